Context: an optimization exercise on an open-source flow, tuned for small area, a short achievable clock period and few clock cycles. The choices shown serve that exercise and are no tape-out recipe.
Where RTL was checked, it was by simulation tests only, not by an equivalence proof against the original.
The runs stand in the order in which they began. Some may have run side by side, so a run need not build on the results above it, and the first need not be the original design.
The series may have gaps, and a smaller design here may also do less where the tests do not look.
No functional check of the RTL was part of runs 3, 4, 6, 10, 12 to 15, 20, 22 and 24.

File: design/flow/run.sh
#!/bin/bash
# synth_recipe.tcl (not shown) runs the flow's synth.tcl, then flattens the netlist and writes it again
# the make line also repeats each setting of config.mk as NAME=value (left out here)
make -C /OpenROAD-flow-scripts/flow DESIGN_CONFIG=/design/flow/config.mk WORK_HOME=/design/flow/orfs CLKGATE_MAP_FILE= SYNTH_SCRIPT=/design/flow/synth_recipe.tcl finish
File: design/flow/config.mk
export PLATFORM = sky130hd
export DESIGN_NAME = proc
export DESIGN_NICKNAME = proc
export VERILOG_FILES = /design/flow/design.v
export SDC_FILE = /design/flow/constraint.sdc
export NUM_CORES = 4
export LEC_CHECK = 0
export CAP_MARGIN = 20
export CORE_MARGIN = 2
export CORE_UTILIZATION = 30
export SLEW_MARGIN = 20
File: design/flow/constraint.sdc
create_clock -name core_clock -period 10.0 [get_ports {clk}]
set_input_delay 2.0000 -clock core_clock [delete_from_list [all_inputs] [get_ports {clk}]]
set_output_delay 2.0000 -clock core_clock [all_outputs]
set_load 0.01 [all_outputs]
File: design/flow/design.v
module dff (q, d, clk, rst);
    output         q;
    input          d;
    input          clk;
    input          rst;
    reg            state;
    assign q = state;
    always @(posedge clk) begin
      state <= rst? 0 : d;
    end
endmodule
module dffen(q, d, en, clk, rst);
  output q;
  input d;
  input en;
  input clk;
  input rst;
  dff dff(.q (q), .d (en ? d : q), .clk (clk), .rst (rst));
endmodule
module dffen3(
	input [2:0] d,
	output [2:0] q,
	input en, clk, rst);
	dffen d0(.d (d[0]), .q (q[0]), .en (en), .rst (rst), .clk (clk));
	dffen d1(.d (d[1]), .q (q[1]), .en (en), .rst (rst), .clk (clk));
	dffen d2(.d (d[2]), .q (q[2]), .en (en), .rst (rst), .clk (clk));
endmodule 
module dffen5(q, d, en, clk, rst);
  output [4:0] q;
  input [4:0] d;
  input en;
  input clk;
  input rst;
  dffen dff0(.q (q[0]), .d (d[0]), .clk (clk), .rst (rst), .en (en));
  dffen dff1(.q (q[1]), .d (d[1]), .clk (clk), .rst (rst), .en (en));
  dffen dff2(.q (q[2]), .d (d[2]), .clk (clk), .rst (rst), .en (en));
  dffen dff3(.q (q[3]), .d (d[3]), .clk (clk), .rst (rst), .en (en));
  dffen dff4(.q (q[4]), .d (d[4]), .clk (clk), .rst (rst), .en (en));
endmodule
module dffen16(q, d, clk, rst, en);
  output [15:0] q;
  input [15:0] d;
  input clk;
  input rst;
  input en;
  dffen dff0(.q (q[0]),  .d (d[0]),  .clk (clk), .rst (rst), .en (en));
  dffen dff1(.q (q[1]),  .d (d[1]),  .clk (clk), .rst (rst), .en (en));
  dffen dff2(.q (q[2]),  .d (d[2]),  .clk (clk), .rst (rst), .en (en));
  dffen dff3(.q (q[3]),  .d (d[3]),  .clk (clk), .rst (rst), .en (en));
  dffen dff4(.q (q[4]),  .d (d[4]),  .clk (clk), .rst (rst), .en (en));
  dffen dff5(.q (q[5]),  .d (d[5]),  .clk (clk), .rst (rst), .en (en));
  dffen dff6(.q (q[6]),  .d (d[6]),  .clk (clk), .rst (rst), .en (en));
  dffen dff7(.q (q[7]),  .d (d[7]),  .clk (clk), .rst (rst), .en (en));
  dffen dff8(.q (q[8]),  .d (d[8]),  .clk (clk), .rst (rst), .en (en));
  dffen dff9(.q (q[9]),  .d (d[9]),  .clk (clk), .rst (rst), .en (en));
  dffen dffA(.q (q[10]), .d (d[10]), .clk (clk), .rst (rst), .en (en));
  dffen dffB(.q (q[11]), .d (d[11]), .clk (clk), .rst (rst), .en (en));
  dffen dffC(.q (q[12]), .d (d[12]), .clk (clk), .rst (rst), .en (en));
  dffen dffD(.q (q[13]), .d (d[13]), .clk (clk), .rst (rst), .en (en));
  dffen dffE(.q (q[14]), .d (d[14]), .clk (clk), .rst (rst), .en (en));
  dffen dffF(.q (q[15]), .d (d[15]), .clk (clk), .rst (rst), .en (en));
endmodule
module cla_4 (
	input [3:0] InA,
	input [3:0] InB,
	input CIn,
	output [3:0] Out,
	output Gen, 
	output Prop,
	output COut);
	wire [3:0] p;
	wire [3:0] g;
	wire [4:0] c;
	assign c[0] = CIn;
	assign COut = c[4];
	assign p[0] = InA[0] | InB[0];
	assign p[1] = InA[1] | InB[1];
	assign p[2] = InA[2] | InB[2];
	assign p[3] = InA[3] | InB[3];
	assign g[0] = InA[0] & InB[0];
	assign g[1] = InA[1] & InB[1];
	assign g[2] = InA[2] & InB[2];
	assign g[3] = InA[3] & InB[3];
	assign c[1] = g[0] | p[0] & c[0];
	assign c[2] = g[1] | (g[0] & p[1]) | (c[0] & p[0] & p[1]);
	assign c[3] = g[2] | (g[1] & p[2]) | (g[0] & p[1] & p[2]) | (c[0] & p[0] & p[1] & p[2]);
	assign c[4] = g[3] | (g[2] & p[3]) | (g[1] & p[2] & p[3]) | (g[0] & p[1] & p[2] & p[3]) | (c[0] & p[0] & p[1] & p[2] & p[3]);
	assign Prop = p[0] & p[1] & p[2] & p[3];
	assign Gen = g[3] | (g[2] & p[3]) | (g[1] & p[2] & p[3]) | (g[0] & p[1] & p[2] & p[3]);
	assign Out[0] = InA[0] ^ InB[0] ^ c[0];
	assign Out[1] = InA[1] ^ InB[1] ^ c[1];
	assign Out[2] = InA[2] ^ InB[2] ^ c[2];
	assign Out[3] = InA[3] ^ InB[3] ^ c[3];
endmodule 
module cla16(
  input [15:0] A,
  input [15:0] B,
  input C,
  output [15:0] Out,
  output OFu,
  output OFs);
  wire CIn1, CIn2, CIn3;
  wire g0, g1, g2, g3, p0, p1, p2, p3;
  assign OFs = (Out[15] != A[15]) & (Out[15] != B[15]);
  wire nc1, nc2, nc3;
  assign CIn1 = g0 | (p0 & C);
  assign CIn2 = g1 | (p1 & CIn1);
  assign CIn3 = g2 | (p2 & CIn2);
  cla_4 submod0(.InA (A[3:0]),   .InB (B[3:0]),   .CIn (C),    .Out (Out[3:0]),   .Gen (g0), .Prop (p0), .COut (nc1));
  cla_4 submod1(.InA (A[7:4]),   .InB (B[7:4]),   .CIn (CIn1), .Out (Out[7:4]),   .Gen (g1), .Prop (p1), .COut (nc2));
  cla_4 submod2(.InA (A[11:8]),  .InB (B[11:8]),  .CIn (CIn2), .Out (Out[11:8]),  .Gen (g2), .Prop (p2), .COut (nc3));
  cla_4 submod3(.InA (A[15:12]), .InB (B[15:12]), .CIn (CIn3), .Out (Out[15:12]), .Gen (g3), .Prop (p3), .COut (OFu)); 
endmodule
module compare(A, B, LT, GT);
  input [15:0] A, B;
  output LT, GT;
  wire [15:0] diff;
  wire posA, posB, posDiff;
  wire negA, negB, negDiff;
  wire nc1, nc2;
  assign negA = A[15];
  assign negB = B[15];
  assign negDiff = diff[15];
  assign posA = (! negA); 
  assign posB = (! negB); 
  assign posDiff = (! negDiff) && (diff != 0);
  assign LT = (negA && posB) || (negDiff && !(posA && negB));
  assign GT = (posA && negB) || (posDiff && !(negA && posB));
  cla16 adder(.A (A), .B (~B), .C (1'b1), .Out (diff), .OFu (nc1), .OFs (nc2));
endmodule
module btr (In, Out);
  input [15:0] In;
  output [15:0] Out;
  assign Out[15] = In[0];
  assign Out[14] = In[1];
  assign Out[13] = In[2];
  assign Out[12] = In[3];
  assign Out[11] = In[4];
  assign Out[10] = In[5];
  assign Out[9] = In[6];
  assign Out[8] = In[7];
  assign Out[7] = In[8];
  assign Out[6] = In[9];
  assign Out[5] = In[10];
  assign Out[4] = In[11];
  assign Out[3] = In[12];
  assign Out[2] = In[13];
  assign Out[1] = In[14];
  assign Out[0] = In[15];
endmodule
module shifter (In, Cnt, Op, Out);
  input [15:0] In;
  input [3:0] Cnt;
  input [1:0] Op;
  output [15:0] Out;
  assign Out =
    Op == 0 ? (
      Cnt == 0 ? In :
      Cnt == 1 ? {In[14:0], In[15]} :
      Cnt == 2 ? {In[13:0], In[15:14]} :
      Cnt == 3 ? {In[12:0], In[15:13]} :
      Cnt == 4 ? {In[11:0], In[15:12]} :
      Cnt == 5 ? {In[10:0], In[15:11]} :
      Cnt == 6 ? {In[9:0], In[15:10]} :
      Cnt == 7 ? {In[8:0], In[15:9]} :
      Cnt == 8 ? {In[7:0], In[15:8]} :
      Cnt == 9 ? {In[6:0], In[15:7]} :
      Cnt == 10 ? {In[5:0], In[15:6]} :
      Cnt == 11 ? {In[4:0], In[15:5]} :
      Cnt == 12 ? {In[3:0], In[15:4]} :
      Cnt == 13 ? {In[2:0], In[15:3]} :
      Cnt == 14 ? {In[1:0], In[15:2]} :
      {In[0], In[15:1]}
    ) : Op == 1 ? (
      Cnt == 0 ? In :
      Cnt == 1 ? In << 1 :
      Cnt == 2 ? In << 2 :
      Cnt == 3 ? In << 3 :
      Cnt == 4 ? In << 4 :
      Cnt == 5 ? In << 5 :
      Cnt == 6 ? In << 6 :
      Cnt == 7 ? In << 7 :
      Cnt == 8 ? In << 8 :
      Cnt == 9 ? In << 9 :
      Cnt == 10 ? In << 10 :
      Cnt == 11 ? In << 11 :
      Cnt == 12 ? In << 12 :
      Cnt == 13 ? In << 13 :
      Cnt == 14 ? In << 14 :
      In << 15
    ) : Op == 2 ? (
      Cnt == 0 ? In :
      Cnt == 1 ? {In[0], In[15:1]} :
      Cnt == 2 ? {In[1:0], In[15:2]} :
      Cnt == 3 ? {In[2:0], In[15:3]} :
      Cnt == 4 ? {In[3:0], In[15:4]} :
      Cnt == 5 ? {In[4:0], In[15:5]} :
      Cnt == 6 ? {In[5:0], In[15:6]} :
      Cnt == 7 ? {In[6:0], In[15:7]} :
      Cnt == 8 ? {In[7:0], In[15:8]} :
      Cnt == 9 ? {In[8:0], In[15:9]} :
      Cnt == 10 ? {In[9:0], In[15:10]} :
      Cnt == 11 ? {In[10:0], In[15:11]} :
      Cnt == 12 ? {In[11:0], In[15:12]} :
      Cnt == 13 ? {In[12:0], In[15:13]} :
      Cnt == 14 ? {In[13:0], In[15:14]} :
      {In[14:0], In[15]}
    ) : (
      Cnt == 0 ? In :
      Cnt == 1 ? In >> 1 :
      Cnt == 2 ? In >> 2 :
      Cnt == 3 ? In >> 3 :
      Cnt == 4 ? In >> 4 :
      Cnt == 5 ? In >> 5 :
      Cnt == 6 ? In >> 6 :
      Cnt == 7 ? In >> 7 :
      Cnt == 8 ? In >> 8 :
      Cnt == 9 ? In >> 9 :
      Cnt == 10 ? In >> 10 :
      Cnt == 11 ? In >> 11 :
      Cnt == 12 ? In >> 12 :
      Cnt == 13 ? In >> 13 :
      Cnt == 14 ? In >> 14 :
      In >> 15
    );
endmodule
module mux8_1x16(A, B, C, D, E, F, G, H, S, Out);
  input [15:0] A, B, C, D, E, F, G, H;
  input [2:0] S;
  output [15:0] Out;
  assign Out =
    S[2]
      ? (S[1]
        ? (S[0] ? H : G)
        : (S[0] ? F : E))
      : (S[1]
        ? (S[0] ? D : C)
        : (S[0] ? B : A));
endmodule
module alu (
  input [15:0] A,
  input [15:0] B,
  input [4:0] Op,
  output err,
  output [15:0] Out);
  wire [15:0] OShift, OAdd, OBtr;
  wire aLTb, aGTb, aNeg, aPos;
  reg [15:0] OutReg;
  wire OFs, OFu; 
  assign Out = OutReg;
  assign err = 0;
  always @* begin
  casex(Op)
   5'b0000x : OutReg = OAdd;  
   5'b00010 : OutReg = A ^ B;  
   5'b00011 : OutReg = A & ~B;  
   5'b001xx : OutReg = OShift;  
   5'b01000 : begin OutReg[15:1] = 15'b0; OutReg[0] = ~(aLTb | aGTb); end  
   5'b01001 : begin OutReg[15:1] = 15'b0; OutReg[0] = aLTb; end  
   5'b01010 : begin OutReg[15:1] = 15'b0; OutReg[0] = ~aGTb; end  
   5'b01011 : begin OutReg[15:1] = 15'b0; OutReg[0] = OFu; end  
   5'b01100 : begin OutReg[15:1] = 15'b0; OutReg[0] = ~(aNeg | aPos); end  
   5'b01101 : begin OutReg[15:1] = 15'b0; OutReg[0] = aNeg | aPos;  end  
   5'b01110 : begin OutReg[15:1] = 15'b0; OutReg[0] = aNeg; end  
   5'b01111 : begin OutReg[15:1] = 15'b0; OutReg[0] = ~aNeg; end  
   5'b10000 : OutReg = B;  
   5'b10001 : begin OutReg[15:8] = A[7:0]; OutReg[7:0] = B[7:0]; end  
   5'b10010 : OutReg = OBtr;  
   default  : OutReg = 16'b0;
  endcase
  end
  shifter shift(.In (A), .Cnt (B[3:0]), .Op (Op[1:0]), .Out (OShift));
  cla16 adder(.A ((Op == 5'b00001) ? ~A : A), .B (B), .C (Op == 5'b00001),
              .Out (OAdd), .OFu (OFu), .OFs (OFs));
  btr btr0(.In (A), .Out (OBtr));
  compare compR(.A (A), .B (B), .LT (aLTb), .GT(aGTb));
  compare compZ(.A (A), .B (16'b0), .LT (aNeg), .GT(aPos));
endmodule
module rf ( read1data, read2data, err,  
            clk, rst, read1regsel, read2regsel, writeregsel, writedata, write  
          );
   input clk, rst;
   input [2:0]  read1regsel;
   input [2:0]  read2regsel;
   input [2:0]  writeregsel;
   input [15:0] writedata;
   input        write;
   output [15:0] read1data;
   output [15:0] read2data;
   output        err;
   wire [15:0] q0, q1, q2, q3, q4, q5, q6, q7;
   wire [15:0] d0, d1, d2, d3, d4, d5, d6, d7;
   assign err = 0;
   assign d0 = (writeregsel == 0) && write ? writedata : q0;
   assign d1 = (writeregsel == 1) && write ? writedata : q1;
   assign d2 = (writeregsel == 2) && write ? writedata : q2;
   assign d3 = (writeregsel == 3) && write ? writedata : q3;
   assign d4 = (writeregsel == 4) && write ? writedata : q4;
   assign d5 = (writeregsel == 5) && write ? writedata : q5;
   assign d6 = (writeregsel == 6) && write ? writedata : q6;
   assign d7 = (writeregsel == 7) && write ? writedata : q7;
   mux8_1x16 r1mux(.A (q0), .B (q1), .C (q2), .D (q3), .E (q4), .F (q5),
      .G (q6), .H (q7), .S (read1regsel), .Out (read1data));
   mux8_1x16 r2mux(.A (q0), .B (q1), .C (q2), .D (q3), .E (q4), .F (q5),
      .G (q6), .H (q7), .S (read2regsel), .Out (read2data));
   dffen16 reg0(.q (q0), .d (d0), .clk (clk), .rst (rst), .en (1'b1));
   dffen16 reg1(.q (q1), .d (d1), .clk (clk), .rst (rst), .en (1'b1));
   dffen16 reg2(.q (q2), .d (d2), .clk (clk), .rst (rst), .en (1'b1));
   dffen16 reg3(.q (q3), .d (d3), .clk (clk), .rst (rst), .en (1'b1));
   dffen16 reg4(.q (q4), .d (d4), .clk (clk), .rst (rst), .en (1'b1));
   dffen16 reg5(.q (q5), .d (d5), .clk (clk), .rst (rst), .en (1'b1));
   dffen16 reg6(.q (q6), .d (d6), .clk (clk), .rst (rst), .en (1'b1));
   dffen16 reg7(.q (q7), .d (d7), .clk (clk), .rst (rst), .en (1'b1));
endmodule
module rf_bypass (read1data, read2data, err,
    clk, rst, read1regsel, read2regsel, writeregsel, writedata, write);
  input clk, rst;
  input [2:0] read1regsel;
  input [2:0] read2regsel;
  input [2:0] writeregsel;
  input [15:0] writedata;
  input        write;
  output [15:0] read1data;
  output [15:0] read2data;
  output        err;
  wire [15:0] r1d, r2d;
  assign read1data = (write && (read1regsel == writeregsel)) ? writedata : r1d;
  assign read2data = (write && (read2regsel == writeregsel)) ? writedata : r2d;
  rf rf0(.clk (clk), .rst (rst),
    .read1regsel (read1regsel),
    .read2regsel (read2regsel),
    .writeregsel (writeregsel),
    .writedata (writedata), .write (write), .err (err),
    .read1data (r1d), .read2data (r2d));
endmodule
module control(
	input [4:0] instr,
	input [1:0] op,
	output[1:0] regdest,
	output zext, imm8, jumpl, jumpr, jumpi, branch, m2r, memrd, memwr, ALU_src, regwrite, err, halt,
	output [4:0] ALU_op);
	reg [17:0] instr_demux;
	assign halt = instr_demux[17];
	assign regdest[1:0] = instr_demux[16:15];
	assign jumpl = instr_demux[14] & ~halt;
	assign jumpr = instr_demux[13] & ~halt;
	assign jumpi = instr_demux[12] & ~halt;
	assign branch = instr_demux[11] & ~halt;
	assign m2r = instr_demux[10];
	assign memrd = instr_demux[9];
	assign memwr = instr_demux[8] & ~halt;
	assign ALU_src = instr_demux[7];
	assign regwrite = instr_demux[6] & ~halt;
	assign err = instr_demux[5];
	assign ALU_op = instr_demux[4:0];
	assign imm8 = (instr[4:2] == 3'b011) || ({instr[4:2], instr[0]} == 4'b0011) || instr == 5'b11000 || instr == 5'b10010;
	assign zext = (instr==5'b01010) || (instr==5'b01011) || (instr==5'b10010);
	always @ (instr, op)
	 begin
	  casex (instr)				    
		5'b00000 : instr_demux = 18'b100000000000000000;  
		5'b00001 : instr_demux = 18'b000000000000000000;  
		5'b0001x : instr_demux = 18'b000000000000100000;  
		5'b00100 : instr_demux = 18'b000001000000000000;  
		5'b00110 : instr_demux = 18'b011101000001000000;  
		5'b00101 : instr_demux = 18'b000010000010000000;  
		5'b00111 : instr_demux = 18'b011110000011000000;  
		5'b010xx : begin instr_demux[17:2] = 16'b0010000000110000; instr_demux[1:0] = instr[1:0]; end  
		5'b011xx : begin instr_demux[17:2] = 16'b0000001000100011; instr_demux[1:0] = instr[1:0]; end  
		5'b10000 : instr_demux = 18'b000000000110000000;  
		5'b10001 : instr_demux = 18'b001000011011000000;  
		5'b10010 : instr_demux = 18'b010000000011010001;  
		5'b10011 : instr_demux = 18'b010000000111000000;  
		5'b101xx : begin instr_demux[17:2] = 16'b0010000000110001; instr_demux[1:0] = instr[1:0]; end  
		5'b11000 : instr_demux = 18'b010000000011010000;  
		5'b11001 : instr_demux = 18'b000000000001010010;  
		5'b1101x : instr_demux = {15'b000000000001000, ~instr[0], op};
		5'b111xx : begin instr_demux[17:2] = 16'b0000000000010010; instr_demux[1:0] = instr[1:0]; end  
		5'b????? : instr_demux = 18'b000000000000000000;  
	  endcase
	 end
endmodule 
module fetch(
	input [15:0] PC_new,
	input clk, rst, halt, stall,
	input brjmp,
	output [15:0] PC_incr,
	output [15:0] instr,
  output ready,
	output err,
	output valid,
	output [15:0] imem_addr,
	input  [15:0] imem_rdata,
	input         imem_ready);
	wire [15:0] pcCurrent;
	wire f_done;
	assign valid = f_done;
	dffen16 pc (.q (pcCurrent), .d (PC_new), .en (~stall || brjmp), .clk (clk), .rst (rst)); 
	cla16 incrPC (.A (pcCurrent), .B (halt ? 16'b0 : 16'h2), .C (1'b0), .Out (PC_incr));
	assign err = pcCurrent[0];
        assign ready = f_done; 
	assign imem_addr = {pcCurrent[15:1], 1'b0};
	assign instr = imem_rdata;
	assign f_done = imem_ready;
endmodule 
module decode(
	input [15:0] instr, write_data,
	input clk, rst, wb_regwrite,
	input [2:0] wb_writesel,
	input valid,
	output jumpr, jumpi, jumpl, branch, memtoreg, memread, memwrite, ALU_Source, halt, regwrite,
	output [15:0] read1data, read2data, imm,
	output [2:0] writesel,
	output [4:0] ALU_op,
	output err);
	wire [1:0] regdest;
	wire [1:0] err_internal;
	wire imm8, zext;
	assign err = |err_internal;
	assign imm[4:0] = instr[4:0];
	assign imm[15:5] = jumpi ? ({{5{zext ? 1'b0 : instr[10]}}, instr[10:5]}) : imm8 ? ({{8{zext ? 1'b0 : instr[7]}}, instr[7:5]}) : ({11{zext ? 1'b0 : instr[4]}});
	control control0 (.instr (valid ? instr[15:11] : 5'b00001), .op (instr[1:0]), .branch(branch), .halt (halt),
					  .m2r(memtoreg), .memrd(memread), .memwr(memwrite), .ALU_op(ALU_op),
					  .ALU_src (ALU_Source), .jumpi(jumpi), .jumpr(jumpr), .jumpl (jumpl),
					  .regwrite(regwrite), .regdest(regdest), .err(err_internal[1]), .imm8 (imm8), .zext (zext));
	assign writesel = regdest[1] ? (regdest[0] ? 3'b111 : instr[10:8]): regdest[0] ? instr[7:5] : instr[4:2];
	rf_bypass regFile0 (.read1data (read1data), .read2data (read2data), .err (err_internal[0]),
				 .clk (clk), .rst (rst), .read1regsel (instr[10:8]), .read2regsel (instr[7:5]),
				 .writeregsel (wb_writesel), .writedata (write_data), .write (wb_regwrite));
endmodule 
module execute(
	input [15:0] PC_incr, read1data, read2data, imm,
	input [4:0] ALU_op,
	input clk, rst,
	input ALU_source,
	input jumpr, jumpi, branch,
	output [15:0] ALU_out, PC_new,
	output err);
  wire [15:0] aluin2;
  wire nc1, nc2;
  cla16 jumpbr(.A (jumpr ? read1data : PC_incr),
               .B ((jumpr | jumpi | (branch & ALU_out[0])) ? imm : 16'b0),
               .C (1'b0), .Out (PC_new));
  assign aluin2 = ALU_source ? imm : read2data;
  alu alu0(.A (read1data), .B (aluin2), .Op (ALU_op), .err (err), .Out (ALU_out));
endmodule 
module memory(
	input [15:0] ALU_out, mem_write_data,
	input mem_read, mem_write,
	input clk, rst,
	output [15:0] mem_out,
  output ready,
	output err,
	output [15:0] dmem_addr,
	output [15:0] dmem_wdata,
	output        dmem_rd,
	output        dmem_wr,
	input  [15:0] dmem_rdata,
	input         dmem_ready);
    assign dmem_addr = {ALU_out[15:1], 1'b0};
    assign dmem_wdata = mem_write_data;
    assign dmem_rd = ~ALU_out[0] & mem_read;
    assign dmem_wr = ~ALU_out[0] & mem_write;
    assign mem_out = dmem_rdata;
    assign ready = dmem_ready | ~(dmem_rd | dmem_wr);
    assign err = 1'b0;
endmodule
module write(
	input [15:0] mem_out, ALU_out, PC_incr,
    input memtoreg,
	input clk, rst, jumpl,
	output [15:0] write_data,
	output err);
	assign write_data = jumpl ? PC_incr : (memtoreg ? mem_out : ALU_out);
  assign err = 0;
endmodule
module pipe_fetch(
	input [15:0] d_PC_incr,
  input [15:0] d_instr,
  input d_valid,
  input en,
  input clk,
  input rst,
  output q_valid,
  output [15:0] q_PC_incr,
  output [15:0] q_instr);
  dffen regvalid(.q (q_valid), .d (d_valid), .en (en), .clk (clk), .rst (rst));
  dffen16 regpci(.q (q_PC_incr), .d (d_PC_incr), .en (en), .clk (clk), .rst (rst));
  dffen16 reginst(.q (q_instr), .d (d_instr), .en (en), .clk (clk), .rst (rst));
endmodule 
module pipe_decode(
  input [15:0] d_PC_incr,
  input en,
  input d_jumpr, d_jumpi, d_jumpl, d_branch, d_memtoreg, d_memread, d_memwrite, d_ALU_Source, d_halt,
  input [15:0] d_read1data, d_read2data, d_imm,
  input [4:0] d_ALU_op,
  input clk,
  input rst,
  input d_regwrite,
  input [2:0] d_writereg,
  input [15:0] d_instr,
  input nopify,
  output [2:0] q_writereg,
  output q_regwrite,
  output q_jumpr, q_jumpi, q_jumpl, q_branch, q_memtoreg, q_memread, q_memwrite, q_ALU_Source, q_halt,
  output [15:0] q_read1data, q_read2data, q_imm,
  output [4:0] q_ALU_op,
  output [15:0] q_PC_incr,
  output [15:0] q_instr);
  dffen3 regwritereg(.q (q_writereg), .d (nopify ? 3'b000 : d_writereg), .en (en), .clk (clk), .rst (rst));
  dffen16 regpci(.q (q_PC_incr), .d (nopify ? 16'h0000 : d_PC_incr), .en (en), .clk (clk), .rst (rst));
  dffen regregwr(.q (q_regwrite), .d (nopify ? 1'b0 : d_regwrite), .en (en), .clk (clk), .rst (rst));
  dffen regji(.q (q_jumpi), .d (nopify ? 1'b0 : d_jumpi), .en (en), .clk (clk), .rst (rst));
  dffen regjr(.q (q_jumpr), .d (nopify ? 1'b0 : d_jumpr), .en (en), .clk (clk), .rst (rst));
  dffen regjl(.q (q_jumpl), .d (nopify ? 1'b0 : d_jumpl), .en (en), .clk (clk), .rst (rst));
  dffen regbr(.q (q_branch), .d (nopify ? 1'b0 : d_branch), .en (en), .clk (clk), .rst (rst));
  dffen regm2r(.q (q_memtoreg), .d (nopify ? 1'b0 : d_memtoreg), .en (en), .clk (clk), .rst (rst));
  dffen regmemrd(.q (q_memread), .d (nopify ? 1'b0 : d_memread), .en (en), .clk (clk), .rst (rst));
  dffen regmemwr(.q (q_memwrite), .d (nopify ? 1'b0 : d_memwrite), .en (en), .clk (clk), .rst (rst));
  dffen regalusrc(.q (q_ALU_Source), .d (nopify ? 1'b0 : d_ALU_Source), .en (en), .clk (clk), .rst (rst));
  dffen reghalt(.q (q_halt), .d (nopify ? 1'b0 : d_halt), .en (en), .clk (clk), .rst (rst));
  dffen16 regr1d(.q (q_read1data), .d (nopify ? 16'h0000 : d_read1data), .en (en), .clk (clk), .rst (rst));
  dffen16 regr2d(.q (q_read2data), .d (nopify ? 16'h0000 : d_read2data), .en (en), .clk (clk), .rst (rst));
  dffen16 regimm(.q (q_imm), .d (nopify ? 16'h0000 : d_imm), .en (en), .clk (clk), .rst (rst));
  dffen5 regaluop(.q (q_ALU_op), .d (nopify ? 5'b00000 : d_ALU_op), .en (en), .clk (clk), .rst (rst));
  dffen16 reginstr(.q (q_instr), .d (nopify ? 16'h0000 : d_instr), .en (en), .clk (clk), .rst (rst));
endmodule 
module pipe_execute(
  input [15:0] d_PC_incr,
  input [15:0] d_PC_new,
  input [15:0] d_ALU_out,
  input [15:0] d_mem_write_data,
  input d_mem_read, d_mem_write, d_memtoreg,
  input clk, rst,
  input d_regwrite,
  input [2:0] d_writereg,
  input d_jumpl,
  input en,
  input d_halt,
  output q_jumpl,
  output [2:0] q_writereg,
  output q_regwrite,
  output [15:0] q_PC_incr,
  output [15:0] q_PC_new,
  output [15:0] q_ALU_out,
  output [15:0] q_mem_write_data,
	output q_halt,
  output q_mem_read, q_mem_write, q_memtoreg);
	dffen reghalt(.q (q_halt), .d (d_halt), .en (en), .clk (clk), .rst (rst));
  dffen regjumpl (.q (q_jumpl), .d (d_jumpl), .en (en), .clk (clk), .rst (rst));
  dffen3 regwritereg(.q (q_writereg), .d (d_writereg), .en (en), .clk (clk), .rst (rst));
  dffen regregwr(.q (q_regwrite), .d (d_regwrite), .en (en), .clk (clk), .rst (rst));
  dffen16 regpcincr (.q (q_PC_incr), .d (d_PC_incr), .en (en), .clk (clk), .rst (rst));
  dffen16 regpcnew (.q (q_PC_new), .d (d_PC_new), .en (en), .clk (clk), .rst (rst));
  dffen16 regaluout (.q (q_ALU_out), .d (d_ALU_out), .en (en), .clk (clk), .rst (rst));
  dffen16 regmemwrdata (.q (q_mem_write_data), .d (d_mem_write_data), .en (en), .clk (clk), .rst (rst));
  dffen regmemrd (.q (q_mem_read), .d (d_mem_read), .en (en), .clk (clk), .rst (rst));
  dffen regmemwr (.q (q_mem_write), .d (d_mem_write), .en (en), .clk (clk), .rst (rst));
  dffen regm2r (.q (q_memtoreg), .d (d_memtoreg), .en (en), .clk (clk), .rst (rst));
endmodule 
module pipe_memory(
	input [15:0] d_mem_out,
	input [15:0] d_ALU_out,
	input [15:0] d_PC_incr,
	input [15:0] d_PC_new,
	input d_memtoreg,
  input d_regwrite,
  input [2:0] d_writereg,
  input d_jumpl,
  input en,
  input d_halt,
  output q_jumpl,
  output [2:0] q_writereg,
  output q_regwrite,
	output [15:0] q_mem_out,
	output [15:0] q_ALU_out,
	output [15:0] q_PC_incr,
	output [15:0] q_PC_new,
	output q_memtoreg,
	output q_halt,
	input clk, rst);
	dffen reghalt(.q (q_halt), .d (d_halt), .en (en), .clk (clk), .rst (rst));
	dffen regjumpl(.q (q_jumpl), .d (d_halt ? 1'b0 : d_jumpl), .en (en), .clk (clk), .rst (rst));
    dffen3 regwritereg(.q (q_writereg), .d (d_halt ? 3'b0 : d_writereg), .en (en), .clk (clk), .rst (rst));
	dffen regregwr(.q (q_regwrite), .d (d_halt ? 1'b0 : d_regwrite), .en (en), .clk (clk), .rst (rst));
	dffen16 regmemout (.q (q_mem_out), .d (d_halt ? 16'b0 : d_mem_out), .en (en), .clk (clk), .rst (rst));
	dffen16 regaluout (.q (q_ALU_out), .d (d_halt ? 16'b0 : d_ALU_out), .en (en), .clk (clk), .rst (rst));
	dffen16 regpcincr (.q (q_PC_incr), .d (d_halt ? 16'b0 : d_PC_incr), .en (en), .clk (clk), .rst (rst));
	dffen16 regpcnew (.q (q_PC_new), .d (d_halt ? 16'b0 : d_PC_new), .en (en), .clk (clk), .rst (rst));
	dffen regm2r (.q (q_memtoreg), .d (d_halt ? 1'b0 : d_memtoreg), .en (en), .clk (clk), .rst (rst));
endmodule 
module proc (
  input         clk,
  input         rst,
  output [15:0] imem_addr,
  input  [15:0] imem_rdata,
  input         imem_ready,
  output [15:0] dmem_addr,
  output [15:0] dmem_wdata,
  output        dmem_rd,
  output        dmem_wr,
  input  [15:0] dmem_rdata,
  input         dmem_ready,
  output        halt);
  wire err;
  wire [4:0] err_all;
  assign err = |err_all;
  wire [15:0] f_PC_new, f_PC_incr, f_instr;
  wire f_en, f_stall;
  wire [15:0] d_instr, d_read1data, d_read2data, d_imm, d_PC_incr;
  wire [4:0] d_ALU_op;
  wire [2:0] d_writereg;
  wire d_en, d_valid;
  wire d_jumpr, d_jumpi, d_jumpl, d_branch, d_m2r, d_memrd, d_memwr, d_ALU_src, d_halt, d_regwrite;
  wire [15:0] e_read1data, e_read2data, e_imm, e_PC_new, e_ALU_out, e_PC_incr;
  wire [15:0] e_read1data_bypass, e_read2data_bypass;
  wire [4:0] e_ALU_op;
  wire [2:0] e_writereg;
  wire e_en;
  wire e_jumpr, e_jumpi, e_jumpl, e_branch, e_m2r, e_memrd, e_memwr, e_ALU_src, e_halt, e_regwrite;
  wire [15:0] e_instr;  
  wire flush;
  wire [15:0] m_PC_new, m_ALU_out, m_PC_incr, m_memdata, m_mem_out;
  wire [2:0] m_writereg;
  wire m_ready;
  wire m_en;
  wire m_jumpl, m_m2r, m_memrd, m_memwr, m_halt, m_regwrite;
  wire [15:0] w_write_data, w_ALU_out, w_mem_out, w_PC_incr, w_PC_new;
  wire w_jumpl, w_m2r, w_regwrite, w_halt;
  wire [2:0] w_writereg;
  wire f_valid, f_ready, f_halt;
  wire mem_stall;
  assign f_PC_new = f_stall ? e_PC_new : f_PC_incr;
  fetch  fetch0 (.PC_new (f_PC_new), .PC_incr (f_PC_incr), .instr (f_instr),
    .halt (f_halt), .err (err_all[0]), .clk (clk), .rst (rst),
    .stall (f_stall | flush), .brjmp (e_branch | e_jumpi | e_jumpr),
    .ready (f_ready), .valid (f_valid),
    .imem_addr (imem_addr), .imem_rdata (imem_rdata), .imem_ready (imem_ready));
  pipe_fetch pfetch0 (.d_valid (f_valid), .q_valid (d_valid), .d_PC_incr (f_PC_incr),
    .d_instr (f_stall | flush ? 16'b0000100000000000 : f_instr), .en (f_en),
    .clk (clk), .rst (rst), .q_PC_incr (d_PC_incr), .q_instr (d_instr));
  decode  decode0 (.valid (d_valid), .instr (d_instr), .jumpi (d_jumpi),
    .jumpr (d_jumpr), .jumpl (d_jumpl), .branch (d_branch), .halt (d_halt),
    .memtoreg (d_m2r), .memread (d_memrd), .memwrite (d_memwr), .ALU_op (d_ALU_op),
		.ALU_Source (d_ALU_src), .read1data (d_read1data), .read2data (d_read2data),
    .imm (d_imm), .writesel (d_writereg), .write_data(w_write_data),
    .regwrite (d_regwrite), .wb_regwrite(w_regwrite & ~mem_stall),
		.wb_writesel (w_writereg), .err (err_all[1]), .clk (clk), .rst (rst));
  pipe_decode pdecode0 (.d_PC_incr (d_PC_incr), .en (d_en), .d_jumpr (d_jumpr),
    .d_jumpi (d_jumpi), .d_jumpl (d_jumpl), .d_branch (d_branch),
    .d_memtoreg (d_m2r), .d_memread (d_memrd), .d_memwrite (d_memwr),
    .d_ALU_Source (d_ALU_src),	.d_halt (d_halt), .d_read1data (d_read1data),
    .d_writereg (d_writereg), .d_read2data (d_read2data), .d_imm (d_imm),
		.d_ALU_op (d_ALU_op), .clk (clk), .rst (rst), .d_regwrite (d_regwrite),
    .q_regwrite (e_regwrite), .q_writereg (e_writereg), .q_jumpr (e_jumpr),
    .q_jumpi (e_jumpi), .q_jumpl (e_jumpl), .q_branch (e_branch),
		.q_memtoreg (e_m2r), .q_memread (e_memrd), .q_memwrite (e_memwr),
    .q_ALU_Source (e_ALU_src), .q_halt (e_halt), .q_read1data (e_read1data),
    .q_read2data (e_read2data), .q_imm (e_imm), .q_ALU_op (e_ALU_op),
    .q_PC_incr (e_PC_incr), .d_instr (d_instr), .q_instr (e_instr),
    .nopify(flush));
  execute execute0 (.PC_incr (e_PC_incr), .PC_new (e_PC_new), .read1data (e_read1data_bypass),
		.read2data (e_read2data_bypass), .imm (e_imm),	.jumpr (e_jumpr), .jumpi (e_jumpi),
		.branch (e_branch), .ALU_source (e_ALU_src), .ALU_op (e_ALU_op), .ALU_out (e_ALU_out),
		.err (err_all[2]), .clk (clk), .rst (rst));
  pipe_execute pexecute0 (.en (e_en), .d_PC_incr (e_PC_incr), .d_PC_new (e_PC_new), .d_ALU_out (e_ALU_out),
		.d_mem_write_data (e_read2data_bypass), .d_mem_read (e_memrd), .d_jumpl (e_jumpl), .d_mem_write (e_memwr),
		.d_memtoreg (e_m2r), .clk (clk), .rst (rst), .d_regwrite (e_regwrite), .q_regwrite (m_regwrite),
		.q_PC_incr (m_PC_incr), .d_writereg (e_writereg), .q_writereg (m_writereg), .q_PC_new (m_PC_new),
		.q_ALU_out (m_ALU_out), .q_mem_write_data (m_memdata), .q_mem_read (m_memrd), .q_mem_write (m_memwr),
		.q_memtoreg (m_m2r), .q_jumpl (m_jumpl), .d_halt (e_halt), .q_halt (m_halt));
  memory  memory0(.ALU_out (m_ALU_out), .mem_write_data (m_memdata), .mem_read (m_memrd), .mem_write (m_memwr),
		.mem_out (m_mem_out), .err (err_all[3]), .clk (clk), .rst (rst), .ready (m_ready),
		.dmem_addr (dmem_addr), .dmem_wdata (dmem_wdata), .dmem_rd (dmem_rd), .dmem_wr (dmem_wr),
		.dmem_rdata (dmem_rdata), .dmem_ready (dmem_ready));
  pipe_memory pmemory0 (.en (m_en), .d_mem_out (m_mem_out), .d_ALU_out (m_ALU_out), .d_PC_incr (m_PC_incr), .d_PC_new (m_PC_new),
		.d_memtoreg (m_m2r), .d_jumpl (m_jumpl), .d_regwrite (m_regwrite), .d_writereg (m_writereg), .q_writereg (w_writereg),
		.q_regwrite (w_regwrite), .q_mem_out (w_mem_out), .q_ALU_out (w_ALU_out), .q_PC_incr (w_PC_incr),
		.q_PC_new (w_PC_new), .q_memtoreg (w_m2r), .q_jumpl (w_jumpl), .d_halt (m_halt | ((m_memwr | m_memrd) & m_ALU_out[0])), .q_halt (w_halt), .clk (clk), .rst (rst));
  write  write0 (.mem_out (w_mem_out), .ALU_out (w_ALU_out), .write_data (w_write_data), .jumpl (w_jumpl),
		.PC_incr (w_PC_incr), .err (err_all[4]), .memtoreg (w_m2r), .clk (clk), .rst (rst));
  assign flush = e_jumpi | e_jumpr | (e_branch & e_ALU_out[0]);
  assign halt = w_halt;
  assign f_halt = d_halt;
  assign mem_stall = (m_memrd | m_memwr) & ~m_ready;
  assign f_en = ~d_halt & ~mem_stall;
  assign d_en = ~mem_stall;
  assign e_en = ~mem_stall;
  assign m_en = ~mem_stall;
  wire d_jump, e_jump;
  assign d_jump = d_jumpi | d_jumpr;
  assign e_jump = e_jumpi | e_jumpr;
  wire dhazard, reads_regs, reads_regt;
  assign f_stall = dhazard | d_branch | e_branch | d_jump | e_jump | mem_stall | ~(f_ready);
  assign dhazard = d_m2r & (reads_regs & (f_instr[10:8] == d_writereg) | reads_regt & (f_instr[7:5] == d_writereg));
  assign reads_regs = ~( ~|f_instr[15:13]                               
                       | ~|f_instr[15:14] & f_instr[13] & ~f_instr[11]  
                       | (f_instr[15:11] == 5'b11000) );                
  assign reads_regt = (f_instr[15:11] == 5'b10000)        
                    | (f_instr[15:11] == 5'b10011)        
                    | &f_instr[15:14] & |f_instr[13:12];  
  assign e_read1data_bypass
    = (m_regwrite & (e_instr[10:8] == m_writereg))
    ? m_ALU_out
    : (w_regwrite & (e_instr[10:8] == w_writereg))
    ? w_write_data
    : e_read1data;
  assign e_read2data_bypass
    = (m_regwrite & (e_instr[7:5] == m_writereg))
    ? m_ALU_out
    : (w_regwrite & (e_instr[7:5] == w_writereg))
    ? w_write_data
    : e_read2data;
endmodule
==> results of run 1 <==
[final cells by class]
type / count / share of cell area [%]
timing repair buffer: 225 / 6.394
clock buffer: 58 / 4.070
sequential: 371 / 24.52
multi-input combinational: 2684 / 57.96
clock inverter: 21 / 1.069
inverter: 95 / 1.177
tap: 1165 / 4.809
[worst max path at each step]
stage / start / end / slack [ns] / cells past startpoint
2_1_floorplan: pmemory0.regwritereg.d0.dff.state$_SDFFE_PP0N_ / fetch0.pc.dffF.dff.state$_SDFFE_PP0P_ / 1.02 / 47
3_3_place_gp: pmemory0.regwritereg.d1.dff.state$_SDFFE_PP0N_ / fetch0.pc.dffF.dff.state$_SDFFE_PP0P_ / 1.10 / 39
3_5_place_dp: pmemory0.regwritereg.d1.dff.state$_SDFFE_PP0N_ / fetch0.pc.dffF.dff.state$_SDFFE_PP0P_ / 0.73 / 39
4_1_cts: pmemory0.regwritereg.d1.dff.state$_SDFFE_PP0N_ / fetch0.pc.dffF.dff.state$_SDFFE_PP0P_ / 0.69 / 39
5_1_grt: pmemory0.regwritereg.d0.dff.state$_SDFFE_PP0N_ / fetch0.pc.dffF.dff.state$_SDFFE_PP0P_ / 0.009 / 39
6_report: pmemory0.regwritereg.d0.dff.state$_SDFFE_PP0N_ / fetch0.pc.dffF.dff.state$_SDFFE_PP0P_ / 0.65 / 39
[placed cells by master (no fill, tap or decap), drive strengths merged, types with 14 or more instances in the layout]
master,count
o211ai,34
nand2,594
nor3,48
a21oi,427
nand4,18
a22o,15
mux4,64
o22ai,66
a32o,71
buf,141
inv,94
nor2b,25
clkbuf,59
clkdlybuf4s50,83
o21ai,200
ha,103
o31ai,17
nand3,70
xnor2,56
a211oi,35
dfxtp,371
mux2i,88
a22oi,88
a221oi,53
o221ai,28
clkinv,14
nor2,279
xor2,16
nand2b,19
mux2,25
a2111oi,16
a31oi,28
nor4,36
[worst reg2reg max path, delay by kind of cell, from the launching register on]
| kind | cells | cell delay, ns |
|---|---|---|
| compound gates | 21 | 5.07 |
| mux | 1 | 0.25 |
| simple gates | 9 | 1.35 |
| xor+xnor | 2 | 0.59 |
| buf+inv | 3 | 0.76 |
| fa+ha+maj | 3 | 0.83 |
| flops | 1 | 0.37 |
[kinds of logic (layout without fill, tap and decap cells)]
logic type	after synthesis	count (layout)	share of synthesized area (%)
compound gates	1199	1199	29.22
xor+xnor	73	73	2.513
fa+ha+maj	114	114	5.613
buf+inv	480	399	7.815
flops	371	371	27.63
mux	177	177	9.686
other cells	1	2	0.01395
simple gates	1119	1119	17.51
[per-layer routing]
metal / vias up / GRT usage [%] / part of all wire [%]
met1: 13810 / 35.68 / 39
met3: 519 / 7.646 / 12
li1: 12670 / - / -
met5: - / 0 / 0.030
met2: 1977 / 40.67 / 42
met4: 6 / 14.17 / 6.4
[timing repair]
item                       CTS  global route
hold endpoints to repair     0             0
setup endpoints to repair    0             1
hold buffers                 0             0
gates resized for setup      0             1
[per-stage QoR]
| step | cell area (µm²) | util (%) | hold WS (ns) |
|---|---|---|---|
| finish | 30310 | 34.19 | 0.4518 |
| CTS | 30290 | 34.17 | 0.4530 |
| detailed placement | 28730 | 32.41 | 0.4449 |
| global placement | 28720 | 32.40 | 0.4414 |
| global route | 30310 | 34.19 | 0.4700 |
| floorplan | 26890 | - | 0.4315 |
==> impl_metrics.py, run 1 <==
metrics = {
    "route": {
        "drtPass1Iterations": 10,
        "avgViaCountPerCell": 6.275,
        "drtAntennaViolNets": 0,
        "wl_per_cell_um": 28.12,
        "drt_iter0_markers": 4459,
        "wl_um": 129900,
        "post-route-drc-count": 0,
        "num_vias": 28980,
    },
    "logic_synthesis": {
        "synth_cell_types": 93,
        "synth_common_cells": "nand2_1, a21oi_1, dfxtp_1",
        "synth-async-reset-ratio_pct": 0,
        "yosysMostFrequentCell": "nand2_1",
        "yosys.area.top_type_share_pct": 27.63,
        "ys_warn_count": 3,
        "syn_inst": 3534,
        "dominantRegCellSynth": "dfxtp_1",
        "yosysTopAreaCell": "dfxtp_1",
        "synth-seq-cells": 371,
        "synth.avg_cell_area_um2": 7.607,
        "netlist_area_mm2": 0.02688,
        "synth-seq-area-share_pct": 27.63,
        "synth_top_cells_by_area": "dfxtp_1, nand2_1, a21oi_1",
        "synth_edf_count": 0,
    },
    "worst_setup_path": {
        "r2r_start": "pmemory0.regwritereg.d0.dff.state$_SDFFE_PP0N_",
        "worstSetupStartpointType": "flop",
        "cp_data_required_time_ns": 10.48,
        "r2r_cells": 39,
        "path_buf_inv": 3,
        "r2r_end": "fetch0.pc.dffF.dff.state$_SDFFE_PP0P_",
        "critPathTopFamily": "compound AO/OA/AOI/OAI gates",
        "crit_path_top_delay_cell": "o41ai_1",
        "critPathMaxStageDelay_ns": 0.61,
        "cp-end-kind": "flop",
        "rrSetupSlack_ns": 0.65,
        "crit_fanout": 29,
        "crit_type": "flop to flop",
        "worstPathArrival_ns": 9.83,
        "crit_path_frequent_cell": "o21bai_1",
    },
    "placed_design": {
        "routabilityCongestion": 1.040,
        "placedCellCount": 4539,
        "dp_hpwl_um": 87140,
        "dp_slack_ns": 0.7251,
        "numPortBuffers": 84,
    },
    "die": {
        "core_area_mm2": 0.08865,
        "die_y_um": 303.3,
        "top_level_ports": 87,
        "floorplan.initialDensity_pct": 30.32,
        "die_w_um": 303.3,
        "die_area_mm2": 0.09202,
        "std_cell_rows": 109,
    },
    "final_layout": {
        "regArea_mm2": 0.007432,
        "final_cells": 4619,
        "drive_gt1_share_pct": 10.74,
        "final.fill_count": 9431,
        "diodes": 0,
        "multi_input_area_mm2": 0.01757,
        "fin_nets": 3571,
        "syn_to_final_growth_pct": 12.75,
    },
    "worst_hold_path": {
        "hold_depth": 2,
        "hold_start": "pexecute0.regpcincr.dffE.dff.state$_SDFFE_PP0N_",
        "hp-class": "flop to flop",
        "hold-path-endpoint": "pexecute0.regpcincr.dffE.dff.state$_SDFFE_PP0N_",
    },
    "cts": {
        "cts_num_sinks": 371,
        "cts_buffers": 44,
        "cts_setup_buffers": 0,
        "clock_latency_ns": 0.61,
        "htreeDepth": 2,
        "clockRootBuffer": "clkbuf_16",
        "cts_tree": "done",
        "clockBufferDepth": 3,
        "clkTransAtPathRegs_ns": 0.06,
    },
    "timing": {
        "drv_slew": 0,
        "fin_worst_skew_ns": 0.04602,
        "setup_viol": 0,
        "layout_setup_ws_ns": 0.6533,
        "fin_crit_sh_pct": 93.47,
        "hold_viol_final": 0,
        "slew_headroom_pct": 19.89,
        "grt_setup_unrepaired": "false",
        "worst_pin_slew_ns": 1.171,
        "max_freq_mhz": 107.0,
        "fin_tns_setup_ns": 0,
        "period_needed_ns": 9.347,
    },
    "grt": {
        "grt.overflow.total": 0,
        "grtUsageTotal_pct": 27.24,
        "grt_pass1_wl_um": 187800,
        "grt_start_max_net_pins": 108,
        "antenna_found_initial": 4,
        "grt_pass1_vias": 27140,
    },
    "outcome": {
        "outcome": "complete, no violations",
    },
    "flow_run": {
        "maxCapViolCount": 0,
    },
}
Testbench counts, summed over its fixed seeds: cycles 27,704.
Power of run 1 is not shown: the default activity estimate is doubtful for this run.
==> inputs of run 2 (changes only) <==
==> design/flow/design.v (replaced) <==
module proc (
  input         clk,
  input         rst,
  output [15:0] imem_addr,
  input  [15:0] imem_rdata,
  input         imem_ready,
  output [15:0] dmem_addr,
  output [15:0] dmem_wdata,
  output        dmem_rd,
  output        dmem_wr,
  input  [15:0] dmem_rdata,
  input         dmem_ready,
  output        halt);
  localparam [15:0] NOP = 16'h0800;
  reg [15:0] ir;
  reg [15:0] pc2;
  reg [15:0] r0, r1, r2, r3, r4, r5, r6, r7;
  wire [4:0] op = ir[15:11];
  wire [1:0] fn = ir[1:0];
  wire op_halt  = (op == 5'b00000);
  wire op_j     = (op == 5'b00100);
  wire op_jr    = (op == 5'b00101);
  wire op_jal   = (op == 5'b00110);
  wire op_jalr  = (op == 5'b00111);
  wire op_addi  = (op == 5'b01000);
  wire op_subi  = (op == 5'b01001);
  wire op_xori  = (op == 5'b01010);
  wire op_andni = (op == 5'b01011);
  wire op_br    = (op[4:2] == 3'b011);
  wire op_st    = (op == 5'b10000);
  wire op_ld    = (op == 5'b10001);
  wire op_slbi  = (op == 5'b10010);
  wire op_stu   = (op == 5'b10011);
  wire op_shi   = (op[4:2] == 3'b101);
  wire op_lbi   = (op == 5'b11000);
  wire op_btr   = (op == 5'b11001);
  wire op_shr   = (op == 5'b11010);
  wire op_ar    = (op == 5'b11011);
  wire op_set   = (op[4:2] == 3'b111);
  wire op_mem   = op_st | op_ld | op_stu;
  wire rfmt     = op_ar | op_shr | op_set;         
  wire inv      = op_subi | (op_ar & fn == 2'b01) | (op == 5'b11101) | (op == 5'b11110);
  wire imm8f    = op_jr | op_jalr | op_lbi;        
  wire zx5      = op_xori | op_andni;
  wire [15:0] imm = imm8f ? {{8{ir[7]}}, ir[7:0]}
                          : {{11{ir[4] & ~zx5}}, ir[4:0]};
  function [15:0] rsel;
    input [2:0] s;
    input [15:0] a0, a1, a2, a3, a4, a5, a6, a7;
    case (s)
      3'd0: rsel = a0; 3'd1: rsel = a1; 3'd2: rsel = a2; 3'd3: rsel = a3;
      3'd4: rsel = a4; 3'd5: rsel = a5; 3'd6: rsel = a6; default: rsel = a7;
    endcase
  endfunction
  wire [15:0] rs = rsel(ir[10:8], r0, r1, r2, r3, r4, r5, r6, r7);
  wire [15:0] rt = rsel(ir[7:5],  r0, r1, r2, r3, r4, r5, r6, r7);
  wire [15:0] y = rfmt ? rt : imm;
  wire [15:0] x = rs ^ {16{inv}};
  wire [16:0] sum = {1'b0, x} + {1'b0, y} + {16'b0, inv};
  wire [3:0] cnt  = op_shr ? rt[3:0] : ir[3:0];
  wire [1:0] sk   = op_shr ? fn : op[1:0];         
  wire [3:0] lamt = sk[1] ? (4'd0 - cnt) : cnt;
  wire [31:0] dbl = {rs, rs} << lamt;
  wire [15:0] rot = dbl[31:16];
  reg  [15:0] smask;
  integer i;
  always @* begin
    for (i = 0; i < 16; i = i + 1)
      smask[i] = ~sk[0] | (sk[1] ? (i + cnt <= 15) : (i >= cnt));
  end
  wire [15:0] shres = rot & smask;
  wire eq  = (rs == rt);
  wire ovf = (rt[15] ^ rs[15]) & (sum[15] ^ rt[15]);
  wire ge  = ~(sum[15] ^ ovf);                     
  reg setbit;
  always @* begin
    case (op[1:0])
      2'b00: setbit = eq;
      2'b01: setbit = ge & ~eq;                    
      2'b10: setbit = ge;                          
      default: setbit = sum[16];                   
    endcase
  end
  wire [15:0] btr;
  genvar g;
  generate for (g = 0; g < 16; g = g + 1) begin : rev
    assign btr[g] = rs[15 - g];
  end endgenerate
  wire arith = op_addi | op_subi | (op_ar & ~fn[1]) | op_stu;
  wire lxor  = op_xori | (op_ar & fn == 2'b10);
  wire landn = op_andni | (op_ar & fn == 2'b11);
  wire shf   = op_shi | op_shr;
  wire link  = op_jal | op_jalr;
  wire [15:0] res =
      ({16{arith}}  & sum[15:0])
    | ({16{lxor}}   & (rs ^ y))
    | ({16{landn}}  & (rs & ~y))
    | ({16{shf}}    & shres)
    | ({16{op_set}} & {15'b0, setbit})
    | ({16{op_btr}} & btr)
    | ({16{op_lbi}} & imm)
    | ({16{op_slbi}} & {rs[7:0], ir[7:0]})
    | ({16{link}}   & pc2)
    | ({16{op_ld}}  & dmem_rdata);
  wire misal = op_mem & sum[0];
  assign dmem_addr  = {sum[15:1], 1'b0};
  assign dmem_wdata = rt;
  assign dmem_rd    = op_ld & ~sum[0];
  assign dmem_wr    = (op_st | op_stu) & ~sum[0];
  wire stop = op_halt | misal;
  wire hold = stop | ((dmem_rd | dmem_wr) & ~dmem_ready);
  assign halt = stop;
  wire wr = arith | lxor | landn | shf | op_set | op_btr | op_lbi | op_slbi | link | op_ld;
  wire [2:0] wsel = link ? 3'd7
                  : (op_lbi | op_slbi | op_stu) ? ir[10:8]
                  : (rfmt | op_btr) ? ir[4:2]
                  : ir[7:5];
  wire we = wr & ~hold;
  always @(posedge clk) begin
    if (we && wsel == 3'd0) r0 <= res;
    if (we && wsel == 3'd1) r1 <= res;
    if (we && wsel == 3'd2) r2 <= res;
    if (we && wsel == 3'd3) r3 <= res;
    if (we && wsel == 3'd4) r4 <= res;
    if (we && wsel == 3'd5) r5 <= res;
    if (we && wsel == 3'd6) r6 <= res;
    if (we && wsel == 3'd7) r7 <= res;
  end
  wire taken = op_br & (op[1] ? (rs[15] ^ op[0]) : ((rs == 16'b0) ^ op[0]));
  wire [15:0] boff = (op_j | op_jal) ? {{5{ir[10]}}, ir[10:0]} : {{8{ir[7]}}, ir[7:0]};
  wire [15:0] btgt = pc2 + boff;
  wire [15:0] nxt = (op_jr | op_jalr) ? sum[15:0]
                  : (taken | op_j | op_jal) ? btgt
                  : pc2;
  assign imem_addr = {nxt[15:1], 1'b0};
  always @(posedge clk) begin
    if (rst) begin
      ir  <= NOP;
      pc2 <= 16'h0000;
    end else if (!hold) begin
      ir  <= imem_ready ? imem_rdata : NOP;
      pc2 <= imem_ready ? nxt + 16'd2 : nxt;
    end
  end
endmodule
==> impl_metrics.py, run 2 <==
metrics = {
    "logic_synthesis": {
        "syn_inst": 1462,
        "yosysMostFrequentCell": "nand2_1",
        "yosys.area.top_type_share_pct": 28.70,
        "synth-seq-cells": 160,
        "synth_cell_types": 104,
        "synth.avg_cell_area_um2": 9.160,
        "yosysTopAreaCell": "edfxtp_1",
        "synth-seq-area-share_pct": 33.49,
        "synth_edf_count": 128,
        "ys_warn_count": 1,
        "synth-async-reset-ratio_pct": 0,
        "netlist_area_mm2": 0.01339,
        "dominantRegCellSynth": "edfxtp_1",
        "synth_top_cells_by_area": "edfxtp_1, mux2i_1, ha_1",
        "synth_common_cells": "nand2_1, edfxtp_1, a21oi_1",
    },
    "final_layout": {
        "syn_to_final_growth_pct": 14.73,
        "layout_common_cells": "nand2_1, edfxtp_1, a21oi_1",
        "drive_gt1_share_pct": 10.51,
        "final_util_pct": 34.82,
        "final_common_cell": "nand2_1",
        "fin_nets": 1593,
        "diodes": 0,
    },
    "worst_setup_path": {
        "worstSetupStartpointType": "flop",
        "rrSetupSlack_ns": 3.59,
        "crit_type": "flop to primary output",
        "cp_data_required_time_ns": 8.00,
        "r2r_end": "r2[2]$_DFFE_PP_",
        "crit_fanout": 26,
        "r2r_cells": 13,
        "r2r_start": "ir[12]$_SDFFE_PP0P_",
        "cp-end-kind": "primary output",
        "worstPathArrival_ns": 6.27,
    },
    "route": {
        "avgViaCountPerCell": 5.863,
        "drtAntennaViolNets": 0,
        "drt_iter0_markers": 1504,
        "drtPass1Iterations": 6,
        "wl_per_cell_um": 23.54,
        "post-route-drc-count": 0,
        "num_vias": 12280,
        "wl_um": 49330,
    },
    "cts": {
        "clockBufferDepth": 2,
        "cts_setup_buffers": 0,
        "cts_buffers": 17,
        "clock_latency_ns": 0.46,
        "clockRootBuffer": "clkbuf_16",
        "hold_buffers": 0,
        "cts_tree": "done",
        "clkTransAtPathRegs_ns": 0.07,
        "post_cts_resize_count": 0,
        "cts_num_sinks": 160,
        "htreeDepth": 4,
    },
    "timing": {
        "grt_setup_unrepaired": "false",
        "fin_tns_setup_ns": 0,
        "max_freq_mhz": 121.0,
        "setup_viol": 0,
        "hold_viol_final": 0,
        "slew_headroom_pct": 20.43,
        "period_needed_ns": 8.266,
        "fin_worst_skew_ns": 0.01830,
        "fin_crit_sh_pct": 82.66,
        "holdWs_ns": 0.5535,
        "worst_pin_slew_ns": 1.181,
        "drv_slew": 0,
    },
    "grt": {
        "antenna_found_initial": 0,
        "grt_pass1_vias": 11630,
        "grt_pass1_wl_um": 73800,
        "grtUsageTotal_pct": 20.86,
        "grt_start_max_net_pins": 42,
        "grt.overflow.total": 0,
    },
    "die": {
        "std_cell_rows": 77,
        "die_y_um": 215.3,
        "die_area_mm2": 0.04635,
        "top_level_ports": 87,
        "floorplan.initialDensity_pct": 30.35,
        "die_w_um": 215.3,
        "core_area_mm2": 0.04412,
    },
    "outcome": {
        "outcome": "complete, no violations",
    },
    "flow_run": {
        "maxCapViolCount": 0,
    },
    "placed_design": {
        "numPortBuffers": 84,
        "routabilityCongestion": 0.9758,
        "dp_hpwl_um": 36590,
    },
    "worst_hold_path": {
        "hp-class": "flop to flop",
        "hold_start": "pc2[4]$_SDFFE_PP0P_",
        "hold-path-endpoint": "pc2[4]$_SDFFE_PP0P_",
        "hold_depth": 2,
    },
}
## run 2: worst max-delay path, cell delays in order (launching register included)
cell and delay, ns:
dfxtp_1 0.90, nor2b_1 0.25, nand3_1 0.61, o2111ai_1 0.32, a21oi_1 0.61, a21oi_1 0.14, inv_1 0.10, ha_1 0.26
a21oi_1 0.36, nand2_1 0.09, a311o_1 0.38, a2111o_1 0.42, o311ai_0 0.19, nor2_1 0.12, a31oi_1 0.43, clkdlybuf4s50_1 0.64
## run 2: worst max-delay path by stage
stage	from	endpoint	slack, ns	cells after the start
after global placement	ir[14]$_SDFFE_PP0P_	imem_addr[12]	2.42	15
final	ir[14]$_SDFFE_PP0P_	imem_addr[12]	1.73	15
after detailed placement	ir[15]$_SDFFE_PP0P_	imem_addr[12]	2.38	15
after CTS	ir[14]$_SDFFE_PP0P_	imem_addr[12]	1.88	15
after floorplan	ir[7]$_SDFFE_PP0P_	imem_addr[12]	3.38	19
after global routing	ir[14]$_SDFFE_PP0P_	imem_addr[12]	1.37	15
## run 2: cell type report
type                            instances  area, µm²
Sequential cell                       160       4491
Fill cell                            4517      28760
Inverter                               56      210.2
Timing Repair Buffer                  120       1111
Clock inverter                         15      173.9
Multi-Input combinational cell       1135       8213
Tap cell                              592      740.7
Clock buffer                           17      425.4
## run 2: routing by layer
layer | share of wire [%] | vias up | GRT usage, %
met2 | 45 | 602 | 33.09
met3 | 8.7 | 124 | 4.020
met4 | 3.6 | 0 | 7.770
met5 | 0 | - | 0
met1 | 43 | 5997 | 28.13
li1 | - | 5559 | -
## run 2: logic make-up after synthesis
kind of cell	Yosys count	share of synthesized area, %
compound gates	446	23.01
mux	126	10.63
buf+inv	168	5.998
xor+xnor	73	4.943
fa+ha+maj	67	6.372
other cells	1	0.02800
simple gates	421	15.53
flops	160	33.49
## run 2: metrics by stage
stage / cell area [µm²] / setup slack (ns) / cells
3_5_place_dp: 14740 / 2.378 / 2063
2_1_floorplan: 13400 / 3.384 / 1463
3_3_place_gp: 14740 / 2.424 / 2063
4_1_cts: 15340 / 1.883 / 2095
6_report: 15360 / 1.734 / 2095
5_1_grt: 15360 / 1.369 / 2095
Testbench counts for the RTL of run 2, summed over its fixed seeds: cycles 20,438.
Power of run 2 is not shown: the default activity estimate is doubtful for this run.
==> inputs of run 3 (changes only) <==
--- a/design/flow/design.v
+++ b/design/flow/design.v
@@ -54,22 +54,22 @@
   endfunction
   wire [15:0] rs = rsel(ir[10:8], r0, r1, r2, r3, r4, r5, r6, r7);
   wire [15:0] rt = rsel(ir[7:5],  r0, r1, r2, r3, r4, r5, r6, r7);
-  wire [15:0] y = rfmt ? rt : imm;
-  wire [15:0] x = rs ^ {16{inv}};
+  wire pcrel = op_br | op_j | op_jal;
+  wire [15:0] boff = (op_j | op_jal) ? {{5{ir[10]}}, ir[10:0]} : {{8{ir[7]}}, ir[7:0]};
+  wire [15:0] y = rfmt ? rt : pcrel ? boff : imm;
+  wire [15:0] x = pcrel ? pc2 : rs ^ {16{inv}};
   wire [16:0] sum = {1'b0, x} + {1'b0, y} + {16'b0, inv};
   wire [3:0] cnt  = op_shr ? rt[3:0] : ir[3:0];
   wire [1:0] sk   = op_shr ? fn : op[1:0];         
   wire [3:0] lamt = sk[1] ? (4'd0 - cnt) : cnt;
   wire [31:0] dbl = {rs, rs} << lamt;
   wire [15:0] rot = dbl[31:16];
-  reg  [15:0] smask;
-  integer i;
-  always @* begin
-    for (i = 0; i < 16; i = i + 1)
-      smask[i] = ~sk[0] | (sk[1] ? (i + cnt <= 15) : (i >= cnt));
-  end
+  wire [15:0] mask_l = 16'hffff << cnt;
+  wire [15:0] mask_r = 16'hffff >> cnt;
+  wire [15:0] smask = ~sk[0] ? 16'hffff : sk[1] ? mask_r : mask_l;
   wire [15:0] shres = rot & smask;
-  wire eq  = (rs == rt);
+  wire [15:0] xr = rs ^ y;
+  wire eq  = ~|xr;
   wire ovf = (rt[15] ^ rs[15]) & (sum[15] ^ rt[15]);
   wire ge  = ~(sum[15] ^ ovf);                     
   reg setbit;
@@ -93,7 +93,7 @@
   wire link  = op_jal | op_jalr;
   wire [15:0] res =
       ({16{arith}}  & sum[15:0])
-    | ({16{lxor}}   & (rs ^ y))
+    | ({16{lxor}}   & xr)
     | ({16{landn}}  & (rs & ~y))
     | ({16{shf}}    & shres)
     | ({16{op_set}} & {15'b0, setbit})
@@ -127,11 +127,7 @@
     if (we && wsel == 3'd7) r7 <= res;
   end
   wire taken = op_br & (op[1] ? (rs[15] ^ op[0]) : ((rs == 16'b0) ^ op[0]));
-  wire [15:0] boff = (op_j | op_jal) ? {{5{ir[10]}}, ir[10:0]} : {{8{ir[7]}}, ir[7:0]};
-  wire [15:0] btgt = pc2 + boff;
-  wire [15:0] nxt = (op_jr | op_jalr) ? sum[15:0]
-                  : (taken | op_j | op_jal) ? btgt
-                  : pc2;
+  wire [15:0] nxt = (taken | op_j | op_jal | op_jr | op_jalr) ? sum[15:0] : pc2;
   assign imem_addr = {nxt[15:1], 1'b0};
   always @(posedge clk) begin
     if (rst) begin
--- a/design/flow/config.mk
+++ b/design/flow/config.mk
@@ -5,7 +5,8 @@
 export SDC_FILE = /design/flow/constraint.sdc
 export NUM_CORES = 4
 export LEC_CHECK = 0
+export ABC_AREA = 1
 export CAP_MARGIN = 20
 export CORE_MARGIN = 2
-export CORE_UTILIZATION = 30
+export CORE_UTILIZATION = 60
 export SLEW_MARGIN = 20
==> impl_metrics.py, run 3 <==
metrics = {
    "cts": {
        "clockRootBuffer": "clkbuf_16",
        "cts_setup_buffers": 0,
        "hold_buffers": 0,
        "post_cts_resize_count": 0,
        "cts_buffers": 17,
        "clock_latency_ns": 0.44,
        "cts_num_sinks": 160,
        "htreeDepth": 4,
        "clkTransAtPathRegs_ns": 0.07,
        "cts_tree": "done",
        "clockBufferDepth": 2,
    },
    "die": {
        "die_y_um": 144.8,
        "floorplan.initialDensity_pct": 61.10,
        "std_cell_rows": 51,
        "die_w_um": 144.8,
        "core_area_mm2": 0.01946,
        "die_area_mm2": 0.02096,
        "top_level_ports": 87,
    },
    "final_layout": {
        "final_common_cell": "nand2_1",
        "final_util_pct": 68.65,
        "diodes": 0,
        "layout_common_cells": "nand2_1, inv_1, o21ai_0",
        "final.fill_count": 1640,
        "fin_nets": 1737,
        "multi_input_area_mm2": 0.006028,
        "drive_gt1_share_pct": 6.265,
        "syn_to_final_growth_pct": 12.35,
        "regArea_mm2": 0.004484,
    },
    "outcome": {
        "outcome": "complete, no violations",
    },
    "flow_run": {
        "maxCapViolCount": 0,
    },
    "grt": {
        "grt_start_max_net_pins": 43,
        "antenna_found_initial": 0,
        "grtUsageTotal_pct": 43.00,
        "grt.overflow.total": 0,
        "grt_pass1_vias": 11250,
        "grt_pass1_wl_um": 66220,
    },
    "route": {
        "num_vias": 12510,
        "post-route-drc-count": 0,
        "drt_iter0_markers": 2137,
        "drtPass1Iterations": 6,
        "avgViaCountPerCell": 6.444,
        "drtAntennaViolNets": 0,
        "wl_um": 44190,
        "wl_per_cell_um": 22.77,
    },
    "worst_hold_path": {
        "hp-class": "flop to flop",
    },
    "worst_setup_path": {
        "worstSetupStartpointType": "flop",
        "crit_type": "flop to primary output",
        "crit_fanout": 21,
        "worstPathArrival_ns": 6.14,
        "cp-end-kind": "primary output",
        "cp_data_required_time_ns": 8.00,
    },
    "logic_synthesis": {
        "ys_warn_count": 1,
        "synth-seq-area-share_pct": 37.71,
        "yosysMostFrequentCell": "nand2_1",
        "netlist_area_mm2": 0.01189,
        "synth-async-reset-ratio_pct": 0,
        "yosys.area.top_type_share_pct": 32.32,
        "yosysTopAreaCell": "edfxtp_1",
        "synth_common_cells": "nand2_1, inv_1, o21ai_0",
        "synth_top_cells_by_area": "edfxtp_1, nand2_1, inv_1",
        "syn_inst": 1623,
        "synth-seq-cells": 160,
        "synth_edf_count": 128,
        "dominantRegCellSynth": "edfxtp_1",
        "synth_cell_types": 54,
        "synth.avg_cell_area_um2": 7.327,
    },
    "timing": {
        "slew_headroom_pct": 20.07,
        "max_freq_mhz": 122.9,
        "setup_viol": 0,
        "hold_viol_final": 0,
        "fin_worst_skew_ns": 0.01495,
        "period_needed_ns": 8.136,
        "fin_tns_setup_ns": 0,
        "worst_pin_slew_ns": 1.195,
        "fin_crit_sh_pct": 81.36,
        "drv_slew": 0,
        "grt_setup_unrepaired": "false",
    },
    "placed_design": {
        "dp_hpwl_um": 32630,
        "routabilityCongestion": 1.057,
        "numPortBuffers": 84,
    },
}
run 3: logic make-up after synthesis:
kind of cell,count (synthesis),synth area share [%]
multiplexers,1,0.08418
XOR/XNOR,18,1.389
AND/OR/NAND/NOR,678,25.33
flip-flops,160,37.71
other,1,0.03154
adder cells (fa/ha/maj),38,4.125
buffers and inverters,335,11.76
AO/OA/AOI/OAI,392,19.57
run 3: area by class of cell:
cell class,instances,area share [%]
inverters,247,6.940
clock inverters,14,1.040
flip-flops and latches,160,33.56
well taps,265,2.482
repair buffers,108,7.642
clock buffers,18,3.212
multi-input cells,1129,45.12
run 3: worst paths after layout:
kind / depth (start not counted) / slack [ns] / start / endpoint
max: 26 / 1.86 / ir[13]$_SDFFE_PP0N_ / imem_addr[12]
min: 2 / 0.54 / pc2[5]$_SDFFE_PP0N_ / pc2[5]$_SDFFE_PP0N_
max reg2reg: 23 / 3.98 / ir[8]$_SDFFE_PP0N_ / r7[0]$_DFFE_PP_
min reg2reg: 2 / 0.54 / pc2[5]$_SDFFE_PP0N_ / pc2[5]$_SDFFE_PP0N_
run 3: layer usage:
layer  routed length, µm  part of all wire [%]  track usage, %
met1               17010                    38           59.36
met2               18100                    41           61.07
met3                6496                    15           12.67
met4                2578                   5.8           22.38
met5                   0                     0               0
run 3: critical path: stages, from the launching register on:
cell,delay [ns]
dfxtp_1,0.37
inv_1,0.05
nor2_1,0.12
inv_1,0.05
nor2_1,0.14
clkinv_1,0.44
nor2_1,0.50
nor2_1,0.08
buf_4,0.22
inv_1,0.44
a21oi_1,0.07
o21ai_0,0.10
o21ai_0,0.11
inv_1,0.09
fa_1,0.18
inv_1,0.09
fa_1,0.45
nand3b_1,0.17
nand2_1,0.12
nand4_1,0.09
o211ai_1,0.14
a31oi_1,0.16
o21ai_0,0.29
xor2_1,0.41
nand2_1,0.12
nand2_1,0.13
clkdlybuf4s50_1,0.55
run 3: through the flow:
stage / setup WS, ns / hold slack (ns) / std cells / cell area, µm²
floorplan: 3.952 / 0.4685 / 1624 / 11900
global placement: 2.546 / 0.5065 / 1909 / 12790
detailed placement: 2.413 / 0.5130 / 1909 / 12790
CTS: 1.929 / 0.5234 / 1941 / 13360
global route: 1.221 / 0.5560 / 1941 / 13360
finish: 1.864 / 0.5384 / 1941 / 13360
Power of run 3 is not shown: the default activity estimate is doubtful for this run.
==> inputs of run 4 (changes only) <==
--- a/design/flow/config.mk
+++ b/design/flow/config.mk
@@ -9,4 +9,5 @@
 export CAP_MARGIN = 20
 export CORE_MARGIN = 2
 export CORE_UTILIZATION = 60
+export SETUP_SLACK_MARGIN = 3
 export SLEW_MARGIN = 20
==> impl_metrics.py, run 4 <==
metrics = {
    "worst_setup_path": {
        "r2r_start": "ir[7]$_SDFFE_PP0N_",
        "startpoint": "ir[6]$_SDFFE_PP0N_",
        "worstPathArrival_ns": 4.92,
        "cp_data_required_time_ns": 8.00,
        "worstPathCellList": "inv_2, nand3_4, clkinvlp_4, buf_4, buf_4, a221oi_2, nand3_2, o21ai_1, inv_1, ha_1, nand2_1, o311a_1, o21ai_1, nand2_1, a21oi_1, xor2_1, nand2_1, nand2_2, clkdlybuf4s50_1",
        "crit_path_frequent_cell": "nand2_1",
        "cp-end-kind": "primary output",
        "crit_fanout": 9,
        "crit_path_top_delay_cell": "clkdlybuf4s50_1",
        "critPathMaxStageDelay_ns": 0.56,
        "path_buf_inv": 6,
        "critPathTopFamily": "compound AO/OA/AOI/OAI gates",
        "crit_type": "flop to primary output",
        "worstSetupStartpointType": "flop",
    },
    "timing": {
        "setup_viol": 0,
        "drv_slew": 0,
        "slew_headroom_pct": 22.07,
        "fin_worst_skew_ns": 0.01838,
        "fin_tns_setup_ns": 0,
        "holdWs_ns": 0.5387,
        "worst_pin_slew_ns": 1.164,
        "layout_setup_ws_ns": 3.077,
        "fin_crit_sh_pct": 69.23,
        "max_freq_mhz": 144.4,
        "period_needed_ns": 6.923,
        "hold_viol_final": 0,
        "grt_setup_unrepaired": "true",
    },
    "grt": {
        "antenna_found_initial": 0,
        "grtUsageTotal_pct": 44.13,
        "grt_start_max_net_pins": 43,
        "grt_pass1_wl_um": 67830,
        "grt.overflow.total": 0,
        "grt_pass1_vias": 11590,
    },
    "route": {
        "drtAntennaViolNets": 0,
        "num_vias": 13190,
        "wl_met3_um": 7641,
        "top_layer": "met4",
        "met2_length_um": 19260,
        "wl_met1_um": 17250,
        "drtPass1Iterations": 10,
        "post-route-drc-count": 0,
        "wl_per_cell_um": 23.53,
        "wl_um": 47290,
        "avgViaCountPerCell": 6.562,
        "drt_iter0_markers": 2266,
    },
    "logic_synthesis": {
        "synth_top_cells_by_area": "edfxtp_1, nand2_1, inv_1",
        "ys_warn_count": 1,
        "syn_inst": 1623,
        "synth-async-reset-ratio_pct": 0,
        "yosysMostFrequentCell": "nand2_1",
        "yosys.area.top_type_share_pct": 32.32,
        "yosysTopAreaCell": "edfxtp_1",
        "netlist_area_mm2": 0.01189,
        "synth_edf_count": 128,
        "synth_common_cells": "nand2_1, inv_1, o21ai_0",
        "synth_cell_types": 54,
        "synth.avg_cell_area_um2": 7.327,
        "dominantRegCellSynth": "edfxtp_1",
        "synth-seq-area-share_pct": 37.71,
        "synth-seq-cells": 160,
    },
    "placed_design": {
        "dp_slack_ns": 2.413,
        "routabilityCongestion": 1.057,
        "dp_hpwl_um": 32630,
        "numPortBuffers": 84,
    },
    "final_layout": {
        "fin_nets": 1806,
        "syn_to_final_growth_pct": 20.14,
        "diodes": 0,
        "drive_gt1_share_pct": 13.70,
        "final_common_cell": "nand2_1",
        "layout_common_cells": "nand2_1, inv_1, nor2_1",
    },
    "worst_hold_path": {
        "hp-class": "flop to flop",
        "hold_start": "pc2[5]$_SDFFE_PP0N_",
    },
    "outcome": {
        "outcome": "complete, no violations",
    },
    "die": {
        "die_area_mm2": 0.02096,
        "core_area_mm2": 0.01946,
        "die_y_um": 144.8,
        "std_cell_rows": 51,
        "floorplan.initialDensity_pct": 61.10,
        "die_w_um": 144.8,
        "top_level_ports": 87,
    },
    "cts": {
        "clockBufferDepth": 2,
        "cts_num_sinks": 160,
        "cts_tree": "done",
        "htreeDepth": 4,
        "hold_buffers": 0,
        "clock_latency_ns": 0.45,
        "clockRootBuffer": "clkbuf_16",
        "cts_buffers": 17,
        "clkTransAtPathRegs_ns": 0.07,
    },
    "flow_run": {
        "maxCapViolCount": 0,
    },
}
## run 4: cell counts after synthesis
Identical to the previous run, type by type.
## run 4: cells by family after synthesis
group	share of synthesized area (%)
AO/OA/AOI/OAI	19.57
XOR/XNOR	1.389
adder cells (fa/ha/maj)	4.125
buffers and inverters	11.76
flip-flops	37.71
multiplexers	0.08418
other	0.03154
AND/OR/NAND/NOR	25.33
## run 4: through the flow
stage | util, % | std cells | area [µm²]
CTS | 70.75 | 1972 | 13770
global placement | 65.73 | 1909 | 12790
floorplan | - | 1624 | 11900
detailed placement | 65.73 | 1909 | 12790
global route | 73.40 | 2010 | 14290
finish | 73.40 | 2010 | 14290
## run 4: worst paths after layout
check,endpoint,slack [ns],cells after the start
setup / recovery,imem_addr[9],3.08,19
hold / removal,pc2[5]$_SDFFE_PP0N_,0.54,2
setup reg to reg,r4[14]$_DFFE_PP_,4.86,17
hold reg to reg,pc2[5]$_SDFFE_PP0N_,0.54,2
## run 4: cell type report
| class | instances | area, µm² |
|---|---|---|
| repair buffers | 174 | 1574 |
| fillers | 1529 | 5176 |
| multi-input cells | 1131 | 6316 |
| inverters | 247 | 978.4 |
| flip-flops and latches | 160 | 4513 |
| clock buffers | 18 | 429.2 |
| repair inverters | 1 | 5.005 |
| well taps | 265 | 331.6 |
| clock inverters | 14 | 138.9 |
## run 4: metal layers
layer | global-route usage, % | up-vias
met5 | 0 | -
met4 | 24.32 | 0
met3 | 13.46 | 256
met2 | 62.12 | 1202
met1 | 60.54 | 5924
li1 | - | 5808
## run 4: repair_timing
action,in CTS,in global routing
gates cloned,0,3
setup buffers,31,34
endpoints found under the setup margin,27,18
resized for setup,53,65
pin swaps,7,19
hold endpoints to repair,0,0
## run 4: tightest hold or removal path: stages, from the launching register on
cell and delay (ns):
dfxtp_1 0.36, nand2_1 0.08, a21oi_1 0.06
Power of run 4 is not shown: the default activity estimate is doubtful for this run.
==> inputs of run 5 (changes only) <==
--- a/design/flow/design.v
+++ b/design/flow/design.v
@@ -1,3 +1,43 @@
+module cla16 (
+  input  [15:0] a,
+  input  [15:0] b,
+  input         ci,
+  output [15:0] s,
+  output        co);
+  wire [15:0] g0 = a & b;
+  wire [15:0] p0 = a ^ b;
+  wire [15:0] g1, p1, g2, p2, g3, p3, g4, p4;
+  genvar i;
+  generate for (i = 0; i < 16; i = i + 1) begin : pfx
+    if (i % 2 == 1) begin : l1
+      assign g1[i] = g0[i] | (p0[i] & g0[i - 1]);
+      assign p1[i] = p0[i] & p0[i - 1];
+    end else begin : l1n
+      assign g1[i] = g0[i]; assign p1[i] = p0[i];
+    end
+    if (i % 4 >= 2) begin : l2
+      assign g2[i] = g1[i] | (p1[i] & g1[(i / 4) * 4 + 1]);
+      assign p2[i] = p1[i] & p1[(i / 4) * 4 + 1];
+    end else begin : l2n
+      assign g2[i] = g1[i]; assign p2[i] = p1[i];
+    end
+    if (i % 8 >= 4) begin : l3
+      assign g3[i] = g2[i] | (p2[i] & g2[(i / 8) * 8 + 3]);
+      assign p3[i] = p2[i] & p2[(i / 8) * 8 + 3];
+    end else begin : l3n
+      assign g3[i] = g2[i]; assign p3[i] = p2[i];
+    end
+    if (i >= 8) begin : l4
+      assign g4[i] = g3[i] | (p3[i] & g3[7]);
+      assign p4[i] = p3[i] & p3[7];
+    end else begin : l4n
+      assign g4[i] = g3[i]; assign p4[i] = p3[i];
+    end
+  end endgenerate
+  wire [16:0] c = {g4 | (p4 & {16{ci}}), ci};
+  assign s  = p0 ^ c[15:0];
+  assign co = c[16];
+endmodule
 module proc (
   input         clk,
   input         rst,
@@ -14,6 +54,7 @@
   localparam [15:0] NOP = 16'h0800;
   reg [15:0] ir;
   reg [15:0] pc2;
+  reg f_pcrel, f_rfmt, f_inv, f_jmp, f_br, f_ld, f_st;
   reg [15:0] r0, r1, r2, r3, r4, r5, r6, r7;
   wire [4:0] op = ir[15:11];
   wire [1:0] fn = ir[1:0];
@@ -37,9 +78,9 @@
   wire op_shr   = (op == 5'b11010);
   wire op_ar    = (op == 5'b11011);
   wire op_set   = (op[4:2] == 3'b111);
-  wire op_mem   = op_st | op_ld | op_stu;
-  wire rfmt     = op_ar | op_shr | op_set;         
-  wire inv      = op_subi | (op_ar & fn == 2'b01) | (op == 5'b11101) | (op == 5'b11110);
+  wire op_mem   = f_ld | f_st;
+  wire rfmt     = f_rfmt;                          
+  wire inv      = f_inv;                           
   wire imm8f    = op_jr | op_jalr | op_lbi;        
   wire zx5      = op_xori | op_andni;
   wire [15:0] imm = imm8f ? {{8{ir[7]}}, ir[7:0]}
@@ -52,13 +93,15 @@
       3'd4: rsel = a4; 3'd5: rsel = a5; 3'd6: rsel = a6; default: rsel = a7;
     endcase
   endfunction
-  wire [15:0] rs = rsel(ir[10:8], r0, r1, r2, r3, r4, r5, r6, r7);
-  wire [15:0] rt = rsel(ir[7:5],  r0, r1, r2, r3, r4, r5, r6, r7);
-  wire pcrel = op_br | op_j | op_jal;
+  reg  [15:0] rs, rt;
+  wire [15:0] rfa = rsel(imem_rdata[10:8], r0, r1, r2, r3, r4, r5, r6, r7);
+  wire [15:0] rfb = rsel(imem_rdata[7:5],  r0, r1, r2, r3, r4, r5, r6, r7);
+  wire pcrel = f_pcrel;
   wire [15:0] boff = (op_j | op_jal) ? {{5{ir[10]}}, ir[10:0]} : {{8{ir[7]}}, ir[7:0]};
   wire [15:0] y = rfmt ? rt : pcrel ? boff : imm;
   wire [15:0] x = pcrel ? pc2 : rs ^ {16{inv}};
-  wire [16:0] sum = {1'b0, x} + {1'b0, y} + {16'b0, inv};
+  wire [16:0] sum;
+  cla16 add (.a(x), .b(y), .ci(inv), .s(sum[15:0]), .co(sum[16]));
   wire [3:0] cnt  = op_shr ? rt[3:0] : ir[3:0];
   wire [1:0] sk   = op_shr ? fn : op[1:0];         
   wire [3:0] lamt = sk[1] ? (4'd0 - cnt) : cnt;
@@ -105,8 +148,8 @@
   wire misal = op_mem & sum[0];
   assign dmem_addr  = {sum[15:1], 1'b0};
   assign dmem_wdata = rt;
-  assign dmem_rd    = op_ld & ~sum[0];
-  assign dmem_wr    = (op_st | op_stu) & ~sum[0];
+  assign dmem_rd    = f_ld & ~sum[0];
+  assign dmem_wr    = f_st & ~sum[0];
   wire stop = op_halt | misal;
   wire hold = stop | ((dmem_rd | dmem_wr) & ~dmem_ready);
   assign halt = stop;
@@ -126,16 +169,33 @@
     if (we && wsel == 3'd6) r6 <= res;
     if (we && wsel == 3'd7) r7 <= res;
   end
-  wire taken = op_br & (op[1] ? (rs[15] ^ op[0]) : ((rs == 16'b0) ^ op[0]));
-  wire [15:0] nxt = (taken | op_j | op_jal | op_jr | op_jalr) ? sum[15:0] : pc2;
+  wire taken = f_br & (op[1] ? (rs[15] ^ op[0]) : ((rs == 16'b0) ^ op[0]));
+  wire [15:0] nxt = (taken | f_jmp) ? sum[15:0] : pc2;
   assign imem_addr = {nxt[15:1], 1'b0};
+  wire [15:0] fi = imem_ready ? imem_rdata : NOP;
+  always @(posedge clk) begin
+    if (!hold) begin
+      rs <= (wr && wsel == imem_rdata[10:8]) ? res : rfa;
+      rt <= (wr && wsel == imem_rdata[7:5])  ? res : rfb;
+    end
+  end
+  wire [4:0] fo = fi[15:11];
   always @(posedge clk) begin
     if (rst) begin
       ir  <= NOP;
       pc2 <= 16'h0000;
+      {f_pcrel, f_rfmt, f_inv, f_jmp, f_br, f_ld, f_st} <= 7'b0;
     end else if (!hold) begin
-      ir  <= imem_ready ? imem_rdata : NOP;
+      ir  <= fi;
       pc2 <= imem_ready ? nxt + 16'd2 : nxt;
+      f_pcrel <= (fo[4:2] == 3'b011) | (fo == 5'b00100) | (fo == 5'b00110);
+      f_rfmt  <= (fo == 5'b11011) | (fo == 5'b11010) | (fo[4:2] == 3'b111);
+      f_inv   <= (fo == 5'b01001) | (fo == 5'b11011 && fi[1:0] == 2'b01)
+               | (fo == 5'b11101) | (fo == 5'b11110);
+      f_jmp   <= (fo[4:2] == 3'b001);
+      f_br    <= (fo[4:2] == 3'b011);
+      f_ld    <= (fo == 5'b10001);
+      f_st    <= (fo == 5'b10000) | (fo == 5'b10011);
     end
   end
 endmodule
==> impl_metrics.py, run 5 <==
metrics = {
    "outcome": {
        "outcome": "complete, no violations",
    },
    "grt": {
        "grtUsageTotal_pct": 39.14,
        "grt_pass1_wl_um": 70610,
        "grt_start_max_net_pins": 37,
        "grt.overflow.total": 0,
        "grt_pass1_vias": 12210,
        "antenna_found_initial": 0,
    },
    "logic_synthesis": {
        "yosysMostFrequentCell": "nand2_1",
        "synth_common_cells": "nand2_1, inv_1, edfxtp_1",
        "netlist_area_mm2": 0.01333,
        "synth.avg_cell_area_um2": 7.908,
        "synth-async-reset-ratio_pct": 0,
        "synth_cell_types": 62,
        "synth-seq-area-share_pct": 41.89,
        "synth_top_cells_by_area": "edfxtp_1, nand2_1, inv_1",
        "yosysTopAreaCell": "edfxtp_1",
        "ys_warn_count": 1,
        "yosys.area.top_type_share_pct": 36.04,
        "dominantRegCellSynth": "edfxtp_1",
        "syn_inst": 1686,
        "synth-seq-cells": 199,
        "synth_edf_count": 160,
    },
    "timing": {
        "setup_viol": 0,
        "fin_crit_sh_pct": 64.96,
        "fin_tns_setup_ns": 0,
        "slew_headroom_pct": 20.95,
        "worst_pin_slew_ns": 1.182,
        "max_freq_mhz": 153.9,
        "hold_viol_final": 0,
        "drv_slew": 0,
        "fin_worst_skew_ns": 0.02183,
        "grt_setup_unrepaired": "false",
        "period_needed_ns": 6.496,
        "layout_setup_ws_ns": 3.504,
    },
    "placed_design": {
        "numPortBuffers": 84,
        "routabilityCongestion": 1.034,
        "dp_hpwl_um": 33820,
        "dp_slack_ns": 3.828,
    },
    "die": {
        "floorplan.initialDensity_pct": 61.09,
        "core_area_mm2": 0.02182,
        "die_area_mm2": 0.02343,
        "top_level_ports": 87,
        "die_w_um": 153.1,
        "die_y_um": 153.1,
        "std_cell_rows": 54,
    },
    "cts": {
        "cts_num_sinks": 199,
        "hold_buffers": 0,
        "clock_latency_ns": 0.45,
        "htreeDepth": 4,
        "cts_setup_buffers": 0,
        "clkTransAtPathRegs_ns": 0.08,
        "cts_buffers": 17,
        "clockRootBuffer": "clkbuf_16",
        "cts_tree": "done",
        "clockBufferDepth": 2,
    },
    "route": {
        "avgViaCountPerCell": 6.412,
        "drt_iter0_markers": 1809,
        "drtPass1Iterations": 8,
        "wl_per_cell_um": 22.92,
        "wl_um": 46150,
        "post-route-drc-count": 0,
        "num_vias": 12910,
        "drtAntennaViolNets": 0,
    },
    "worst_setup_path": {
        "critPathTopFamily": "simple AND/OR/NAND/NOR gates",
        "worstSetupStartpointType": "flop",
        "crit_fanout": 18,
        "cp-end-kind": "primary output",
        "crit_path_top_delay_cell": "dfxtp_1",
        "r2r_cells": 15,
        "cp_data_required_time_ns": 8.00,
        "critical_path_depth": 15,
        "path_buf_inv": 4,
        "worstPathArrival_ns": 4.50,
        "critPathMaxStageDelay_ns": 0.80,
        "crit_type": "flop to primary output",
        "worstPathCellList": "inv_1, or2_2, o21ai_0, inv_1, ha_1, nand2_1, nor2_1, and2_1, nand3_1, nand3_1, nand2_1, nand2_1, inv_1, o21ai_0, clkdlybuf4s50_1",
    },
    "worst_hold_path": {
        "hp-class": "flop to flop",
        "hold_depth": 2,
    },
    "final_layout": {
        "diodes": 0,
        "final.fill_count": 1849,
        "final_common_cell": "nand2_1",
        "fin_nets": 1794,
        "syn_to_final_growth_pct": 11.03,
        "layout_common_cells": "nand2_1, inv_1, edfxtp_1",
        "drive_gt1_share_pct": 6.751,
    },
    "flow_run": {
        "maxCapViolCount": 0,
    },
}
[run 5: cell count changes after synthesis, sizes merged, moves of 12 or more]
cell	delta
o21ai	-29
o221ai	+38
xnor2	+16
a221oi	-21
nand4	-47
nand3	-19
o211ai	+18
o22ai	+51
nand2	+31
nor2	-13
inv	+12
edfxtp	+32
[run 5: cell families after synthesis]
kind of cell | after synthesis | synth area share [%]
adder cells (fa/ha/maj) | 38 | 3.622
AO/OA/AOI/OAI | 447 | 21.21
flip-flops | 199 | 41.89
XOR/XNOR | 33 | 2.309
multiplexers | 2 | 0.1595
AND/OR/NAND/NOR | 620 | 19.94
other | 1 | 0.02813
buffers and inverters | 346 | 10.84
[run 5: worst paths after layout]
| path | slack, ns | to | from |
|---|---|---|---|
| min reg2reg | 0.48 | f_jmp$_SDFFE_PP0N_ | f_jmp$_SDFFE_PP0N_ |
| max reg2reg | 5.34 | rs[12]$_DFFE_PN_ | ir[15]$_SDFFE_PP0N_ |
| max | 3.50 | imem_addr[14] | f_rfmt$_SDFFE_PP0N_ |
| min | 0.48 | f_jmp$_SDFFE_PP0N_ | f_jmp$_SDFFE_PP0N_ |
[run 5: through the flow]
stage,hold slack (ns),util (%),area (µm²),instances
after floorplan,0.4453,-,13340,1687
after global placement,0.4567,64.98,14180,1981
after detailed placement,0.4657,64.99,14180,1981
after CTS,0.4792,67.81,14800,2013
after global routing,0.5316,67.83,14800,2013
final,0.4817,67.83,14800,2013
[run 5: final cells by class]
| type | count | area (µm²) | area share [%] |
|---|---|---|---|
| flip-flops and latches | 199 | 5587 | 37.74 |
| clock inverters | 15 | 191.4 | 1.293 |
| multi-input cells | 1142 | 6306 | 42.60 |
| inverters | 260 | 982.2 | 6.635 |
| clock buffers | 17 | 425.4 | 2.874 |
| repair buffers | 100 | 960.9 | 6.491 |
| well taps | 280 | 350.3 | 2.367 |
[run 5: tightest hold or removal path: stages, from the launching register on]
cell and delay, ns:
dfxtp_1 0.32, nand2_1 0.06, a21oi_1 0.06
[run 5: repair_timing]
action / in CTS / in global routing
endpoints found under the hold margin: 0 / 0
gates resized for setup: 0 / 1
endpoints found under the setup margin: 0 / 5
[run 5: metal layers]
| metal | track usage [%] | routed length, µm | vias up |
|---|---|---|---|
| met5 | 0 | 0 | - |
| met4 | 21.43 | 2911 | 0 |
| met3 | 5.245 | 4877 | 205 |
| met2 | 65.03 | 21380 | 916 |
| met1 | 49.67 | 16980 | 5890 |
| li1 | - | - | 5897 |
Testbench counts for the RTL of run 5, summed over its fixed seeds: cycles 20,438.
Power of run 5 is not shown: the default activity estimate is doubtful for this run.
==> inputs of run 6 (changes only) <==
--- a/design/flow/design.v
+++ b/design/flow/design.v
@@ -93,9 +93,8 @@
       3'd4: rsel = a4; 3'd5: rsel = a5; 3'd6: rsel = a6; default: rsel = a7;
     endcase
   endfunction
-  reg  [15:0] rs, rt;
-  wire [15:0] rfa = rsel(imem_rdata[10:8], r0, r1, r2, r3, r4, r5, r6, r7);
-  wire [15:0] rfb = rsel(imem_rdata[7:5],  r0, r1, r2, r3, r4, r5, r6, r7);
+  wire [15:0] rs = rsel(ir[10:8], r0, r1, r2, r3, r4, r5, r6, r7);
+  wire [15:0] rt = rsel(ir[7:5],  r0, r1, r2, r3, r4, r5, r6, r7);
   wire pcrel = f_pcrel;
   wire [15:0] boff = (op_j | op_jal) ? {{5{ir[10]}}, ir[10:0]} : {{8{ir[7]}}, ir[7:0]};
   wire [15:0] y = rfmt ? rt : pcrel ? boff : imm;
@@ -173,12 +172,6 @@
   wire [15:0] nxt = (taken | f_jmp) ? sum[15:0] : pc2;
   assign imem_addr = {nxt[15:1], 1'b0};
   wire [15:0] fi = imem_ready ? imem_rdata : NOP;
-  always @(posedge clk) begin
-    if (!hold) begin
-      rs <= (wr && wsel == imem_rdata[10:8]) ? res : rfa;
-      rt <= (wr && wsel == imem_rdata[7:5])  ? res : rfb;
-    end
-  end
   wire [4:0] fo = fi[15:11];
   always @(posedge clk) begin
     if (rst) begin
==> impl_metrics.py, run 6 <==
metrics = {
    "grt": {
        "grtUsageTotal_pct": 41.96,
        "grt.met1_usage_pct": 58.02,
        "grt_most_used_layer": "met2",
        "grt_pass1_wl_um": 68490,
        "antenna_found_initial": 0,
        "grt_util_met2_pct": 60.94,
        "grt_pass1_vias": 11880,
        "grtUsageMet3_pct": 11.81,
        "grt.overflow.total": 0,
        "grt_start_max_net_pins": 47,
    },
    "logic_synthesis": {
        "syn_inst": 1658,
        "synth_top_cells_by_area": "edfxtp_1, nand2_1, dfxtp_1",
        "synth.avg_cell_area_um2": 7.357,
        "yosysMostFrequentCell": "nand2_1",
        "synth_cell_types": 63,
        "synth_common_cells": "nand2_1, inv_1, o21ai_0",
        "dominantRegCellSynth": "edfxtp_1",
        "synth-seq-cells": 167,
        "yosysTopAreaCell": "edfxtp_1",
        "ys_warn_count": 1,
        "netlist_area_mm2": 0.01220,
        "synth-async-reset-ratio_pct": 0,
        "synth-seq-area-share_pct": 37.91,
        "yosys.area.top_type_share_pct": 31.51,
        "synth_edf_count": 128,
    },
    "worst_hold_path": {
        "hp-class": "flop to flop",
    },
    "cts": {
        "clockRootBuffer": "clkbuf_16",
        "hold_buffers": 0,
        "htreeDepth": 4,
        "clockBufferDepth": 2,
        "cts_tree": "done",
        "clkTransAtPathRegs_ns": 0.08,
        "cts_buffers": 17,
        "cts_num_sinks": 167,
        "clock_latency_ns": 0.44,
    },
    "final_layout": {
        "diodes": 0,
        "layout_common_cells": "nand2_1, inv_1, edfxtp_1",
        "final.fill_count": 1573,
        "syn_to_final_growth_pct": 18.44,
        "final_common_cell": "nand2_1",
        "final_util_pct": 71.86,
        "fin_nets": 1815,
        "drive_gt1_share_pct": 11.52,
    },
    "die": {
        "top_level_ports": 87,
        "die_area_mm2": 0.02149,
        "std_cell_rows": 52,
        "die_w_um": 146.6,
        "die_y_um": 146.6,
        "floorplan.initialDensity_pct": 60.67,
        "core_area_mm2": 0.02010,
    },
    "route": {
        "drtAntennaViolNets": 0,
        "wl_per_cell_um": 23.45,
        "num_vias": 13370,
        "drt_iter0_markers": 2081,
        "post-route-drc-count": 0,
        "drtPass1Iterations": 14,
        "wl_um": 47450,
        "avgViaCountPerCell": 6.606,
    },
    "worst_setup_path": {
        "worstSetupStartpointType": "flop",
        "cp-end-kind": "primary output",
        "crit_fanout": 12,
        "crit_type": "flop to primary output",
        "worstPathArrival_ns": 4.90,
        "cp_data_required_time_ns": 8.00,
    },
    "outcome": {
        "outcome": "complete, no violations",
    },
    "timing": {
        "fin_crit_sh_pct": 69.01,
        "holdWs_ns": 0.4829,
        "max_freq_mhz": 144.9,
        "period_needed_ns": 6.901,
        "fin_tns_setup_ns": 0,
        "slew_headroom_pct": 32.37,
        "grt_setup_unrepaired": "true",
        "fin_worst_skew_ns": 0.01744,
        "worst_pin_slew_ns": 1.011,
        "hold_viol_final": 0,
        "setup_viol": 0,
        "drv_slew": 0,
    },
    "flow_run": {
        "maxCapViolCount": 0,
    },
    "placed_design": {
        "numPortBuffers": 84,
        "dp_hpwl_um": 32520,
        "routabilityCongestion": 1.061,
    },
}
==> run 6: what timing repair did <==
item / CTS / global route
pin swaps: 3 / 9
resized for setup: 41 / 46
endpoints found under the setup margin: 25 / 21
buffers inserted: 20 / 19
cloned: 3 / 3
==> run 6: worst max-delay path, stage by stage, from the launching register on <==
cell and delay (ns):
dfxtp_2 0.39, inv_2 0.23, nor3_2 0.07, buf_4 0.21, clkinvlp_4 0.29, o21ai_0 0.18, a221oi_1 0.26, a21oi_1 0.19
or2_2 0.31, nand2_1 0.14, inv_1 0.08, ha_1 0.34, nand2_1 0.11, nor4_2 0.20, nand3_1 0.13, o2111ai_2 0.13
a21o_1 0.20, xor2_2 0.23, o21a_1 0.20, clkdlybuf4s50_1 0.55
==> run 6: final timing paths <==
| kind | from | end | slack (ns) | depth (start not counted) |
|---|---|---|---|---|
| worst max-delay path | ir[7]$_SDFFE_PP0N_ | imem_addr[15] | 3.10 | 19 |
| worst min-delay path | f_jmp$_SDFFE_PP0N_ | f_jmp$_SDFFE_PP0N_ | 0.48 | 2 |
| worst min register to register | f_jmp$_SDFFE_PP0N_ | f_jmp$_SDFFE_PP0N_ | 0.48 | 2 |
| worst max register to register | ir[10]$_SDFFE_PP0N_ | r7[1]$_DFFE_PP_ | 4.74 | 17 |
==> run 6: final cells by class <==
class	count	area (µm²)	area share, %
repair inverters	2	15.01	0.1039
inverters	211	837.1	5.794
clock inverters	14	158.9	1.100
flip-flops and latches	167	4644	32.15
repair buffers	147	1484	10.27
well taps	270	337.8	2.338
clock buffers	18	429.2	2.970
multi-input cells	1195	6541	45.28
==> run 6: routing by layer <==
metal	vias up	wire (µm)	part of all wire, %
met2	1202	19880	42
met5	-	0	0
met4	0	2839	6.0
met3	268	7315	15
met1	6054	17420	37
li1	5847	-	-
==> run 6: kinds of logic (layout without fill, tap and decap cells) <==
kind of cell | Yosys count | count (layout) | share of synthesized area [%]
flip-flops | 167 | 167 | 37.91
AO/OA/AOI/OAI | 363 | 363 | 18.26
adder cells (fa/ha/maj) | 38 | 38 | 3.959
XOR/XNOR | 22 | 22 | 1.641
other | 1 | 2 | 0.03074
AND/OR/NAND/NOR | 767 | 768 | 27.79
buffers and inverters | 298 | 392 | 10.25
multiplexers | 2 | 2 | 0.1641
==> run 6: through the flow <==
step	worst slack (ns)	cells	cell area [µm²]
after detailed placement	2.844	1947	13080
after global placement	2.953	1947	13080
after floorplan	4.604	1659	12200
final	3.099	2024	14450
after CTS	3.000	2002	14050
after global routing	2.917	2024	14450
Power of run 6 is not shown: the default activity estimate is doubtful for this run.
==> inputs of run 7 (changes only) <==
--- a/design/flow/design.v
+++ b/design/flow/design.v
@@ -93,8 +93,9 @@
       3'd4: rsel = a4; 3'd5: rsel = a5; 3'd6: rsel = a6; default: rsel = a7;
     endcase
   endfunction
-  wire [15:0] rs = rsel(ir[10:8], r0, r1, r2, r3, r4, r5, r6, r7);
-  wire [15:0] rt = rsel(ir[7:5],  r0, r1, r2, r3, r4, r5, r6, r7);
+  reg  [15:0] rs, rt;
+  wire [15:0] rfa = rsel(imem_rdata[10:8], r0, r1, r2, r3, r4, r5, r6, r7);
+  wire [15:0] rfb = rsel(imem_rdata[7:5],  r0, r1, r2, r3, r4, r5, r6, r7);
   wire pcrel = f_pcrel;
   wire [15:0] boff = (op_j | op_jal) ? {{5{ir[10]}}, ir[10:0]} : {{8{ir[7]}}, ir[7:0]};
   wire [15:0] y = rfmt ? rt : pcrel ? boff : imm;
@@ -172,6 +173,12 @@
   wire [15:0] nxt = (taken | f_jmp) ? sum[15:0] : pc2;
   assign imem_addr = {nxt[15:1], 1'b0};
   wire [15:0] fi = imem_ready ? imem_rdata : NOP;
+  always @(posedge clk) begin
+    if (!hold) begin
+      rs <= (wr && wsel == imem_rdata[10:8]) ? res : rfa;
+      rt <= (wr && wsel == imem_rdata[7:5])  ? res : rfb;
+    end
+  end
   wire [4:0] fo = fi[15:11];
   always @(posedge clk) begin
     if (rst) begin
==> design/flow/flow/run.sh (new file) <==
#!/bin/bash
# The standard layout, with two changes: ports are buffered with buf_1 cells
# (instead of the clkdlybuf4s50_1 that buffer_ports picks by default), and
# the resizer may change a cell's footprint when it sizes cells up or down.
set -euo pipefail
bash standard.sh MATCH_CELL_FOOTPRINT=0 "BUFFER_PORTS_ARGS=-buffer_cell sky130_fd_sc_hd__buf_1" finish > flow_make.log 2>&1
==> design/flow/standard.sh (new file) <==
#!/bin/bash
# synth_recipe.tcl (not shown) runs the flow's synth.tcl, then flattens the netlist and writes it again
# the make line also repeats each setting of config.mk as NAME=value (left out here)
make -C /OpenROAD-flow-scripts/flow DESIGN_CONFIG=/design/flow/config.mk WORK_HOME=/design/flow/orfs CLKGATE_MAP_FILE= SYNTH_SCRIPT=/design/flow/synth_recipe.tcl "${@:-finish}"
removed: design/flow/run.sh
==> impl_metrics.py, run 7 <==
metrics = {
    "final_layout": {
        "fin_nets": 1795,
        "final.fill_count": 1906,
        "layout_common_cells": "nand2_1, inv_1, edfxtp_1",
        "drive_gt1_share_pct": 6.863,
        "fin_area_mm2": 0.01433,
        "syn_to_final_growth_pct": 7.470,
        "final_common_cell": "nand2_1",
        "diodes": 0,
    },
    "cts": {
        "cts_num_sinks": 199,
        "hold_buffers": 0,
        "cts_tree": "done",
        "clockBufferDepth": 2,
        "clockRootBuffer": "clkbuf_16",
        "post_cts_resize_count": 0,
        "cts_setup_buffers": 0,
        "cts_buffers": 17,
        "clock_latency_ns": 0.46,
        "htreeDepth": 4,
        "clkTransAtPathRegs_ns": 0.09,
    },
    "logic_synthesis": {
        "synth_top_cells_by_area": "edfxtp_1, nand2_1, inv_1",
        "yosys.area.top_type_share_pct": 36.04,
        "synth.avg_cell_area_um2": 7.908,
        "syn_inst": 1686,
        "yosysTopAreaCell": "edfxtp_1",
        "ys_warn_count": 1,
        "dominantRegCellSynth": "edfxtp_1",
        "synth_cell_types": 62,
        "synth-async-reset-ratio_pct": 0,
        "yosysMostFrequentCell": "nand2_1",
        "synth-seq-cells": 199,
        "synth_edf_count": 160,
        "synth_common_cells": "nand2_1, inv_1, edfxtp_1",
        "netlist_area_mm2": 0.01333,
        "synth-seq-area-share_pct": 41.89,
    },
    "timing": {
        "slew_headroom_pct": 24.76,
        "grt_setup_unrepaired": "false",
        "setup_viol": 0,
        "fin_crit_sh_pct": 64.65,
        "hold_viol_final": 0,
        "layout_setup_ws_ns": 3.535,
        "worst_pin_slew_ns": 1.125,
        "drv_slew": 0,
        "fin_tns_setup_ns": 0,
        "fin_worst_skew_ns": 0.02087,
        "holdWs_ns": 0.4835,
        "max_freq_mhz": 154.7,
        "period_needed_ns": 6.465,
    },
    "placed_design": {
        "numPortBuffers": 84,
        "postPlaceCellArea_mm2": 0.01366,
        "dp_hpwl_um": 33560,
        "dp_slack_ns": 4.143,
        "routabilityCongestion": 1.012,
    },
    "die": {
        "core_area_mm2": 0.02182,
        "die_area_mm2": 0.02343,
        "floorplan.initialDensity_pct": 61.09,
        "top_level_ports": 87,
        "die_y_um": 153.1,
        "die_w_um": 153.1,
        "std_cell_rows": 54,
    },
    "grt": {
        "grt_pass1_vias": 12150,
        "grt_pass1_wl_um": 70060,
        "antenna_found_initial": 0,
        "grt.overflow.total": 0,
        "grtUsageTotal_pct": 39.16,
        "grt_start_max_net_pins": 61,
    },
    "worst_setup_path": {
        "crit_type": "flop to primary output",
        "cp_data_required_time_ns": 8.00,
        "worstPathArrival_ns": 4.46,
        "cp-end-kind": "primary output",
        "worstSetupStartpointType": "flop",
        "crit_fanout": 35,
    },
    "route": {
        "wl_um": 46150,
        "drtAntennaViolNets": 0,
        "drt_iter0_markers": 1614,
        "drtPass1Iterations": 7,
        "num_vias": 12750,
        "avgViaCountPerCell": 6.332,
        "wl_per_cell_um": 22.92,
        "post-route-drc-count": 0,
    },
    "flow_run": {
        "maxCapViolCount": 0,
    },
    "outcome": {
        "outcome": "complete, no violations",
    },
    "worst_hold_path": {
        "hp-class": "flop to flop",
    },
}
[run 7: cell count changes after synthesis, moves of 19 or more]
cell / previous run / this run
o21ai_0: 135 / 77
a221oi_1: 28 / 9
inv_1: 199 / 234
o21ai_1: 11 / 46
edfxtp_1: 128 / 160
a21oi_1: 83 / 107
o22ai_1: 14 / 76
o211ai_1: 6 / 28
nand2_1: 411 / 350
o221ai_1: 3 / 42
nand4_1: 59 / 25
[run 7: layout make-up]
type | instances | area, µm² | area share, %
tap | 280 | 350.3 | 2.445
sequential | 199 | 5585 | 38.98
multi-input combinational | 1142 | 6316 | 44.08
timing repair buffer | 101 | 442.9 | 3.091
clock inverter | 15 | 230.2 | 1.607
clock buffer | 17 | 425.4 | 2.969
inverter | 260 | 978.4 | 6.829
[run 7: path summary, 6_finish.rpt]
path	cells after the start	from	endpoint	slack (ns)
worst max-delay path	18	f_pcrel$_SDFFE_PP0N_	imem_addr[15]	3.54
worst min-delay path	2	f_jmp$_SDFFE_PP0N_	f_jmp$_SDFFE_PP0N_	0.48
worst max register to register	21	f_pcrel$_SDFFE_PP0N_	rs[0]$_DFFE_PN_	4.98
worst min register to register	2	f_jmp$_SDFFE_PP0N_	f_jmp$_SDFFE_PP0N_	0.48
[run 7: through the flow]
stage | util, % | instances
after detailed placement | 62.61 | 1982
final | 65.66 | 2014
after CTS | 65.61 | 2014
after floorplan | - | 1687
after global routing | 65.66 | 2014
after global placement | 62.61 | 1982
[run 7: cell families after synthesis]
logic type	Yosys count	synth area share, %
xor gates and xnor gates	33	2.309
muxes	2	0.1595
adders and majority gates	38	3.622
DFF	199	41.89
buffers and inverters	346	10.84
AOI/OAI and AO/OA	447	21.21
other	1	0.02813
and+or+nand+nor	620	19.94
[run 7: layer usage]
layer	wire length, µm	up-vias	global-route usage, %	part of all wire, %
met4	3136	0	24.96	6.8
met5	0	-	0	0
met1	16780	5816	48.80	36
li1	-	5910	-	-
met2	21490	844	63.63	47
met3	4745	182	6.323	10
[run 7: critical path, cell delays in order (launching register included)]
cell,delay [ns]
dfxtp_1,0.40
clkinv_1,0.74
o211ai_1,0.59
nand2_1,0.10
nand2_1,0.19
o21ai_0,0.16
inv_1,0.09
ha_1,0.27
a21oi_1,0.15
o21ai_0,0.17
inv_1,0.16
nor2_1,0.06
a211oi_1,0.25
o21ai_0,0.17
nand2_1,0.09
nand2_1,0.10
nand2_1,0.08
nand2_1,0.09
buf_1,0.14
Testbench counts for the RTL of run 7, summed over its fixed seeds: cycles 20,438.
Power of run 7 is not shown: the default activity estimate is doubtful for this run.
==> inputs of run 8 (changes only) <==
--- a/design/flow/config.mk
+++ b/design/flow/config.mk
@@ -9,5 +9,5 @@
 export CAP_MARGIN = 20
 export CORE_MARGIN = 2
 export CORE_UTILIZATION = 60
-export SETUP_SLACK_MARGIN = 3
+export SETUP_SLACK_MARGIN = 5
 export SLEW_MARGIN = 20
==> impl_metrics.py, run 8 <==
metrics = {
    "cts": {
        "clockRootBuffer": "clkbuf_16",
        "cts_num_sinks": 199,
        "clkTransAtPathRegs_ns": 0.09,
        "clockBufferDepth": 2,
        "hold_buffers": 0,
        "clock_latency_ns": 0.46,
        "cts_tree": "done",
        "cts_buffers": 17,
        "htreeDepth": 4,
    },
    "grt": {
        "antenna_found_initial": 0,
        "grt.overflow.total": 0,
        "grt_pass1_vias": 12800,
        "grt_start_max_net_pins": 61,
        "grtUsageTotal_pct": 40.74,
        "grt_pass1_wl_um": 73200,
    },
    "logic_synthesis": {
        "yosys.area.top_type_share_pct": 36.04,
        "syn_inst": 1686,
        "netlist_area_mm2": 0.01333,
        "synth-async-reset-ratio_pct": 0,
        "synth_cell_types": 62,
        "synth_compound_area_share_pct": 21.21,
        "synth-seq-cells": 199,
        "synth-xor-area-share_pct": 2.309,
        "synth_top_family_by_area": "compound AO/OA/AOI/OAI gates",
        "synthSimpleGateAreaFrac_pct": 19.94,
        "synth_edf_count": 160,
        "synth-seq-area-share_pct": 41.89,
        "yosysTopAreaCell": "edfxtp_1",
        "synthMuxAreaShare_pct": 0.1595,
        "synth_fa_ha_area_share_pct": 3.622,
        "synth_common_cells": "nand2_1, inv_1, edfxtp_1",
        "ys_warn_count": 1,
        "dominantRegCellSynth": "edfxtp_1",
        "yosysMostFrequentCell": "nand2_1",
        "synth.avg_cell_area_um2": 7.908,
        "synth_top_cells_by_area": "edfxtp_1, nand2_1, inv_1",
    },
    "timing": {
        "max_freq_mhz": 179.7,
        "hold_viol_final": 0,
        "worst_pin_slew_ns": 1.175,
        "slew_headroom_pct": 21.43,
        "period_needed_ns": 5.564,
        "drv_slew": 0,
        "grt_setup_unrepaired": "true",
        "fin_tns_setup_ns": 0,
        "setup_viol": 0,
        "fin_crit_sh_pct": 55.64,
        "fin_worst_skew_ns": 0.01918,
        "layout_setup_ws_ns": 4.436,
    },
    "die": {
        "top_level_ports": 87,
        "core_area_mm2": 0.02182,
        "die_area_mm2": 0.02343,
        "std_cell_rows": 54,
        "floorplan.initialDensity_pct": 61.09,
        "die_y_um": 153.1,
        "die_w_um": 153.1,
    },
    "worst_setup_path": {
        "worstPathArrival_ns": 3.56,
        "cp_data_required_time_ns": 8.00,
        "crit_fanout": 6,
        "worstSetupStartpointType": "flop",
        "r2r_cells": 38,
        "crit_type": "flop to primary output",
        "cp-end-kind": "primary output",
    },
    "final_layout": {
        "layout_common_cells": "nand2_1, inv_1, edfxtp_1",
        "multi_input_area_mm2": 0.007238,
        "regArea_mm2": 0.005607,
        "fin_nets": 1928,
        "drive_gt1_share_pct": 23.14,
        "final_util_pct": 76.01,
        "final_common_cell": "nand2_1",
        "syn_to_final_growth_pct": 24.42,
        "diodes": 0,
        "final.fill_count": 1591,
    },
    "outcome": {
        "outcome": "complete, no violations",
    },
    "route": {
        "wl_met1_um": 17590,
        "wl_met3_um": 6162,
        "drtAntennaViolNets": 0,
        "drtPass1Iterations": 9,
        "avgViaCountPerCell": 6.543,
        "met2_length_um": 23980,
        "post-route-drc-count": 0,
        "wl_per_cell_um": 24.36,
        "top_layer": "met4",
        "num_vias": 14050,
        "wl_um": 52310,
        "drt_iter0_markers": 1996,
    },
    "placed_design": {
        "numPortBuffers": 84,
        "dp_hpwl_um": 33560,
        "dp_slack_ns": 4.143,
        "routabilityCongestion": 1.012,
    },
    "worst_hold_path": {
        "hold_depth": 2,
        "hp-class": "flop to flop",
    },
    "flow_run": {
        "maxCapViolCount": 0,
    },
}
## run 8: cell counts after synthesis
Identical to the previous run, type by type.
## run 8: cells by family (layout without fill, tap and decap cells)
kind of cell,Yosys count,count (layout)
AND/OR/NAND/NOR,620,623
AO/OA/AOI/OAI,447,447
buffers and inverters,346,523
flip-flops,199,199
adder cells (fa/ha/maj),38,38
XOR/XNOR,33,33
multiplexers,2,2
other,1,2
## run 8: repair_timing
item | 4_1_cts | 5_1_grt
resized for setup | 169 | 174
buffers inserted | 69 | 55
pin swaps | 35 | 54
endpoints found under the setup margin | 30 | 192
gates cloned | 1 | 8
## run 8: routing by layer
| metal | global-route usage, % | vias to the layer above |
|---|---|---|
| li1 | - | 6181 |
| met1 | 50.00 | 6434 |
| met4 | 25.62 | 0 |
| met2 | 67.11 | 1120 |
| met3 | 6.720 | 312 |
| met5 | 0 | - |
## run 8: path summary, 6_finish.rpt
kind	startpoint	endpoint	slack [ns]
worst max-delay path	ir[13]$_SDFFE_PP0N_	imem_addr[15]	4.44
worst min register to register	f_jmp$_SDFFE_PP0N_	f_jmp$_SDFFE_PP0N_	0.48
worst max register to register	ir[13]$_SDFFE_PP0N_	rs[0]$_DFFE_PN_	4.73
worst min-delay path	f_jmp$_SDFFE_PP0N_	f_jmp$_SDFFE_PP0N_	0.48
## run 8: layout make-up
type,count,share of cell area (%)
Inverter,260,6.042
Clock inverter,15,1.388
Multi-Input combinational cell,1145,43.63
Tap cell,280,2.112
Sequential cell,199,33.80
Timing Repair Buffer,230,10.42
Timing Repair inverter,1,0.04526
Clock buffer,17,2.564
## run 8: stage by stage
| stage | instance area, µm² | hold WS [ns] | std cells |
|---|---|---|---|
| floorplan | 13340 | 0.4453 | 1687 |
| global placement | 13660 | 0.4560 | 1982 |
| detailed placement | 13660 | 0.4687 | 1982 |
| CTS | 15390 | 0.4818 | 2084 |
| global route | 16590 | 0.5256 | 2147 |
| finish | 16590 | 0.4834 | 2147 |
## run 8: critical path: stages, from the launching register on
cell,delay (ns)
dfxtp_2,0.36
inv_4,0.05
nor2_4,0.14
nand2_4,0.08
nor2_4,0.10
a21oi_4,0.05
o211ai_1,0.41
nand2_1,0.17
nand2_4,0.16
o21ai_4,0.08
inv_2,0.07
ha_4,0.21
a21oi_2,0.17
o21ai_2,0.10
inv_2,0.07
nor2_2,0.04
a211oi_2,0.25
o21ai_2,0.10
nand2_1,0.11
nand2_2,0.10
nand2_2,0.08
nand2_2,0.06
buf_6,0.12
Power of run 8 is not shown: the default activity estimate is doubtful for this run.
==> inputs of run 9 (changes only) <==
==> design/flow/flow/run.sh (replaced) <==
#!/bin/bash
# The standard layout, with two changes: ports are buffered with buf_1 cells
# (instead of the clkdlybuf4s50_1 that buffer_ports picks by default), and
# the resizer may change a cell's footprint when it sizes cells up or down.
set -euo pipefail
bash standard.sh MATCH_CELL_FOOTPRINT=0 SETUP_SLACK_MARGIN=6 "BUFFER_PORTS_ARGS=-buffer_cell sky130_fd_sc_hd__buf_1" finish > flow_make.log 2>&1
--- a/design/flow/config.mk
+++ b/design/flow/config.mk
@@ -9,5 +9,5 @@
 export CAP_MARGIN = 20
 export CORE_MARGIN = 2
 export CORE_UTILIZATION = 60
-export SETUP_SLACK_MARGIN = 5
+export SETUP_SLACK_MARGIN = 4
 export SLEW_MARGIN = 20
==> impl_metrics.py, run 9 <==
metrics = {
    "outcome": {
        "outcome": "complete, no violations",
    },
    "timing": {
        "slew_headroom_pct": 19.47,
        "worst_pin_slew_ns": 1.203,
        "drv_slew": 0,
        "max_freq_mhz": 184.6,
        "grt_setup_unrepaired": "true",
        "hold_viol_final": 0,
        "setup_viol": 0,
        "period_needed_ns": 5.416,
        "fin_worst_skew_ns": 0.01990,
        "fin_tns_setup_ns": 0,
        "fin_crit_sh_pct": 54.16,
    },
    "cts": {
        "htreeDepth": 4,
        "cts_buffers": 17,
        "clkTransAtPathRegs_ns": 0.09,
        "cts_num_sinks": 199,
        "cts_tree": "done",
        "clockRootBuffer": "clkbuf_16",
        "clockBufferDepth": 2,
        "clock_latency_ns": 0.47,
    },
    "grt": {
        "grt.overflow.total": 0,
        "grtUsageTotal_pct": 41.50,
        "grt_start_max_net_pins": 61,
        "grt_pass1_wl_um": 74090,
        "antenna_found_initial": 0,
        "grt_pass1_vias": 12880,
    },
    "worst_setup_path": {
        "worstPathArrival_ns": 3.42,
        "r2r_start": "ir[13]$_SDFFE_PP0N_",
        "r2r_cells": 27,
        "rrSetupSlack_ns": 5.86,
        "crit_fanout": 4,
        "cp-end-kind": "primary output",
        "crit_type": "flop to primary output",
        "worstSetupStartpointType": "flop",
        "cp_data_required_time_ns": 8.00,
        "r2r_end": "rs[0]$_DFFE_PN_",
    },
    "logic_synthesis": {
        "yosysTopAreaCell": "edfxtp_1",
        "synth_compound_area_share_pct": 21.21,
        "synthSimpleGateAreaFrac_pct": 19.94,
        "netlist_area_mm2": 0.01333,
        "syn_inst": 1686,
        "synth_fa_ha_area_share_pct": 3.622,
        "synth-seq-cells": 199,
        "synth_top_cells_by_area": "edfxtp_1, nand2_1, inv_1",
        "synth-seq-area-share_pct": 41.89,
        "dominantRegCellSynth": "edfxtp_1",
        "synth_top_family_by_area": "compound AO/OA/AOI/OAI gates",
        "synth_cell_types": 62,
        "synth-async-reset-ratio_pct": 0,
        "ys_warn_count": 1,
        "yosysMostFrequentCell": "nand2_1",
        "synth.avg_cell_area_um2": 7.908,
        "yosys.area.top_type_share_pct": 36.04,
        "synth_edf_count": 160,
        "synth-xor-area-share_pct": 2.309,
        "synth_common_cells": "nand2_1, inv_1, edfxtp_1",
        "synthMuxAreaShare_pct": 0.1595,
    },
    "die": {
        "die_area_mm2": 0.02343,
        "core_area_mm2": 0.02182,
        "die_w_um": 153.1,
        "std_cell_rows": 54,
        "top_level_ports": 87,
        "die_y_um": 153.1,
        "floorplan.initialDensity_pct": 61.09,
    },
    "route": {
        "drtAntennaViolNets": 0,
        "drt_iter0_markers": 1894,
        "num_vias": 13690,
        "drtPass1Iterations": 6,
        "avgViaCountPerCell": 6.466,
        "wl_per_cell_um": 23.88,
        "wl_um": 50560,
        "post-route-drc-count": 0,
    },
    "worst_hold_path": {
        "hp-class": "flop to flop",
        "hold-path-endpoint": "f_st$_SDFFE_PP0N_",
        "hold_start": "f_st$_SDFFE_PP0N_",
        "hold_depth": 2,
    },
    "flow_run": {
        "maxCapViolCount": 0,
    },
    "final_layout": {
        "final_common_cell": "nand2_1",
        "layout_common_cells": "nand2_1, inv_1, edfxtp_1",
        "diodes": 0,
        "syn_to_final_growth_pct": 22.22,
        "fin_nets": 1898,
        "drive_gt1_share_pct": 23.14,
        "final_util_pct": 74.67,
    },
    "placed_design": {
        "dp_hpwl_um": 33700,
        "routabilityCongestion": 1.011,
        "numPortBuffers": 84,
    },
}
## run 9: logic make-up (layout without fill, tap and decap cells)
logic type | Yosys count | after routing
adder cells (fa/ha/maj) | 38 | 38
buffers and inverters | 346 | 491
XOR/XNOR | 33 | 33
flip-flops | 199 | 199
AO/OA/AOI/OAI | 447 | 450
AND/OR/NAND/NOR | 620 | 622
other | 1 | 2
multiplexers | 2 | 2
## run 9: timing repair
| item | 4_1_cts | 5_1_grt |
|---|---|---|
| setup endpoints to repair | 193 | 137 |
| setup buffers | 71 | 29 |
| gates cloned | 2 | 3 |
| pin swaps | 71 | 49 |
| resized for setup | 182 | 74 |
| hold buffers | 0 | 0 |
## run 9: metal layers
layer / track usage (%) / wire [µm] / vias to the layer above
met3: 6.861 / 5540 / 260
met2: 66.90 / 23130 / 1052
met5: 0 / 0 / -
met1: 52.33 / 18080 / 6257
li1: - / - / 6119
met4: 25.84 / 3805 / 0
## run 9: worst max-delay path, cell delays in order, from the launching register on
cell and delay, ns:
dfxtp_2 0.36, inv_4 0.05, nor2_4 0.12, nand2_2 0.07
nor2_2 0.10, a21oi_2 0.06, o211ai_1 0.37, buf_4 0.21
o21ai_2 0.05, nand2_1 0.09, o21ai_2 0.07, inv_2 0.08
ha_4 0.22, nand2_1 0.08, nand2_2 0.06, a21oi_4 0.18
nand3_4 0.15, nand2_4 0.10, nand2_1 0.07, nand2_2 0.10
nand2_4 0.09, o21ai_4 0.16, buf_6 0.12
## run 9: cell type report
class	count	area (µm²)
clock buffer	17	425.4
clock inverter	15	231.5
fill	1598	5528
inverter	260	999.7
multi-input combinational	1147	7244
sequential	199	5615
tap	280	350.3
timing repair buffer	199	1429
## run 9: worst max path at each step
stage,depth (start not counted),endpoint,start
after global routing,22,imem_addr[15],ir[13]$_SDFFE_PP0N_
after global placement,16,imem_addr[15],f_rfmt$_SDFFE_PP0N_
after CTS,20,imem_addr[13],ir[13]$_SDFFE_PP0N_
final,22,imem_addr[10],ir[13]$_SDFFE_PP0N_
after detailed placement,16,imem_addr[15],f_rfmt$_SDFFE_PP0N_
after floorplan,19,imem_addr[15],ir[13]$_SDFFE_PP0N_
## run 9: through the flow
| step | worst slack (ns) | cells | hold WS [ns] | instance area [µm²] |
|---|---|---|---|---|
| floorplan | 5.533 | 1687 | 0.4453 | 13660 |
| global placement | 4.803 | 1979 | 0.4573 | 13920 |
| detailed placement | 4.744 | 1979 | 0.4658 | 13920 |
| CTS | 4.687 | 2084 | 0.4767 | 15740 |
| global route | 4.453 | 2117 | 0.5206 | 16300 |
| finish | 4.584 | 2117 | 0.5099 | 16300 |
Power of run 9 is not shown: the default activity estimate is doubtful for this run.
==> inputs of run 10 (changes only) <==
==> design/flow/design.v (replaced) <==
module cla16 (
  input  [15:0] a,
  input  [15:0] b,
  input         ci,
  output [15:0] s,
  output        co);
  wire [15:0] g0 = a & b;
  wire [15:0] p0 = a ^ b;
  wire [15:0] g1, p1, g2, p2, g3, p3, g4, p4;
  genvar i;
  generate for (i = 0; i < 16; i = i + 1) begin : pfx
    if (i % 2 == 1) begin : l1
      assign g1[i] = g0[i] | (p0[i] & g0[i - 1]);
      assign p1[i] = p0[i] & p0[i - 1];
    end else begin : l1n
      assign g1[i] = g0[i]; assign p1[i] = p0[i];
    end
    if (i % 4 >= 2) begin : l2
      assign g2[i] = g1[i] | (p1[i] & g1[(i / 4) * 4 + 1]);
      assign p2[i] = p1[i] & p1[(i / 4) * 4 + 1];
    end else begin : l2n
      assign g2[i] = g1[i]; assign p2[i] = p1[i];
    end
    if (i % 8 >= 4) begin : l3
      assign g3[i] = g2[i] | (p2[i] & g2[(i / 8) * 8 + 3]);
      assign p3[i] = p2[i] & p2[(i / 8) * 8 + 3];
    end else begin : l3n
      assign g3[i] = g2[i]; assign p3[i] = p2[i];
    end
    if (i >= 8) begin : l4
      assign g4[i] = g3[i] | (p3[i] & g3[7]);
      assign p4[i] = p3[i] & p3[7];
    end else begin : l4n
      assign g4[i] = g3[i]; assign p4[i] = p3[i];
    end
  end endgenerate
  wire [16:0] c = {g4 | (p4 & {16{ci}}), ci};
  assign s  = p0 ^ c[15:0];
  assign co = c[16];
endmodule
module proc (
  input         clk,
  input         rst,
  output [15:0] imem_addr,
  input  [15:0] imem_rdata,
  input         imem_ready,
  output [15:0] dmem_addr,
  output [15:0] dmem_wdata,
  output        dmem_rd,
  output        dmem_wr,
  input  [15:0] dmem_rdata,
  input         dmem_ready,
  output        halt);
  localparam [15:0] NOP = 16'h0800;
  reg [15:0] ir;           
  reg [15:0] pc2;          
  reg [15:0] x, y;         
  reg [15:0] rt;           
  reg e_inv;               
  reg e_redir;             
  reg e_ld, e_st, e_halt;
  reg [15:0] r0, r1, r2, r3, r4, r5, r6, r7;
  wire [4:0] op = ir[15:11];
  wire [1:0] fn = ir[1:0];
  wire op_jal   = (op == 5'b00110);
  wire op_jalr  = (op == 5'b00111);
  wire op_addi  = (op == 5'b01000);
  wire op_subi  = (op == 5'b01001);
  wire op_xori  = (op == 5'b01010);
  wire op_andni = (op == 5'b01011);
  wire op_slbi  = (op == 5'b10010);
  wire op_stu   = (op == 5'b10011);
  wire op_shi   = (op[4:2] == 3'b101);
  wire op_lbi   = (op == 5'b11000);
  wire op_btr   = (op == 5'b11001);
  wire op_shr   = (op == 5'b11010);
  wire op_ar    = (op == 5'b11011);
  wire op_set   = (op[4:2] == 3'b111);
  wire [16:0] sum;
  cla16 add (.a(x), .b(y), .ci(e_inv), .s(sum[15:0]), .co(sum[16]));
  wire [3:0] cnt  = y[3:0];
  wire [1:0] sk   = op_shr ? fn : op[1:0];         
  wire [3:0] lamt = sk[1] ? (4'd0 - cnt) : cnt;
  wire [31:0] dbl = {x, x} << lamt;
  wire [15:0] rot = dbl[31:16];
  wire [15:0] mask_l = 16'hffff << cnt;
  wire [15:0] mask_r = 16'hffff >> cnt;
  wire [15:0] smask = ~sk[0] ? 16'hffff : sk[1] ? mask_r : mask_l;
  wire [15:0] shres = rot & smask;
  wire [15:0] xr = x ^ y;
  wire ovf = ~(y[15] ^ x[15]) & (sum[15] ^ y[15]);
  wire ge  = ~(sum[15] ^ ovf);                     
  reg setbit;
  always @* begin
    case (op[1:0])
      2'b00: setbit = ~|xr;                        
      2'b01: setbit = ge & ~&xr;                   
      2'b10: setbit = ge;                          
      default: setbit = sum[16];                   
    endcase
  end
  wire [15:0] btr;
  genvar g;
  generate for (g = 0; g < 16; g = g + 1) begin : rev
    assign btr[g] = x[15 - g];
  end endgenerate
  wire arith = op_addi | op_subi | (op_ar & ~fn[1]) | op_stu;
  wire lxor  = op_xori | (op_ar & fn == 2'b10);
  wire landn = op_andni | (op_ar & fn == 2'b11);
  wire shf   = op_shi | op_shr;
  wire link  = op_jal | op_jalr;
  wire [15:0] res =
      ({16{arith}}   & sum[15:0])
    | ({16{lxor}}    & xr)
    | ({16{landn}}   & (x & ~y))
    | ({16{shf}}     & shres)
    | ({16{op_set}}  & {15'b0, setbit})
    | ({16{op_btr}}  & btr)
    | ({16{op_lbi}}  & y)
    | ({16{op_slbi}} & {x[7:0], ir[7:0]})
    | ({16{link}}    & pc2)
    | ({16{e_ld}}    & dmem_rdata);
  assign dmem_addr  = {sum[15:1], 1'b0};
  assign dmem_wdata = rt;
  assign dmem_rd    = e_ld & ~sum[0];
  assign dmem_wr    = e_st & ~sum[0];
  wire stop = e_halt | ((e_ld | e_st) & sum[0]);
  wire hold = stop | ((dmem_rd | dmem_wr) & ~dmem_ready);
  assign halt = stop;
  wire wr = arith | lxor | landn | shf | op_set | op_btr | op_lbi | op_slbi | link | e_ld;
  wire [2:0] wsel = link ? 3'd7
                  : (op_lbi | op_slbi | op_stu) ? ir[10:8]
                  : (op_ar | op_shr | op_set | op_btr) ? ir[4:2]
                  : ir[7:5];
  wire we = wr & ~hold;
  always @(posedge clk) begin
    if (we && wsel == 3'd0) r0 <= res;
    if (we && wsel == 3'd1) r1 <= res;
    if (we && wsel == 3'd2) r2 <= res;
    if (we && wsel == 3'd3) r3 <= res;
    if (we && wsel == 3'd4) r4 <= res;
    if (we && wsel == 3'd5) r5 <= res;
    if (we && wsel == 3'd6) r6 <= res;
    if (we && wsel == 3'd7) r7 <= res;
  end
  wire [15:0] nxt = e_redir ? sum[15:0] : pc2;
  wire [15:0] nxt2 = nxt + 16'd2;
  assign imem_addr = {nxt[15:1], 1'b0};
  wire [15:0] fi = imem_ready ? imem_rdata : NOP;
  wire [4:0] fo = fi[15:11];
  function [15:0] rsel;
    input [2:0] s;
    input [15:0] a0, a1, a2, a3, a4, a5, a6, a7;
    case (s)
      3'd0: rsel = a0; 3'd1: rsel = a1; 3'd2: rsel = a2; 3'd3: rsel = a3;
      3'd4: rsel = a4; 3'd5: rsel = a5; 3'd6: rsel = a6; default: rsel = a7;
    endcase
  endfunction
  wire [15:0] rfa = rsel(imem_rdata[10:8], r0, r1, r2, r3, r4, r5, r6, r7);
  wire [15:0] rfb = rsel(imem_rdata[7:5],  r0, r1, r2, r3, r4, r5, r6, r7);
  wire [15:0] rsb = (wr && wsel == imem_rdata[10:8]) ? res : rfa;
  wire [15:0] rtb = (wr && wsel == imem_rdata[7:5])  ? res : rfb;
  wire f_j     = (fo == 5'b00100) | (fo == 5'b00110);           
  wire f_jr    = (fo == 5'b00101) | (fo == 5'b00111);           
  wire f_br    = (fo[4:2] == 3'b011);
  wire f_pcrel = f_br | f_j;
  wire f_rfmt  = (fo == 5'b11011) | (fo == 5'b11010) | (fo[4:2] == 3'b111);
  wire f_inv   = (fo == 5'b01001) | (fo == 5'b11011 && fi[1:0] == 2'b01)
               | (fo == 5'b11101) | (fo == 5'b11110);
  wire f_imm8  = f_br | f_jr | (fo == 5'b11000);                 
  wire f_zx5   = (fo == 5'b01010) | (fo == 5'b01011);           
  wire [15:0] f_imm = f_j    ? {{5{fi[10]}}, fi[10:0]}
                    : f_imm8 ? {{8{fi[7]}}, fi[7:0]}
                    : {{11{fi[4] & ~f_zx5}}, fi[4:0]};
  wire f_cond  = fo[1] ? (rsb[15] ^ fo[0]) : ((rsb == 16'b0) ^ fo[0]);
  always @(posedge clk) begin
    if (!hold) begin
      x  <= f_pcrel ? nxt2 : (rsb ^ {16{f_inv}});
      y  <= f_rfmt ? rtb : f_imm;
      rt <= rtb;
    end
    if (rst) begin
      ir  <= NOP;
      pc2 <= 16'h0000;
      {e_inv, e_redir, e_ld, e_st, e_halt} <= 5'b0;
    end else if (!hold) begin
      ir      <= fi;
      pc2     <= imem_ready ? nxt2 : nxt;
      e_inv   <= f_inv;
      e_redir <= f_j | f_jr | (f_br & f_cond);
      e_ld    <= (fo == 5'b10001);
      e_st    <= (fo == 5'b10000) | (fo == 5'b10011);
      e_halt  <= (fo == 5'b00000);
    end
  end
endmodule
==> design/flow/flow/run.sh (replaced) <==
#!/bin/bash
# The standard layout, with two changes: ports are buffered with buf_1 cells
# (instead of the clkdlybuf4s50_1 that buffer_ports picks by default), and
# the resizer may change a cell's footprint when it sizes cells up or down.
set -euo pipefail
bash standard.sh MATCH_CELL_FOOTPRINT=0 "BUFFER_PORTS_ARGS=-buffer_cell sky130_fd_sc_hd__buf_1" finish > flow_make.log 2>&1
==> impl_metrics.py, run 10 <==
metrics = {
    "outcome": {
        "outcome": "complete, no violations",
    },
    "placed_design": {
        "postPlaceCellArea_mm2": 0.01464,
        "numPortBuffers": 84,
        "dp_hpwl_um": 35880,
        "routabilityCongestion": 1.055,
    },
    "cts": {
        "clock_latency_ns": 0.55,
        "htreeDepth": 1,
        "clockBufferDepth": 3,
        "clkTransAtPathRegs_ns": 0.06,
        "clockRootBuffer": "clkbuf_16",
        "hold_buffers": 0,
        "cts_num_sinks": 213,
        "cts_buffers": 24,
        "cts_tree": "done",
    },
    "logic_synthesis": {
        "synth_top_family_by_area": "simple AND/OR/NAND/NOR gates",
        "synth_edf_count": 176,
        "synth-seq-cells": 213,
        "synth_top_cells_by_area": "edfxtp_1, nand2_1, inv_1",
        "netlist_area_mm2": 0.01426,
        "dominantRegCellSynth": "edfxtp_1",
        "syn_inst": 1811,
        "synth_compound_area_share_pct": 16.33,
        "yosys.area.top_type_share_pct": 37.06,
        "synth-xor-area-share_pct": 2.290,
        "yosysMostFrequentCell": "nand2_1",
        "yosysTopAreaCell": "edfxtp_1",
        "synth_common_cells": "nand2_1, inv_1, edfxtp_1",
        "synth_cell_types": 60,
        "synthSimpleGateAreaFrac_pct": 24.37,
        "synth-seq-area-share_pct": 42.26,
        "synth.avg_cell_area_um2": 7.874,
        "ys_warn_count": 1,
        "synthMuxAreaShare_pct": 1.027,
        "synth_fa_ha_area_share_pct": 3.387,
        "synth-async-reset-ratio_pct": 0,
    },
    "worst_setup_path": {
        "crit_fanout": 14,
        "cp_data_required_time_ns": 8.00,
        "worstSetupStartpointType": "flop",
        "crit_type": "flop to primary output",
        "worstPathArrival_ns": 3.72,
        "cp-end-kind": "primary output",
    },
    "die": {
        "die_y_um": 158.2,
        "floorplan.initialDensity_pct": 60.93,
        "top_level_ports": 87,
        "core_area_mm2": 0.02340,
        "std_cell_rows": 56,
        "die_area_mm2": 0.02502,
        "die_w_um": 158.2,
    },
    "final_layout": {
        "fin_area_mm2": 0.01545,
        "final.fill_count": 2056,
        "final_common_cell": "nand2_1",
        "drive_gt1_share_pct": 6.424,
        "syn_to_final_growth_pct": 8.318,
        "diodes": 0,
        "fin_nets": 1925,
        "layout_common_cells": "nand2_1, inv_1, edfxtp_1",
    },
    "route": {
        "drtAntennaViolNets": 0,
        "post-route-drc-count": 0,
        "drtPass1Iterations": 6,
        "drt_iter0_markers": 1841,
        "wl_per_cell_um": 22.18,
        "avgViaCountPerCell": 6.278,
        "wl_um": 48510,
        "num_vias": 13730,
    },
    "timing": {
        "slew_headroom_pct": 20.79,
        "fin_tns_setup_ns": 0,
        "drv_slew": 0,
        "max_freq_mhz": 174.7,
        "period_needed_ns": 5.723,
        "fin_worst_skew_ns": 0.02936,
        "grt_setup_unrepaired": "false",
        "worst_pin_slew_ns": 1.188,
        "hold_viol_final": 0,
        "setup_viol": 0,
        "fin_crit_sh_pct": 57.23,
    },
    "grt": {
        "antenna_found_initial": 0,
        "grt_pass1_vias": 12460,
        "grtUsageTotal_pct": 38.56,
        "grt.overflow.total": 0,
        "grt_pass1_wl_um": 72010,
        "grt_start_max_net_pins": 88,
    },
    "flow_run": {
        "maxCapViolCount": 0,
    },
    "worst_hold_path": {
        "hp-class": "flop to flop",
    },
}
==> run 10: cell types whose count changed in the layout (fill, tap and decap cells not counted), sizes merged, moves of 16 or more <==
cell / change
edfxtp: +16
o221ai: -32
nand3: +99
buf: -93
nand2: +53
o21ai: -36
==> run 10: worst paths after layout <==
kind                       startpoint                   to  slack [ns]  cells after the start
hold reg to reg   pc2[8]$_SDFFE_PP0N_  pc2[8]$_SDFFE_PP0N_        0.46                      2
hold / removal    pc2[8]$_SDFFE_PP0N_  pc2[8]$_SDFFE_PP0N_        0.46                      2
setup / recovery       y[0]$_DFFE_PN_        imem_addr[12]        4.28                     13
setup reg to reg       y[0]$_DFFE_PN_      r3[1]$_DFFE_PP_        4.92                     11
==> run 10: final cells by class <==
| cell class | instances | area [µm²] | share of cell area, % |
|---|---|---|---|
| Inverter | 267 | 1005 | 6.505 |
| Multi-Input combinational cell | 1244 | 6787 | 43.94 |
| Tap cell | 319 | 399.1 | 2.584 |
| Clock buffer | 33 | 686.9 | 4.447 |
| Clock inverter | 10 | 100.1 | 0.6480 |
| Sequential cell | 213 | 6026 | 39.01 |
| Timing Repair Buffer | 101 | 442.9 | 2.868 |
==> run 10: what timing repair did <==
item	in CTS	in global routing
buffers inserted	0	3
gates resized for setup	0	0
endpoints found under the setup margin	0	7
==> run 10: cells by family after synthesis <==
group                      Yosys count
other                                1
muxes                               13
DFF                                213
AOI/OAI and AO/OA                  382
and+or+nand+nor                    776
adders and majority gates           38
buffers and inverters              355
xor gates and xnor gates            33
==> run 10: layer usage <==
metal | global-route usage, % | wire length (µm) | up-vias
met5 | 0 | 0 | -
met4 | 14.97 | 2032 | 0
met3 | 6.570 | 5912 | 148
met2 | 58.49 | 20790 | 970
met1 | 55.32 | 19780 | 6336
li1 | - | - | 6276
==> run 10: metrics by stage <==
stage	hold slack (ns)	std cells	util, %	worst slack [ns]
4_1_cts	0.4638	2184	65.91	4.104
3_3_place_gp	0.4527	2141	62.54	4.724
3_5_place_dp	0.4551	2141	62.54	4.671
2_1_floorplan	0.4384	1812	-	5.418
5_1_grt	0.4834	2187	66.00	4.009
6_report	0.4619	2187	66.00	4.277
==> run 10: critical path, cell delays in order, from the launching register on <==
cell and delay, ns:
edfxtp_1 0.61, inv_1 0.32, ha_1 0.40, nor2_1 0.18
nand2_1 0.09, nor2_2 0.27, nand2_1 0.12, nand3_1 0.17
nand3_1 0.12, nand3_1 0.11, and2_1 0.22, nand2_1 0.07
o21ai_1 0.29, buf_1 0.20
Power of run 10 is not shown: the default activity estimate is doubtful for this run.
==> inputs of run 11 (changes only) <==
==> design/flow/design.v: back to that of run 5 <==
==> impl_metrics.py, run 11 <==
metrics = {
    "timing": {
        "hold_viol_final": 0,
        "fin_worst_skew_ns": 0.02460,
        "max_freq_mhz": 172.7,
        "worst_pin_slew_ns": 1.152,
        "setup_viol": 0,
        "grt_setup_unrepaired": "false",
        "period_needed_ns": 5.792,
        "slew_headroom_pct": 23.00,
        "drv_slew": 0,
        "fin_tns_setup_ns": 0,
        "fin_crit_sh_pct": 57.92,
    },
    "route": {
        "avgViaCountPerCell": 6.393,
        "wl_per_cell_um": 22.99,
        "num_vias": 12900,
        "wl_um": 46390,
        "drt_iter0_markers": 1844,
        "drtAntennaViolNets": 0,
        "post-route-drc-count": 0,
        "drtPass1Iterations": 6,
    },
    "cts": {
        "clkTransAtPathRegs_ns": 0.09,
        "htreeDepth": 4,
        "clock_latency_ns": 0.46,
        "clockRootBuffer": "clkbuf_16",
        "cts_num_sinks": 199,
        "clockBufferDepth": 2,
        "cts_buffers": 17,
        "hold_buffers": 0,
        "cts_tree": "done",
    },
    "logic_synthesis": {
        "dominantRegCellSynth": "edfxtp_1",
        "synth_edf_count": 160,
        "ys_warn_count": 1,
        "synth-seq-area-share_pct": 41.89,
        "synth_common_cells": "nand2_1, inv_1, edfxtp_1",
        "synth.avg_cell_area_um2": 7.908,
        "synth_top_cells_by_area": "edfxtp_1, nand2_1, inv_1",
        "syn_inst": 1686,
        "netlist_area_mm2": 0.01333,
        "yosysMostFrequentCell": "nand2_1",
        "synth-async-reset-ratio_pct": 0,
        "yosys.area.top_type_share_pct": 36.04,
        "synth_cell_types": 62,
        "synth-seq-cells": 199,
        "yosysTopAreaCell": "edfxtp_1",
    },
    "die": {
        "top_level_ports": 87,
        "std_cell_rows": 54,
        "die_w_um": 153.1,
        "die_y_um": 153.1,
        "floorplan.initialDensity_pct": 61.09,
        "die_area_mm2": 0.02343,
        "core_area_mm2": 0.02182,
    },
    "worst_setup_path": {
        "crit_path_top_delay_cell": "dfxtp_1",
        "r2r_cells": 17,
        "worstSetupStartpointType": "flop",
        "rrSetupSlack_ns": 5.38,
        "crit_fanout": 18,
        "crit_path_frequent_cell": "nand2_1",
        "r2r_start": "ir[13]$_SDFFE_PP0N_",
        "crit_type": "flop to primary output",
        "r2r_end": "rs[3]$_DFFE_PN_",
        "worstPathArrival_ns": 3.79,
        "worstPathCellList": "clkinvlp_4, o211ai_1, nand2_1, nand2_4, o21ai_1, inv_1, ha_2, nand2_1, nor2_1, inv_1, nor2_1, a211oi_2, o211ai_1, nand2_1, nand2_1, nand2_1, clkbuf_2",
        "critPathMaxStageDelay_ns": 0.53,
        "cp-end-kind": "primary output",
        "cp_data_required_time_ns": 8.00,
    },
    "final_layout": {
        "layout_common_cells": "nand2_1, inv_1, edfxtp_1",
        "fin_nets": 1799,
        "final_common_cell": "nand2_1",
        "diodes": 0,
        "syn_to_final_growth_pct": 8.446,
        "drive_gt1_share_pct": 8.573,
        "final.fill_count": 1898,
    },
    "flow_run": {
        "maxCapViolCount": 0,
    },
    "worst_hold_path": {
        "hold_start": "f_jmp$_SDFFE_PP0N_",
        "hp-class": "flop to flop",
        "hold-path-endpoint": "f_jmp$_SDFFE_PP0N_",
        "hold_depth": 2,
    },
    "grt": {
        "grt_pass1_vias": 12180,
        "grt.overflow.total": 0,
        "grtUsageTotal_pct": 39.29,
        "grt_start_max_net_pins": 61,
        "grt_pass1_wl_um": 70350,
        "antenna_found_initial": 0,
    },
    "placed_design": {
        "dp_hpwl_um": 33560,
        "routabilityCongestion": 1.012,
        "numPortBuffers": 84,
    },
    "outcome": {
        "outcome": "complete, no violations",
    },
}
## run 11: worst max-delay path, delay by kind of cell, from the launching register on
family                     cells  cell delay (ns)
buffers and inverters          4             0.74
DFF                            1             0.53
and+or+nand+nor                8             0.86
AOI/OAI and AO/OA              4             0.89
adders and majority gates      1             0.32
## run 11: how the worst max path moves through the flow
stage                               end                  from  slack (ns)
final                     imem_addr[15]  f_pcrel$_SDFFE_PP0N_        4.21
after global routing      imem_addr[15]   ir[13]$_SDFFE_PP0N_        3.94
after CTS                 imem_addr[15]   ir[11]$_SDFFE_PP1N_        4.00
after detailed placement  imem_addr[15]  f_pcrel$_SDFFE_PP0N_        4.14
after global placement    imem_addr[13]  f_pcrel$_SDFFE_PP0N_        4.28
after floorplan           imem_addr[14]    f_inv$_SDFFE_PP0N_        5.04
## run 11: logic make-up (layout without fill, tap and decap cells)
family | Yosys count | in the layout | synth area share, %
AOI/OAI and AO/OA | 447 | 447 | 21.21
xor gates and xnor gates | 33 | 33 | 2.309
adders and majority gates | 38 | 38 | 3.622
buffers and inverters | 346 | 397 | 10.84
DFF | 199 | 199 | 41.89
muxes | 2 | 2 | 0.1595
other | 1 | 2 | 0.02813
and+or+nand+nor | 620 | 620 | 19.94
## run 11: routing by layer
metal / global-route usage (%) / vias up / wire (µm)
met3: 6.379 / 205 / 4782
met2: 64.03 / 863 / 21560
met4: 24.56 / 0 / 3245
met5: 0 / - / 0
li1: - / 5916 / -
met1: 48.95 / 5917 / 16810
## run 11: layout make-up
type / count / area [µm²] / share of cell area (%)
Timing Repair Buffer: 104 / 466.7 / 3.228
Multi-Input combinational cell: 1142 / 6410 / 44.33
Tap cell: 280 / 350.3 / 2.423
Clock inverter: 15 / 230.2 / 1.592
Inverter: 260 / 982.2 / 6.793
Clock buffer: 17 / 425.4 / 2.942
Timing Repair inverter: 1 / 5.005 / 0.03461
Sequential cell: 199 / 5589 / 38.66
## run 11: repair_timing
item / in CTS / in global routing
endpoints found under the hold margin: 0 / 0
setup endpoints to repair: 9 / 12
setup buffers: 1 / 2
pin swaps: 2 / 5
resized for setup: 5 / 33
gates cloned: 1 / 0
## run 11: stage by stage
stage          std cells  util, %  hold slack [ns]  cell area [µm²]  setup WS, ns
3_3_place_gp        1982    62.61           0.4560            13660         4.278
4_1_cts             2016    65.71           0.4818            14340         4.001
2_1_floorplan       1687        -           0.4453            13340         5.044
6_report            2018    66.25           0.4834            14460         4.208
5_1_grt             2018    66.25           0.5256            14460         3.943
3_5_place_dp        1982    62.61           0.4687            13660         4.143
Testbench counts for the RTL of run 11, summed over its fixed seeds: cycles 20,438.
Power of run 11 is not shown: the default activity estimate is doubtful for this run.
==> inputs of run 12 (changes only) <==
==> design/flow/design.v (replaced) <==
module cla16 (
  input  [15:0] a,
  input  [15:0] b,
  input         ci,
  output [15:0] s,
  output        co);
  wire [15:0] g0 = a & b;
  wire [15:0] p0 = a ^ b;
  wire [15:0] g1, p1, g2, p2, g3, p3, g4, p4;
  genvar i;
  generate for (i = 0; i < 16; i = i + 1) begin : pfx
    if (i % 2 == 1) begin : l1
      assign g1[i] = g0[i] | (p0[i] & g0[i - 1]);
      assign p1[i] = p0[i] & p0[i - 1];
    end else begin : l1n
      assign g1[i] = g0[i]; assign p1[i] = p0[i];
    end
    if (i % 4 >= 2) begin : l2
      assign g2[i] = g1[i] | (p1[i] & g1[(i / 4) * 4 + 1]);
      assign p2[i] = p1[i] & p1[(i / 4) * 4 + 1];
    end else begin : l2n
      assign g2[i] = g1[i]; assign p2[i] = p1[i];
    end
    if (i % 8 >= 4) begin : l3
      assign g3[i] = g2[i] | (p2[i] & g2[(i / 8) * 8 + 3]);
      assign p3[i] = p2[i] & p2[(i / 8) * 8 + 3];
    end else begin : l3n
      assign g3[i] = g2[i]; assign p3[i] = p2[i];
    end
    if (i >= 8) begin : l4
      assign g4[i] = g3[i] | (p3[i] & g3[7]);
      assign p4[i] = p3[i] & p3[7];
    end else begin : l4n
      assign g4[i] = g3[i]; assign p4[i] = p3[i];
    end
  end endgenerate
  wire [16:0] c = {g4 | (p4 & {16{ci}}), ci};
  assign s  = p0 ^ c[15:0];
  assign co = c[16];
endmodule
module proc (
  input         clk,
  input         rst,
  output [15:0] imem_addr,
  input  [15:0] imem_rdata,
  input         imem_ready,
  output [15:0] dmem_addr,
  output [15:0] dmem_wdata,
  output        dmem_rd,
  output        dmem_wr,
  input  [15:0] dmem_rdata,
  input         dmem_ready,
  output        halt);
  localparam [15:0] NOP = 16'h0800;
  reg [4:0] op;            
  reg [1:0] fn;            
  reg [2:0] wsel;          
  reg [15:0] pc2;          
  reg [15:0] x, y;         
  reg [15:0] rt;           
  reg e_inv;               
  reg e_redir;             
  reg e_ld, e_st, e_halt;
  reg [15:0] r0, r1, r2, r3, r4, r5, r6, r7;
  wire op_jal   = (op == 5'b00110);
  wire op_jalr  = (op == 5'b00111);
  wire op_addi  = (op == 5'b01000);
  wire op_subi  = (op == 5'b01001);
  wire op_xori  = (op == 5'b01010);
  wire op_andni = (op == 5'b01011);
  wire op_slbi  = (op == 5'b10010);
  wire op_stu   = (op == 5'b10011);
  wire op_shi   = (op[4:2] == 3'b101);
  wire op_lbi   = (op == 5'b11000);
  wire op_btr   = (op == 5'b11001);
  wire op_shr   = (op == 5'b11010);
  wire op_ar    = (op == 5'b11011);
  wire op_set   = (op[4:2] == 3'b111);
  wire [16:0] sum;
  cla16 add (.a(x), .b(y), .ci(e_inv), .s(sum[15:0]), .co(sum[16]));
  wire [3:0] cnt  = y[3:0];
  wire [1:0] sk   = op_shr ? fn : op[1:0];         
  wire [3:0] lamt = sk[1] ? (4'd0 - cnt) : cnt;
  wire [31:0] dbl = {x, x} << lamt;
  wire [15:0] rot = dbl[31:16];
  wire [15:0] mask_l = 16'hffff << cnt;
  wire [15:0] mask_r = 16'hffff >> cnt;
  wire [15:0] smask = ~sk[0] ? 16'hffff : sk[1] ? mask_r : mask_l;
  wire [15:0] shres = rot & smask;
  wire [15:0] xr = x ^ y;
  wire ovf = ~(y[15] ^ x[15]) & (sum[15] ^ y[15]);
  wire ge  = ~(sum[15] ^ ovf);                     
  reg setbit;
  always @* begin
    case (op[1:0])
      2'b00: setbit = ~|xr;                        
      2'b01: setbit = ge & ~&xr;                   
      2'b10: setbit = ge;                          
      default: setbit = sum[16];                   
    endcase
  end
  wire [15:0] btr;
  genvar g;
  generate for (g = 0; g < 16; g = g + 1) begin : rev
    assign btr[g] = x[15 - g];
  end endgenerate
  wire arith = op_addi | op_subi | (op_ar & ~fn[1]) | op_stu;
  wire lxor  = op_xori | (op_ar & fn == 2'b10);
  wire landn = op_andni | (op_ar & fn == 2'b11);
  wire shf   = op_shi | op_shr;
  wire link  = op_jal | op_jalr;
  wire [15:0] res =
      ({16{arith}}   & sum[15:0])
    | ({16{lxor}}    & xr)
    | ({16{landn}}   & (x & ~y))
    | ({16{shf}}     & shres)
    | ({16{op_set}}  & {15'b0, setbit})
    | ({16{op_btr}}  & btr)
    | ({16{op_lbi}}  & y)
    | ({16{op_slbi}} & {x[7:0], y[7:0]})
    | ({16{link}}    & pc2)
    | ({16{e_ld}}    & dmem_rdata);
  assign dmem_addr  = {sum[15:1], 1'b0};
  assign dmem_wdata = rt;
  assign dmem_rd    = e_ld & ~sum[0];
  assign dmem_wr    = e_st & ~sum[0];
  wire stop = e_halt | ((e_ld | e_st) & sum[0]);
  wire hold = stop | ((dmem_rd | dmem_wr) & ~dmem_ready);
  assign halt = stop;
  wire wr = arith | lxor | landn | shf | op_set | op_btr | op_lbi | op_slbi | link | e_ld;
  wire we = wr & ~hold;
  always @(posedge clk) begin
    if (we && wsel == 3'd0) r0 <= res;
    if (we && wsel == 3'd1) r1 <= res;
    if (we && wsel == 3'd2) r2 <= res;
    if (we && wsel == 3'd3) r3 <= res;
    if (we && wsel == 3'd4) r4 <= res;
    if (we && wsel == 3'd5) r5 <= res;
    if (we && wsel == 3'd6) r6 <= res;
    if (we && wsel == 3'd7) r7 <= res;
  end
  wire [15:0] nxt = e_redir ? sum[15:0] : pc2;
  wire [15:0] nxt2 = nxt + 16'd2;
  assign imem_addr = {nxt[15:1], 1'b0};
  wire [15:0] fi = imem_ready ? imem_rdata : NOP;
  wire [4:0] fo = fi[15:11];
  function [15:0] rsel;
    input [2:0] s;
    input [15:0] a0, a1, a2, a3, a4, a5, a6, a7;
    case (s)
      3'd0: rsel = a0; 3'd1: rsel = a1; 3'd2: rsel = a2; 3'd3: rsel = a3;
      3'd4: rsel = a4; 3'd5: rsel = a5; 3'd6: rsel = a6; default: rsel = a7;
    endcase
  endfunction
  wire [15:0] rfa = rsel(imem_rdata[10:8], r0, r1, r2, r3, r4, r5, r6, r7);
  wire [15:0] rfb = rsel(imem_rdata[7:5],  r0, r1, r2, r3, r4, r5, r6, r7);
  wire [15:0] rsb = (wr && wsel == imem_rdata[10:8]) ? res : rfa;
  wire [15:0] rtb = (wr && wsel == imem_rdata[7:5])  ? res : rfb;
  wire f_j     = (fo == 5'b00100) | (fo == 5'b00110);           
  wire f_jr    = (fo == 5'b00101) | (fo == 5'b00111);           
  wire f_br    = (fo[4:2] == 3'b011);
  wire f_pcrel = f_br | f_j;
  wire f_rfmt  = (fo == 5'b11011) | (fo == 5'b11010) | (fo[4:2] == 3'b111);
  wire f_inv   = (fo == 5'b01001) | (fo == 5'b11011 && fi[1:0] == 2'b01)
               | (fo == 5'b11101) | (fo == 5'b11110);
  wire f_imm8  = f_br | f_jr | (fo == 5'b11000);                 
  wire f_zx5   = (fo == 5'b01010) | (fo == 5'b01011);           
  wire f_slbi  = (fo == 5'b10010);                                
  wire [15:0] f_imm = f_j    ? {{5{fi[10]}}, fi[10:0]}
                    : f_imm8 ? {{8{fi[7]}}, fi[7:0]}
                    : f_slbi ? {8'b0, fi[7:0]}
                    : {{11{fi[4] & ~f_zx5}}, fi[4:0]};
  wire [2:0] f_wsel = (fo == 5'b00110 || fo == 5'b00111) ? 3'd7               
                    : (fo == 5'b11000 || fo == 5'b10010 || fo == 5'b10011) ? fi[10:8]   
                    : (fo[4:3] == 2'b11) ? fi[4:2]                              
                    : fi[7:5];
  wire f_cond  = fo[1] ? (rsb[15] ^ fo[0]) : ((rsb == 16'b0) ^ fo[0]);
  always @(posedge clk) begin
    if (!hold) begin
      x  <= f_pcrel ? nxt2 : (rsb ^ {16{f_inv}});
      y  <= f_rfmt ? rtb : f_imm;
      rt <= rtb;
    end
    if (rst) begin
      op  <= NOP[15:11];
      pc2 <= 16'h0000;
      {e_inv, e_redir, e_ld, e_st, e_halt} <= 5'b0;
    end else if (!hold) begin
      op      <= fo;
      fn      <= fi[1:0];
      wsel    <= f_wsel;
      pc2     <= imem_ready ? nxt2 : nxt;
      e_inv   <= f_inv;
      e_redir <= f_j | f_jr | (f_br & f_cond);
      e_ld    <= (fo == 5'b10001);
      e_st    <= (fo == 5'b10000) | (fo == 5'b10011);
      e_halt  <= (fo == 5'b00000);
    end
  end
endmodule
==> impl_metrics.py, run 12 <==
metrics = {
    "logic_synthesis": {
        "yosysTopAreaCell": "edfxtp_1",
        "synth_cell_types": 59,
        "synth_common_cells": "nand2_1, inv_1, edfxtp_1",
        "synth-seq-area-share_pct": 42.74,
        "synth_top_cells_by_area": "edfxtp_1, nand2_1, inv_1",
        "netlist_area_mm2": 0.01393,
        "yosys.area.top_type_share_pct": 39.01,
        "synth_edf_count": 181,
        "synth-async-reset-ratio_pct": 0,
        "dominantRegCellSynth": "edfxtp_1",
        "ys_warn_count": 1,
        "synth-seq-cells": 207,
        "synth.avg_cell_area_um2": 7.890,
        "yosysMostFrequentCell": "nand2_1",
        "syn_inst": 1766,
    },
    "cts": {
        "hold_buffers": 0,
        "clkTransAtPathRegs_ns": 0.07,
        "clockRootBuffer": "clkbuf_16",
        "clock_latency_ns": 0.51,
        "htreeDepth": 1,
        "clockBufferDepth": 3,
        "cts_num_sinks": 207,
        "cts_tree": "done",
        "post_cts_resize_count": 0,
        "cts_buffers": 22,
    },
    "grt": {
        "grt.overflow.total": 0,
        "grt_start_max_net_pins": 74,
        "grt_pass1_vias": 11960,
        "grt_pass1_wl_um": 69370,
        "grtUsageTotal_pct": 37.85,
        "antenna_found_initial": 0,
    },
    "die": {
        "die_w_um": 156.4,
        "die_y_um": 156.4,
        "top_level_ports": 87,
        "core_area_mm2": 0.02271,
        "std_cell_rows": 55,
        "floorplan.initialDensity_pct": 61.36,
        "die_area_mm2": 0.02446,
    },
    "route": {
        "num_vias": 13320,
        "wl_per_cell_um": 21.96,
        "drtAntennaViolNets": 0,
        "wl_um": 46430,
        "avgViaCountPerCell": 6.300,
        "post-route-drc-count": 0,
        "drt_iter0_markers": 2067,
        "drtPass1Iterations": 6,
    },
    "worst_setup_path": {
        "crit_type": "flop to primary output",
        "r2r_start": "y[0]$_DFFE_PN_",
        "cp_data_required_time_ns": 8.00,
        "crit_fanout": 17,
        "worstPathCellList": "inv_1, ha_1, nor2_1, nand2_1, nor2_2, nand2_1, nand3_2, nand2_1, nand3_1, and2_1, nand2_1, o21ai_1, buf_1",
        "startpoint": "y[0]$_DFFE_PN_",
        "cp-end-kind": "primary output",
        "rrSetupSlack_ns": 4.80,
        "crit_path_top_delay_cell": "edfxtp_1",
        "worstSetupStartpointType": "flop",
        "critPathMaxStageDelay_ns": 0.73,
        "r2r_cells": 10,
        "worstPathArrival_ns": 3.62,
        "crit_path_frequent_cell": "nand2_1",
    },
    "timing": {
        "hold_viol_final": 0,
        "max_freq_mhz": 178.0,
        "drv_slew": 0,
        "setup_viol": 0,
        "fin_crit_sh_pct": 56.19,
        "layout_setup_ws_ns": 4.381,
        "fin_worst_skew_ns": 0.01608,
        "slew_headroom_pct": 23.18,
        "period_needed_ns": 5.619,
        "worst_pin_slew_ns": 1.140,
        "fin_tns_setup_ns": 0,
        "grt_setup_unrepaired": "false",
    },
    "final_layout": {
        "layout_common_cells": "nand2_1, inv_1, edfxtp_1",
        "final_common_cell": "nand2_1",
        "syn_to_final_growth_pct": 8.530,
        "fin_nets": 1888,
        "drive_gt1_share_pct": 6.124,
        "diodes": 0,
    },
    "worst_hold_path": {
        "hold_depth": 2,
        "hold_start": "pc2[15]$_SDFFE_PP0N_",
        "hp-class": "flop to flop",
    },
    "placed_design": {
        "dp_slack_ns": 4.564,
        "numPortBuffers": 84,
        "routabilityCongestion": 0.9904,
        "dp_hpwl_um": 34950,
    },
    "outcome": {
        "outcome": "complete, no violations",
    },
    "flow_run": {
        "maxCapViolCount": 0,
    },
}
-- run 12: cells by family after synthesis --
family	synth area share, %
AND/OR/NAND/NOR	23.35
AO/OA/AOI/OAI	15.97
buffers and inverters	10.58
flip-flops	42.74
adder cells (fa/ha/maj)	3.466
XOR/XNOR	2.469
multiplexers	1.392
other	0.02691
-- run 12: metrics by stage --
stage | instances | hold WS (ns) | area [µm²] | utilization (%)
after CTS | 2110 | 0.4677 | 15080 | 66.42
after floorplan | 1767 | 0.4438 | 13940 | -
after detailed placement | 2071 | 0.4570 | 14310 | 62.99
after global placement | 2071 | 0.4532 | 14310 | 62.99
after global routing | 2114 | 0.4907 | 15120 | 66.60
final | 2114 | 0.4687 | 15120 | 66.60
-- run 12: path summary, 6_finish.rpt --
kind | end
worst max-delay path | imem_addr[12]
worst min-delay path | pc2[15]$_SDFFE_PP0N_
worst max register to register | r6[8]$_DFFE_PP_
worst min register to register | pc2[15]$_SDFFE_PP0N_
-- run 12: area by class of cell --
cell class                      instances  area [µm²]
Clock buffer                           24       579.3
Clock inverter                         15       198.9
Fill cell                            1952        7586
Inverter                              274        1033
Multi-Input combinational cell       1204        6519
Sequential cell                       207        5956
Tap cell                              285       356.6
Timing Repair Buffer                  105       480.5
-- run 12: repair_timing --
item | in CTS | in global routing
setup buffers | 0 | 3
hold endpoints to repair | 0 | 0
setup endpoints to repair | 0 | 9
-- run 12: routing by layer --
layer / track usage [%] / routed length, µm
met2: 54.46 / 19250
met5: 0 / 0
met1: 56.57 / 19190
met3: 7.200 / 6013
met4: 14.50 / 1982
-- run 12: worst max-delay path: cells and delay by family (launching register included) --
family	cells	cell delay, ns
simple gates	9	1.27
fa+ha+maj	1	0.38
compound gates	1	0.24
buf+inv	2	0.46
flops	1	0.73
Power of run 12 is not shown: the default activity estimate is doubtful for this run.
==> inputs of run 13 (changes only) <==
--- a/design/flow/design.v
+++ b/design/flow/design.v
@@ -54,11 +54,12 @@
   localparam [15:0] NOP = 16'h0800;
   reg [4:0] op;            
   reg [1:0] fn;            
+  reg [7:0] imm;           
   reg [2:0] wsel;          
   reg [15:0] pc2;          
-  reg [15:0] x, y;         
-  reg [15:0] rt;           
-  reg e_inv;               
+  reg [15:0] rs, rt;       
+  reg [15:0] s;            
+  reg sco;                 
   reg e_redir;             
   reg e_ld, e_st, e_halt;
   reg [15:0] r0, r1, r2, r3, r4, r5, r6, r7;
@@ -76,33 +77,33 @@
   wire op_shr   = (op == 5'b11010);
   wire op_ar    = (op == 5'b11011);
   wire op_set   = (op[4:2] == 3'b111);
-  wire [16:0] sum;
-  cla16 add (.a(x), .b(y), .ci(e_inv), .s(sum[15:0]), .co(sum[16]));
+  wire [15:0] y = (op_ar | op_shr | op_set) ? rt : {11'b0, imm[4:0]};
   wire [3:0] cnt  = y[3:0];
   wire [1:0] sk   = op_shr ? fn : op[1:0];         
   wire [3:0] lamt = sk[1] ? (4'd0 - cnt) : cnt;
-  wire [31:0] dbl = {x, x} << lamt;
+  wire [31:0] dbl = {rs, rs} << lamt;
   wire [15:0] rot = dbl[31:16];
   wire [15:0] mask_l = 16'hffff << cnt;
   wire [15:0] mask_r = 16'hffff >> cnt;
   wire [15:0] smask = ~sk[0] ? 16'hffff : sk[1] ? mask_r : mask_l;
   wire [15:0] shres = rot & smask;
-  wire [15:0] xr = x ^ y;
-  wire ovf = ~(y[15] ^ x[15]) & (sum[15] ^ y[15]);
-  wire ge  = ~(sum[15] ^ ovf);                     
+  wire [15:0] xr = rs ^ y;
+  wire eq  = ~|xr;
+  wire ovf = (rt[15] ^ rs[15]) & (s[15] ^ rt[15]);
+  wire ge  = ~(s[15] ^ ovf);                       
   reg setbit;
   always @* begin
     case (op[1:0])
-      2'b00: setbit = ~|xr;                        
-      2'b01: setbit = ge & ~&xr;                   
+      2'b00: setbit = eq;
+      2'b01: setbit = ge & ~eq;                    
       2'b10: setbit = ge;                          
-      default: setbit = sum[16];                   
+      default: setbit = sco;                       
     endcase
   end
   wire [15:0] btr;
   genvar g;
   generate for (g = 0; g < 16; g = g + 1) begin : rev
-    assign btr[g] = x[15 - g];
+    assign btr[g] = rs[15 - g];
   end endgenerate
   wire arith = op_addi | op_subi | (op_ar & ~fn[1]) | op_stu;
   wire lxor  = op_xori | (op_ar & fn == 2'b10);
@@ -110,21 +111,21 @@
   wire shf   = op_shi | op_shr;
   wire link  = op_jal | op_jalr;
   wire [15:0] res =
-      ({16{arith}}   & sum[15:0])
+      ({16{arith}}   & s)
     | ({16{lxor}}    & xr)
-    | ({16{landn}}   & (x & ~y))
+    | ({16{landn}}   & (rs & ~y))
     | ({16{shf}}     & shres)
     | ({16{op_set}}  & {15'b0, setbit})
     | ({16{op_btr}}  & btr)
-    | ({16{op_lbi}}  & y)
-    | ({16{op_slbi}} & {x[7:0], y[7:0]})
+    | ({16{op_lbi}}  & {{8{imm[7]}}, imm})
+    | ({16{op_slbi}} & {rs[7:0], imm})
     | ({16{link}}    & pc2)
     | ({16{e_ld}}    & dmem_rdata);
-  assign dmem_addr  = {sum[15:1], 1'b0};
+  assign dmem_addr  = {s[15:1], 1'b0};
   assign dmem_wdata = rt;
-  assign dmem_rd    = e_ld & ~sum[0];
-  assign dmem_wr    = e_st & ~sum[0];
-  wire stop = e_halt | ((e_ld | e_st) & sum[0]);
+  assign dmem_rd    = e_ld & ~s[0];
+  assign dmem_wr    = e_st & ~s[0];
+  wire stop = e_halt | ((e_ld | e_st) & s[0]);
   wire hold = stop | ((dmem_rd | dmem_wr) & ~dmem_ready);
   assign halt = stop;
   wire wr = arith | lxor | landn | shf | op_set | op_btr | op_lbi | op_slbi | link | e_ld;
@@ -139,15 +140,16 @@
     if (we && wsel == 3'd6) r6 <= res;
     if (we && wsel == 3'd7) r7 <= res;
   end
-  wire [15:0] nxt = e_redir ? sum[15:0] : pc2;
+  wire [15:0] nxt = e_redir ? s : pc2;
   wire [15:0] nxt2 = nxt + 16'd2;
   assign imem_addr = {nxt[15:1], 1'b0};
-  wire [15:0] fi = imem_ready ? imem_rdata : NOP;
+  wire [15:0] fi = imem_rdata;
   wire [4:0] fo = fi[15:11];
+  wire [4:0] fop = imem_ready ? fo : NOP[15:11];
   function [15:0] rsel;
-    input [2:0] s;
+    input [2:0] sl;
     input [15:0] a0, a1, a2, a3, a4, a5, a6, a7;
-    case (s)
+    case (sl)
       3'd0: rsel = a0; 3'd1: rsel = a1; 3'd2: rsel = a2; 3'd3: rsel = a3;
       3'd4: rsel = a4; 3'd5: rsel = a5; 3'd6: rsel = a6; default: rsel = a7;
     endcase
@@ -163,38 +165,40 @@
   wire f_rfmt  = (fo == 5'b11011) | (fo == 5'b11010) | (fo[4:2] == 3'b111);
   wire f_inv   = (fo == 5'b01001) | (fo == 5'b11011 && fi[1:0] == 2'b01)
                | (fo == 5'b11101) | (fo == 5'b11110);
-  wire f_imm8  = f_br | f_jr | (fo == 5'b11000);                 
-  wire f_zx5   = (fo == 5'b01010) | (fo == 5'b01011);           
-  wire f_slbi  = (fo == 5'b10010);                                
+  wire f_imm8  = f_br | f_jr;                                     
   wire [15:0] f_imm = f_j    ? {{5{fi[10]}}, fi[10:0]}
                     : f_imm8 ? {{8{fi[7]}}, fi[7:0]}
-                    : f_slbi ? {8'b0, fi[7:0]}
-                    : {{11{fi[4] & ~f_zx5}}, fi[4:0]};
+                    : {{11{fi[4]}}, fi[4:0]};
   wire [2:0] f_wsel = (fo == 5'b00110 || fo == 5'b00111) ? 3'd7               
                     : (fo == 5'b11000 || fo == 5'b10010 || fo == 5'b10011) ? fi[10:8]   
                     : (fo[4:3] == 2'b11) ? fi[4:2]                              
                     : fi[7:5];
   wire f_cond  = fo[1] ? (rsb[15] ^ fo[0]) : ((rsb == 16'b0) ^ fo[0]);
+  wire [15:0] fx = f_pcrel ? nxt2 : (rsb ^ {16{f_inv}});
+  wire [15:0] fy = f_rfmt ? rtb : f_imm;
+  wire [16:0] fsum;
+  cla16 add (.a(fx), .b(fy), .ci(f_inv), .s(fsum[15:0]), .co(fsum[16]));
   always @(posedge clk) begin
     if (!hold) begin
-      x  <= f_pcrel ? nxt2 : (rsb ^ {16{f_inv}});
-      y  <= f_rfmt ? rtb : f_imm;
-      rt <= rtb;
+      rs  <= rsb;
+      rt  <= rtb;
+      s   <= fsum[15:0];
+      sco <= fsum[16];
+      fn  <= fi[1:0];
+      imm <= fi[7:0];
     end
     if (rst) begin
       op  <= NOP[15:11];
       pc2 <= 16'h0000;
-      {e_inv, e_redir, e_ld, e_st, e_halt} <= 5'b0;
+      {e_redir, e_ld, e_st, e_halt} <= 4'b0;
     end else if (!hold) begin
-      op      <= fo;
-      fn      <= fi[1:0];
+      op      <= fop;
       wsel    <= f_wsel;
       pc2     <= imem_ready ? nxt2 : nxt;
-      e_inv   <= f_inv;
-      e_redir <= f_j | f_jr | (f_br & f_cond);
-      e_ld    <= (fo == 5'b10001);
-      e_st    <= (fo == 5'b10000) | (fo == 5'b10011);
-      e_halt  <= (fo == 5'b00000);
+      e_redir <= imem_ready & (f_j | f_jr | (f_br & f_cond));
+      e_ld    <= (fop == 5'b10001);
+      e_st    <= (fop == 5'b10000) | (fop == 5'b10011);
+      e_halt  <= (fop == 5'b00000);
     end
   end
 endmodule
==> impl_metrics.py, run 13 <==
metrics = {
    "route": {
        "num_vias": 13600,
        "drtAntennaViolNets": 0,
        "wl_um": 50330,
        "wl_per_cell_um": 23.55,
        "avgViaCountPerCell": 6.365,
        "post-route-drc-count": 0,
        "drtPass1Iterations": 6,
        "drt_iter0_markers": 2098,
    },
    "final_layout": {
        "drive_gt1_share_pct": 12.55,
        "syn_to_final_growth_pct": 10.60,
        "final.fill_count": 2020,
        "final_util_pct": 67.43,
        "final_cells": 2137,
        "fin_nets": 1874,
        "final_common_cell": "nand2_1",
        "layout_common_cells": "nand2_1, inv_1, edfxtp_1",
    },
    "grt": {
        "grt.overflow.total": 0,
        "grtUsageTotal_pct": 39.66,
        "antenna_found_initial": 1,
        "grt_pass1_vias": 12130,
        "grt_pass1_wl_um": 73040,
        "grt_start_max_net_pins": 79,
    },
    "logic_synthesis": {
        "yosysMostFrequentCell": "nand2_1",
        "synth_edf_count": 188,
        "synth-seq-cells": 213,
        "yosys.area.top_type_share_pct": 39.45,
        "ys_warn_count": 1,
        "synth_cell_types": 63,
        "syn_inst": 1733,
        "synth_common_cells": "nand2_1, inv_1, edfxtp_1",
        "synth.avg_cell_area_um2": 8.257,
        "synth-seq-area-share_pct": 42.95,
        "dominantRegCellSynth": "edfxtp_1",
        "yosysTopAreaCell": "edfxtp_1",
        "netlist_area_mm2": 0.01431,
        "synth_top_cells_by_area": "edfxtp_1, nand2_1, inv_1",
        "synth-async-reset-ratio_pct": 0,
    },
    "cts": {
        "clock_latency_ns": 0.55,
        "clkTransAtPathRegs_ns": 0.06,
        "htreeDepth": 1,
        "cts_num_sinks": 213,
        "clockBufferDepth": 3,
        "cts_buffers": 24,
        "clockRootBuffer": "clkbuf_16",
        "cts_tree": "done",
        "hold_buffers": 0,
    },
    "worst_setup_path": {
        "worstPathArrival_ns": 6.08,
        "critPathMaxStageDelay_ns": 0.32,
        "cp_data_required_time_ns": 10.36,
        "critPathTopFamily": "compound AO/OA/AOI/OAI gates",
        "crit_type": "input port to flop",
        "path_buf_inv": 6,
        "cp-end-kind": "flop",
        "r2r_start": "op[4]$_SDFFE_PP0N_",
        "crit_fanout": 10,
        "worstSetupStartpointType": "input port",
        "crit_path_top_delay_cell": "a221oi_1",
        "startpoint": "imem_rdata[9]",
    },
    "timing": {
        "setup_viol": 0,
        "fin_worst_skew_ns": 0.03222,
        "slew_headroom_pct": 33.91,
        "grt_setup_unrepaired": "false",
        "worst_pin_slew_ns": 0.9913,
        "drv_slew": 0,
        "fin_crit_sh_pct": 57.23,
        "period_needed_ns": 5.723,
        "hold_viol_final": 0,
        "fin_tns_setup_ns": 0,
        "max_freq_mhz": 174.7,
    },
    "outcome": {
        "outcome": "complete, no violations",
    },
    "die": {
        "floorplan.initialDensity_pct": 60.96,
        "die_w_um": 158.4,
        "die_area_mm2": 0.02510,
        "core_area_mm2": 0.02347,
        "die_y_um": 158.4,
        "top_level_ports": 87,
        "std_cell_rows": 56,
    },
    "worst_hold_path": {
        "hp-class": "flop to flop",
        "hold_start": "pc2[4]$_SDFFE_PP0N_",
    },
    "placed_design": {
        "dp_hpwl_um": 36630,
        "routabilityCongestion": 1.012,
        "placedCellCount": 2063,
        "numPortBuffers": 84,
    },
    "flow_run": {
        "maxCapViolCount": 0,
    },
}
-- run 13: cell types whose count changed after synthesis, moves of 21 or more --
cell and delta:
nand2_1 -26, inv_1 -28, nand2_2 +37, nand3_1 -73, a21oi_1 -25, nand3_2 +21
-- run 13: final timing paths --
check                              to  slack, ns  cells past startpoint
hold reg to reg   pc2[4]$_SDFFE_PP0N_       0.48                      2
hold / removal    pc2[4]$_SDFFE_PP0N_       0.48                      2
setup reg to reg      s[15]$_DFFE_PN_       4.37                     30
setup / recovery      s[15]$_DFFE_PN_       4.28                     27
-- run 13: timing repair --
action / in CTS / in global routing
buffers inserted: 9 / 20
cloned: 0 / 1
resized for setup: 13 / 32
endpoints found under the setup margin: 8 / 10
pin swaps: 1 / 5
-- run 13: logic make-up after synthesis --
kind of cell | share of synthesized area (%)
DFF | 42.95
and+or+nand+nor | 23.34
adders and majority gates | 3.445
xor gates and xnor gates | 2.754
buffers and inverters | 10.68
other | 0.02621
AOI/OAI and AO/OA | 16.74
muxes | 0.06995
-- run 13: metrics by stage --
step | hold WS [ns] | worst slack, ns | cell area (µm²)
floorplan | 0.4446 | 4.239 | 14310
global placement | 0.4530 | 3.132 | 14630
detailed placement | 0.4676 | 3.049 | 14630
finish | 0.4791 | 4.277 | 15830
CTS | 0.4805 | 4.012 | 15530
global route | 0.5058 | 3.988 | 15830
-- run 13: layer usage --
layer  global-route usage (%)  up-vias  routed length [µm]
li1                         -     6080                   -
met1                    53.64     6312               19360
met2                    63.23      995               22010
met3                    5.879      216                5716
met4                    18.53        0                3242
met5                        0        -                   0
-- run 13: worst reg2reg max path: cells and delay by family, from the launching register on --
kind                       cells  cell delay [ns]
xor gates and xnor gates       1             0.16
buffers and inverters          4             0.64
and+or+nand+nor               14             1.65
AOI/OAI and AO/OA              9             1.92
adders and majority gates      2             0.54
DFF                            1             0.46
-- run 13: area by class of cell --
class,count,area [µm²],share of cell area (%)
Multi-Input combinational cell,1173,6753,42.67
Sequential cell,213,6155,38.89
Inverter,253,984.7,6.222
Timing Repair Buffer,134,729.5,4.609
Clock buffer,32,693.2,4.380
Tap cell,319,399.1,2.522
Clock inverter,11,102.6,0.6483
Timing Repair inverter,1,7.507,0.04743
Antenna cell,1,2.502,0.01581
Power of run 13 is not shown: the default activity estimate is doubtful for this run.
==> inputs of run 14 (changes only) <==
--- a/design/flow/config.mk
+++ b/design/flow/config.mk
@@ -5,7 +5,7 @@
 export SDC_FILE = /design/flow/constraint.sdc
 export NUM_CORES = 4
 export LEC_CHECK = 0
-export ABC_AREA = 1
+export ABC_AREA = 0
 export CAP_MARGIN = 20
 export CORE_MARGIN = 2
 export CORE_UTILIZATION = 60
==> impl_metrics.py, run 14 <==
metrics = {
    "outcome": {
        "outcome": "complete, no violations",
    },
    "timing": {
        "max_freq_mhz": 172.1,
        "fin_worst_skew_ns": 0.02879,
        "hold_viol_final": 0,
        "setup_viol": 0,
        "fin_tns_setup_ns": 0,
        "grt_setup_unrepaired": "false",
        "fin_crit_sh_pct": 58.12,
        "period_needed_ns": 5.812,
        "slew_headroom_pct": 25.00,
        "drv_slew": 0,
        "worst_pin_slew_ns": 1.124,
    },
    "final_layout": {
        "multi_input_area_mm2": 0.007415,
        "fin_nets": 1534,
        "final.fill_count": 1885,
        "layout_common_cells": "edfxtp_1, nand2_1, nor2_1",
        "drive_gt1_share_pct": 13.79,
        "regArea_mm2": 0.006162,
        "final_common_cell": "edfxtp_1",
        "syn_to_final_growth_pct": 11.22,
    },
    "worst_setup_path": {
        "worstSetupStartpointType": "input port",
        "worstPathCellList": "clkbuf_4, buf_4, nand2b_1, nor2_2, a22oi_1, a21oi_1, mux2i_4, xor2_1, o21ai_1, inv_1, ha_1, nand2_1, a21oi_1, o31ai_2, a21oi_2, a41oi_2, nor3_2, o31a_1, o21a_1, o21ai_0, nand2b_1",
        "critPathMaxStageDelay_ns": 0.36,
        "crit_type": "input port to flop",
        "cp_data_required_time_ns": 10.29,
        "worstPathArrival_ns": 6.10,
        "rrSetupSlack_ns": 4.22,
        "crit_fanout": 31,
        "crit_path_top_delay_cell": "a21oi_1",
        "cp-end-kind": "flop",
    },
    "logic_synthesis": {
        "synth_top_cells_by_area": "edfxtp_1, mux2i_1, nand2_1",
        "dominantRegCellSynth": "edfxtp_1",
        "netlist_area_mm2": 0.01414,
        "syn_inst": 1429,
        "synth.avg_cell_area_um2": 9.897,
        "synth-seq-cells": 213,
        "synth-async-reset-ratio_pct": 0,
        "yosysTopAreaCell": "edfxtp_1",
        "ys_warn_count": 1,
        "yosysMostFrequentCell": "edfxtp_1",
        "synth_common_cells": "edfxtp_1, nand2_1, nor2_1",
        "synth_edf_count": 188,
        "synth-seq-area-share_pct": 43.46,
        "yosys.area.top_type_share_pct": 39.92,
        "synth_cell_types": 78,
    },
    "grt": {
        "grt_most_used_layer": "met2",
        "grt_pass1_vias": 11040,
        "grt.overflow.total": 0,
        "grt_start_max_net_pins": 81,
        "antenna_found_initial": 1,
        "grtUsageMet3_pct": 11.23,
        "grtUsageTotal_pct": 37.89,
        "grt.met1_usage_pct": 53.38,
        "grt_pass1_wl_um": 68880,
        "grt_util_met2_pct": 56.48,
    },
    "worst_hold_path": {
        "hp-class": "flop to flop",
    },
    "cts": {
        "cts_buffers": 25,
        "cts_num_sinks": 213,
        "hold_buffers": 0,
        "cts_tree": "done",
        "clockBufferDepth": 3,
        "clock_latency_ns": 0.56,
        "htreeDepth": 1,
        "clkTransAtPathRegs_ns": 0.06,
        "clockRootBuffer": "clkbuf_16",
    },
    "route": {
        "post-route-drc-count": 0,
        "avgViaCountPerCell": 6.774,
        "drtPass1Iterations": 10,
        "wl_um": 47620,
        "drt_iter0_markers": 1644,
        "wl_per_cell_um": 26.47,
        "drtAntennaViolNets": 0,
        "num_vias": 12190,
    },
    "placed_design": {
        "dp_hpwl_um": 33970,
        "routabilityCongestion": 1.016,
        "numPortBuffers": 84,
    },
    "die": {
        "std_cell_rows": 56,
        "die_y_um": 157.5,
        "top_level_ports": 87,
        "die_area_mm2": 0.02481,
        "die_w_um": 157.5,
        "core_area_mm2": 0.02333,
        "floorplan.initialDensity_pct": 60.61,
    },
    "flow_run": {
        "maxCapViolCount": 0,
    },
}
==> run 14: path summary, 6_finish.rpt <==
kind                           start                end  cells after the start
hold reg to reg    e_st$_SDFFE_PP0N_  e_st$_SDFFE_PP0N_                      2
hold / removal     e_st$_SDFFE_PP0N_  e_st$_SDFFE_PP0N_                      2
setup / recovery       imem_rdata[9]      sco$_DFFE_PN_                     21
setup reg to reg  op[4]$_SDFFE_PP0N_      sco$_DFFE_PN_                     22
==> run 14: routing by layer <==
layer	wire, µm	share of wire (%)
met1	18860	40
met2	21050	44
met3	6117	13
met4	1595	3.3
met5	0	0
==> run 14: stage by stage <==
step,hold slack (ns),utilization [%],area [µm²],setup slack (ns),instances
floorplan,0.4403,-,14150,4.036,1430
global placement,0.4648,62.27,14530,2.702,1739
detailed placement,0.4729,62.27,14530,2.458,1739
CTS,0.4818,66.69,15560,4.040,1792
global route,0.4960,67.40,15730,4.003,1798
finish,0.4822,67.41,15730,4.188,1799
==> run 14: final cells by class <==
cell class / instances / share of cell area, %
Multi-Input combinational cell: 1051 / 47.14
Inverter: 35 / 0.8750
Antenna cell: 1 / 0.01591
Sequential cell: 213 / 39.18
Timing Repair Buffer: 134 / 4.606
Clock buffer: 29 / 4.137
Clock inverter: 17 / 1.511
Tap cell: 319 / 2.538
==> run 14: kinds of logic after synthesis <==
family	count (synthesis)	synth area share, %
flip-flops	213	43.46
multiplexers	135	12.32
other	1	0.02652
adder cells (fa/ha/maj)	38	3.415
AO/OA/AOI/OAI	368	16.82
XOR/XNOR	63	4.167
AND/OR/NAND/NOR	445	14.31
buffers and inverters	166	5.476
==> run 14: repair_timing <==
item                                    in CTS  in global routing
setup buffers                                7                  6
hold endpoints to repair                     0                  0
resized for setup                           35                 27
endpoints found under the setup margin      15                  7
pin swaps                                    2                  2
==> run 14: critical path: cells and delay by family <==
family / cells / cell delay (ns)
AOI/OAI and AO/OA: 10 / 2.05
and+or+nand+nor: 5 / 0.76
buffers and inverters: 3 / 0.66
adders and majority gates: 1 / 0.27
xor gates and xnor gates: 1 / 0.16
muxes: 1 / 0.15
Power of run 14 is not shown: the default activity estimate is doubtful for this run.
==> inputs of run 15 (changes only) <==
==> design/flow/config.mk (replaced) <==
export PLATFORM = sky130hd
export DESIGN_NAME = proc
export DESIGN_NICKNAME = proc
export VERILOG_FILES = /design/flow/design.v
export SDC_FILE = /design/flow/constraint.sdc
export NUM_CORES = 4
export LEC_CHECK = 0
export ABC_AREA = 1
export CAP_MARGIN = 20
export CORE_MARGIN = 2
export CORE_UTILIZATION = 60
export SETUP_SLACK_MARGIN = 5
export SLEW_MARGIN = 20
==> impl_metrics.py, run 15 <==
metrics = {
    "logic_synthesis": {
        "synth_common_cells": "nand2_1, inv_1, edfxtp_1",
        "syn_inst": 1733,
        "synthMuxAreaShare_pct": 0.06995,
        "netlist_area_mm2": 0.01431,
        "synth_fa_ha_area_share_pct": 3.445,
        "yosys.area.top_type_share_pct": 39.45,
        "synth-xor-area-share_pct": 2.754,
        "synth.avg_cell_area_um2": 8.257,
        "synth_top_cells_by_area": "edfxtp_1, nand2_1, inv_1",
        "synth_compound_area_share_pct": 16.74,
        "yosysTopAreaCell": "edfxtp_1",
        "synth-async-reset-ratio_pct": 0,
        "synth_top_family_by_area": "simple AND/OR/NAND/NOR gates",
        "dominantRegCellSynth": "edfxtp_1",
        "synth-seq-area-share_pct": 42.95,
        "ys_warn_count": 1,
        "synthSimpleGateAreaFrac_pct": 23.34,
        "synth_cell_types": 63,
        "yosysMostFrequentCell": "nand2_1",
        "synth_edf_count": 188,
        "synth-seq-cells": 213,
    },
    "die": {
        "die_area_mm2": 0.02510,
        "std_cell_rows": 56,
        "die_w_um": 158.4,
        "top_level_ports": 87,
        "die_y_um": 158.4,
        "core_area_mm2": 0.02347,
        "floorplan.initialDensity_pct": 60.96,
    },
    "placed_design": {
        "dp_hpwl_um": 36940,
        "numPortBuffers": 84,
        "routabilityCongestion": 1.028,
    },
    "cts": {
        "htreeDepth": 1,
        "cts_num_sinks": 213,
        "clockBufferDepth": 3,
        "cts_tree": "done",
        "cts_buffers": 24,
        "clock_latency_ns": 0.53,
        "clockRootBuffer": "clkbuf_16",
        "hold_buffers": 0,
        "clkTransAtPathRegs_ns": 0.06,
    },
    "grt": {
        "grt_pass1_wl_um": 76290,
        "grt.overflow.total": 0,
        "grt_start_max_net_pins": 79,
        "grt_pass1_vias": 12720,
        "grtUsageTotal_pct": 41.32,
        "antenna_found_initial": 1,
    },
    "route": {
        "num_vias": 14240,
        "met2_length_um": 23690,
        "drtAntennaViolNets": 0,
        "wl_met3_um": 6301,
        "post-route-drc-count": 0,
        "wl_um": 53130,
        "drt_iter0_markers": 2156,
        "drtPass1Iterations": 6,
        "wl_per_cell_um": 23.85,
        "top_layer": "met4",
        "avgViaCountPerCell": 6.394,
        "wl_met1_um": 19290,
    },
    "timing": {
        "fin_worst_skew_ns": 0.01295,
        "slew_headroom_pct": 33.19,
        "fin_tns_setup_ns": 0,
        "hold_viol_final": 0,
        "fin_crit_sh_pct": 51.14,
        "max_freq_mhz": 195.5,
        "worst_pin_slew_ns": 1.002,
        "drv_slew": 0,
        "period_needed_ns": 5.114,
        "setup_viol": 0,
        "grt_setup_unrepaired": "true",
    },
    "worst_setup_path": {
        "crit_type": "input port to flop",
        "worstPathArrival_ns": 5.39,
        "crit_fanout": 6,
        "cp_data_required_time_ns": 10.27,
        "cp-end-kind": "flop",
        "worstSetupStartpointType": "input port",
    },
    "final_layout": {
        "syn_to_final_growth_pct": 21.61,
        "drive_gt1_share_pct": 21.87,
        "layout_common_cells": "nand2_1, inv_1, edfxtp_1",
        "final_common_cell": "nand2_1",
        "fin_nets": 1963,
    },
    "worst_hold_path": {
        "hp-class": "flop to flop",
    },
    "outcome": {
        "outcome": "complete, no violations",
    },
    "flow_run": {
        "maxCapViolCount": 0,
    },
}
## run 15: cell count changes after synthesis, sizes merged, moves of 42 or more
cell	previous run	this run
mux2	42	0
mux2i	68	1
nand3	41	119
inv	33	245
o22ai	17	79
nand2	177	426
## run 15: what timing repair did
| action | CTS | global route |
|---|---|---|
| pin swaps | 37 | 44 |
| endpoints found under the setup margin | 17 | 12 |
| buffers inserted | 65 | 55 |
| endpoints found under the hold margin | 0 | 0 |
| gates cloned | 3 | 2 |
| resized for setup | 116 | 90 |
## run 15: stage by stage
step / instances / setup slack (ns) / hold slack, ns / utilization (%) / cell area [µm²]
2_1_floorplan: 1734 / 4.807 / 0.4446 / - / 14500
3_3_place_gp: 2057 / 3.210 / 0.4534 / 62.62 / 14700
3_5_place_dp: 2057 / 3.147 / 0.4635 / 62.62 / 14700
4_1_cts: 2169 / 5.000 / 0.5027 / 70.37 / 16520
5_1_grt: 2227 / 4.781 / 0.5214 / 74.14 / 17400
6_report: 2227 / 4.886 / 0.5053 / 74.14 / 17400
## run 15: worst max-delay path, cell delays in order
cell and delay, ns:
buf_8 0.11, clkinvlp_4 0.12, buf_4 0.17, nor3_4 0.15, buf_4 0.17, clkinvlp_4 0.20
buf_4 0.22, o22ai_1 0.11, o31ai_1 0.11, o21ai_1 0.18, nand2_1 0.09, o21ai_2 0.09
ha_4 0.16, nand2_1 0.07, inv_2 0.07, nand3_2 0.10, o211ai_1 0.24, a21oi_2 0.07
nor2_2 0.14, nand4_1 0.13, or2_4 0.27, o211ai_1 0.13, a21o_1 0.19, xor2_1 0.08
## run 15: cell families after synthesis
| logic type | after synthesis |
|---|---|
| XOR/XNOR | 45 |
| multiplexers | 1 |
| flip-flops | 213 |
| AO/OA/AOI/OAI | 374 |
| AND/OR/NAND/NOR | 712 |
| buffers and inverters | 348 |
| other | 1 |
| adder cells (fa/ha/maj) | 39 |
## run 15: worst paths after layout
check	slack, ns	start	end	cells after the start
worst max-delay path	4.89	imem_rdata[5]	s[15]$_DFFE_PN_	24
worst min-delay path	0.51	e_halt$_SDFFE_PP0N_	e_halt$_SDFFE_PP0N_	2
worst max register to register	5.07	op[1]$_SDFFE_PP0N_	s[15]$_DFFE_PN_	26
worst min register to register	0.51	e_halt$_SDFFE_PP0N_	e_halt$_SDFFE_PP0N_	2
## run 15: cell type report
cell class / instances / area, µm²
Antenna cell: 1 / 2.502
Clock buffer: 32 / 693.2
Clock inverter: 12 / 173.9
Fill cell: 1844 / 6071
Inverter: 253 / 1017
Multi-Input combinational cell: 1176 / 7397
Sequential cell: 213 / 6161
Tap cell: 319 / 399.1
Timing Repair Buffer: 220 / 1550
Timing Repair inverter: 1 / 7.507
## run 15: layer usage
metal	vias to the layer above	global-route usage, %
met5	-	0
met4	0	22.05
met3	249	7.295
met2	1108	66.05
met1	6593	53.86
li1	6289	-
Power of run 15 is not shown: the default activity estimate is doubtful for this run.
==> inputs of run 16 (changes only) <==
==> design/flow/design.v: back to that of run 5 <==
--- a/design/flow/config.mk
+++ b/design/flow/config.mk
@@ -11,3 +11,4 @@
 export CORE_UTILIZATION = 60
 export SETUP_SLACK_MARGIN = 5
 export SLEW_MARGIN = 20
+export TNS_END_PERCENT = 0
==> impl_metrics.py, run 16 <==
metrics = {
    "timing": {
        "fin_tns_setup_ns": 0,
        "period_needed_ns": 5.562,
        "max_freq_mhz": 179.8,
        "drv_slew": 0,
        "slew_headroom_pct": 20.84,
        "hold_viol_final": 0,
        "worst_pin_slew_ns": 1.184,
        "fin_crit_sh_pct": 55.62,
        "grt_setup_unrepaired": "true",
        "setup_viol": 0,
        "fin_worst_skew_ns": 0.02067,
    },
    "final_layout": {
        "final_common_cell": "nand2_1",
        "fin_nets": 1853,
        "layout_common_cells": "nand2_1, inv_1, edfxtp_1",
        "diodes": 0,
        "final.fill_count": 1798,
        "syn_to_final_growth_pct": 13.87,
        "drive_gt1_share_pct": 14.12,
        "fin_area_mm2": 0.01518,
    },
    "logic_synthesis": {
        "dominantRegCellSynth": "edfxtp_1",
        "yosysMostFrequentCell": "nand2_1",
        "ys_warn_count": 1,
        "syn_inst": 1686,
        "synth_edf_count": 160,
        "synth.avg_cell_area_um2": 7.908,
        "synth_top_cells_by_area": "edfxtp_1, nand2_1, inv_1",
        "yosys.area.top_type_share_pct": 36.04,
        "synth-seq-area-share_pct": 41.89,
        "yosysTopAreaCell": "edfxtp_1",
        "synth-seq-cells": 199,
        "netlist_area_mm2": 0.01333,
        "synth_common_cells": "nand2_1, inv_1, edfxtp_1",
        "synth_cell_types": 62,
        "synth-async-reset-ratio_pct": 0,
    },
    "die": {
        "floorplan.initialDensity_pct": 61.09,
        "die_w_um": 153.1,
        "std_cell_rows": 54,
        "die_y_um": 153.1,
        "die_area_mm2": 0.02343,
        "core_area_mm2": 0.02182,
        "top_level_ports": 87,
    },
    "route": {
        "drtPass1Iterations": 9,
        "avgViaCountPerCell": 6.391,
        "wl_um": 47860,
        "drtAntennaViolNets": 0,
        "post-route-drc-count": 0,
        "wl_per_cell_um": 23.10,
        "num_vias": 13240,
        "drt_iter0_markers": 1529,
    },
    "worst_setup_path": {
        "path_buf_inv": 4,
        "crit_path_top_delay_cell": "o211ai_1",
        "worstSetupStartpointType": "flop",
        "critPathTopFamily": "compound AO/OA/AOI/OAI gates",
        "cp_data_required_time_ns": 8.00,
        "cp-end-kind": "primary output",
        "crit_fanout": 6,
        "critPathMaxStageDelay_ns": 0.45,
        "worstPathArrival_ns": 3.56,
        "crit_path_frequent_cell": "nand2_2",
        "worstPathCellList": "inv_4, nor2_4, nand2_2, nor2_4, a21oi_4, o211ai_1, nand2_1, nand2_4, o21ai_4, inv_2, ha_4, a21oi_2, o21ai_2, inv_2, nor2_1, a211oi_2, o21ai_2, nand2_1, nand2_2, nand2_2, nand2_2, buf_6",
        "crit_type": "flop to primary output",
    },
    "placed_design": {
        "postPlaceCellArea_mm2": 0.01366,
        "dp_hpwl_um": 33560,
        "routabilityCongestion": 1.012,
        "numPortBuffers": 84,
    },
    "cts": {
        "clock_latency_ns": 0.46,
        "cts_buffers": 17,
        "clockRootBuffer": "clkbuf_16",
        "clockBufferDepth": 2,
        "clkTransAtPathRegs_ns": 0.09,
        "htreeDepth": 4,
        "cts_tree": "done",
        "cts_num_sinks": 199,
    },
    "grt": {
        "grtUsageTotal_pct": 40.37,
        "grt_pass1_wl_um": 72380,
        "grt_start_max_net_pins": 61,
        "antenna_found_initial": 0,
        "grt_pass1_vias": 12590,
        "grt.overflow.total": 0,
    },
    "outcome": {
        "outcome": "complete, no violations",
    },
    "flow_run": {
        "maxCapViolCount": 0,
    },
    "worst_hold_path": {
        "hp-class": "flop to flop",
    },
}
## run 16: cell count changes in the layout (fill, tap and decap cells not counted), sizes merged, moves of 23 or more
cell	delta
a21oi	+30
nand3	-35
nand2	-68
o221ai	+35
o21ai	+44
buf	-62
inv	+23
edfxtp	-28
## run 16: worst min-delay path, stage by stage, from the launching register on
cell,delay [ns]
dfxtp_1,0.32
nand2_1,0.06
a21oi_1,0.06
## run 16: per-layer routing
layer	vias up	wire length, µm	GRT usage, %
li1	6042	-	-
met1	6093	17170	49.48
met2	891	22300	65.97
met3	216	4885	7.003
met4	0	3508	26.15
met5	-	0	0
## run 16: cell families (layout without fill, tap and decap cells)
logic type / after synthesis / count (layout) / synth area share (%)
AOI/OAI and AO/OA: 447 / 447 / 21.21
xor gates and xnor gates: 33 / 33 / 2.309
adders and majority gates: 38 / 38 / 3.622
buffers and inverters: 346 / 451 / 10.84
DFF: 199 / 199 / 41.89
muxes: 2 / 2 / 0.1595
other: 1 / 2 / 0.02813
and+or+nand+nor: 620 / 620 / 19.94
## run 16: worst paths after layout
path	startpoint	slack [ns]	depth (start not counted)	end
max	ir[13]$_SDFFE_PP0N_	4.44	22	imem_addr[15]
min	f_jmp$_SDFFE_PP0N_	0.48	2	f_jmp$_SDFFE_PP0N_
max reg2reg	ir[13]$_SDFFE_PP0N_	4.45	33	r3[4]$_DFFE_PP_
min reg2reg	f_jmp$_SDFFE_PP0N_	0.48	2	f_jmp$_SDFFE_PP0N_
## run 16: through the flow
stage	hold slack, ns	instances	setup slack [ns]	utilization [%]
6_report	0.4817	2072	4.438	69.57
3_5_place_dp	0.4687	1982	4.143	62.61
4_1_cts	0.4818	2067	4.599	68.91
3_3_place_gp	0.4560	1982	4.278	62.61
5_1_grt	0.5256	2072	4.278	69.57
2_1_floorplan	0.4453	1687	5.044	-
## run 16: layout make-up
class	instances	area [µm²]	area share (%)
clock inverter	15	230.2	1.516
tap	280	350.3	2.308
timing repair buffer	158	909.6	5.991
clock buffer	17	425.4	2.802
timing repair inverter	1	7.507	0.04945
sequential	199	5597	36.86
inverter	260	988.4	6.511
multi-input combinational	1142	6674	43.96
## run 16: timing repair
item / CTS / global route
gates resized for setup: 96 / 19
endpoints found under the setup margin: 30 / 196
pin swaps: 26 / 15
cloned: 1 / 0
setup buffers: 52 / 5
hold buffers: 0 / 0
Testbench counts for the RTL of run 16, summed over its fixed seeds: cycles 20,438.
Power of run 16 is not shown: the default activity estimate is doubtful for this run.
==> inputs of run 17 (changes only) <==
--- a/design/flow/design.v
+++ b/design/flow/design.v
@@ -172,30 +172,30 @@
   wire taken = f_br & (op[1] ? (rs[15] ^ op[0]) : ((rs == 16'b0) ^ op[0]));
   wire [15:0] nxt = (taken | f_jmp) ? sum[15:0] : pc2;
   assign imem_addr = {nxt[15:1], 1'b0};
-  wire [15:0] fi = imem_ready ? imem_rdata : NOP;
+  wire [15:0] fi = imem_rdata;
+  wire [4:0] fo = fi[15:11];
+  wire [4:0] fop = imem_ready ? fo : NOP[15:11];
   always @(posedge clk) begin
     if (!hold) begin
       rs <= (wr && wsel == imem_rdata[10:8]) ? res : rfa;
       rt <= (wr && wsel == imem_rdata[7:5])  ? res : rfb;
-    end
-  end
-  wire [4:0] fo = fi[15:11];
-  always @(posedge clk) begin
-    if (rst) begin
-      ir  <= NOP;
-      pc2 <= 16'h0000;
-      {f_pcrel, f_rfmt, f_inv, f_jmp, f_br, f_ld, f_st} <= 7'b0;
-    end else if (!hold) begin
-      ir  <= fi;
-      pc2 <= imem_ready ? nxt + 16'd2 : nxt;
+      ir[10:0] <= fi[10:0];
       f_pcrel <= (fo[4:2] == 3'b011) | (fo == 5'b00100) | (fo == 5'b00110);
       f_rfmt  <= (fo == 5'b11011) | (fo == 5'b11010) | (fo[4:2] == 3'b111);
       f_inv   <= (fo == 5'b01001) | (fo == 5'b11011 && fi[1:0] == 2'b01)
                | (fo == 5'b11101) | (fo == 5'b11110);
-      f_jmp   <= (fo[4:2] == 3'b001);
-      f_br    <= (fo[4:2] == 3'b011);
-      f_ld    <= (fo == 5'b10001);
-      f_st    <= (fo == 5'b10000) | (fo == 5'b10011);
+    end
+    if (rst) begin
+      ir[15:11] <= NOP[15:11];
+      pc2 <= 16'h0000;
+      {f_jmp, f_br, f_ld, f_st} <= 4'b0;
+    end else if (!hold) begin
+      ir[15:11] <= fop;
+      pc2 <= imem_ready ? nxt + 16'd2 : nxt;
+      f_jmp   <= (fop[4:2] == 3'b001);
+      f_br    <= (fop[4:2] == 3'b011);
+      f_ld    <= (fop == 5'b10001);
+      f_st    <= (fop == 5'b10000) | (fop == 5'b10011);
     end
   end
 endmodule
--- a/design/flow/config.mk
+++ b/design/flow/config.mk
@@ -9,6 +9,5 @@
 export CAP_MARGIN = 20
 export CORE_MARGIN = 2
 export CORE_UTILIZATION = 60
-export SETUP_SLACK_MARGIN = 5
+export SETUP_SLACK_MARGIN = 4
 export SLEW_MARGIN = 20
-export TNS_END_PERCENT = 0
==> impl_metrics.py, run 17 <==
metrics = {
    "outcome": {
        "outcome": "complete, no violations",
    },
    "final_layout": {
        "final_util_pct": 66.05,
        "layout_common_cells": "nand2_1, inv_1, edfxtp_1",
        "final_common_cell": "nand2_1",
        "drive_gt1_share_pct": 8.884,
        "final_cells": 1991,
        "syn_to_final_growth_pct": 8.461,
        "fin_nets": 1772,
        "diodes": 0,
    },
    "timing": {
        "grt_setup_unrepaired": "false",
        "fin_tns_setup_ns": 0,
        "fin_crit_sh_pct": 58.08,
        "drv_slew": 0,
        "slew_headroom_pct": 19.84,
        "fin_worst_skew_ns": 0.02974,
        "period_needed_ns": 5.808,
        "setup_viol": 0,
        "hold_viol_final": 0,
        "worst_pin_slew_ns": 1.199,
        "max_freq_mhz": 172.2,
        "holdWs_ns": 0.5070,
    },
    "logic_synthesis": {
        "netlist_area_mm2": 0.01325,
        "yosys.area.top_type_share_pct": 39.44,
        "synth_top_cells_by_area": "edfxtp_1, nand2_1, inv_1",
        "synth_cell_types": 57,
        "synth-seq-area-share_pct": 43.21,
        "yosysMostFrequentCell": "nand2_1",
        "synth-seq-cells": 199,
        "synth-async-reset-ratio_pct": 0,
        "syn_inst": 1650,
        "synth_edf_count": 174,
        "synth.avg_cell_area_um2": 8.030,
        "synth_common_cells": "nand2_1, inv_1, edfxtp_1",
        "ys_warn_count": 1,
        "yosysTopAreaCell": "edfxtp_1",
        "dominantRegCellSynth": "edfxtp_1",
    },
    "grt": {
        "antenna_found_initial": 0,
        "grt_pass1_wl_um": 68050,
        "grt_pass1_vias": 11590,
        "grtUsageTotal_pct": 38.29,
        "grt_start_max_net_pins": 71,
        "grt.overflow.total": 0,
    },
    "route": {
        "drt_iter0_markers": 1572,
        "drtAntennaViolNets": 0,
        "post-route-drc-count": 0,
        "wl_um": 45510,
        "num_vias": 12620,
        "avgViaCountPerCell": 6.340,
        "drtPass1Iterations": 8,
        "wl_per_cell_um": 22.86,
    },
    "cts": {
        "clkTransAtPathRegs_ns": 0.10,
        "clockRootBuffer": "clkbuf_16",
        "clock_latency_ns": 0.46,
        "clockBufferDepth": 2,
        "htreeDepth": 4,
        "cts_num_sinks": 199,
        "cts_tree": "done",
        "cts_buffers": 17,
        "hold_buffers": 0,
    },
    "die": {
        "top_level_ports": 87,
        "floorplan.initialDensity_pct": 60.90,
        "std_cell_rows": 54,
        "core_area_mm2": 0.02176,
        "die_y_um": 152.6,
        "die_w_um": 152.6,
        "die_area_mm2": 0.02329,
    },
    "worst_hold_path": {
        "hold_depth": 2,
        "hold-path-endpoint": "f_st$_SDFFE_PP0N_",
        "hold_start": "f_st$_SDFFE_PP0N_",
        "hp-class": "flop to flop",
    },
    "placed_design": {
        "placedCellCount": 1951,
        "routabilityCongestion": 1.036,
        "numPortBuffers": 84,
        "dp_hpwl_um": 33420,
    },
    "worst_setup_path": {
        "crit_type": "flop to primary output",
        "rrSetupSlack_ns": 5.73,
        "r2r_cells": 12,
        "r2r_end": "r6[8]$_DFFE_PP_",
        "worstSetupStartpointType": "flop",
        "cp_data_required_time_ns": 8.00,
        "startpoint": "ir[13]$_SDFFE_PP0N_",
        "worstPathArrival_ns": 3.81,
        "crit_fanout": 6,
        "r2r_start": "f_pcrel$_DFFE_PN_",
        "cp-end-kind": "primary output",
    },
    "flow_run": {
        "maxCapViolCount": 0,
    },
}
## run 17: cell type report
class | count | area (µm²)
well taps | 280 | 350.3
clock inverters | 15 | 190.2
repair buffers | 106 | 481.7
multi-input cells | 1106 | 6176
clock buffers | 17 | 425.4
fillers | 1909 | 7386
flip-flops and latches | 199 | 5733
repair inverters | 1 | 7.507
inverters | 267 | 1006
## run 17: critical path: stages (launching register included)
cell	delay, ns
dfxtp_2	0.37
inv_2	0.07
nor2_4	0.11
nand2_1	0.09
nor2_1	0.14
a21oi_2	0.07
o211ai_1	0.32
nand2_1	0.10
nand2_1	0.22
o21ai_0	0.19
inv_1	0.15
ha_4	0.17
nand2_1	0.12
nor3_2	0.23
nand3_1	0.12
nand3_2	0.13
inv_1	0.06
o21bai_2	0.14
xor2_1	0.21
buf_4	0.16
buf_1	0.21
## run 17: kinds of logic after synthesis
| family | after synthesis | share of synthesized area [%] |
|---|---|---|
| buffers and inverters | 346 | 10.97 |
| adders and majority gates | 38 | 3.645 |
| muxes | 3 | 0.2361 |
| AOI/OAI and AO/OA | 427 | 19.91 |
| other | 1 | 0.02830 |
| DFF | 199 | 43.21 |
| xor gates and xnor gates | 34 | 2.389 |
| and+or+nand+nor | 602 | 19.61 |
## run 17: per-layer routing
metal  routed length, µm  vias to the layer above  global-route usage (%)
li1                    -                     5774                       -
met1               17030                     5853                   49.64
met2               20820                      816                   60.75
met3                5001                      179                   7.935
met4                2649                        0                   20.37
met5                   0                        -                       0
## run 17: worst max path at each step
stage	end	slack, ns	cells past startpoint
finish	dmem_addr[15]	4.19	20
global route	imem_addr[15]	3.97	21
CTS	imem_addr[15]	4.01	20
detailed placement	imem_addr[15]	3.97	17
global placement	imem_addr[15]	4.11	17
floorplan	imem_addr[15]	4.89	15
## run 17: per-stage QoR
step	instance area, µm²	setup slack (ns)
after CTS	14220	4.011
after global placement	13580	4.111
after floorplan	13250	4.888
after detailed placement	13580	3.969
final	14370	4.192
after global routing	14370	3.973
## run 17: repair_timing
action | 4_1_cts | 5_1_grt
cloned | 0 | 1
resized for setup | 4 | 35
buffers inserted | 1 | 6
setup endpoints to repair | 11 | 11
pin swaps | 1 | 3
Testbench counts for the RTL of run 17, summed over its fixed seeds: cycles 20,438.
Power of run 17 is not shown: the default activity estimate is doubtful for this run.
==> inputs of run 18 (changes only) <==
--- a/design/flow/design.v
+++ b/design/flow/design.v
@@ -172,30 +172,30 @@
   wire taken = f_br & (op[1] ? (rs[15] ^ op[0]) : ((rs == 16'b0) ^ op[0]));
   wire [15:0] nxt = (taken | f_jmp) ? sum[15:0] : pc2;
   assign imem_addr = {nxt[15:1], 1'b0};
-  wire [15:0] fi = imem_rdata;
-  wire [4:0] fo = fi[15:11];
-  wire [4:0] fop = imem_ready ? fo : NOP[15:11];
+  wire [15:0] fi = imem_ready ? imem_rdata : NOP;
   always @(posedge clk) begin
     if (!hold) begin
       rs <= (wr && wsel == imem_rdata[10:8]) ? res : rfa;
       rt <= (wr && wsel == imem_rdata[7:5])  ? res : rfb;
-      ir[10:0] <= fi[10:0];
+    end
+  end
+  wire [4:0] fo = fi[15:11];
+  always @(posedge clk) begin
+    if (rst) begin
+      ir  <= NOP;
+      pc2 <= 16'h0000;
+      {f_pcrel, f_rfmt, f_inv, f_jmp, f_br, f_ld, f_st} <= 7'b0;
+    end else if (!hold) begin
+      ir  <= fi;
+      pc2 <= imem_ready ? nxt + 16'd2 : nxt;
       f_pcrel <= (fo[4:2] == 3'b011) | (fo == 5'b00100) | (fo == 5'b00110);
       f_rfmt  <= (fo == 5'b11011) | (fo == 5'b11010) | (fo[4:2] == 3'b111);
       f_inv   <= (fo == 5'b01001) | (fo == 5'b11011 && fi[1:0] == 2'b01)
                | (fo == 5'b11101) | (fo == 5'b11110);
-    end
-    if (rst) begin
-      ir[15:11] <= NOP[15:11];
-      pc2 <= 16'h0000;
-      {f_jmp, f_br, f_ld, f_st} <= 4'b0;
-    end else if (!hold) begin
-      ir[15:11] <= fop;
-      pc2 <= imem_ready ? nxt + 16'd2 : nxt;
-      f_jmp   <= (fop[4:2] == 3'b001);
-      f_br    <= (fop[4:2] == 3'b011);
-      f_ld    <= (fop == 5'b10001);
-      f_st    <= (fop == 5'b10000) | (fop == 5'b10011);
+      f_jmp   <= (fo[4:2] == 3'b001);
+      f_br    <= (fo[4:2] == 3'b011);
+      f_ld    <= (fo == 5'b10001);
+      f_st    <= (fo == 5'b10000) | (fo == 5'b10011);
     end
   end
 endmodule
--- a/design/flow/config.mk
+++ b/design/flow/config.mk
@@ -11,3 +11,4 @@
 export CORE_UTILIZATION = 60
 export SETUP_SLACK_MARGIN = 4
 export SLEW_MARGIN = 20
+export TNS_END_PERCENT = 0
==> impl_metrics.py, run 18 <==
metrics = {
    "final_layout": {
        "fin_area_mm2": 0.01446,
        "syn_to_final_growth_pct": 8.446,
        "final_common_cell": "nand2_1",
        "drive_gt1_share_pct": 8.573,
        "fin_nets": 1799,
        "diodes": 0,
        "layout_common_cells": "nand2_1, inv_1, edfxtp_1",
    },
    "logic_synthesis": {
        "synthMuxAreaShare_pct": 0.1595,
        "synth-async-reset-ratio_pct": 0,
        "syn_inst": 1686,
        "synth-seq-area-share_pct": 41.89,
        "dominantRegCellSynth": "edfxtp_1",
        "synthSimpleGateAreaFrac_pct": 19.94,
        "netlist_area_mm2": 0.01333,
        "synth_edf_count": 160,
        "yosysTopAreaCell": "edfxtp_1",
        "synth_compound_area_share_pct": 21.21,
        "yosysMostFrequentCell": "nand2_1",
        "yosys.area.top_type_share_pct": 36.04,
        "synth_top_cells_by_area": "edfxtp_1, nand2_1, inv_1",
        "synth_common_cells": "nand2_1, inv_1, edfxtp_1",
        "synth.avg_cell_area_um2": 7.908,
        "synth_fa_ha_area_share_pct": 3.622,
        "ys_warn_count": 1,
        "synth_cell_types": 62,
        "synth_top_family_by_area": "compound AO/OA/AOI/OAI gates",
        "synth-seq-cells": 199,
        "synth-xor-area-share_pct": 2.309,
    },
    "timing": {
        "layout_setup_ws_ns": 4.208,
        "hold_viol_final": 0,
        "setup_viol": 0,
        "worst_pin_slew_ns": 1.152,
        "fin_tns_setup_ns": 0,
        "max_freq_mhz": 172.7,
        "drv_slew": 0,
        "slew_headroom_pct": 23.00,
        "fin_worst_skew_ns": 0.02460,
        "holdWs_ns": 0.4834,
        "fin_crit_sh_pct": 57.92,
        "grt_setup_unrepaired": "false",
        "period_needed_ns": 5.792,
    },
    "cts": {
        "htreeDepth": 4,
        "cts_tree": "done",
        "hold_buffers": 0,
        "clkTransAtPathRegs_ns": 0.09,
        "clockRootBuffer": "clkbuf_16",
        "clockBufferDepth": 2,
        "cts_num_sinks": 199,
        "clock_latency_ns": 0.46,
        "cts_buffers": 17,
    },
    "worst_setup_path": {
        "worstSetupStartpointType": "flop",
        "rrSetupSlack_ns": 5.38,
        "crit_type": "flop to primary output",
        "cp_data_required_time_ns": 8.00,
        "crit_fanout": 18,
        "cp-end-kind": "primary output",
        "r2r_cells": 17,
        "worstPathArrival_ns": 3.79,
    },
    "route": {
        "post-route-drc-count": 0,
        "wl_um": 46390,
        "drt_iter0_markers": 1844,
        "drtAntennaViolNets": 0,
        "avgViaCountPerCell": 6.393,
        "drtPass1Iterations": 6,
        "wl_per_cell_um": 22.99,
        "num_vias": 12900,
    },
    "worst_hold_path": {
        "hold_depth": 2,
        "hp-class": "flop to flop",
    },
    "placed_design": {
        "dp_hpwl_um": 33560,
        "postPlaceCellArea_mm2": 0.01366,
        "routabilityCongestion": 1.012,
        "numPortBuffers": 84,
        "dp_slack_ns": 4.143,
    },
    "die": {
        "std_cell_rows": 54,
        "top_level_ports": 87,
        "die_w_um": 153.1,
        "die_area_mm2": 0.02343,
        "core_area_mm2": 0.02182,
        "floorplan.initialDensity_pct": 61.09,
        "die_y_um": 153.1,
    },
    "grt": {
        "grt.overflow.total": 0,
        "antenna_found_initial": 0,
        "grt_pass1_vias": 12180,
        "grt_pass1_wl_um": 70350,
        "grt_start_max_net_pins": 61,
        "grtUsageTotal_pct": 39.29,
    },
    "outcome": {
        "outcome": "complete, no violations",
    },
    "flow_run": {
        "maxCapViolCount": 0,
    },
}
[run 18: routing by layer]
layer | vias to the layer above | wire length (µm) | global-route usage [%]
met2 | 863 | 21560 | 64.03
met4 | 0 | 3245 | 24.56
li1 | 5916 | - | -
met1 | 5917 | 16810 | 48.95
met3 | 205 | 4782 | 6.379
met5 | - | 0 | 0
[run 18: cells by family after synthesis]
family                   after synthesis
adder cells (fa/ha/maj)               38
AO/OA/AOI/OAI                        447
multiplexers                           2
buffers and inverters                346
flip-flops                           199
XOR/XNOR                              33
other                                  1
AND/OR/NAND/NOR                      620
[run 18: cell type report]
type | instances | area, µm²
fillers | 1898 | 7365
multi-input cells | 1142 | 6410
repair buffers | 104 | 466.7
clock buffers | 17 | 425.4
flip-flops and latches | 199 | 5589
repair inverters | 1 | 5.005
well taps | 280 | 350.3
inverters | 260 | 982.2
clock inverters | 15 | 230.2
[run 18: final timing paths]
path | start | to
worst max-delay path | f_pcrel$_SDFFE_PP0N_ | imem_addr[15]
worst min register to register | f_jmp$_SDFFE_PP0N_ | f_jmp$_SDFFE_PP0N_
worst max register to register | ir[13]$_SDFFE_PP0N_ | rs[3]$_DFFE_PN_
worst min-delay path | f_jmp$_SDFFE_PP0N_ | f_jmp$_SDFFE_PP0N_
[run 18: critical path: stages (launching register included)]
cell,delay (ns)
dfxtp_1,0.53
clkinvlp_4,0.40
o211ai_1,0.36
nand2_1,0.17
nand2_4,0.13
o21ai_1,0.11
inv_1,0.10
ha_2,0.32
nand2_1,0.13
nor2_1,0.06
inv_1,0.10
nor2_1,0.07
a211oi_2,0.28
o211ai_1,0.14
nand2_1,0.13
nand2_1,0.06
nand2_1,0.11
clkbuf_2,0.14
[run 18: what timing repair did]
action                     4_1_cts  5_1_grt
resized for setup                5       33
cloned                           1        0
buffers inserted                 1        2
pin swaps                        2        5
setup endpoints to repair        9       12
[run 18: through the flow]
step	util, %	cells
final	66.25	2018
after global routing	66.25	2018
after CTS	65.71	2016
after detailed placement	62.61	1982
after global placement	62.61	1982
after floorplan	-	1687
Testbench counts for the RTL of run 18, summed over its fixed seeds: cycles 20,438.
Power of run 18 is not shown: the default activity estimate is doubtful for this run.
==> inputs of run 19 (changes only) <==
--- a/design/flow/design.v
+++ b/design/flow/design.v
@@ -172,30 +172,30 @@
   wire taken = f_br & (op[1] ? (rs[15] ^ op[0]) : ((rs == 16'b0) ^ op[0]));
   wire [15:0] nxt = (taken | f_jmp) ? sum[15:0] : pc2;
   assign imem_addr = {nxt[15:1], 1'b0};
-  wire [15:0] fi = imem_ready ? imem_rdata : NOP;
+  wire [15:0] fi = imem_rdata;
+  wire [4:0] fo = fi[15:11];
+  wire [4:0] fop = imem_ready ? fo : NOP[15:11];
   always @(posedge clk) begin
     if (!hold) begin
       rs <= (wr && wsel == imem_rdata[10:8]) ? res : rfa;
       rt <= (wr && wsel == imem_rdata[7:5])  ? res : rfb;
-    end
-  end
-  wire [4:0] fo = fi[15:11];
-  always @(posedge clk) begin
-    if (rst) begin
-      ir  <= NOP;
-      pc2 <= 16'h0000;
-      {f_pcrel, f_rfmt, f_inv, f_jmp, f_br, f_ld, f_st} <= 7'b0;
-    end else if (!hold) begin
-      ir  <= fi;
-      pc2 <= imem_ready ? nxt + 16'd2 : nxt;
+      ir[10:0] <= fi[10:0];
       f_pcrel <= (fo[4:2] == 3'b011) | (fo == 5'b00100) | (fo == 5'b00110);
       f_rfmt  <= (fo == 5'b11011) | (fo == 5'b11010) | (fo[4:2] == 3'b111);
       f_inv   <= (fo == 5'b01001) | (fo == 5'b11011 && fi[1:0] == 2'b01)
                | (fo == 5'b11101) | (fo == 5'b11110);
-      f_jmp   <= (fo[4:2] == 3'b001);
-      f_br    <= (fo[4:2] == 3'b011);
-      f_ld    <= (fo == 5'b10001);
-      f_st    <= (fo == 5'b10000) | (fo == 5'b10011);
+    end
+    if (rst) begin
+      ir[15:11] <= NOP[15:11];
+      pc2 <= 16'h0000;
+      {f_jmp, f_br, f_ld, f_st} <= 4'b0;
+    end else if (!hold) begin
+      ir[15:11] <= fop;
+      pc2 <= imem_ready ? nxt + 16'd2 : nxt;
+      f_jmp   <= (fop[4:2] == 3'b001);
+      f_br    <= (fop[4:2] == 3'b011);
+      f_ld    <= (fop == 5'b10001);
+      f_st    <= (fop == 5'b10000) | (fop == 5'b10011);
     end
   end
 endmodule
--- a/design/flow/config.mk
+++ b/design/flow/config.mk
@@ -9,6 +9,6 @@
 export CAP_MARGIN = 20
 export CORE_MARGIN = 2
 export CORE_UTILIZATION = 60
-export SETUP_SLACK_MARGIN = 4
+export SETUP_SLACK_MARGIN = 4.5
 export SLEW_MARGIN = 20
 export TNS_END_PERCENT = 0
==> impl_metrics.py, run 19 <==
metrics = {
    "outcome": {
        "outcome": "complete, no violations",
    },
    "worst_setup_path": {
        "worstPathCellList": "buf_4, nor2_4, a31oi_2, nand2_1, o211ai_1, a22oi_2, inv_1, ha_1, nand2_1, nor3_4, nand3_2, nand3_4, inv_2, o21bai_4, xor2_2, nand2_1, o21ai_2, buf_2",
        "worstPathArrival_ns": 3.51,
        "crit_path_frequent_cell": "nand2_1",
        "startpoint": "ir[13]$_SDFFE_PP0N_",
        "cp_data_required_time_ns": 8.00,
        "worstSetupStartpointType": "flop",
        "critPathMaxStageDelay_ns": 0.37,
        "path_buf_inv": 4,
        "critPathTopFamily": "simple AND/OR/NAND/NOR gates",
        "crit_fanout": 4,
        "r2r_start": "f_pcrel$_DFFE_PN_",
        "crit_path_top_delay_cell": "dfxtp_4",
        "cp-end-kind": "primary output",
        "crit_type": "flop to primary output",
    },
    "cts": {
        "clockRootBuffer": "clkbuf_16",
        "clkTransAtPathRegs_ns": 0.09,
        "clock_latency_ns": 0.46,
        "hold_buffers": 0,
        "htreeDepth": 4,
        "cts_buffers": 17,
        "cts_num_sinks": 199,
        "cts_tree": "done",
        "clockBufferDepth": 2,
    },
    "logic_synthesis": {
        "synth_compound_area_share_pct": 19.91,
        "dominantRegCellSynth": "edfxtp_1",
        "synth_top_cells_by_area": "edfxtp_1, nand2_1, inv_1",
        "synth-seq-cells": 199,
        "synthSimpleGateAreaFrac_pct": 19.61,
        "yosysTopAreaCell": "edfxtp_1",
        "synth_fa_ha_area_share_pct": 3.645,
        "synth-xor-area-share_pct": 2.389,
        "synthMuxAreaShare_pct": 0.2361,
        "synth-async-reset-ratio_pct": 0,
        "ys_warn_count": 1,
        "synth_cell_types": 57,
        "synth_edf_count": 174,
        "synth.avg_cell_area_um2": 8.030,
        "yosysMostFrequentCell": "nand2_1",
        "syn_inst": 1650,
        "netlist_area_mm2": 0.01325,
        "synth_common_cells": "nand2_1, inv_1, edfxtp_1",
        "synth_top_family_by_area": "compound AO/OA/AOI/OAI gates",
        "yosys.area.top_type_share_pct": 39.44,
        "synth-seq-area-share_pct": 43.21,
    },
    "placed_design": {
        "routabilityCongestion": 1.036,
        "dp_hpwl_um": 33420,
        "numPortBuffers": 84,
    },
    "timing": {
        "fin_crit_sh_pct": 55.09,
        "grt_setup_unrepaired": "true",
        "fin_tns_setup_ns": 0,
        "period_needed_ns": 5.509,
        "setup_viol": 0,
        "drv_slew": 0,
        "slew_headroom_pct": 20.08,
        "hold_viol_final": 0,
        "fin_worst_skew_ns": 0.02568,
        "worst_pin_slew_ns": 1.195,
        "max_freq_mhz": 181.5,
    },
    "final_layout": {
        "final_common_cell": "nand2_1",
        "fin_nets": 1786,
        "layout_common_cells": "nand2_1, inv_1, edfxtp_1",
        "regArea_mm2": 0.005739,
        "drive_gt1_share_pct": 12.00,
        "diodes": 0,
        "syn_to_final_growth_pct": 11.26,
        "multi_input_area_mm2": 0.006424,
        "final.fill_count": 1850,
    },
    "route": {
        "wl_um": 45930,
        "num_vias": 12700,
        "wl_per_cell_um": 22.91,
        "drtPass1Iterations": 9,
        "avgViaCountPerCell": 6.333,
        "post-route-drc-count": 0,
        "drt_iter0_markers": 1497,
        "drtAntennaViolNets": 0,
    },
    "grt": {
        "grt_pass1_wl_um": 69230,
        "grt_start_max_net_pins": 71,
        "grtUsageTotal_pct": 38.91,
        "antenna_found_initial": 0,
        "grt_pass1_vias": 11790,
        "grt.overflow.total": 0,
    },
    "die": {
        "core_area_mm2": 0.02176,
        "die_area_mm2": 0.02329,
        "die_y_um": 152.6,
        "top_level_ports": 87,
        "floorplan.initialDensity_pct": 60.90,
        "die_w_um": 152.6,
        "std_cell_rows": 54,
    },
    "worst_hold_path": {
        "hold_start": "f_st$_SDFFE_PP0N_",
        "hp-class": "flop to flop",
    },
    "flow_run": {
        "maxCapViolCount": 0,
    },
}
## run 19: layout make-up
type / count / area share (%)
clock inverter: 15 / 1.290
multi-input combinational: 1106 / 43.58
timing repair buffer: 120 / 3.998
timing repair inverter: 1 / 0.05093
sequential: 199 / 38.94
tap: 280 / 2.377
clock buffer: 17 / 2.886
inverter: 267 / 6.884
## run 19: kinds of logic (layout without fill, tap and decap cells)
| group | after synthesis | after routing |
|---|---|---|
| AOI/OAI and AO/OA | 427 | 427 |
| xor gates and xnor gates | 34 | 34 |
| adders and majority gates | 38 | 38 |
| buffers and inverters | 346 | 420 |
| DFF | 199 | 199 |
| muxes | 3 | 3 |
| other | 1 | 2 |
| and+or+nand+nor | 602 | 602 |
## run 19: what timing repair did
item	CTS	global route
endpoints found under the setup margin	23	16
pin swaps	18	19
hold endpoints to repair	0	0
cloned	1	0
resized for setup	78	26
setup buffers	17	4
## run 19: stage by stage
step | hold slack (ns) | util (%) | setup WS, ns | cells | area, µm²
CTS | 0.5071 | 67.09 | 4.505 | 2001 | 14600
floorplan | 0.4687 | - | 4.888 | 1651 | 13250
finish | 0.5108 | 67.75 | 4.491 | 2005 | 14740
detailed placement | 0.4925 | 62.43 | 3.969 | 1951 | 13580
global route | 0.5345 | 67.75 | 4.291 | 2005 | 14740
global placement | 0.4820 | 62.43 | 4.111 | 1951 | 13580
## run 19: per-layer routing
metal  routed length, µm  share of wire (%)  vias to the layer above  global-route usage (%)
met3                5478                 12                      212                   8.163
met5                   0                  0                        -                       0
met1               16620                 36                     5796                   50.43
met4                3222                7.0                        0                   21.96
li1                    -                  -                     5801                       -
met2               20610                 45                      889                   61.07
## run 19: worst min-delay path, stage by stage (launching register included)
cell and delay, ns:
dfxtp_1 0.34, nand2_1 0.07, a21oi_1 0.06
## run 19: final timing paths
check	end	slack, ns	depth (start not counted)
max	imem_addr[15]	4.49	18
min	f_st$_SDFFE_PP0N_	0.51	2
max reg2reg	r6[8]$_DFFE_PP_	5.74	12
min reg2reg	f_st$_SDFFE_PP0N_	0.51	2
Testbench counts for the RTL of run 19, summed over its fixed seeds: cycles 20,438.
Power of run 19 is not shown: the default activity estimate is doubtful for this run.
==> inputs of run 20 (changes only) <==
--- a/design/flow/design.v
+++ b/design/flow/design.v
@@ -52,12 +52,13 @@
   input         dmem_ready,
   output        halt);
   localparam [15:0] NOP = 16'h0800;
-  reg [15:0] ir;
+  reg [4:0] op;            
+  reg [1:0] fn;            
+  reg [2:0] wsel;          
+  reg [15:0] yi;           
   reg [15:0] pc2;
-  reg f_pcrel, f_rfmt, f_inv, f_jmp, f_br, f_ld, f_st;
+  reg f_rfmt, f_inv, f_redir, f_ld, f_st;
   reg [15:0] r0, r1, r2, r3, r4, r5, r6, r7;
-  wire [4:0] op = ir[15:11];
-  wire [1:0] fn = ir[1:0];
   wire op_halt  = (op == 5'b00000);
   wire op_j     = (op == 5'b00100);
   wire op_jr    = (op == 5'b00101);
@@ -81,10 +82,6 @@
   wire op_mem   = f_ld | f_st;
   wire rfmt     = f_rfmt;                          
   wire inv      = f_inv;                           
-  wire imm8f    = op_jr | op_jalr | op_lbi;        
-  wire zx5      = op_xori | op_andni;
-  wire [15:0] imm = imm8f ? {{8{ir[7]}}, ir[7:0]}
-                          : {{11{ir[4] & ~zx5}}, ir[4:0]};
   function [15:0] rsel;
     input [2:0] s;
     input [15:0] a0, a1, a2, a3, a4, a5, a6, a7;
@@ -96,13 +93,11 @@
   reg  [15:0] rs, rt;
   wire [15:0] rfa = rsel(imem_rdata[10:8], r0, r1, r2, r3, r4, r5, r6, r7);
   wire [15:0] rfb = rsel(imem_rdata[7:5],  r0, r1, r2, r3, r4, r5, r6, r7);
-  wire pcrel = f_pcrel;
-  wire [15:0] boff = (op_j | op_jal) ? {{5{ir[10]}}, ir[10:0]} : {{8{ir[7]}}, ir[7:0]};
-  wire [15:0] y = rfmt ? rt : pcrel ? boff : imm;
-  wire [15:0] x = pcrel ? pc2 : rs ^ {16{inv}};
+  wire [15:0] y = rfmt ? rt : yi;
+  wire [15:0] x = rs;
   wire [16:0] sum;
   cla16 add (.a(x), .b(y), .ci(inv), .s(sum[15:0]), .co(sum[16]));
-  wire [3:0] cnt  = op_shr ? rt[3:0] : ir[3:0];
+  wire [3:0] cnt  = y[3:0];
   wire [1:0] sk   = op_shr ? fn : op[1:0];         
   wire [3:0] lamt = sk[1] ? (4'd0 - cnt) : cnt;
   wire [31:0] dbl = {rs, rs} << lamt;
@@ -112,14 +107,15 @@
   wire [15:0] smask = ~sk[0] ? 16'hffff : sk[1] ? mask_r : mask_l;
   wire [15:0] shres = rot & smask;
   wire [15:0] xr = rs ^ y;
-  wire eq  = ~|xr;
-  wire ovf = (rt[15] ^ rs[15]) & (sum[15] ^ rt[15]);
+  wire eq  = ~|xr;                                
+  wire ne  = ~&xr;                                 
+  wire ovf = ~(rt[15] ^ rs[15]) & (sum[15] ^ rt[15]);
   wire ge  = ~(sum[15] ^ ovf);                     
   reg setbit;
   always @* begin
     case (op[1:0])
       2'b00: setbit = eq;
-      2'b01: setbit = ge & ~eq;                    
+      2'b01: setbit = ge & ne;                     
       2'b10: setbit = ge;                          
       default: setbit = sum[16];                   
     endcase
@@ -141,8 +137,8 @@
     | ({16{shf}}    & shres)
     | ({16{op_set}} & {15'b0, setbit})
     | ({16{op_btr}} & btr)
-    | ({16{op_lbi}} & imm)
-    | ({16{op_slbi}} & {rs[7:0], ir[7:0]})
+    | ({16{op_lbi}} & yi)
+    | ({16{op_slbi}} & {rs[7:0], yi[7:0]})
     | ({16{link}}   & pc2)
     | ({16{op_ld}}  & dmem_rdata);
   wire misal = op_mem & sum[0];
@@ -154,10 +150,6 @@
   wire hold = stop | ((dmem_rd | dmem_wr) & ~dmem_ready);
   assign halt = stop;
   wire wr = arith | lxor | landn | shf | op_set | op_btr | op_lbi | op_slbi | link | op_ld;
-  wire [2:0] wsel = link ? 3'd7
-                  : (op_lbi | op_slbi | op_stu) ? ir[10:8]
-                  : (rfmt | op_btr) ? ir[4:2]
-                  : ir[7:5];
   wire we = wr & ~hold;
   always @(posedge clk) begin
     if (we && wsel == 3'd0) r0 <= res;
@@ -169,31 +161,46 @@
     if (we && wsel == 3'd6) r6 <= res;
     if (we && wsel == 3'd7) r7 <= res;
   end
-  wire taken = f_br & (op[1] ? (rs[15] ^ op[0]) : ((rs == 16'b0) ^ op[0]));
-  wire [15:0] nxt = (taken | f_jmp) ? sum[15:0] : pc2;
+  wire [15:0] nxt = f_redir ? sum[15:0] : pc2;
+  wire [15:0] nxt2 = nxt + 16'd2;
   assign imem_addr = {nxt[15:1], 1'b0};
   wire [15:0] fi = imem_rdata;
   wire [4:0] fo = fi[15:11];
   wire [4:0] fop = imem_ready ? fo : NOP[15:11];
+  wire f_pc  = (fo[4:2] == 3'b011) | (fo == 5'b00100) | (fo == 5'b00110);    
+  wire f_sub = (fo == 5'b01001) | (fo == 5'b11011 && fi[1:0] == 2'b01)        
+             | (fo == 5'b11101) | (fo == 5'b11110);                          
+  wire [15:0] rsb = (wr && wsel == imem_rdata[10:8]) ? res : rfa;
+  wire f_cond = fo[1] ? (rsb[15] ^ fo[0]) : ((rsb == 16'b0) ^ fo[0]);
+  wire f_j    = (fo == 5'b00100) | (fo == 5'b00110);                          
+  wire f_imm8 = (fo[4:2] == 3'b011) | (fo == 5'b00101) | (fo == 5'b00111)     
+              | (fo == 5'b11000) | (fo == 5'b10010);                          
+  wire f_zx5  = (fo == 5'b01010) | (fo == 5'b01011);                          
+  wire [15:0] f_imm = f_j    ? {{5{fi[10]}}, fi[10:0]}
+                    : f_imm8 ? {{8{fi[7]}}, fi[7:0]}
+                    : {{11{fi[4] & ~f_zx5}}, fi[4:0]};
+  wire [2:0] f_wsel = (fo == 5'b00110 || fo == 5'b00111) ? 3'd7               
+                    : (fo == 5'b11000 || fo == 5'b10010 || fo == 5'b10011) ? fi[10:8]   
+                    : (fo[4:3] == 2'b11) ? fi[4:2]                              
+                    : fi[7:5];
   always @(posedge clk) begin
     if (!hold) begin
-      rs <= (wr && wsel == imem_rdata[10:8]) ? res : rfa;
+      rs <= f_pc ? nxt2 : (rsb ^ {16{f_sub}});
       rt <= (wr && wsel == imem_rdata[7:5])  ? res : rfb;
-      ir[10:0] <= fi[10:0];
-      f_pcrel <= (fo[4:2] == 3'b011) | (fo == 5'b00100) | (fo == 5'b00110);
+      fn   <= fi[1:0];
+      wsel <= f_wsel;
+      yi   <= f_imm;
       f_rfmt  <= (fo == 5'b11011) | (fo == 5'b11010) | (fo[4:2] == 3'b111);
-      f_inv   <= (fo == 5'b01001) | (fo == 5'b11011 && fi[1:0] == 2'b01)
-               | (fo == 5'b11101) | (fo == 5'b11110);
+      f_inv   <= f_sub;
     end
     if (rst) begin
-      ir[15:11] <= NOP[15:11];
+      op  <= NOP[15:11];
       pc2 <= 16'h0000;
-      {f_jmp, f_br, f_ld, f_st} <= 4'b0;
+      {f_redir, f_ld, f_st} <= 3'b0;
     end else if (!hold) begin
-      ir[15:11] <= fop;
-      pc2 <= imem_ready ? nxt + 16'd2 : nxt;
-      f_jmp   <= (fop[4:2] == 3'b001);
-      f_br    <= (fop[4:2] == 3'b011);
+      op  <= fop;
+      pc2 <= imem_ready ? nxt2 : nxt;
+      f_redir <= (fop[4:2] == 3'b001) | ((fop[4:2] == 3'b011) & f_cond);
       f_ld    <= (fop == 5'b10001);
       f_st    <= (fop == 5'b10000) | (fop == 5'b10011);
     end
==> impl_metrics.py, run 20 <==
metrics = {
    "worst_setup_path": {
        "r2r_cells": 20,
        "cp-end-kind": "primary output",
        "crit_fanout": 12,
        "crit_path_top_delay_cell": "edfxtp_1",
        "path_buf_inv": 4,
        "worstSetupStartpointType": "flop",
        "cp_data_required_time_ns": 8.00,
        "crit_type": "flop to primary output",
        "critPathTopFamily": "buffers and inverters",
        "worstPathArrival_ns": 3.44,
        "critPathMaxStageDelay_ns": 0.51,
        "critical_path_depth": 16,
        "crit_path_frequent_cell": "nand2_1",
        "worstPathCellList": "buf_4, nand2_1, o21ai_0, buf_4, ha_1, inv_1, a21oi_2, nand3_1, nand2_1, nand2_1, nand2_1, nand2_1, xor2_2, nand2_1, o21ai_2, buf_1",
    },
    "cts": {
        "cts_buffers": 17,
        "clkTransAtPathRegs_ns": 0.10,
        "clock_latency_ns": 0.46,
        "cts_num_sinks": 200,
        "cts_tree": "done",
        "clockRootBuffer": "clkbuf_16",
        "clockBufferDepth": 2,
        "hold_buffers": 0,
        "htreeDepth": 4,
    },
    "final_layout": {
        "drive_gt1_share_pct": 6.294,
        "layout_common_cells": "nand2_1, inv_1, nand3_1",
        "fin_nets": 1904,
        "syn_to_final_growth_pct": 8.151,
        "diodes": 0,
        "fin_area_mm2": 0.01473,
        "final_cells": 2128,
        "final_common_cell": "nand2_1",
    },
    "logic_synthesis": {
        "synth-seq-cells": 200,
        "ys_warn_count": 1,
        "yosysMostFrequentCell": "nand2_1",
        "synth_common_cells": "nand2_1, inv_1, nand3_1",
        "synth_cell_types": 56,
        "synth-async-reset-ratio_pct": 0,
        "dominantRegCellSynth": "edfxtp_1",
        "synth-seq-area-share_pct": 42.35,
        "netlist_area_mm2": 0.01362,
        "synth_edf_count": 176,
        "synth.avg_cell_area_um2": 7.636,
        "synth_top_cells_by_area": "edfxtp_1, nand2_1, inv_1",
        "yosysTopAreaCell": "edfxtp_1",
        "yosys.area.top_type_share_pct": 38.82,
        "syn_inst": 1783,
    },
    "route": {
        "post-route-drc-count": 0,
        "wl_per_cell_um": 23.25,
        "avgViaCountPerCell": 6.383,
        "drtPass1Iterations": 7,
        "wl_um": 49470,
        "drt_iter0_markers": 1970,
        "num_vias": 13580,
        "drtAntennaViolNets": 0,
    },
    "die": {
        "std_cell_rows": 55,
        "die_y_um": 154.6,
        "die_area_mm2": 0.02391,
        "core_area_mm2": 0.02243,
        "top_level_ports": 87,
        "floorplan.initialDensity_pct": 60.69,
        "die_w_um": 154.6,
    },
    "timing": {
        "fin_crit_sh_pct": 54.39,
        "hold_viol_final": 0,
        "period_needed_ns": 5.439,
        "slew_headroom_pct": 22.10,
        "fin_tns_setup_ns": 0,
        "grt_setup_unrepaired": "true",
        "setup_viol": 0,
        "holdWs_ns": 0.4698,
        "fin_worst_skew_ns": 0.02453,
        "worst_pin_slew_ns": 1.164,
        "drv_slew": 0,
        "max_freq_mhz": 183.8,
    },
    "worst_hold_path": {
        "hold_depth": 2,
        "hp-class": "flop to flop",
    },
    "grt": {
        "grtUsageMet3_pct": 7.453,
        "antenna_found_initial": 1,
        "grtUsageTotal_pct": 41.18,
        "grt_most_used_layer": "met2",
        "grt_util_met2_pct": 64.46,
        "grt_pass1_vias": 12490,
        "grt.met1_usage_pct": 53.63,
        "grt.overflow.total": 0,
        "grt_pass1_wl_um": 73660,
        "grt_start_max_net_pins": 66,
    },
    "placed_design": {
        "postPlaceCellArea_mm2": 0.01399,
        "placedCellCount": 2086,
        "routabilityCongestion": 1.028,
        "numPortBuffers": 84,
        "dp_hpwl_um": 36920,
    },
    "outcome": {
        "outcome": "complete, no violations",
    },
    "flow_run": {
        "maxCapViolCount": 0,
    },
}
## run 20: routing by layer
layer / routed length (µm) / up-vias
met5: 12 / -
met4: 3199 / 2
met3: 5546 / 187
met2: 22130 / 942
met1: 18580 / 6289
li1: - / 6162
## run 20: metrics by stage
stage	utilization (%)	setup slack, ns
2_1_floorplan	-	5.421
3_3_place_gp	62.34	4.551
3_5_place_dp	62.34	4.508
4_1_cts	65.28	4.496
5_1_grt	65.64	4.387
6_report	65.64	4.561
## run 20: path summary, 6_finish.rpt
check                           start                  end  slack (ns)
hold reg to reg   pc2[9]$_SDFFE_PP0N_  pc2[9]$_SDFFE_PP0N_        0.47
setup / recovery     f_rfmt$_DFFE_PN_         imem_addr[7]        4.56
hold / removal    pc2[9]$_SDFFE_PP0N_  pc2[9]$_SDFFE_PP0N_        0.47
setup reg to reg     f_rfmt$_DFFE_PN_  pc2[9]$_SDFFE_PP0N_        5.46
## run 20: tightest hold or removal path, cell delays in order (launching register included)
cell     delay (ns)
dfxtp_1        0.32
nand2_1        0.06
a21oi_1        0.05
## run 20: cell type report
| cell class | count | area (µm²) |
|---|---|---|
| Fill cell | 1972 | 7709 |
| Multi-Input combinational cell | 1229 | 6450 |
| Sequential cell | 200 | 5766 |
| Inverter | 274 | 1036 |
| Timing Repair Buffer | 108 | 495.5 |
| Clock buffer | 17 | 425.4 |
| Tap cell | 285 | 356.6 |
| Clock inverter | 15 | 196.4 |
## run 20: cells by family after synthesis
logic type      count (synthesis)  synth area share, %
fa+ha+maj                      38                3.547
other cells                     1              0.02754
flops                         200                42.35
buf+inv                       355                10.62
compound gates                359                16.08
simple gates                  806                25.78
xor+xnor                       24                1.599
## run 20: what timing repair did
action	in CTS	in global routing
resized for setup	2	16
setup buffers	4	6
pin swaps	0	2
endpoints found under the setup margin	24	13
Power of run 20 is not shown: the default activity estimate is doubtful for this run.
==> inputs of run 21 (changes only) <==
--- a/design/flow/design.v
+++ b/design/flow/design.v
@@ -57,7 +57,7 @@
   reg [2:0] wsel;          
   reg [15:0] yi;           
   reg [15:0] pc2;
-  reg f_rfmt, f_inv, f_redir, f_ld, f_st;
+  reg f_pcrel, f_rfmt, f_inv, f_jmp, f_br, f_ld, f_st;
   reg [15:0] r0, r1, r2, r3, r4, r5, r6, r7;
   wire op_halt  = (op == 5'b00000);
   wire op_j     = (op == 5'b00100);
@@ -93,8 +93,9 @@
   reg  [15:0] rs, rt;
   wire [15:0] rfa = rsel(imem_rdata[10:8], r0, r1, r2, r3, r4, r5, r6, r7);
   wire [15:0] rfb = rsel(imem_rdata[7:5],  r0, r1, r2, r3, r4, r5, r6, r7);
+  wire pcrel = f_pcrel;
   wire [15:0] y = rfmt ? rt : yi;
-  wire [15:0] x = rs;
+  wire [15:0] x = pcrel ? pc2 : rs ^ {16{inv}};
   wire [16:0] sum;
   cla16 add (.a(x), .b(y), .ci(inv), .s(sum[15:0]), .co(sum[16]));
   wire [3:0] cnt  = y[3:0];
@@ -107,15 +108,14 @@
   wire [15:0] smask = ~sk[0] ? 16'hffff : sk[1] ? mask_r : mask_l;
   wire [15:0] shres = rot & smask;
   wire [15:0] xr = rs ^ y;
-  wire eq  = ~|xr;                                
-  wire ne  = ~&xr;                                 
-  wire ovf = ~(rt[15] ^ rs[15]) & (sum[15] ^ rt[15]);
+  wire eq  = ~|xr;
+  wire ovf = (rt[15] ^ rs[15]) & (sum[15] ^ rt[15]);
   wire ge  = ~(sum[15] ^ ovf);                     
   reg setbit;
   always @* begin
     case (op[1:0])
       2'b00: setbit = eq;
-      2'b01: setbit = ge & ne;                     
+      2'b01: setbit = ge & ~eq;                    
       2'b10: setbit = ge;                          
       default: setbit = sum[16];                   
     endcase
@@ -161,17 +161,12 @@
     if (we && wsel == 3'd6) r6 <= res;
     if (we && wsel == 3'd7) r7 <= res;
   end
-  wire [15:0] nxt = f_redir ? sum[15:0] : pc2;
-  wire [15:0] nxt2 = nxt + 16'd2;
+  wire taken = f_br & (op[1] ? (rs[15] ^ op[0]) : ((rs == 16'b0) ^ op[0]));
+  wire [15:0] nxt = (taken | f_jmp) ? sum[15:0] : pc2;
   assign imem_addr = {nxt[15:1], 1'b0};
   wire [15:0] fi = imem_rdata;
   wire [4:0] fo = fi[15:11];
   wire [4:0] fop = imem_ready ? fo : NOP[15:11];
-  wire f_pc  = (fo[4:2] == 3'b011) | (fo == 5'b00100) | (fo == 5'b00110);    
-  wire f_sub = (fo == 5'b01001) | (fo == 5'b11011 && fi[1:0] == 2'b01)        
-             | (fo == 5'b11101) | (fo == 5'b11110);                          
-  wire [15:0] rsb = (wr && wsel == imem_rdata[10:8]) ? res : rfa;
-  wire f_cond = fo[1] ? (rsb[15] ^ fo[0]) : ((rsb == 16'b0) ^ fo[0]);
   wire f_j    = (fo == 5'b00100) | (fo == 5'b00110);                          
   wire f_imm8 = (fo[4:2] == 3'b011) | (fo == 5'b00101) | (fo == 5'b00111)     
               | (fo == 5'b11000) | (fo == 5'b10010);                          
@@ -185,22 +180,25 @@
                     : fi[7:5];
   always @(posedge clk) begin
     if (!hold) begin
-      rs <= f_pc ? nxt2 : (rsb ^ {16{f_sub}});
+      rs <= (wr && wsel == imem_rdata[10:8]) ? res : rfa;
       rt <= (wr && wsel == imem_rdata[7:5])  ? res : rfb;
       fn   <= fi[1:0];
       wsel <= f_wsel;
       yi   <= f_imm;
+      f_pcrel <= (fo[4:2] == 3'b011) | (fo == 5'b00100) | (fo == 5'b00110);
       f_rfmt  <= (fo == 5'b11011) | (fo == 5'b11010) | (fo[4:2] == 3'b111);
-      f_inv   <= f_sub;
+      f_inv   <= (fo == 5'b01001) | (fo == 5'b11011 && fi[1:0] == 2'b01)
+               | (fo == 5'b11101) | (fo == 5'b11110);
     end
     if (rst) begin
       op  <= NOP[15:11];
       pc2 <= 16'h0000;
-      {f_redir, f_ld, f_st} <= 3'b0;
+      {f_jmp, f_br, f_ld, f_st} <= 4'b0;
     end else if (!hold) begin
       op  <= fop;
-      pc2 <= imem_ready ? nxt2 : nxt;
-      f_redir <= (fop[4:2] == 3'b001) | ((fop[4:2] == 3'b011) & f_cond);
+      pc2 <= imem_ready ? nxt + 16'd2 : nxt;
+      f_jmp   <= (fop[4:2] == 3'b001);
+      f_br    <= (fop[4:2] == 3'b011);
       f_ld    <= (fop == 5'b10001);
       f_st    <= (fop == 5'b10000) | (fop == 5'b10011);
     end
--- a/design/flow/config.mk
+++ b/design/flow/config.mk
@@ -9,6 +9,6 @@
 export CAP_MARGIN = 20
 export CORE_MARGIN = 2
 export CORE_UTILIZATION = 60
-export SETUP_SLACK_MARGIN = 4.5
+export SETUP_SLACK_MARGIN = 5
 export SLEW_MARGIN = 20
 export TNS_END_PERCENT = 0
==> impl_metrics.py, run 21 <==
metrics = {
    "logic_synthesis": {
        "synth-async-reset-ratio_pct": 0,
        "synthSimpleGateAreaFrac_pct": 19.33,
        "yosysTopAreaCell": "edfxtp_1",
        "yosysMostFrequentCell": "nand2_1",
        "synth_top_cells_by_area": "edfxtp_1, nand2_1, inv_1",
        "synth_compound_area_share_pct": 19.48,
        "synth-xor-area-share_pct": 2.559,
        "syn_inst": 1644,
        "synth_edf_count": 177,
        "synth_top_family_by_area": "compound AO/OA/AOI/OAI gates",
        "synth-seq-area-share_pct": 43.56,
        "synthMuxAreaShare_pct": 0.2249,
        "yosys.area.top_type_share_pct": 39.81,
        "synth_common_cells": "nand2_1, inv_1, edfxtp_1",
        "synth-seq-cells": 202,
        "synth_cell_types": 60,
        "netlist_area_mm2": 0.01335,
        "ys_warn_count": 1,
        "dominantRegCellSynth": "edfxtp_1",
        "synth.avg_cell_area_um2": 8.121,
        "synth_fa_ha_area_share_pct": 3.618,
    },
    "worst_setup_path": {
        "crit_type": "flop to primary output",
        "crit_path_frequent_cell": "nand2_2",
        "cp_data_required_time_ns": 8.00,
        "critPathTopFamily": "flip-flops",
        "cp-end-kind": "primary output",
        "critPathMaxStageDelay_ns": 0.59,
        "crit_fanout": 5,
        "path_buf_inv": 3,
        "crit_path_top_delay_cell": "edfxtp_1",
        "worstPathCellList": "xnor2_1, a21oi_2, ha_1, nand2_2, inv_2, a21oi_4, nand2_2, nand2_2, nand3_2, nand2_2, nand2_4, xor2_2, buf_4, buf_1",
        "worstSetupStartpointType": "flop",
        "worstPathArrival_ns": 3.17,
    },
    "cts": {
        "clockRootBuffer": "clkbuf_16",
        "hold_buffers": 0,
        "htreeDepth": 1,
        "clkTransAtPathRegs_ns": 0.06,
        "cts_buffers": 22,
        "cts_num_sinks": 202,
        "cts_tree": "done",
        "clockBufferDepth": 3,
        "clock_latency_ns": 0.51,
    },
    "final_layout": {
        "syn_to_final_growth_pct": 15.53,
        "final.fill_count": 1701,
        "layout_common_cells": "nand2_1, inv_1, edfxtp_1",
        "final_common_cell": "nand2_1",
        "drive_gt1_share_pct": 14.92,
        "multi_input_area_mm2": 0.006641,
        "diodes": 0,
        "fin_nets": 1815,
        "regArea_mm2": 0.005816,
    },
    "outcome": {
        "outcome": "complete, no violations",
    },
    "route": {
        "wl_per_cell_um": 23.64,
        "avgViaCountPerCell": 6.415,
        "post-route-drc-count": 0,
        "drt_iter0_markers": 1857,
        "wl_um": 48130,
        "drtPass1Iterations": 6,
        "drtAntennaViolNets": 0,
        "num_vias": 13060,
    },
    "grt": {
        "grt_start_max_net_pins": 69,
        "grtUsageTotal_pct": 39.53,
        "grt.overflow.total": 0,
        "grt_pass1_vias": 12190,
        "grt_pass1_wl_um": 71320,
        "antenna_found_initial": 0,
    },
    "die": {
        "die_y_um": 153.2,
        "core_area_mm2": 0.02182,
        "die_area_mm2": 0.02346,
        "floorplan.initialDensity_pct": 61.17,
        "die_w_um": 153.2,
        "std_cell_rows": 54,
        "top_level_ports": 87,
    },
    "timing": {
        "worst_pin_slew_ns": 1.220,
        "max_freq_mhz": 193.6,
        "drv_slew": 0,
        "period_needed_ns": 5.166,
        "setup_viol": 0,
        "slew_headroom_pct": 18.56,
        "fin_tns_setup_ns": 0,
        "fin_worst_skew_ns": 0.02371,
        "grt_setup_unrepaired": "true",
        "fin_crit_sh_pct": 51.66,
        "hold_viol_final": 0,
    },
    "placed_design": {
        "numPortBuffers": 84,
        "routabilityCongestion": 1.052,
        "dp_hpwl_um": 32980,
    },
    "flow_run": {
        "maxCapViolCount": 0,
    },
    "worst_hold_path": {
        "hp-class": "flop to flop",
    },
}
## run 21: per-layer routing
layer / up-vias / part of all wire, % / track usage, %
li1: 5838 / - / -
met1: 6068 / 37 / 52.76
met2: 932 / 46 / 64.67
met3: 223 / 11 / 5.217
met4: 0 / 6.4 / 17.99
met5: - / 0 / 0
## run 21: final cells by class
| class | count | share of cell area, % |
|---|---|---|
| Tap cell | 280 | 2.271 |
| Timing Repair Buffer | 152 | 5.711 |
| Sequential cell | 202 | 37.71 |
| Clock buffer | 28 | 3.715 |
| Clock inverter | 11 | 0.6652 |
| Timing Repair inverter | 2 | 0.08112 |
| Inverter | 276 | 6.790 |
| Multi-Input combinational cell | 1085 | 43.06 |
## run 21: worst min-delay path: cells and delay by family, from the launching register on
family / cells / cell delay, ns
flip-flops: 1 / 0.33
AND/OR/NAND/NOR: 1 / 0.07
AO/OA/AOI/OAI: 1 / 0.05
## run 21: timing repair
item,4_1_cts,5_1_grt
buffers inserted,35,18
cloned,3,2
setup endpoints to repair,31,23
pin swaps,19,35
gates resized for setup,70,92
## run 21: worst paths after layout
kind | depth (start not counted) | slack (ns) | from | end
max | 14 | 4.83 | rs[6]$_DFFE_PN_ | dmem_addr[15]
min | 2 | 0.50 | op[2]$_SDFFE_PP0N_ | op[2]$_SDFFE_PP0N_
max reg2reg | 17 | 5.71 | f_rfmt$_DFFE_PN_ | rt[1]$_DFFE_PN_
min reg2reg | 2 | 0.50 | op[2]$_SDFFE_PP0N_ | op[2]$_SDFFE_PP0N_
## run 21: cell families after synthesis
logic type / Yosys count
buffers and inverters: 359
xor gates and xnor gates: 36
muxes: 3
DFF: 202
AOI/OAI and AO/OA: 405
adders and majority gates: 38
and+or+nand+nor: 600
other: 1
## run 21: per-stage QoR
step	hold WS, ns	instance area [µm²]	std cells	setup slack [ns]	util [%]
after global placement	0.4782	13660	1939	4.580	62.58
after CTS	0.4997	14880	2016	4.978	68.20
after global routing	0.5405	15420	2036	4.744	70.67
after floorplan	0.4643	13360	1645	5.084	-
after detailed placement	0.4911	13660	1939	4.399	62.58
final	0.5040	15420	2036	4.834	70.67
Testbench counts for the RTL of run 21, summed over its fixed seeds: cycles 20,438.
Power of run 21 is not shown: the default activity estimate is doubtful for this run.
==> inputs of run 22 (changes only) <==
==> design/flow/design.v: back to that of run 20 <==
==> impl_metrics.py, run 22 <==
metrics = {
    "outcome": {
        "outcome": "complete, no violations",
    },
    "logic_synthesis": {
        "netlist_area_mm2": 0.01362,
        "synth-async-reset-ratio_pct": 0,
        "yosysMostFrequentCell": "nand2_1",
        "synth-seq-cells": 200,
        "synth_cell_types": 56,
        "synth_common_cells": "nand2_1, inv_1, nand3_1",
        "synth-seq-area-share_pct": 42.35,
        "syn_inst": 1783,
        "synth.avg_cell_area_um2": 7.636,
        "synth_edf_count": 176,
        "yosysTopAreaCell": "edfxtp_1",
        "ys_warn_count": 1,
        "dominantRegCellSynth": "edfxtp_1",
        "yosys.area.top_type_share_pct": 38.82,
        "synth_top_cells_by_area": "edfxtp_1, nand2_1, inv_1",
    },
    "route": {
        "num_vias": 13760,
        "avgViaCountPerCell": 6.393,
        "wl_um": 50020,
        "drtAntennaViolNets": 0,
        "post-route-drc-count": 0,
        "drtPass1Iterations": 8,
        "drt_iter0_markers": 1997,
        "wl_per_cell_um": 23.24,
    },
    "grt": {
        "grt.overflow.total": 0,
        "grt_start_max_net_pins": 66,
        "antenna_found_initial": 2,
        "grt_util_met2_pct": 65.71,
        "grt_pass1_wl_um": 74680,
        "grt_pass1_vias": 12630,
        "grt.met1_usage_pct": 53.86,
        "grtUsageMet3_pct": 7.509,
        "grtUsageTotal_pct": 41.58,
        "grt_most_used_layer": "met2",
    },
    "cts": {
        "clockBufferDepth": 2,
        "cts_num_sinks": 200,
        "clock_latency_ns": 0.46,
        "clockRootBuffer": "clkbuf_16",
        "hold_buffers": 0,
        "clkTransAtPathRegs_ns": 0.10,
        "htreeDepth": 4,
        "cts_tree": "done",
        "cts_buffers": 17,
    },
    "worst_setup_path": {
        "critPathMaxStageDelay_ns": 0.37,
        "rrSetupSlack_ns": 5.59,
        "worstPathCellList": "buf_6, clkinvlp_4, or2_2, o21ai_4, ha_1, nor2_2, nand2_2, nor2_2, nor2_4, nand2_4, nand2_2, nand2_1, nand2_1, and2_4, nand2_1, o21ai_4, buf_2",
        "worstSetupStartpointType": "flop",
        "crit_path_top_delay_cell": "edfxtp_1",
        "cp-end-kind": "primary output",
        "r2r_cells": 23,
        "path_buf_inv": 3,
        "r2r_start": "f_rfmt$_DFFE_PN_",
        "worstPathArrival_ns": 3.02,
        "cp_data_required_time_ns": 8.00,
        "crit_path_frequent_cell": "nand2_1",
        "crit_type": "flop to primary output",
        "r2r_end": "f_redir$_SDFFE_PP0N_",
        "critPathTopFamily": "simple AND/OR/NAND/NOR gates",
        "crit_fanout": 5,
    },
    "flow_run": {
        "maxCapViolCount": 0,
    },
    "timing": {
        "period_needed_ns": 5.018,
        "slew_headroom_pct": 18.14,
        "grt_setup_unrepaired": "true",
        "fin_worst_skew_ns": 0.02266,
        "drv_slew": 0,
        "layout_setup_ws_ns": 4.982,
        "setup_viol": 0,
        "fin_crit_sh_pct": 50.18,
        "hold_viol_final": 0,
        "worst_pin_slew_ns": 1.223,
        "max_freq_mhz": 199.3,
        "fin_tns_setup_ns": 0,
    },
    "die": {
        "die_y_um": 154.6,
        "die_w_um": 154.6,
        "die_area_mm2": 0.02391,
        "std_cell_rows": 55,
        "top_level_ports": 87,
        "floorplan.initialDensity_pct": 60.69,
        "core_area_mm2": 0.02243,
    },
    "placed_design": {
        "dp_slack_ns": 4.508,
        "postPlaceCellArea_mm2": 0.01399,
        "numPortBuffers": 84,
        "dp_hpwl_um": 36920,
        "routabilityCongestion": 1.028,
    },
    "final_layout": {
        "fin_nets": 1927,
        "final_common_cell": "nand2_1",
        "drive_gt1_share_pct": 11.31,
        "fin_area_mm2": 0.01532,
        "layout_common_cells": "nand2_1, inv_1, nand3_1",
        "syn_to_final_growth_pct": 12.52,
    },
    "worst_hold_path": {
        "hold_depth": 2,
        "hp-class": "flop to flop",
        "hold_start": "pc2[9]$_SDFFE_PP0N_",
        "hold-path-endpoint": "pc2[9]$_SDFFE_PP0N_",
    },
}
## run 22: changes by cell type in the layout (fill, tap and decap cells not counted), sizes merged, moves of 17 or more
cell	before	now
o21a	22	4
nor2	118	144
xnor2	25	8
nand2	354	406
buf	149	127
nand3	75	185
o221ai	26	6
## run 22: metal layers
| metal | up-vias | routed length (µm) |
|---|---|---|
| met5 | - | 27 |
| met4 | 2 | 3466 |
| met3 | 212 | 5626 |
| met2 | 1016 | 22280 |
| met1 | 6312 | 18620 |
| li1 | 6216 | - |
## run 22: worst max path at each step
stage / slack [ns] / cells after the start / from / end
floorplan: 5.42 / 15 / f_rfmt$_DFFE_PN_ / imem_addr[12]
global placement: 4.55 / 12 / f_rfmt$_DFFE_PN_ / imem_addr[13]
detailed placement: 4.51 / 12 / f_rfmt$_DFFE_PN_ / imem_addr[13]
CTS: 4.99 / 18 / f_rfmt$_DFFE_PN_ / imem_addr[11]
global route: 4.88 / 17 / f_rfmt$_DFFE_PN_ / imem_addr[10]
finish: 4.98 / 17 / f_rfmt$_DFFE_PN_ / imem_addr[10]
## run 22: area by class of cell
| type | count | area, µm² |
|---|---|---|
| fill | 1916 | 7114 |
| multi-input combinational | 1229 | 6838 |
| sequential | 200 | 5766 |
| inverter | 274 | 1039 |
| timing repair buffer | 130 | 689.4 |
| clock buffer | 17 | 425.4 |
| tap | 285 | 356.6 |
| clock inverter | 15 | 196.4 |
| timing repair inverter | 1 | 7.507 |
| antenna | 1 | 2.502 |
## run 22: timing repair
action / CTS / global route
setup buffers: 25 / 7
gates cloned: 1 / 0
endpoints found under the setup margin: 33 / 22
pin swaps: 11 / 12
gates resized for setup: 85 / 47
## run 22: cell families after synthesis
| kind of cell | synth area share (%) |
|---|---|
| AOI/OAI and AO/OA | 16.08 |
| xor gates and xnor gates | 1.599 |
| adders and majority gates | 3.547 |
| buffers and inverters | 10.62 |
| DFF | 42.35 |
| other | 0.02754 |
| and+or+nand+nor | 25.78 |
## run 22: worst min-delay path, stage by stage, from the launching register on
cell and delay, ns:
dfxtp_1 0.32, nand2_1 0.06, a21oi_1 0.05
## run 22: stage by stage
stage	instances	hold WS [ns]	utilization (%)
after global routing	2151	0.4922	68.28
after CTS	2144	0.4732	67.22
after detailed placement	2086	0.4590	62.34
after floorplan	1784	0.4359	-
final	2152	0.4688	68.29
after global placement	2086	0.4540	62.34
Power of run 22 is not shown: the default activity estimate is doubtful for this run.
==> inputs of run 23 (changes only) <==
==> design/flow/design.v: back to that of run 21 <==
--- a/design/flow/config.mk
+++ b/design/flow/config.mk
@@ -9,6 +9,6 @@
 export CAP_MARGIN = 20
 export CORE_MARGIN = 2
 export CORE_UTILIZATION = 60
-export SETUP_SLACK_MARGIN = 5
+export SETUP_SLACK_MARGIN = 4.5
 export SLEW_MARGIN = 20
 export TNS_END_PERCENT = 0
==> impl_metrics.py, run 23 <==
metrics = {
    "route": {
        "wl_per_cell_um": 22.69,
        "post-route-drc-count": 0,
        "num_vias": 12480,
        "drtPass1Iterations": 6,
        "drtAntennaViolNets": 0,
        "avgViaCountPerCell": 6.272,
        "drt_iter0_markers": 1539,
        "wl_um": 45150,
    },
    "timing": {
        "max_freq_mhz": 188.9,
        "setup_viol": 0,
        "fin_crit_sh_pct": 52.94,
        "fin_tns_setup_ns": 0,
        "slew_headroom_pct": 30.34,
        "drv_slew": 0,
        "holdWs_ns": 0.4916,
        "worst_pin_slew_ns": 1.042,
        "fin_worst_skew_ns": 0.02608,
        "hold_viol_final": 0,
        "grt_setup_unrepaired": "true",
        "period_needed_ns": 5.294,
    },
    "cts": {
        "cts_buffers": 21,
        "cts_num_sinks": 202,
        "clkTransAtPathRegs_ns": 0.06,
        "clock_latency_ns": 0.51,
        "clockBufferDepth": 3,
        "hold_buffers": 0,
        "clockRootBuffer": "clkbuf_16",
        "htreeDepth": 1,
        "cts_tree": "done",
    },
    "logic_synthesis": {
        "yosysMostFrequentCell": "nand2_1",
        "synth_edf_count": 177,
        "dominantRegCellSynth": "edfxtp_1",
        "synth-seq-cells": 202,
        "synth-async-reset-ratio_pct": 0,
        "synth-seq-area-share_pct": 43.56,
        "synth_top_cells_by_area": "edfxtp_1, nand2_1, inv_1",
        "ys_warn_count": 1,
        "synth_cell_types": 60,
        "syn_inst": 1644,
        "netlist_area_mm2": 0.01335,
        "synth.avg_cell_area_um2": 8.121,
        "synth_common_cells": "nand2_1, inv_1, edfxtp_1",
        "yosysTopAreaCell": "edfxtp_1",
        "yosys.area.top_type_share_pct": 39.81,
    },
    "grt": {
        "grt.overflow.total": 0,
        "grt_pass1_wl_um": 68350,
        "antenna_found_initial": 0,
        "grt_start_max_net_pins": 60,
        "grtUsageTotal_pct": 38.03,
        "grt_pass1_vias": 11580,
    },
    "final_layout": {
        "layout_common_cells": "nand2_1, inv_1, edfxtp_1",
        "final_util_pct": 66.53,
        "syn_to_final_growth_pct": 8.763,
        "final_common_cell": "nand2_1",
        "diodes": 0,
        "final.fill_count": 1825,
        "drive_gt1_share_pct": 8.187,
        "fin_nets": 1769,
    },
    "flow_run": {
        "maxCapViolCount": 0,
    },
    "worst_setup_path": {
        "cp-end-kind": "primary output",
        "worstPathArrival_ns": 3.29,
        "crit_type": "flop to primary output",
        "worstSetupStartpointType": "flop",
        "crit_fanout": 11,
        "cp_data_required_time_ns": 8.00,
    },
    "placed_design": {
        "routabilityCongestion": 1.006,
        "numPortBuffers": 84,
        "dp_hpwl_um": 33340,
    },
    "worst_hold_path": {
        "hp-class": "flop to flop",
    },
    "die": {
        "die_y_um": 153.2,
        "die_w_um": 153.2,
        "core_area_mm2": 0.02182,
        "top_level_ports": 87,
        "std_cell_rows": 54,
        "die_area_mm2": 0.02346,
        "floorplan.initialDensity_pct": 61.17,
    },
    "outcome": {
        "outcome": "complete, no violations",
    },
}
## run 23: timing repair
| action | CTS | global route |
|---|---|---|
| setup endpoints to repair | 21 | 7 |
| gates resized for setup | 6 | 22 |
| gates cloned | 1 | 0 |
| pin swaps | 0 | 1 |
| setup buffers | 8 | 5 |
## run 23: worst max-delay path, cell delays in order, from the launching register on
cell and delay [ns]:
edfxtp_1 0.40, clkbuf_4 0.22, o21ai_2 0.36, ha_1 0.35, nand2_1 0.11, nand2_1 0.05
nand2_1 0.05, nand2_1 0.07, nand2_1 0.08, nand3_1 0.17, nand2_1 0.14, nand2_1 0.09
xor2_2 0.31, nand2_2 0.10, nand2_2 0.11, buf_1 0.16
## run 23: final cells by class
class | count | area [µm²] | share of cell area (%)
well taps | 280 | 350.3 | 2.413
inverters | 276 | 1040 | 7.161
repair inverters | 1 | 7.507 | 0.05170
clock inverters | 14 | 118.9 | 0.8186
flip-flops and latches | 202 | 5816 | 40.05
multi-input cells | 1084 | 6128 | 42.21
repair buffers | 109 | 523.0 | 3.602
clock buffers | 24 | 536.8 | 3.697
## run 23: through the flow
stage,instances,area [µm²],worst slack [ns]
3_5_place_dp,1938,13650,4.553
6_report,1990,14520,4.706
3_3_place_gp,1938,13650,4.610
5_1_grt,1990,14520,4.485
4_1_cts,1985,14410,4.507
2_1_floorplan,1645,13350,4.919
## run 23: cell families after synthesis
family	Yosys count	synth area share (%)
DFF	202	43.56
and+or+nand+nor	600	19.33
adders and majority gates	38	3.618
AOI/OAI and AO/OA	405	19.48
xor gates and xnor gates	36	2.559
other	1	0.02809
buffers and inverters	359	11.21
muxes	3	0.2249
## run 23: final timing paths
check	start	to	slack, ns	depth (start not counted)
setup / recovery	f_rfmt$_DFFE_PN_	imem_addr[10]	4.71	15
hold / removal	f_ld$_SDFFE_PP0N_	f_ld$_SDFFE_PP0N_	0.49	2
setup reg to reg	f_rfmt$_DFFE_PN_	rs[12]$_DFFE_PN_	5.94	17
hold reg to reg	f_ld$_SDFFE_PP0N_	f_ld$_SDFFE_PP0N_	0.49	2
## run 23: per-layer routing
metal  wire length, µm  global-route usage, %
met2             21410                  63.27
met5                 0                      0
met1             16730                  49.45
met3              4646                  5.727
met4              2370                  17.20
Testbench counts for the RTL of run 23, summed over its fixed seeds: cycles 20,438.
Power of run 23 is not shown: the default activity estimate is doubtful for this run.
==> inputs of run 24 (changes only) <==
==> design/flow/design.v: back to that of run 20 <==
==> design/flow/flow/run.sh (replaced) <==
#!/bin/bash
# The standard layout, with two changes: ports are buffered with buf_1 cells
# (instead of the clkdlybuf4s50_1 that buffer_ports picks by default), and
# the resizer may change a cell's footprint when it sizes cells up or down.
set -euo pipefail
bash standard.sh MATCH_CELL_FOOTPRINT=0 SETUP_SLACK_MARGIN=5.5 "BUFFER_PORTS_ARGS=-buffer_cell sky130_fd_sc_hd__buf_1" finish > flow_make.log 2>&1
--- a/design/flow/config.mk
+++ b/design/flow/config.mk
@@ -9,6 +9,6 @@
 export CAP_MARGIN = 20
 export CORE_MARGIN = 2
 export CORE_UTILIZATION = 60
-export SETUP_SLACK_MARGIN = 4.5
+export SETUP_SLACK_MARGIN = 5
 export SLEW_MARGIN = 20
 export TNS_END_PERCENT = 0
==> impl_metrics.py, run 24 <==
metrics = {
    "cts": {
        "cts_buffers": 17,
        "clock_latency_ns": 0.45,
        "cts_num_sinks": 200,
        "clockRootBuffer": "clkbuf_16",
        "htreeDepth": 4,
        "clkTransAtPathRegs_ns": 0.09,
        "clockBufferDepth": 2,
        "cts_tree": "done",
    },
    "worst_hold_path": {
        "hp-class": "flop to flop",
    },
    "logic_synthesis": {
        "yosys.area.top_type_share_pct": 38.82,
        "ys_warn_count": 1,
        "synth-seq-area-share_pct": 42.35,
        "netlist_area_mm2": 0.01362,
        "syn_inst": 1783,
        "synthMuxAreaShare_pct": 0,
        "synth.avg_cell_area_um2": 7.636,
        "synth-xor-area-share_pct": 1.599,
        "yosysTopAreaCell": "edfxtp_1",
        "yosysMostFrequentCell": "nand2_1",
        "synth_top_cells_by_area": "edfxtp_1, nand2_1, inv_1",
        "dominantRegCellSynth": "edfxtp_1",
        "synth-seq-cells": 200,
        "synth-async-reset-ratio_pct": 0,
        "synthSimpleGateAreaFrac_pct": 25.78,
        "synth_cell_types": 56,
        "synth_common_cells": "nand2_1, inv_1, nand3_1",
        "synth_fa_ha_area_share_pct": 3.547,
        "synth_top_family_by_area": "simple AND/OR/NAND/NOR gates",
        "synth_compound_area_share_pct": 16.08,
        "synth_edf_count": 176,
    },
    "timing": {
        "period_needed_ns": 5.116,
        "worst_pin_slew_ns": 1.226,
        "layout_setup_ws_ns": 4.884,
        "fin_worst_skew_ns": 0.02045,
        "fin_tns_setup_ns": 0,
        "max_freq_mhz": 195.5,
        "grt_setup_unrepaired": "true",
        "fin_crit_sh_pct": 51.16,
        "slew_headroom_pct": 18.15,
        "setup_viol": 0,
        "hold_viol_final": 0,
        "holdWs_ns": 0.4703,
        "drv_slew": 0,
    },
    "final_layout": {
        "final_util_pct": 69.38,
        "final_common_cell": "nand2_1",
        "regArea_mm2": 0.005766,
        "multi_input_area_mm2": 0.006989,
        "fin_nets": 1935,
        "layout_common_cells": "nand2_1, inv_1, nand3_1",
        "syn_to_final_growth_pct": 14.31,
        "final.fill_count": 1884,
        "drive_gt1_share_pct": 13.50,
    },
    "route": {
        "drtPass1Iterations": 9,
        "wl_um": 50810,
        "post-route-drc-count": 0,
        "avgViaCountPerCell": 6.440,
        "num_vias": 13910,
        "drtAntennaViolNets": 0,
        "wl_per_cell_um": 23.52,
        "drt_iter0_markers": 2016,
    },
    "worst_setup_path": {
        "critPathMaxStageDelay_ns": 0.52,
        "crit_type": "flop to primary output",
        "cp-end-kind": "primary output",
        "crit_path_top_delay_cell": "edfxtp_1",
        "worstSetupStartpointType": "flop",
        "critPathTopFamily": "simple AND/OR/NAND/NOR gates",
        "cp_data_required_time_ns": 8.00,
        "worstPathCellList": "buf_6, buf_8, nand2_2, o21ai_4, ha_4, inv_2, a21oi_4, nand2_2, nand2_4, nand2_4, a21boi_2, and2_4, nand2_1, o21ai_4, buf_6",
        "path_buf_inv": 4,
        "worstPathArrival_ns": 3.12,
        "crit_fanout": 9,
    },
    "die": {
        "core_area_mm2": 0.02243,
        "die_area_mm2": 0.02391,
        "die_w_um": 154.6,
        "std_cell_rows": 55,
        "die_y_um": 154.6,
        "floorplan.initialDensity_pct": 60.69,
        "top_level_ports": 87,
    },
    "grt": {
        "antenna_found_initial": 1,
        "grt_pass1_vias": 12730,
        "grt.overflow.total": 0,
        "grt_util_met2_pct": 65.28,
        "grt_most_used_layer": "met2",
        "grt_start_max_net_pins": 60,
        "grtUsageTotal_pct": 41.93,
        "grt.met1_usage_pct": 52.01,
        "grt_pass1_wl_um": 74780,
        "grtUsageMet3_pct": 10.34,
    },
    "placed_design": {
        "dp_slack_ns": 4.489,
        "dp_hpwl_um": 36650,
        "routabilityCongestion": 1.091,
        "numPortBuffers": 84,
    },
    "outcome": {
        "outcome": "complete, no violations",
    },
    "flow_run": {
        "maxCapViolCount": 0,
    },
}
==> run 24: cell types whose count changed after synthesis, sizes merged, moves of 17 or more <==
| cell | previous run | this run |
|---|---|---|
| o21a | 22 | 4 |
| xnor2 | 25 | 8 |
| nand2 | 353 | 406 |
| o221ai | 26 | 6 |
| nand3 | 75 | 185 |
| nor2 | 118 | 144 |
==> run 24: final timing paths <==
path / startpoint / end / slack [ns] / cells after the start
worst max-delay path: f_rfmt$_DFFE_PN_ / imem_addr[9] / 4.88 / 15
worst min-delay path: pc2[5]$_SDFFE_PP0N_ / pc2[5]$_SDFFE_PP0N_ / 0.47 / 2
worst max register to register: f_rfmt$_DFFE_PN_ / f_redir$_SDFFE_PP0N_ / 5.58 / 23
worst min register to register: pc2[5]$_SDFFE_PP0N_ / pc2[5]$_SDFFE_PP0N_ / 0.47 / 2
==> run 24: stage by stage <==
stage               cell area (µm²)  instances
detailed placement            13980       2085
global placement              13980       2085
global route                  15560       2159
finish                        15560       2160
floorplan                     13630       1784
CTS                           14780       2126
==> run 24: cell type report <==
| type | instances | share of cell area, % |
|---|---|---|
| diodes | 1 | 0.01608 |
| clock buffers | 18 | 2.757 |
| clock inverters | 14 | 1.238 |
| inverters | 274 | 6.673 |
| multi-input cells | 1229 | 44.91 |
| flip-flops and latches | 200 | 37.04 |
| well taps | 285 | 2.291 |
| repair buffers | 138 | 5.025 |
| repair inverters | 1 | 0.04824 |
==> run 24: what timing repair did <==
action | in CTS | in global routing
hold buffers | 0 | 0
pin swaps | 4 | 37
gates resized for setup | 29 | 154
gates cloned | 0 | 1
buffers inserted | 9 | 32
endpoints found under the setup margin | 229 | 81
==> run 24: logic make-up (layout without fill, tap and decap cells) <==
| group | count (synthesis) | after routing |
|---|---|---|
| DFF | 200 | 200 |
| xor gates and xnor gates | 24 | 24 |
| buffers and inverters | 355 | 445 |
| adders and majority gates | 38 | 38 |
| AOI/OAI and AO/OA | 359 | 359 |
| other | 1 | 3 |
| and+or+nand+nor | 806 | 806 |
==> run 24: routing by layer <==
metal	vias to the layer above	wire length, µm
met3	265	6208
met1	6387	17810
met2	1022	22770
li1	6236	-
met5	-	0
met4	0	4024
==> run 24: worst reg2reg max path: stages, from the launching register on <==
cell	delay [ns]
edfxtp_1	0.52
buf_6	0.18
buf_8	0.15
o21ai_4	0.26
buf_4	0.20
ha_1	0.20
inv_1	0.05
ha_1	0.31
nand2_1	0.08
nand2_1	0.38
nand3_1	0.28
nand3_1	0.10
nand3_1	0.21
nand3_1	0.50
nand2_1	0.19
nand2_1	0.10
nor2_1	0.11
nand2_1	0.05
nor2_1	0.09
nand2_1	0.10
nand2_1	0.07
nand2_1	0.04
nand3_1	0.09
a21oi_2	0.05
Power of run 24 is not shown: the default activity estimate is doubtful for this run.
==> inputs of run 25 (changes only) <==
==> design/flow/design.v: back to that of run 21 <==
==> design/flow/flow/run.sh (replaced) <==
#!/bin/bash
# The standard layout, with two changes: ports are buffered with buf_1 cells
# (instead of the clkdlybuf4s50_1 that buffer_ports picks by default), and
# the resizer may change a cell's footprint when it sizes cells up or down.
set -euo pipefail
bash standard.sh MATCH_CELL_FOOTPRINT=0 "BUFFER_PORTS_ARGS=-buffer_cell sky130_fd_sc_hd__buf_1" finish > flow_make.log 2>&1
--- a/design/flow/config.mk
+++ b/design/flow/config.mk
@@ -8,7 +8,7 @@
 export ABC_AREA = 1
 export CAP_MARGIN = 20
 export CORE_MARGIN = 2
-export CORE_UTILIZATION = 60
-export SETUP_SLACK_MARGIN = 5
+export CORE_UTILIZATION = 50
+export SETUP_SLACK_MARGIN = 4.5
 export SLEW_MARGIN = 20
 export TNS_END_PERCENT = 0
==> impl_metrics.py, run 25 <==
metrics = {
    "logic_synthesis": {
        "synth_edf_count": 177,
        "synth-async-reset-ratio_pct": 0,
        "yosysTopAreaCell": "edfxtp_1",
        "synth-seq-area-share_pct": 43.56,
        "ys_warn_count": 1,
        "synth.avg_cell_area_um2": 8.121,
        "yosysMostFrequentCell": "nand2_1",
        "syn_inst": 1644,
        "dominantRegCellSynth": "edfxtp_1",
        "synth_cell_types": 60,
        "netlist_area_mm2": 0.01335,
        "synth-seq-cells": 202,
        "synth_common_cells": "nand2_1, inv_1, edfxtp_1",
        "yosys.area.top_type_share_pct": 39.81,
        "synth_top_cells_by_area": "edfxtp_1, nand2_1, inv_1",
    },
    "timing": {
        "fin_crit_sh_pct": 53.35,
        "grt_setup_unrepaired": "false",
        "fin_worst_skew_ns": 0.02283,
        "holdWs_ns": 0.5016,
        "setup_viol": 0,
        "hold_viol_final": 0,
        "fin_tns_setup_ns": 0,
        "period_needed_ns": 5.335,
        "slew_headroom_pct": 22.78,
        "max_freq_mhz": 187.4,
        "worst_pin_slew_ns": 1.129,
        "drv_slew": 0,
    },
    "worst_setup_path": {
        "worstSetupStartpointType": "flop",
        "cp-end-kind": "primary output",
        "r2r_start": "f_rfmt$_DFFE_PN_",
        "crit_fanout": 5,
        "cp_data_required_time_ns": 8.00,
        "worstPathArrival_ns": 3.33,
        "rrSetupSlack_ns": 5.79,
        "crit_type": "flop to primary output",
        "r2r_end": "rt[1]$_DFFE_PN_",
        "r2r_cells": 17,
    },
    "die": {
        "die_area_mm2": 0.02802,
        "top_level_ports": 87,
        "std_cell_rows": 59,
        "die_w_um": 167.4,
        "core_area_mm2": 0.02613,
        "die_y_um": 167.4,
        "floorplan.initialDensity_pct": 51.09,
    },
    "route": {
        "wl_met3_um": 4281,
        "drtPass1Iterations": 16,
        "drt_iter0_markers": 1537,
        "avgViaCountPerCell": 5.939,
        "post-route-drc-count": 0,
        "num_vias": 12220,
        "wl_um": 47380,
        "wl_met1_um": 18800,
        "wl_per_cell_um": 23.02,
        "met2_length_um": 22240,
        "drtAntennaViolNets": 0,
        "top_layer": "met4",
    },
    "cts": {
        "clock_latency_ns": 0.52,
        "cts_buffers": 24,
        "clkTransAtPathRegs_ns": 0.06,
        "htreeDepth": 1,
        "clockBufferDepth": 3,
        "cts_num_sinks": 202,
        "cts_tree": "done",
        "clockRootBuffer": "clkbuf_16",
    },
    "final_layout": {
        "final_common_cell": "nand2_1",
        "layout_common_cells": "nand2_1, inv_1, edfxtp_1",
        "drive_gt1_share_pct": 8.706,
        "fin_nets": 1780,
        "syn_to_final_growth_pct": 10.81,
        "diodes": 0,
    },
    "placed_design": {
        "numPortBuffers": 84,
        "routabilityCongestion": 1.055,
        "dp_hpwl_um": 34500,
    },
    "worst_hold_path": {
        "hold-path-endpoint": "f_ld$_SDFFE_PP0N_",
        "hold_depth": 2,
        "hp-class": "flop to flop",
        "hold_start": "f_ld$_SDFFE_PP0N_",
    },
    "flow_run": {
        "maxCapViolCount": 0,
    },
    "grt": {
        "grtUsageTotal_pct": 33.24,
        "grt_pass1_vias": 11200,
        "grt_pass1_wl_um": 70040,
        "grt.overflow.total": 0,
        "grt_start_max_net_pins": 50,
        "antenna_found_initial": 0,
    },
    "outcome": {
        "outcome": "complete, no violations",
    },
}
-- run 25: changes by cell type in the layout (fill, tap and decap cells not counted), sizes merged, moves of 7 or more --
cell | before | now
xnor2 | 8 | 25
o221ai | 6 | 26
clkbuf | 21 | 30
nor2 | 144 | 118
a41oi | 11 | 0
o211ai | 20 | 32
inv | 278 | 270
nand3 | 185 | 75
o2111ai | 2 | 9
nand4 | 36 | 28
o21a | 4 | 22
nand2 | 406 | 353
clkinv | 10 | 17
buf | 135 | 115
-- run 25: critical path, stage by stage (launching register included) --
cell and delay (ns):
edfxtp_1 0.44, buf_4 0.19, buf_2 0.17, o21ai_4 0.24
ha_1 0.34, nand2_1 0.11, nand2_1 0.06, nand2_1 0.05
nand2_1 0.07, nand2_1 0.09, nand3_1 0.17, xor2_1 0.48
nand2_1 0.13, nand2_2 0.11, buf_1 0.16
-- run 25: timing repair --
item                                    4_1_cts  5_1_grt
pin swaps                                     0        6
gates resized for setup                       9       28
buffers inserted                              6       12
hold buffers                                  0        0
cloned                                        1        1
endpoints found under the setup margin       24       10
-- run 25: area by class of cell --
cell class,count,area (µm²)
timing repair buffer,117,589.3
multi-input combinational,1084,6167
clock buffer,28,615.6
tap,335,419.2
sequential,202,5816
timing repair inverter,1,7.507
fill,2471,11340
clock inverter,15,138.9
inverter,276,1040
-- run 25: cells by family after synthesis --
group                    share of synthesized area, %
AND/OR/NAND/NOR                                 19.33
AO/OA/AOI/OAI                                   19.48
buffers and inverters                           11.21
flip-flops                                      43.56
adder cells (fa/ha/maj)                         3.618
XOR/XNOR                                        2.559
multiplexers                                   0.2249
other                                         0.02809
-- run 25: routing by layer --
layer	vias up	GRT usage, %
li1	5788	-
met1	5661	44.20
met2	644	55.75
met3	129	4.349
met4	0	12.55
met5	-	0
-- run 25: worst max path at each step --
stage	start	end	cells after the start
floorplan	f_inv$_DFFE_PN_	imem_addr[15]	14
global placement	f_inv$_DFFE_PN_	imem_addr[15]	13
detailed placement	f_rfmt$_DFFE_PN_	imem_addr[15]	15
CTS	f_rfmt$_DFFE_PN_	imem_addr[15]	16
global route	f_rfmt$_DFFE_PN_	imem_addr[15]	16
finish	f_rfmt$_DFFE_PN_	imem_addr[8]	14
-- run 25: per-stage QoR --
step	util (%)	setup WS [ns]	std cells	instance area, µm²
floorplan	-	4.919	1645	13350
global placement	52.52	4.659	1994	13730
detailed placement	52.52	4.562	1994	13730
CTS	55.80	4.502	2044	14580
global route	56.61	4.438	2058	14790
finish	56.61	4.665	2058	14790
Testbench counts for the RTL of run 25, summed over its fixed seeds: cycles 20,438.
Power of run 25 is not shown: the default activity estimate is doubtful for this run.
==> inputs of run 26 (changes only) <==
==> design/flow/config.mk (replaced) <==
export PLATFORM = sky130hd
export DESIGN_NAME = proc
export DESIGN_NICKNAME = proc
export VERILOG_FILES = /design/flow/design.v
export SDC_FILE = /design/flow/constraint.sdc
export NUM_CORES = 4
export LEC_CHECK = 0
export ABC_AREA = 0
export CAP_MARGIN = 20
export CORE_MARGIN = 2
export CORE_UTILIZATION = 60
export SETUP_SLACK_MARGIN = 4.5
export SLEW_MARGIN = 20
export TNS_END_PERCENT = 0
==> impl_metrics.py, run 26 <==
metrics = {
    "worst_setup_path": {
        "startpoint": "f_rfmt$_DFFE_PN_",
        "crit_type": "flop to primary output",
        "cp_data_required_time_ns": 8.00,
        "crit_path_top_delay_cell": "edfxtp_1",
        "r2r_end": "r5[4]$_DFFE_PP_",
        "rrSetupSlack_ns": 4.82,
        "critPathMaxStageDelay_ns": 0.47,
        "r2r_cells": 14,
        "worstPathCellList": "buf_6, buf_4, mux2_2, ha_1, a221oi_2, o31a_1, o22ai_4, o2111a_1, a311oi_4, inv_1, buf_2",
        "r2r_start": "f_rfmt$_DFFE_PN_",
        "crit_fanout": 8,
        "worstPathArrival_ns": 3.59,
        "critPathCapture": "imem_addr[14]",
        "worstSetupStartpointType": "flop",
        "cp-end-kind": "primary output",
    },
    "route": {
        "post-route-drc-count": 0,
        "wl_um": 45390,
        "drtPass1Iterations": 6,
        "drt_iter0_markers": 1592,
        "drtAntennaViolNets": 0,
        "avgViaCountPerCell": 6.917,
        "num_vias": 12050,
        "wl_per_cell_um": 26.06,
    },
    "logic_synthesis": {
        "netlist_area_mm2": 0.01353,
        "synth-seq-area-share_pct": 43.00,
        "yosys.area.top_type_share_pct": 39.30,
        "synth_cell_types": 81,
        "synth-async-reset-ratio_pct": 0,
        "synth-seq-cells": 202,
        "yosysTopAreaCell": "edfxtp_1",
        "syn_inst": 1377,
        "synth_top_cells_by_area": "edfxtp_1, mux2i_1, o21ai_0",
        "ys_warn_count": 1,
        "dominantRegCellSynth": "edfxtp_1",
        "synth_common_cells": "edfxtp_1, nand2_1, o21ai_0",
        "synth_edf_count": 177,
        "synth.avg_cell_area_um2": 9.822,
        "yosysMostFrequentCell": "edfxtp_1",
    },
    "die": {
        "core_area_mm2": 0.02196,
        "top_level_ports": 87,
        "floorplan.initialDensity_pct": 61.60,
        "die_area_mm2": 0.02376,
        "std_cell_rows": 54,
        "die_y_um": 154.1,
        "die_w_um": 154.1,
    },
    "timing": {
        "period_needed_ns": 5.590,
        "hold_viol_final": 0,
        "setup_viol": 0,
        "fin_tns_setup_ns": 0,
        "worst_pin_slew_ns": 1.001,
        "drv_slew": 0,
        "fin_worst_skew_ns": 0.03254,
        "slew_headroom_pct": 32.75,
        "max_freq_mhz": 178.9,
        "grt_setup_unrepaired": "true",
        "fin_crit_sh_pct": 55.90,
    },
    "placed_design": {
        "routabilityCongestion": 1.003,
        "placedCellCount": 1667,
        "dp_hpwl_um": 30900,
        "numPortBuffers": 84,
    },
    "final_layout": {
        "drive_gt1_share_pct": 14.36,
        "final.fill_count": 1724,
        "final_common_cell": "edfxtp_1",
        "final_util_pct": 69.52,
        "multi_input_area_mm2": 0.007322,
        "layout_common_cells": "edfxtp_1, nand2_1, o21ai_0",
        "fin_nets": 1520,
        "regArea_mm2": 0.005816,
        "syn_to_final_growth_pct": 12.86,
        "diodes": 0,
        "final_cells": 1742,
    },
    "cts": {
        "clock_latency_ns": 0.54,
        "clkTransAtPathRegs_ns": 0.06,
        "cts_tree": "done",
        "htreeDepth": 1,
        "clockBufferDepth": 3,
        "clockRootBuffer": "clkbuf_16",
        "cts_buffers": 22,
        "cts_num_sinks": 202,
    },
    "grt": {
        "grtUsageTotal_pct": 37.58,
        "antenna_found_initial": 1,
        "grt.overflow.total": 0,
        "grt_pass1_vias": 11270,
        "grt_pass1_wl_um": 67630,
        "grt_start_max_net_pins": 69,
    },
    "flow_run": {
        "maxCapViolCount": 0,
    },
    "worst_hold_path": {
        "hold_start": "f_st$_SDFFE_PP0N_",
        "hp-class": "flop to flop",
    },
    "outcome": {
        "outcome": "complete, no violations",
    },
}
-- run 26: cell types whose count changed in the layout (fill, tap and decap cells not counted), moves of 36 or more --
cell and change:
o21ai_0 +63, o22ai_1 -78, nand2_1 -185, buf_4 +36
inv_1 -200, a22oi_1 +42, nand3_1 -41, mux2i_1 +68
-- run 26: repair_timing --
item / 4_1_cts / 5_1_grt
hold endpoints to repair: 0 / 0
hold buffers: 0 / 0
setup endpoints to repair: 27 / 22
pin swaps: 5 / 11
setup buffers: 14 / 20
resized for setup: 33 / 30
-- run 26: worst max-delay path: cells and delay by family (launching register included) --
family	cells	cell delay (ns)
compound gates	5	1.44
mux	1	0.36
fa+ha+maj	1	0.31
buf+inv	4	0.49
flops	1	0.47
-- run 26: cells by family after synthesis --
kind of cell               share of synthesized area (%)
buffers and inverters                              5.116
xor gates and xnor gates                           2.914
DFF                                                43.00
muxes                                              11.63
AOI/OAI and AO/OA                                  20.97
other                                            0.02773
and+or+nand+nor                                    12.78
adders and majority gates                          3.571
-- run 26: how the worst min path moves through the flow --
stage	endpoint	slack [ns]	depth (start not counted)
after global placement	f_st$_SDFFE_PP0N_	0.46	2
after floorplan	f_ld$_SDFFE_PP0N_	0.45	2
after CTS	f_st$_SDFFE_PP0N_	0.48	2
after global routing	f_st$_SDFFE_PP0N_	0.51	2
final	f_st$_SDFFE_PP0N_	0.48	2
after detailed placement	f_st$_SDFFE_PP0N_	0.47	2
-- run 26: final cells by class --
type	count	share of cell area [%]
well taps	280	2.295
multi-input cells	1014	47.97
clock buffers	29	3.779
inverters	55	1.352
repair buffers	151	5.615
clock inverters	11	0.8934
flip-flops and latches	202	38.10
-- run 26: metal layers --
metal	GRT usage, %	up-vias	wire length [µm]
met5	0	-	9
met4	23.36	2	3218
met3	5.468	180	4217
met2	60.47	812	20850
met1	48.21	5686	17090
li1	-	5369	-
-- run 26: through the flow --
step	hold slack [ns]	instance area, µm²	setup slack [ns]
final	0.4766	15260	4.410
after global routing	0.5084	15260	4.288
after CTS	0.4795	14950	4.401
after detailed placement	0.4714	13990	3.748
after global placement	0.4625	13990	3.801
after floorplan	0.4497	13530	4.546
Power of run 26 is not shown: the default activity estimate is doubtful for this run.
==> inputs of run 27 (changes only) <==
--- a/design/flow/design.v
+++ b/design/flow/design.v
@@ -55,9 +55,9 @@
   reg [4:0] op;            
   reg [1:0] fn;            
   reg [2:0] wsel;          
-  reg [15:0] yi;           
+  reg [15:0] y;            
   reg [15:0] pc2;
-  reg f_pcrel, f_rfmt, f_inv, f_jmp, f_br, f_ld, f_st;
+  reg f_inv, f_redir, f_ld, f_st;
   reg [15:0] r0, r1, r2, r3, r4, r5, r6, r7;
   wire op_halt  = (op == 5'b00000);
   wire op_j     = (op == 5'b00100);
@@ -80,7 +80,6 @@
   wire op_ar    = (op == 5'b11011);
   wire op_set   = (op[4:2] == 3'b111);
   wire op_mem   = f_ld | f_st;
-  wire rfmt     = f_rfmt;                          
   wire inv      = f_inv;                           
   function [15:0] rsel;
     input [2:0] s;
@@ -93,9 +92,7 @@
   reg  [15:0] rs, rt;
   wire [15:0] rfa = rsel(imem_rdata[10:8], r0, r1, r2, r3, r4, r5, r6, r7);
   wire [15:0] rfb = rsel(imem_rdata[7:5],  r0, r1, r2, r3, r4, r5, r6, r7);
-  wire pcrel = f_pcrel;
-  wire [15:0] y = rfmt ? rt : yi;
-  wire [15:0] x = pcrel ? pc2 : rs ^ {16{inv}};
+  wire [15:0] x = rs;
   wire [16:0] sum;
   cla16 add (.a(x), .b(y), .ci(inv), .s(sum[15:0]), .co(sum[16]));
   wire [3:0] cnt  = y[3:0];
@@ -108,14 +105,15 @@
   wire [15:0] smask = ~sk[0] ? 16'hffff : sk[1] ? mask_r : mask_l;
   wire [15:0] shres = rot & smask;
   wire [15:0] xr = rs ^ y;
-  wire eq  = ~|xr;
-  wire ovf = (rt[15] ^ rs[15]) & (sum[15] ^ rt[15]);
+  wire eq  = ~|xr;                                
+  wire ne  = ~&xr;                                 
+  wire ovf = ~(y[15] ^ rs[15]) & (sum[15] ^ y[15]);
   wire ge  = ~(sum[15] ^ ovf);                     
   reg setbit;
   always @* begin
     case (op[1:0])
       2'b00: setbit = eq;
-      2'b01: setbit = ge & ~eq;                    
+      2'b01: setbit = ge & ne;                     
       2'b10: setbit = ge;                          
       default: setbit = sum[16];                   
     endcase
@@ -137,8 +135,8 @@
     | ({16{shf}}    & shres)
     | ({16{op_set}} & {15'b0, setbit})
     | ({16{op_btr}} & btr)
-    | ({16{op_lbi}} & yi)
-    | ({16{op_slbi}} & {rs[7:0], yi[7:0]})
+    | ({16{op_lbi}} & y)
+    | ({16{op_slbi}} & {rs[7:0], y[7:0]})
     | ({16{link}}   & pc2)
     | ({16{op_ld}}  & dmem_rdata);
   wire misal = op_mem & sum[0];
@@ -161,12 +159,19 @@
     if (we && wsel == 3'd6) r6 <= res;
     if (we && wsel == 3'd7) r7 <= res;
   end
-  wire taken = f_br & (op[1] ? (rs[15] ^ op[0]) : ((rs == 16'b0) ^ op[0]));
-  wire [15:0] nxt = (taken | f_jmp) ? sum[15:0] : pc2;
+  wire [15:0] nxt = f_redir ? sum[15:0] : pc2;
+  wire [15:0] nxt2 = nxt + 16'd2;
   assign imem_addr = {nxt[15:1], 1'b0};
   wire [15:0] fi = imem_rdata;
   wire [4:0] fo = fi[15:11];
   wire [4:0] fop = imem_ready ? fo : NOP[15:11];
+  wire f_pc  = (fo[4:2] == 3'b011) | (fo == 5'b00100) | (fo == 5'b00110);    
+  wire f_sub = (fo == 5'b01001) | (fo == 5'b11011 && fi[1:0] == 2'b01)        
+             | (fo == 5'b11101) | (fo == 5'b11110);                          
+  wire [15:0] rsb = (wr && wsel == imem_rdata[10:8]) ? res : rfa;
+  wire [15:0] rtb = (wr && wsel == imem_rdata[7:5])  ? res : rfb;
+  wire f_rfmt = (fo == 5'b11011) | (fo == 5'b11010) | (fo[4:2] == 3'b111);
+  wire f_cond = fo[1] ? (rsb[15] ^ fo[0]) : ((rsb == 16'b0) ^ fo[0]);
   wire f_j    = (fo == 5'b00100) | (fo == 5'b00110);                          
   wire f_imm8 = (fo[4:2] == 3'b011) | (fo == 5'b00101) | (fo == 5'b00111)     
               | (fo == 5'b11000) | (fo == 5'b10010);                          
@@ -180,25 +185,21 @@
                     : fi[7:5];
   always @(posedge clk) begin
     if (!hold) begin
-      rs <= (wr && wsel == imem_rdata[10:8]) ? res : rfa;
-      rt <= (wr && wsel == imem_rdata[7:5])  ? res : rfb;
+      rs <= f_pc ? nxt2 : (rsb ^ {16{f_sub}});
+      rt <= rtb;
+      y  <= f_rfmt ? rtb : f_imm;
       fn   <= fi[1:0];
       wsel <= f_wsel;
-      yi   <= f_imm;
-      f_pcrel <= (fo[4:2] == 3'b011) | (fo == 5'b00100) | (fo == 5'b00110);
-      f_rfmt  <= (fo == 5'b11011) | (fo == 5'b11010) | (fo[4:2] == 3'b111);
-      f_inv   <= (fo == 5'b01001) | (fo == 5'b11011 && fi[1:0] == 2'b01)
-               | (fo == 5'b11101) | (fo == 5'b11110);
+      f_inv   <= f_sub;
     end
     if (rst) begin
       op  <= NOP[15:11];
       pc2 <= 16'h0000;
-      {f_jmp, f_br, f_ld, f_st} <= 4'b0;
+      {f_redir, f_ld, f_st} <= 3'b0;
     end else if (!hold) begin
       op  <= fop;
-      pc2 <= imem_ready ? nxt + 16'd2 : nxt;
-      f_jmp   <= (fop[4:2] == 3'b001);
-      f_br    <= (fop[4:2] == 3'b011);
+      pc2 <= imem_ready ? nxt2 : nxt;
+      f_redir <= (fop[4:2] == 3'b001) | ((fop[4:2] == 3'b011) & f_cond);
       f_ld    <= (fop == 5'b10001);
       f_st    <= (fop == 5'b10000) | (fop == 5'b10011);
     end
==> design/flow/config.mk (replaced) <==
export PLATFORM = sky130hd
export DESIGN_NAME = proc
export DESIGN_NICKNAME = proc
export VERILOG_FILES = /design/flow/design.v
export SDC_FILE = /design/flow/constraint.sdc
export NUM_CORES = 4
export LEC_CHECK = 0
export ABC_AREA = 1
export CAP_MARGIN = 20
export CORE_MARGIN = 2
export CORE_UTILIZATION = 60
export SETUP_SLACK_MARGIN = 5
export SLEW_MARGIN = 20
export TNS_END_PERCENT = 0
==> impl_metrics.py, run 27 <==
metrics = {
    "flow_run": {
        "maxCapViolCount": 0,
    },
    "final_layout": {
        "fin_nets": 1896,
        "syn_to_final_growth_pct": 8.948,
        "diodes": 0,
        "drive_gt1_share_pct": 11.10,
        "final_common_cell": "nand2_1",
        "layout_common_cells": "nand2_1, inv_1, edfxtp_1",
    },
    "worst_setup_path": {
        "crit_type": "flop to primary output",
        "cp_data_required_time_ns": 8.00,
        "r2r_start": "y[1]$_DFFE_PN_",
        "cp-end-kind": "primary output",
        "r2r_cells": 16,
        "startpoint": "rs[3]$_DFFE_PN_",
        "worstSetupStartpointType": "flop",
        "r2r_end": "rs[13]$_DFFE_PN_",
        "worstPathArrival_ns": 2.92,
        "rrSetupSlack_ns": 6.16,
        "crit_fanout": 5,
    },
    "route": {
        "wl_per_cell_um": 23.18,
        "wl_um": 49990,
        "post-route-drc-count": 0,
        "drtPass1Iterations": 7,
        "drtAntennaViolNets": 0,
        "avgViaCountPerCell": 6.256,
        "num_vias": 13490,
        "drt_iter0_markers": 1814,
    },
    "die": {
        "top_level_ports": 87,
        "floorplan.initialDensity_pct": 60.89,
        "die_area_mm2": 0.02492,
        "die_w_um": 157.9,
        "die_y_um": 157.9,
        "std_cell_rows": 56,
        "core_area_mm2": 0.02333,
    },
    "logic_synthesis": {
        "yosysMostFrequentCell": "nand2_1",
        "synth_top_cells_by_area": "edfxtp_1, nand2_1, inv_1",
        "synth-seq-cells": 206,
        "synth_fa_ha_area_share_pct": 3.400,
        "synth_top_family_by_area": "simple AND/OR/NAND/NOR gates",
        "netlist_area_mm2": 0.01421,
        "synthMuxAreaShare_pct": 1.101,
        "synth-xor-area-share_pct": 2.360,
        "dominantRegCellSynth": "edfxtp_1",
        "syn_inst": 1755,
        "yosys.area.top_type_share_pct": 38.47,
        "synth_compound_area_share_pct": 14.90,
        "synth-async-reset-ratio_pct": 0,
        "synth_common_cells": "nand2_1, inv_1, edfxtp_1",
        "synth_cell_types": 67,
        "ys_warn_count": 1,
        "synth_edf_count": 182,
        "synth.avg_cell_area_um2": 8.095,
        "synth-seq-area-share_pct": 41.85,
        "synthSimpleGateAreaFrac_pct": 25.53,
        "yosysTopAreaCell": "edfxtp_1",
    },
    "outcome": {
        "outcome": "complete, no violations",
    },
    "worst_hold_path": {
        "hp-class": "flop to flop",
        "hold_depth": 2,
        "hold-path-endpoint": "pc2[6]$_SDFFE_PP0N_",
        "hold_start": "pc2[6]$_SDFFE_PP0N_",
    },
    "timing": {
        "fin_tns_setup_ns": 0,
        "hold_viol_final": 0,
        "fin_worst_skew_ns": 0.01933,
        "fin_crit_sh_pct": 49.20,
        "grt_setup_unrepaired": "true",
        "period_needed_ns": 4.920,
        "slew_headroom_pct": 36.87,
        "setup_viol": 0,
        "drv_slew": 0,
        "worst_pin_slew_ns": 0.9444,
        "max_freq_mhz": 203.2,
    },
    "cts": {
        "clockRootBuffer": "clkbuf_16",
        "clockBufferDepth": 3,
        "cts_tree": "done",
        "cts_buffers": 22,
        "clock_latency_ns": 0.54,
        "htreeDepth": 1,
        "hold_buffers": 0,
        "clkTransAtPathRegs_ns": 0.07,
        "cts_num_sinks": 206,
    },
    "grt": {
        "grt_pass1_vias": 12460,
        "grtUsageMet3_pct": 7.391,
        "grt_most_used_layer": "met2",
        "grtUsageTotal_pct": 39.82,
        "grt_pass1_wl_um": 73680,
        "antenna_found_initial": 1,
        "grt.met1_usage_pct": 50.57,
        "grt_util_met2_pct": 63.60,
        "grt.overflow.total": 0,
        "grt_start_max_net_pins": 64,
    },
    "placed_design": {
        "numPortBuffers": 84,
        "dp_hpwl_um": 36650,
        "routabilityCongestion": 1.017,
    },
}
## run 27: cell count changes in the layout (fill, tap and decap cells not counted), sizes merged, moves of 24 or more
cell,previous run,this run
a22oi,44,3
nor2,83,123
nand2,150,400
o22ai,6,67
mux2i,73,1
o21ai,121,94
nand3,31,190
xnor2,33,9
inv,55,265
## run 27: worst max path at each step
stage	endpoint	slack [ns]	cells past startpoint
global route	imem_addr[10]	4.98	14
global placement	imem_addr[13]	4.98	15
detailed placement	imem_addr[13]	4.87	15
CTS	imem_addr[15]	5.05	14
floorplan	imem_addr[13]	5.52	15
finish	imem_addr[9]	5.08	12
## run 27: final cells by class
type,count,area (µm²)
clock inverters,16,151.4
multi-input cells,1199,6785
inverters,270,1027
clock buffers,24,558.0
fillers,2005,7855
well taps,319,399.1
flip-flops and latches,206,5946
repair buffers,123,610.6
## run 27: critical path: stages, from the launching register on
cell and delay, ns:
edfxtp_1 0.48, ha_2 0.44, nor2_2 0.07, buf_4 0.14
nand2_2 0.07, nand2_1 0.08, nand2_2 0.15, nand3_4 0.13
a21oi_1 0.18, and2_1 0.21, nand2_1 0.08, o21ai_2 0.14
buf_1 0.19
## run 27: per-stage QoR
stage | utilization [%] | setup slack [ns] | hold WS (ns) | instance area [µm²] | std cells
after global placement | 62.47 | 4.981 | 0.4550 | 14580 | 2099
after CTS | 65.93 | 5.047 | 0.4698 | 15380 | 2151
after detailed placement | 62.47 | 4.874 | 0.4610 | 14580 | 2099
after global routing | 66.33 | 4.984 | 0.4883 | 15480 | 2157
after floorplan | - | 5.521 | 0.4408 | 14210 | 1756
final | 66.33 | 5.080 | 0.4654 | 15480 | 2157
## run 27: routing by layer
metal,part of all wire [%],up-vias
li1,-,6142
met1,37,6221
met2,46,914
met5,0.026,-
met4,6.9,2
met3,10,215
## run 27: cell families after synthesis
| family | count (synthesis) |
|---|---|
| AOI/OAI and AO/OA | 336 |
| other | 1 |
| adders and majority gates | 38 |
| muxes | 14 |
| buffers and inverters | 352 |
| xor gates and xnor gates | 34 |
| and+or+nand+nor | 774 |
| DFF | 206 |
## run 27: timing repair
action	in CTS	in global routing
gates cloned	0	1
resized for setup	6	17
setup endpoints to repair	29	8
buffers inserted	12	5
pin swaps	1	2
Testbench counts for the RTL of run 27, summed over its fixed seeds: cycles 20,438.
Power of run 27 is not shown: the default activity estimate is doubtful for this run.
==> inputs of run 28 (changes only) <==
==> design/flow/design.v: back to that of run 21 <==
--- a/design/flow/config.mk
+++ b/design/flow/config.mk
@@ -8,7 +8,8 @@
 export ABC_AREA = 1
 export CAP_MARGIN = 20
 export CORE_MARGIN = 2
-export CORE_UTILIZATION = 60
-export SETUP_SLACK_MARGIN = 5
+export CORE_UTILIZATION = 65
+export PLACE_DENSITY = 0.7
+export SETUP_SLACK_MARGIN = 4.5
 export SLEW_MARGIN = 20
 export TNS_END_PERCENT = 0
==> impl_metrics.py, run 28 <==
metrics = {
    "outcome": {
        "outcome": "complete, no violations",
    },
    "logic_synthesis": {
        "synth_edf_count": 177,
        "synth-seq-area-share_pct": 43.56,
        "synth-async-reset-ratio_pct": 0,
        "yosysMostFrequentCell": "nand2_1",
        "yosysTopAreaCell": "edfxtp_1",
        "synth_common_cells": "nand2_1, inv_1, edfxtp_1",
        "synth.avg_cell_area_um2": 8.121,
        "dominantRegCellSynth": "edfxtp_1",
        "ys_warn_count": 1,
        "synth_top_cells_by_area": "edfxtp_1, nand2_1, inv_1",
        "syn_inst": 1644,
        "synth-seq-cells": 202,
        "yosys.area.top_type_share_pct": 39.81,
        "synth_cell_types": 60,
        "netlist_area_mm2": 0.01335,
    },
    "placed_design": {
        "postPlaceCellArea_mm2": 0.01366,
        "numPortBuffers": 84,
        "dp_hpwl_um": 30820,
        "routabilityCongestion": 1.003,
    },
    "timing": {
        "fin_tns_setup_ns": 0,
        "max_freq_mhz": 189.7,
        "worst_pin_slew_ns": 1.107,
        "fin_worst_skew_ns": 0.01689,
        "setup_viol": 0,
        "drv_slew": 0,
        "hold_viol_final": 0,
        "grt_setup_unrepaired": "true",
        "slew_headroom_pct": 25.98,
        "fin_crit_sh_pct": 52.72,
        "period_needed_ns": 5.272,
    },
    "die": {
        "core_area_mm2": 0.02017,
        "die_y_um": 147.3,
        "die_w_um": 147.3,
        "top_level_ports": 87,
        "std_cell_rows": 52,
        "die_area_mm2": 0.02170,
        "floorplan.initialDensity_pct": 66.19,
    },
    "cts": {
        "cts_buffers": 21,
        "clockBufferDepth": 3,
        "clock_latency_ns": 0.52,
        "hold_buffers": 0,
        "clockRootBuffer": "clkbuf_16",
        "clkTransAtPathRegs_ns": 0.06,
        "htreeDepth": 1,
        "cts_tree": "done",
        "cts_num_sinks": 202,
    },
    "worst_setup_path": {
        "rrSetupSlack_ns": 5.84,
        "r2r_cells": 9,
        "crit_type": "flop to primary output",
        "crit_fanout": 22,
        "cp-end-kind": "primary output",
        "worstPathArrival_ns": 3.27,
        "r2r_end": "rt[4]$_DFFE_PN_",
        "cp_data_required_time_ns": 8.00,
        "startpoint": "f_rfmt$_DFFE_PN_",
        "r2r_start": "op[1]$_SDFFE_PP0N_",
        "worstSetupStartpointType": "flop",
    },
    "final_layout": {
        "final.fill_count": 1643,
        "fin_nets": 1765,
        "final_common_cell": "nand2_1",
        "drive_gt1_share_pct": 7.995,
        "syn_to_final_growth_pct": 8.144,
        "fin_area_mm2": 0.01444,
        "diodes": 0,
        "layout_common_cells": "nand2_1, inv_1, edfxtp_1",
    },
    "route": {
        "drtAntennaViolNets": 0,
        "avgViaCountPerCell": 6.317,
        "num_vias": 12450,
        "wl_per_cell_um": 21.91,
        "post-route-drc-count": 0,
        "wl_um": 43190,
        "drtPass1Iterations": 5,
        "drt_iter0_markers": 1689,
    },
    "grt": {
        "grt.overflow.total": 0,
        "grt_pass1_wl_um": 65850,
        "antenna_found_initial": 0,
        "grt_start_max_net_pins": 39,
        "grt_pass1_vias": 11720,
        "grtUsageTotal_pct": 39.62,
    },
    "worst_hold_path": {
        "hold_start": "f_ld$_SDFFE_PP0N_",
        "hold_depth": 2,
        "hp-class": "flop to flop",
        "hold-path-endpoint": "f_ld$_SDFFE_PP0N_",
    },
    "flow_run": {
        "maxCapViolCount": 0,
    },
}
==> run 28: worst max-delay path, stage by stage, from the launching register on <==
cell,delay (ns)
edfxtp_1,0.38
buf_6,0.19
nor2_2,0.15
inv_1,0.13
o21ai_0,0.16
inv_1,0.10
ha_1,0.37
nand2_1,0.14
o21ai_2,0.24
a21boi_2,0.09
nand3_1,0.10
nand2_1,0.07
nand2_2,0.10
xor2_2,0.19
nand2_1,0.09
o21ai_2,0.09
buf_2,0.16
==> run 28: area by class of cell <==
type	instances	area, µm²	share of cell area [%]
sequential	202	5816	40.28
clock inverter	8	42.54	0.2947
inverter	276	1040	7.202
clock buffer	25	540.5	3.744
timing repair inverter	1	7.507	0.05200
timing repair buffer	105	506.7	3.510
tap	270	337.8	2.340
multi-input combinational	1084	6147	42.58
==> run 28: cells by family after synthesis <==
group	count (synthesis)	share of synthesized area (%)
other	1	0.02809
AOI/OAI and AO/OA	405	19.48
DFF	202	43.56
adders and majority gates	38	3.618
xor gates and xnor gates	36	2.559
muxes	3	0.2249
and+or+nand+nor	600	19.33
buffers and inverters	359	11.21
==> run 28: metal layers <==
layer  global-route usage (%)  vias to the layer above  part of all wire, %
met4                    22.50                        0                  6.7
met2                    65.02                      868                   46
li1                         -                     5746                    -
met1                    49.67                     5635                   36
met5                        0                        -                    0
met3                    7.174                      201                   11
==> run 28: worst max path at each step <==
stage                         end  slack (ns)  depth (start not counted)
floorplan           imem_addr[15]        4.92                         14
global placement    imem_addr[15]        4.66                         13
detailed placement  imem_addr[15]        4.57                         14
CTS                 imem_addr[15]        4.53                         16
global route        imem_addr[15]        4.45                         16
finish              imem_addr[15]        4.73                         16
==> run 28: timing repair <==
action	in CTS	in global routing
endpoints found under the setup margin	14	7
pin swaps	1	4
gates resized for setup	8	25
buffers inserted	5	1
cloned	1	0
==> run 28: through the flow <==
stage                     hold slack [ns]  worst slack [ns]  util [%]  instances
final                              0.5000             4.728     71.58       1971
after global routing               0.5558             4.449     71.58       1971
after CTS                          0.4998             4.526     71.07       1970
after detailed placement           0.4908             4.567     67.72       1931
after global placement             0.4823             4.665     67.72       1931
after floorplan                    0.4643             4.919         -       1645
Testbench counts for the RTL of run 28, summed over its fixed seeds: cycles 20,438.
Power of run 28 is not shown: the default activity estimate is doubtful for this run.
==> inputs of run 29 (changes only) <==
==> design/flow/design.v: back to that of run 27 <==
--- a/design/flow/config.mk
+++ b/design/flow/config.mk
@@ -10,6 +10,6 @@
 export CORE_MARGIN = 2
 export CORE_UTILIZATION = 65
 export PLACE_DENSITY = 0.7
-export SETUP_SLACK_MARGIN = 4.5
+export SETUP_SLACK_MARGIN = 5
 export SLEW_MARGIN = 20
 export TNS_END_PERCENT = 0
==> impl_metrics.py, run 29 <==
metrics = {
    "cts": {
        "clock_latency_ns": 0.53,
        "htreeDepth": 1,
        "clockRootBuffer": "clkbuf_16",
        "clockBufferDepth": 3,
        "cts_num_sinks": 206,
        "cts_tree": "done",
        "cts_buffers": 22,
        "clkTransAtPathRegs_ns": 0.06,
    },
    "logic_synthesis": {
        "synth-async-reset-ratio_pct": 0,
        "synth_common_cells": "nand2_1, inv_1, edfxtp_1",
        "yosys.area.top_type_share_pct": 38.47,
        "netlist_area_mm2": 0.01421,
        "yosysTopAreaCell": "edfxtp_1",
        "synth_fa_ha_area_share_pct": 3.400,
        "synth-seq-area-share_pct": 41.85,
        "synth_edf_count": 182,
        "synth_cell_types": 67,
        "yosysMostFrequentCell": "nand2_1",
        "synth-xor-area-share_pct": 2.360,
        "synth.avg_cell_area_um2": 8.095,
        "synth_compound_area_share_pct": 14.90,
        "synth_top_cells_by_area": "edfxtp_1, nand2_1, inv_1",
        "synthSimpleGateAreaFrac_pct": 25.53,
        "ys_warn_count": 1,
        "syn_inst": 1755,
        "synth-seq-cells": 206,
        "dominantRegCellSynth": "edfxtp_1",
        "synthMuxAreaShare_pct": 1.101,
        "synth_top_family_by_area": "simple AND/OR/NAND/NOR gates",
    },
    "worst_setup_path": {
        "worstPathArrival_ns": 2.96,
        "cp-end-kind": "primary output",
        "crit_type": "flop to primary output",
        "crit_path_frequent_cell": "nand2_1",
        "crit_path_top_delay_cell": "edfxtp_1",
        "worstSetupStartpointType": "flop",
        "worstPathCellList": "inv_1, ha_1, inv_1, a21o_1, a21oi_4, buf_4, buf_4, nand2_1, nand2_1, nand4_1, nand2_2, nand2_1, o21ai_0, clkbuf_2",
        "critPathMaxStageDelay_ns": 0.45,
        "cp_data_required_time_ns": 8.00,
        "crit_fanout": 4,
    },
    "grt": {
        "grt_pass1_wl_um": 73910,
        "grt_util_met2_pct": 65.96,
        "grt.met1_usage_pct": 52.13,
        "grtUsageTotal_pct": 41.25,
        "grtUsageMet3_pct": 7.330,
        "grt.overflow.total": 0,
        "grt_most_used_layer": "met2",
        "grt_pass1_vias": 12930,
        "grt_start_max_net_pins": 60,
        "antenna_found_initial": 1,
    },
    "final_layout": {
        "final_common_cell": "nand2_1",
        "regArea_mm2": 0.005946,
        "multi_input_area_mm2": 0.006817,
        "final.fill_count": 1699,
        "fin_nets": 1899,
        "syn_to_final_growth_pct": 8.834,
        "layout_common_cells": "nand2_1, inv_1, edfxtp_1",
        "drive_gt1_share_pct": 11.17,
        "diodes": 0,
        "final_util_pct": 71.51,
        "final_cells": 2116,
    },
    "die": {
        "core_area_mm2": 0.02162,
        "die_area_mm2": 0.02305,
        "floorplan.initialDensity_pct": 65.71,
        "top_level_ports": 87,
        "die_w_um": 151.8,
        "die_y_um": 151.8,
        "std_cell_rows": 54,
    },
    "route": {
        "drtPass1Iterations": 7,
        "wl_um": 49540,
        "post-route-drc-count": 0,
        "drt_iter0_markers": 2099,
        "avgViaCountPerCell": 6.562,
        "num_vias": 13890,
        "wl_per_cell_um": 23.41,
        "drtAntennaViolNets": 0,
    },
    "timing": {
        "holdWs_ns": 0.4689,
        "fin_crit_sh_pct": 49.62,
        "hold_viol_final": 0,
        "max_freq_mhz": 201.5,
        "grt_setup_unrepaired": "true",
        "drv_slew": 0,
        "fin_tns_setup_ns": 0,
        "slew_headroom_pct": 24.16,
        "worst_pin_slew_ns": 1.133,
        "period_needed_ns": 4.962,
        "fin_worst_skew_ns": 0.03113,
        "setup_viol": 0,
    },
    "flow_run": {
        "maxCapViolCount": 0,
    },
    "worst_hold_path": {
        "hp-class": "flop to flop",
    },
    "placed_design": {
        "placedCellCount": 2059,
        "dp_hpwl_um": 35930,
        "numPortBuffers": 84,
        "routabilityCongestion": 1.033,
    },
    "outcome": {
        "outcome": "complete, no violations",
    },
}
[run 29: layer usage]
metal	wire length [µm]	vias to the layer above
met5	0	-
met4	3738	0
met3	5954	249
met2	22440	1144
met1	17400	6339
li1	-	6153
[run 29: worst max-delay path: cells and delay by family (launching register included)]
kind / cells / cell delay, ns
AO/OA/AOI/OAI: 3 / 0.57
flip-flops: 1 / 0.45
buffers and inverters: 5 / 0.63
adder cells (fa/ha/maj): 1 / 0.36
AND/OR/NAND/NOR: 5 / 0.42
[run 29: area by class of cell]
class                   instances  share of cell area, %
clock inverters                 9                 0.6636
multi-input cells            1199                  44.09
well taps                     280                  2.266
inverters                     270                  6.644
flip-flops and latches        206                  38.46
repair buffers                126                  4.087
clock buffers                  26                  3.795
[run 29: logic make-up (layout without fill, tap and decap cells)]
group                    after synthesis  count (layout)
XOR/XNOR                              34              34
adder cells (fa/ha/maj)               38              38
AND/OR/NAND/NOR                      774             775
AO/OA/AOI/OAI                        336             336
buffers and inverters                352             431
flip-flops                           206             206
other                                  1               2
multiplexers                          14              14
[run 29: final timing paths]
check / start / to / slack (ns) / depth (start not counted)
worst max-delay path: y[7]$_DFFE_PN_ / imem_addr[14] / 5.04 / 14
worst min-delay path: pc2[9]$_SDFFE_PP0N_ / pc2[9]$_SDFFE_PP0N_ / 0.47 / 2
worst max register to register: rs[1]$_DFFE_PN_ / rs[13]$_DFFE_PN_ / 6.17 / 15
worst min register to register: pc2[9]$_SDFFE_PP0N_ / pc2[9]$_SDFFE_PP0N_ / 0.47 / 2
[run 29: what timing repair did]
item	4_1_cts	5_1_grt
setup endpoints to repair	29	6
hold buffers	0	0
pin swaps	0	4
gates cloned	0	1
resized for setup	6	20
setup buffers	9	12
[run 29: through the flow]
step | setup slack, ns | instance area (µm²)
after floorplan | 5.521 | 14210
after global placement | 4.964 | 14520
after detailed placement | 4.800 | 14520
after CTS | 5.005 | 15280
after global routing | 4.948 | 15460
final | 5.038 | 15460
Testbench counts for the RTL of run 29, summed over its fixed seeds: cycles 20,438.
Power of run 29 is not shown: the default activity estimate is doubtful for this run.
==> inputs of run 30 (changes only) <==
==> design/flow/flow/run.sh (replaced) <==
#!/bin/bash
# The standard layout, with two changes: ports are buffered with buf_1 cells
# (instead of the clkdlybuf4s50_1 that buffer_ports picks by default), and
# the resizer may change a cell's footprint when it sizes cells up or down.
set -euo pipefail
bash standard.sh MATCH_CELL_FOOTPRINT=0 SETUP_SLACK_MARGIN=6 "BUFFER_PORTS_ARGS=-buffer_cell sky130_fd_sc_hd__buf_1" finish > flow_make.log 2>&1
--- a/design/flow/config.mk
+++ b/design/flow/config.mk
@@ -8,8 +8,7 @@
 export ABC_AREA = 1
 export CAP_MARGIN = 20
 export CORE_MARGIN = 2
-export CORE_UTILIZATION = 65
-export PLACE_DENSITY = 0.7
+export CORE_UTILIZATION = 60
 export SETUP_SLACK_MARGIN = 5
 export SLEW_MARGIN = 20
 export TNS_END_PERCENT = 0
==> impl_metrics.py, run 30 <==
metrics = {
    "grt": {
        "grt_pass1_wl_um": 74210,
        "grt.overflow.total": 0,
        "grt_start_max_net_pins": 72,
        "grt_pass1_vias": 12470,
        "antenna_found_initial": 1,
        "grtUsageTotal_pct": 39.85,
    },
    "route": {
        "drt_iter0_markers": 2114,
        "wl_per_cell_um": 23.08,
        "wl_um": 50460,
        "num_vias": 13830,
        "drtPass1Iterations": 6,
        "post-route-drc-count": 0,
        "drtAntennaViolNets": 0,
        "avgViaCountPerCell": 6.326,
    },
    "cts": {
        "cts_tree": "done",
        "cts_num_sinks": 206,
        "clock_latency_ns": 0.54,
        "hold_buffers": 0,
        "clockRootBuffer": "clkbuf_16",
        "clockBufferDepth": 3,
        "htreeDepth": 1,
        "clkTransAtPathRegs_ns": 0.06,
        "cts_buffers": 22,
    },
    "logic_synthesis": {
        "synthMuxAreaShare_pct": 1.101,
        "netlist_area_mm2": 0.01421,
        "synth_top_family_by_area": "simple AND/OR/NAND/NOR gates",
        "synth-async-reset-ratio_pct": 0,
        "synth_edf_count": 182,
        "synth_cell_types": 67,
        "synth_compound_area_share_pct": 14.90,
        "synth.avg_cell_area_um2": 8.095,
        "synth_fa_ha_area_share_pct": 3.400,
        "dominantRegCellSynth": "edfxtp_1",
        "synth-seq-cells": 206,
        "yosysTopAreaCell": "edfxtp_1",
        "synth_common_cells": "nand2_1, inv_1, edfxtp_1",
        "synthSimpleGateAreaFrac_pct": 25.53,
        "synth_top_cells_by_area": "edfxtp_1, nand2_1, inv_1",
        "yosys.area.top_type_share_pct": 38.47,
        "yosysMostFrequentCell": "nand2_1",
        "synth-xor-area-share_pct": 2.360,
        "synth-seq-area-share_pct": 41.85,
        "syn_inst": 1755,
        "ys_warn_count": 1,
    },
    "final_layout": {
        "layout_common_cells": "nand2_1, inv_1, edfxtp_1",
        "fin_area_mm2": 0.01612,
        "diodes": 0,
        "drive_gt1_share_pct": 15.16,
        "fin_nets": 1925,
        "syn_to_final_growth_pct": 13.44,
        "final.fill_count": 1967,
        "final_common_cell": "nand2_1",
    },
    "timing": {
        "drv_slew": 0,
        "fin_worst_skew_ns": 0.04143,
        "slew_headroom_pct": 35.46,
        "max_freq_mhz": 212.4,
        "fin_crit_sh_pct": 47.07,
        "hold_viol_final": 0,
        "period_needed_ns": 4.707,
        "setup_viol": 0,
        "layout_setup_ws_ns": 5.293,
        "grt_setup_unrepaired": "true",
        "worst_pin_slew_ns": 0.9680,
        "fin_tns_setup_ns": 0,
    },
    "worst_setup_path": {
        "worstSetupStartpointType": "flop",
        "crit_path_top_delay_cell": "edfxtp_1",
        "crit_type": "flop to primary output",
        "crit_path_frequent_cell": "nand2_1",
        "crit_fanout": 3,
        "worstPathArrival_ns": 2.71,
        "r2r_cells": 18,
        "cp_data_required_time_ns": 8.00,
        "critPathMaxStageDelay_ns": 0.49,
        "cp-end-kind": "primary output",
        "worstPathCellList": "ha_4, inv_4, a21o_1, a21oi_4, buf_4, nand2_1, nand2_1, nand4_1, nand2_2, nand2_1, o21ai_2, clkbuf_2",
    },
    "placed_design": {
        "routabilityCongestion": 1.016,
        "postPlaceCellArea_mm2": 0.01459,
        "numPortBuffers": 84,
        "dp_slack_ns": 5.027,
        "dp_hpwl_um": 36410,
    },
    "die": {
        "std_cell_rows": 56,
        "top_level_ports": 87,
        "die_area_mm2": 0.02492,
        "die_y_um": 157.9,
        "floorplan.initialDensity_pct": 60.89,
        "core_area_mm2": 0.02333,
        "die_w_um": 157.9,
    },
    "worst_hold_path": {
        "hold_depth": 2,
        "hp-class": "flop to flop",
    },
    "outcome": {
        "outcome": "complete, no violations",
    },
    "flow_run": {
        "maxCapViolCount": 0,
    },
}
==> run 30: cell type report <==
type	count	area (µm²)	area share [%]
timing repair buffer	152	897.1	5.567
multi-input combinational	1199	7077	43.91
tap	319	399.1	2.477
clock inverter	14	170.2	1.056
sequential	206	5946	36.89
inverter	270	1040	6.452
clock buffer	26	586.8	3.641
==> run 30: kinds of logic after synthesis <==
family                     after synthesis
and+or+nand+nor                        774
other                                    1
muxes                                   14
xor gates and xnor gates                34
adders and majority gates               38
AOI/OAI and AO/OA                      336
buffers and inverters                  352
DFF                                    206
==> run 30: what timing repair did <==
item                       CTS  global route
setup endpoints to repair   43            75
setup buffers               37            12
gates resized for setup     82            15
gates cloned                 2             0
pin swaps                   16            13
==> run 30: per-layer routing <==
layer  wire [µm]  share of wire, %  up-vias  track usage (%)
met5           0                 0        -                0
met4        3447               6.8        0            21.90
met3        5396                11      224            7.336
met2       22620                45      957            63.02
met1       19000                38     6432            51.92
li1            -                 -     6216                -
==> run 30: worst max-delay path, delay by kind of cell, from the launching register on <==
family / cells / cell delay [ns]
DFF: 1 / 0.49
and+or+nand+nor: 5 / 0.45
AOI/OAI and AO/OA: 3 / 0.53
adders and majority gates: 1 / 0.36
buffers and inverters: 3 / 0.37
==> run 30: metrics by stage <==
stage,cells,util (%),hold slack [ns]
final,2186,69.07,0.4685
after global routing,2186,69.07,0.4890
after CTS,2174,68.49,0.4664
after detailed placement,2095,62.54,0.4574
after global placement,2095,62.54,0.4523
after floorplan,1756,-,0.4408
==> run 30: worst paths after layout <==
path	end	slack, ns	from
worst max-delay path	imem_addr[14]	5.29	rs[7]$_DFFE_PN_
worst min-delay path	pc2[5]$_SDFFE_PP0N_	0.47	pc2[5]$_SDFFE_PP0N_
worst max register to register	rs[13]$_DFFE_PN_	6.27	y[0]$_DFFE_PN_
worst min register to register	pc2[5]$_SDFFE_PP0N_	0.47	pc2[5]$_SDFFE_PP0N_
Power of run 30 is not shown: the default activity estimate is doubtful for this run.
==> inputs of run 31 (changes only) <==
==> design/flow/flow/run.sh (replaced) <==
#!/bin/bash
# The standard layout, with two changes: ports are buffered with buf_1 cells
# (instead of the clkdlybuf4s50_1 that buffer_ports picks by default), and
# the resizer may change a cell's footprint when it sizes cells up or down.
set -euo pipefail
bash standard.sh MATCH_CELL_FOOTPRINT=0 SETUP_SLACK_MARGIN=5.5 "BUFFER_PORTS_ARGS=-buffer_cell sky130_fd_sc_hd__buf_1" finish > flow_make.log 2>&1
==> impl_metrics.py, run 31 <==
metrics = {
    "outcome": {
        "outcome": "complete, no violations",
    },
    "final_layout": {
        "layout_common_cells": "nand2_1, inv_1, edfxtp_1",
        "fin_nets": 1927,
        "drive_gt1_share_pct": 15.25,
        "diodes": 0,
        "final.fill_count": 1945,
        "final_common_cell": "nand2_1",
        "multi_input_area_mm2": 0.007097,
        "syn_to_final_growth_pct": 13.11,
        "regArea_mm2": 0.005946,
        "final_util_pct": 68.87,
    },
    "timing": {
        "grt_setup_unrepaired": "true",
        "slew_headroom_pct": 37.61,
        "period_needed_ns": 4.681,
        "setup_viol": 0,
        "max_freq_mhz": 213.6,
        "fin_worst_skew_ns": 0.01565,
        "drv_slew": 0,
        "fin_crit_sh_pct": 46.81,
        "worst_pin_slew_ns": 0.9123,
        "layout_setup_ws_ns": 5.319,
        "hold_viol_final": 0,
        "fin_tns_setup_ns": 0,
    },
    "logic_synthesis": {
        "netlist_area_mm2": 0.01421,
        "dominantRegCellSynth": "edfxtp_1",
        "synth_edf_count": 182,
        "synth-seq-area-share_pct": 41.85,
        "syn_inst": 1755,
        "synth_cell_types": 67,
        "yosysTopAreaCell": "edfxtp_1",
        "synth_common_cells": "nand2_1, inv_1, edfxtp_1",
        "ys_warn_count": 1,
        "synth_top_cells_by_area": "edfxtp_1, nand2_1, inv_1",
        "synth-async-reset-ratio_pct": 0,
        "synth.avg_cell_area_um2": 8.095,
        "yosys.area.top_type_share_pct": 38.47,
        "yosysMostFrequentCell": "nand2_1",
        "synth-seq-cells": 206,
    },
    "cts": {
        "cts_num_sinks": 206,
        "cts_buffers": 22,
        "clkTransAtPathRegs_ns": 0.06,
        "clock_latency_ns": 0.54,
        "clockRootBuffer": "clkbuf_16",
        "cts_tree": "done",
        "htreeDepth": 1,
        "hold_buffers": 0,
        "clockBufferDepth": 3,
    },
    "die": {
        "std_cell_rows": 56,
        "floorplan.initialDensity_pct": 60.89,
        "top_level_ports": 87,
        "die_area_mm2": 0.02492,
        "die_y_um": 157.9,
        "die_w_um": 157.9,
        "core_area_mm2": 0.02333,
    },
    "worst_hold_path": {
        "hp-class": "flop to flop",
        "hold_start": "pc2[6]$_SDFFE_PP0N_",
        "hold-path-endpoint": "pc2[6]$_SDFFE_PP0N_",
        "hold_depth": 2,
    },
    "route": {
        "drtPass1Iterations": 7,
        "drtAntennaViolNets": 0,
        "wl_per_cell_um": 23.37,
        "post-route-drc-count": 0,
        "avgViaCountPerCell": 6.316,
        "wl_um": 51140,
        "num_vias": 13820,
        "drt_iter0_markers": 1817,
    },
    "worst_setup_path": {
        "crit_path_top_delay_cell": "edfxtp_1",
        "rrSetupSlack_ns": 6.15,
        "r2r_start": "rs[0]$_DFFE_PN_",
        "crit_type": "flop to primary output",
        "crit_path_frequent_cell": "a21oi_2",
        "worstPathCellList": "inv_2, ha_4, inv_4, a21o_1, a21oi_2, buf_6, nand3_4, a21oi_2, and2_4, nand2_1, o21ai_4, buf_2",
        "critPathMaxStageDelay_ns": 0.42,
        "crit_fanout": 5,
        "r2r_cells": 17,
        "cp_data_required_time_ns": 8.00,
        "worstPathArrival_ns": 2.68,
        "worstSetupStartpointType": "flop",
        "cp-end-kind": "primary output",
        "r2r_end": "pc2[13]$_SDFFE_PP0N_",
    },
    "grt": {
        "grtUsageTotal_pct": 40.74,
        "grt_start_max_net_pins": 64,
        "grt.overflow.total": 0,
        "grt_pass1_wl_um": 75390,
        "antenna_found_initial": 2,
        "grt_pass1_vias": 12820,
    },
    "flow_run": {
        "maxCapViolCount": 0,
    },
    "placed_design": {
        "routabilityCongestion": 1.017,
        "dp_slack_ns": 4.874,
        "numPortBuffers": 84,
        "dp_hpwl_um": 36650,
    },
}
run 31: per-layer routing:
metal / routed length, µm / vias up / GRT usage, %
met5: 27 / - / 0
met4: 3522 / 4 / 24.55
met3: 5178 / 232 / 7.829
met2: 23500 / 936 / 65.13
met1: 18910 / 6445 / 51.34
li1: - / 6202 / -
run 31: worst max path at each step:
| stage | startpoint | slack, ns | endpoint |
|---|---|---|---|
| 2_1_floorplan | y[3]$_DFFE_PN_ | 5.52 | imem_addr[13] |
| 3_3_place_gp | y[0]$_DFFE_PN_ | 4.98 | imem_addr[13] |
| 3_5_place_dp | y[0]$_DFFE_PN_ | 4.87 | imem_addr[13] |
| 4_1_cts | y[3]$_DFFE_PN_ | 5.39 | imem_addr[13] |
| 5_1_grt | rs[1]$_DFFE_PN_ | 5.25 | imem_addr[9] |
| 6_report | y[7]$_DFFE_PN_ | 5.32 | imem_addr[9] |
run 31: cells by family (layout without fill, tap and decap cells):
kind of cell / Yosys count / count (layout) / synth area share [%]
AND/OR/NAND/NOR: 774 / 775 / 25.53
buffers and inverters: 352 / 464 / 10.82
AO/OA/AOI/OAI: 336 / 336 / 14.90
flip-flops: 206 / 206 / 41.85
adder cells (fa/ha/maj): 38 / 38 / 3.400
XOR/XNOR: 34 / 34 / 2.360
multiplexers: 14 / 14 / 1.101
other: 1 / 2 / 0.02640
run 31: critical path: cells and delay by family (launching register included):
family / cells / cell delay, ns
buffers and inverters: 4 / 0.42
AND/OR/NAND/NOR: 3 / 0.37
flip-flops: 1 / 0.42
adder cells (fa/ha/maj): 1 / 0.31
AO/OA/AOI/OAI: 4 / 0.61
run 31: per-stage QoR:
step | cell area (µm²) | cells | hold WS (ns)
3_5_place_dp | 14580 | 2099 | 0.4610
4_1_cts | 15890 | 2179 | 0.4698
3_3_place_gp | 14580 | 2099 | 0.4550
5_1_grt | 16070 | 2188 | 0.4884
2_1_floorplan | 14210 | 1756 | 0.4408
6_report | 16070 | 2188 | 0.4668
run 31: cell type report:
class	instances	area share, %
clock buffer	24	3.473
clock inverter	16	0.9421
inverter	270	6.408
multi-input combinational	1199	44.16
sequential	206	37.00
tap	319	2.484
timing repair buffer	154	5.528
run 31: repair_timing:
action,in CTS,in global routing
endpoints found under the hold margin,0,0
endpoints found under the setup margin,33,24
gates cloned,1,0
pin swaps,11,15
resized for setup,81,32
buffers inserted,39,9
Power of run 31 is not shown: the default activity estimate is doubtful for this run.
==> inputs of run 32 (changes only) <==
--- a/design/flow/config.mk
+++ b/design/flow/config.mk
@@ -8,7 +8,8 @@
 export ABC_AREA = 1
 export CAP_MARGIN = 20
 export CORE_MARGIN = 2
-export CORE_UTILIZATION = 60
+export CORE_UTILIZATION = 65
+export PLACE_DENSITY = 0.7
 export SETUP_SLACK_MARGIN = 5
 export SLEW_MARGIN = 20
 export TNS_END_PERCENT = 0
==> impl_metrics.py, run 32 <==
metrics = {
    "outcome": {
        "outcome": "complete, no violations",
    },
    "logic_synthesis": {
        "syn_inst": 1755,
        "yosysTopAreaCell": "edfxtp_1",
        "yosysMostFrequentCell": "nand2_1",
        "synth-seq-cells": 206,
        "yosys.area.top_type_share_pct": 38.47,
        "ys_warn_count": 1,
        "dominantRegCellSynth": "edfxtp_1",
        "synth.avg_cell_area_um2": 8.095,
        "synth_top_cells_by_area": "edfxtp_1, nand2_1, inv_1",
        "netlist_area_mm2": 0.01421,
        "synth_edf_count": 182,
        "synth_cell_types": 67,
        "synth-seq-area-share_pct": 41.85,
        "synth_common_cells": "nand2_1, inv_1, edfxtp_1",
        "synth-async-reset-ratio_pct": 0,
    },
    "cts": {
        "clockRootBuffer": "clkbuf_16",
        "cts_tree": "done",
        "clock_latency_ns": 0.53,
        "cts_buffers": 22,
        "cts_num_sinks": 206,
        "hold_buffers": 0,
        "clockBufferDepth": 3,
        "htreeDepth": 1,
        "clkTransAtPathRegs_ns": 0.06,
    },
    "worst_setup_path": {
        "crit_type": "flop to primary output",
        "critPathMaxStageDelay_ns": 0.46,
        "crit_fanout": 10,
        "worstPathCellList": "buf_6, ha_1, a21oi_2, nand2_2, nand2_4, nand3_4, buf_6, nand2_2, nand2_1, and2_4, nand2_2, o21ai_4, buf_2",
        "cp_data_required_time_ns": 8.00,
        "worstPathArrival_ns": 2.70,
        "crit_path_top_delay_cell": "edfxtp_1",
        "worstSetupStartpointType": "flop",
        "crit_path_frequent_cell": "nand2_2",
        "cp-end-kind": "primary output",
    },
    "grt": {
        "grt_start_max_net_pins": 60,
        "grt.overflow.total": 0,
        "grtUsageTotal_pct": 41.95,
        "antenna_found_initial": 1,
        "grt_pass1_vias": 13130,
        "grt_pass1_wl_um": 75070,
    },
    "timing": {
        "fin_crit_sh_pct": 46.97,
        "grt_setup_unrepaired": "true",
        "max_freq_mhz": 212.9,
        "setup_viol": 0,
        "slew_headroom_pct": 24.20,
        "worst_pin_slew_ns": 1.133,
        "fin_tns_setup_ns": 0,
        "fin_worst_skew_ns": 0.02942,
        "period_needed_ns": 4.697,
        "hold_viol_final": 0,
        "drv_slew": 0,
    },
    "final_layout": {
        "layout_common_cells": "nand2_1, inv_1, edfxtp_1",
        "final_common_cell": "nand2_1",
        "syn_to_final_growth_pct": 11.56,
        "fin_nets": 1918,
        "drive_gt1_share_pct": 13.91,
    },
    "die": {
        "die_w_um": 151.8,
        "top_level_ports": 87,
        "floorplan.initialDensity_pct": 65.71,
        "core_area_mm2": 0.02162,
        "die_area_mm2": 0.02305,
        "std_cell_rows": 54,
        "die_y_um": 151.8,
    },
    "flow_run": {
        "maxCapViolCount": 0,
    },
    "route": {
        "wl_met3_um": 5932,
        "drtAntennaViolNets": 0,
        "post-route-drc-count": 0,
        "num_vias": 13930,
        "top_layer": "met4",
        "met2_length_um": 22730,
        "drtPass1Iterations": 8,
        "wl_met1_um": 17510,
        "avgViaCountPerCell": 6.520,
        "wl_um": 49960,
        "wl_per_cell_um": 23.39,
        "drt_iter0_markers": 2205,
    },
    "worst_hold_path": {
        "hp-class": "flop to flop",
    },
    "placed_design": {
        "routabilityCongestion": 1.033,
        "numPortBuffers": 84,
        "dp_hpwl_um": 35930,
    },
}
run 32: cell counts after synthesis:
Identical to the previous run, type by type.
run 32: final timing paths:
path,from,end,slack (ns),cells after the start
max,y[2]$_DFFE_PN_,imem_addr[9],5.30,13
min,pc2[10]$_SDFFE_PP0N_,pc2[10]$_SDFFE_PP0N_,0.47,2
max reg2reg,rs[0]$_DFFE_PN_,r2[1]$_DFFE_PP_,6.14,11
min reg2reg,pc2[10]$_SDFFE_PP0N_,pc2[10]$_SDFFE_PP0N_,0.47,2
run 32: kinds of logic after synthesis:
family          after synthesis  share of synthesized area (%)
simple gates                774                          25.53
buf+inv                     352                          10.82
compound gates              336                          14.90
flops                       206                          41.85
fa+ha+maj                    38                          3.400
xor+xnor                     34                          2.360
mux                          14                          1.101
other cells                   1                        0.02640
run 32: worst max-delay path, delay by kind of cell, from the launching register on:
family,cells,cell delay [ns]
simple gates,7,0.72
buf+inv,3,0.49
flops,1,0.46
compound gates,2,0.28
fa+ha+maj,1,0.22
run 32: layer usage:
layer / track usage, % / vias up
met5: 0 / -
met4: 26.84 / 0
met3: 7.616 / 251
met2: 66.95 / 1118
met1: 52.94 / 6362
li1: - / 6195
run 32: cell type report:
class	count	area (µm²)
antenna	1	2.502
clock buffer	26	586.8
clock inverter	9	102.6
fill	1668	5773
inverter	270	1030
multi-input combinational	1199	7023
sequential	206	5946
tap	280	350.3
timing repair buffer	145	807.0
run 32: metrics by stage:
stage                     utilization (%)  setup WS [ns]  instances  cell area (µm²)  hold WS, ns
after floorplan                         -          5.521       1756            14210       0.4408
after global placement              67.16          4.964       2059            14520       0.4549
after detailed placement            67.16          4.800       2059            14520       0.4611
after CTS                           72.61          5.353       2127            15700       0.4704
after global routing                73.29          5.193       2135            15850       0.4948
final                               73.30          5.303       2136            15850       0.4697
run 32: timing repair:
| item | in CTS | in global routing |
|---|---|---|
| gates resized for setup | 66 | 22 |
| pin swaps | 14 | 11 |
| endpoints found under the setup margin | 34 | 26 |
| setup buffers | 32 | 8 |
| endpoints found under the hold margin | 0 | 0 |
| cloned | 1 | 0 |
Power of run 32 is not shown: the default activity estimate is doubtful for this run.

separate check: timing with driven ports:
In the flow no input, the clock included, has a driving cell. The finished layouts below were timed again as built, in two steps. Step 1, drivers: a clkbuf_16 drives clk and a buf_2 each remaining input, both assumed. Step 2 times the ports against the registers' clock, not the clock port: input delays grow and output delays shrink by t, the midpoint of the rising clock arrivals with the driver on. Slacks: ideal / step 1 / step 2; pairs: ideal / step 1.
run | t (ns) | setup slack, ns | worst register clock-pin slew, ns
run 1 | 0.652 | 0.653 / 0.653 / 0.653 | 0.07 / 0.07
run 2 | 0.505 | 1.734 / 1.676 / 2.181 | 0.08 / 0.08
run 3 | 0.482 | 1.864 / 1.814 / 2.297 | 0.08 / 0.08
run 4 | 0.484 | 3.077 / 3.029 / 3.513 | 0.08 / 0.08
run 5 | 0.493 | 3.504 / 3.453 / 3.946 | 0.09 / 0.09
run 6 | 0.478 | 3.099 / 3.049 / 3.527 | 0.08 / 0.08
run 7 | 0.500 | 3.535 / 3.488 / 3.988 | 0.10 / 0.10
run 8 | 0.500 | 4.436 / 4.387 / 4.732 | 0.10 / 0.10
run 9 | 0.513 | 4.584 / 4.530 / 5.043 | 0.10 / 0.10
run 10 | 0.587 | 4.277 / 4.225 / 4.579 | 0.06 / 0.06
run 11 | 0.500 | 4.208 / 4.161 / 4.661 | 0.10 / 0.10
run 12 | 0.556 | 4.381 / 4.331 / 4.528 | 0.07 / 0.07
run 13 | 0.585 | 4.277 / 4.271 / 3.686 | 0.07 / 0.07
run 14 | 0.601 | 4.188 / 4.223 / 3.623 | 0.07 / 0.07
run 15 | 0.573 | 4.886 / 4.844 / 4.271 | 0.07 / 0.07
run 16 | 0.500 | 4.438 / 4.388 / 4.447 | 0.10 / 0.10
run 17 | 0.495 | 4.192 / 4.141 / 4.636 | 0.10 / 0.10
run 18 | 0.500 | 4.208 / 4.161 / 4.661 | 0.10 / 0.10
run 19 | 0.493 | 4.491 / 4.444 / 4.937 | 0.10 / 0.10
run 20 | 0.495 | 4.561 / 4.510 / 4.919 | 0.10 / 0.10
run 21 | 0.542 | 4.834 / 4.789 / 5.330 | 0.06 / 0.06
run 22 | 0.497 | 4.982 / 4.930 / 4.825 | 0.10 / 0.10
run 23 | 0.542 | 4.706 / 4.661 / 5.203 | 0.06 / 0.06
run 24 | 0.491 | 4.884 / 4.835 / 4.975 | 0.09 / 0.09
run 25 | 0.559 | 4.665 / 4.615 / 5.174 | 0.06 / 0.06
run 26 | 0.566 | 4.410 / 4.364 / 4.818 | 0.07 / 0.07
run 27 | 0.580 | 5.080 / 5.030 / 4.901 | 0.08 / 0.08
run 28 | 0.564 | 4.728 / 4.678 / 5.241 | 0.06 / 0.06
run 29 | 0.561 | 5.038 / 4.989 / 4.752 | 0.07 / 0.07
run 30 | 0.564 | 5.293 / 5.246 / 4.856 | 0.08 / 0.08
run 31 | 0.582 | 5.319 / 5.267 / 4.857 | 0.07 / 0.07
run 32 | 0.565 | 5.303 / 5.253 / 4.817 | 0.07 / 0.07
After both steps every run listed still meets setup and hold. The setup slack of run 15, which loses most, moves by -0.042 ns with the drivers and by -0.615 ns with both steps.
